This design comes from an exercise in tuning for small area on the open sky130 flow, not from production work. Only simulation tests tie the RTL to the original design; equivalence was not proved. The runs stand in the order in which they began. Some may have run side by side, so a run need not build on the results above it, and the first need not be the original design. The series may have gaps, and a smaller design here may also do less where the tests do not look. Power figures rest on the tool's default switching activity, not on a simulated workload.

**flow/hann_window.mem**
```
0000
0014
0050
00b4
0140
01f3
02cd
03cd
04f3
063d
07ad
093f
0af3
0cc9
0ebf
10d4
1306
1555
17be
1a41
1cdb
1f8b
2250
2527
280e
2b05
2e09
3119
3431
3751
3a77
3da0
40ca
43f4
471b
4a3e
4d5b
506f
5379
5677
5966
5c46
5f14
61cf
6474
6703
6979
6bd5
6e15
7039
723f
7425
75ea
778e
790e
7a6c
7ba4
7cb7
7da4
7e6b
7f0a
7f82
7fd2
7ffa
7ffa
7fd2
7f82
7f0a
7e6b
7da4
7cb7
7ba4
7a6c
790e
778e
75ea
7425
723f
7039
6e15
6bd5
6979
6703
6474
61cf
5f14
5c46
5966
5677
5379
506f
4d5b
4a3e
471b
43f4
40ca
3da0
3a77
3751
3431
3119
2e09
2b05
280e
2527
2250
1f8b
1cdb
1a41
17be
1555
1306
10d4
0ebf
0cc9
0af3
093f
07ad
063d
04f3
03cd
02cd
01f3
0140
00b4
0050
0014
0000
```
**flow/run.sh**
```bash
#!/bin/bash
# synth_recipe.tcl (not shown) runs the flow's synth.tcl, then flattens the netlist and writes it again
# the make line also repeats each setting of config.mk as NAME=value (left out here)
make -C /OpenROAD-flow-scripts/flow DESIGN_CONFIG=/design/flow/config.mk WORK_HOME=/design/flow/orfs CLKGATE_MAP_FILE= SYNTH_SCRIPT=/design/flow/synth_recipe.tcl finish
```
**flow/config.mk**
```make
export PLATFORM = sky130hd
export DESIGN_NAME = hann_windowing_unit
export DESIGN_NICKNAME = hann_windowing_unit
export VERILOG_FILES = /design/flow/design.v
export SDC_FILE = /design/flow/constraint.sdc
export NUM_CORES = 4
export LEC_CHECK = 0
export CAP_MARGIN = 20
export CORE_MARGIN = 2
export CORE_UTILIZATION = 40
export SLEW_MARGIN = 20
```
**flow/constraint.sdc**
```tcl
create_clock -name core_clock -period 7.5 [get_ports {clk}]
set_input_delay 1.5000 -clock core_clock [delete_from_list [all_inputs] [get_ports {clk}]]
set_output_delay 1.5000 -clock core_clock [all_outputs]
set_load 0.01 [all_outputs]
```
**flow/design.v**
```verilog
`timescale 1ns / 1ps
module hann_window (
    input  wire        clk,
    input  wire        rst,
    input  wire        in_valid,          
    output reg  signed [15:0] hann_coeff,
    output reg         out_valid          
);
    reg [6:0] addr;
    reg signed [15:0] rom [0:127];        
    initial $readmemh("hann_window.mem", rom);
    always @(posedge clk) begin
        if (rst) begin
            addr <= 0;
            hann_coeff <= 0;
            out_valid <= 0;
        end else if (in_valid) begin
            hann_coeff <= rom[addr];
            out_valid <= 1;
            addr <= (addr == 127) ? 0 : addr + 1;
        end else begin
            out_valid <= 0;
        end
    end
endmodule
`timescale 1ns / 1ps
module hann_windowing_unit (
    input  wire        clk,
    input  wire        rst,
    input  wire        in_valid,
    input  wire [31:0] in_data,
    output reg         out_valid,
    output reg  [31:0] out_data
);
    wire signed [15:0] hann_coeff;
    wire               coeff_valid;
    hann_window u_hann (
        .clk       (clk),
        .rst       (rst),
        .in_valid  (in_valid),
        .hann_coeff(hann_coeff),
        .out_valid (coeff_valid)
    );
    reg [31:0] sample_d;
    always @(posedge clk) begin
        if (in_valid)
            sample_d <= in_data;
    end
    reg signed [31:0] prod_re;
    reg signed [31:0] prod_im;
    reg               prod_valid;
    always @(posedge clk) begin
        if (rst) begin
            prod_valid <= 1'b0;
        end else begin
            prod_valid <= coeff_valid;
            if (coeff_valid) begin
                prod_re <= $signed(sample_d[15:0])  * hann_coeff;
                prod_im <= $signed(sample_d[31:16]) * hann_coeff;
            end
        end
    end
    always @(posedge clk) begin
        if (rst) begin
            out_valid <= 1'b0;
        end else begin
            out_valid <= prod_valid;
            if (prod_valid)
                out_data <= {prod_im[30:15], prod_re[30:15]};
        end
    end
endmodule
```
==> run summary, run 1 <==
The synthesized area per cell is 9.36 um2. The via count of the first global-routing pass came out at 19000. Across all register-to-register paths, the minimum setup slack is 0.44 ns.

The minimum clock period came out at 7.06 ns. The total wirelength of the detailed-routed design is 61000 um. The number of failing setup endpoints in the final timing report came out at 0. By startpoint and endpoint, the worst setup path is classified as reg2reg.

The final HPWL from detailed placement is 48200 um. The post-cts repair resize count came out at 0. Measured against its own limit, the worst slew margin works out to 26.3%. Entering global routing, the biggest net connects 82 pins.

The kind of launch point of the worst setup path is a register. The worst setup path is captured at a register. The largest fanout of any net on the critical path is 24. The startpoint identified for the worst hold timing path is prod_re[19]$_DFFE_PP_. The post-route cell area is 26100 um2. The leakage power of the design came out at 12.4 nW. The proportion of synthesized flip-flops having asynchronous set or reset is 0%. The number of nets at the end of the flow is 3246. The aggregate global-route resource usage is 20.8%. The setup clock skew after layout is 0.0146 ns. The top-level I/O count came out at 68.

The clock transition time at the flip-flop clock pins of the worst setup and hold paths came out at 0.06 ns. After detailed routing, the number of remaining DRC violations is 0. The antenna diode count came out at 0.

The number of maximum-capacitance constraint violations is 0. The worst path uses 94.1% of the clock period. The H-tree generated during clock tree synthesis spans 4 levels.

The post-synthesis instance area came out at 24100 um2. The die footprint came out at 62200 um2. Dividing the detail-routed wire length by the instance count gives 18.2 um.

The maximum VDD drop is 0.182 mV. The number of buffers created by CTS came out at 17. In this run the critical register-to-register path is launched from u_hann.hann_coeff[1]$_SDFFE_PP0P_. Following the worst setup path forward leads to its endpoint at prod_re[29]$_DFFE_PP_. For the worst setup path, the data arrival time is 7.28 ns. The worst-case setup margin in the final layout came out at 0.445 ns. The synthesized netlist devotes 48.8% of its cell area to adder and majority cells.

The quantity of I/O buffers inserted on ports came out at 67. Before CTS, the worst setup slack after placement is 0.459 ns. After synthesis, the largest family of logic cells by area is adder cells. The core footprint came out at 59200 um2. Routability-driven placement finished with a final weighted congestion of 0.923. Setup repair after global routing left no endpoint under its margin. Summing the areas of all and, or, nand and nor instances in the mapped netlist gives 14.8% of the synthesized area.

The clock net sink count came out at 121. During synthesis, Yosys emitted a total of 2 warnings. The number of distinct library cells after synthesis came out at 70. The number of cells on the worst hold path came out at 0. The number of non-filler instances in the completed layout is 3346. The post-synthesis compound-gate area fraction is 8.43%.

The area added between synthesis and finish is 8.19%. The count of pins over their slew limit came out at 0. The number of antenna violations at the first check in global routing came out at 0. The effective utilization at floorplan came out at 40.7%. The wire length of the first global-routing pass is 102000 um. The chip height is 249 um.

CTS placed an instance of clkbuf_16 at the clock tree root. Among all flip-flop cells after synthesis, the most frequent one is edfxtp_1. The path class of the tightest hold or removal check is reg2reg. The count of TritonRoute iterations in the first routing pass came out at 7.

The net count after synthesis came out at 3260. STA puts the critical path data required time at 7.72 ns. TritonCTS built the clock tree. By count the netlist is led by inv_1 (553), fa_1 (480), nand2_1 (300). The number of hold-repair buffers added at the cts stage came out at 0.

In this run the worst setup path begins at u_hann.hann_coeff[1]$_SDFFE_PP0P_. The post-synthesis instance total came out at 2574. The power per unit of standard cell area is 134 nW/um2. Static timing analysis puts the maximum clock frequency at 142 MHz. The number of cell instances on the worst register-to-register path is 19. The synthesized design devotes to its leading area cell type 39.9% of total area. The sequential area share after synthesis came out at 14.0%. Setup total negative slack on the finished layout was measured at 0 ns. In this run the deepest clock path goes through 2 buffers. Of the post-synthesis cell area, the part taken by muxes is 1.09%.

The fraction of final layout cells with drive strength greater than 1 is 3.89%. The total overflow left after global routing is 0. The actual slew at the worst max-slew pin is 1.11 ns. The number of vias per cell after detailed routing came out at 5.15.

The remaining number of nets flagged by the antenna check after routing came out at 0. Once placement finished, the instance area stood at 25500 um2. The number of cells in the design after placement came out at 3313. Yosys mapped a number of flops with a built-in enable equal to 96. The minimum hold slack came out at 0.417 ns.

The synthesized design spends more area on one cell type than any other, namely fa_1. At the later pin of the worst-skew pair, clock insertion delay measures 0.49 ns. The flow ran to the end and the layout has no timing, DRC or antenna violations.

In this run the critical register-to-register path is captured at prod_re[29]$_DFFE_PP_. The via total after detailed routing came out at 17200. Among all cell types in the netlist, the one instantiated most often is inv_1.

The count of routing violations after the opening detailed-route iteration came out at 1143. After synthesis, the cell types taking the most area are fa_1 (40%), edfxtp_1 (12%), ha_1 (8.9%), inv_1 (8.6%), and2_1 (6.3%). Row generation in the floorplan step produced 89 rows.

The width of the die came out at 249 um. The number of storage elements in the synthesis netlist came out at 121. The post-CTS setup buffer count came out at 0. The area share of xor/xnor cells in the synthesized design came out at 1.89%. The final hold violation count came out at 0.
worst min-delay path by stage:
stage / endpoint / slack, ns
after CTS: out_data[15]$_DFFE_PP_ / 0.42
after global routing: out_data[4]$_DFFE_PP_ / 0.42
after detailed placement: out_data[12]$_DFFE_PP_ / 0.40
final: out_data[4]$_DFFE_PP_ / 0.42
after global placement: out_data[5]$_DFFE_PP_ / 0.40
after floorplan: out_data[0]$_DFFE_PP_ / 0.40
cells by family after synthesis:
kind of cell    after synthesis
compound gates              311
mux                          16
buf+inv                     693
simple gates                730
xor+xnor                     52
flops                       121
fa+ha+maj                   651
per-stage QoR:
step	utilization (%)	power [mW]
final	44.0	3.48
after global placement	43.0	2.62
after detailed placement	43.0	2.65
after global routing	44.0	3.83
after CTS	44.0	3.54
after floorplan	-	2.20
where the power goes:
part	switching (mW)	total [mW]	internal (mW)	leakage, nW
Sequential	0.0883	0.916	0.828	1.11
Combinational	0.990	1.72	0.732	11.0
Clock	0.376	0.843	0.467	0.280
cell usage in the layout (no fill, tap or decap), drive strengths merged, types with 13 or more instances in the layout:
cell,instances
inv,561
fa,480
nand2,300
and2,242
ha,171
edfxtp,96
nor2,91
o21ai,84
a21oi,71
clkdlybuf4s50,66
xnor2,39
buf,39
a211oi,31
dfxtp,25
nand3,19
nor3,19
o211ai,17
clkbuf,17
nand2b,15
a31oi,14
a21o,13
xor2,13
layout make-up:
| class | instances | area, um2 |
|---|---|---|
| Clock buffer | 17 | 425 |
| Clock inverter | 15 | 161 |
| Fill cell | 5705 | 33200 |
| Inverter | 555 | 2080 |
| Multi-Input combinational cell | 1760 | 18100 |
| Sequential cell | 121 | 3390 |
| Tap cell | 773 | 967 |
| Timing Repair Buffer | 105 | 963 |
layer usage:
metal	vias to the layer above	GRT usage [%]	share of wire, %
met4	0	7.28	2.4
met5	-	0	0
li1	7914	-	-
met3	103	3.69	5.6
met1	8711	28.0	45
met2	518	33.8	47
sequential cells by signal, summed over array words and instances, names as in the netlist:
register	count
out_data	32
sample_d	32
prod_im	16
prod_re	16
u_hann.hann_coeff	15
u_hann.addr	7
out_valid	1
prod_valid	1
u_hann.out_valid	1
critical path: stages (launching register included):
cell and delay, ns:
dfxtp_1 0.98, buf_4 0.32, nand2_1 0.09, fa_1 0.54
fa_1 0.53, fa_1 0.52, inv_1 0.06, fa_1 0.46
fa_1 0.51, inv_1 0.05, fa_1 0.47, inv_1 0.04
ha_1 0.28, a21o_1 0.16, a221oi_1 0.63, a211oi_1 0.16
or2_2 0.37, o21ai_1 0.32, o21bai_1 0.12, xor2_1 0.15
==> run 2, diff against run 1 <==
==> flow/design.v (replaced) <==
`timescale 1ns / 1ps
module hann_window(pos, digits);
  input [6:0] pos;
  wire [6:0] pos;
  output [15:0] digits;
  wire [15:0] digits;
  wire _000_;
  wire _001_;
  wire _002_;
  wire _003_;
  wire _004_;
  wire _005_;
  wire _006_;
  wire _007_;
  wire _008_;
  wire _009_;
  wire _010_;
  wire _011_;
  wire _012_;
  wire _013_;
  wire _014_;
  wire _015_;
  wire _016_;
  wire _017_;
  wire _018_;
  wire _019_;
  wire _020_;
  wire _021_;
  wire _022_;
  wire _023_;
  wire _024_;
  wire _025_;
  wire _026_;
  wire _027_;
  wire _028_;
  wire _029_;
  wire _030_;
  wire _031_;
  wire _032_;
  wire _033_;
  wire _034_;
  wire _035_;
  wire _036_;
  wire _037_;
  wire _038_;
  wire _039_;
  wire _040_;
  wire _041_;
  wire _042_;
  wire _043_;
  wire _044_;
  wire _045_;
  wire _046_;
  wire _047_;
  wire _048_;
  wire _049_;
  wire _050_;
  wire _051_;
  wire _052_;
  wire _053_;
  wire _054_;
  wire _055_;
  wire _056_;
  wire _057_;
  wire _058_;
  wire _059_;
  wire _060_;
  wire _061_;
  wire _062_;
  wire _063_;
  wire _064_;
  wire _065_;
  wire _066_;
  wire _067_;
  wire _068_;
  wire _069_;
  wire _070_;
  wire _071_;
  wire _072_;
  wire _073_;
  wire _074_;
  wire _075_;
  wire _076_;
  wire _077_;
  wire _078_;
  wire _079_;
  wire _080_;
  wire _081_;
  wire _082_;
  wire _083_;
  wire _084_;
  wire _085_;
  wire _086_;
  wire _087_;
  wire _088_;
  wire _089_;
  wire _090_;
  wire _091_;
  wire _092_;
  wire _093_;
  wire _094_;
  wire _095_;
  wire _096_;
  wire _097_;
  wire _098_;
  wire _099_;
  wire _100_;
  wire _101_;
  wire _102_;
  wire _103_;
  wire _104_;
  wire _105_;
  wire _106_;
  wire _107_;
  wire _108_;
  wire _109_;
  wire _110_;
  wire _111_;
  wire _112_;
  wire _113_;
  wire _114_;
  wire _115_;
  wire _116_;
  wire _117_;
  wire _118_;
  wire _119_;
  wire _120_;
  wire _121_;
  wire _122_;
  wire _123_;
  wire _124_;
  wire _125_;
  wire _126_;
  wire _127_;
  wire _128_;
  wire _129_;
  wire _130_;
  wire _131_;
  wire _132_;
  wire _133_;
  wire _134_;
  wire _135_;
  wire _136_;
  wire _137_;
  wire _138_;
  wire _139_;
  wire _140_;
  wire _141_;
  wire _142_;
  wire _143_;
  wire _144_;
  wire _145_;
  wire _146_;
  wire _147_;
  wire _148_;
  wire _149_;
  wire _150_;
  wire _151_;
  wire _152_;
  wire _153_;
  wire _154_;
  wire _155_;
  wire _156_;
  wire _157_;
  wire _158_;
  wire _159_;
  wire _160_;
  wire _161_;
  wire _162_;
  wire _163_;
  wire _164_;
  wire _165_;
  wire _166_;
  hw_nand2_1 _167_ (
    .A(pos[6]),
    .B(pos[5]),
    .Y(_096_)
  );
  hw_o21ai_0 _168_ (
    .A1(pos[6]),
    .A2(pos[5]),
    .B1(_096_),
    .Y(_097_)
  );
  hw_inv_1 _169_ (
    .A(_097_),
    .Y(_098_)
  );
  hw_nand2_1 _170_ (
    .A(pos[6]),
    .B(pos[4]),
    .Y(_099_)
  );
  hw_o21ai_0 _171_ (
    .A1(pos[6]),
    .A2(pos[4]),
    .B1(_099_),
    .Y(_100_)
  );
  hw_inv_1 _172_ (
    .A(_100_),
    .Y(_101_)
  );
  hw_nand2_1 _173_ (
    .A(pos[1]),
    .B(pos[6]),
    .Y(_102_)
  );
  hw_o21ai_0 _174_ (
    .A1(pos[1]),
    .A2(pos[6]),
    .B1(_102_),
    .Y(_103_)
  );
  hw_inv_1 _175_ (
    .A(_103_),
    .Y(_104_)
  );
  hw_nand2_1 _176_ (
    .A(pos[6]),
    .B(pos[0]),
    .Y(_105_)
  );
  hw_o21ai_0 _177_ (
    .A1(pos[6]),
    .A2(pos[0]),
    .B1(_105_),
    .Y(_106_)
  );
  hw_inv_1 _178_ (
    .A(_106_),
    .Y(_107_)
  );
  hw_nor2_1 _179_ (
    .A(_103_),
    .B(_106_),
    .Y(_108_)
  );
  hw_nand2_1 _180_ (
    .A(pos[6]),
    .B(pos[3]),
    .Y(_109_)
  );
  hw_o21ai_0 _181_ (
    .A1(pos[6]),
    .A2(pos[3]),
    .B1(_109_),
    .Y(_110_)
  );
  hw_inv_1 _182_ (
    .A(_110_),
    .Y(_111_)
  );
  hw_nand2_1 _183_ (
    .A(pos[6]),
    .B(pos[2]),
    .Y(_112_)
  );
  hw_o21ai_0 _184_ (
    .A1(pos[6]),
    .A2(pos[2]),
    .B1(_112_),
    .Y(_113_)
  );
  hw_inv_1 _185_ (
    .A(_113_),
    .Y(_114_)
  );
  hw_nor2_1 _186_ (
    .A(_110_),
    .B(_113_),
    .Y(_115_)
  );
  hw_nor2_1 _187_ (
    .A(_103_),
    .B(_113_),
    .Y(_116_)
  );
  hw_inv_1 _188_ (
    .A(_116_),
    .Y(_117_)
  );
  hw_nand2_1 _189_ (
    .A(_107_),
    .B(_111_),
    .Y(_118_)
  );
  hw_nor2_1 _190_ (
    .A(_117_),
    .B(_118_),
    .Y(_119_)
  );
  hw_nor2_1 _191_ (
    .A(_101_),
    .B(_119_),
    .Y(_120_)
  );
  hw_inv_1 _192_ (
    .A(_120_),
    .Y(_121_)
  );
  hw_nor2_1 _193_ (
    .A(_097_),
    .B(_120_),
    .Y(digits[15])
  );
  hw_nor2_1 _194_ (
    .A(_104_),
    .B(_107_),
    .Y(_122_)
  );
  hw_nand2_1 _195_ (
    .A(_111_),
    .B(_117_),
    .Y(_123_)
  );
  hw_nor2_1 _196_ (
    .A(_108_),
    .B(_123_),
    .Y(_124_)
  );
  hw_nor2_1 _197_ (
    .A(_103_),
    .B(_107_),
    .Y(_125_)
  );
  hw_nor2_1 _198_ (
    .A(_104_),
    .B(_106_),
    .Y(_126_)
  );
  hw_nor2_1 _199_ (
    .A(_125_),
    .B(_126_),
    .Y(_127_)
  );
  hw_inv_1 _200_ (
    .A(_127_),
    .Y(_128_)
  );
  hw_nor2_1 _201_ (
    .A(_107_),
    .B(_114_),
    .Y(_129_)
  );
  hw_nor2_1 _202_ (
    .A(_110_),
    .B(_129_),
    .Y(_130_)
  );
  hw_a31oi_1 _203_ (
    .A1(_111_),
    .A2(_117_),
    .A3(_128_),
    .B1(_130_),
    .Y(_131_)
  );
  hw_nand2_1 _204_ (
    .A(_097_),
    .B(_101_),
    .Y(_132_)
  );
  hw_o22ai_1 _205_ (
    .A1(_131_),
    .A2(_132_),
    .B1(_097_),
    .B2(_121_),
    .Y(digits[14])
  );
  hw_o22ai_1 _206_ (
    .A1(_100_),
    .A2(_111_),
    .B1(_101_),
    .B2(_131_),
    .Y(_133_)
  );
  hw_nor2_1 _207_ (
    .A(_111_),
    .B(_114_),
    .Y(_134_)
  );
  hw_inv_1 _208_ (
    .A(_134_),
    .Y(_135_)
  );
  hw_nor2_1 _209_ (
    .A(_119_),
    .B(_132_),
    .Y(_136_)
  );
  hw_a22o_1 _210_ (
    .A1(_098_),
    .A2(_133_),
    .B1(_135_),
    .B2(_136_),
    .X(digits[13])
  );
  hw_nor2_1 _211_ (
    .A(_104_),
    .B(_114_),
    .Y(_137_)
  );
  hw_nor2_1 _212_ (
    .A(_113_),
    .B(_122_),
    .Y(_138_)
  );
  hw_nor2_1 _213_ (
    .A(_137_),
    .B(_138_),
    .Y(_139_)
  );
  hw_nor2_1 _214_ (
    .A(_128_),
    .B(_139_),
    .Y(_140_)
  );
  hw_o21ai_0 _215_ (
    .A1(_110_),
    .A2(_140_),
    .B1(_135_),
    .Y(_141_)
  );
  hw_o22a_1 _216_ (
    .A1(_100_),
    .A2(_111_),
    .B1(_101_),
    .B2(_141_),
    .X(_142_)
  );
  hw_nor2_1 _217_ (
    .A(_100_),
    .B(_141_),
    .Y(_143_)
  );
  hw_o21ai_0 _218_ (
    .A1(_101_),
    .A2(_115_),
    .B1(_097_),
    .Y(_144_)
  );
  hw_o22ai_1 _219_ (
    .A1(_097_),
    .A2(_142_),
    .B1(_143_),
    .B2(_144_),
    .Y(digits[12])
  );
  hw_nor2_1 _220_ (
    .A(_111_),
    .B(_139_),
    .Y(_145_)
  );
  hw_a21o_1 _221_ (
    .A1(_111_),
    .A2(_139_),
    .B1(_145_),
    .X(_146_)
  );
  hw_nand2_1 _222_ (
    .A(_100_),
    .B(_146_),
    .Y(_147_)
  );
  hw_nor2_1 _223_ (
    .A(_111_),
    .B(_122_),
    .Y(_148_)
  );
  hw_o21ai_0 _224_ (
    .A1(_114_),
    .A2(_148_),
    .B1(_101_),
    .Y(_149_)
  );
  hw_a21o_1 _225_ (
    .A1(_110_),
    .A2(_138_),
    .B1(_149_),
    .X(_150_)
  );
  hw_nor2_1 _226_ (
    .A(_114_),
    .B(_128_),
    .Y(_151_)
  );
  hw_o21ai_0 _227_ (
    .A1(_104_),
    .A2(_113_),
    .B1(_111_),
    .Y(_152_)
  );
  hw_inv_1 _228_ (
    .A(_152_),
    .Y(_153_)
  );
  hw_nor2_1 _229_ (
    .A(_107_),
    .B(_117_),
    .Y(_154_)
  );
  hw_o21ai_0 _230_ (
    .A1(_107_),
    .A2(_117_),
    .B1(_153_),
    .Y(_155_)
  );
  hw_nor2_1 _231_ (
    .A(_151_),
    .B(_155_),
    .Y(_156_)
  );
  hw_o21ai_0 _232_ (
    .A1(_151_),
    .A2(_155_),
    .B1(_146_),
    .Y(_157_)
  );
  hw_o21ai_0 _233_ (
    .A1(_104_),
    .A2(_114_),
    .B1(_100_),
    .Y(_158_)
  );
  hw_nand2_1 _234_ (
    .A(_101_),
    .B(_157_),
    .Y(_159_)
  );
  hw_o21ai_0 _235_ (
    .A1(_123_),
    .A2(_158_),
    .B1(_159_),
    .Y(_160_)
  );
  hw_a32o_1 _236_ (
    .A1(_098_),
    .A2(_150_),
    .A3(_147_),
    .B1(_097_),
    .B2(_160_),
    .X(digits[11])
  );
  hw_nor2_1 _237_ (
    .A(_103_),
    .B(_114_),
    .Y(_161_)
  );
  hw_nor2_1 _238_ (
    .A(_113_),
    .B(_127_),
    .Y(_162_)
  );
  hw_nor2_1 _239_ (
    .A(_129_),
    .B(_162_),
    .Y(_163_)
  );
  hw_o21ai_0 _240_ (
    .A1(_103_),
    .A2(_114_),
    .B1(_163_),
    .Y(_164_)
  );
  hw_inv_1 _241_ (
    .A(_164_),
    .Y(_165_)
  );
  hw_a31oi_1 _242_ (
    .A1(_104_),
    .A2(_114_),
    .A3(_110_),
    .B1(_101_),
    .Y(_166_)
  );
  hw_nand2_1 _243_ (
    .A(_164_),
    .B(_166_),
    .Y(_000_)
  );
  hw_o21ai_0 _244_ (
    .A1(_113_),
    .A2(_122_),
    .B1(_110_),
    .Y(_001_)
  );
  hw_nor2_1 _245_ (
    .A(_128_),
    .B(_001_),
    .Y(_002_)
  );
  hw_nor2_1 _246_ (
    .A(_149_),
    .B(_002_),
    .Y(_003_)
  );
  hw_nor2_1 _247_ (
    .A(_111_),
    .B(_137_),
    .Y(_004_)
  );
  hw_nand2_1 _248_ (
    .A(_113_),
    .B(_128_),
    .Y(_005_)
  );
  hw_o31a_1 _249_ (
    .A1(_111_),
    .A2(_139_),
    .A3(_125_),
    .B1(_005_),
    .X(_006_)
  );
  hw_o21ai_0 _250_ (
    .A1(_004_),
    .A2(_006_),
    .B1(_164_),
    .Y(_007_)
  );
  hw_nor2_1 _251_ (
    .A(_100_),
    .B(_007_),
    .Y(_008_)
  );
  hw_o21ai_0 _252_ (
    .A1(_104_),
    .A2(_110_),
    .B1(_166_),
    .Y(_009_)
  );
  hw_nand2_1 _253_ (
    .A(_098_),
    .B(_000_),
    .Y(_010_)
  );
  hw_nand2_1 _254_ (
    .A(_097_),
    .B(_009_),
    .Y(_011_)
  );
  hw_o22ai_1 _255_ (
    .A1(_003_),
    .A2(_010_),
    .B1(_008_),
    .B2(_011_),
    .Y(digits[10])
  );
  hw_nor2_1 _256_ (
    .A(_151_),
    .B(_001_),
    .Y(_012_)
  );
  hw_nor2_1 _257_ (
    .A(_100_),
    .B(_012_),
    .Y(_013_)
  );
  hw_nor2_1 _258_ (
    .A(_125_),
    .B(_134_),
    .Y(_014_)
  );
  hw_o21ai_0 _259_ (
    .A1(_128_),
    .A2(_134_),
    .B1(_013_),
    .Y(_015_)
  );
  hw_nand2_1 _260_ (
    .A(_110_),
    .B(_162_),
    .Y(_016_)
  );
  hw_o21ai_0 _261_ (
    .A1(_106_),
    .A2(_137_),
    .B1(_130_),
    .Y(_017_)
  );
  hw_nand3_1 _262_ (
    .A(_097_),
    .B(_017_),
    .C(_016_),
    .Y(_018_)
  );
  hw_nand2_1 _263_ (
    .A(_132_),
    .B(_018_),
    .Y(_019_)
  );
  hw_o21ai_0 _264_ (
    .A1(_123_),
    .A2(_127_),
    .B1(_166_),
    .Y(_020_)
  );
  hw_nor2_1 _265_ (
    .A(_161_),
    .B(_020_),
    .Y(_021_)
  );
  hw_or3_1 _266_ (
    .A(_101_),
    .B(_137_),
    .C(_021_),
    .X(_022_)
  );
  hw_nor2_1 _267_ (
    .A(_100_),
    .B(_156_),
    .Y(_023_)
  );
  hw_nor2_1 _268_ (
    .A(_129_),
    .B(_014_),
    .Y(_024_)
  );
  hw_inv_1 _269_ (
    .A(_024_),
    .Y(_025_)
  );
  hw_nand2_1 _270_ (
    .A(_023_),
    .B(_025_),
    .Y(_026_)
  );
  hw_a32oi_1 _271_ (
    .A1(_098_),
    .A2(_026_),
    .A3(_022_),
    .B1(_015_),
    .B2(_019_),
    .Y(digits[9])
  );
  hw_or2_1 _272_ (
    .A(_101_),
    .B(_006_),
    .X(_027_)
  );
  hw_o21ai_0 _273_ (
    .A1(_106_),
    .A2(_137_),
    .B1(_110_),
    .Y(_028_)
  );
  hw_inv_1 _274_ (
    .A(_028_),
    .Y(_029_)
  );
  hw_nand3_1 _275_ (
    .A(_117_),
    .B(_028_),
    .C(_118_),
    .Y(_030_)
  );
  hw_nor2_1 _276_ (
    .A(_126_),
    .B(_030_),
    .Y(_031_)
  );
  hw_o21ai_0 _277_ (
    .A1(_125_),
    .A2(_031_),
    .B1(_101_),
    .Y(_032_)
  );
  hw_nand2_1 _278_ (
    .A(_101_),
    .B(_016_),
    .Y(_033_)
  );
  hw_nor2_1 _279_ (
    .A(_110_),
    .B(_163_),
    .Y(_034_)
  );
  hw_nor2_1 _280_ (
    .A(_107_),
    .B(_111_),
    .Y(_035_)
  );
  hw_o32a_1 _281_ (
    .A1(_101_),
    .A2(_035_),
    .A3(_034_),
    .B1(_124_),
    .B2(_033_),
    .X(_036_)
  );
  hw_a32o_1 _282_ (
    .A1(_097_),
    .A2(_032_),
    .A3(_027_),
    .B1(_098_),
    .B2(_036_),
    .X(digits[8])
  );
  hw_o22ai_1 _283_ (
    .A1(_151_),
    .A2(_001_),
    .B1(_104_),
    .B2(_115_),
    .Y(_037_)
  );
  hw_nor2_1 _284_ (
    .A(_101_),
    .B(_037_),
    .Y(_038_)
  );
  hw_o21ai_0 _285_ (
    .A1(_148_),
    .A2(_157_),
    .B1(_038_),
    .Y(_039_)
  );
  hw_a31oi_1 _286_ (
    .A1(_103_),
    .A2(_114_),
    .A3(_110_),
    .B1(_153_),
    .Y(_040_)
  );
  hw_inv_1 _287_ (
    .A(_040_),
    .Y(_041_)
  );
  hw_o21bai_1 _288_ (
    .A1(_129_),
    .A2(_041_),
    .B1_N(_149_),
    .Y(_042_)
  );
  hw_or2_1 _289_ (
    .A(_116_),
    .B(_146_),
    .X(_043_)
  );
  hw_nor2_1 _290_ (
    .A(_111_),
    .B(_014_),
    .Y(_044_)
  );
  hw_nor2_1 _291_ (
    .A(_100_),
    .B(_044_),
    .Y(_045_)
  );
  hw_nand2_1 _292_ (
    .A(_115_),
    .B(_127_),
    .Y(_046_)
  );
  hw_a32oi_1 _293_ (
    .A1(_100_),
    .A2(_005_),
    .A3(_043_),
    .B1(_045_),
    .B2(_046_),
    .Y(_047_)
  );
  hw_a32oi_1 _294_ (
    .A1(_097_),
    .A2(_042_),
    .A3(_039_),
    .B1(_098_),
    .B2(_047_),
    .Y(digits[7])
  );
  hw_nor2_1 _295_ (
    .A(_129_),
    .B(_152_),
    .Y(_048_)
  );
  hw_inv_1 _296_ (
    .A(_048_),
    .Y(_049_)
  );
  hw_o21ai_0 _297_ (
    .A1(_108_),
    .A2(_049_),
    .B1(_013_),
    .Y(_050_)
  );
  hw_nor2_1 _298_ (
    .A(_101_),
    .B(_002_),
    .Y(_051_)
  );
  hw_o21ai_0 _299_ (
    .A1(_125_),
    .A2(_152_),
    .B1(_051_),
    .Y(_052_)
  );
  hw_nor2_1 _300_ (
    .A(_158_),
    .B(_031_),
    .Y(_053_)
  );
  hw_inv_1 _301_ (
    .A(_053_),
    .Y(_054_)
  );
  hw_o21ai_0 _302_ (
    .A1(_126_),
    .A2(_054_),
    .B1(_021_),
    .Y(_055_)
  );
  hw_nor2_1 _303_ (
    .A(_111_),
    .B(_024_),
    .Y(_056_)
  );
  hw_o21ai_0 _304_ (
    .A1(_153_),
    .A2(_056_),
    .B1(_013_),
    .Y(_057_)
  );
  hw_and3_1 _305_ (
    .A(_098_),
    .B(_052_),
    .C(_050_),
    .X(_058_)
  );
  hw_a31o_1 _306_ (
    .A1(_097_),
    .A2(_057_),
    .A3(_055_),
    .B1(_058_),
    .X(digits[6])
  );
  hw_nand2_1 _307_ (
    .A(_097_),
    .B(_030_),
    .Y(_059_)
  );
  hw_nand2_1 _308_ (
    .A(_132_),
    .B(_059_),
    .Y(_060_)
  );
  hw_nand2_1 _309_ (
    .A(_114_),
    .B(_045_),
    .Y(_061_)
  );
  hw_o21ai_0 _310_ (
    .A1(_126_),
    .A2(_061_),
    .B1(_060_),
    .Y(_062_)
  );
  hw_nand2_1 _311_ (
    .A(_110_),
    .B(_163_),
    .Y(_063_)
  );
  hw_inv_1 _312_ (
    .A(_063_),
    .Y(_064_)
  );
  hw_nand2_1 _313_ (
    .A(_106_),
    .B(_111_),
    .Y(_065_)
  );
  hw_nor2_1 _314_ (
    .A(_139_),
    .B(_065_),
    .Y(_066_)
  );
  hw_a31oi_1 _315_ (
    .A1(_103_),
    .A2(_106_),
    .A3(_111_),
    .B1(_101_),
    .Y(_067_)
  );
  hw_o21ai_0 _316_ (
    .A1(_111_),
    .A2(_151_),
    .B1(_067_),
    .Y(_068_)
  );
  hw_nor2_1 _317_ (
    .A(_066_),
    .B(_068_),
    .Y(_069_)
  );
  hw_a31oi_1 _318_ (
    .A1(_101_),
    .A2(_155_),
    .A3(_063_),
    .B1(_069_),
    .Y(_070_)
  );
  hw_o21a_1 _319_ (
    .A1(_097_),
    .A2(_070_),
    .B1(_062_),
    .X(digits[5])
  );
  hw_nand2_1 _320_ (
    .A(_043_),
    .B(_051_),
    .Y(_071_)
  );
  hw_nor2_1 _321_ (
    .A(_145_),
    .B(_048_),
    .Y(_072_)
  );
  hw_o21ai_0 _322_ (
    .A1(_145_),
    .A2(_048_),
    .B1(_101_),
    .Y(_073_)
  );
  hw_nor2_1 _323_ (
    .A(_111_),
    .B(_126_),
    .Y(_074_)
  );
  hw_inv_1 _324_ (
    .A(_074_),
    .Y(_075_)
  );
  hw_o21ai_0 _325_ (
    .A1(_154_),
    .A2(_075_),
    .B1(_023_),
    .Y(_076_)
  );
  hw_o22ai_1 _326_ (
    .A1(_117_),
    .A2(_118_),
    .B1(_111_),
    .B2(_122_),
    .Y(_077_)
  );
  hw_o21ai_0 _327_ (
    .A1(_059_),
    .A2(_077_),
    .B1(_132_),
    .Y(_078_)
  );
  hw_a32oi_1 _328_ (
    .A1(_098_),
    .A2(_073_),
    .A3(_071_),
    .B1(_076_),
    .B2(_078_),
    .Y(digits[4])
  );
  hw_nor2_1 _329_ (
    .A(_154_),
    .B(_074_),
    .Y(_079_)
  );
  hw_nor2_1 _330_ (
    .A(_126_),
    .B(_135_),
    .Y(_080_)
  );
  hw_o32a_1 _331_ (
    .A1(_100_),
    .A2(_080_),
    .A3(_034_),
    .B1(_101_),
    .B2(_079_),
    .X(_081_)
  );
  hw_a221o_1 _332_ (
    .A1(_004_),
    .A2(_025_),
    .B1(_153_),
    .B2(_164_),
    .C1(_100_),
    .X(_082_)
  );
  hw_nand3_1 _333_ (
    .A(_097_),
    .B(_020_),
    .C(_082_),
    .Y(_083_)
  );
  hw_o21ai_0 _334_ (
    .A1(_097_),
    .A2(_081_),
    .B1(_083_),
    .Y(digits[3])
  );
  hw_a222oi_1 _335_ (
    .A1(_132_),
    .A2(_059_),
    .B1(_000_),
    .B2(_051_),
    .C1(_101_),
    .C2(_037_),
    .Y(_084_)
  );
  hw_or2_1 _336_ (
    .A(_115_),
    .B(_050_),
    .X(_085_)
  );
  hw_o21ai_0 _337_ (
    .A1(_165_),
    .A2(_072_),
    .B1(_166_),
    .Y(_086_)
  );
  hw_a31oi_1 _338_ (
    .A1(_098_),
    .A2(_086_),
    .A3(_085_),
    .B1(_084_),
    .Y(digits[2])
  );
  hw_o21ai_0 _339_ (
    .A1(_007_),
    .A2(_040_),
    .B1(_067_),
    .Y(_087_)
  );
  hw_o311a_1 _340_ (
    .A1(_056_),
    .A2(_066_),
    .A3(_100_),
    .B1(_097_),
    .C1(_087_),
    .X(_088_)
  );
  hw_or3_1 _341_ (
    .A(_056_),
    .B(_071_),
    .C(_151_),
    .X(_089_)
  );
  hw_nor2_1 _342_ (
    .A(_130_),
    .B(_033_),
    .Y(_090_)
  );
  hw_nand2_1 _343_ (
    .A(_042_),
    .B(_090_),
    .Y(_091_)
  );
  hw_a31o_1 _344_ (
    .A1(_098_),
    .A2(_091_),
    .A3(_089_),
    .B1(_088_),
    .X(digits[1])
  );
  hw_a31oi_1 _345_ (
    .A1(_101_),
    .A2(_113_),
    .A3(_065_),
    .B1(_053_),
    .Y(_092_)
  );
  hw_nor2_1 _346_ (
    .A(_140_),
    .B(_029_),
    .Y(_093_)
  );
  hw_o21ai_0 _347_ (
    .A1(_064_),
    .A2(_093_),
    .B1(_101_),
    .Y(_094_)
  );
  hw_nand2_1 _348_ (
    .A(_120_),
    .B(_001_),
    .Y(_095_)
  );
  hw_a32oi_1 _349_ (
    .A1(_097_),
    .A2(_095_),
    .A3(_094_),
    .B1(_098_),
    .B2(_092_),
    .Y(digits[0])
  );
endmodule
module hw_a21o_1 (input wire A1, input wire A2, input wire B1, output wire X);
    assign X = (A1&A2) | (B1);
endmodule
module hw_a221o_1 (input wire A1, input wire A2, input wire B1, input wire B2, input wire C1, output wire X);
    assign X = (B1&B2) | (A1&A2) | (C1);
endmodule
module hw_a222oi_1 (input wire A1, input wire A2, input wire B1, input wire B2, input wire C1, input wire C2, output wire Y);
    assign Y = (~A1&~B1&~C1) | (~A1&~B1&~C2) | (~A1&~B2&~C1) | (~A2&~B1&~C1) | (~A1&~B2&~C2) | (~A2&~B1&~C2) | (~A2&~B2&~C1) | (~A2&~B2&~C2);
endmodule
module hw_a22o_1 (input wire A1, input wire A2, input wire B1, input wire B2, output wire X);
    assign X = (B1&B2) | (A1&A2);
endmodule
module hw_a31o_1 (input wire A1, input wire A2, input wire A3, input wire B1, output wire X);
    assign X = (A1&A2&A3) | (B1);
endmodule
module hw_a31oi_1 (input wire A1, input wire A2, input wire A3, input wire B1, output wire Y);
    assign Y = (~A1&~B1) | (~A2&~B1) | (~A3&~B1);
endmodule
module hw_a32o_1 (input wire A1, input wire A2, input wire A3, input wire B1, input wire B2, output wire X);
    assign X = (A1&A2&A3) | (B1&B2);
endmodule
module hw_a32oi_1 (input wire A1, input wire A2, input wire A3, input wire B1, input wire B2, output wire Y);
    assign Y = (~A1&~B1) | (~A1&~B2) | (~A2&~B1) | (~A3&~B1) | (~A2&~B2) | (~A3&~B2);
endmodule
module hw_and2_1 (input wire A, input wire B, output wire X);
    assign X = (A&B);
endmodule
module hw_and3_1 (input wire A, input wire B, input wire C, output wire X);
    assign X = (A&B&C);
endmodule
module hw_inv_1 (input wire A, output wire Y);
    assign Y = (~A);
endmodule
module hw_nand2_1 (input wire A, input wire B, output wire Y);
    assign Y = (~A) | (~B);
endmodule
module hw_nand3_1 (input wire A, input wire B, input wire C, output wire Y);
    assign Y = (~A) | (~B) | (~C);
endmodule
module hw_nand3b_1 (input wire A_N, input wire B, input wire C, output wire Y);
    assign Y = (A_N) | (~B) | (~C);
endmodule
module hw_nand4_1 (input wire A, input wire B, input wire C, input wire D, output wire Y);
    assign Y = (~A) | (~B) | (~C) | (~D);
endmodule
module hw_nor2_1 (input wire A, input wire B, output wire Y);
    assign Y = (~A&~B);
endmodule
module hw_o21a_1 (input wire A1, input wire A2, input wire B1, output wire X);
    assign X = (A1&B1) | (A2&B1);
endmodule
module hw_o21ai_0 (input wire A1, input wire A2, input wire B1, output wire Y);
    assign Y = (~A1&~A2) | (~B1);
endmodule
module hw_o21bai_1 (input wire A1, input wire A2, input wire B1_N, output wire Y);
    assign Y = (~A1&~A2) | (B1_N);
endmodule
module hw_o22a_1 (input wire A1, input wire A2, input wire B1, input wire B2, output wire X);
    assign X = (A1&B1) | (A2&B1) | (A1&B2) | (A2&B2);
endmodule
module hw_o22ai_1 (input wire A1, input wire A2, input wire B1, input wire B2, output wire Y);
    assign Y = (~B1&~B2) | (~A1&~A2);
endmodule
module hw_o311a_1 (input wire A1, input wire A2, input wire A3, input wire B1, input wire C1, output wire X);
    assign X = (A1&B1&C1) | (A2&B1&C1) | (A3&B1&C1);
endmodule
module hw_o31a_1 (input wire A1, input wire A2, input wire A3, input wire B1, output wire X);
    assign X = (A1&B1) | (A2&B1) | (A3&B1);
endmodule
module hw_o32a_1 (input wire A1, input wire A2, input wire A3, input wire B1, input wire B2, output wire X);
    assign X = (A1&B1) | (A1&B2) | (A2&B1) | (A3&B1) | (A2&B2) | (A3&B2);
endmodule
module hw_or2_1 (input wire A, input wire B, output wire X);
    assign X = (A) | (B);
endmodule
module hw_or3_1 (input wire A, input wire B, input wire C, output wire X);
    assign X = (A) | (B) | (C);
endmodule
module hw_xnor2_1 (input wire A, input wire B, output wire Y);
    assign Y = (~A&~B) | (A&B);
endmodule
module hw_fa (input wire a, input wire b, input wire c, output wire s, output wire co);
    assign s  = a ^ b ^ c;
    assign co = (a & b) | (a & c) | (b & c);
endmodule
module hw_ha (input wire a, input wire b, output wire s, output wire co);
    assign s  = a ^ b;
    assign co = a & b;
endmodule
`timescale 1ns / 1ps
module hann_windowing_unit (
    input  wire        clk,
    input  wire        rst,
    input  wire        in_valid,
    input  wire [31:0] in_data,
    output reg         out_valid,
    output reg  [31:0] out_data
);
    reg  [6:0]  pos;
    wire [15:0] digits;
    hann_window u_hann (.pos(pos), .digits(digits));
    reg  [31:0] sample_d;
    reg  [15:0] digits_d;
    reg         valid_d;
    always @(posedge clk) begin
        if (rst) begin
            pos     <= 7'd0;
            valid_d <= 1'b0;
        end else begin
            valid_d <= in_valid;
            if (in_valid)
                pos <= pos + 7'd1;
        end
        sample_d <= in_data;
        digits_d <= digits;
    end
    wire [7:0] dpos, dposn, dtwo, dpt;
    wire [6:0] dneg, dnegn;
    wire       dtwon7;
    hann_dec u_dec (.digits(digits_d), .pos(dpos), .posn(dposn), .two(dtwo), .neg(dneg),
                    .negn(dnegn), .pt(dpt), .twon7(dtwon7));
    wire [15:0] prod_re_n, prod_im_n;
    hann_mul u_mul_re (.x(sample_d[15:0]), .pos(dpos), .posn(dposn), .two(dtwo), .neg(dneg),
                       .negn(dnegn), .pt(dpt), .twon7(dtwon7), .yn(prod_re_n));
    hann_mul u_mul_im (.x(sample_d[31:16]), .pos(dpos), .posn(dposn), .two(dtwo), .neg(dneg),
                       .negn(dnegn), .pt(dpt), .twon7(dtwon7), .yn(prod_im_n));
    reg [31:0] prod_n;
    reg        prod_valid;
    always @(posedge clk) begin
        if (rst)
            prod_valid <= 1'b0;
        else
            prod_valid <= valid_d;
        prod_n <= {prod_im_n, prod_re_n};
    end
    wire [31:0] prod;
    genvar gi;
    generate for (gi = 0; gi < 32; gi = gi + 1) begin : oinv
        hw_inv_1 u_inv (.A(prod_n[gi]), .Y(prod[gi]));
    end endgenerate
    always @(posedge clk) begin
        if (rst)
            out_valid <= 1'b0;
        else
            out_valid <= prod_valid;
        out_data <= prod;
    end
endmodule
module hann_dec(digits, pos, posn, two, neg, negn, pt, twon7);
  input [15:0] digits;
  wire [15:0] digits;
  output [7:0] pos;
  wire [7:0] pos;
  output [7:0] posn;
  wire [7:0] posn;
  output [7:0] two;
  wire [7:0] two;
  output [6:0] neg;
  wire [6:0] neg;
  output [6:0] negn;
  wire [6:0] negn;
  output [7:0] pt;
  wire [7:0] pt;
  output twon7;
  wire twon7;
  wire _00_;
  wire _01_;
  wire _02_;
  wire _03_;
  wire _04_;
  wire _05_;
  wire _06_;
  wire _07_;
  wire _08_;
  wire _09_;
  wire _10_;
  wire _11_;
  wire _12_;
  wire _13_;
  wire _14_;
  hw_inv_1 _15_ (
    .A(digits[6]),
    .Y(_00_)
  );
  hw_inv_1 _16_ (
    .A(digits[7]),
    .Y(_01_)
  );
  hw_inv_1 _17_ (
    .A(digits[3]),
    .Y(_02_)
  );
  hw_inv_1 _18_ (
    .A(digits[2]),
    .Y(_03_)
  );
  hw_inv_1 _19_ (
    .A(digits[14]),
    .Y(_04_)
  );
  hw_inv_1 _20_ (
    .A(digits[1]),
    .Y(_05_)
  );
  hw_inv_1 _21_ (
    .A(digits[0]),
    .Y(_06_)
  );
  hw_inv_1 _22_ (
    .A(digits[9]),
    .Y(_07_)
  );
  hw_inv_1 _23_ (
    .A(digits[8]),
    .Y(_08_)
  );
  hw_inv_1 _24_ (
    .A(digits[10]),
    .Y(_09_)
  );
  hw_inv_1 _25_ (
    .A(digits[11]),
    .Y(_10_)
  );
  hw_inv_1 _26_ (
    .A(digits[5]),
    .Y(_11_)
  );
  hw_inv_1 _27_ (
    .A(digits[4]),
    .Y(_12_)
  );
  hw_inv_1 _28_ (
    .A(digits[13]),
    .Y(_13_)
  );
  hw_inv_1 _29_ (
    .A(digits[12]),
    .Y(_14_)
  );
  hw_nor2_1 _30_ (
    .A(_00_),
    .B(_01_),
    .Y(neg[3])
  );
  hw_inv_1 _31_ (
    .A(neg[3]),
    .Y(negn[3])
  );
  hw_nor2_1 _32_ (
    .A(digits[3]),
    .B(_03_),
    .Y(pos[1])
  );
  hw_inv_1 _33_ (
    .A(pos[1]),
    .Y(posn[1])
  );
  hw_nand2_1 _34_ (
    .A(_04_),
    .B(digits[15]),
    .Y(twon7)
  );
  hw_inv_1 _35_ (
    .A(twon7),
    .Y(two[7])
  );
  hw_nor2_1 _36_ (
    .A(_05_),
    .B(_06_),
    .Y(neg[0])
  );
  hw_inv_1 _37_ (
    .A(neg[0]),
    .Y(negn[0])
  );
  hw_nor2_1 _38_ (
    .A(_07_),
    .B(_08_),
    .Y(neg[4])
  );
  hw_inv_1 _39_ (
    .A(neg[4]),
    .Y(negn[4])
  );
  hw_nor2_1 _40_ (
    .A(_00_),
    .B(digits[7]),
    .Y(pos[3])
  );
  hw_inv_1 _41_ (
    .A(pos[3]),
    .Y(posn[3])
  );
  hw_nor2_1 _42_ (
    .A(digits[1]),
    .B(_06_),
    .Y(pos[0])
  );
  hw_inv_1 _43_ (
    .A(pos[0]),
    .Y(posn[0])
  );
  hw_nor2_1 _44_ (
    .A(_04_),
    .B(digits[15]),
    .Y(pos[7])
  );
  hw_inv_1 _45_ (
    .A(pos[7]),
    .Y(posn[7])
  );
  hw_nor2_1 _46_ (
    .A(_09_),
    .B(_10_),
    .Y(neg[5])
  );
  hw_inv_1 _47_ (
    .A(neg[5]),
    .Y(negn[5])
  );
  hw_nor2_1 _48_ (
    .A(_09_),
    .B(digits[11]),
    .Y(pos[5])
  );
  hw_inv_1 _49_ (
    .A(pos[5]),
    .Y(posn[5])
  );
  hw_nor2_1 _50_ (
    .A(digits[10]),
    .B(_10_),
    .Y(two[5])
  );
  hw_o21ai_0 _51_ (
    .A1(digits[10]),
    .A2(_10_),
    .B1(posn[5]),
    .Y(pt[5])
  );
  hw_nor2_1 _52_ (
    .A(_11_),
    .B(_12_),
    .Y(neg[2])
  );
  hw_inv_1 _53_ (
    .A(neg[2]),
    .Y(negn[2])
  );
  hw_nor2_1 _54_ (
    .A(digits[9]),
    .B(_08_),
    .Y(pos[4])
  );
  hw_inv_1 _55_ (
    .A(pos[4]),
    .Y(posn[4])
  );
  hw_nor2_1 _56_ (
    .A(_07_),
    .B(digits[8]),
    .Y(two[4])
  );
  hw_o21ai_0 _57_ (
    .A1(_07_),
    .A2(digits[8]),
    .B1(posn[4]),
    .Y(pt[4])
  );
  hw_nor2_1 _58_ (
    .A(_13_),
    .B(_14_),
    .Y(neg[6])
  );
  hw_inv_1 _59_ (
    .A(neg[6]),
    .Y(negn[6])
  );
  hw_nor2_1 _60_ (
    .A(digits[6]),
    .B(_01_),
    .Y(two[3])
  );
  hw_o21ai_0 _61_ (
    .A1(digits[6]),
    .A2(_01_),
    .B1(posn[3]),
    .Y(pt[3])
  );
  hw_nor2_1 _62_ (
    .A(digits[13]),
    .B(_14_),
    .Y(pos[6])
  );
  hw_inv_1 _63_ (
    .A(pos[6]),
    .Y(posn[6])
  );
  hw_nor2_1 _64_ (
    .A(_13_),
    .B(digits[12]),
    .Y(two[6])
  );
  hw_o21ai_0 _65_ (
    .A1(_13_),
    .A2(digits[12]),
    .B1(posn[6]),
    .Y(pt[6])
  );
  hw_nor2_1 _66_ (
    .A(digits[5]),
    .B(_12_),
    .Y(pos[2])
  );
  hw_inv_1 _67_ (
    .A(pos[2]),
    .Y(posn[2])
  );
  hw_nor2_1 _68_ (
    .A(_11_),
    .B(digits[4]),
    .Y(two[2])
  );
  hw_o21ai_0 _69_ (
    .A1(_11_),
    .A2(digits[4]),
    .B1(posn[2]),
    .Y(pt[2])
  );
  hw_nor2_1 _70_ (
    .A(_02_),
    .B(_03_),
    .Y(neg[1])
  );
  hw_inv_1 _71_ (
    .A(neg[1]),
    .Y(negn[1])
  );
  hw_nor2_1 _72_ (
    .A(_02_),
    .B(digits[2]),
    .Y(two[1])
  );
  hw_o21ai_0 _73_ (
    .A1(_02_),
    .A2(digits[2]),
    .B1(posn[1]),
    .Y(pt[1])
  );
  hw_nand2_1 _74_ (
    .A(twon7),
    .B(posn[7]),
    .Y(pt[7])
  );
  hw_nor2_1 _75_ (
    .A(_05_),
    .B(digits[0]),
    .Y(two[0])
  );
  hw_o21ai_0 _76_ (
    .A1(_05_),
    .A2(digits[0]),
    .B1(posn[0]),
    .Y(pt[0])
  );
endmodule
module hann_cla(ra, rb, cn);
  input [26:0] ra;
  wire [26:0] ra;
  input [26:0] rb;
  wire [26:0] rb;
  output [3:0] cn;
  wire [3:0] cn;
  wire _000_;
  wire _001_;
  wire _002_;
  wire _003_;
  wire _004_;
  wire _005_;
  wire _006_;
  wire _007_;
  wire _008_;
  wire _009_;
  wire _010_;
  wire _011_;
  wire _012_;
  wire _013_;
  wire _014_;
  wire _015_;
  wire _016_;
  wire _017_;
  wire _018_;
  wire _019_;
  wire _020_;
  wire _021_;
  wire _022_;
  wire _023_;
  wire _024_;
  wire _025_;
  wire _026_;
  wire _027_;
  wire _028_;
  wire _029_;
  wire _030_;
  wire _031_;
  wire _032_;
  wire _033_;
  wire _034_;
  wire _035_;
  wire _036_;
  wire _037_;
  wire _038_;
  wire _039_;
  wire _040_;
  wire _041_;
  wire _042_;
  wire _043_;
  wire _044_;
  wire _045_;
  wire _046_;
  wire _047_;
  wire _048_;
  wire _049_;
  wire _050_;
  wire _051_;
  wire _052_;
  wire _053_;
  wire _054_;
  wire _055_;
  wire _056_;
  wire _057_;
  wire _058_;
  wire _059_;
  wire _060_;
  wire _061_;
  wire _062_;
  wire _063_;
  wire _064_;
  wire _065_;
  wire _066_;
  wire _067_;
  wire _068_;
  wire _069_;
  wire _070_;
  wire _071_;
  wire _072_;
  wire _073_;
  wire _074_;
  wire _075_;
  wire _076_;
  wire _077_;
  wire _078_;
  wire _079_;
  wire _080_;
  wire _081_;
  wire _082_;
  hw_inv_1 _083_ (
    .A(ra[1]),
    .Y(_041_)
  );
  hw_nor2_1 _084_ (
    .A(rb[0]),
    .B(ra[0]),
    .Y(_042_)
  );
  hw_nand2_1 _085_ (
    .A(rb[3]),
    .B(ra[3]),
    .Y(_043_)
  );
  hw_nand2_1 _086_ (
    .A(rb[2]),
    .B(ra[2]),
    .Y(_044_)
  );
  hw_nand4_1 _087_ (
    .A(_042_),
    .B(_041_),
    .C(_043_),
    .D(_044_),
    .Y(_045_)
  );
  hw_or2_1 _088_ (
    .A(rb[3]),
    .B(ra[3]),
    .X(_046_)
  );
  hw_nor2_1 _089_ (
    .A(rb[2]),
    .B(ra[2]),
    .Y(_047_)
  );
  hw_nand2_1 _090_ (
    .A(_047_),
    .B(_043_),
    .Y(_048_)
  );
  hw_nand2_1 _091_ (
    .A(rb[4]),
    .B(ra[4]),
    .Y(_049_)
  );
  hw_nand2_1 _092_ (
    .A(rb[7]),
    .B(ra[7]),
    .Y(_050_)
  );
  hw_nand2_1 _093_ (
    .A(rb[6]),
    .B(ra[6]),
    .Y(_051_)
  );
  hw_nand2_1 _094_ (
    .A(rb[5]),
    .B(ra[5]),
    .Y(_052_)
  );
  hw_nand4_1 _095_ (
    .A(_049_),
    .B(_050_),
    .C(_051_),
    .D(_052_),
    .Y(_053_)
  );
  hw_a31oi_1 _096_ (
    .A1(_045_),
    .A2(_046_),
    .A3(_048_),
    .B1(_053_),
    .Y(_054_)
  );
  hw_nand3_1 _097_ (
    .A(_050_),
    .B(_051_),
    .C(_052_),
    .Y(_055_)
  );
  hw_o22a_1 _098_ (
    .A1(rb[5]),
    .A2(ra[5]),
    .B1(rb[4]),
    .B2(ra[4]),
    .X(_056_)
  );
  hw_inv_1 _099_ (
    .A(rb[6]),
    .Y(_057_)
  );
  hw_inv_1 _100_ (
    .A(ra[6]),
    .Y(_058_)
  );
  hw_nor2_1 _101_ (
    .A(rb[7]),
    .B(ra[7]),
    .Y(_059_)
  );
  hw_a31oi_1 _102_ (
    .A1(_050_),
    .A2(_057_),
    .A3(_058_),
    .B1(_059_),
    .Y(_060_)
  );
  hw_o21ai_0 _103_ (
    .A1(_055_),
    .A2(_056_),
    .B1(_060_),
    .Y(_061_)
  );
  hw_nand2_1 _104_ (
    .A(rb[9]),
    .B(ra[9]),
    .Y(_062_)
  );
  hw_nand2_1 _105_ (
    .A(rb[8]),
    .B(ra[8]),
    .Y(_063_)
  );
  hw_nand2_1 _106_ (
    .A(_062_),
    .B(_063_),
    .Y(_064_)
  );
  hw_inv_1 _107_ (
    .A(_064_),
    .Y(_065_)
  );
  hw_nand2_1 _108_ (
    .A(rb[12]),
    .B(ra[12]),
    .Y(_066_)
  );
  hw_nand2_1 _109_ (
    .A(rb[14]),
    .B(ra[14]),
    .Y(_067_)
  );
  hw_nand2_1 _110_ (
    .A(rb[13]),
    .B(ra[13]),
    .Y(_068_)
  );
  hw_nand3_1 _111_ (
    .A(_066_),
    .B(_067_),
    .C(_068_),
    .Y(_069_)
  );
  hw_nand2_1 _112_ (
    .A(rb[11]),
    .B(ra[11]),
    .Y(_070_)
  );
  hw_nand2_1 _113_ (
    .A(rb[10]),
    .B(ra[10]),
    .Y(_071_)
  );
  hw_nand2_1 _114_ (
    .A(_070_),
    .B(_071_),
    .Y(_072_)
  );
  hw_inv_1 _115_ (
    .A(_072_),
    .Y(_073_)
  );
  hw_nand3b_1 _116_ (
    .A_N(_069_),
    .B(_065_),
    .C(_073_),
    .Y(_074_)
  );
  hw_o21bai_1 _117_ (
    .A1(_061_),
    .A2(_054_),
    .B1_N(_074_),
    .Y(_075_)
  );
  hw_nor2_1 _118_ (
    .A(rb[12]),
    .B(ra[12]),
    .Y(_076_)
  );
  hw_nor2_1 _119_ (
    .A(rb[13]),
    .B(ra[13]),
    .Y(_077_)
  );
  hw_nand2_1 _120_ (
    .A(_077_),
    .B(_067_),
    .Y(_078_)
  );
  hw_o21ai_0 _121_ (
    .A1(rb[14]),
    .A2(ra[14]),
    .B1(_078_),
    .Y(_079_)
  );
  hw_a31oi_1 _122_ (
    .A1(_067_),
    .A2(_068_),
    .A3(_076_),
    .B1(_079_),
    .Y(_080_)
  );
  hw_inv_1 _123_ (
    .A(rb[10]),
    .Y(_081_)
  );
  hw_inv_1 _124_ (
    .A(ra[10]),
    .Y(_082_)
  );
  hw_nor2_1 _125_ (
    .A(rb[11]),
    .B(ra[11]),
    .Y(_000_)
  );
  hw_a31oi_1 _126_ (
    .A1(_070_),
    .A2(_081_),
    .A3(_082_),
    .B1(_000_),
    .Y(_001_)
  );
  hw_o22ai_1 _127_ (
    .A1(rb[9]),
    .A2(ra[9]),
    .B1(rb[8]),
    .B2(ra[8]),
    .Y(_002_)
  );
  hw_nand4_1 _128_ (
    .A(_002_),
    .B(_062_),
    .C(_070_),
    .D(_071_),
    .Y(_003_)
  );
  hw_a21o_1 _129_ (
    .A1(_003_),
    .A2(_001_),
    .B1(_069_),
    .X(_004_)
  );
  hw_nand3_1 _130_ (
    .A(_075_),
    .B(_080_),
    .C(_004_),
    .Y(_005_)
  );
  hw_inv_1 _131_ (
    .A(_005_),
    .Y(cn[0])
  );
  hw_nand2_1 _132_ (
    .A(rb[15]),
    .B(ra[15]),
    .Y(_006_)
  );
  hw_nand2_1 _133_ (
    .A(rb[18]),
    .B(ra[18]),
    .Y(_007_)
  );
  hw_nand2_1 _134_ (
    .A(rb[17]),
    .B(ra[17]),
    .Y(_008_)
  );
  hw_nand2_1 _135_ (
    .A(rb[16]),
    .B(ra[16]),
    .Y(_009_)
  );
  hw_nand3_1 _136_ (
    .A(_007_),
    .B(_008_),
    .C(_009_),
    .Y(_010_)
  );
  hw_inv_1 _137_ (
    .A(_010_),
    .Y(_011_)
  );
  hw_nand2_1 _138_ (
    .A(_011_),
    .B(_006_),
    .Y(_012_)
  );
  hw_a31oi_1 _139_ (
    .A1(_075_),
    .A2(_080_),
    .A3(_004_),
    .B1(_012_),
    .Y(_013_)
  );
  hw_o22ai_1 _140_ (
    .A1(rb[16]),
    .A2(ra[16]),
    .B1(rb[15]),
    .B2(ra[15]),
    .Y(_014_)
  );
  hw_o22ai_1 _141_ (
    .A1(rb[18]),
    .A2(ra[18]),
    .B1(rb[17]),
    .B2(ra[17]),
    .Y(_015_)
  );
  hw_a22o_1 _142_ (
    .A1(_007_),
    .A2(_015_),
    .B1(_011_),
    .B2(_014_),
    .X(_016_)
  );
  hw_nor2_1 _143_ (
    .A(_016_),
    .B(_013_),
    .Y(cn[1])
  );
  hw_nand2_1 _144_ (
    .A(rb[19]),
    .B(ra[19]),
    .Y(_017_)
  );
  hw_inv_1 _145_ (
    .A(rb[21]),
    .Y(_018_)
  );
  hw_inv_1 _146_ (
    .A(ra[21]),
    .Y(_019_)
  );
  hw_nand2_1 _147_ (
    .A(rb[22]),
    .B(ra[22]),
    .Y(_020_)
  );
  hw_o21ai_0 _148_ (
    .A1(_018_),
    .A2(_019_),
    .B1(_020_),
    .Y(_021_)
  );
  hw_inv_1 _149_ (
    .A(_021_),
    .Y(_022_)
  );
  hw_nand2_1 _150_ (
    .A(rb[20]),
    .B(ra[20]),
    .Y(_023_)
  );
  hw_nand3_1 _151_ (
    .A(_022_),
    .B(_017_),
    .C(_023_),
    .Y(_024_)
  );
  hw_o21bai_1 _152_ (
    .A1(_016_),
    .A2(_013_),
    .B1_N(_024_),
    .Y(_025_)
  );
  hw_o22ai_1 _153_ (
    .A1(rb[20]),
    .A2(ra[20]),
    .B1(rb[19]),
    .B2(ra[19]),
    .Y(_026_)
  );
  hw_nor2_1 _154_ (
    .A(rb[22]),
    .B(ra[22]),
    .Y(_027_)
  );
  hw_a31o_1 _155_ (
    .A1(_020_),
    .A2(_018_),
    .A3(_019_),
    .B1(_027_),
    .X(_028_)
  );
  hw_a31oi_1 _156_ (
    .A1(_022_),
    .A2(_023_),
    .A3(_026_),
    .B1(_028_),
    .Y(_029_)
  );
  hw_nand2_1 _157_ (
    .A(_025_),
    .B(_029_),
    .Y(_030_)
  );
  hw_inv_1 _158_ (
    .A(_030_),
    .Y(cn[2])
  );
  hw_nand2_1 _159_ (
    .A(rb[23]),
    .B(ra[23]),
    .Y(_031_)
  );
  hw_nand2_1 _160_ (
    .A(rb[26]),
    .B(ra[26]),
    .Y(_032_)
  );
  hw_nand2_1 _161_ (
    .A(rb[25]),
    .B(ra[25]),
    .Y(_033_)
  );
  hw_nand2_1 _162_ (
    .A(rb[24]),
    .B(ra[24]),
    .Y(_034_)
  );
  hw_nand3_1 _163_ (
    .A(_032_),
    .B(_033_),
    .C(_034_),
    .Y(_035_)
  );
  hw_inv_1 _164_ (
    .A(_035_),
    .Y(_036_)
  );
  hw_o22ai_1 _165_ (
    .A1(rb[24]),
    .A2(ra[24]),
    .B1(rb[23]),
    .B2(ra[23]),
    .Y(_037_)
  );
  hw_nor2_1 _166_ (
    .A(rb[25]),
    .B(ra[25]),
    .Y(_038_)
  );
  hw_nor2_1 _167_ (
    .A(rb[26]),
    .B(ra[26]),
    .Y(_039_)
  );
  hw_a221o_1 _168_ (
    .A1(_032_),
    .A2(_038_),
    .B1(_036_),
    .B2(_037_),
    .C1(_039_),
    .X(_040_)
  );
  hw_a31oi_1 _169_ (
    .A1(_030_),
    .A2(_031_),
    .A3(_036_),
    .B1(_040_),
    .Y(cn[3])
  );
endmodule
module hann_mul (
    input  wire [15:0] x,
    input  wire [7:0]  pos, input wire [7:0] posn, input wire [7:0] two,
    input  wire [6:0]  neg, input wire [6:0] negn, input wire [7:0] pt,
    input  wire        twon7,
    output wire [15:0] yn
);
    wire [15:0] xn;
    hw_inv_1 u_xn0 (.A(x[0]), .Y(xn[0]));
    hw_inv_1 u_xn1 (.A(x[1]), .Y(xn[1]));
    hw_inv_1 u_xn2 (.A(x[2]), .Y(xn[2]));
    hw_inv_1 u_xn3 (.A(x[3]), .Y(xn[3]));
    hw_inv_1 u_xn4 (.A(x[4]), .Y(xn[4]));
    hw_inv_1 u_xn5 (.A(x[5]), .Y(xn[5]));
    hw_inv_1 u_xn6 (.A(x[6]), .Y(xn[6]));
    hw_inv_1 u_xn7 (.A(x[7]), .Y(xn[7]));
    hw_inv_1 u_xn8 (.A(x[8]), .Y(xn[8]));
    hw_inv_1 u_xn9 (.A(x[9]), .Y(xn[9]));
    hw_inv_1 u_xn10 (.A(x[10]), .Y(xn[10]));
    hw_inv_1 u_xn11 (.A(x[11]), .Y(xn[11]));
    hw_inv_1 u_xn12 (.A(x[12]), .Y(xn[12]));
    hw_inv_1 u_xn13 (.A(x[13]), .Y(xn[13]));
    hw_inv_1 u_xn14 (.A(x[14]), .Y(xn[14]));
    hw_inv_1 u_xn15 (.A(x[15]), .Y(xn[15]));
    wire pn0_0;
    wire pn0_1;
    wire pn0_2;
    wire pn0_3;
    wire pn0_4;
    wire pn0_5;
    wire pn0_6;
    wire pn0_7;
    wire pn0_8;
    wire pn0_9;
    wire pn0_10;
    wire pn0_11;
    wire pn0_12;
    wire pn0_13;
    wire pn0_14;
    wire pn0_15;
    wire pn0_16;
    wire pn1_0;
    wire pn1_1;
    wire pn1_2;
    wire pn1_3;
    wire pn1_4;
    wire pn1_5;
    wire pn1_6;
    wire pn1_7;
    wire pn1_8;
    wire pn1_9;
    wire pn1_10;
    wire pn1_11;
    wire pn1_12;
    wire pn1_13;
    wire pn1_14;
    wire pn1_15;
    wire pn1_16;
    wire pn2_0;
    wire pn2_1;
    wire pn2_2;
    wire pn2_3;
    wire pn2_4;
    wire pn2_5;
    wire pn2_6;
    wire pn2_7;
    wire pn2_8;
    wire pn2_9;
    wire pn2_10;
    wire pn2_11;
    wire pn2_12;
    wire pn2_13;
    wire pn2_14;
    wire pn2_15;
    wire pn2_16;
    wire pn3_0;
    wire pn3_1;
    wire pn3_2;
    wire pn3_3;
    wire pn3_4;
    wire pn3_5;
    wire pn3_6;
    wire pn3_7;
    wire pn3_8;
    wire pn3_9;
    wire pn3_10;
    wire pn3_11;
    wire pn3_12;
    wire pn3_13;
    wire pn3_14;
    wire pn3_15;
    wire pn3_16;
    wire pn4_0;
    wire pn4_1;
    wire pn4_2;
    wire pn4_3;
    wire pn4_4;
    wire pn4_5;
    wire pn4_6;
    wire pn4_7;
    wire pn4_8;
    wire pn4_9;
    wire pn4_10;
    wire pn4_11;
    wire pn4_12;
    wire pn4_13;
    wire pn4_14;
    wire pn4_15;
    wire pn4_16;
    wire pn5_0;
    wire pn5_1;
    wire pn5_2;
    wire pn5_3;
    wire pn5_4;
    wire pn5_5;
    wire pn5_6;
    wire pn5_7;
    wire pn5_8;
    wire pn5_9;
    wire pn5_10;
    wire pn5_11;
    wire pn5_12;
    wire pn5_13;
    wire pn5_14;
    wire pn5_15;
    wire pn5_16;
    wire pn6_0;
    wire pn6_1;
    wire pn6_2;
    wire pn6_3;
    wire pn6_4;
    wire pn6_5;
    wire pn6_6;
    wire pn6_7;
    wire pn6_8;
    wire pn6_9;
    wire pn6_10;
    wire pn6_11;
    wire pn6_12;
    wire pn6_13;
    wire pn6_14;
    wire pn6_15;
    wire pn6_16;
    wire pn7_0;
    wire pn7_1;
    wire pn7_2;
    wire pn7_3;
    wire pn7_4;
    wire pn7_5;
    wire pn7_6;
    wire pn7_7;
    wire pn7_8;
    wire pn7_9;
    wire pn7_10;
    wire pn7_11;
    wire pn7_12;
    wire pn7_13;
    wire pn7_14;
    wire pn7_15;
    wire pn7_16;
    wire t1;
    wire t2;
    wire t3;
    wire t4;
    wire t5;
    wire t6;
    wire t7;
    wire t8;
    wire t9;
    wire t10;
    wire t11;
    wire t12;
    wire t13;
    wire t14;
    wire t15;
    wire t16;
    wire t17;
    wire t18;
    wire t19;
    wire t20;
    wire t21;
    wire t22;
    wire t23;
    wire t24;
    wire t25;
    wire t26;
    wire t27;
    wire t28;
    wire t29;
    wire t30;
    wire t31;
    wire t32;
    wire t33;
    wire t34;
    wire t35;
    wire t36;
    wire t37;
    wire t38;
    wire t39;
    wire t40;
    wire t41;
    wire t42;
    wire t43;
    wire t44;
    wire t45;
    wire t46;
    wire t47;
    wire t48;
    wire t49;
    wire t50;
    wire t51;
    wire t52;
    wire t53;
    wire t54;
    wire t55;
    wire t56;
    wire t57;
    wire t58;
    wire t59;
    wire t60;
    wire t61;
    wire t62;
    wire t63;
    wire t64;
    wire t65;
    wire t66;
    wire t67;
    wire t68;
    wire t69;
    wire t70;
    wire t71;
    wire t72;
    wire t73;
    wire t74;
    wire t75;
    wire t76;
    wire t77;
    wire t78;
    wire t79;
    wire t80;
    wire t81;
    wire t82;
    wire t83;
    wire t84;
    wire t85;
    wire t86;
    wire t87;
    wire t88;
    wire t89;
    wire t90;
    wire t91;
    wire t92;
    wire t93;
    wire t94;
    wire t95;
    wire t96;
    wire t97;
    wire t98;
    wire t99;
    wire t100;
    wire t101;
    wire t102;
    wire t103;
    wire t104;
    wire t105;
    wire t106;
    wire t107;
    wire t108;
    wire t109;
    wire t110;
    wire t111;
    wire t112;
    wire t113;
    wire t114;
    wire t115;
    wire t116;
    wire t117;
    wire t118;
    wire t119;
    wire t120;
    wire t121;
    wire t122;
    wire t123;
    wire t124;
    wire t125;
    wire t126;
    wire t127;
    wire t128;
    wire t129;
    wire t130;
    wire t131;
    wire t132;
    wire t133;
    wire t134;
    wire t135;
    wire t136;
    wire t137;
    wire t138;
    wire t139;
    wire t140;
    wire t141;
    wire t142;
    wire t143;
    wire t144;
    wire t145;
    wire t146;
    wire t147;
    wire t148;
    wire t149;
    wire t150;
    wire t151;
    wire t152;
    wire t153;
    wire t154;
    wire t155;
    wire t156;
    wire t157;
    wire t158;
    wire t159;
    wire t160;
    wire t161;
    wire t162;
    wire t163;
    wire t164;
    wire t165;
    wire t166;
    wire t167;
    wire t168;
    wire t169;
    wire t170;
    wire t171;
    wire t172;
    wire t173;
    wire t174;
    wire t175;
    wire t176;
    wire t177;
    wire t178;
    wire t179;
    wire t180;
    wire t181;
    wire t182;
    wire t183;
    wire t184;
    wire t185;
    wire t186;
    wire t187;
    wire t188;
    wire t189;
    wire t190;
    wire t191;
    wire t192;
    wire t193;
    wire t194;
    wire t195;
    wire t196;
    wire t197;
    wire t198;
    wire t199;
    wire t200;
    wire t201;
    wire t202;
    wire t203;
    wire t204;
    wire t205;
    wire t206;
    wire t207;
    wire t208;
    wire t209;
    wire t210;
    wire t211;
    wire t212;
    wire t213;
    wire t214;
    wire t215;
    wire t216;
    wire t217;
    wire t218;
    wire t219;
    wire t220;
    wire t221;
    wire t222;
    wire t223;
    wire t224;
    wire t225;
    wire t226;
    wire t227;
    wire t228;
    wire t229;
    wire t230;
    wire t231;
    wire t232;
    wire t233;
    wire t234;
    wire t235;
    wire t236;
    wire t237;
    wire t238;
    wire t239;
    wire t240;
    wire t241;
    wire t242;
    wire t243;
    wire t244;
    wire t245;
    wire t246;
    wire t247;
    wire t248;
    wire t249;
    wire t250;
    wire t251;
    wire t252;
    hw_o22a_1 u_pn0_0 (.A1(posn[0]), .A2(xn[0]), .B1(negn[0]), .B2(x[0]), .X(pn0_0));
    hw_a222oi_1 u_pn0_1 (.A1(pos[0]), .A2(x[1]), .B1(neg[0]), .B2(xn[1]), .C1(two[0]), .C2(x[0]), .Y(pn0_1));
    hw_a222oi_1 u_pn0_2 (.A1(pos[0]), .A2(x[2]), .B1(neg[0]), .B2(xn[2]), .C1(two[0]), .C2(x[1]), .Y(pn0_2));
    hw_a222oi_1 u_pn0_3 (.A1(pos[0]), .A2(x[3]), .B1(neg[0]), .B2(xn[3]), .C1(two[0]), .C2(x[2]), .Y(pn0_3));
    hw_a222oi_1 u_pn0_4 (.A1(pos[0]), .A2(x[4]), .B1(neg[0]), .B2(xn[4]), .C1(two[0]), .C2(x[3]), .Y(pn0_4));
    hw_a222oi_1 u_pn0_5 (.A1(pos[0]), .A2(x[5]), .B1(neg[0]), .B2(xn[5]), .C1(two[0]), .C2(x[4]), .Y(pn0_5));
    hw_a222oi_1 u_pn0_6 (.A1(pos[0]), .A2(x[6]), .B1(neg[0]), .B2(xn[6]), .C1(two[0]), .C2(x[5]), .Y(pn0_6));
    hw_a222oi_1 u_pn0_7 (.A1(pos[0]), .A2(x[7]), .B1(neg[0]), .B2(xn[7]), .C1(two[0]), .C2(x[6]), .Y(pn0_7));
    hw_a222oi_1 u_pn0_8 (.A1(pos[0]), .A2(x[8]), .B1(neg[0]), .B2(xn[8]), .C1(two[0]), .C2(x[7]), .Y(pn0_8));
    hw_a222oi_1 u_pn0_9 (.A1(pos[0]), .A2(x[9]), .B1(neg[0]), .B2(xn[9]), .C1(two[0]), .C2(x[8]), .Y(pn0_9));
    hw_a222oi_1 u_pn0_10 (.A1(pos[0]), .A2(x[10]), .B1(neg[0]), .B2(xn[10]), .C1(two[0]), .C2(x[9]), .Y(pn0_10));
    hw_a222oi_1 u_pn0_11 (.A1(pos[0]), .A2(x[11]), .B1(neg[0]), .B2(xn[11]), .C1(two[0]), .C2(x[10]), .Y(pn0_11));
    hw_a222oi_1 u_pn0_12 (.A1(pos[0]), .A2(x[12]), .B1(neg[0]), .B2(xn[12]), .C1(two[0]), .C2(x[11]), .Y(pn0_12));
    hw_a222oi_1 u_pn0_13 (.A1(pos[0]), .A2(x[13]), .B1(neg[0]), .B2(xn[13]), .C1(two[0]), .C2(x[12]), .Y(pn0_13));
    hw_a222oi_1 u_pn0_14 (.A1(pos[0]), .A2(x[14]), .B1(neg[0]), .B2(xn[14]), .C1(two[0]), .C2(x[13]), .Y(pn0_14));
    hw_a222oi_1 u_pn0_15 (.A1(pos[0]), .A2(x[15]), .B1(neg[0]), .B2(xn[15]), .C1(two[0]), .C2(x[14]), .Y(pn0_15));
    hw_a22o_1 u_pn0_16 (.A1(pt[0]), .A2(x[15]), .B1(neg[0]), .B2(xn[15]), .X(pn0_16));
    hw_o22a_1 u_pn1_0 (.A1(posn[1]), .A2(xn[0]), .B1(negn[1]), .B2(x[0]), .X(pn1_0));
    hw_a222oi_1 u_pn1_1 (.A1(pos[1]), .A2(x[1]), .B1(neg[1]), .B2(xn[1]), .C1(two[1]), .C2(x[0]), .Y(pn1_1));
    hw_a222oi_1 u_pn1_2 (.A1(pos[1]), .A2(x[2]), .B1(neg[1]), .B2(xn[2]), .C1(two[1]), .C2(x[1]), .Y(pn1_2));
    hw_a222oi_1 u_pn1_3 (.A1(pos[1]), .A2(x[3]), .B1(neg[1]), .B2(xn[3]), .C1(two[1]), .C2(x[2]), .Y(pn1_3));
    hw_a222oi_1 u_pn1_4 (.A1(pos[1]), .A2(x[4]), .B1(neg[1]), .B2(xn[4]), .C1(two[1]), .C2(x[3]), .Y(pn1_4));
    hw_a222oi_1 u_pn1_5 (.A1(pos[1]), .A2(x[5]), .B1(neg[1]), .B2(xn[5]), .C1(two[1]), .C2(x[4]), .Y(pn1_5));
    hw_a222oi_1 u_pn1_6 (.A1(pos[1]), .A2(x[6]), .B1(neg[1]), .B2(xn[6]), .C1(two[1]), .C2(x[5]), .Y(pn1_6));
    hw_a222oi_1 u_pn1_7 (.A1(pos[1]), .A2(x[7]), .B1(neg[1]), .B2(xn[7]), .C1(two[1]), .C2(x[6]), .Y(pn1_7));
    hw_a222oi_1 u_pn1_8 (.A1(pos[1]), .A2(x[8]), .B1(neg[1]), .B2(xn[8]), .C1(two[1]), .C2(x[7]), .Y(pn1_8));
    hw_a222oi_1 u_pn1_9 (.A1(pos[1]), .A2(x[9]), .B1(neg[1]), .B2(xn[9]), .C1(two[1]), .C2(x[8]), .Y(pn1_9));
    hw_a222oi_1 u_pn1_10 (.A1(pos[1]), .A2(x[10]), .B1(neg[1]), .B2(xn[10]), .C1(two[1]), .C2(x[9]), .Y(pn1_10));
    hw_a222oi_1 u_pn1_11 (.A1(pos[1]), .A2(x[11]), .B1(neg[1]), .B2(xn[11]), .C1(two[1]), .C2(x[10]), .Y(pn1_11));
    hw_a222oi_1 u_pn1_12 (.A1(pos[1]), .A2(x[12]), .B1(neg[1]), .B2(xn[12]), .C1(two[1]), .C2(x[11]), .Y(pn1_12));
    hw_a222oi_1 u_pn1_13 (.A1(pos[1]), .A2(x[13]), .B1(neg[1]), .B2(xn[13]), .C1(two[1]), .C2(x[12]), .Y(pn1_13));
    hw_a222oi_1 u_pn1_14 (.A1(pos[1]), .A2(x[14]), .B1(neg[1]), .B2(xn[14]), .C1(two[1]), .C2(x[13]), .Y(pn1_14));
    hw_a222oi_1 u_pn1_15 (.A1(pos[1]), .A2(x[15]), .B1(neg[1]), .B2(xn[15]), .C1(two[1]), .C2(x[14]), .Y(pn1_15));
    hw_a22o_1 u_pn1_16 (.A1(pt[1]), .A2(x[15]), .B1(neg[1]), .B2(xn[15]), .X(pn1_16));
    hw_o22a_1 u_pn2_0 (.A1(posn[2]), .A2(xn[0]), .B1(negn[2]), .B2(x[0]), .X(pn2_0));
    hw_a222oi_1 u_pn2_1 (.A1(pos[2]), .A2(x[1]), .B1(neg[2]), .B2(xn[1]), .C1(two[2]), .C2(x[0]), .Y(pn2_1));
    hw_a222oi_1 u_pn2_2 (.A1(pos[2]), .A2(x[2]), .B1(neg[2]), .B2(xn[2]), .C1(two[2]), .C2(x[1]), .Y(pn2_2));
    hw_a222oi_1 u_pn2_3 (.A1(pos[2]), .A2(x[3]), .B1(neg[2]), .B2(xn[3]), .C1(two[2]), .C2(x[2]), .Y(pn2_3));
    hw_a222oi_1 u_pn2_4 (.A1(pos[2]), .A2(x[4]), .B1(neg[2]), .B2(xn[4]), .C1(two[2]), .C2(x[3]), .Y(pn2_4));
    hw_a222oi_1 u_pn2_5 (.A1(pos[2]), .A2(x[5]), .B1(neg[2]), .B2(xn[5]), .C1(two[2]), .C2(x[4]), .Y(pn2_5));
    hw_a222oi_1 u_pn2_6 (.A1(pos[2]), .A2(x[6]), .B1(neg[2]), .B2(xn[6]), .C1(two[2]), .C2(x[5]), .Y(pn2_6));
    hw_a222oi_1 u_pn2_7 (.A1(pos[2]), .A2(x[7]), .B1(neg[2]), .B2(xn[7]), .C1(two[2]), .C2(x[6]), .Y(pn2_7));
    hw_a222oi_1 u_pn2_8 (.A1(pos[2]), .A2(x[8]), .B1(neg[2]), .B2(xn[8]), .C1(two[2]), .C2(x[7]), .Y(pn2_8));
    hw_a222oi_1 u_pn2_9 (.A1(pos[2]), .A2(x[9]), .B1(neg[2]), .B2(xn[9]), .C1(two[2]), .C2(x[8]), .Y(pn2_9));
    hw_a222oi_1 u_pn2_10 (.A1(pos[2]), .A2(x[10]), .B1(neg[2]), .B2(xn[10]), .C1(two[2]), .C2(x[9]), .Y(pn2_10));
    hw_a222oi_1 u_pn2_11 (.A1(pos[2]), .A2(x[11]), .B1(neg[2]), .B2(xn[11]), .C1(two[2]), .C2(x[10]), .Y(pn2_11));
    hw_a222oi_1 u_pn2_12 (.A1(pos[2]), .A2(x[12]), .B1(neg[2]), .B2(xn[12]), .C1(two[2]), .C2(x[11]), .Y(pn2_12));
    hw_a222oi_1 u_pn2_13 (.A1(pos[2]), .A2(x[13]), .B1(neg[2]), .B2(xn[13]), .C1(two[2]), .C2(x[12]), .Y(pn2_13));
    hw_a222oi_1 u_pn2_14 (.A1(pos[2]), .A2(x[14]), .B1(neg[2]), .B2(xn[14]), .C1(two[2]), .C2(x[13]), .Y(pn2_14));
    hw_a222oi_1 u_pn2_15 (.A1(pos[2]), .A2(x[15]), .B1(neg[2]), .B2(xn[15]), .C1(two[2]), .C2(x[14]), .Y(pn2_15));
    hw_a22o_1 u_pn2_16 (.A1(pt[2]), .A2(x[15]), .B1(neg[2]), .B2(xn[15]), .X(pn2_16));
    hw_o22a_1 u_pn3_0 (.A1(posn[3]), .A2(xn[0]), .B1(negn[3]), .B2(x[0]), .X(pn3_0));
    hw_a222oi_1 u_pn3_1 (.A1(pos[3]), .A2(x[1]), .B1(neg[3]), .B2(xn[1]), .C1(two[3]), .C2(x[0]), .Y(pn3_1));
    hw_a222oi_1 u_pn3_2 (.A1(pos[3]), .A2(x[2]), .B1(neg[3]), .B2(xn[2]), .C1(two[3]), .C2(x[1]), .Y(pn3_2));
    hw_a222oi_1 u_pn3_3 (.A1(pos[3]), .A2(x[3]), .B1(neg[3]), .B2(xn[3]), .C1(two[3]), .C2(x[2]), .Y(pn3_3));
    hw_a222oi_1 u_pn3_4 (.A1(pos[3]), .A2(x[4]), .B1(neg[3]), .B2(xn[4]), .C1(two[3]), .C2(x[3]), .Y(pn3_4));
    hw_a222oi_1 u_pn3_5 (.A1(pos[3]), .A2(x[5]), .B1(neg[3]), .B2(xn[5]), .C1(two[3]), .C2(x[4]), .Y(pn3_5));
    hw_a222oi_1 u_pn3_6 (.A1(pos[3]), .A2(x[6]), .B1(neg[3]), .B2(xn[6]), .C1(two[3]), .C2(x[5]), .Y(pn3_6));
    hw_a222oi_1 u_pn3_7 (.A1(pos[3]), .A2(x[7]), .B1(neg[3]), .B2(xn[7]), .C1(two[3]), .C2(x[6]), .Y(pn3_7));
    hw_a222oi_1 u_pn3_8 (.A1(pos[3]), .A2(x[8]), .B1(neg[3]), .B2(xn[8]), .C1(two[3]), .C2(x[7]), .Y(pn3_8));
    hw_a222oi_1 u_pn3_9 (.A1(pos[3]), .A2(x[9]), .B1(neg[3]), .B2(xn[9]), .C1(two[3]), .C2(x[8]), .Y(pn3_9));
    hw_a222oi_1 u_pn3_10 (.A1(pos[3]), .A2(x[10]), .B1(neg[3]), .B2(xn[10]), .C1(two[3]), .C2(x[9]), .Y(pn3_10));
    hw_a222oi_1 u_pn3_11 (.A1(pos[3]), .A2(x[11]), .B1(neg[3]), .B2(xn[11]), .C1(two[3]), .C2(x[10]), .Y(pn3_11));
    hw_a222oi_1 u_pn3_12 (.A1(pos[3]), .A2(x[12]), .B1(neg[3]), .B2(xn[12]), .C1(two[3]), .C2(x[11]), .Y(pn3_12));
    hw_a222oi_1 u_pn3_13 (.A1(pos[3]), .A2(x[13]), .B1(neg[3]), .B2(xn[13]), .C1(two[3]), .C2(x[12]), .Y(pn3_13));
    hw_a222oi_1 u_pn3_14 (.A1(pos[3]), .A2(x[14]), .B1(neg[3]), .B2(xn[14]), .C1(two[3]), .C2(x[13]), .Y(pn3_14));
    hw_a222oi_1 u_pn3_15 (.A1(pos[3]), .A2(x[15]), .B1(neg[3]), .B2(xn[15]), .C1(two[3]), .C2(x[14]), .Y(pn3_15));
    hw_a22o_1 u_pn3_16 (.A1(pt[3]), .A2(x[15]), .B1(neg[3]), .B2(xn[15]), .X(pn3_16));
    hw_o22a_1 u_pn4_0 (.A1(posn[4]), .A2(xn[0]), .B1(negn[4]), .B2(x[0]), .X(pn4_0));
    hw_a222oi_1 u_pn4_1 (.A1(pos[4]), .A2(x[1]), .B1(neg[4]), .B2(xn[1]), .C1(two[4]), .C2(x[0]), .Y(pn4_1));
    hw_a222oi_1 u_pn4_2 (.A1(pos[4]), .A2(x[2]), .B1(neg[4]), .B2(xn[2]), .C1(two[4]), .C2(x[1]), .Y(pn4_2));
    hw_a222oi_1 u_pn4_3 (.A1(pos[4]), .A2(x[3]), .B1(neg[4]), .B2(xn[3]), .C1(two[4]), .C2(x[2]), .Y(pn4_3));
    hw_a222oi_1 u_pn4_4 (.A1(pos[4]), .A2(x[4]), .B1(neg[4]), .B2(xn[4]), .C1(two[4]), .C2(x[3]), .Y(pn4_4));
    hw_a222oi_1 u_pn4_5 (.A1(pos[4]), .A2(x[5]), .B1(neg[4]), .B2(xn[5]), .C1(two[4]), .C2(x[4]), .Y(pn4_5));
    hw_a222oi_1 u_pn4_6 (.A1(pos[4]), .A2(x[6]), .B1(neg[4]), .B2(xn[6]), .C1(two[4]), .C2(x[5]), .Y(pn4_6));
    hw_a222oi_1 u_pn4_7 (.A1(pos[4]), .A2(x[7]), .B1(neg[4]), .B2(xn[7]), .C1(two[4]), .C2(x[6]), .Y(pn4_7));
    hw_a222oi_1 u_pn4_8 (.A1(pos[4]), .A2(x[8]), .B1(neg[4]), .B2(xn[8]), .C1(two[4]), .C2(x[7]), .Y(pn4_8));
    hw_a222oi_1 u_pn4_9 (.A1(pos[4]), .A2(x[9]), .B1(neg[4]), .B2(xn[9]), .C1(two[4]), .C2(x[8]), .Y(pn4_9));
    hw_a222oi_1 u_pn4_10 (.A1(pos[4]), .A2(x[10]), .B1(neg[4]), .B2(xn[10]), .C1(two[4]), .C2(x[9]), .Y(pn4_10));
    hw_a222oi_1 u_pn4_11 (.A1(pos[4]), .A2(x[11]), .B1(neg[4]), .B2(xn[11]), .C1(two[4]), .C2(x[10]), .Y(pn4_11));
    hw_a222oi_1 u_pn4_12 (.A1(pos[4]), .A2(x[12]), .B1(neg[4]), .B2(xn[12]), .C1(two[4]), .C2(x[11]), .Y(pn4_12));
    hw_a222oi_1 u_pn4_13 (.A1(pos[4]), .A2(x[13]), .B1(neg[4]), .B2(xn[13]), .C1(two[4]), .C2(x[12]), .Y(pn4_13));
    hw_a222oi_1 u_pn4_14 (.A1(pos[4]), .A2(x[14]), .B1(neg[4]), .B2(xn[14]), .C1(two[4]), .C2(x[13]), .Y(pn4_14));
    hw_a222oi_1 u_pn4_15 (.A1(pos[4]), .A2(x[15]), .B1(neg[4]), .B2(xn[15]), .C1(two[4]), .C2(x[14]), .Y(pn4_15));
    hw_a22o_1 u_pn4_16 (.A1(pt[4]), .A2(x[15]), .B1(neg[4]), .B2(xn[15]), .X(pn4_16));
    hw_o22a_1 u_pn5_0 (.A1(posn[5]), .A2(xn[0]), .B1(negn[5]), .B2(x[0]), .X(pn5_0));
    hw_a222oi_1 u_pn5_1 (.A1(pos[5]), .A2(x[1]), .B1(neg[5]), .B2(xn[1]), .C1(two[5]), .C2(x[0]), .Y(pn5_1));
    hw_a222oi_1 u_pn5_2 (.A1(pos[5]), .A2(x[2]), .B1(neg[5]), .B2(xn[2]), .C1(two[5]), .C2(x[1]), .Y(pn5_2));
    hw_a222oi_1 u_pn5_3 (.A1(pos[5]), .A2(x[3]), .B1(neg[5]), .B2(xn[3]), .C1(two[5]), .C2(x[2]), .Y(pn5_3));
    hw_a222oi_1 u_pn5_4 (.A1(pos[5]), .A2(x[4]), .B1(neg[5]), .B2(xn[4]), .C1(two[5]), .C2(x[3]), .Y(pn5_4));
    hw_a222oi_1 u_pn5_5 (.A1(pos[5]), .A2(x[5]), .B1(neg[5]), .B2(xn[5]), .C1(two[5]), .C2(x[4]), .Y(pn5_5));
    hw_a222oi_1 u_pn5_6 (.A1(pos[5]), .A2(x[6]), .B1(neg[5]), .B2(xn[6]), .C1(two[5]), .C2(x[5]), .Y(pn5_6));
    hw_a222oi_1 u_pn5_7 (.A1(pos[5]), .A2(x[7]), .B1(neg[5]), .B2(xn[7]), .C1(two[5]), .C2(x[6]), .Y(pn5_7));
    hw_a222oi_1 u_pn5_8 (.A1(pos[5]), .A2(x[8]), .B1(neg[5]), .B2(xn[8]), .C1(two[5]), .C2(x[7]), .Y(pn5_8));
    hw_a222oi_1 u_pn5_9 (.A1(pos[5]), .A2(x[9]), .B1(neg[5]), .B2(xn[9]), .C1(two[5]), .C2(x[8]), .Y(pn5_9));
    hw_a222oi_1 u_pn5_10 (.A1(pos[5]), .A2(x[10]), .B1(neg[5]), .B2(xn[10]), .C1(two[5]), .C2(x[9]), .Y(pn5_10));
    hw_a222oi_1 u_pn5_11 (.A1(pos[5]), .A2(x[11]), .B1(neg[5]), .B2(xn[11]), .C1(two[5]), .C2(x[10]), .Y(pn5_11));
    hw_a222oi_1 u_pn5_12 (.A1(pos[5]), .A2(x[12]), .B1(neg[5]), .B2(xn[12]), .C1(two[5]), .C2(x[11]), .Y(pn5_12));
    hw_a222oi_1 u_pn5_13 (.A1(pos[5]), .A2(x[13]), .B1(neg[5]), .B2(xn[13]), .C1(two[5]), .C2(x[12]), .Y(pn5_13));
    hw_a222oi_1 u_pn5_14 (.A1(pos[5]), .A2(x[14]), .B1(neg[5]), .B2(xn[14]), .C1(two[5]), .C2(x[13]), .Y(pn5_14));
    hw_a222oi_1 u_pn5_15 (.A1(pos[5]), .A2(x[15]), .B1(neg[5]), .B2(xn[15]), .C1(two[5]), .C2(x[14]), .Y(pn5_15));
    hw_a22o_1 u_pn5_16 (.A1(pt[5]), .A2(x[15]), .B1(neg[5]), .B2(xn[15]), .X(pn5_16));
    hw_o22a_1 u_pn6_0 (.A1(posn[6]), .A2(xn[0]), .B1(negn[6]), .B2(x[0]), .X(pn6_0));
    hw_a222oi_1 u_pn6_1 (.A1(pos[6]), .A2(x[1]), .B1(neg[6]), .B2(xn[1]), .C1(two[6]), .C2(x[0]), .Y(pn6_1));
    hw_a222oi_1 u_pn6_2 (.A1(pos[6]), .A2(x[2]), .B1(neg[6]), .B2(xn[2]), .C1(two[6]), .C2(x[1]), .Y(pn6_2));
    hw_a222oi_1 u_pn6_3 (.A1(pos[6]), .A2(x[3]), .B1(neg[6]), .B2(xn[3]), .C1(two[6]), .C2(x[2]), .Y(pn6_3));
    hw_a222oi_1 u_pn6_4 (.A1(pos[6]), .A2(x[4]), .B1(neg[6]), .B2(xn[4]), .C1(two[6]), .C2(x[3]), .Y(pn6_4));
    hw_a222oi_1 u_pn6_5 (.A1(pos[6]), .A2(x[5]), .B1(neg[6]), .B2(xn[5]), .C1(two[6]), .C2(x[4]), .Y(pn6_5));
    hw_a222oi_1 u_pn6_6 (.A1(pos[6]), .A2(x[6]), .B1(neg[6]), .B2(xn[6]), .C1(two[6]), .C2(x[5]), .Y(pn6_6));
    hw_a222oi_1 u_pn6_7 (.A1(pos[6]), .A2(x[7]), .B1(neg[6]), .B2(xn[7]), .C1(two[6]), .C2(x[6]), .Y(pn6_7));
    hw_a222oi_1 u_pn6_8 (.A1(pos[6]), .A2(x[8]), .B1(neg[6]), .B2(xn[8]), .C1(two[6]), .C2(x[7]), .Y(pn6_8));
    hw_a222oi_1 u_pn6_9 (.A1(pos[6]), .A2(x[9]), .B1(neg[6]), .B2(xn[9]), .C1(two[6]), .C2(x[8]), .Y(pn6_9));
    hw_a222oi_1 u_pn6_10 (.A1(pos[6]), .A2(x[10]), .B1(neg[6]), .B2(xn[10]), .C1(two[6]), .C2(x[9]), .Y(pn6_10));
    hw_a222oi_1 u_pn6_11 (.A1(pos[6]), .A2(x[11]), .B1(neg[6]), .B2(xn[11]), .C1(two[6]), .C2(x[10]), .Y(pn6_11));
    hw_a222oi_1 u_pn6_12 (.A1(pos[6]), .A2(x[12]), .B1(neg[6]), .B2(xn[12]), .C1(two[6]), .C2(x[11]), .Y(pn6_12));
    hw_a222oi_1 u_pn6_13 (.A1(pos[6]), .A2(x[13]), .B1(neg[6]), .B2(xn[13]), .C1(two[6]), .C2(x[12]), .Y(pn6_13));
    hw_a222oi_1 u_pn6_14 (.A1(pos[6]), .A2(x[14]), .B1(neg[6]), .B2(xn[14]), .C1(two[6]), .C2(x[13]), .Y(pn6_14));
    hw_a222oi_1 u_pn6_15 (.A1(pos[6]), .A2(x[15]), .B1(neg[6]), .B2(xn[15]), .C1(two[6]), .C2(x[14]), .Y(pn6_15));
    hw_a22o_1 u_pn6_16 (.A1(pt[6]), .A2(x[15]), .B1(neg[6]), .B2(xn[15]), .X(pn6_16));
    hw_nand2_1 u_pn7_0 (.A(pos[7]), .B(x[0]), .Y(pn7_0));
    hw_o22a_1 u_pn7_1 (.A1(posn[7]), .A2(xn[1]), .B1(twon7), .B2(xn[0]), .X(pn7_1));
    hw_o22a_1 u_pn7_2 (.A1(posn[7]), .A2(xn[2]), .B1(twon7), .B2(xn[1]), .X(pn7_2));
    hw_o22a_1 u_pn7_3 (.A1(posn[7]), .A2(xn[3]), .B1(twon7), .B2(xn[2]), .X(pn7_3));
    hw_o22a_1 u_pn7_4 (.A1(posn[7]), .A2(xn[4]), .B1(twon7), .B2(xn[3]), .X(pn7_4));
    hw_o22a_1 u_pn7_5 (.A1(posn[7]), .A2(xn[5]), .B1(twon7), .B2(xn[4]), .X(pn7_5));
    hw_o22a_1 u_pn7_6 (.A1(posn[7]), .A2(xn[6]), .B1(twon7), .B2(xn[5]), .X(pn7_6));
    hw_o22a_1 u_pn7_7 (.A1(posn[7]), .A2(xn[7]), .B1(twon7), .B2(xn[6]), .X(pn7_7));
    hw_o22a_1 u_pn7_8 (.A1(posn[7]), .A2(xn[8]), .B1(twon7), .B2(xn[7]), .X(pn7_8));
    hw_o22a_1 u_pn7_9 (.A1(posn[7]), .A2(xn[9]), .B1(twon7), .B2(xn[8]), .X(pn7_9));
    hw_o22a_1 u_pn7_10 (.A1(posn[7]), .A2(xn[10]), .B1(twon7), .B2(xn[9]), .X(pn7_10));
    hw_o22a_1 u_pn7_11 (.A1(posn[7]), .A2(xn[11]), .B1(twon7), .B2(xn[10]), .X(pn7_11));
    hw_o22a_1 u_pn7_12 (.A1(posn[7]), .A2(xn[12]), .B1(twon7), .B2(xn[11]), .X(pn7_12));
    hw_o22a_1 u_pn7_13 (.A1(posn[7]), .A2(xn[13]), .B1(twon7), .B2(xn[12]), .X(pn7_13));
    hw_o22a_1 u_pn7_14 (.A1(posn[7]), .A2(xn[14]), .B1(twon7), .B2(xn[13]), .X(pn7_14));
    hw_o22a_1 u_pn7_15 (.A1(posn[7]), .A2(xn[15]), .B1(twon7), .B2(xn[14]), .X(pn7_15));
    hw_and2_1 u_pn7_16 (.A(pt[7]), .B(x[15]), .X(pn7_16));
    hw_xnor2_1 u_t1 (.A(pn0_10), .B(pn1_8), .Y(t1));
    hw_or2_1 u_t2 (.A(pn0_10), .B(pn1_8), .X(t2));
    hw_xnor2_1 u_t3 (.A(pn0_11), .B(pn1_9), .Y(t3));
    hw_or2_1 u_t4 (.A(pn0_11), .B(pn1_9), .X(t4));
    hw_fa u_t5 (.a(pn0_12), .b(pn1_10), .c(pn2_8), .s(t5), .co(t6));
    hw_xnor2_1 u_t7 (.A(pn3_6), .B(pn4_4), .Y(t7));
    hw_or2_1 u_t8 (.A(pn3_6), .B(pn4_4), .X(t8));
    hw_fa u_t9 (.a(pn0_13), .b(pn1_11), .c(pn2_9), .s(t9), .co(t10));
    hw_xnor2_1 u_t11 (.A(pn3_7), .B(pn4_5), .Y(t11));
    hw_or2_1 u_t12 (.A(pn3_7), .B(pn4_5), .X(t12));
    hw_fa u_t13 (.a(pn0_14), .b(pn1_12), .c(pn2_10), .s(t13), .co(t14));
    hw_fa u_t15 (.a(pn3_8), .b(pn4_6), .c(pn5_4), .s(t15), .co(t16));
    hw_fa u_t17 (.a(pn0_15), .b(pn1_13), .c(pn2_11), .s(t17), .co(t18));
    hw_fa u_t19 (.a(pn3_9), .b(pn4_7), .c(pn5_5), .s(t19), .co(t20));
    hw_ha u_t21 (.a(pn0_16), .b(pn1_14), .s(t21), .co(t22));
    hw_fa u_t23 (.a(pn2_12), .b(pn3_10), .c(pn4_8), .s(t23), .co(t24));
    hw_xnor2_1 u_t25 (.A(pn5_6), .B(pn6_4), .Y(t25));
    hw_or2_1 u_t26 (.A(pn5_6), .B(pn6_4), .X(t26));
    hw_ha u_t27 (.a(pn1_15), .b(pn2_13), .s(t27), .co(t28));
    hw_fa u_t29 (.a(pn3_11), .b(pn4_9), .c(pn5_7), .s(t29), .co(t30));
    hw_xnor2_1 u_t31 (.A(pn6_5), .B(pn7_3), .Y(t31));
    hw_or2_1 u_t32 (.A(pn6_5), .B(pn7_3), .X(t32));
    hw_fa u_t33 (.a(pn1_16), .b(pn2_14), .c(pn3_12), .s(t33), .co(t34));
    hw_fa u_t35 (.a(pn4_10), .b(pn5_8), .c(pn6_6), .s(t35), .co(t36));
    hw_ha u_t37 (.a(pn2_15), .b(pn3_13), .s(t37), .co(t38));
    hw_xnor2_1 u_t39 (.A(pn4_11), .B(pn5_9), .Y(t39));
    hw_or2_1 u_t40 (.A(pn4_11), .B(pn5_9), .X(t40));
    hw_fa u_t41 (.a(pn2_16), .b(pn3_14), .c(pn4_12), .s(t41), .co(t42));
    hw_inv_1 u_t43 (.A(pn3_15), .Y(t43));
    hw_xnor2_1 u_t45 (.A(pn0_6), .B(pn1_4), .Y(t45));
    hw_or2_1 u_t46 (.A(pn0_6), .B(pn1_4), .X(t46));
    hw_xnor2_1 u_t47 (.A(pn0_7), .B(pn1_5), .Y(t47));
    hw_or2_1 u_t48 (.A(pn0_7), .B(pn1_5), .X(t48));
    hw_fa u_t49 (.a(pn0_8), .b(pn1_6), .c(pn2_4), .s(t49), .co(t50));
    hw_xnor2_1 u_t51 (.A(pn3_2), .B(pn4_0), .Y(t51));
    hw_or2_1 u_t52 (.A(pn3_2), .B(pn4_0), .X(t52));
    hw_fa u_t53 (.a(pn0_9), .b(pn1_7), .c(pn2_5), .s(t53), .co(t54));
    hw_xnor2_1 u_t55 (.A(pn3_3), .B(pn4_1), .Y(t55));
    hw_or2_1 u_t56 (.A(pn3_3), .B(pn4_1), .X(t56));
    hw_fa u_t57 (.a(t1), .b(pn2_6), .c(pn3_4), .s(t57), .co(t58));
    hw_fa u_t59 (.a(pn4_2), .b(pn5_0), .c(negn[5]), .s(t59), .co(t60));
    hw_fa u_t61 (.a(t3), .b(pn2_7), .c(pn3_5), .s(t61), .co(t62));
    hw_fa u_t63 (.a(pn4_3), .b(pn5_1), .c(t2), .s(t63), .co(t64));
    hw_fa u_t65 (.a(t5), .b(t7), .c(pn5_2), .s(t65), .co(t66));
    hw_fa u_t67 (.a(pn6_0), .b(negn[6]), .c(t4), .s(t67), .co(t68));
    hw_fa u_t69 (.a(t9), .b(t11), .c(pn5_3), .s(t69), .co(t70));
    hw_fa u_t71 (.a(pn6_1), .b(t6), .c(t8), .s(t71), .co(t72));
    hw_fa u_t73 (.a(t13), .b(t15), .c(pn6_2), .s(t73), .co(t74));
    hw_fa u_t75 (.a(pn7_0), .b(t10), .c(t12), .s(t75), .co(t76));
    hw_fa u_t77 (.a(t17), .b(t19), .c(pn6_3), .s(t77), .co(t78));
    hw_fa u_t79 (.a(pn7_1), .b(t14), .c(t16), .s(t79), .co(t80));
    hw_fa u_t81 (.a(t21), .b(t23), .c(t25), .s(t81), .co(t82));
    hw_fa u_t83 (.a(pn7_2), .b(t18), .c(t20), .s(t83), .co(t84));
    hw_fa u_t85 (.a(t27), .b(t29), .c(t31), .s(t85), .co(t86));
    hw_fa u_t87 (.a(t22), .b(t24), .c(t26), .s(t87), .co(t88));
    hw_fa u_t89 (.a(t33), .b(t35), .c(pn7_4), .s(t89), .co(t90));
    hw_fa u_t91 (.a(t28), .b(t30), .c(t32), .s(t91), .co(t92));
    hw_fa u_t93 (.a(t37), .b(t39), .c(pn6_7), .s(t93), .co(t94));
    hw_fa u_t95 (.a(pn7_5), .b(t34), .c(t36), .s(t95), .co(t96));
    hw_fa u_t97 (.a(t41), .b(pn5_10), .c(pn6_8), .s(t97), .co(t98));
    hw_fa u_t99 (.a(pn7_6), .b(t38), .c(t40), .s(t99), .co(t100));
    hw_fa u_t101 (.a(t43), .b(pn4_13), .c(pn5_11), .s(t101), .co(t102));
    hw_fa u_t103 (.a(pn6_9), .b(pn7_7), .c(t42), .s(t103), .co(t104));
    hw_fa u_t105 (.a(pn3_16), .b(pn4_14), .c(pn5_12), .s(t105), .co(t106));
    hw_fa u_t107 (.a(pn6_10), .b(pn7_8), .c(pn3_15), .s(t107), .co(t108));
    hw_ha u_t109 (.a(pn4_15), .b(pn5_13), .s(t109), .co(t110));
    hw_xnor2_1 u_t111 (.A(pn6_11), .B(pn7_9), .Y(t111));
    hw_or2_1 u_t112 (.A(pn6_11), .B(pn7_9), .X(t112));
    hw_fa u_t113 (.a(pn4_16), .b(pn5_14), .c(pn6_12), .s(t113), .co(t114));
    hw_inv_1 u_t115 (.A(pn5_15), .Y(t115));
    hw_xnor2_1 u_t117 (.A(pn0_4), .B(pn1_2), .Y(t117));
    hw_or2_1 u_t118 (.A(pn0_4), .B(pn1_2), .X(t118));
    hw_xnor2_1 u_t119 (.A(pn0_5), .B(pn1_3), .Y(t119));
    hw_or2_1 u_t120 (.A(pn0_5), .B(pn1_3), .X(t120));
    hw_fa u_t121 (.a(t45), .b(pn2_2), .c(pn3_0), .s(t121), .co(t122));
    hw_fa u_t123 (.a(t47), .b(pn2_3), .c(pn3_1), .s(t123), .co(t124));
    hw_fa u_t125 (.a(t49), .b(t51), .c(negn[4]), .s(t125), .co(t126));
    hw_fa u_t127 (.a(t53), .b(t55), .c(t50), .s(t127), .co(t128));
    hw_fa u_t129 (.a(t57), .b(t59), .c(t54), .s(t129), .co(t130));
    hw_fa u_t131 (.a(t61), .b(t63), .c(t58), .s(t131), .co(t132));
    hw_fa u_t133 (.a(t65), .b(t67), .c(t62), .s(t133), .co(t134));
    hw_fa u_t135 (.a(t69), .b(t71), .c(t66), .s(t135), .co(t136));
    hw_fa u_t137 (.a(t73), .b(t75), .c(t70), .s(t137), .co(t138));
    hw_fa u_t139 (.a(t77), .b(t79), .c(t74), .s(t139), .co(t140));
    hw_fa u_t141 (.a(t81), .b(t83), .c(t78), .s(t141), .co(t142));
    hw_fa u_t143 (.a(t85), .b(t87), .c(t82), .s(t143), .co(t144));
    hw_fa u_t145 (.a(t89), .b(t91), .c(t86), .s(t145), .co(t146));
    hw_fa u_t147 (.a(t93), .b(t95), .c(t90), .s(t147), .co(t148));
    hw_fa u_t149 (.a(t97), .b(t99), .c(t94), .s(t149), .co(t150));
    hw_fa u_t151 (.a(t101), .b(t103), .c(t98), .s(t151), .co(t152));
    hw_fa u_t153 (.a(t105), .b(t107), .c(t102), .s(t153), .co(t154));
    hw_fa u_t155 (.a(t109), .b(t111), .c(t106), .s(t155), .co(t156));
    hw_fa u_t157 (.a(t113), .b(pn7_10), .c(t110), .s(t157), .co(t158));
    hw_fa u_t159 (.a(t115), .b(pn6_13), .c(pn7_11), .s(t159), .co(t160));
    hw_fa u_t161 (.a(pn5_16), .b(pn6_14), .c(pn7_12), .s(t161), .co(t162));
    hw_inv_1 u_t163 (.A(pn6_15), .Y(t163));
    hw_xnor2_1 u_t165 (.A(pn0_2), .B(pn1_0), .Y(t165));
    hw_or2_1 u_t166 (.A(pn0_2), .B(pn1_0), .X(t166));
    hw_xnor2_1 u_t167 (.A(pn0_3), .B(pn1_1), .Y(t167));
    hw_or2_1 u_t168 (.A(pn0_3), .B(pn1_1), .X(t168));
    hw_fa u_t169 (.a(t117), .b(pn2_0), .c(negn[2]), .s(t169), .co(t170));
    hw_fa u_t171 (.a(t119), .b(pn2_1), .c(t118), .s(t171), .co(t172));
    hw_fa u_t173 (.a(t121), .b(negn[3]), .c(t120), .s(t173), .co(t174));
    hw_fa u_t175 (.a(t123), .b(t46), .c(t122), .s(t175), .co(t176));
    hw_fa u_t177 (.a(t125), .b(t48), .c(t124), .s(t177), .co(t178));
    hw_fa u_t179 (.a(t127), .b(t52), .c(t126), .s(t179), .co(t180));
    hw_fa u_t181 (.a(t129), .b(t56), .c(t128), .s(t181), .co(t182));
    hw_fa u_t183 (.a(t131), .b(t60), .c(t130), .s(t183), .co(t184));
    hw_fa u_t185 (.a(t133), .b(t64), .c(t132), .s(t185), .co(t186));
    hw_fa u_t187 (.a(t135), .b(t68), .c(t134), .s(t187), .co(t188));
    hw_fa u_t189 (.a(t137), .b(t72), .c(t136), .s(t189), .co(t190));
    hw_fa u_t191 (.a(t139), .b(t76), .c(t138), .s(t191), .co(t192));
    hw_fa u_t193 (.a(t141), .b(t80), .c(t140), .s(t193), .co(t194));
    hw_fa u_t195 (.a(t143), .b(t84), .c(t142), .s(t195), .co(t196));
    hw_fa u_t197 (.a(t145), .b(t88), .c(t144), .s(t197), .co(t198));
    hw_fa u_t199 (.a(t147), .b(t92), .c(t146), .s(t199), .co(t200));
    hw_fa u_t201 (.a(t149), .b(t96), .c(t148), .s(t201), .co(t202));
    hw_fa u_t203 (.a(t151), .b(t100), .c(t150), .s(t203), .co(t204));
    hw_fa u_t205 (.a(t153), .b(t104), .c(t152), .s(t205), .co(t206));
    hw_fa u_t207 (.a(t155), .b(t108), .c(t154), .s(t207), .co(t208));
    hw_fa u_t209 (.a(t157), .b(t112), .c(t156), .s(t209), .co(t210));
    hw_fa u_t211 (.a(t159), .b(t114), .c(t158), .s(t211), .co(t212));
    hw_fa u_t213 (.a(t161), .b(pn5_15), .c(t160), .s(t213), .co(t214));
    hw_fa u_t215 (.a(t163), .b(pn7_13), .c(t162), .s(t215), .co(t216));
    hw_fa u_t217 (.a(pn6_16), .b(pn7_14), .c(pn6_15), .s(t217), .co(t218));
    hw_inv_1 u_t219 (.A(pn7_15), .Y(t219));
    hw_fa u_t221 (.a(t191), .b(t190), .c(cn[0]), .s(t221), .co(t222));
    hw_fa u_t223 (.a(t193), .b(t192), .c(t222), .s(t223), .co(t224));
    hw_fa u_t225 (.a(t195), .b(t194), .c(t224), .s(t225), .co(t226));
    hw_fa u_t227 (.a(t197), .b(t196), .c(t226), .s(t227), .co(t228));
    hw_fa u_t229 (.a(t199), .b(t198), .c(cn[1]), .s(t229), .co(t230));
    hw_fa u_t231 (.a(t201), .b(t200), .c(t230), .s(t231), .co(t232));
    hw_fa u_t233 (.a(t203), .b(t202), .c(t232), .s(t233), .co(t234));
    hw_fa u_t235 (.a(t205), .b(t204), .c(t234), .s(t235), .co(t236));
    hw_fa u_t237 (.a(t207), .b(t206), .c(cn[2]), .s(t237), .co(t238));
    hw_fa u_t239 (.a(t209), .b(t208), .c(t238), .s(t239), .co(t240));
    hw_fa u_t241 (.a(t211), .b(t210), .c(t240), .s(t241), .co(t242));
    hw_fa u_t243 (.a(t213), .b(t212), .c(t242), .s(t243), .co(t244));
    hw_fa u_t245 (.a(t215), .b(t214), .c(cn[3]), .s(t245), .co(t246));
    hw_fa u_t247 (.a(t217), .b(t216), .c(t246), .s(t247), .co(t248));
    hw_fa u_t249 (.a(t219), .b(t218), .c(t248), .s(t249), .co(t250));
    hw_fa u_t251 (.a(pn7_16), .b(pn7_15), .c(t250), .s(t251), .co(t252));
    wire [3:0] cn;
    hann_cla u_cla (.ra({t213, t211, t209, t207, t205, t203, t201, t199, t197, t195, t193, t191, t189, t187, t185, t183, t181, t179, t177, t175, t173, t171, t169, t167, t165, pn0_1, pn0_0}), .rb({t212, t210, t208, t206, t204, t202, t200, t198, t196, t194, t192, t190, t188, t186, t184, t182, t180, t178, t176, t174, t172, t170, t168, t166, negn[1], 1'b1, negn[0]}), .cn(cn));
    assign yn = {t251, t249, t247, t245, t243, t241, t239, t237, t235, t233, t231, t229, t227, t225, t223, t221};
endmodule
--- a/flow/config.mk
+++ b/flow/config.mk
@@ -11 +11,2 @@
 export SLEW_MARGIN = 20
+export SYNTH_HIERARCHICAL = 1
removed: flow/hann_window.mem
==> run 2 against run 1 <==
  * Still clean
  * Total power down 8.1%
  * Clock power down 3.6%
  * Register-to-register slack better by 0.26 ns
  * Global-route usage up 5.1 points
  * Critical endpoint is now prod_n[15]$_DFF_P_
  * Highest routed layer unchanged
==> run summary, run 2 <==
The effective utilization at floorplan is 40.6%. The number of filler cells placed in the layout came out at 2887. The worst setup path is captured at a register.

The count of routing violations after the opening detailed-route iteration came out at 3035. The master cell of the clock root buffer is clkbuf_16. The critical path data required time came out at 7.82 ns.

The count of warnings emitted by yosys is 7. TritonCTS built the clock tree. The kind of launch point of the worst setup path is a register. Traced cell by cell, the critical path runs through inv_1 > nor2_2 > buf_4 > a222oi_1 > fa_1 > fa_1 > fa_1 > fa_1 > nand2_1 > nand3_1 > nand3b_1 > o21bai_1 > a31oi_1 > o21bai_1 > nand2_1 > a31oi_1 > fa_1 > fa_1 > fa_1 > fa_1. Once the clock tree was built, the resizer swapped 0 gates to a different size.

The total negative setup slack is 0 ns. The worst hold path class is reg2reg. The total wirelength of the detailed-routed design came out at 42500 um. The total grt overflow is 0. The data arrival time of the worst path came out at 7.11 ns. The fraction of final layout cells with drive strength greater than 1 came out at 6.98%. Detailed placement finished with a half-perimeter wire length of 30100 um. The number of H-tree levels is 4.

The remaining number of nets flagged by the antenna check after routing came out at 0. The largest registers in the layout are out_data (32), prod_n (32), sample_d (32). The run finished with no timing, DRC or antenna violations.

The clock net sink count came out at 122. Across the VDD grid, the largest voltage drop is 0.220 mV. For this design the static power due to leakage is 4.86 nW. Dividing total power by cell area gives a power density of 224 nW/um2.

The normalized max-slew margin came out at 38.5%. The final hold violation count is 0. In this run the deepest clock path goes through 2 buffers.

The largest net degree at the start of global routing came out at 34. In the final layout, the multi-input gates occupy 9170 um2. The total DRC errors in the routed layout came out at 0. When the netlist entered floorplanning its net count stood at 1468. From synthesis to final layout, the design area changed by 15.2%. The latest clock arrival within the worst-skew pair came out at 0.44 ns. The tool flagged a number of max-cap violations equal to 0.

Counting both buffers and inverters, the worst setup path holds a total of 2. The post-route cell area came out at 14300 um2. In this run the worst path has a maximum fanout of 17. The synthesized area per cell is 10.1 um2.

The first global-routing pass estimated 65800 um of wire. In the final routed layout, each cell accounts on average for 24.6 um. The via count of the first global-routing pass is 11400. By startpoint and endpoint, the worst setup path is classified as reg2reg.

Summing all flip-flop and latch instances after layout gives 2440 um2. The share of the cycle needed by the critical path after routing is 90.5%. The number of hold-repair buffers added at the cts stage came out at 0. The number of antenna violations at the first check in global routing is 0. The cell that appears most often on the critical path is fa_1. The area after detailed placement is 13700 um2. The aggregate global-route resource usage is 25.9%. The via total after detailed routing is 11700. The library cell contributing the largest single delay on the critical path is nor2_2. The worst path needs 6.79 ns of the cycle, external delays included. For the pin with the worst max-slew slack, the measured transition is 0.922 ns. The maximum cell stage delay along the critical path came out at 0.71 ns. During placement, the flow inserted port buffers numbering 67. The number of setup buffers added after CTS is 0.

The top achievable clock speed is 147 MHz. The count of pins over their slew limit is 0. Leaving out fill and tap cells, the most frequent cells in the layout are a222oi_1 (211), fa_1 (204), inv_1 (149).

The largest delay contributor family on the critical path is adder cells. The chip height is 180 um. The post-synthesis instance area came out at 12400 um2. For this design the top-level I/O count stands at 68.

After clock tree synthesis, the clock-pin slew on the worst setup and hold paths is 0.06 ns. Setup repair after global routing left no endpoint under its margin. The post-synthesis instance total came out at 1220.

The number of failing setup endpoints in the final timing report came out at 0. The number of placement rows is 64. The number of buffers created by CTS is 17.

The antenna diode count is 0. The number of vias per cell after detailed routing came out at 6.78. The number of nets at the end of the flow is 1568.

The die footprint came out at 32400 um2. The setup clock skew after layout is 0.0107 ns. The final core utilization came out at 46.8%. The core footprint is 30500 um2. Routability-driven placement finished with a final weighted congestion of 0.953. The die is 180 um wide.

Leaving out fill and tap cells, the most frequent cell in the layout is a222oi_1. The count of TritonRoute iterations in the first routing pass is 19.
run 2: final cells by class:
type	instances	share of cell area, %
clock buffers	21	3.16
clock inverters	11	0.851
well taps	396	3.47
inverters	149	3.92
multi-input cells	915	64.3
flip-flops and latches	122	17.1
repair buffers	115	7.23
run 2: power breakdown:
part           internal [mW]  leakage (nW)  total, mW  switching, mW
sequential             0.848          1.02      0.924         0.0753
combinational          0.659          3.57       1.46          0.804
clock                  0.495         0.265      0.813          0.318
total                   2.00          4.86       3.20           1.20
run 2: stage by stage:
stage	cells	setup WS [ns]	hold slack, ns	total power [mW]
floorplan	1220	1.07	0.338	2.18
global placement	1697	1.03	0.338	2.38
detailed placement	1697	0.928	0.342	2.39
CTS	1729	0.911	0.347	3.24
global route	1729	0.615	0.367	3.47
finish	1729	0.709	0.345	3.20
run 2: worst register-to-register path, stage by stage (launching register included):
cell and delay (ns):
dfxtp_1 0.34, inv_1 0.07, nor2_2 0.71, buf_4 0.38
a222oi_1 0.14, fa_1 0.52, fa_1 0.52, fa_1 0.51
fa_1 0.50, nand2_1 0.13, nand3_1 0.10, nand3b_1 0.19
o21bai_1 0.27, a31oi_1 0.29, o21bai_1 0.11, nand2_1 0.12
a31oi_1 0.11, fa_1 0.41, fa_1 0.40, fa_1 0.39
fa_1 0.43
run 2: metal layers:
layer | part of all wire (%) | wire length [um] | vias to the layer above | GRT usage (%)
met2 | 44 | 18600 | 939 | 38.9
met3 | 12 | 4920 | 151 | 6.16
met5 | 0 | 0 | - | 0
met4 | 4.5 | 1900 | 0 | 11.5
li1 | - | - | 4919 | -
met1 | 40 | 17000 | 5709 | 35.4
run 2: path summary, 6_finish.rpt:
kind	cells past startpoint	start	slack, ns	endpoint
worst min-delay path	1	prod_n[19]$_DFF_P_	0.35	out_data[19]$_DFF_P_
worst max register to register	20	digits_d[4]$_DFF_P_	0.71	prod_n[15]$_DFF_P_
worst max-delay path	20	digits_d[4]$_DFF_P_	0.71	prod_n[15]$_DFF_P_
worst min register to register	1	prod_n[19]$_DFF_P_	0.35	out_data[19]$_DFF_P_
## Run 3: large edit since run 2, in outline
flow/design.v: 2915 -> 3094 lines; modules unchanged: 31
  hann_window: edited, 1189 -> 1179 lines
  hw_a211o_1: new, 3 lines
  hw_o21ai_1: new, 3 lines
  hw_o311ai_0: new, 3 lines
  hw_xor2_1: new, 3 lines
  hann_dec: edited, 319 -> 273 lines
  hann_mul: edited, 694 -> 917 lines, shown in part
==> module hann_window as of run 3 <==
module hann_window(pos, digits);
  input [6:0] pos;
  wire [6:0] pos;
  output [15:0] digits;
  wire [15:0] digits;
  wire _000_;
  wire _001_;
  wire _002_;
  wire _003_;
  wire _004_;
  wire _005_;
  wire _006_;
  wire _007_;
  wire _008_;
  wire _009_;
  wire _010_;
  wire _011_;
  wire _012_;
  wire _013_;
  wire _014_;
  wire _015_;
  wire _016_;
  wire _017_;
  wire _018_;
  wire _019_;
  wire _020_;
  wire _021_;
  wire _022_;
  wire _023_;
  wire _024_;
  wire _025_;
  wire _026_;
  wire _027_;
  wire _028_;
  wire _029_;
  wire _030_;
  wire _031_;
  wire _032_;
  wire _033_;
  wire _034_;
  wire _035_;
  wire _036_;
  wire _037_;
  wire _038_;
  wire _039_;
  wire _040_;
  wire _041_;
  wire _042_;
  wire _043_;
  wire _044_;
  wire _045_;
  wire _046_;
  wire _047_;
  wire _048_;
  wire _049_;
  wire _050_;
  wire _051_;
  wire _052_;
  wire _053_;
  wire _054_;
  wire _055_;
  wire _056_;
  wire _057_;
  wire _058_;
  wire _059_;
  wire _060_;
  wire _061_;
  wire _062_;
  wire _063_;
  wire _064_;
  wire _065_;
  wire _066_;
  wire _067_;
  wire _068_;
  wire _069_;
  wire _070_;
  wire _071_;
  wire _072_;
  wire _073_;
  wire _074_;
  wire _075_;
  wire _076_;
  wire _077_;
  wire _078_;
  wire _079_;
  wire _080_;
  wire _081_;
  wire _082_;
  wire _083_;
  wire _084_;
  wire _085_;
  wire _086_;
  wire _087_;
  wire _088_;
  wire _089_;
  wire _090_;
  wire _091_;
  wire _092_;
  wire _093_;
  wire _094_;
  wire _095_;
  wire _096_;
  wire _097_;
  wire _098_;
  wire _099_;
  wire _100_;
  wire _101_;
  wire _102_;
  wire _103_;
  wire _104_;
  wire _105_;
  wire _106_;
  wire _107_;
  wire _108_;
  wire _109_;
  wire _110_;
  wire _111_;
  wire _112_;
  wire _113_;
  wire _114_;
  wire _115_;
  wire _116_;
  wire _117_;
  wire _118_;
  wire _119_;
  wire _120_;
  wire _121_;
  wire _122_;
  wire _123_;
  wire _124_;
  wire _125_;
  wire _126_;
  wire _127_;
  wire _128_;
  wire _129_;
  wire _130_;
  wire _131_;
  wire _132_;
  wire _133_;
  wire _134_;
  wire _135_;
  wire _136_;
  wire _137_;
  wire _138_;
  wire _139_;
  wire _140_;
  wire _141_;
  wire _142_;
  wire _143_;
  wire _144_;
  wire _145_;
  wire _146_;
  wire _147_;
  wire _148_;
  wire _149_;
  wire _150_;
  wire _151_;
  wire _152_;
  wire _153_;
  wire _154_;
  wire _155_;
  wire _156_;
  wire _157_;
  wire _158_;
  wire _159_;
  wire _160_;
  wire _161_;
  wire _162_;
  wire _163_;
  wire _164_;
  wire _165_;
  hw_nand2_1 _166_ (
    .A(pos[5]),
    .B(pos[6]),
    .Y(_093_)
  );
  hw_o21ai_0 _167_ (
    .A1(pos[5]),
    .A2(pos[6]),
    .B1(_093_),
    .Y(_094_)
  );
  hw_inv_1 _168_ (
    .A(_094_),
    .Y(digits[14])
  );
  hw_nand2_1 _169_ (
    .A(pos[6]),
    .B(pos[4]),
    .Y(_095_)
  );
  hw_o21ai_0 _170_ (
    .A1(pos[6]),
    .A2(pos[4]),
    .B1(_095_),
    .Y(_096_)
  );
  hw_inv_1 _171_ (
    .A(_096_),
    .Y(_097_)
  );
  hw_nand2_1 _172_ (
    .A(pos[6]),
    .B(pos[3]),
    .Y(_098_)
  );
  hw_o21ai_0 _173_ (
    .A1(pos[6]),
    .A2(pos[3]),
    .B1(_098_),
    .Y(_099_)
  );
  hw_inv_1 _174_ (
    .A(_099_),
    .Y(_100_)
  );
  hw_nand2_1 _175_ (
    .A(pos[6]),
    .B(pos[2]),
    .Y(_101_)
  );
  hw_o21ai_0 _176_ (
    .A1(pos[6]),
    .A2(pos[2]),
    .B1(_101_),
    .Y(_102_)
  );
  hw_inv_1 _177_ (
    .A(_102_),
    .Y(_103_)
  );
  hw_nand2_1 _178_ (
    .A(pos[6]),
    .B(pos[1]),
    .Y(_104_)
  );
  hw_o21ai_0 _179_ (
    .A1(pos[6]),
    .A2(pos[1]),
    .B1(_104_),
    .Y(_105_)
  );
  hw_inv_1 _180_ (
    .A(_105_),
    .Y(_106_)
  );
  hw_nor2_1 _181_ (
    .A(_102_),
    .B(_105_),
    .Y(_107_)
  );
  hw_nor2_1 _182_ (
    .A(_100_),
    .B(_107_),
    .Y(_108_)
  );
  hw_inv_1 _183_ (
    .A(_108_),
    .Y(_109_)
  );
  hw_nand2_1 _184_ (
    .A(pos[6]),
    .B(pos[0]),
    .Y(_110_)
  );
  hw_o21ai_0 _185_ (
    .A1(pos[6]),
    .A2(pos[0]),
    .B1(_110_),
    .Y(_111_)
  );
  hw_inv_1 _186_ (
    .A(_111_),
    .Y(_112_)
  );
  hw_nor2_1 _187_ (
    .A(_105_),
    .B(_111_),
    .Y(_113_)
  );
  hw_nor2_1 _188_ (
    .A(_103_),
    .B(_113_),
    .Y(_114_)
  );
  hw_nor2_1 _189_ (
    .A(_099_),
    .B(_114_),
    .Y(_115_)
  );
  hw_inv_1 _190_ (
    .A(_115_),
    .Y(_116_)
  );
  hw_nor2_1 _191_ (
    .A(_094_),
    .B(_116_),
    .Y(_117_)
  );
  hw_o22a_1 _192_ (
    .A1(_097_),
    .A2(_117_),
    .B1(digits[14]),
    .B2(_109_),
    .X(digits[13])
  );
  hw_nand2_1 _193_ (
    .A(_109_),
    .B(_116_),
    .Y(_118_)
  );
  hw_nand2_1 _194_ (
    .A(_097_),
    .B(_118_),
    .Y(_119_)
  );
  hw_and3_1 _195_ (
    .A(_106_),
    .B(_112_),
    .C(_100_),
    .X(_120_)
  );
  hw_nand2_1 _196_ (
    .A(_103_),
    .B(_113_),
    .Y(_121_)
  );
  hw_nor2_1 _197_ (
    .A(_099_),
    .B(_121_),
    .Y(_122_)
  );
  hw_nor2_1 _198_ (
    .A(_102_),
    .B(_111_),
    .Y(_123_)
  );
  hw_nor2_1 _199_ (
    .A(_106_),
    .B(_112_),
    .Y(_124_)
  );
  hw_inv_1 _200_ (
    .A(_124_),
    .Y(_125_)
  );
  hw_nand3_1 _201_ (
    .A(_103_),
    .B(_125_),
    .C(_099_),
    .Y(_126_)
  );
  hw_nor2_1 _202_ (
    .A(_103_),
    .B(_112_),
    .Y(_127_)
  );
  hw_nor2_1 _203_ (
    .A(_103_),
    .B(_125_),
    .Y(_128_)
  );
  hw_nor2_1 _204_ (
    .A(_096_),
    .B(_128_),
    .Y(_129_)
  );
  hw_nor2_1 _205_ (
    .A(_094_),
    .B(_129_),
    .Y(_130_)
  );
  hw_nor2_1 _206_ (
    .A(digits[14]),
    .B(_122_),
    .Y(_131_)
  );
  hw_a32oi_1 _207_ (
    .A1(_126_),
    .A2(_130_),
    .A3(_118_),
    .B1(_119_),
    .B2(_131_),
    .Y(digits[12])
  );
  hw_nor2_1 _208_ (
    .A(_103_),
    .B(_105_),
    .Y(_132_)
  );
  hw_nor2_1 _209_ (
    .A(_102_),
    .B(_106_),
    .Y(_133_)
  );
  hw_inv_1 _210_ (
    .A(_133_),
    .Y(_134_)
  );
  hw_nor2_1 _211_ (
    .A(_132_),
    .B(_133_),
    .Y(_135_)
  );
  hw_nor2_1 _212_ (
    .A(_099_),
    .B(_127_),
    .Y(_136_)
  );
  hw_inv_1 _213_ (
    .A(_136_),
    .Y(_137_)
  );
  hw_o21ai_0 _214_ (
    .A1(_103_),
    .A2(_113_),
    .B1(_108_),
    .Y(_138_)
  );
  hw_nand2_1 _215_ (
    .A(_099_),
    .B(_138_),
    .Y(_139_)
  );
  hw_o21ai_0 _216_ (
    .A1(_135_),
    .A2(_137_),
    .B1(_139_),
    .Y(_140_)
  );
  hw_nand2_1 _217_ (
    .A(_097_),
    .B(_140_),
    .Y(_141_)
  );
  hw_nand2_1 _218_ (
    .A(_115_),
    .B(_121_),
    .Y(_142_)
  );
  hw_nand2_1 _219_ (
    .A(_096_),
    .B(_142_),
    .Y(_143_)
  );
  hw_a31oi_1 _220_ (
    .A1(_103_),
    .A2(_125_),
    .A3(_099_),
    .B1(_140_),
    .Y(_144_)
  );
  hw_o32a_1 _221_ (
    .A1(_096_),
    .A2(_128_),
    .A3(_109_),
    .B1(_097_),
    .B2(_144_),
    .X(_145_)
  );
  hw_a32o_1 _222_ (
    .A1(_094_),
    .A2(_143_),
    .A3(_141_),
    .B1(digits[14]),
    .B2(_145_),
    .X(digits[11])
  );
  hw_nor2_1 _223_ (
    .A(_123_),
    .B(_127_),
    .Y(_146_)
  );
  hw_nor2_1 _224_ (
    .A(_100_),
    .B(_146_),
    .Y(_147_)
  );
  hw_inv_1 _225_ (
    .A(_147_),
    .Y(_148_)
  );
  hw_nor2_1 _226_ (
    .A(_105_),
    .B(_148_),
    .Y(_149_)
  );
  hw_nor2_1 _227_ (
    .A(_100_),
    .B(_103_),
    .Y(_150_)
  );
  hw_inv_1 _228_ (
    .A(_150_),
    .Y(_151_)
  );
  hw_nor2_1 _229_ (
    .A(_113_),
    .B(_124_),
    .Y(_152_)
  );
  hw_nor2_1 _230_ (
    .A(_150_),
    .B(_152_),
    .Y(_153_)
  );
  hw_or3_1 _231_ (
    .A(_100_),
    .B(_149_),
    .C(_153_),
    .X(_154_)
  );
  hw_inv_1 _232_ (
    .A(_154_),
    .Y(_155_)
  );
  hw_nor2_1 _233_ (
    .A(_099_),
    .B(_112_),
    .Y(_156_)
  );
  hw_inv_1 _234_ (
    .A(_156_),
    .Y(_157_)
  );
  hw_and3_1 _235_ (
    .A(_100_),
    .B(_111_),
    .C(_135_),
    .X(_158_)
  );
  hw_or2_1 _236_ (
    .A(_097_),
    .B(_120_),
    .X(_159_)
  );
  hw_and3_1 _237_ (
    .A(_097_),
    .B(_102_),
    .C(_157_),
    .X(_160_)
  );
  hw_o22ai_1 _238_ (
    .A1(_128_),
    .A2(_139_),
    .B1(_129_),
    .B2(_160_),
    .Y(_161_)
  );
  hw_o311ai_0 _239_ (
    .A1(_158_),
    .A2(_159_),
    .A3(_155_),
    .B1(digits[14]),
    .C1(_161_),
    .Y(_162_)
  );
  hw_nor2_1 _240_ (
    .A(_105_),
    .B(_112_),
    .Y(_163_)
  );
  hw_nor2_1 _241_ (
    .A(_103_),
    .B(_163_),
    .Y(_164_)
  );
  hw_nor2_1 _242_ (
    .A(_106_),
    .B(_151_),
    .Y(_165_)
  );
  hw_and3_1 _243_ (
    .A(_105_),
    .B(_150_),
    .C(_112_),
    .X(_000_)
  );
  hw_nand2_1 _244_ (
    .A(_103_),
    .B(_163_),
    .Y(_001_)
  );
  hw_o311a_1 _245_ (
    .A1(_103_),
    .A2(_163_),
    .A3(_000_),
    .B1(_097_),
    .C1(_001_),
    .X(_002_)
  );
  hw_nor2_1 _246_ (
    .A(_099_),
    .B(_113_),
    .Y(_003_)
  );
  hw_o21ai_0 _247_ (
    .A1(_112_),
    .A2(_134_),
    .B1(_003_),
    .Y(_004_)
  );
  hw_inv_1 _248_ (
    .A(_004_),
    .Y(_005_)
  );
  hw_nor2_1 _249_ (
    .A(_097_),
    .B(_004_),
    .Y(_006_)
  );
  hw_o31a_1 _250_ (
    .A1(digits[14]),
    .A2(_006_),
    .A3(_002_),
    .B1(_162_),
    .X(digits[10])
  );
  hw_nand2_1 _251_ (
    .A(_138_),
    .B(_148_),
    .Y(_007_)
  );
  hw_o21ai_0 _252_ (
    .A1(_132_),
    .A2(_007_),
    .B1(_151_),
    .Y(_008_)
  );
  hw_nor2_1 _253_ (
    .A(_109_),
    .B(_124_),
    .Y(_009_)
  );
  hw_o31a_1 _254_ (
    .A1(_113_),
    .A2(_124_),
    .A3(_135_),
    .B1(_100_),
    .X(_010_)
  );
  hw_nor2_1 _255_ (
    .A(_009_),
    .B(_010_),
    .Y(_011_)
  );
  hw_nor2_1 _256_ (
    .A(_008_),
    .B(_011_),
    .Y(_012_)
  );
  hw_nor2_1 _257_ (
    .A(_100_),
    .B(_113_),
    .Y(_013_)
  );
  hw_o22ai_1 _258_ (
    .A1(_008_),
    .A2(_011_),
    .B1(_123_),
    .B2(_013_),
    .Y(_014_)
  );
  hw_nor2_1 _259_ (
    .A(_111_),
    .B(_014_),
    .Y(_015_)
  );
  hw_nor2_1 _260_ (
    .A(_105_),
    .B(_136_),
    .Y(_016_)
  );
  hw_nor2_1 _261_ (
    .A(_015_),
    .B(_016_),
    .Y(_017_)
  );
  hw_nand2_1 _262_ (
    .A(_096_),
    .B(_017_),
    .Y(_018_)
  );
  hw_or2_1 _263_ (
    .A(_147_),
    .B(_158_),
    .X(_019_)
  );
  hw_o311ai_0 _264_ (
    .A1(_096_),
    .A2(_115_),
    .A3(_019_),
    .B1(digits[14]),
    .C1(_018_),
    .Y(_020_)
  );
  hw_nor2_1 _265_ (
    .A(_096_),
    .B(_153_),
    .Y(_021_)
  );
  hw_nor2_1 _266_ (
    .A(_106_),
    .B(_146_),
    .Y(_022_)
  );
  hw_nor2_1 _267_ (
    .A(_159_),
    .B(_022_),
    .Y(_023_)
  );
  hw_inv_1 _268_ (
    .A(_023_),
    .Y(_024_)
  );
  hw_o32a_1 _269_ (
    .A1(_096_),
    .A2(_153_),
    .A3(_000_),
    .B1(_108_),
    .B2(_024_),
    .X(_025_)
  );
  hw_o21ai_0 _270_ (
    .A1(digits[14]),
    .A2(_025_),
    .B1(_020_),
    .Y(digits[9])
  );
  hw_nor2_1 _271_ (
    .A(_100_),
    .B(_111_),
    .Y(_026_)
  );
  hw_nor2_1 _272_ (
    .A(_096_),
    .B(_026_),
    .Y(_027_)
  );
  hw_o22ai_1 _273_ (
    .A1(_002_),
    .A2(_027_),
    .B1(_112_),
    .B2(_150_),
    .Y(_028_)
  );
  hw_o21a_1 _274_ (
    .A1(_097_),
    .A2(_008_),
    .B1(_028_),
    .X(_029_)
  );
  hw_or2_1 _275_ (
    .A(_094_),
    .B(_160_),
    .X(_030_)
  );
  hw_o21ai_0 _276_ (
    .A1(_106_),
    .A2(_146_),
    .B1(_013_),
    .Y(_031_)
  );
  hw_nor2_1 _277_ (
    .A(_097_),
    .B(_100_),
    .Y(_032_)
  );
  hw_o21a_1 _278_ (
    .A1(_023_),
    .A2(_032_),
    .B1(_031_),
    .X(_033_)
  );
  hw_nor2_1 _279_ (
    .A(_016_),
    .B(_033_),
    .Y(_034_)
  );
  hw_nor2_1 _280_ (
    .A(_163_),
    .B(_034_),
    .Y(_035_)
  );
  hw_o22ai_1 _281_ (
    .A1(digits[14]),
    .A2(_029_),
    .B1(_030_),
    .B2(_035_),
    .Y(digits[8])
  );
  hw_nor2_1 _282_ (
    .A(_109_),
    .B(_164_),
    .Y(_036_)
  );
  hw_o21ai_0 _283_ (
    .A1(_122_),
    .A2(_036_),
    .B1(_097_),
    .Y(_037_)
  );
  hw_o21ai_0 _284_ (
    .A1(_102_),
    .A2(_124_),
    .B1(_013_),
    .Y(_038_)
  );
  hw_nor2_1 _285_ (
    .A(_103_),
    .B(_111_),
    .Y(_039_)
  );
  hw_nor2_1 _286_ (
    .A(_097_),
    .B(_039_),
    .Y(_040_)
  );
  hw_o21ai_0 _287_ (
    .A1(_032_),
    .A2(_040_),
    .B1(_038_),
    .Y(_041_)
  );
  hw_o21a_1 _288_ (
    .A1(_096_),
    .A2(_103_),
    .B1(_141_),
    .X(_042_)
  );
  hw_o22a_1 _289_ (
    .A1(_005_),
    .A2(_042_),
    .B1(_159_),
    .B2(_165_),
    .X(_043_)
  );
  hw_nor2_1 _290_ (
    .A(_094_),
    .B(_043_),
    .Y(_044_)
  );
  hw_a31oi_1 _291_ (
    .A1(_094_),
    .A2(_041_),
    .A3(_037_),
    .B1(_044_),
    .Y(digits[7])
  );
  hw_or2_1 _292_ (
    .A(_135_),
    .B(_017_),
    .X(_045_)
  );
  hw_nand2_1 _293_ (
    .A(_138_),
    .B(_027_),
    .Y(_046_)
  );
  hw_inv_1 _294_ (
    .A(_046_),
    .Y(_047_)
  );
  hw_nor2_1 _295_ (
    .A(_021_),
    .B(_047_),
    .Y(_048_)
  );
  hw_o22ai_1 _296_ (
    .A1(_021_),
    .A2(_047_),
    .B1(_105_),
    .B2(_137_),
    .Y(_049_)
  );
  hw_nand3_1 _297_ (
    .A(digits[14]),
    .B(_049_),
    .C(_045_),
    .Y(_050_)
  );
  hw_o21ai_0 _298_ (
    .A1(_102_),
    .A2(_124_),
    .B1(_003_),
    .Y(_051_)
  );
  hw_inv_1 _299_ (
    .A(_051_),
    .Y(_052_)
  );
  hw_nor2_1 _300_ (
    .A(_120_),
    .B(_052_),
    .Y(_053_)
  );
  hw_inv_1 _301_ (
    .A(_053_),
    .Y(_054_)
  );
  hw_nand2_1 _302_ (
    .A(_099_),
    .B(_164_),
    .Y(_055_)
  );
  hw_o21ai_0 _303_ (
    .A1(_105_),
    .A2(_157_),
    .B1(_040_),
    .Y(_056_)
  );
  hw_inv_1 _304_ (
    .A(_056_),
    .Y(_057_)
  );
  hw_a32oi_1 _305_ (
    .A1(_097_),
    .A2(_148_),
    .A3(_053_),
    .B1(_055_),
    .B2(_057_),
    .Y(_058_)
  );
  hw_o21ai_0 _306_ (
    .A1(digits[14]),
    .A2(_058_),
    .B1(_050_),
    .Y(digits[6])
  );
  hw_nor2_1 _307_ (
    .A(_009_),
    .B(_054_),
    .Y(_059_)
  );
  hw_o22ai_1 _308_ (
    .A1(_021_),
    .A2(_047_),
    .B1(_133_),
    .B2(_059_),
    .Y(_060_)
  );
  hw_o21ai_0 _309_ (
    .A1(_132_),
    .A2(_157_),
    .B1(_096_),
    .Y(_061_)
  );
  hw_a211o_1 _310_ (
    .A1(_099_),
    .A2(_107_),
    .B1(_026_),
    .C1(_061_),
    .X(_062_)
  );
  hw_nor2_1 _311_ (
    .A(_120_),
    .B(_156_),
    .Y(_063_)
  );
  hw_nor2_1 _312_ (
    .A(_102_),
    .B(_063_),
    .Y(_064_)
  );
  hw_o32a_1 _313_ (
    .A1(_096_),
    .A2(_149_),
    .A3(_064_),
    .B1(_097_),
    .B2(_014_),
    .X(_065_)
  );
  hw_a32o_1 _314_ (
    .A1(digits[14]),
    .A2(_062_),
    .A3(_060_),
    .B1(_094_),
    .B2(_065_),
    .X(digits[5])
  );
  hw_a32o_1 _315_ (
    .A1(_097_),
    .A2(_142_),
    .A3(_031_),
    .B1(_096_),
    .B2(_011_),
    .X(_066_)
  );
  hw_nand2_1 _316_ (
    .A(_100_),
    .B(_107_),
    .Y(_067_)
  );
  hw_nand2_1 _317_ (
    .A(_114_),
    .B(_157_),
    .Y(_068_)
  );
  hw_nand2_1 _318_ (
    .A(_067_),
    .B(_068_),
    .Y(_069_)
  );
  hw_nand2_1 _319_ (
    .A(_097_),
    .B(_069_),
    .Y(_070_)
  );
  hw_o22ai_1 _320_ (
    .A1(_106_),
    .A2(_146_),
    .B1(_032_),
    .B2(_040_),
    .Y(_071_)
  );
  hw_a32oi_1 _321_ (
    .A1(digits[14]),
    .A2(_071_),
    .A3(_070_),
    .B1(_094_),
    .B2(_066_),
    .Y(digits[4])
  );
  hw_nor2_1 _322_ (
    .A(_096_),
    .B(_036_),
    .Y(_072_)
  );
  hw_o21ai_0 _323_ (
    .A1(_103_),
    .A2(_063_),
    .B1(_072_),
    .Y(_073_)
  );
  hw_nand3_1 _324_ (
    .A(_100_),
    .B(_121_),
    .C(_125_),
    .Y(_074_)
  );
  hw_o31a_1 _325_ (
    .A1(_102_),
    .A2(_105_),
    .A3(_100_),
    .B1(_074_),
    .X(_075_)
  );
  hw_nand2_1 _326_ (
    .A(_096_),
    .B(_075_),
    .Y(_076_)
  );
  hw_nand3_1 _327_ (
    .A(_094_),
    .B(_076_),
    .C(_073_),
    .Y(_077_)
  );
  hw_nor2_1 _328_ (
    .A(_096_),
    .B(_005_),
    .Y(_078_)
  );
  hw_o21ai_0 _329_ (
    .A1(_151_),
    .A2(_152_),
    .B1(_078_),
    .Y(_079_)
  );
  hw_o31a_1 _330_ (
    .A1(_097_),
    .A2(_052_),
    .A3(_015_),
    .B1(_079_),
    .X(_080_)
  );
  hw_o21ai_0 _331_ (
    .A1(_094_),
    .A2(_080_),
    .B1(_077_),
    .Y(digits[3])
  );
  hw_nor2_1 _332_ (
    .A(_026_),
    .B(_054_),
    .Y(_081_)
  );
  hw_nor2_1 _333_ (
    .A(_127_),
    .B(_038_),
    .Y(_082_)
  );
  hw_o32a_1 _334_ (
    .A1(_096_),
    .A2(_115_),
    .A3(_082_),
    .B1(_097_),
    .B2(_081_),
    .X(_083_)
  );
  hw_a222oi_1 _335_ (
    .A1(_114_),
    .A2(_157_),
    .B1(_135_),
    .B2(_003_),
    .C1(_119_),
    .C2(_046_),
    .Y(_084_)
  );
  hw_o21ai_0 _336_ (
    .A1(_107_),
    .A2(_056_),
    .B1(_094_),
    .Y(_085_)
  );
  hw_o22ai_1 _337_ (
    .A1(_094_),
    .A2(_083_),
    .B1(_084_),
    .B2(_085_),
    .Y(digits[2])
  );
  hw_nor2_1 _338_ (
    .A(_007_),
    .B(_071_),
    .Y(_086_)
  );
  hw_nand3_1 _339_ (
    .A(_137_),
    .B(_072_),
    .C(_001_),
    .Y(_087_)
  );
  hw_nor2_1 _340_ (
    .A(_012_),
    .B(_061_),
    .Y(_088_)
  );
  hw_nand2_1 _341_ (
    .A(digits[14]),
    .B(_087_),
    .Y(_089_)
  );
  hw_o21ai_0 _342_ (
    .A1(_019_),
    .A2(_048_),
    .B1(_094_),
    .Y(_090_)
  );
  hw_o22ai_1 _343_ (
    .A1(_086_),
    .A2(_089_),
    .B1(_088_),
    .B2(_090_),
    .Y(digits[1])
  );
  hw_a31o_1 _344_ (
    .A1(_096_),
    .A2(_055_),
    .A3(_051_),
    .B1(_030_),
    .X(_091_)
  );
  hw_a32oi_1 _345_ (
    .A1(_142_),
    .A2(_074_),
    .A3(_047_),
    .B1(_075_),
    .B2(_088_),
    .Y(_092_)
  );
  hw_o21a_1 _346_ (
    .A1(digits[14]),
    .A2(_092_),
    .B1(_091_),
    .X(digits[0])
  );
  assign digits[15] = 1'h0;
endmodule
==> module hw_a211o_1 as of run 3 <==
module hw_a211o_1 (input wire A1, input wire A2, input wire B1, input wire C1, output wire X);
    assign X = (A1&A2) | (B1) | (C1);
endmodule
==> module hw_o21ai_1 as of run 3 <==
module hw_o21ai_1 (input wire A1, input wire A2, input wire B1, output wire Y);
    assign Y = (~A1&~A2) | (~B1);
endmodule
==> module hw_o311ai_0 as of run 3 <==
module hw_o311ai_0 (input wire A1, input wire A2, input wire A3, input wire B1, input wire C1, output wire Y);
    assign Y = (~A1&~A2&~A3) | (~B1) | (~C1);
endmodule
==> module hw_xor2_1 as of run 3 <==
module hw_xor2_1 (input wire A, input wire B, output wire X);
    assign X = (A&~B) | (~A&B);
endmodule
==> module hann_dec as of run 3 <==
module hann_dec(digits, pos, posn, two, neg, negn, pt, twon7);
  input [15:0] digits;
  wire [15:0] digits;
  output [7:0] pos;
  wire [7:0] pos;
  output [7:0] posn;
  wire [7:0] posn;
  output [7:0] two;
  wire [7:0] two;
  output [6:0] neg;
  wire [6:0] neg;
  output [6:0] negn;
  wire [6:0] negn;
  output [7:0] pt;
  wire [7:0] pt;
  output twon7;
  wire twon7;
  wire _00_;
  wire _01_;
  wire _02_;
  wire _03_;
  wire _04_;
  wire _05_;
  wire _06_;
  wire _07_;
  wire _08_;
  wire _09_;
  wire _10_;
  wire _11_;
  hw_inv_1 _12_ (
    .A(digits[5]),
    .Y(negn[2])
  );
  hw_inv_1 _13_ (
    .A(digits[9]),
    .Y(negn[4])
  );
  hw_inv_1 _14_ (
    .A(digits[3]),
    .Y(negn[1])
  );
  hw_inv_1 _15_ (
    .A(digits[11]),
    .Y(negn[5])
  );
  hw_inv_1 _16_ (
    .A(digits[13]),
    .Y(negn[6])
  );
  hw_inv_1 _17_ (
    .A(digits[7]),
    .Y(negn[3])
  );
  hw_inv_1 _18_ (
    .A(digits[1]),
    .Y(negn[0])
  );
  hw_inv_1 _19_ (
    .A(digits[0]),
    .Y(posn[0])
  );
  hw_nor2_1 _20_ (
    .A(digits[5]),
    .B(digits[6]),
    .Y(_00_)
  );
  hw_and2_1 _21_ (
    .A(digits[5]),
    .B(digits[6]),
    .X(_01_)
  );
  hw_nor2_1 _22_ (
    .A(_00_),
    .B(_01_),
    .Y(pos[3])
  );
  hw_inv_1 _23_ (
    .A(pos[3]),
    .Y(posn[3])
  );
  hw_and2_1 _24_ (
    .A(digits[3]),
    .B(digits[4]),
    .X(_02_)
  );
  hw_nor2_1 _25_ (
    .A(digits[3]),
    .B(digits[4]),
    .Y(_03_)
  );
  hw_o22ai_1 _26_ (
    .A1(digits[5]),
    .A2(_02_),
    .B1(negn[2]),
    .B2(_03_),
    .Y(pt[2])
  );
  hw_inv_1 _27_ (
    .A(pt[2]),
    .Y(two[2])
  );
  hw_and2_1 _28_ (
    .A(digits[11]),
    .B(digits[12]),
    .X(_04_)
  );
  hw_nor2_1 _29_ (
    .A(digits[11]),
    .B(digits[12]),
    .Y(_05_)
  );
  hw_o22ai_1 _30_ (
    .A1(digits[13]),
    .A2(_04_),
    .B1(negn[6]),
    .B2(_05_),
    .Y(pt[6])
  );
  hw_inv_1 _31_ (
    .A(pt[6]),
    .Y(two[6])
  );
  hw_o22ai_1 _32_ (
    .A1(digits[7]),
    .A2(_01_),
    .B1(negn[3]),
    .B2(_00_),
    .Y(pt[3])
  );
  hw_inv_1 _33_ (
    .A(pt[3]),
    .Y(two[3])
  );
  hw_and2_1 _34_ (
    .A(digits[9]),
    .B(digits[10]),
    .X(_06_)
  );
  hw_nor2_1 _35_ (
    .A(digits[9]),
    .B(digits[10]),
    .Y(_07_)
  );
  hw_o22ai_1 _36_ (
    .A1(digits[11]),
    .A2(_06_),
    .B1(negn[5]),
    .B2(_07_),
    .Y(pt[5])
  );
  hw_inv_1 _37_ (
    .A(pt[5]),
    .Y(two[5])
  );
  hw_and2_1 _38_ (
    .A(digits[7]),
    .B(digits[8]),
    .X(_08_)
  );
  hw_nor2_1 _39_ (
    .A(digits[7]),
    .B(digits[8]),
    .Y(_09_)
  );
  hw_o22ai_1 _40_ (
    .A1(digits[9]),
    .A2(_08_),
    .B1(negn[4]),
    .B2(_09_),
    .Y(pt[4])
  );
  hw_inv_1 _41_ (
    .A(pt[4]),
    .Y(two[4])
  );
  hw_nor2_1 _42_ (
    .A(_02_),
    .B(_03_),
    .Y(pos[2])
  );
  hw_inv_1 _43_ (
    .A(pos[2]),
    .Y(posn[2])
  );
  hw_and2_1 _44_ (
    .A(digits[1]),
    .B(digits[2]),
    .X(_10_)
  );
  hw_nor2_1 _45_ (
    .A(digits[1]),
    .B(digits[2]),
    .Y(_11_)
  );
  hw_o22ai_1 _46_ (
    .A1(digits[3]),
    .A2(_10_),
    .B1(negn[1]),
    .B2(_11_),
    .Y(pt[1])
  );
  hw_inv_1 _47_ (
    .A(pt[1]),
    .Y(two[1])
  );
  hw_nor2_1 _48_ (
    .A(_04_),
    .B(_05_),
    .Y(pos[6])
  );
  hw_inv_1 _49_ (
    .A(pos[6]),
    .Y(posn[6])
  );
  hw_nor2_1 _50_ (
    .A(_10_),
    .B(_11_),
    .Y(pos[1])
  );
  hw_inv_1 _51_ (
    .A(pos[1]),
    .Y(posn[1])
  );
  hw_nor2_1 _52_ (
    .A(_06_),
    .B(_07_),
    .Y(pos[5])
  );
  hw_inv_1 _53_ (
    .A(pos[5]),
    .Y(posn[5])
  );
  hw_nor2_1 _54_ (
    .A(negn[0]),
    .B(digits[0]),
    .Y(two[0])
  );
  hw_inv_1 _55_ (
    .A(two[0]),
    .Y(pt[0])
  );
  hw_nand2_1 _56_ (
    .A(digits[13]),
    .B(digits[14]),
    .Y(pt[7])
  );
  hw_inv_1 _57_ (
    .A(pt[7]),
    .Y(two[7])
  );
  hw_o21ai_0 _58_ (
    .A1(digits[13]),
    .A2(digits[14]),
    .B1(pt[7]),
    .Y(posn[7])
  );
  hw_inv_1 _59_ (
    .A(posn[7]),
    .Y(pos[7])
  );
  hw_nor2_1 _60_ (
    .A(_08_),
    .B(_09_),
    .Y(pos[4])
  );
  hw_inv_1 _61_ (
    .A(pos[4]),
    .Y(posn[4])
  );
  assign twon7 = pt[7];
  assign neg = { digits[13], digits[11], digits[9], digits[7], digits[5], digits[3], digits[1] };
  assign pos[0] = digits[0];
endmodule
==> module hann_mul, changes in run 3, first 101 of 680 lines <==
@@ -24,120 +24,239 @@
     hw_inv_1 u_xn15 (.A(x[15]), .Y(xn[15]));
+    wire sl0_0;
     wire pn0_0;
+    wire sl0_1;
     wire pn0_1;
+    wire sl0_2;
     wire pn0_2;
+    wire sl0_3;
     wire pn0_3;
+    wire sl0_4;
     wire pn0_4;
+    wire sl0_5;
     wire pn0_5;
+    wire sl0_6;
     wire pn0_6;
+    wire sl0_7;
     wire pn0_7;
+    wire sl0_8;
     wire pn0_8;
+    wire sl0_9;
     wire pn0_9;
+    wire sl0_10;
     wire pn0_10;
+    wire sl0_11;
     wire pn0_11;
+    wire sl0_12;
     wire pn0_12;
+    wire sl0_13;
     wire pn0_13;
+    wire sl0_14;
     wire pn0_14;
+    wire sl0_15;
     wire pn0_15;
+    wire sl0_16;
     wire pn0_16;
+    wire sl1_0;
     wire pn1_0;
+    wire sl1_1;
     wire pn1_1;
+    wire sl1_2;
     wire pn1_2;
+    wire sl1_3;
     wire pn1_3;
+    wire sl1_4;
     wire pn1_4;
+    wire sl1_5;
     wire pn1_5;
+    wire sl1_6;
     wire pn1_6;
+    wire sl1_7;
     wire pn1_7;
+    wire sl1_8;
     wire pn1_8;
+    wire sl1_9;
     wire pn1_9;
+    wire sl1_10;
     wire pn1_10;
+    wire sl1_11;
     wire pn1_11;
+    wire sl1_12;
     wire pn1_12;
+    wire sl1_13;
     wire pn1_13;
+    wire sl1_14;
     wire pn1_14;
+    wire sl1_15;
     wire pn1_15;
+    wire sl1_16;
     wire pn1_16;
+    wire sl2_0;
     wire pn2_0;
+    wire sl2_1;
     wire pn2_1;
+    wire sl2_2;
     wire pn2_2;
+    wire sl2_3;
     wire pn2_3;
+    wire sl2_4;
     wire pn2_4;
+    wire sl2_5;
     wire pn2_5;
+    wire sl2_6;
     wire pn2_6;
+    wire sl2_7;
     wire pn2_7;
+    wire sl2_8;
     wire pn2_8;
+    wire sl2_9;
     wire pn2_9;
+    wire sl2_10;
     wire pn2_10;
+    wire sl2_11;
     wire pn2_11;
+    wire sl2_12;
     wire pn2_12;
+    wire sl2_13;
     wire pn2_13;
+    wire sl2_14;
     wire pn2_14;
+    wire sl2_15;
--- a/flow/config.mk
+++ b/flow/config.mk
@@ -10,2 +10,3 @@
 export CORE_UTILIZATION = 40
+export CTS_BUF_LIST = sky130_fd_sc_hd__clkbuf_8
 export SLEW_MARGIN = 20
==> run 3 against run 2 <==
  * Still clean on timing, DRC and antenna
  * Die area rose by 7.7%
  * Synthesized cell count increased by 17%
  * Worst hold slack improved by 0.0094 ns
  * Synthesized area is 7.9% higher
  * Sequential cell count shrank 1
  * Design area rose by 7.5%
==> run summary, run 3 <==
The top cell types in the final layout, fill and taps aside, are xnor2_1 (257), o22ai_1 (229), fa_1 (204). The largest fanout of any net on the critical path is 25. OpenSTA, run right after detailed placement, puts the worst setup slack at 0.556 ns. Each instance of the synthesized netlist takes up on average 9.39 um2.

The post-route cell area is 15300 um2. The critical path endpoint category is a register. The number of antenna diodes in the final layout is 0. The maximum VDD drop is 0.282 mV.

After legalization and detailed placement, the total HPWL measured 29000 um. The largest registers in the layout are out_data (32), prod_n (32), sample_d (32). Derived from the worst setup path, the maximum achievable clock frequency is 142 MHz. The total DRC errors in the routed layout is 0. Max-cap violations in this run came to 0. Setup repair after global routing left no endpoint under its margin. Compared with the post-synthesis result, the final layout area differs by 14.8%. STA classifies the critical path startpoint as a register. For this block, the via count after detailed routing is 11400. The total wirelength of the detailed-routed design is 39500 um.

The routability-driven placement congestion ratio is 0.946. The width of the die came out at 187 um. Power spread over the standard cell area amounts to 191 nW/um2. The number of antenna violations at the first check in global routing was 0. After detailed routing, the average wire length per cell comes to 19.8 um.

Routed signal wires occupy layers up through met4. The number of H-tree levels came out at 4. The largest net degree at the start of global routing came out at 32.

The effective utilization at floorplan came out at 40.8%. The total grt overflow is 0. Data on the critical path arrives at its endpoint at 7.38 ns. The number of nets handed over by synthesis was 1670.

The quantity of I/O buffers inserted on ports came out at 67. The remaining number of nets flagged by the antenna check after routing is 0. The post-cts repair resize count is 0. The core footprint is 32700 um2. The run finished with no timing, DRC or antenna violations.

After layout, the worst path uses 93.7% of the clock period. The master cell of the clock root buffer is clkbuf_8. The minimum clock period is 7.03 ns. The leakage power of the design came out at 5.02 nW.

On the final layout, the worst clock skew is 0.0171 ns. The chip height came out at 187 um. The latest clock arrival within the worst-skew pair came out at 0.48 ns. The total length of routed met3 wires is 3540 um. The count of TritonRoute iterations in the first routing pass is 7.

The final hold violation count came out at 0. The via count of the first global-routing pass came out at 11300. The clock transition time at the flip-flop clock pins of the worst setup and hold paths came out at 0.07 ns. The number of nets at the end of the flow came out at 1794. The top-level I/O count came out at 68. The critical path is of the reg2reg type. In the post-route analysis, the smallest setup slack over all paths is 0.475 ns. The most frequent standard cell in the layout excluding fill and tap cells is xnor2_1. The path class of the tightest hold or removal check is reg2reg. The number of failing setup endpoints in the final timing report came out at 0. The number of cell instances on the worst register-to-register path came out at 21.

The post-synthesis instance total came out at 1422. The routed length on met2 is 18000 um. Along the worst hold path, the cell count comes to 1.

The fraction of final layout cells with drive strength greater than 1 is 6.09%. The deepest clock path buffer count came out at 2. The number of vias per cell after detailed routing came out at 5.71. The aggregate global-route resource usage came out at 23.0%. The number of hold-repair buffers added at the cts stage is 0.

The critical path data required time came out at 7.85 ns. The first global-routing pass estimated 63100 um of wire. At the pin with the least slew margin, the transition time is 1.12 ns. The number of buffers created by CTS came out at 17. TritonCTS built the clock tree. For this block, wires on met1 add up to 17400 um. The count of warnings emitted by yosys came out at 7.

In the final timing run, aggregate negative setup slack is 0 ns. The die footprint is 34900 um2. The count of pins over their slew limit came to 0. The initialized floorplan defines 66 standard-cell rows.

Measured against its own limit, the worst slew margin works out to 25.2%. The placed instances occupy a cell area of 14900 um2. The clock net sink count came out at 121.

The post-CTS setup buffer count is 0. The post-synthesis instance area came out at 13400 um2. The first routing iteration left 1038 violations.
-- run 3: area by class of cell --
type	count	area (um2)
fill	3246	17400
multi-input combinational	1145	10400
sequential	121	2430
timing repair buffer	115	1030
tap	442	553
inverter	146	548
clock buffer	19	262
clock inverter	13	156
-- run 3: report_power, final --
part           internal [mW]  total (mW)  switching [mW]
logic                  0.654        1.43           0.776
clock network          0.322       0.617           0.295
registers              0.840       0.890          0.0499
total                   1.82        2.94            1.12
-- run 3: worst max-delay path, stage by stage, from the launching register on --
cell	delay, ns
dfxtp_2	0.34
buf_4	0.29
o22ai_2	0.54
buf_4	0.40
o22ai_1	0.13
xnor2_1	0.28
fa_1	0.48
fa_1	0.52
fa_1	0.52
fa_1	0.50
nand2_1	0.11
nand3_1	0.15
nand3b_1	0.18
o21bai_1	0.17
a31oi_1	0.29
o21bai_1	0.12
nand2_1	0.13
a31oi_1	0.13
fa_1	0.39
fa_1	0.38
fa_1	0.38
fa_1	0.43
-- run 3: final timing paths --
kind	start	endpoint	slack, ns
worst max register to register	digits_d[3]$_DFF_P_	prod_n[31]$_DFF_P_	0.47
worst min register to register	prod_n[4]$_DFF_P_	out_data[4]$_DFF_P_	0.35
worst min-delay path	prod_n[4]$_DFF_P_	out_data[4]$_DFF_P_	0.35
worst max-delay path	digits_d[3]$_DFF_P_	prod_n[31]$_DFF_P_	0.47
-- run 3: routing by layer --
metal	global-route usage, %	vias to the layer above
li1	-	5171
met3	5.40	61
met4	6.01	0
met1	32.7	5655
met2	35.1	547
met5	0	-
-- run 3: per-stage QoR --
step           power [mW]  util (%)  std cells  hold WS, ns
4_1_cts              2.99      46.9       2001        0.359
3_5_place_dp         2.35      45.6       1969        0.342
6_report             2.94      46.9       2001        0.355
2_1_floorplan        1.87         -       1422        0.338
5_1_grt              3.22      46.9       2001        0.364
3_3_place_gp         2.33      45.6       1969        0.342
==> run 4, diff against run 3 <==
==> flow/flow/run.sh (new file) <==
#!/bin/bash
# Standard layout, except that the port buffers inserted before global
# placement are the platform's smallest buffer (buf_1) instead of the one
# buffer_ports picks on its own. Everything else, synthesis included, is
# standard.sh unchanged.
set -e
echo 'export BUFFER_PORTS_ARGS = -buffer_cell sky130_fd_sc_hd__buf_1' >> config.mk
bash standard.sh > standard.log 2>&1
==> flow/standard.sh (new file) <==
#!/bin/bash
# synth_recipe.tcl (not shown) runs the flow's synth.tcl, then flattens the netlist and writes it again
# the make line also repeats each setting of config.mk as NAME=value (left out here)
make -C /OpenROAD-flow-scripts/flow DESIGN_CONFIG=/design/flow/config.mk WORK_HOME=/design/flow/orfs CLKGATE_MAP_FILE= SYNTH_SCRIPT=/design/flow/synth_recipe.tcl "${@:-finish}"
--- a/flow/config.mk
+++ b/flow/config.mk
@@ -11,3 +11,6 @@
 export CTS_BUF_LIST = sky130_fd_sc_hd__clkbuf_8
+export CTS_CLUSTER_DIAMETER = 100
+export CTS_CLUSTER_SIZE = 30
 export SLEW_MARGIN = 20
 export SYNTH_HIERARCHICAL = 1
+export BUFFER_PORTS_ARGS = -buffer_cell sky130_fd_sc_hd__buf_1
removed: flow/run.sh
==> run 4 against run 3 <==
  * Still clean
  * Synthesized cell count did not move
  * Sequential cell count did not move
  * Global-route usage barely moved
  * Sequential share of layout area rose by 0.45 points
  * Sequential power barely moved
  * Via count fell by 1.2%
  * Setup slack got worse by 0.081 ns
  * Maximum frequency fell by 1.1%
  * Register-to-register slack got worse by 0.08 ns
  * Critical path depth did not move
  * Critical endpoint unchanged
==> run summary, run 4 <==
The run finished with no timing, DRC or antenna violations. The number of buffers created by CTS is 17. The area added between synthesis and finish came out at 11.6%. The portion of total power attributed to the clock network came out at 21.7%.

The leakage power of the design is 4.83 nW. CTS placed an instance of clkbuf_8 at the clock tree root. The synthesized area per cell came out at 9.39 um2. The number of antenna violations at the first check in global routing came out at 0.

The post-synthesis instance area is 13400 um2. The net count after synthesis came out at 1670. The final core utilization came out at 45.6%. Net switching is 40.4% of the power. The data arrival time of the worst path is 7.47 ns. The worst setup path is of the reg2reg kind. In this run the worst setup path begins at digits_d[1]$_DFF_P_. In this run the most critical hold path is launched from prod_n[0]$_DFF_P_. 0 antenna diodes ended up in the layout. The width of the die came out at 187 um. The final HPWL from detailed placement came out at 28800 um. The via count of the first global-routing pass came to 11300.

The combinational cell fraction of total power came out at 46.8%. The number of nets at the end of the flow came out at 1794. The sequential cell area is 2430 um2. The worst-case setup margin in the final layout is 0.393 ns. The top-level I/O count came out at 68. The startpoint identified for the worst register-to-register timing path is digits_d[1]$_DFF_P_. The number of placement rows came out at 66. The count of pins over their slew limit is 0. Global routing used 23.0% of the available tracks across all layers. The total grt overflow is 0.

The via total after detailed routing is 11300. The number of gates resized after CTS was 0. The register share of total power came out at 31.5%. The number of vias per cell after detailed routing came out at 5.64. The total wirelength of the detailed-routed design came out at 39200 um. The post-placement worst setup slack came out at 0.612 ns. The maximum VDD drop is 0.148 mV. The number of hold-repair buffers added at the cts stage is 0. TritonCTS built the clock tree. The library cells used most frequently in the layout, excluding fill and tap cells, are xnor2_1 (257), o22ai_1 (229), fa_1 (204). The filler cells instantiated in the layout total 3278.

The wire length of the first global-routing pass came out at 63400 um. The largest registers in the layout are out_data (32), prod_n (32), sample_d (32). Setup repair after global routing left no endpoint under its margin.

The net switching power figure is 1.14 mW. The number of non-filler instances in the completed layout is 2001. The latest clock arrival within the worst-skew pair is 0.50 ns.

The effective utilization at floorplan is 40.8%. The post-synthesis instance total is 1422. In this run the power density over the cells is 189 nW/um2. Clock-pin slew was measured on the worst setup and hold paths at 0.10 ns.

Once the clock tree was built, the setup fixing pass inserted 0 buffers. The multi-input combinational cell area came out at 10400 um2. The number of maximum-capacitance constraint violations is 0. The die covers 34900 um2. The most frequent standard cell in the layout excluding fill and tap cells is xnor2_1. The core footprint is 32700 um2. The worst setup path is captured at a register. The internal portion of the total power is 1.68 mW. Summed over all failing endpoints, the final setup total negative slack is 0 ns.

The largest net degree at the start of global routing came out at 36. The setup clock skew after layout came out at 0.0244 ns. The count of routing violations after the opening detailed-route iteration came out at 1235. After layout, the worst path uses 94.8% of the clock period. After detailed routing, the number of remaining DRC violations is 0. Based on the critical path, the design can be clocked at up to 141 MHz.

The critical path data required time is 7.86 ns. The count of warnings emitted by yosys came out at 7. The first detailed-routing pass took 6 iterations. Setup violations remaining at the end of the flow were counted as 0. The average routed wire per standard cell is 19.6 um. The normalized max-slew margin came out at 45.4%. The final hold violation count came out at 0. The quantity of I/O buffers inserted on ports came out at 67.

At the pin with the least slew margin, the transition time is 0.819 ns. The clock net sink count came out at 121. The worst hold path class is reg2reg. The number of H-tree levels came out at 4.

The minimum clock period came out at 7.11 ns. The largest fanout of any net on the critical path is 14. The deepest clock path buffer count is 2. The number of cells in the design after placement came out at 1969.

The fraction of final layout cells with drive strength greater than 1 is 6.03%. The detail route stage leaves a number of antenna-violating nets equal to 0. The routability-driven placement congestion ratio is 0.951. The chip height came out at 187 um. The worst setup path is launched from a register.
## run 4: cell type report
type                            count  share of cell area [%]
Timing Repair Buffer              115                    4.19
Clock buffer                       17                    1.57
Inverter                          146                    3.68
Clock inverter                     15                    1.11
Multi-Input combinational cell   1145                    69.4
Tap cell                          442                    3.71
Sequential cell                   121                    16.3
## run 4: worst paths after layout
path                               to  slack (ns)  cells past startpoint
hold reg to reg   out_data[0]$_DFF_P_        0.34                      1
setup reg to reg   prod_n[31]$_DFF_P_        0.39                     21
setup / recovery   prod_n[31]$_DFF_P_        0.39                     21
hold / removal    out_data[0]$_DFF_P_        0.34                      1
## run 4: layer usage
| layer | vias to the layer above | wire length [um] | global-route usage [%] |
|---|---|---|---|
| met5 | - | 0 | 0 |
| met4 | 0 | 791 | 6.81 |
| met3 | 64 | 3330 | 5.04 |
| met2 | 515 | 18000 | 35.5 |
| met1 | 5547 | 17200 | 32.3 |
| li1 | 5166 | - | - |
## run 4: power groups by stage
| stage | clock (mW) | sequential (mW) | combinational [mW] |
|---|---|---|---|
| CTS | 0.643 | 0.890 | 1.34 |
| global placement | 0 | 0.903 | 1.30 |
| detailed placement | 0 | 0.904 | 1.32 |
| floorplan | 0 | 0.942 | 0.924 |
| global route | 0.668 | 0.907 | 1.52 |
| finish | 0.613 | 0.888 | 1.32 |
## run 4: through the flow
stage	area, um2	power (mW)	hold slack [ns]
after global placement	14500	2.21	0.339
after floorplan	13400	1.87	0.338
after detailed placement	14500	2.23	0.341
after CTS	14900	2.87	0.341
after global routing	14900	3.09	0.364
final	14900	2.82	0.335
## run 4: critical path, stage by stage, from the launching register on
cell	delay (ns)
dfxtp_2	0.35
and2_1	0.18
nor2_1	0.44
inv_1	0.44
o22ai_1	0.30
xnor2_1	0.22
fa_1	0.50
fa_1	0.52
fa_1	0.52
fa_1	0.51
nand2_1	0.10
nand3_1	0.15
nand3b_1	0.20
o21bai_1	0.19
a31oi_1	0.35
o21bai_1	0.13
nand2_1	0.13
a31oi_1	0.14
fa_1	0.40
fa_1	0.38
fa_1	0.39
fa_1	0.43
==> run 5, diff against run 4 <==
==> flow/flow/run.sh (replaced) <==
#!/bin/bash
# Standard layout, except that:
#  - the port buffers inserted before global placement are the platform's
#    smallest buffer (buf_1) instead of the one buffer_ports picks on its own;
#  - clock tree synthesis inserts no dummy loads.
# Everything else, synthesis included, is standard.sh unchanged.
set -e
echo 'export BUFFER_PORTS_ARGS = -buffer_cell sky130_fd_sc_hd__buf_1' >> config.mk
echo 'export CTS_ARGS = -sink_clustering_enable -repair_clock_nets -buf_list sky130_fd_sc_hd__clkbuf_8 -dont_use_dummy_load' >> config.mk
bash standard.sh > standard.log 2>&1
--- a/flow/config.mk
+++ b/flow/config.mk
@@ -11,4 +11,2 @@
 export CTS_BUF_LIST = sky130_fd_sc_hd__clkbuf_8
-export CTS_CLUSTER_DIAMETER = 100
-export CTS_CLUSTER_SIZE = 30
 export SLEW_MARGIN = 20
@@ -16 +14,2 @@
 export BUFFER_PORTS_ARGS = -buffer_cell sky130_fd_sc_hd__buf_1
+export CTS_ARGS = -sink_clustering_enable -repair_clock_nets -buf_list sky130_fd_sc_hd__clkbuf_8 -dont_use_dummy_load
==> run 5 against run 4 <==
  * Via count grew 0.11%
  * Critical path type unchanged
  * Maximum frequency about the same
  * Highest routed layer unchanged
  * Global-route usage is 0.088 points lower
  * Sequential power about the same
  * Clock power fell by about 30%
  * Synthesized cell count stayed put
  * Count of clock-buffer cells in the layout unchanged
  * Setup slack got worse by 0.0056 ns
==> run summary, run 5 <==
Max-cap violations in this run came to 0. The data arrival time of the worst path came out at 7.46 ns. The highest layer touched by signal routing is met4. The critical path starts at digits_d[1]$_DFF_P_.

The normalized max-slew margin is 45.2%. The number of buffers created by CTS is 17. The master cell of the clock root buffer is clkbuf_8. The number of H-tree levels came out at 4. The launch point of the worst reg-to-reg path is digits_d[1]$_DFF_P_. The number of placement rows is 66. The post-cts repair resize count came out at 0. STA classifies the critical path endpoint as a register.

The leakage power of the design is 4.75 nW. Data on the critical path is required at its endpoint by 7.85 ns. The quantity of I/O buffers inserted on ports came out at 67.

The worst hold path class is reg2reg. Of the cells placed in the final design, the portion with a size suffix greater than 1 is 5.18%. Global routing used 22.9% of the available tracks. After detailed routing, the met2 layer carries 18000 um of wire.

The total wirelength of the detailed-routed design came out at 39200 um. The clock transition time at the flip-flop clock pins of the worst setup and hold paths came out at 0.06 ns. The chip height came out at 187 um. The cell area that synthesis handed to floorplanning was 13400 um2. The final hold violation count came out at 0.

Along the worst path, the maximum fanout reaches 14. The count of pins over their slew limit came out at 0. The kind of launch point of the worst setup path is a register. The average routed wire per standard cell came out at 19.7 um. Counting I/O delays and the setup requirement, the final critical path takes 7.11 ns. The total negative setup slack came out at 0 ns. The post-placement worst setup slack came out at 0.612 ns. The longest clock path from root to sink contains 2 buffers. The synthesized area per cell is 9.39 um2.

The via count of the first global-routing pass came out at 11300. In the final design database the tool counted 1794 nets. In this run the most critical hold path is launched from prod_n[25]$_DFF_P_. The routed layout has 11300 vias. Dividing total power by cell area gives a power density of 179 nW/um2. The total grt overflow came out at 0. VDD sags by at most 0.141 mV.

The total DRC errors in the routed layout came out at 0. The number of nets handed over by synthesis was 1670. The largest net degree at the start of global routing came out at 36. The share of the cycle needed by the critical path after routing is 94.8%. Compared with the post-synthesis result, the final layout area differs by 10.4%. The post-CTS setup buffer count is 0. Setup violations remaining at the end of the flow were counted as 0.

The count of routing violations after the opening detailed-route iteration came out at 1201. For this configuration, the core starts out at a cell density of 40.8%. The core footprint came out at 32700 um2. The total length of routed met3 wires came out at 3260 um. The critical path is of the reg2reg type. In the layout the commonest cells are xnor2_1 (257), o22ai_1 (229), fa_1 (204).

Once detail routing completed, the nets flagged for antenna violations numbered 0. In the synthesized netlist, the number of instances is 1422. The die footprint is 34900 um2. The count of warnings emitted by yosys is 7.

The number of vias per cell after detailed routing came out at 5.69. The clock net sink count is 121. The congestion estimate from routability-driven global placement came to 0.951. The top achievable clock speed came out at 141 MHz. The latest clock arrival within the worst-skew pair is 0.49 ns.

The antenna diode count is 0. The pre-antenna-repair detailed-routing pass consisted of 6 iterations. The number of filler cells placed in the layout is 3281. The setup clock skew after layout is 0.0424 ns. Setup repair after global routing left no endpoint under its margin. After detailed routing, the wire length on met1 is 17200 um.

The width of the die is 187 um. The run finished with no timing, DRC or antenna violations. Detailed placement finished with a half-perimeter wire length of 28800 um. The worst-case setup margin in the final layout came out at 0.388 ns. The largest registers in the layout are out_data (32), prod_n (32), sample_d (32).

TritonCTS built the clock tree. Leaving out fill and tap cells, the most frequent cell in the layout is xnor2_1. The number of antenna violations at the first check in global routing is 0. 68 I/O pins were placed.

The wire length of the first global-routing pass came out at 63200 um. The actual slew at the worst max-slew pin came out at 0.822 ns. The number of hold-repair buffers added at the cts stage is 0.
run 5: cell type report:
class	count	area, um2	area share, %
clock buffer	17	234	1.59
tap	442	553	3.75
inverter	146	548	3.72
timing repair buffer	115	624	4.23
multi-input combinational	1145	10400	70.2
sequential	121	2430	16.5
run 5: final timing paths:
path                                to  slack, ns  cells after the start
setup / recovery    prod_n[31]$_DFF_P_       0.39                     21
hold / removal    out_data[25]$_DFF_P_       0.35                      1
setup reg to reg    prod_n[31]$_DFF_P_       0.39                     21
hold reg to reg   out_data[25]$_DFF_P_       0.35                      1
run 5: per-stage QoR:
| step | cell area, um2 | utilization, % | hold WS, ns | power (mW) | instances |
|---|---|---|---|---|---|
| floorplan | 13400 | - | 0.338 | 1.87 | 1422 |
| global placement | 14500 | 44.4 | 0.339 | 2.21 | 1969 |
| detailed placement | 14500 | 44.4 | 0.341 | 2.23 | 1969 |
| CTS | 14700 | 45.1 | 0.348 | 2.69 | 1986 |
| global route | 14700 | 45.1 | 0.359 | 2.90 | 1986 |
| finish | 14700 | 45.1 | 0.345 | 2.64 | 1986 |
run 5: where the power goes:
part	leakage (nW)	switching (mW)	internal (mW)
Sequential	1.02	0.0481	0.841
Combinational	3.62	0.778	0.540
Clock	0.122	0.234	0.198
run 5: critical path, stage by stage (launching register included):
cell and delay (ns):
dfxtp_2 0.34, and2_1 0.18, nor2_1 0.44, inv_1 0.44, o22ai_1 0.29, xnor2_1 0.22, fa_1 0.50, fa_1 0.52
fa_1 0.51, fa_1 0.50, nand2_1 0.11, nand3_1 0.15, nand3b_1 0.20, o21bai_1 0.19, a31oi_1 0.34, o21bai_1 0.13
nand2_1 0.14, a31oi_1 0.16, fa_1 0.41, fa_1 0.38, fa_1 0.39, fa_1 0.43
run 5: metal layers:
metal,vias up,track usage (%)
li1,5160,-
met1,5567,32.2
met2,523,35.4
met3,54,5.13
met4,0,6.62
met5,-,0
==> run 6: too many edits to list; what changed since run 5 <==
flow/design.v: 3094 -> 3078 lines; modules unchanged: 34
  hann_window: edited, 1179 -> 1262 lines
  hw_a311oi_1: new, 3 lines
  hann_dec: edited, 273 -> 312 lines
  hann_mul: edited, 917 -> 779 lines, shown in part
  removed: hw_o32a_1
==> module hann_window as of run 6 <==
module hann_window(pos, digits);
  input [6:0] pos;
  wire [6:0] pos;
  output [15:0] digits;
  wire [15:0] digits;
  wire _000_;
  wire _001_;
  wire _002_;
  wire _003_;
  wire _004_;
  wire _005_;
  wire _006_;
  wire _007_;
  wire _008_;
  wire _009_;
  wire _010_;
  wire _011_;
  wire _012_;
  wire _013_;
  wire _014_;
  wire _015_;
  wire _016_;
  wire _017_;
  wire _018_;
  wire _019_;
  wire _020_;
  wire _021_;
  wire _022_;
  wire _023_;
  wire _024_;
  wire _025_;
  wire _026_;
  wire _027_;
  wire _028_;
  wire _029_;
  wire _030_;
  wire _031_;
  wire _032_;
  wire _033_;
  wire _034_;
  wire _035_;
  wire _036_;
  wire _037_;
  wire _038_;
  wire _039_;
  wire _040_;
  wire _041_;
  wire _042_;
  wire _043_;
  wire _044_;
  wire _045_;
  wire _046_;
  wire _047_;
  wire _048_;
  wire _049_;
  wire _050_;
  wire _051_;
  wire _052_;
  wire _053_;
  wire _054_;
  wire _055_;
  wire _056_;
  wire _057_;
  wire _058_;
  wire _059_;
  wire _060_;
  wire _061_;
  wire _062_;
  wire _063_;
  wire _064_;
  wire _065_;
  wire _066_;
  wire _067_;
  wire _068_;
  wire _069_;
  wire _070_;
  wire _071_;
  wire _072_;
  wire _073_;
  wire _074_;
  wire _075_;
  wire _076_;
  wire _077_;
  wire _078_;
  wire _079_;
  wire _080_;
  wire _081_;
  wire _082_;
  wire _083_;
  wire _084_;
  wire _085_;
  wire _086_;
  wire _087_;
  wire _088_;
  wire _089_;
  wire _090_;
  wire _091_;
  wire _092_;
  wire _093_;
  wire _094_;
  wire _095_;
  wire _096_;
  wire _097_;
  wire _098_;
  wire _099_;
  wire _100_;
  wire _101_;
  wire _102_;
  wire _103_;
  wire _104_;
  wire _105_;
  wire _106_;
  wire _107_;
  wire _108_;
  wire _109_;
  wire _110_;
  wire _111_;
  wire _112_;
  wire _113_;
  wire _114_;
  wire _115_;
  wire _116_;
  wire _117_;
  wire _118_;
  wire _119_;
  wire _120_;
  wire _121_;
  wire _122_;
  wire _123_;
  wire _124_;
  wire _125_;
  wire _126_;
  wire _127_;
  wire _128_;
  wire _129_;
  wire _130_;
  wire _131_;
  wire _132_;
  wire _133_;
  wire _134_;
  wire _135_;
  wire _136_;
  wire _137_;
  wire _138_;
  wire _139_;
  wire _140_;
  wire _141_;
  wire _142_;
  wire _143_;
  wire _144_;
  wire _145_;
  wire _146_;
  wire _147_;
  wire _148_;
  wire _149_;
  wire _150_;
  wire _151_;
  wire _152_;
  wire _153_;
  wire _154_;
  wire _155_;
  wire _156_;
  wire _157_;
  wire _158_;
  wire _159_;
  wire _160_;
  wire _161_;
  wire _162_;
  wire _163_;
  wire _164_;
  wire _165_;
  wire _166_;
  wire _167_;
  wire _168_;
  wire _169_;
  wire _170_;
  wire _171_;
  wire _172_;
  wire _173_;
  wire _174_;
  wire _175_;
  wire _176_;
  wire _177_;
  hw_nand3_1 _178_ (
    .A(_107_),
    .B(_099_),
    .C(_098_),
    .Y(_101_)
  );
  hw_o21ai_0 _179_ (
    .A1(_097_),
    .A2(_100_),
    .B1(_101_),
    .Y(digits[1])
  );
  hw_o21ai_0 _180_ (
    .A1(_117_),
    .A2(_161_),
    .B1(_124_),
    .Y(_102_)
  );
  hw_nand3_1 _181_ (
    .A(_123_),
    .B(_145_),
    .C(_163_),
    .Y(_103_)
  );
  hw_or2_1 _182_ (
    .A(_043_),
    .B(_076_),
    .X(_104_)
  );
  hw_o311a_1 _183_ (
    .A1(_124_),
    .A2(_012_),
    .A3(_020_),
    .B1(_108_),
    .C1(_102_),
    .X(_105_)
  );
  hw_a31o_1 _184_ (
    .A1(_107_),
    .A2(_104_),
    .A3(_103_),
    .B1(_105_),
    .X(digits[0])
  );
  hw_nand2_1 _185_ (
    .A(pos[6]),
    .B(pos[5]),
    .Y(_106_)
  );
  hw_o21ai_0 _186_ (
    .A1(pos[6]),
    .A2(pos[5]),
    .B1(_106_),
    .Y(_107_)
  );
  hw_inv_1 _187_ (
    .A(_107_),
    .Y(_108_)
  );
  hw_nand2_1 _188_ (
    .A(pos[6]),
    .B(pos[1]),
    .Y(_109_)
  );
  hw_o21ai_0 _189_ (
    .A1(pos[6]),
    .A2(pos[1]),
    .B1(_109_),
    .Y(_110_)
  );
  hw_inv_1 _190_ (
    .A(_110_),
    .Y(_111_)
  );
  hw_nand2_1 _191_ (
    .A(pos[6]),
    .B(pos[3]),
    .Y(_112_)
  );
  hw_o21ai_0 _192_ (
    .A1(pos[6]),
    .A2(pos[3]),
    .B1(_112_),
    .Y(_113_)
  );
  hw_inv_1 _193_ (
    .A(_113_),
    .Y(_114_)
  );
  hw_nand2_1 _194_ (
    .A(pos[6]),
    .B(pos[2]),
    .Y(_115_)
  );
  hw_o21ai_0 _195_ (
    .A1(pos[6]),
    .A2(pos[2]),
    .B1(_115_),
    .Y(_116_)
  );
  hw_inv_1 _196_ (
    .A(_116_),
    .Y(_117_)
  );
  hw_nor2_1 _197_ (
    .A(_113_),
    .B(_116_),
    .Y(_118_)
  );
  hw_nor2_1 _198_ (
    .A(_110_),
    .B(_116_),
    .Y(_119_)
  );
  hw_inv_1 _199_ (
    .A(_119_),
    .Y(_120_)
  );
  hw_nor2_1 _200_ (
    .A(_113_),
    .B(_120_),
    .Y(_121_)
  );
  hw_nand2_1 _201_ (
    .A(pos[6]),
    .B(pos[4]),
    .Y(_122_)
  );
  hw_o21ai_0 _202_ (
    .A1(pos[6]),
    .A2(pos[4]),
    .B1(_122_),
    .Y(_123_)
  );
  hw_inv_1 _203_ (
    .A(_123_),
    .Y(_124_)
  );
  hw_and3_1 _204_ (
    .A(_121_),
    .B(_124_),
    .C(_108_),
    .X(digits[15])
  );
  hw_nor2_1 _205_ (
    .A(_107_),
    .B(digits[15]),
    .Y(digits[14])
  );
  hw_nor2_1 _206_ (
    .A(_114_),
    .B(_117_),
    .Y(_125_)
  );
  hw_nor2_1 _207_ (
    .A(_114_),
    .B(_119_),
    .Y(_126_)
  );
  hw_o21ai_0 _208_ (
    .A1(_111_),
    .A2(_114_),
    .B1(_124_),
    .Y(_127_)
  );
  hw_inv_1 _209_ (
    .A(_127_),
    .Y(_128_)
  );
  hw_nor2_1 _210_ (
    .A(_123_),
    .B(_126_),
    .Y(_129_)
  );
  hw_nor2_1 _211_ (
    .A(_111_),
    .B(_117_),
    .Y(_130_)
  );
  hw_inv_1 _212_ (
    .A(_130_),
    .Y(_131_)
  );
  hw_nand2_1 _213_ (
    .A(pos[6]),
    .B(pos[0]),
    .Y(_132_)
  );
  hw_o21ai_0 _214_ (
    .A1(pos[6]),
    .A2(pos[0]),
    .B1(_132_),
    .Y(_133_)
  );
  hw_inv_1 _215_ (
    .A(_133_),
    .Y(_134_)
  );
  hw_nor2_1 _216_ (
    .A(_111_),
    .B(_134_),
    .Y(_135_)
  );
  hw_nor2_1 _217_ (
    .A(_131_),
    .B(_134_),
    .Y(_136_)
  );
  hw_o21ai_0 _218_ (
    .A1(_131_),
    .A2(_134_),
    .B1(_120_),
    .Y(_137_)
  );
  hw_o21ai_0 _219_ (
    .A1(_117_),
    .A2(_134_),
    .B1(_114_),
    .Y(_138_)
  );
  hw_inv_1 _220_ (
    .A(_138_),
    .Y(_139_)
  );
  hw_nor2_1 _221_ (
    .A(_130_),
    .B(_138_),
    .Y(_140_)
  );
  hw_inv_1 _222_ (
    .A(_140_),
    .Y(_141_)
  );
  hw_nor2_1 _223_ (
    .A(_113_),
    .B(_140_),
    .Y(_142_)
  );
  hw_nand2_1 _224_ (
    .A(_113_),
    .B(_117_),
    .Y(_143_)
  );
  hw_nor2_1 _225_ (
    .A(_135_),
    .B(_143_),
    .Y(_144_)
  );
  hw_inv_1 _226_ (
    .A(_144_),
    .Y(_145_)
  );
  hw_o21ai_0 _227_ (
    .A1(_123_),
    .A2(_137_),
    .B1(_145_),
    .Y(_146_)
  );
  hw_or3_1 _228_ (
    .A(_107_),
    .B(_142_),
    .C(_146_),
    .X(_147_)
  );
  hw_a31oi_1 _229_ (
    .A1(_110_),
    .A2(_133_),
    .A3(_113_),
    .B1(_124_),
    .Y(_148_)
  );
  hw_nor2_1 _230_ (
    .A(_111_),
    .B(_116_),
    .Y(_149_)
  );
  hw_inv_1 _231_ (
    .A(_149_),
    .Y(_150_)
  );
  hw_nand2_1 _232_ (
    .A(_114_),
    .B(_150_),
    .Y(_151_)
  );
  hw_nor2_1 _233_ (
    .A(_110_),
    .B(_134_),
    .Y(_152_)
  );
  hw_o21ai_0 _234_ (
    .A1(_151_),
    .A2(_152_),
    .B1(_148_),
    .Y(_153_)
  );
  hw_nand2_1 _235_ (
    .A(_120_),
    .B(_123_),
    .Y(_154_)
  );
  hw_o311a_1 _236_ (
    .A1(_123_),
    .A2(_126_),
    .A3(_140_),
    .B1(_153_),
    .C1(_154_),
    .X(_155_)
  );
  hw_o21a_1 _237_ (
    .A1(_108_),
    .A2(_155_),
    .B1(_147_),
    .X(digits[12])
  );
  hw_o21ai_0 _238_ (
    .A1(_126_),
    .A2(digits[12]),
    .B1(_123_),
    .Y(_156_)
  );
  hw_nor2_1 _239_ (
    .A(_107_),
    .B(_129_),
    .Y(_157_)
  );
  hw_a22o_1 _240_ (
    .A1(_129_),
    .A2(_147_),
    .B1(_156_),
    .B2(_157_),
    .X(digits[13])
  );
  hw_nor2_1 _241_ (
    .A(_121_),
    .B(_142_),
    .Y(_158_)
  );
  hw_o21ai_0 _242_ (
    .A1(_129_),
    .A2(_130_),
    .B1(_158_),
    .Y(_159_)
  );
  hw_nor2_1 _243_ (
    .A(_113_),
    .B(_137_),
    .Y(_160_)
  );
  hw_nor2_1 _244_ (
    .A(_113_),
    .B(_134_),
    .Y(_161_)
  );
  hw_inv_1 _245_ (
    .A(_161_),
    .Y(_162_)
  );
  hw_nor2_1 _246_ (
    .A(_160_),
    .B(_161_),
    .Y(_163_)
  );
  hw_nor2_1 _247_ (
    .A(_130_),
    .B(_163_),
    .Y(_164_)
  );
  hw_o21a_1 _248_ (
    .A1(_124_),
    .A2(_164_),
    .B1(_159_),
    .X(_165_)
  );
  hw_nor2_1 _249_ (
    .A(_108_),
    .B(_165_),
    .Y(_166_)
  );
  hw_nor2_1 _250_ (
    .A(_111_),
    .B(_133_),
    .Y(_167_)
  );
  hw_nor2_1 _251_ (
    .A(_110_),
    .B(_133_),
    .Y(_168_)
  );
  hw_nor2_1 _252_ (
    .A(_135_),
    .B(_168_),
    .Y(_169_)
  );
  hw_inv_1 _253_ (
    .A(_169_),
    .Y(_170_)
  );
  hw_nor2_1 _254_ (
    .A(_117_),
    .B(_167_),
    .Y(_171_)
  );
  hw_nor2_1 _255_ (
    .A(_117_),
    .B(_169_),
    .Y(_172_)
  );
  hw_inv_1 _256_ (
    .A(_172_),
    .Y(_173_)
  );
  hw_nor2_1 _257_ (
    .A(_117_),
    .B(_170_),
    .Y(_174_)
  );
  hw_nor2_1 _258_ (
    .A(_119_),
    .B(_174_),
    .Y(_175_)
  );
  hw_inv_1 _259_ (
    .A(_175_),
    .Y(_176_)
  );
  hw_nor2_1 _260_ (
    .A(_114_),
    .B(_176_),
    .Y(_177_)
  );
  hw_o21ai_0 _261_ (
    .A1(_114_),
    .A2(_131_),
    .B1(_145_),
    .Y(_000_)
  );
  hw_inv_1 _262_ (
    .A(_000_),
    .Y(_001_)
  );
  hw_nand2_1 _263_ (
    .A(_177_),
    .B(_001_),
    .Y(_002_)
  );
  hw_nand2_1 _264_ (
    .A(_158_),
    .B(_002_),
    .Y(_003_)
  );
  hw_nand2_1 _265_ (
    .A(_123_),
    .B(_003_),
    .Y(_004_)
  );
  hw_nor2_1 _266_ (
    .A(_121_),
    .B(_123_),
    .Y(_005_)
  );
  hw_o21ai_0 _267_ (
    .A1(_114_),
    .A2(_137_),
    .B1(_005_),
    .Y(_006_)
  );
  hw_a31oi_1 _268_ (
    .A1(_108_),
    .A2(_006_),
    .A3(_004_),
    .B1(_166_),
    .Y(digits[11])
  );
  hw_nor2_1 _269_ (
    .A(_116_),
    .B(_152_),
    .Y(_007_)
  );
  hw_nor2_1 _270_ (
    .A(_171_),
    .B(_007_),
    .Y(_008_)
  );
  hw_nor2_1 _271_ (
    .A(_113_),
    .B(_008_),
    .Y(_009_)
  );
  hw_nand2_1 _272_ (
    .A(_114_),
    .B(_167_),
    .Y(_010_)
  );
  hw_nand2_1 _273_ (
    .A(_113_),
    .B(_131_),
    .Y(_011_)
  );
  hw_o21ai_0 _274_ (
    .A1(_168_),
    .A2(_011_),
    .B1(_143_),
    .Y(_012_)
  );
  hw_o21ai_0 _275_ (
    .A1(_171_),
    .A2(_007_),
    .B1(_012_),
    .Y(_013_)
  );
  hw_inv_1 _276_ (
    .A(_013_),
    .Y(_014_)
  );
  hw_nor2_1 _277_ (
    .A(_172_),
    .B(_014_),
    .Y(_015_)
  );
  hw_nor2_1 _278_ (
    .A(_125_),
    .B(_133_),
    .Y(_016_)
  );
  hw_nand2_1 _279_ (
    .A(_010_),
    .B(_015_),
    .Y(_017_)
  );
  hw_o21ai_0 _280_ (
    .A1(_015_),
    .A2(_016_),
    .B1(_010_),
    .Y(_018_)
  );
  hw_or3_1 _281_ (
    .A(_113_),
    .B(_008_),
    .C(_018_),
    .X(_019_)
  );
  hw_nor2_1 _282_ (
    .A(_135_),
    .B(_141_),
    .Y(_020_)
  );
  hw_nor2_1 _283_ (
    .A(_111_),
    .B(_020_),
    .Y(_021_)
  );
  hw_o21ai_0 _284_ (
    .A1(_111_),
    .A2(_020_),
    .B1(_123_),
    .Y(_022_)
  );
  hw_o21ai_0 _285_ (
    .A1(_124_),
    .A2(_144_),
    .B1(_022_),
    .Y(_023_)
  );
  hw_o21ai_0 _286_ (
    .A1(_125_),
    .A2(_133_),
    .B1(_113_),
    .Y(_024_)
  );
  hw_nor2_1 _287_ (
    .A(_120_),
    .B(_134_),
    .Y(_025_)
  );
  hw_a211o_1 _288_ (
    .A1(_116_),
    .A2(_017_),
    .B1(_123_),
    .C1(_025_),
    .X(_026_)
  );
  hw_nand2_1 _289_ (
    .A(_107_),
    .B(_026_),
    .Y(_027_)
  );
  hw_a31oi_1 _290_ (
    .A1(_023_),
    .A2(_024_),
    .A3(_019_),
    .B1(_027_),
    .Y(_028_)
  );
  hw_o21ai_0 _291_ (
    .A1(_160_),
    .A2(_177_),
    .B1(_124_),
    .Y(_029_)
  );
  hw_nor2_1 _292_ (
    .A(_124_),
    .B(_025_),
    .Y(_030_)
  );
  hw_nor2_1 _293_ (
    .A(_145_),
    .B(_168_),
    .Y(_031_)
  );
  hw_inv_1 _294_ (
    .A(_031_),
    .Y(_032_)
  );
  hw_nand3_1 _295_ (
    .A(_030_),
    .B(_032_),
    .C(_173_),
    .Y(_033_)
  );
  hw_a31oi_1 _296_ (
    .A1(_108_),
    .A2(_033_),
    .A3(_029_),
    .B1(_028_),
    .Y(digits[10])
  );
  hw_a31oi_1 _297_ (
    .A1(_110_),
    .A2(_133_),
    .A3(_113_),
    .B1(_014_),
    .Y(_034_)
  );
  hw_o21a_1 _298_ (
    .A1(_113_),
    .A2(_176_),
    .B1(_034_),
    .X(_035_)
  );
  hw_o22a_1 _299_ (
    .A1(_123_),
    .A2(_035_),
    .B1(_121_),
    .B2(_022_),
    .X(_036_)
  );
  hw_nor2_1 _300_ (
    .A(_130_),
    .B(_133_),
    .Y(_037_)
  );
  hw_nor2_1 _301_ (
    .A(_138_),
    .B(_037_),
    .Y(_038_)
  );
  hw_o21ai_0 _302_ (
    .A1(_125_),
    .A2(_170_),
    .B1(_124_),
    .Y(_039_)
  );
  hw_nor2_1 _303_ (
    .A(_114_),
    .B(_173_),
    .Y(_040_)
  );
  hw_or2_1 _304_ (
    .A(_039_),
    .B(_040_),
    .X(_041_)
  );
  hw_o311ai_0 _305_ (
    .A1(_124_),
    .A2(_031_),
    .A3(_038_),
    .B1(_107_),
    .C1(_041_),
    .Y(_042_)
  );
  hw_o21ai_0 _306_ (
    .A1(_107_),
    .A2(_036_),
    .B1(_042_),
    .Y(digits[9])
  );
  hw_nor2_1 _307_ (
    .A(_118_),
    .B(_133_),
    .Y(_043_)
  );
  hw_and3_1 _308_ (
    .A(_114_),
    .B(_117_),
    .C(_170_),
    .X(_044_)
  );
  hw_o21ai_0 _309_ (
    .A1(_043_),
    .A2(_044_),
    .B1(_123_),
    .Y(_045_)
  );
  hw_or2_1 _310_ (
    .A(_161_),
    .B(_039_),
    .X(_046_)
  );
  hw_o21ai_0 _311_ (
    .A1(_174_),
    .A2(_000_),
    .B1(_030_),
    .Y(_047_)
  );
  hw_nor2_1 _312_ (
    .A(_127_),
    .B(_016_),
    .Y(_048_)
  );
  hw_nor2_1 _313_ (
    .A(_108_),
    .B(_048_),
    .Y(_049_)
  );
  hw_a32o_1 _314_ (
    .A1(digits[14]),
    .A2(_046_),
    .A3(_045_),
    .B1(_047_),
    .B2(_049_),
    .X(digits[8])
  );
  hw_nor2_1 _315_ (
    .A(_114_),
    .B(_007_),
    .Y(_050_)
  );
  hw_nor2_1 _316_ (
    .A(_141_),
    .B(_007_),
    .Y(_051_)
  );
  hw_inv_1 _317_ (
    .A(_051_),
    .Y(_052_)
  );
  hw_nor2_1 _318_ (
    .A(_174_),
    .B(_001_),
    .Y(_053_)
  );
  hw_o21ai_0 _319_ (
    .A1(_051_),
    .A2(_053_),
    .B1(_123_),
    .Y(_054_)
  );
  hw_nand2_1 _320_ (
    .A(_123_),
    .B(_044_),
    .Y(_055_)
  );
  hw_o31a_1 _321_ (
    .A1(_123_),
    .A2(_044_),
    .A3(_050_),
    .B1(_055_),
    .X(_056_)
  );
  hw_o21ai_0 _322_ (
    .A1(_133_),
    .A2(_011_),
    .B1(_162_),
    .Y(_057_)
  );
  hw_nor2_1 _323_ (
    .A(_117_),
    .B(_057_),
    .Y(_058_)
  );
  hw_o21ai_0 _324_ (
    .A1(_021_),
    .A2(_058_),
    .B1(_123_),
    .Y(_059_)
  );
  hw_nor2_1 _325_ (
    .A(_123_),
    .B(_139_),
    .Y(_060_)
  );
  hw_o21ai_0 _326_ (
    .A1(_168_),
    .A2(_011_),
    .B1(_060_),
    .Y(_061_)
  );
  hw_a31oi_1 _327_ (
    .A1(_006_),
    .A2(_061_),
    .A3(_059_),
    .B1(_108_),
    .Y(_062_)
  );
  hw_a31oi_1 _328_ (
    .A1(_054_),
    .A2(_056_),
    .A3(_108_),
    .B1(_062_),
    .Y(digits[7])
  );
  hw_o21ai_0 _329_ (
    .A1(_134_),
    .A2(_174_),
    .B1(_114_),
    .Y(_063_)
  );
  hw_nand4_1 _330_ (
    .A(_123_),
    .B(_063_),
    .C(_002_),
    .D(_110_),
    .Y(_064_)
  );
  hw_nor2_1 _331_ (
    .A(_123_),
    .B(_149_),
    .Y(_065_)
  );
  hw_o21ai_0 _332_ (
    .A1(_126_),
    .A2(_150_),
    .B1(_124_),
    .Y(_066_)
  );
  hw_o21bai_1 _333_ (
    .A1(_136_),
    .A2(_024_),
    .B1_N(_066_),
    .Y(_067_)
  );
  hw_o31a_1 _334_ (
    .A1(_040_),
    .A2(_053_),
    .A3(_009_),
    .B1(_124_),
    .X(_068_)
  );
  hw_nand3_1 _335_ (
    .A(_107_),
    .B(_067_),
    .C(_064_),
    .Y(_069_)
  );
  hw_o21ai_0 _336_ (
    .A1(_153_),
    .A2(_172_),
    .B1(_108_),
    .Y(_070_)
  );
  hw_o21ai_0 _337_ (
    .A1(_068_),
    .A2(_070_),
    .B1(_069_),
    .Y(digits[6])
  );
  hw_o22ai_1 _338_ (
    .A1(_111_),
    .A2(_133_),
    .B1(_114_),
    .B2(_007_),
    .Y(_071_)
  );
  hw_o22ai_1 _339_ (
    .A1(_114_),
    .A2(_123_),
    .B1(_123_),
    .B2(_171_),
    .Y(_072_)
  );
  hw_inv_1 _340_ (
    .A(_072_),
    .Y(_073_)
  );
  hw_nor2_1 _341_ (
    .A(_071_),
    .B(_073_),
    .Y(_074_)
  );
  hw_nand3b_1 _342_ (
    .A_N(_040_),
    .B(_063_),
    .C(_123_),
    .Y(_075_)
  );
  hw_o21ai_0 _343_ (
    .A1(_110_),
    .A2(_162_),
    .B1(_065_),
    .Y(_076_)
  );
  hw_o21ai_0 _344_ (
    .A1(_123_),
    .A2(_139_),
    .B1(_076_),
    .Y(_077_)
  );
  hw_nand2_1 _345_ (
    .A(_125_),
    .B(_133_),
    .Y(_078_)
  );
  hw_nand3_1 _346_ (
    .A(_032_),
    .B(_077_),
    .C(_078_),
    .Y(_079_)
  );
  hw_a311oi_1 _347_ (
    .A1(_120_),
    .A2(_123_),
    .A3(_057_),
    .B1(_108_),
    .C1(_074_),
    .Y(_080_)
  );
  hw_a31oi_1 _348_ (
    .A1(_108_),
    .A2(_079_),
    .A3(_075_),
    .B1(_080_),
    .Y(digits[5])
  );
  hw_o21ai_0 _349_ (
    .A1(_111_),
    .A2(_133_),
    .B1(_113_),
    .Y(_081_)
  );
  hw_o22ai_1 _350_ (
    .A1(_175_),
    .A2(_063_),
    .B1(_025_),
    .B2(_081_),
    .Y(_082_)
  );
  hw_nor2_1 _351_ (
    .A(_123_),
    .B(_082_),
    .Y(_083_)
  );
  hw_a31oi_1 _352_ (
    .A1(_148_),
    .A2(_010_),
    .A3(_052_),
    .B1(_083_),
    .Y(_084_)
  );
  hw_or2_1 _353_ (
    .A(_124_),
    .B(_018_),
    .X(_085_)
  );
  hw_o21bai_1 _354_ (
    .A1(_139_),
    .A2(_000_),
    .B1_N(_066_),
    .Y(_086_)
  );
  hw_a32oi_1 _355_ (
    .A1(_108_),
    .A2(_086_),
    .A3(_085_),
    .B1(_107_),
    .B2(_084_),
    .Y(digits[4])
  );
  hw_o21ai_0 _356_ (
    .A1(_113_),
    .A2(_124_),
    .B1(_154_),
    .Y(_087_)
  );
  hw_o21ai_0 _357_ (
    .A1(_168_),
    .A2(_063_),
    .B1(_087_),
    .Y(_088_)
  );
  hw_nand3_1 _358_ (
    .A(_052_),
    .B(_072_),
    .C(_013_),
    .Y(_089_)
  );
  hw_o21ai_0 _359_ (
    .A1(_043_),
    .A2(_044_),
    .B1(_011_),
    .Y(_090_)
  );
  hw_a32oi_1 _360_ (
    .A1(_124_),
    .A2(_143_),
    .A3(_090_),
    .B1(_030_),
    .B2(_081_),
    .Y(_091_)
  );
  hw_a32o_1 _361_ (
    .A1(_107_),
    .A2(_089_),
    .A3(_088_),
    .B1(_108_),
    .B2(_091_),
    .X(digits[3])
  );
  hw_nor2_1 _362_ (
    .A(_035_),
    .B(_057_),
    .Y(_092_)
  );
  hw_nor2_1 _363_ (
    .A(_051_),
    .B(_092_),
    .Y(_093_)
  );
  hw_nor2_1 _364_ (
    .A(_124_),
    .B(_093_),
    .Y(_094_)
  );
  hw_a311oi_1 _365_ (
    .A1(_128_),
    .A2(_078_),
    .A3(_131_),
    .B1(_108_),
    .C1(_094_),
    .Y(_095_)
  );
  hw_or3_1 _366_ (
    .A(_040_),
    .B(_053_),
    .C(_073_),
    .X(_096_)
  );
  hw_a31o_1 _367_ (
    .A1(_108_),
    .A2(_054_),
    .A3(_096_),
    .B1(_095_),
    .X(digits[2])
  );
  hw_nor2_1 _368_ (
    .A(_124_),
    .B(_017_),
    .Y(_097_)
  );
  hw_o21ai_0 _369_ (
    .A1(_071_),
    .A2(_082_),
    .B1(_023_),
    .Y(_098_)
  );
  hw_o311ai_0 _370_ (
    .A1(_134_),
    .A2(_174_),
    .A3(_151_),
    .B1(_124_),
    .C1(_034_),
    .Y(_099_)
  );
  hw_nand2_1 _371_ (
    .A(_108_),
    .B(_061_),
    .Y(_100_)
  );
endmodule
==> module hw_a311oi_1 as of run 6 <==
module hw_a311oi_1 (input wire A1, input wire A2, input wire A3, input wire B1, input wire C1, output wire Y);
    assign Y = (~A1&~B1&~C1) | (~A2&~B1&~C1) | (~A3&~B1&~C1);
endmodule
==> module hann_dec as of run 6 <==
module hann_dec(digits, pos, posn, two, neg, negn, pt, twon7);
  input [15:0] digits;
  wire [15:0] digits;
  output [7:0] pos;
  wire [7:0] pos;
  output [7:0] posn;
  wire [7:0] posn;
  output [7:0] two;
  wire [7:0] two;
  output [6:0] neg;
  wire [6:0] neg;
  output [6:0] negn;
  wire [6:0] negn;
  output [7:0] pt;
  wire [7:0] pt;
  output twon7;
  wire twon7;
  wire _00_;
  wire _01_;
  wire _02_;
  wire _03_;
  wire _04_;
  wire _05_;
  wire _06_;
  wire _07_;
  wire _08_;
  wire _09_;
  wire _10_;
  wire _11_;
  wire _12_;
  wire _13_;
  wire _14_;
  wire _15_;
  hw_inv_1 _16_ (
    .A(digits[1]),
    .Y(_02_)
  );
  hw_inv_1 _17_ (
    .A(digits[0]),
    .Y(_03_)
  );
  hw_inv_1 _18_ (
    .A(digits[13]),
    .Y(negn[6])
  );
  hw_inv_1 _19_ (
    .A(digits[15]),
    .Y(_04_)
  );
  hw_inv_1 _20_ (
    .A(digits[6]),
    .Y(_05_)
  );
  hw_inv_1 _21_ (
    .A(digits[7]),
    .Y(_06_)
  );
  hw_inv_1 _22_ (
    .A(digits[4]),
    .Y(_07_)
  );
  hw_inv_1 _23_ (
    .A(digits[5]),
    .Y(_08_)
  );
  hw_inv_1 _24_ (
    .A(digits[11]),
    .Y(negn[5])
  );
  hw_inv_1 _25_ (
    .A(digits[9]),
    .Y(negn[4])
  );
  hw_inv_1 _26_ (
    .A(digits[8]),
    .Y(posn[4])
  );
  hw_inv_1 _27_ (
    .A(digits[3]),
    .Y(_09_)
  );
  hw_inv_1 _28_ (
    .A(digits[2]),
    .Y(_10_)
  );
  hw_nor2_1 _29_ (
    .A(_02_),
    .B(_03_),
    .Y(neg[0])
  );
  hw_inv_1 _30_ (
    .A(neg[0]),
    .Y(negn[0])
  );
  hw_nand2_1 _31_ (
    .A(digits[14]),
    .B(digits[13]),
    .Y(_11_)
  );
  hw_nand2_1 _32_ (
    .A(_04_),
    .B(_11_),
    .Y(_12_)
  );
  hw_nor2_1 _33_ (
    .A(digits[14]),
    .B(digits[13]),
    .Y(_13_)
  );
  hw_o21ai_0 _34_ (
    .A1(_04_),
    .A2(_13_),
    .B1(_12_),
    .Y(twon7)
  );
  hw_inv_1 _35_ (
    .A(twon7),
    .Y(two[7])
  );
  hw_nor2_1 _36_ (
    .A(_05_),
    .B(digits[7]),
    .Y(pos[3])
  );
  hw_inv_1 _37_ (
    .A(pos[3]),
    .Y(posn[3])
  );
  hw_nor2_1 _38_ (
    .A(_07_),
    .B(digits[5]),
    .Y(pos[2])
  );
  hw_inv_1 _39_ (
    .A(pos[2]),
    .Y(posn[2])
  );
  hw_nor2_1 _40_ (
    .A(digits[1]),
    .B(_03_),
    .Y(pos[0])
  );
  hw_inv_1 _41_ (
    .A(pos[0]),
    .Y(posn[0])
  );
  hw_nor2_1 _42_ (
    .A(_05_),
    .B(_06_),
    .Y(neg[3])
  );
  hw_inv_1 _43_ (
    .A(neg[3]),
    .Y(negn[3])
  );
  hw_nor2_1 _44_ (
    .A(_07_),
    .B(_08_),
    .Y(neg[2])
  );
  hw_inv_1 _45_ (
    .A(neg[2]),
    .Y(negn[2])
  );
  hw_and2_1 _46_ (
    .A(digits[9]),
    .B(digits[10]),
    .X(_14_)
  );
  hw_nor2_1 _47_ (
    .A(digits[9]),
    .B(digits[10]),
    .Y(_15_)
  );
  hw_nor2_1 _48_ (
    .A(_14_),
    .B(_15_),
    .Y(pos[5])
  );
  hw_inv_1 _49_ (
    .A(pos[5]),
    .Y(posn[5])
  );
  hw_nor2_1 _50_ (
    .A(negn[4]),
    .B(digits[8]),
    .Y(two[4])
  );
  hw_inv_1 _51_ (
    .A(two[4]),
    .Y(pt[4])
  );
  hw_nor2_1 _52_ (
    .A(_12_),
    .B(_13_),
    .Y(pos[7])
  );
  hw_inv_1 _53_ (
    .A(pos[7]),
    .Y(posn[7])
  );
  hw_nand2_1 _54_ (
    .A(twon7),
    .B(posn[7]),
    .Y(pt[7])
  );
  hw_nor2_1 _55_ (
    .A(digits[6]),
    .B(_06_),
    .Y(two[3])
  );
  hw_o21ai_0 _56_ (
    .A1(digits[6]),
    .A2(_06_),
    .B1(posn[3]),
    .Y(pt[3])
  );
  hw_nor2_1 _57_ (
    .A(_09_),
    .B(_10_),
    .Y(neg[1])
  );
  hw_inv_1 _58_ (
    .A(neg[1]),
    .Y(negn[1])
  );
  hw_and2_1 _59_ (
    .A(digits[11]),
    .B(digits[12]),
    .X(_00_)
  );
  hw_nor2_1 _60_ (
    .A(digits[11]),
    .B(digits[12]),
    .Y(_01_)
  );
  hw_nor2_1 _61_ (
    .A(_00_),
    .B(_01_),
    .Y(pos[6])
  );
  hw_inv_1 _62_ (
    .A(pos[6]),
    .Y(posn[6])
  );
  hw_nor2_1 _63_ (
    .A(digits[4]),
    .B(_08_),
    .Y(two[2])
  );
  hw_o21ai_0 _64_ (
    .A1(digits[4]),
    .A2(_08_),
    .B1(posn[2]),
    .Y(pt[2])
  );
  hw_o22ai_1 _65_ (
    .A1(digits[13]),
    .A2(_00_),
    .B1(negn[6]),
    .B2(_01_),
    .Y(pt[6])
  );
  hw_inv_1 _66_ (
    .A(pt[6]),
    .Y(two[6])
  );
  hw_nor2_1 _67_ (
    .A(digits[3]),
    .B(_10_),
    .Y(pos[1])
  );
  hw_inv_1 _68_ (
    .A(pos[1]),
    .Y(posn[1])
  );
  hw_nor2_1 _69_ (
    .A(_09_),
    .B(digits[2]),
    .Y(two[1])
  );
  hw_o21ai_0 _70_ (
    .A1(_09_),
    .A2(digits[2]),
    .B1(posn[1]),
    .Y(pt[1])
  );
  hw_o22ai_1 _71_ (
    .A1(digits[11]),
    .A2(_14_),
    .B1(negn[5]),
    .B2(_15_),
    .Y(pt[5])
  );
  hw_inv_1 _72_ (
    .A(pt[5]),
    .Y(two[5])
  );
  hw_nor2_1 _73_ (
    .A(_02_),
    .B(digits[0]),
    .Y(two[0])
  );
  hw_o21ai_0 _74_ (
    .A1(_02_),
    .A2(digits[0]),
    .B1(posn[0]),
    .Y(pt[0])
  );
  assign neg[6:4] = { digits[13], digits[11], digits[9] };
  assign pos[4] = digits[8];
endmodule
==> module hann_mul, changes in run 6, first 101 of 355 lines <==
@@ -24,137 +24,69 @@
     hw_inv_1 u_xn15 (.A(x[15]), .Y(xn[15]));
-    wire sl0_0;
     wire pn0_0;
-    wire sl0_1;
     wire pn0_1;
-    wire sl0_2;
     wire pn0_2;
-    wire sl0_3;
     wire pn0_3;
-    wire sl0_4;
     wire pn0_4;
-    wire sl0_5;
     wire pn0_5;
-    wire sl0_6;
     wire pn0_6;
-    wire sl0_7;
     wire pn0_7;
-    wire sl0_8;
     wire pn0_8;
-    wire sl0_9;
     wire pn0_9;
-    wire sl0_10;
     wire pn0_10;
-    wire sl0_11;
     wire pn0_11;
-    wire sl0_12;
     wire pn0_12;
-    wire sl0_13;
     wire pn0_13;
-    wire sl0_14;
     wire pn0_14;
-    wire sl0_15;
     wire pn0_15;
-    wire sl0_16;
     wire pn0_16;
-    wire sl1_0;
     wire pn1_0;
-    wire sl1_1;
     wire pn1_1;
-    wire sl1_2;
     wire pn1_2;
-    wire sl1_3;
     wire pn1_3;
-    wire sl1_4;
     wire pn1_4;
-    wire sl1_5;
     wire pn1_5;
-    wire sl1_6;
     wire pn1_6;
-    wire sl1_7;
     wire pn1_7;
-    wire sl1_8;
     wire pn1_8;
-    wire sl1_9;
     wire pn1_9;
-    wire sl1_10;
     wire pn1_10;
-    wire sl1_11;
     wire pn1_11;
-    wire sl1_12;
     wire pn1_12;
-    wire sl1_13;
     wire pn1_13;
-    wire sl1_14;
     wire pn1_14;
-    wire sl1_15;
     wire pn1_15;
-    wire sl1_16;
     wire pn1_16;
-    wire sl2_0;
     wire pn2_0;
-    wire sl2_1;
     wire pn2_1;
-    wire sl2_2;
     wire pn2_2;
-    wire sl2_3;
     wire pn2_3;
-    wire sl2_4;
     wire pn2_4;
-    wire sl2_5;
     wire pn2_5;
-    wire sl2_6;
     wire pn2_6;
-    wire sl2_7;
     wire pn2_7;
-    wire sl2_8;
     wire pn2_8;
-    wire sl2_9;
     wire pn2_9;
-    wire sl2_10;
     wire pn2_10;
-    wire sl2_11;
     wire pn2_11;
-    wire sl2_12;
     wire pn2_12;
-    wire sl2_13;
     wire pn2_13;
-    wire sl2_14;
     wire pn2_14;
-    wire sl2_15;
==> run 6 against run 5 <==
  * Still clean on timing, DRC and antenna
  * Setup slack better by 0.34 ns
  * Sequential share of layout area up 0.94 points
  * Combinational power about the same
  * Final cell count down 8.2%
  * Core utilization down 0.50 points
  * Critical endpoint is now prod_n[15]$_DFF_P_
==> run summary, run 6 <==
The flow ran to the end and the layout has no timing, DRC or antenna violations. The sum of routed wire segments on met1 came out at 16400 um. The number of filler cells placed in the layout came out at 3030. The largest fanout of any net on the critical path is 17. Setup repair after global routing left no endpoint under its margin.

Data on the critical path is required at its endpoint by 7.86 ns. The final hold violation count came out at 0. The clock transition time at the flip-flop clock pins of the worst setup and hold paths is 0.08 ns.

For this design the top-level I/O count stands at 68. Clock tree synthesis found a total of 122 sinks. The path with the worst hold slack has its endpoint at out_data[4]$_DFF_P_.

The count of routing violations after the opening detailed-route iteration came out at 1804. In this run the mean area of a mapped cell was 9.78 um2. The final HPWL from detailed placement is 29400 um. The startpoint identified for the worst register-to-register timing path is digits_d[9]$_DFF_P_.

The effective utilization at floorplan is 40.5%. The top achievable clock speed is 148 MHz. The maximum VDD drop is 0.167 mV. The number of placement rows is 65.

The number of vias per cell after detailed routing is 6.24. The core footprint is 31500 um2. The deepest clock path buffer count came out at 2.

The minimum clock period came out at 6.77 ns. The share of the cycle needed by the critical path after routing came out at 90.3%. The post-CTS setup buffer count came out at 0.

The total wirelength of the detailed-routed design came out at 39400 um. The latest clock arrival within the worst-skew pair is 0.49 ns. The data arrival time of the worst path came out at 7.14 ns.

The worst flop-to-flop path endpoint is prod_n[15]$_DFF_P_. Summed over all nets, the switching power comes to 1.10 mW. The number of cell instances on the worst register-to-register path came out at 22. TritonCTS built the clock tree.

In this run switching power makes up 40.9% of total power. The largest registers in the layout are out_data (32), prod_n (32), sample_d (32). The master cell of the clock root buffer is clkbuf_8. Headroom to the max-slew limit came out at 36.7%. The post-cts repair resize count is 0. The startpoint identified for the worst hold timing path is prod_n[4]$_DFF_P_.

The number of antenna violations at the first check in global routing is 0. The minimum hold slack came out at 0.344 ns. The actual slew at the worst max-slew pin is 0.946 ns. The number of cells on the worst hold path came out at 1.

Clock skew on the completed layout was measured at 0.0266 ns. Buffers placed on the I/O ports in this run total 67. The routed length on met2 came out at 17900 um. The die footprint is 33300 um2. The signal on the critical path passes through buf_4 > and2_1 > nor2_1 > inv_1 > o22ai_1 > xnor2_1 > fa_1 > fa_1 > fa_1 > fa_1 > nand2_1 > nand3_1 > nand3b_1 > o21bai_1 > a31oi_1 > o21bai_1 > nand2_1 > a31oi_1 > fa_1 > fa_1 > fa_1 > fa_1. The largest delay contributor family on the critical path is adder cells. The chip height is 182 um.

By startpoint and endpoint, the worst setup path is classified as reg2reg. The number of hold-repair buffers added at the cts stage is 0. The internal power came out at 1.58 mW. The wire length of the first global-routing pass is 63000 um. The total negative setup slack is 0 ns. The number of antenna diodes in the final layout is 0.

The tool flagged a number of max-cap violations equal to 0. The number of buffers and inverters on the critical path is 2. The number of nets in the synthesized netlist is 1550. The combinational cell fraction of total power came out at 49.5%. The leakage power of the design came out at 4.59 nW.

The worst setup path is captured at a register. In this run the cell area of the synthesized design comes to 12700 um2. Setup violations remaining at the end of the flow were counted as 0. The register share of total power came out at 34.3%. For this run, the slowest stage of the critical path takes 0.54 ns. The average routed wire per standard cell came out at 21.6 um. The remaining number of nets flagged by the antenna check after routing is 0. The clock network burns 16.1% of the power. The worst hold path class is reg2reg. The count of TritonRoute iterations in the first routing pass is 13. The kind of launch point of the worst setup path is a register. At the end of routability-driven placement, the weighted congestion stood at 0.940. The aggregate global-route resource usage came out at 24.4%. The library cell contributing the largest single delay on the critical path is fa_1. The most numerous cell on the critical path is fa_1. The area added between synthesis and finish is 10.2%. The width of the die is 182 um. The number of buffers created by CTS is 17. In the final layout, the share of cells above drive strength 1 is 5.28%. The total grt overflow is 0. The most frequent standard cell in the layout excluding fill and tap cells is fa_1. In this run the register-to-register setup slack is 0.73 ns.

The highest metal layer carrying signal wires in the routed design is met4. The via count of the first global-routing pass is 11300. The power per unit of standard cell area is 191 nW/um2. The total DRC errors in the routed layout came out at 0. The routed design uses 3720 um of met3 wire. The post-synthesis instance total came out at 1302. Across all layers, the routed design uses 11400 vias. The number of H-tree levels came out at 4. The count of pins over their slew limit is 0.

The count of warnings emitted by yosys is 7. The largest net degree at the start of global routing came out at 35. The number of nets at the end of the flow is 1671. The library cells used most frequently in the layout, excluding fill and tap cells, are fa_1 (204), inv_1 (149), xnor2_1 (129).
-- run 6: area by class of cell --
class	count	area (um2)	share of cell area (%)
clock buffers	17	234	1.67
inverters	149	559	3.99
multi-input cells	1025	9730	69.4
flip-flops and latches	122	2450	17.4
well taps	402	503	3.58
repair buffers	108	559	3.99
-- run 6: through the flow --
stage / total power, mW / std cells / utilization [%] / worst slack, ns / instance area, um2
after CTS: 2.72 / 1823 / 44.6 / 0.753 / 14000
after floorplan: 1.88 / 1302 / - / 0.907 / 12700
after global routing: 2.96 / 1823 / 44.6 / 0.346 / 14000
after global placement: 2.24 / 1806 / 43.8 / 0.881 / 13800
after detailed placement: 2.26 / 1806 / 43.8 / 0.754 / 13800
final: 2.68 / 1823 / 44.6 / 0.727 / 14000
-- run 6: power by group through the flow --
stage	logic [mW]	registers, mW	clock network (mW)
5_1_grt	1.54	0.938	0.486
3_5_place_dp	1.33	0.933	0
6_report	1.33	0.921	0.433
3_3_place_gp	1.31	0.932	0
2_1_floorplan	0.921	0.963	0
4_1_cts	1.34	0.921	0.460
-- run 6: worst max path at each step --
stage	from	to	slack (ns)	cells after the start
after detailed placement	digits_d[9]$_DFF_P_	prod_n[15]$_DFF_P_	0.75	22
after CTS	digits_d[9]$_DFF_P_	prod_n[15]$_DFF_P_	0.75	22
after global placement	digits_d[9]$_DFF_P_	prod_n[31]$_DFF_P_	0.88	23
after global routing	digits_d[9]$_DFF_P_	prod_n[31]$_DFF_P_	0.35	23
after floorplan	digits_d[9]$_DFF_P_	prod_n[15]$_DFF_P_	0.91	20
final	digits_d[9]$_DFF_P_	prod_n[15]$_DFF_P_	0.73	22
-- run 6: worst register-to-register path, delay by kind of cell (launching register included) --
kind / cells / cell delay [ns]
AOI/OAI and AO/OA: 5 / 0.97
DFF: 1 / 0.31
adders and majority gates: 8 / 3.63
buffers and inverters: 2 / 0.60
xor gates and xnor gates: 1 / 0.16
and+or+nand+nor: 6 / 1.00
-- run 6: layer usage --
layer / vias up / track usage [%]
li1: 5039 / -
met1: 5537 / 32.8
met2: 710 / 38.2
met3: 96 / 6.03
met4: 0 / 8.81
met5: - / 0
==> run 7, diff against run 6 <==
--- a/flow/design.v
+++ b/flow/design.v
@@ -173,80 +173,75 @@
   wire _166_;
-  wire _167_;
-  wire _168_;
-  wire _169_;
-  wire _170_;
-  wire _171_;
-  wire _172_;
-  wire _173_;
-  wire _174_;
-  wire _175_;
-  wire _176_;
-  wire _177_;
-  hw_nand3_1 _178_ (
-    .A(_107_),
-    .B(_099_),
-    .C(_098_),
-    .Y(_101_)
+  hw_nand2_1 _167_ (
+    .A(pos[6]),
+    .B(pos[5]),
+    .Y(_096_)
   );
-  hw_o21ai_0 _179_ (
-    .A1(_097_),
-    .A2(_100_),
-    .B1(_101_),
-    .Y(digits[1])
+  hw_o21ai_0 _168_ (
+    .A1(pos[6]),
+    .A2(pos[5]),
+    .B1(_096_),
+    .Y(_097_)
   );
-  hw_o21ai_0 _180_ (
-    .A1(_117_),
-    .A2(_161_),
-    .B1(_124_),
+  hw_inv_1 _169_ (
+    .A(_097_),
+    .Y(_098_)
+  );
+  hw_nand2_1 _170_ (
+    .A(pos[6]),
+    .B(pos[4]),
+    .Y(_099_)
+  );
+  hw_o21ai_0 _171_ (
+    .A1(pos[6]),
+    .A2(pos[4]),
+    .B1(_099_),
+    .Y(_100_)
+  );
+  hw_inv_1 _172_ (
+    .A(_100_),
+    .Y(_101_)
+  );
+  hw_nand2_1 _173_ (
+    .A(pos[1]),
+    .B(pos[6]),
     .Y(_102_)
   );
-  hw_nand3_1 _181_ (
-    .A(_123_),
-    .B(_145_),
-    .C(_163_),
+  hw_o21ai_0 _174_ (
+    .A1(pos[1]),
+    .A2(pos[6]),
+    .B1(_102_),
     .Y(_103_)
   );
-  hw_or2_1 _182_ (
-    .A(_043_),
-    .B(_076_),
-    .X(_104_)
+  hw_inv_1 _175_ (
+    .A(_103_),
+    .Y(_104_)
   );
-  hw_o311a_1 _183_ (
-    .A1(_124_),
-    .A2(_012_),
-    .A3(_020_),
-    .B1(_108_),
-    .C1(_102_),
-    .X(_105_)
+  hw_nand2_1 _176_ (
+    .A(pos[6]),
+    .B(pos[0]),
+    .Y(_105_)
   );
-  hw_a31o_1 _184_ (
-    .A1(_107_),
-    .A2(_104_),
-    .A3(_103_),
+  hw_o21ai_0 _177_ (
+    .A1(pos[6]),
+    .A2(pos[0]),
     .B1(_105_),
-    .X(digits[0])
-  );
-  hw_nand2_1 _185_ (
-    .A(pos[6]),
-    .B(pos[5]),
     .Y(_106_)
   );
-  hw_o21ai_0 _186_ (
-    .A1(pos[6]),
-    .A2(pos[5]),
-    .B1(_106_),
+  hw_inv_1 _178_ (
+    .A(_106_),
     .Y(_107_)
   );
-  hw_inv_1 _187_ (
-    .A(_107_),
+  hw_nor2_1 _179_ (
+    .A(_103_),
+    .B(_106_),
     .Y(_108_)
   );
-  hw_nand2_1 _188_ (
+  hw_nand2_1 _180_ (
     .A(pos[6]),
-    .B(pos[1]),
+    .B(pos[3]),
     .Y(_109_)
   );
-  hw_o21ai_0 _189_ (
+  hw_o21ai_0 _181_ (
     .A1(pos[6]),
-    .A2(pos[1]),
+    .A2(pos[3]),
     .B1(_109_),
@@ -254,3 +249,3 @@
   );
-  hw_inv_1 _190_ (
+  hw_inv_1 _182_ (
     .A(_110_),
@@ -258,10 +253,10 @@
   );
-  hw_nand2_1 _191_ (
+  hw_nand2_1 _183_ (
     .A(pos[6]),
-    .B(pos[3]),
+    .B(pos[2]),
     .Y(_112_)
   );
-  hw_o21ai_0 _192_ (
+  hw_o21ai_0 _184_ (
     .A1(pos[6]),
-    .A2(pos[3]),
+    .A2(pos[2]),
     .B1(_112_),
@@ -269,3 +264,3 @@
   );
-  hw_inv_1 _193_ (
+  hw_inv_1 _185_ (
     .A(_113_),
@@ -273,14 +268,13 @@
   );
-  hw_nand2_1 _194_ (
-    .A(pos[6]),
-    .B(pos[2]),
+  hw_nor2_1 _186_ (
+    .A(_110_),
+    .B(_113_),
     .Y(_115_)
   );
-  hw_o21ai_0 _195_ (
-    .A1(pos[6]),
-    .A2(pos[2]),
-    .B1(_115_),
+  hw_nor2_1 _187_ (
+    .A(_103_),
+    .B(_113_),
     .Y(_116_)
   );
-  hw_inv_1 _196_ (
+  hw_inv_1 _188_ (
     .A(_116_),
@@ -288,64 +282,57 @@
   );
-  hw_nor2_1 _197_ (
-    .A(_113_),
-    .B(_116_),
+  hw_nand2_1 _189_ (
+    .A(_107_),
+    .B(_111_),
     .Y(_118_)
   );
-  hw_nor2_1 _198_ (
-    .A(_110_),
-    .B(_116_),
+  hw_nor2_1 _190_ (
+    .A(_117_),
+    .B(_118_),
     .Y(_119_)
   );
-  hw_inv_1 _199_ (
-    .A(_119_),
+  hw_nor2_1 _191_ (
+    .A(_101_),
+    .B(_119_),
     .Y(_120_)
   );
-  hw_nor2_1 _200_ (
-    .A(_113_),
-    .B(_120_),
+  hw_inv_1 _192_ (
+    .A(_120_),
     .Y(_121_)
   );
-  hw_nand2_1 _201_ (
-    .A(pos[6]),
-    .B(pos[4]),
+  hw_nor2_1 _193_ (
+    .A(_097_),
+    .B(_120_),
+    .Y(digits[15])
+  );
+  hw_nor2_1 _194_ (
+    .A(_104_),
+    .B(_107_),
     .Y(_122_)
   );
-  hw_o21ai_0 _202_ (
-    .A1(pos[6]),
-    .A2(pos[4]),
-    .B1(_122_),
+  hw_nand2_1 _195_ (
+    .A(_111_),
+    .B(_117_),
     .Y(_123_)
   );
-  hw_inv_1 _203_ (
-    .A(_123_),
+  hw_nor2_1 _196_ (
+    .A(_108_),
+    .B(_123_),
     .Y(_124_)
   );
-  hw_and3_1 _204_ (
-    .A(_121_),
-    .B(_124_),
-    .C(_108_),
-    .X(digits[15])
-  );
-  hw_nor2_1 _205_ (
-    .A(_107_),
-    .B(digits[15]),
-    .Y(digits[14])
-  );
-  hw_nor2_1 _206_ (
-    .A(_114_),
-    .B(_117_),
+  hw_nor2_1 _197_ (
+    .A(_103_),
+    .B(_107_),
     .Y(_125_)
   );
-  hw_nor2_1 _207_ (
-    .A(_114_),
-    .B(_119_),
+  hw_nor2_1 _198_ (
+    .A(_104_),
+    .B(_106_),
     .Y(_126_)
   );
-  hw_o21ai_0 _208_ (
-    .A1(_111_),
-    .A2(_114_),
-    .B1(_124_),
+  hw_nor2_1 _199_ (
+    .A(_125_),
+    .B(_126_),
     .Y(_127_)
   );
-  hw_inv_1 _209_ (
+  hw_inv_1 _200_ (
     .A(_127_),
@@ -353,276 +340,250 @@
   );
-  hw_nor2_1 _210_ (
-    .A(_123_),
-    .B(_126_),
+  hw_nor2_1 _201_ (
+    .A(_107_),
+    .B(_114_),
     .Y(_129_)
   );
-  hw_nor2_1 _211_ (
-    .A(_111_),
-    .B(_117_),
+  hw_nor2_1 _202_ (
+    .A(_110_),
+    .B(_129_),
     .Y(_130_)
   );
-  hw_inv_1 _212_ (
-    .A(_130_),
+  hw_a31oi_1 _203_ (
+    .A1(_111_),
+    .A2(_117_),
+    .A3(_128_),
+    .B1(_130_),
     .Y(_131_)
   );
-  hw_nand2_1 _213_ (
-    .A(pos[6]),
-    .B(pos[0]),
+  hw_nand2_1 _204_ (
+    .A(_097_),
+    .B(_101_),
     .Y(_132_)
   );
-  hw_o21ai_0 _214_ (
-    .A1(pos[6]),
-    .A2(pos[0]),
-    .B1(_132_),
+  hw_o22ai_1 _205_ (
+    .A1(_131_),
+    .A2(_132_),
+    .B1(_097_),
+    .B2(_121_),
+    .Y(digits[14])
+  );
+  hw_o22ai_1 _206_ (
+    .A1(_100_),
+    .A2(_111_),
+    .B1(_101_),
+    .B2(_131_),
     .Y(_133_)
   );
-  hw_inv_1 _215_ (
-    .A(_133_),
+  hw_nor2_1 _207_ (
+    .A(_111_),
+    .B(_114_),
     .Y(_134_)
   );
-  hw_nor2_1 _216_ (
-    .A(_111_),
-    .B(_134_),
+  hw_inv_1 _208_ (
+    .A(_134_),
     .Y(_135_)
   );
-  hw_nor2_1 _217_ (
-    .A(_131_),
-    .B(_134_),
+  hw_nor2_1 _209_ (
+    .A(_119_),
+    .B(_132_),
     .Y(_136_)
   );
-  hw_o21ai_0 _218_ (
-    .A1(_131_),
-    .A2(_134_),
-    .B1(_120_),
+  hw_a22o_1 _210_ (
+    .A1(_098_),
+    .A2(_133_),
+    .B1(_135_),
+    .B2(_136_),
+    .X(digits[13])
+  );
+  hw_nor2_1 _211_ (
+    .A(_104_),
+    .B(_114_),
     .Y(_137_)
   );
-  hw_o21ai_0 _219_ (
-    .A1(_117_),
-    .A2(_134_),
-    .B1(_114_),
+  hw_nor2_1 _212_ (
+    .A(_113_),
+    .B(_122_),
     .Y(_138_)
   );
-  hw_inv_1 _220_ (
-    .A(_138_),
+  hw_nor2_1 _213_ (
+    .A(_137_),
+    .B(_138_),
     .Y(_139_)
   );
-  hw_nor2_1 _221_ (
-    .A(_130_),
-    .B(_138_),
+  hw_nor2_1 _214_ (
+    .A(_128_),
+    .B(_139_),
     .Y(_140_)
   );
-  hw_inv_1 _222_ (
-    .A(_140_),
+  hw_o21ai_0 _215_ (
+    .A1(_110_),
+    .A2(_140_),
+    .B1(_135_),
     .Y(_141_)
   );
-  hw_nor2_1 _223_ (
-    .A(_113_),
-    .B(_140_),
-    .Y(_142_)
+  hw_o22a_1 _216_ (
+    .A1(_100_),
+    .A2(_111_),
+    .B1(_101_),
+    .B2(_141_),
+    .X(_142_)
   );
-  hw_nand2_1 _224_ (
-    .A(_113_),
-    .B(_117_),
+  hw_nor2_1 _217_ (
+    .A(_100_),
+    .B(_141_),
     .Y(_143_)
   );
-  hw_nor2_1 _225_ (
-    .A(_135_),
-    .B(_143_),
+  hw_o21ai_0 _218_ (
+    .A1(_101_),
+    .A2(_115_),
+    .B1(_097_),
     .Y(_144_)
   );
-  hw_inv_1 _226_ (
-    .A(_144_),
+  hw_o22ai_1 _219_ (
+    .A1(_097_),
+    .A2(_142_),
+    .B1(_143_),
+    .B2(_144_),
+    .Y(digits[12])
+  );
+  hw_nor2_1 _220_ (
+    .A(_111_),
+    .B(_139_),
     .Y(_145_)
   );
-  hw_o21ai_0 _227_ (
-    .A1(_123_),
-    .A2(_137_),
+  hw_a21o_1 _221_ (
+    .A1(_111_),
+    .A2(_139_),
     .B1(_145_),
-    .Y(_146_)
+    .X(_146_)
   );
-  hw_or3_1 _228_ (
-    .A(_107_),
-    .B(_142_),
-    .C(_146_),
-    .X(_147_)
+  hw_nand2_1 _222_ (
+    .A(_100_),
+    .B(_146_),
+    .Y(_147_)
   );
-  hw_a31oi_1 _229_ (
-    .A1(_110_),
-    .A2(_133_),
-    .A3(_113_),
-    .B1(_124_),
+  hw_nor2_1 _223_ (
+    .A(_111_),
+    .B(_122_),
     .Y(_148_)
   );
-  hw_nor2_1 _230_ (
-    .A(_111_),
-    .B(_116_),
+  hw_o21ai_0 _224_ (
+    .A1(_114_),
+    .A2(_148_),
+    .B1(_101_),
     .Y(_149_)
   );
-  hw_inv_1 _231_ (
-    .A(_149_),
-    .Y(_150_)
+  hw_a21o_1 _225_ (
+    .A1(_110_),
+    .A2(_138_),
+    .B1(_149_),
+    .X(_150_)
   );
-  hw_nand2_1 _232_ (
+  hw_nor2_1 _226_ (
     .A(_114_),
-    .B(_150_),
+    .B(_128_),
     .Y(_151_)
   );
-  hw_nor2_1 _233_ (
-    .A(_110_),
-    .B(_134_),
+  hw_o21ai_0 _227_ (
+    .A1(_104_),
+    .A2(_113_),
+    .B1(_111_),
     .Y(_152_)
   );
-  hw_o21ai_0 _234_ (
-    .A1(_151_),
-    .A2(_152_),
-    .B1(_148_),
+  hw_inv_1 _228_ (
+    .A(_152_),
     .Y(_153_)
   );
-  hw_nand2_1 _235_ (
-    .A(_120_),
-    .B(_123_),
+  hw_nor2_1 _229_ (
+    .A(_107_),
+    .B(_117_),
     .Y(_154_)
   );
-  hw_o311a_1 _236_ (
-    .A1(_123_),
-    .A2(_126_),
-    .A3(_140_),
+  hw_o21ai_0 _230_ (
+    .A1(_107_),
+    .A2(_117_),
     .B1(_153_),
-    .C1(_154_),
-    .X(_155_)
-  );
-  hw_o21a_1 _237_ (
-    .A1(_108_),
-    .A2(_155_),
-    .B1(_147_),
-    .X(digits[12])
+    .Y(_155_)
   );
-  hw_o21ai_0 _238_ (
-    .A1(_126_),
-    .A2(digits[12]),
-    .B1(_123_),
+  hw_nor2_1 _231_ (
+    .A(_151_),
+    .B(_155_),
     .Y(_156_)
   );
-  hw_nor2_1 _239_ (
-    .A(_107_),
-    .B(_129_),
+  hw_o21ai_0 _232_ (
+    .A1(_151_),
+    .A2(_155_),
+    .B1(_146_),
     .Y(_157_)
   );
-  hw_a22o_1 _240_ (
-    .A1(_129_),
-    .A2(_147_),
-    .B1(_156_),
-    .B2(_157_),
-    .X(digits[13])
-  );
-  hw_nor2_1 _241_ (
-    .A(_121_),
-    .B(_142_),
+  hw_o21ai_0 _233_ (
+    .A1(_104_),
+    .A2(_114_),
+    .B1(_100_),
     .Y(_158_)
   );
-  hw_o21ai_0 _242_ (
-    .A1(_129_),
-    .A2(_130_),
-    .B1(_158_),
+  hw_nand2_1 _234_ (
+    .A(_101_),
+    .B(_157_),
     .Y(_159_)
   );
-  hw_nor2_1 _243_ (
-    .A(_113_),
-    .B(_137_),
+  hw_o21ai_0 _235_ (
+    .A1(_123_),
+    .A2(_158_),
+    .B1(_159_),
     .Y(_160_)
   );
-  hw_nor2_1 _244_ (
-    .A(_113_),
-    .B(_134_),
+  hw_a32o_1 _236_ (
+    .A1(_098_),
+    .A2(_150_),
+    .A3(_147_),
+    .B1(_097_),
+    .B2(_160_),
+    .X(digits[11])
+  );
+  hw_nor2_1 _237_ (
+    .A(_103_),
+    .B(_114_),
     .Y(_161_)
   );
-  hw_inv_1 _245_ (
-    .A(_161_),
+  hw_nor2_1 _238_ (
+    .A(_113_),
+    .B(_127_),
     .Y(_162_)
   );
-  hw_nor2_1 _246_ (
-    .A(_160_),
-    .B(_161_),
+  hw_nor2_1 _239_ (
+    .A(_129_),
+    .B(_162_),
     .Y(_163_)
   );
-  hw_nor2_1 _247_ (
-    .A(_130_),
-    .B(_163_),
+  hw_o21ai_0 _240_ (
+    .A1(_103_),
+    .A2(_114_),
+    .B1(_163_),
     .Y(_164_)
   );
-  hw_o21a_1 _248_ (
-    .A1(_124_),
-    .A2(_164_),
-    .B1(_159_),
-    .X(_165_)
+  hw_inv_1 _241_ (
+    .A(_164_),
+    .Y(_165_)
   );
-  hw_nor2_1 _249_ (
-    .A(_108_),
-    .B(_165_),
+  hw_a31oi_1 _242_ (
+    .A1(_104_),
+    .A2(_114_),
+    .A3(_110_),
+    .B1(_101_),
     .Y(_166_)
   );
-  hw_nor2_1 _250_ (
-    .A(_111_),
-    .B(_133_),
-    .Y(_167_)
-  );
-  hw_nor2_1 _251_ (
-    .A(_110_),
-    .B(_133_),
-    .Y(_168_)
-  );
-  hw_nor2_1 _252_ (
-    .A(_135_),
-    .B(_168_),
-    .Y(_169_)
-  );
-  hw_inv_1 _253_ (
-    .A(_169_),
-    .Y(_170_)
-  );
-  hw_nor2_1 _254_ (
-    .A(_117_),
-    .B(_167_),
-    .Y(_171_)
-  );
-  hw_nor2_1 _255_ (
-    .A(_117_),
-    .B(_169_),
-    .Y(_172_)
-  );
-  hw_inv_1 _256_ (
-    .A(_172_),
-    .Y(_173_)
-  );
-  hw_nor2_1 _257_ (
-    .A(_117_),
-    .B(_170_),
-    .Y(_174_)
-  );
-  hw_nor2_1 _258_ (
-    .A(_119_),
-    .B(_174_),
-    .Y(_175_)
-  );
-  hw_inv_1 _259_ (
-    .A(_175_),
-    .Y(_176_)
-  );
-  hw_nor2_1 _260_ (
-    .A(_114_),
-    .B(_176_),
-    .Y(_177_)
-  );
-  hw_o21ai_0 _261_ (
-    .A1(_114_),
-    .A2(_131_),
-    .B1(_145_),
+  hw_nand2_1 _243_ (
+    .A(_164_),
+    .B(_166_),
     .Y(_000_)
   );
-  hw_inv_1 _262_ (
-    .A(_000_),
+  hw_o21ai_0 _244_ (
+    .A1(_113_),
+    .A2(_122_),
+    .B1(_110_),
     .Y(_001_)
   );
-  hw_nand2_1 _263_ (
-    .A(_177_),
+  hw_nor2_1 _245_ (
+    .A(_128_),
     .B(_001_),
@@ -630,4 +591,4 @@
   );
-  hw_nand2_1 _264_ (
-    .A(_158_),
+  hw_nor2_1 _246_ (
+    .A(_149_),
     .B(_002_),
@@ -635,32 +596,27 @@
   );
-  hw_nand2_1 _265_ (
-    .A(_123_),
-    .B(_003_),
+  hw_nor2_1 _247_ (
+    .A(_111_),
+    .B(_137_),
     .Y(_004_)
   );
-  hw_nor2_1 _266_ (
-    .A(_121_),
-    .B(_123_),
+  hw_nand2_1 _248_ (
+    .A(_113_),
+    .B(_128_),
     .Y(_005_)
   );
-  hw_o21ai_0 _267_ (
-    .A1(_114_),
-    .A2(_137_),
+  hw_o31a_1 _249_ (
+    .A1(_111_),
+    .A2(_139_),
+    .A3(_125_),
     .B1(_005_),
-    .Y(_006_)
+    .X(_006_)
   );
-  hw_a31oi_1 _268_ (
-    .A1(_108_),
+  hw_o21ai_0 _250_ (
+    .A1(_004_),
     .A2(_006_),
-    .A3(_004_),
-    .B1(_166_),
-    .Y(digits[11])
-  );
-  hw_nor2_1 _269_ (
-    .A(_116_),
-    .B(_152_),
+    .B1(_164_),
     .Y(_007_)
   );
-  hw_nor2_1 _270_ (
-    .A(_171_),
+  hw_nor2_1 _251_ (
+    .A(_100_),
     .B(_007_),
@@ -668,67 +624,76 @@
   );
-  hw_nor2_1 _271_ (
-    .A(_113_),
-    .B(_008_),
+  hw_o21ai_0 _252_ (
+    .A1(_104_),
+    .A2(_110_),
+    .B1(_166_),
     .Y(_009_)
   );
-  hw_nand2_1 _272_ (
-    .A(_114_),
-    .B(_167_),
+  hw_nand2_1 _253_ (
+    .A(_098_),
+    .B(_000_),
     .Y(_010_)
   );
-  hw_nand2_1 _273_ (
-    .A(_113_),
-    .B(_131_),
+  hw_nand2_1 _254_ (
+    .A(_097_),
+    .B(_009_),
     .Y(_011_)
   );
-  hw_o21ai_0 _274_ (
-    .A1(_168_),
-    .A2(_011_),
-    .B1(_143_),
+  hw_o22ai_1 _255_ (
+    .A1(_003_),
+    .A2(_010_),
+    .B1(_008_),
+    .B2(_011_),
+    .Y(digits[10])
+  );
+  hw_nor2_1 _256_ (
+    .A(_151_),
+    .B(_001_),
     .Y(_012_)
   );
-  hw_o21ai_0 _275_ (
-    .A1(_171_),
-    .A2(_007_),
-    .B1(_012_),
+  hw_nor2_1 _257_ (
+    .A(_100_),
+    .B(_012_),
     .Y(_013_)
   );
-  hw_inv_1 _276_ (
-    .A(_013_),
+  hw_nor2_1 _258_ (
+    .A(_125_),
+    .B(_134_),
     .Y(_014_)
   );
-  hw_nor2_1 _277_ (
-    .A(_172_),
-    .B(_014_),
+  hw_o21ai_0 _259_ (
+    .A1(_128_),
+    .A2(_134_),
+    .B1(_013_),
     .Y(_015_)
   );
-  hw_nor2_1 _278_ (
-    .A(_125_),
-    .B(_133_),
+  hw_nand2_1 _260_ (
+    .A(_110_),
+    .B(_162_),
     .Y(_016_)
   );
-  hw_nand2_1 _279_ (
-    .A(_010_),
-    .B(_015_),
+  hw_o21ai_0 _261_ (
+    .A1(_106_),
+    .A2(_137_),
+    .B1(_130_),
     .Y(_017_)
   );
-  hw_o21ai_0 _280_ (
-    .A1(_015_),
-    .A2(_016_),
-    .B1(_010_),
+  hw_nand3_1 _262_ (
+    .A(_097_),
+    .B(_017_),
+    .C(_016_),
     .Y(_018_)
   );
-  hw_or3_1 _281_ (
-    .A(_113_),
-    .B(_008_),
-    .C(_018_),
-    .X(_019_)
+  hw_nand2_1 _263_ (
+    .A(_132_),
+    .B(_018_),
+    .Y(_019_)
   );
-  hw_nor2_1 _282_ (
-    .A(_135_),
-    .B(_141_),
+  hw_o21ai_0 _264_ (
+    .A1(_123_),
+    .A2(_127_),
+    .B1(_166_),
     .Y(_020_)
   );
-  hw_nor2_1 _283_ (
-    .A(_111_),
+  hw_nor2_1 _265_ (
+    .A(_161_),
     .B(_020_),
@@ -736,104 +701,107 @@
   );
-  hw_o21ai_0 _284_ (
-    .A1(_111_),
-    .A2(_020_),
-    .B1(_123_),
-    .Y(_022_)
+  hw_or3_1 _266_ (
+    .A(_101_),
+    .B(_137_),
+    .C(_021_),
+    .X(_022_)
   );
-  hw_o21ai_0 _285_ (
-    .A1(_124_),
-    .A2(_144_),
-    .B1(_022_),
+  hw_nor2_1 _267_ (
+    .A(_100_),
+    .B(_156_),
     .Y(_023_)
   );
-  hw_o21ai_0 _286_ (
-    .A1(_125_),
-    .A2(_133_),
-    .B1(_113_),
+  hw_nor2_1 _268_ (
+    .A(_129_),
+    .B(_014_),
     .Y(_024_)
   );
-  hw_nor2_1 _287_ (
-    .A(_120_),
-    .B(_134_),
+  hw_inv_1 _269_ (
+    .A(_024_),
     .Y(_025_)
   );
-  hw_a211o_1 _288_ (
-    .A1(_116_),
-    .A2(_017_),
-    .B1(_123_),
-    .C1(_025_),
-    .X(_026_)
+  hw_nand2_1 _270_ (
+    .A(_023_),
+    .B(_025_),
+    .Y(_026_)
   );
-  hw_nand2_1 _289_ (
-    .A(_107_),
-    .B(_026_),
-    .Y(_027_)
+  hw_a32oi_1 _271_ (
+    .A1(_098_),
+    .A2(_026_),
+    .A3(_022_),
+    .B1(_015_),
+    .B2(_019_),
+    .Y(digits[9])
   );
-  hw_a31oi_1 _290_ (
-    .A1(_023_),
-    .A2(_024_),
-    .A3(_019_),
-    .B1(_027_),
+  hw_or2_1 _272_ (
+    .A(_101_),
+    .B(_006_),
+    .X(_027_)
+  );
+  hw_o21ai_0 _273_ (
+    .A1(_106_),
+    .A2(_137_),
+    .B1(_110_),
     .Y(_028_)
   );
-  hw_o21ai_0 _291_ (
-    .A1(_160_),
-    .A2(_177_),
-    .B1(_124_),
+  hw_inv_1 _274_ (
+    .A(_028_),
     .Y(_029_)
   );
-  hw_nor2_1 _292_ (
-    .A(_124_),
-    .B(_025_),
+  hw_nand3_1 _275_ (
+    .A(_117_),
+    .B(_028_),
+    .C(_118_),
     .Y(_030_)
   );
-  hw_nor2_1 _293_ (
-    .A(_145_),
-    .B(_168_),
+  hw_nor2_1 _276_ (
+    .A(_126_),
+    .B(_030_),
     .Y(_031_)
   );
-  hw_inv_1 _294_ (
-    .A(_031_),
+  hw_o21ai_0 _277_ (
+    .A1(_125_),
+    .A2(_031_),
+    .B1(_101_),
     .Y(_032_)
   );
-  hw_nand3_1 _295_ (
-    .A(_030_),
-    .B(_032_),
-    .C(_173_),
+  hw_nand2_1 _278_ (
+    .A(_101_),
+    .B(_016_),
     .Y(_033_)
   );
-  hw_a31oi_1 _296_ (
-    .A1(_108_),
-    .A2(_033_),
-    .A3(_029_),
-    .B1(_028_),
-    .Y(digits[10])
-  );
-  hw_a31oi_1 _297_ (
-    .A1(_110_),
-    .A2(_133_),
-    .A3(_113_),
-    .B1(_014_),
+  hw_nor2_1 _279_ (
+    .A(_110_),
+    .B(_163_),
     .Y(_034_)
   );
-  hw_o21a_1 _298_ (
-    .A1(_113_),
-    .A2(_176_),
-    .B1(_034_),
-    .X(_035_)
+  hw_nor2_1 _280_ (
+    .A(_107_),
+    .B(_111_),
+    .Y(_035_)
   );
-  hw_o22a_1 _299_ (
-    .A1(_123_),
+  hw_o32a_1 _281_ (
+    .A1(_101_),
     .A2(_035_),
-    .B1(_121_),
-    .B2(_022_),
+    .A3(_034_),
+    .B1(_124_),
+    .B2(_033_),
     .X(_036_)
   );
-  hw_nor2_1 _300_ (
-    .A(_130_),
-    .B(_133_),
+  hw_a32o_1 _282_ (
+    .A1(_097_),
+    .A2(_032_),
+    .A3(_027_),
+    .B1(_098_),
+    .B2(_036_),
+    .X(digits[8])
+  );
+  hw_o22ai_1 _283_ (
+    .A1(_151_),
+    .A2(_001_),
+    .B1(_104_),
+    .B2(_115_),
     .Y(_037_)
   );
-  hw_nor2_1 _301_ (
-    .A(_138_),
+  hw_nor2_1 _284_ (
+    .A(_101_),
     .B(_037_),
@@ -841,427 +809,383 @@
   );
-  hw_o21ai_0 _302_ (
-    .A1(_125_),
-    .A2(_170_),
-    .B1(_124_),
+  hw_o21ai_0 _285_ (
+    .A1(_148_),
+    .A2(_157_),
+    .B1(_038_),
     .Y(_039_)
   );
-  hw_nor2_1 _303_ (
-    .A(_114_),
-    .B(_173_),
+  hw_a31oi_1 _286_ (
+    .A1(_103_),
+    .A2(_114_),
+    .A3(_110_),
+    .B1(_153_),
     .Y(_040_)
   );
-  hw_or2_1 _304_ (
-    .A(_039_),
-    .B(_040_),
-    .X(_041_)
+  hw_inv_1 _287_ (
+    .A(_040_),
+    .Y(_041_)
   );
-  hw_o311ai_0 _305_ (
-    .A1(_124_),
-    .A2(_031_),
-    .A3(_038_),
-    .B1(_107_),
-    .C1(_041_),
+  hw_o21bai_1 _288_ (
+    .A1(_129_),
+    .A2(_041_),
+    .B1_N(_149_),
     .Y(_042_)
   );
-  hw_o21ai_0 _306_ (
-    .A1(_107_),
-    .A2(_036_),
-    .B1(_042_),
-    .Y(digits[9])
-  );
-  hw_nor2_1 _307_ (
-    .A(_118_),
-    .B(_133_),
-    .Y(_043_)
+  hw_or2_1 _289_ (
+    .A(_116_),
+    .B(_146_),
+    .X(_043_)
   );
-  hw_and3_1 _308_ (
-    .A(_114_),
-    .B(_117_),
-    .C(_170_),
-    .X(_044_)
+  hw_nor2_1 _290_ (
+    .A(_111_),
+    .B(_014_),
+    .Y(_044_)
   );
-  hw_o21ai_0 _309_ (
-    .A1(_043_),
-    .A2(_044_),
-    .B1(_123_),
+  hw_nor2_1 _291_ (
+    .A(_100_),
+    .B(_044_),
     .Y(_045_)
   );
-  hw_or2_1 _310_ (
-    .A(_161_),
-    .B(_039_),
-    .X(_046_)
-  );
-  hw_o21ai_0 _311_ (
-    .A1(_174_),
-    .A2(_000_),
-    .B1(_030_),
+  hw_nand2_1 _292_ (
+    .A(_115_),
+    .B(_127_),
+    .Y(_046_)
+  );
+  hw_a32oi_1 _293_ (
+    .A1(_100_),
+    .A2(_005_),
+    .A3(_043_),
+    .B1(_045_),
+    .B2(_046_),
     .Y(_047_)
   );
-  hw_nor2_1 _312_ (
-    .A(_127_),
-    .B(_016_),
+  hw_a32oi_1 _294_ (
+    .A1(_097_),
+    .A2(_042_),
+    .A3(_039_),
+    .B1(_098_),
+    .B2(_047_),
+    .Y(digits[7])
+  );
+  hw_nor2_1 _295_ (
+    .A(_129_),
+    .B(_152_),
     .Y(_048_)
   );
-  hw_nor2_1 _313_ (
-    .A(_108_),
-    .B(_048_),
+  hw_inv_1 _296_ (
+    .A(_048_),
     .Y(_049_)
   );
-  hw_a32o_1 _314_ (
-    .A1(digits[14]),
-    .A2(_046_),
-    .A3(_045_),
-    .B1(_047_),
-    .B2(_049_),
-    .X(digits[8])
-  );
-  hw_nor2_1 _315_ (
-    .A(_114_),
-    .B(_007_),
+  hw_o21ai_0 _297_ (
+    .A1(_108_),
+    .A2(_049_),
+    .B1(_013_),
     .Y(_050_)
   );
-  hw_nor2_1 _316_ (
-    .A(_141_),
-    .B(_007_),
+  hw_nor2_1 _298_ (
+    .A(_101_),
+    .B(_002_),
     .Y(_051_)
   );
-  hw_inv_1 _317_ (
-    .A(_051_),
+  hw_o21ai_0 _299_ (
+    .A1(_125_),
+    .A2(_152_),
+    .B1(_051_),
     .Y(_052_)
   );
-  hw_nor2_1 _318_ (
-    .A(_174_),
-    .B(_001_),
+  hw_nor2_1 _300_ (
+    .A(_158_),
+    .B(_031_),
     .Y(_053_)
   );
-  hw_o21ai_0 _319_ (
-    .A1(_051_),
-    .A2(_053_),
-    .B1(_123_),
+  hw_inv_1 _301_ (
+    .A(_053_),
     .Y(_054_)
   );
-  hw_nand2_1 _320_ (
-    .A(_123_),
-    .B(_044_),
+  hw_o21ai_0 _302_ (
+    .A1(_126_),
+    .A2(_054_),
+    .B1(_021_),
     .Y(_055_)
   );
-  hw_o31a_1 _321_ (
-    .A1(_123_),
-    .A2(_044_),
-    .A3(_050_),
-    .B1(_055_),
-    .X(_056_)
+  hw_nor2_1 _303_ (
+    .A(_111_),
+    .B(_024_),
+    .Y(_056_)
   );
-  hw_o21ai_0 _322_ (
-    .A1(_133_),
-    .A2(_011_),
-    .B1(_162_),
+  hw_o21ai_0 _304_ (
+    .A1(_153_),
+    .A2(_056_),
+    .B1(_013_),
     .Y(_057_)
   );
-  hw_nor2_1 _323_ (
-    .A(_117_),
-    .B(_057_),
-    .Y(_058_)
+  hw_and3_1 _305_ (
+    .A(_098_),
+    .B(_052_),
+    .C(_050_),
+    .X(_058_)
   );
-  hw_o21ai_0 _324_ (
-    .A1(_021_),
-    .A2(_058_),
-    .B1(_123_),
+  hw_a31o_1 _306_ (
+    .A1(_097_),
+    .A2(_057_),
+    .A3(_055_),
+    .B1(_058_),
+    .X(digits[6])
+  );
+  hw_nand2_1 _307_ (
+    .A(_097_),
+    .B(_030_),
     .Y(_059_)
   );
-  hw_nor2_1 _325_ (
-    .A(_123_),
-    .B(_139_),
+  hw_nand2_1 _308_ (
+    .A(_132_),
+    .B(_059_),
     .Y(_060_)
   );
-  hw_o21ai_0 _326_ (
-    .A1(_168_),
-    .A2(_011_),
-    .B1(_060_),
+  hw_nand2_1 _309_ (
+    .A(_114_),
+    .B(_045_),
     .Y(_061_)
   );
-  hw_a31oi_1 _327_ (
-    .A1(_006_),
+  hw_o21ai_0 _310_ (
+    .A1(_126_),
     .A2(_061_),
-    .A3(_059_),
-    .B1(_108_),
+    .B1(_060_),
     .Y(_062_)
   );
-  hw_a31oi_1 _328_ (
-    .A1(_054_),
-    .A2(_056_),
-    .A3(_108_),
-    .B1(_062_),
-    .Y(digits[7])
-  );
-  hw_o21ai_0 _329_ (
-    .A1(_134_),
-    .A2(_174_),
-    .B1(_114_),
+  hw_nand2_1 _311_ (
+    .A(_110_),
+    .B(_163_),
     .Y(_063_)
   );
-  hw_nand4_1 _330_ (
-    .A(_123_),
-    .B(_063_),
-    .C(_002_),
-    .D(_110_),
+  hw_inv_1 _312_ (
+    .A(_063_),
     .Y(_064_)
   );
-  hw_nor2_1 _331_ (
-    .A(_123_),
-    .B(_149_),
+  hw_nand2_1 _313_ (
+    .A(_106_),
+    .B(_111_),
     .Y(_065_)
   );
-  hw_o21ai_0 _332_ (
-    .A1(_126_),
-    .A2(_150_),
-    .B1(_124_),
+  hw_nor2_1 _314_ (
+    .A(_139_),
+    .B(_065_),
     .Y(_066_)
   );
-  hw_o21bai_1 _333_ (
-    .A1(_136_),
-    .A2(_024_),
-    .B1_N(_066_),
+  hw_a31oi_1 _315_ (
+    .A1(_103_),
+    .A2(_106_),
+    .A3(_111_),
+    .B1(_101_),
     .Y(_067_)
   );
-  hw_o31a_1 _334_ (
-    .A1(_040_),
-    .A2(_053_),
-    .A3(_009_),
-    .B1(_124_),
-    .X(_068_)
+  hw_o21ai_0 _316_ (
+    .A1(_111_),
+    .A2(_151_),
+    .B1(_067_),
+    .Y(_068_)
   );
-  hw_nand3_1 _335_ (
-    .A(_107_),
-    .B(_067_),
-    .C(_064_),
+  hw_nor2_1 _317_ (
+    .A(_066_),
+    .B(_068_),
     .Y(_069_)
   );
-  hw_o21ai_0 _336_ (
-    .A1(_153_),
-    .A2(_172_),
-    .B1(_108_),
+  hw_a31oi_1 _318_ (
+    .A1(_101_),
+    .A2(_155_),
+    .A3(_063_),
+    .B1(_069_),
     .Y(_070_)
   );
-  hw_o21ai_0 _337_ (
-    .A1(_068_),
+  hw_o21a_1 _319_ (
+    .A1(_097_),
     .A2(_070_),
-    .B1(_069_),
-    .Y(digits[6])
+    .B1(_062_),
+    .X(digits[5])
   );
-  hw_o22ai_1 _338_ (
-    .A1(_111_),
-    .A2(_133_),
-    .B1(_114_),
-    .B2(_007_),
+  hw_nand2_1 _320_ (
+    .A(_043_),
+    .B(_051_),
     .Y(_071_)
   );
-  hw_o22ai_1 _339_ (
-    .A1(_114_),
-    .A2(_123_),
-    .B1(_123_),
-    .B2(_171_),
+  hw_nor2_1 _321_ (
+    .A(_145_),
+    .B(_048_),
     .Y(_072_)
   );
-  hw_inv_1 _340_ (
-    .A(_072_),
+  hw_o21ai_0 _322_ (
+    .A1(_145_),
+    .A2(_048_),
+    .B1(_101_),
     .Y(_073_)
   );
-  hw_nor2_1 _341_ (
-    .A(_071_),
-    .B(_073_),
+  hw_nor2_1 _323_ (
+    .A(_111_),
+    .B(_126_),
     .Y(_074_)
   );
-  hw_nand3b_1 _342_ (
-    .A_N(_040_),
-    .B(_063_),
-    .C(_123_),
+  hw_inv_1 _324_ (
+    .A(_074_),
     .Y(_075_)
   );
-  hw_o21ai_0 _343_ (
-    .A1(_110_),
-    .A2(_162_),
-    .B1(_065_),
+  hw_o21ai_0 _325_ (
+    .A1(_154_),
+    .A2(_075_),
+    .B1(_023_),
     .Y(_076_)
   );
-  hw_o21ai_0 _344_ (
-    .A1(_123_),
-    .A2(_139_),
-    .B1(_076_),
+  hw_o22ai_1 _326_ (
+    .A1(_117_),
+    .A2(_118_),
+    .B1(_111_),
+    .B2(_122_),
     .Y(_077_)
   );
-  hw_nand2_1 _345_ (
-    .A(_125_),
-    .B(_133_),
+  hw_o21ai_0 _327_ (
+    .A1(_059_),
+    .A2(_077_),
+    .B1(_132_),
     .Y(_078_)
   );
-  hw_nand3_1 _346_ (
-    .A(_032_),
-    .B(_077_),
-    .C(_078_),
+  hw_a32oi_1 _328_ (
+    .A1(_098_),
+    .A2(_073_),
+    .A3(_071_),
+    .B1(_076_),
+    .B2(_078_),
+    .Y(digits[4])
+  );
+  hw_nor2_1 _329_ (
+    .A(_154_),
+    .B(_074_),
     .Y(_079_)
   );
-  hw_a311oi_1 _347_ (
-    .A1(_120_),
-    .A2(_123_),
-    .A3(_057_),
-    .B1(_108_),
-    .C1(_074_),
+  hw_nor2_1 _330_ (
+    .A(_126_),
+    .B(_135_),
     .Y(_080_)
   );
-  hw_a31oi_1 _348_ (
-    .A1(_108_),
-    .A2(_079_),
-    .A3(_075_),
-    .B1(_080_),
-    .Y(digits[5])
-  );
-  hw_o21ai_0 _349_ (
-    .A1(_111_),
-    .A2(_133_),
-    .B1(_113_),
-    .Y(_081_)
+  hw_o32a_1 _331_ (
+    .A1(_100_),
+    .A2(_080_),
+    .A3(_034_),
+    .B1(_101_),
+    .B2(_079_),
+    .X(_081_)
   );
-  hw_o22ai_1 _350_ (
-    .A1(_175_),
-    .A2(_063_),
-    .B1(_025_),
-    .B2(_081_),
-    .Y(_082_)
+  hw_a221o_1 _332_ (
+    .A1(_004_),
+    .A2(_025_),
+    .B1(_153_),
+    .B2(_164_),
+    .C1(_100_),
+    .X(_082_)
   );
-  hw_nor2_1 _351_ (
-    .A(_123_),
-    .B(_082_),
+  hw_nand3_1 _333_ (
+    .A(_097_),
+    .B(_020_),
+    .C(_082_),
     .Y(_083_)
   );
-  hw_a31oi_1 _352_ (
-    .A1(_148_),
-    .A2(_010_),
-    .A3(_052_),
+  hw_o21ai_0 _334_ (
+    .A1(_097_),
+    .A2(_081_),
     .B1(_083_),
+    .Y(digits[3])
+  );
+  hw_a222oi_1 _335_ (
+    .A1(_132_),
+    .A2(_059_),
+    .B1(_000_),
+    .B2(_051_),
+    .C1(_101_),
+    .C2(_037_),
     .Y(_084_)
   );
-  hw_or2_1 _353_ (
-    .A(_124_),
-    .B(_018_),
+  hw_or2_1 _336_ (
+    .A(_115_),
+    .B(_050_),
     .X(_085_)
   );
-  hw_o21bai_1 _354_ (
-    .A1(_139_),
-    .A2(_000_),
-    .B1_N(_066_),
+  hw_o21ai_0 _337_ (
+    .A1(_165_),
+    .A2(_072_),
+    .B1(_166_),
     .Y(_086_)
   );
-  hw_a32oi_1 _355_ (
-    .A1(_108_),
+  hw_a31oi_1 _338_ (
+    .A1(_098_),
     .A2(_086_),
     .A3(_085_),
-    .B1(_107_),
-    .B2(_084_),
-    .Y(digits[4])
+    .B1(_084_),
+    .Y(digits[2])
   );
-  hw_o21ai_0 _356_ (
-    .A1(_113_),
-    .A2(_124_),
-    .B1(_154_),
+  hw_o21ai_0 _339_ (
+    .A1(_007_),
+    .A2(_040_),
+    .B1(_067_),
     .Y(_087_)
   );
-  hw_o21ai_0 _357_ (
-    .A1(_168_),
-    .A2(_063_),
-    .B1(_087_),
-    .Y(_088_)
-  );
-  hw_nand3_1 _358_ (
-    .A(_052_),
-    .B(_072_),
-    .C(_013_),
-    .Y(_089_)
-  );
-  hw_o21ai_0 _359_ (
-    .A1(_043_),
-    .A2(_044_),
-    .B1(_011_),
+  hw_o311a_1 _340_ (
+    .A1(_056_),
+    .A2(_066_),
+    .A3(_100_),
+    .B1(_097_),
+    .C1(_087_),
+    .X(_088_)
+  );
+  hw_or3_1 _341_ (
+    .A(_056_),
+    .B(_071_),
+    .C(_151_),
+    .X(_089_)
+  );
+  hw_nor2_1 _342_ (
+    .A(_130_),
+    .B(_033_),
     .Y(_090_)
   );
-  hw_a32oi_1 _360_ (
-    .A1(_124_),
-    .A2(_143_),
-    .A3(_090_),
-    .B1(_030_),
-    .B2(_081_),
+  hw_nand2_1 _343_ (
+    .A(_042_),
+    .B(_090_),
     .Y(_091_)
   );
-  hw_a32o_1 _361_ (
-    .A1(_107_),
-    .A2(_089_),
-    .A3(_088_),
-    .B1(_108_),
-    .B2(_091_),
-    .X(digits[3])
-  );
-  hw_nor2_1 _362_ (
-    .A(_035_),
-    .B(_057_),
+  hw_a31o_1 _344_ (
+    .A1(_098_),
+    .A2(_091_),
+    .A3(_089_),
+    .B1(_088_),
+    .X(digits[1])
+  );
+  hw_a31oi_1 _345_ (
+    .A1(_101_),
+    .A2(_113_),
+    .A3(_065_),
+    .B1(_053_),
     .Y(_092_)
   );
-  hw_nor2_1 _363_ (
-    .A(_051_),
-    .B(_092_),
+  hw_nor2_1 _346_ (
+    .A(_140_),
+    .B(_029_),
     .Y(_093_)
   );
-  hw_nor2_1 _364_ (
-    .A(_124_),
-    .B(_093_),
+  hw_o21ai_0 _347_ (
+    .A1(_064_),
+    .A2(_093_),
+    .B1(_101_),
     .Y(_094_)
   );
-  hw_a311oi_1 _365_ (
-    .A1(_128_),
-    .A2(_078_),
-    .A3(_131_),
-    .B1(_108_),
-    .C1(_094_),
+  hw_nand2_1 _348_ (
+    .A(_120_),
+    .B(_001_),
     .Y(_095_)
   );
-  hw_or3_1 _366_ (
-    .A(_040_),
-    .B(_053_),
-    .C(_073_),
-    .X(_096_)
-  );
-  hw_a31o_1 _367_ (
-    .A1(_108_),
-    .A2(_054_),
-    .A3(_096_),
-    .B1(_095_),
-    .X(digits[2])
-  );
-  hw_nor2_1 _368_ (
-    .A(_124_),
-    .B(_017_),
-    .Y(_097_)
-  );
-  hw_o21ai_0 _369_ (
-    .A1(_071_),
-    .A2(_082_),
-    .B1(_023_),
-    .Y(_098_)
-  );
-  hw_o311ai_0 _370_ (
-    .A1(_134_),
-    .A2(_174_),
-    .A3(_151_),
-    .B1(_124_),
-    .C1(_034_),
-    .Y(_099_)
-  );
-  hw_nand2_1 _371_ (
-    .A(_108_),
-    .B(_061_),
-    .Y(_100_)
+  hw_a32oi_1 _349_ (
+    .A1(_097_),
+    .A2(_095_),
+    .A3(_094_),
+    .B1(_098_),
+    .B2(_092_),
+    .Y(digits[0])
   );
 endmodule
-module hw_a211o_1 (input wire A1, input wire A2, input wire B1, input wire C1, output wire X);
-    assign X = (A1&A2) | (B1) | (C1);
-endmodule
 module hw_a21o_1 (input wire A1, input wire A2, input wire B1, output wire X);
@@ -1278,5 +1202,2 @@
 endmodule
-module hw_a311oi_1 (input wire A1, input wire A2, input wire A3, input wire B1, input wire C1, output wire Y);
-    assign Y = (~A1&~B1&~C1) | (~A2&~B1&~C1) | (~A3&~B1&~C1);
-endmodule
 module hw_a31o_1 (input wire A1, input wire A2, input wire A3, input wire B1, output wire X);
@@ -1323,5 +1244,2 @@
 endmodule
-module hw_o21ai_1 (input wire A1, input wire A2, input wire B1, output wire Y);
-    assign Y = (~A1&~A2) | (~B1);
-endmodule
 module hw_o21bai_1 (input wire A1, input wire A2, input wire B1_N, output wire Y);
@@ -1338,5 +1256,2 @@
 endmodule
-module hw_o311ai_0 (input wire A1, input wire A2, input wire A3, input wire B1, input wire C1, output wire Y);
-    assign Y = (~A1&~A2&~A3) | (~B1) | (~C1);
-endmodule
 module hw_o31a_1 (input wire A1, input wire A2, input wire A3, input wire B1, output wire X);
@@ -1344,2 +1259,5 @@
 endmodule
+module hw_o32a_1 (input wire A1, input wire A2, input wire A3, input wire B1, input wire B2, output wire X);
+    assign X = (A1&B1) | (A1&B2) | (A2&B1) | (A3&B1) | (A2&B2) | (A3&B2);
+endmodule
 module hw_or2_1 (input wire A, input wire B, output wire X);
@@ -1353,5 +1271,2 @@
 endmodule
-module hw_xor2_1 (input wire A, input wire B, output wire X);
-    assign X = (A&~B) | (~A&B);
-endmodule
 module hw_fa (input wire a, input wire b, input wire c, output wire s, output wire co);
@@ -1455,17 +1370,20 @@
   wire _14_;
-  wire _15_;
+  hw_inv_1 _15_ (
+    .A(digits[6]),
+    .Y(_00_)
+  );
   hw_inv_1 _16_ (
-    .A(digits[1]),
-    .Y(_02_)
+    .A(digits[7]),
+    .Y(_01_)
   );
   hw_inv_1 _17_ (
-    .A(digits[0]),
-    .Y(_03_)
+    .A(digits[3]),
+    .Y(_02_)
   );
   hw_inv_1 _18_ (
-    .A(digits[13]),
-    .Y(negn[6])
+    .A(digits[2]),
+    .Y(_03_)
   );
   hw_inv_1 _19_ (
-    .A(digits[15]),
+    .A(digits[14]),
     .Y(_04_)
@@ -1473,3 +1391,3 @@
   hw_inv_1 _20_ (
-    .A(digits[6]),
+    .A(digits[1]),
     .Y(_05_)
@@ -1477,3 +1395,3 @@
   hw_inv_1 _21_ (
-    .A(digits[7]),
+    .A(digits[0]),
     .Y(_06_)
@@ -1481,3 +1399,3 @@
   hw_inv_1 _22_ (
-    .A(digits[4]),
+    .A(digits[9]),
     .Y(_07_)
@@ -1485,3 +1403,3 @@
   hw_inv_1 _23_ (
-    .A(digits[5]),
+    .A(digits[8]),
     .Y(_08_)
@@ -1489,49 +1407,46 @@
   hw_inv_1 _24_ (
-    .A(digits[11]),
-    .Y(negn[5])
+    .A(digits[10]),
+    .Y(_09_)
   );
   hw_inv_1 _25_ (
-    .A(digits[9]),
-    .Y(negn[4])
+    .A(digits[11]),
+    .Y(_10_)
   );
   hw_inv_1 _26_ (
-    .A(digits[8]),
-    .Y(posn[4])
+    .A(digits[5]),
+    .Y(_11_)
   );
   hw_inv_1 _27_ (
-    .A(digits[3]),
-    .Y(_09_)
+    .A(digits[4]),
+    .Y(_12_)
   );
   hw_inv_1 _28_ (
-    .A(digits[2]),
-    .Y(_10_)
+    .A(digits[13]),
+    .Y(_13_)
   );
-  hw_nor2_1 _29_ (
-    .A(_02_),
-    .B(_03_),
-    .Y(neg[0])
+  hw_inv_1 _29_ (
+    .A(digits[12]),
+    .Y(_14_)
   );
-  hw_inv_1 _30_ (
-    .A(neg[0]),
-    .Y(negn[0])
+  hw_nor2_1 _30_ (
+    .A(_00_),
+    .B(_01_),
+    .Y(neg[3])
   );
-  hw_nand2_1 _31_ (
-    .A(digits[14]),
-    .B(digits[13]),
-    .Y(_11_)
+  hw_inv_1 _31_ (
+    .A(neg[3]),
+    .Y(negn[3])
   );
-  hw_nand2_1 _32_ (
-    .A(_04_),
-    .B(_11_),
-    .Y(_12_)
+  hw_nor2_1 _32_ (
+    .A(digits[3]),
+    .B(_03_),
+    .Y(pos[1])
   );
-  hw_nor2_1 _33_ (
-    .A(digits[14]),
-    .B(digits[13]),
-    .Y(_13_)
+  hw_inv_1 _33_ (
+    .A(pos[1]),
+    .Y(posn[1])
   );
-  hw_o21ai_0 _34_ (
-    .A1(_04_),
-    .A2(_13_),
-    .B1(_12_),
+  hw_nand2_1 _34_ (
+    .A(_04_),
+    .B(digits[15]),
     .Y(twon7)
@@ -1544,8 +1459,8 @@
     .A(_05_),
-    .B(digits[7]),
-    .Y(pos[3])
+    .B(_06_),
+    .Y(neg[0])
   );
   hw_inv_1 _37_ (
-    .A(pos[3]),
-    .Y(posn[3])
+    .A(neg[0]),
+    .Y(negn[0])
   );
@@ -1553,49 +1468,48 @@
     .A(_07_),
-    .B(digits[5]),
-    .Y(pos[2])
+    .B(_08_),
+    .Y(neg[4])
   );
   hw_inv_1 _39_ (
-    .A(pos[2]),
-    .Y(posn[2])
+    .A(neg[4]),
+    .Y(negn[4])
   );
   hw_nor2_1 _40_ (
-    .A(digits[1]),
-    .B(_03_),
-    .Y(pos[0])
+    .A(_00_),
+    .B(digits[7]),
+    .Y(pos[3])
   );
   hw_inv_1 _41_ (
-    .A(pos[0]),
-    .Y(posn[0])
+    .A(pos[3]),
+    .Y(posn[3])
   );
   hw_nor2_1 _42_ (
-    .A(_05_),
+    .A(digits[1]),
     .B(_06_),
-    .Y(neg[3])
+    .Y(pos[0])
   );
   hw_inv_1 _43_ (
-    .A(neg[3]),
-    .Y(negn[3])
+    .A(pos[0]),
+    .Y(posn[0])
   );
   hw_nor2_1 _44_ (
-    .A(_07_),
-    .B(_08_),
-    .Y(neg[2])
+    .A(_04_),
+    .B(digits[15]),
+    .Y(pos[7])
   );
   hw_inv_1 _45_ (
-    .A(neg[2]),
-    .Y(negn[2])
+    .A(pos[7]),
+    .Y(posn[7])
   );
-  hw_and2_1 _46_ (
-    .A(digits[9]),
-    .B(digits[10]),
-    .X(_14_)
+  hw_nor2_1 _46_ (
+    .A(_09_),
+    .B(_10_),
+    .Y(neg[5])
   );
-  hw_nor2_1 _47_ (
-    .A(digits[9]),
-    .B(digits[10]),
-    .Y(_15_)
+  hw_inv_1 _47_ (
+    .A(neg[5]),
+    .Y(negn[5])
   );
   hw_nor2_1 _48_ (
-    .A(_14_),
-    .B(_15_),
+    .A(_09_),
+    .B(digits[11]),
     .Y(pos[5])
@@ -1607,32 +1521,58 @@
   hw_nor2_1 _50_ (
-    .A(negn[4]),
-    .B(digits[8]),
-    .Y(two[4])
+    .A(digits[10]),
+    .B(_10_),
+    .Y(two[5])
   );
-  hw_inv_1 _51_ (
-    .A(two[4]),
-    .Y(pt[4])
+  hw_o21ai_0 _51_ (
+    .A1(digits[10]),
+    .A2(_10_),
+    .B1(posn[5]),
+    .Y(pt[5])
   );
   hw_nor2_1 _52_ (
-    .A(_12_),
-    .B(_13_),
-    .Y(pos[7])
+    .A(_11_),
+    .B(_12_),
+    .Y(neg[2])
   );
   hw_inv_1 _53_ (
-    .A(pos[7]),
-    .Y(posn[7])
+    .A(neg[2]),
+    .Y(negn[2])
   );
-  hw_nand2_1 _54_ (
-    .A(twon7),
-    .B(posn[7]),
-    .Y(pt[7])
+  hw_nor2_1 _54_ (
+    .A(digits[9]),
+    .B(_08_),
+    .Y(pos[4])
+  );
+  hw_inv_1 _55_ (
+    .A(pos[4]),
+    .Y(posn[4])
   );
-  hw_nor2_1 _55_ (
+  hw_nor2_1 _56_ (
+    .A(_07_),
+    .B(digits[8]),
+    .Y(two[4])
+  );
+  hw_o21ai_0 _57_ (
+    .A1(_07_),
+    .A2(digits[8]),
+    .B1(posn[4]),
+    .Y(pt[4])
+  );
+  hw_nor2_1 _58_ (
+    .A(_13_),
+    .B(_14_),
+    .Y(neg[6])
+  );
+  hw_inv_1 _59_ (
+    .A(neg[6]),
+    .Y(negn[6])
+  );
+  hw_nor2_1 _60_ (
     .A(digits[6]),
-    .B(_06_),
+    .B(_01_),
     .Y(two[3])
   );
-  hw_o21ai_0 _56_ (
+  hw_o21ai_0 _61_ (
     .A1(digits[6]),
-    .A2(_06_),
+    .A2(_01_),
     .B1(posn[3]),
@@ -1640,38 +1580,39 @@
   );
-  hw_nor2_1 _57_ (
-    .A(_09_),
-    .B(_10_),
-    .Y(neg[1])
+  hw_nor2_1 _62_ (
+    .A(digits[13]),
+    .B(_14_),
+    .Y(pos[6])
   );
-  hw_inv_1 _58_ (
-    .A(neg[1]),
-    .Y(negn[1])
+  hw_inv_1 _63_ (
+    .A(pos[6]),
+    .Y(posn[6])
   );
-  hw_and2_1 _59_ (
-    .A(digits[11]),
+  hw_nor2_1 _64_ (
+    .A(_13_),
     .B(digits[12]),
-    .X(_00_)
+    .Y(two[6])
   );
-  hw_nor2_1 _60_ (
-    .A(digits[11]),
-    .B(digits[12]),
-    .Y(_01_)
+  hw_o21ai_0 _65_ (
+    .A1(_13_),
+    .A2(digits[12]),
+    .B1(posn[6]),
+    .Y(pt[6])
   );
-  hw_nor2_1 _61_ (
-    .A(_00_),
-    .B(_01_),
-    .Y(pos[6])
+  hw_nor2_1 _66_ (
+    .A(digits[5]),
+    .B(_12_),
+    .Y(pos[2])
   );
-  hw_inv_1 _62_ (
-    .A(pos[6]),
-    .Y(posn[6])
+  hw_inv_1 _67_ (
+    .A(pos[2]),
+    .Y(posn[2])
   );
-  hw_nor2_1 _63_ (
-    .A(digits[4]),
-    .B(_08_),
+  hw_nor2_1 _68_ (
+    .A(_11_),
+    .B(digits[4]),
     .Y(two[2])
   );
-  hw_o21ai_0 _64_ (
-    .A1(digits[4]),
-    .A2(_08_),
+  hw_o21ai_0 _69_ (
+    .A1(_11_),
+    .A2(digits[4]),
     .B1(posn[2]),
@@ -1679,24 +1620,13 @@
   );
-  hw_o22ai_1 _65_ (
-    .A1(digits[13]),
-    .A2(_00_),
-    .B1(negn[6]),
-    .B2(_01_),
-    .Y(pt[6])
-  );
-  hw_inv_1 _66_ (
-    .A(pt[6]),
-    .Y(two[6])
-  );
-  hw_nor2_1 _67_ (
-    .A(digits[3]),
-    .B(_10_),
-    .Y(pos[1])
+  hw_nor2_1 _70_ (
+    .A(_02_),
+    .B(_03_),
+    .Y(neg[1])
   );
-  hw_inv_1 _68_ (
-    .A(pos[1]),
-    .Y(posn[1])
+  hw_inv_1 _71_ (
+    .A(neg[1]),
+    .Y(negn[1])
   );
-  hw_nor2_1 _69_ (
-    .A(_09_),
+  hw_nor2_1 _72_ (
+    .A(_02_),
     .B(digits[2]),
@@ -1704,4 +1634,4 @@
   );
-  hw_o21ai_0 _70_ (
-    .A1(_09_),
+  hw_o21ai_0 _73_ (
+    .A1(_02_),
     .A2(digits[2]),
@@ -1710,15 +1640,9 @@
   );
-  hw_o22ai_1 _71_ (
-    .A1(digits[11]),
-    .A2(_14_),
-    .B1(negn[5]),
-    .B2(_15_),
-    .Y(pt[5])
-  );
-  hw_inv_1 _72_ (
-    .A(pt[5]),
-    .Y(two[5])
+  hw_nand2_1 _74_ (
+    .A(twon7),
+    .B(posn[7]),
+    .Y(pt[7])
   );
-  hw_nor2_1 _73_ (
-    .A(_02_),
+  hw_nor2_1 _75_ (
+    .A(_05_),
     .B(digits[0]),
@@ -1726,4 +1650,4 @@
   );
-  hw_o21ai_0 _74_ (
-    .A1(_02_),
+  hw_o21ai_0 _76_ (
+    .A1(_05_),
     .A2(digits[0]),
@@ -1732,4 +1656,2 @@
   );
-  assign neg[6:4] = { digits[13], digits[11], digits[9] };
-  assign pos[4] = digits[8];
 endmodule
@@ -2391,103 +2313,52 @@
     wire pn3_16;
-    wire sl4_0;
     wire pn4_0;
-    wire sl4_1;
     wire pn4_1;
-    wire sl4_2;
     wire pn4_2;
-    wire sl4_3;
     wire pn4_3;
-    wire sl4_4;
     wire pn4_4;
-    wire sl4_5;
     wire pn4_5;
-    wire sl4_6;
     wire pn4_6;
-    wire sl4_7;
     wire pn4_7;
-    wire sl4_8;
     wire pn4_8;
-    wire sl4_9;
     wire pn4_9;
-    wire sl4_10;
     wire pn4_10;
-    wire sl4_11;
     wire pn4_11;
-    wire sl4_12;
     wire pn4_12;
-    wire sl4_13;
     wire pn4_13;
-    wire sl4_14;
     wire pn4_14;
-    wire sl4_15;
     wire pn4_15;
-    wire sl4_16;
     wire pn4_16;
-    wire sl5_0;
     wire pn5_0;
-    wire sl5_1;
     wire pn5_1;
-    wire sl5_2;
     wire pn5_2;
-    wire sl5_3;
     wire pn5_3;
-    wire sl5_4;
     wire pn5_4;
-    wire sl5_5;
     wire pn5_5;
-    wire sl5_6;
     wire pn5_6;
-    wire sl5_7;
     wire pn5_7;
-    wire sl5_8;
     wire pn5_8;
-    wire sl5_9;
     wire pn5_9;
-    wire sl5_10;
     wire pn5_10;
-    wire sl5_11;
     wire pn5_11;
-    wire sl5_12;
     wire pn5_12;
-    wire sl5_13;
     wire pn5_13;
-    wire sl5_14;
     wire pn5_14;
-    wire sl5_15;
     wire pn5_15;
-    wire sl5_16;
     wire pn5_16;
-    wire sl6_0;
     wire pn6_0;
-    wire sl6_1;
     wire pn6_1;
-    wire sl6_2;
     wire pn6_2;
-    wire sl6_3;
     wire pn6_3;
-    wire sl6_4;
     wire pn6_4;
-    wire sl6_5;
     wire pn6_5;
-    wire sl6_6;
     wire pn6_6;
-    wire sl6_7;
     wire pn6_7;
-    wire sl6_8;
     wire pn6_8;
-    wire sl6_9;
     wire pn6_9;
-    wire sl6_10;
     wire pn6_10;
-    wire sl6_11;
     wire pn6_11;
-    wire sl6_12;
     wire pn6_12;
-    wire sl6_13;
     wire pn6_13;
-    wire sl6_14;
     wire pn6_14;
-    wire sl6_15;
     wire pn6_15;
-    wire sl6_16;
     wire pn6_16;
@@ -2814,104 +2685,53 @@
     hw_a22o_1 u_pn3_16 (.A1(pt[3]), .A2(x[15]), .B1(neg[3]), .B2(xn[15]), .X(pn3_16));
-    hw_nand2_1 u_sl4_0 (.A(pos[4]), .B(x[0]), .Y(sl4_0));
-    hw_xor2_1 u_pn4_0 (.A(neg[4]), .B(sl4_0), .X(pn4_0));
-    hw_o22ai_1 u_sl4_1 (.A1(posn[4]), .A2(xn[1]), .B1(pt[4]), .B2(xn[0]), .Y(sl4_1));
-    hw_xnor2_1 u_pn4_1 (.A(neg[4]), .B(sl4_1), .Y(pn4_1));
-    hw_o22ai_1 u_sl4_2 (.A1(posn[4]), .A2(xn[2]), .B1(pt[4]), .B2(xn[1]), .Y(sl4_2));
-    hw_xnor2_1 u_pn4_2 (.A(neg[4]), .B(sl4_2), .Y(pn4_2));
-    hw_o22ai_1 u_sl4_3 (.A1(posn[4]), .A2(xn[3]), .B1(pt[4]), .B2(xn[2]), .Y(sl4_3));
-    hw_xnor2_1 u_pn4_3 (.A(neg[4]), .B(sl4_3), .Y(pn4_3));
-    hw_o22ai_1 u_sl4_4 (.A1(posn[4]), .A2(xn[4]), .B1(pt[4]), .B2(xn[3]), .Y(sl4_4));
-    hw_xnor2_1 u_pn4_4 (.A(neg[4]), .B(sl4_4), .Y(pn4_4));
-    hw_o22ai_1 u_sl4_5 (.A1(posn[4]), .A2(xn[5]), .B1(pt[4]), .B2(xn[4]), .Y(sl4_5));
-    hw_xnor2_1 u_pn4_5 (.A(neg[4]), .B(sl4_5), .Y(pn4_5));
-    hw_o22ai_1 u_sl4_6 (.A1(posn[4]), .A2(xn[6]), .B1(pt[4]), .B2(xn[5]), .Y(sl4_6));
-    hw_xnor2_1 u_pn4_6 (.A(neg[4]), .B(sl4_6), .Y(pn4_6));
-    hw_o22ai_1 u_sl4_7 (.A1(posn[4]), .A2(xn[7]), .B1(pt[4]), .B2(xn[6]), .Y(sl4_7));
-    hw_xnor2_1 u_pn4_7 (.A(neg[4]), .B(sl4_7), .Y(pn4_7));
-    hw_o22ai_1 u_sl4_8 (.A1(posn[4]), .A2(xn[8]), .B1(pt[4]), .B2(xn[7]), .Y(sl4_8));
-    hw_xnor2_1 u_pn4_8 (.A(neg[4]), .B(sl4_8), .Y(pn4_8));
-    hw_o22ai_1 u_sl4_9 (.A1(posn[4]), .A2(xn[9]), .B1(pt[4]), .B2(xn[8]), .Y(sl4_9));
-    hw_xnor2_1 u_pn4_9 (.A(neg[4]), .B(sl4_9), .Y(pn4_9));
-    hw_o22ai_1 u_sl4_10 (.A1(posn[4]), .A2(xn[10]), .B1(pt[4]), .B2(xn[9]), .Y(sl4_10));
-    hw_xnor2_1 u_pn4_10 (.A(neg[4]), .B(sl4_10), .Y(pn4_10));
-    hw_o22ai_1 u_sl4_11 (.A1(posn[4]), .A2(xn[11]), .B1(pt[4]), .B2(xn[10]), .Y(sl4_11));
-    hw_xnor2_1 u_pn4_11 (.A(neg[4]), .B(sl4_11), .Y(pn4_11));
-    hw_o22ai_1 u_sl4_12 (.A1(posn[4]), .A2(xn[12]), .B1(pt[4]), .B2(xn[11]), .Y(sl4_12));
-    hw_xnor2_1 u_pn4_12 (.A(neg[4]), .B(sl4_12), .Y(pn4_12));
-    hw_o22ai_1 u_sl4_13 (.A1(posn[4]), .A2(xn[13]), .B1(pt[4]), .B2(xn[12]), .Y(sl4_13));
-    hw_xnor2_1 u_pn4_13 (.A(neg[4]), .B(sl4_13), .Y(pn4_13));
-    hw_o22ai_1 u_sl4_14 (.A1(posn[4]), .A2(xn[14]), .B1(pt[4]), .B2(xn[13]), .Y(sl4_14));
-    hw_xnor2_1 u_pn4_14 (.A(neg[4]), .B(sl4_14), .Y(pn4_14));
-    hw_o22ai_1 u_sl4_15 (.A1(posn[4]), .A2(xn[15]), .B1(pt[4]), .B2(xn[14]), .Y(sl4_15));
-    hw_xnor2_1 u_pn4_15 (.A(neg[4]), .B(sl4_15), .Y(pn4_15));
-    hw_o21ai_1 u_sl4_16 (.A1(pos[4]), .A2(two[4]), .B1(x[15]), .Y(sl4_16));
-    hw_xnor2_1 u_pn4_16 (.A(neg[4]), .B(sl4_16), .Y(pn4_16));
-    hw_nand2_1 u_sl5_0 (.A(pos[5]), .B(x[0]), .Y(sl5_0));
-    hw_xor2_1 u_pn5_0 (.A(neg[5]), .B(sl5_0), .X(pn5_0));
-    hw_o22ai_1 u_sl5_1 (.A1(posn[5]), .A2(xn[1]), .B1(pt[5]), .B2(xn[0]), .Y(sl5_1));
-    hw_xnor2_1 u_pn5_1 (.A(neg[5]), .B(sl5_1), .Y(pn5_1));
-    hw_o22ai_1 u_sl5_2 (.A1(posn[5]), .A2(xn[2]), .B1(pt[5]), .B2(xn[1]), .Y(sl5_2));
-    hw_xnor2_1 u_pn5_2 (.A(neg[5]), .B(sl5_2), .Y(pn5_2));
-    hw_o22ai_1 u_sl5_3 (.A1(posn[5]), .A2(xn[3]), .B1(pt[5]), .B2(xn[2]), .Y(sl5_3));
-    hw_xnor2_1 u_pn5_3 (.A(neg[5]), .B(sl5_3), .Y(pn5_3));
-    hw_o22ai_1 u_sl5_4 (.A1(posn[5]), .A2(xn[4]), .B1(pt[5]), .B2(xn[3]), .Y(sl5_4));
-    hw_xnor2_1 u_pn5_4 (.A(neg[5]), .B(sl5_4), .Y(pn5_4));
-    hw_o22ai_1 u_sl5_5 (.A1(posn[5]), .A2(xn[5]), .B1(pt[5]), .B2(xn[4]), .Y(sl5_5));
-    hw_xnor2_1 u_pn5_5 (.A(neg[5]), .B(sl5_5), .Y(pn5_5));
-    hw_o22ai_1 u_sl5_6 (.A1(posn[5]), .A2(xn[6]), .B1(pt[5]), .B2(xn[5]), .Y(sl5_6));
-    hw_xnor2_1 u_pn5_6 (.A(neg[5]), .B(sl5_6), .Y(pn5_6));
-    hw_o22ai_1 u_sl5_7 (.A1(posn[5]), .A2(xn[7]), .B1(pt[5]), .B2(xn[6]), .Y(sl5_7));
-    hw_xnor2_1 u_pn5_7 (.A(neg[5]), .B(sl5_7), .Y(pn5_7));
-    hw_o22ai_1 u_sl5_8 (.A1(posn[5]), .A2(xn[8]), .B1(pt[5]), .B2(xn[7]), .Y(sl5_8));
-    hw_xnor2_1 u_pn5_8 (.A(neg[5]), .B(sl5_8), .Y(pn5_8));
-    hw_o22ai_1 u_sl5_9 (.A1(posn[5]), .A2(xn[9]), .B1(pt[5]), .B2(xn[8]), .Y(sl5_9));
-    hw_xnor2_1 u_pn5_9 (.A(neg[5]), .B(sl5_9), .Y(pn5_9));
-    hw_o22ai_1 u_sl5_10 (.A1(posn[5]), .A2(xn[10]), .B1(pt[5]), .B2(xn[9]), .Y(sl5_10));
-    hw_xnor2_1 u_pn5_10 (.A(neg[5]), .B(sl5_10), .Y(pn5_10));
-    hw_o22ai_1 u_sl5_11 (.A1(posn[5]), .A2(xn[11]), .B1(pt[5]), .B2(xn[10]), .Y(sl5_11));
-    hw_xnor2_1 u_pn5_11 (.A(neg[5]), .B(sl5_11), .Y(pn5_11));
-    hw_o22ai_1 u_sl5_12 (.A1(posn[5]), .A2(xn[12]), .B1(pt[5]), .B2(xn[11]), .Y(sl5_12));
-    hw_xnor2_1 u_pn5_12 (.A(neg[5]), .B(sl5_12), .Y(pn5_12));
-    hw_o22ai_1 u_sl5_13 (.A1(posn[5]), .A2(xn[13]), .B1(pt[5]), .B2(xn[12]), .Y(sl5_13));
-    hw_xnor2_1 u_pn5_13 (.A(neg[5]), .B(sl5_13), .Y(pn5_13));
-    hw_o22ai_1 u_sl5_14 (.A1(posn[5]), .A2(xn[14]), .B1(pt[5]), .B2(xn[13]), .Y(sl5_14));
-    hw_xnor2_1 u_pn5_14 (.A(neg[5]), .B(sl5_14), .Y(pn5_14));
-    hw_o22ai_1 u_sl5_15 (.A1(posn[5]), .A2(xn[15]), .B1(pt[5]), .B2(xn[14]), .Y(sl5_15));
-    hw_xnor2_1 u_pn5_15 (.A(neg[5]), .B(sl5_15), .Y(pn5_15));
-    hw_o21ai_1 u_sl5_16 (.A1(pos[5]), .A2(two[5]), .B1(x[15]), .Y(sl5_16));
-    hw_xnor2_1 u_pn5_16 (.A(neg[5]), .B(sl5_16), .Y(pn5_16));
-    hw_nand2_1 u_sl6_0 (.A(pos[6]), .B(x[0]), .Y(sl6_0));
-    hw_xor2_1 u_pn6_0 (.A(neg[6]), .B(sl6_0), .X(pn6_0));
-    hw_o22ai_1 u_sl6_1 (.A1(posn[6]), .A2(xn[1]), .B1(pt[6]), .B2(xn[0]), .Y(sl6_1));
-    hw_xnor2_1 u_pn6_1 (.A(neg[6]), .B(sl6_1), .Y(pn6_1));
-    hw_o22ai_1 u_sl6_2 (.A1(posn[6]), .A2(xn[2]), .B1(pt[6]), .B2(xn[1]), .Y(sl6_2));
-    hw_xnor2_1 u_pn6_2 (.A(neg[6]), .B(sl6_2), .Y(pn6_2));
-    hw_o22ai_1 u_sl6_3 (.A1(posn[6]), .A2(xn[3]), .B1(pt[6]), .B2(xn[2]), .Y(sl6_3));
-    hw_xnor2_1 u_pn6_3 (.A(neg[6]), .B(sl6_3), .Y(pn6_3));
-    hw_o22ai_1 u_sl6_4 (.A1(posn[6]), .A2(xn[4]), .B1(pt[6]), .B2(xn[3]), .Y(sl6_4));
-    hw_xnor2_1 u_pn6_4 (.A(neg[6]), .B(sl6_4), .Y(pn6_4));
-    hw_o22ai_1 u_sl6_5 (.A1(posn[6]), .A2(xn[5]), .B1(pt[6]), .B2(xn[4]), .Y(sl6_5));
-    hw_xnor2_1 u_pn6_5 (.A(neg[6]), .B(sl6_5), .Y(pn6_5));
-    hw_o22ai_1 u_sl6_6 (.A1(posn[6]), .A2(xn[6]), .B1(pt[6]), .B2(xn[5]), .Y(sl6_6));
-    hw_xnor2_1 u_pn6_6 (.A(neg[6]), .B(sl6_6), .Y(pn6_6));
-    hw_o22ai_1 u_sl6_7 (.A1(posn[6]), .A2(xn[7]), .B1(pt[6]), .B2(xn[6]), .Y(sl6_7));
-    hw_xnor2_1 u_pn6_7 (.A(neg[6]), .B(sl6_7), .Y(pn6_7));
-    hw_o22ai_1 u_sl6_8 (.A1(posn[6]), .A2(xn[8]), .B1(pt[6]), .B2(xn[7]), .Y(sl6_8));
-    hw_xnor2_1 u_pn6_8 (.A(neg[6]), .B(sl6_8), .Y(pn6_8));
-    hw_o22ai_1 u_sl6_9 (.A1(posn[6]), .A2(xn[9]), .B1(pt[6]), .B2(xn[8]), .Y(sl6_9));
-    hw_xnor2_1 u_pn6_9 (.A(neg[6]), .B(sl6_9), .Y(pn6_9));
-    hw_o22ai_1 u_sl6_10 (.A1(posn[6]), .A2(xn[10]), .B1(pt[6]), .B2(xn[9]), .Y(sl6_10));
-    hw_xnor2_1 u_pn6_10 (.A(neg[6]), .B(sl6_10), .Y(pn6_10));
-    hw_o22ai_1 u_sl6_11 (.A1(posn[6]), .A2(xn[11]), .B1(pt[6]), .B2(xn[10]), .Y(sl6_11));
-    hw_xnor2_1 u_pn6_11 (.A(neg[6]), .B(sl6_11), .Y(pn6_11));
-    hw_o22ai_1 u_sl6_12 (.A1(posn[6]), .A2(xn[12]), .B1(pt[6]), .B2(xn[11]), .Y(sl6_12));
-    hw_xnor2_1 u_pn6_12 (.A(neg[6]), .B(sl6_12), .Y(pn6_12));
-    hw_o22ai_1 u_sl6_13 (.A1(posn[6]), .A2(xn[13]), .B1(pt[6]), .B2(xn[12]), .Y(sl6_13));
-    hw_xnor2_1 u_pn6_13 (.A(neg[6]), .B(sl6_13), .Y(pn6_13));
-    hw_o22ai_1 u_sl6_14 (.A1(posn[6]), .A2(xn[14]), .B1(pt[6]), .B2(xn[13]), .Y(sl6_14));
-    hw_xnor2_1 u_pn6_14 (.A(neg[6]), .B(sl6_14), .Y(pn6_14));
-    hw_o22ai_1 u_sl6_15 (.A1(posn[6]), .A2(xn[15]), .B1(pt[6]), .B2(xn[14]), .Y(sl6_15));
-    hw_xnor2_1 u_pn6_15 (.A(neg[6]), .B(sl6_15), .Y(pn6_15));
-    hw_o21ai_1 u_sl6_16 (.A1(pos[6]), .A2(two[6]), .B1(x[15]), .Y(sl6_16));
-    hw_xnor2_1 u_pn6_16 (.A(neg[6]), .B(sl6_16), .Y(pn6_16));
+    hw_o22a_1 u_pn4_0 (.A1(posn[4]), .A2(xn[0]), .B1(negn[4]), .B2(x[0]), .X(pn4_0));
+    hw_a222oi_1 u_pn4_1 (.A1(pos[4]), .A2(x[1]), .B1(neg[4]), .B2(xn[1]), .C1(two[4]), .C2(x[0]), .Y(pn4_1));
+    hw_a222oi_1 u_pn4_2 (.A1(pos[4]), .A2(x[2]), .B1(neg[4]), .B2(xn[2]), .C1(two[4]), .C2(x[1]), .Y(pn4_2));
+    hw_a222oi_1 u_pn4_3 (.A1(pos[4]), .A2(x[3]), .B1(neg[4]), .B2(xn[3]), .C1(two[4]), .C2(x[2]), .Y(pn4_3));
+    hw_a222oi_1 u_pn4_4 (.A1(pos[4]), .A2(x[4]), .B1(neg[4]), .B2(xn[4]), .C1(two[4]), .C2(x[3]), .Y(pn4_4));
+    hw_a222oi_1 u_pn4_5 (.A1(pos[4]), .A2(x[5]), .B1(neg[4]), .B2(xn[5]), .C1(two[4]), .C2(x[4]), .Y(pn4_5));
+    hw_a222oi_1 u_pn4_6 (.A1(pos[4]), .A2(x[6]), .B1(neg[4]), .B2(xn[6]), .C1(two[4]), .C2(x[5]), .Y(pn4_6));
+    hw_a222oi_1 u_pn4_7 (.A1(pos[4]), .A2(x[7]), .B1(neg[4]), .B2(xn[7]), .C1(two[4]), .C2(x[6]), .Y(pn4_7));
+    hw_a222oi_1 u_pn4_8 (.A1(pos[4]), .A2(x[8]), .B1(neg[4]), .B2(xn[8]), .C1(two[4]), .C2(x[7]), .Y(pn4_8));
+    hw_a222oi_1 u_pn4_9 (.A1(pos[4]), .A2(x[9]), .B1(neg[4]), .B2(xn[9]), .C1(two[4]), .C2(x[8]), .Y(pn4_9));
+    hw_a222oi_1 u_pn4_10 (.A1(pos[4]), .A2(x[10]), .B1(neg[4]), .B2(xn[10]), .C1(two[4]), .C2(x[9]), .Y(pn4_10));
+    hw_a222oi_1 u_pn4_11 (.A1(pos[4]), .A2(x[11]), .B1(neg[4]), .B2(xn[11]), .C1(two[4]), .C2(x[10]), .Y(pn4_11));
+    hw_a222oi_1 u_pn4_12 (.A1(pos[4]), .A2(x[12]), .B1(neg[4]), .B2(xn[12]), .C1(two[4]), .C2(x[11]), .Y(pn4_12));
+    hw_a222oi_1 u_pn4_13 (.A1(pos[4]), .A2(x[13]), .B1(neg[4]), .B2(xn[13]), .C1(two[4]), .C2(x[12]), .Y(pn4_13));
+    hw_a222oi_1 u_pn4_14 (.A1(pos[4]), .A2(x[14]), .B1(neg[4]), .B2(xn[14]), .C1(two[4]), .C2(x[13]), .Y(pn4_14));
+    hw_a222oi_1 u_pn4_15 (.A1(pos[4]), .A2(x[15]), .B1(neg[4]), .B2(xn[15]), .C1(two[4]), .C2(x[14]), .Y(pn4_15));
+    hw_a22o_1 u_pn4_16 (.A1(pt[4]), .A2(x[15]), .B1(neg[4]), .B2(xn[15]), .X(pn4_16));
+    hw_o22a_1 u_pn5_0 (.A1(posn[5]), .A2(xn[0]), .B1(negn[5]), .B2(x[0]), .X(pn5_0));
+    hw_a222oi_1 u_pn5_1 (.A1(pos[5]), .A2(x[1]), .B1(neg[5]), .B2(xn[1]), .C1(two[5]), .C2(x[0]), .Y(pn5_1));
+    hw_a222oi_1 u_pn5_2 (.A1(pos[5]), .A2(x[2]), .B1(neg[5]), .B2(xn[2]), .C1(two[5]), .C2(x[1]), .Y(pn5_2));
+    hw_a222oi_1 u_pn5_3 (.A1(pos[5]), .A2(x[3]), .B1(neg[5]), .B2(xn[3]), .C1(two[5]), .C2(x[2]), .Y(pn5_3));
+    hw_a222oi_1 u_pn5_4 (.A1(pos[5]), .A2(x[4]), .B1(neg[5]), .B2(xn[4]), .C1(two[5]), .C2(x[3]), .Y(pn5_4));
+    hw_a222oi_1 u_pn5_5 (.A1(pos[5]), .A2(x[5]), .B1(neg[5]), .B2(xn[5]), .C1(two[5]), .C2(x[4]), .Y(pn5_5));
+    hw_a222oi_1 u_pn5_6 (.A1(pos[5]), .A2(x[6]), .B1(neg[5]), .B2(xn[6]), .C1(two[5]), .C2(x[5]), .Y(pn5_6));
+    hw_a222oi_1 u_pn5_7 (.A1(pos[5]), .A2(x[7]), .B1(neg[5]), .B2(xn[7]), .C1(two[5]), .C2(x[6]), .Y(pn5_7));
+    hw_a222oi_1 u_pn5_8 (.A1(pos[5]), .A2(x[8]), .B1(neg[5]), .B2(xn[8]), .C1(two[5]), .C2(x[7]), .Y(pn5_8));
+    hw_a222oi_1 u_pn5_9 (.A1(pos[5]), .A2(x[9]), .B1(neg[5]), .B2(xn[9]), .C1(two[5]), .C2(x[8]), .Y(pn5_9));
+    hw_a222oi_1 u_pn5_10 (.A1(pos[5]), .A2(x[10]), .B1(neg[5]), .B2(xn[10]), .C1(two[5]), .C2(x[9]), .Y(pn5_10));
+    hw_a222oi_1 u_pn5_11 (.A1(pos[5]), .A2(x[11]), .B1(neg[5]), .B2(xn[11]), .C1(two[5]), .C2(x[10]), .Y(pn5_11));
+    hw_a222oi_1 u_pn5_12 (.A1(pos[5]), .A2(x[12]), .B1(neg[5]), .B2(xn[12]), .C1(two[5]), .C2(x[11]), .Y(pn5_12));
+    hw_a222oi_1 u_pn5_13 (.A1(pos[5]), .A2(x[13]), .B1(neg[5]), .B2(xn[13]), .C1(two[5]), .C2(x[12]), .Y(pn5_13));
+    hw_a222oi_1 u_pn5_14 (.A1(pos[5]), .A2(x[14]), .B1(neg[5]), .B2(xn[14]), .C1(two[5]), .C2(x[13]), .Y(pn5_14));
+    hw_a222oi_1 u_pn5_15 (.A1(pos[5]), .A2(x[15]), .B1(neg[5]), .B2(xn[15]), .C1(two[5]), .C2(x[14]), .Y(pn5_15));
+    hw_a22o_1 u_pn5_16 (.A1(pt[5]), .A2(x[15]), .B1(neg[5]), .B2(xn[15]), .X(pn5_16));
+    hw_o22a_1 u_pn6_0 (.A1(posn[6]), .A2(xn[0]), .B1(negn[6]), .B2(x[0]), .X(pn6_0));
+    hw_a222oi_1 u_pn6_1 (.A1(pos[6]), .A2(x[1]), .B1(neg[6]), .B2(xn[1]), .C1(two[6]), .C2(x[0]), .Y(pn6_1));
+    hw_a222oi_1 u_pn6_2 (.A1(pos[6]), .A2(x[2]), .B1(neg[6]), .B2(xn[2]), .C1(two[6]), .C2(x[1]), .Y(pn6_2));
+    hw_a222oi_1 u_pn6_3 (.A1(pos[6]), .A2(x[3]), .B1(neg[6]), .B2(xn[3]), .C1(two[6]), .C2(x[2]), .Y(pn6_3));
+    hw_a222oi_1 u_pn6_4 (.A1(pos[6]), .A2(x[4]), .B1(neg[6]), .B2(xn[4]), .C1(two[6]), .C2(x[3]), .Y(pn6_4));
+    hw_a222oi_1 u_pn6_5 (.A1(pos[6]), .A2(x[5]), .B1(neg[6]), .B2(xn[5]), .C1(two[6]), .C2(x[4]), .Y(pn6_5));
+    hw_a222oi_1 u_pn6_6 (.A1(pos[6]), .A2(x[6]), .B1(neg[6]), .B2(xn[6]), .C1(two[6]), .C2(x[5]), .Y(pn6_6));
+    hw_a222oi_1 u_pn6_7 (.A1(pos[6]), .A2(x[7]), .B1(neg[6]), .B2(xn[7]), .C1(two[6]), .C2(x[6]), .Y(pn6_7));
+    hw_a222oi_1 u_pn6_8 (.A1(pos[6]), .A2(x[8]), .B1(neg[6]), .B2(xn[8]), .C1(two[6]), .C2(x[7]), .Y(pn6_8));
+    hw_a222oi_1 u_pn6_9 (.A1(pos[6]), .A2(x[9]), .B1(neg[6]), .B2(xn[9]), .C1(two[6]), .C2(x[8]), .Y(pn6_9));
+    hw_a222oi_1 u_pn6_10 (.A1(pos[6]), .A2(x[10]), .B1(neg[6]), .B2(xn[10]), .C1(two[6]), .C2(x[9]), .Y(pn6_10));
+    hw_a222oi_1 u_pn6_11 (.A1(pos[6]), .A2(x[11]), .B1(neg[6]), .B2(xn[11]), .C1(two[6]), .C2(x[10]), .Y(pn6_11));
+    hw_a222oi_1 u_pn6_12 (.A1(pos[6]), .A2(x[12]), .B1(neg[6]), .B2(xn[12]), .C1(two[6]), .C2(x[11]), .Y(pn6_12));
+    hw_a222oi_1 u_pn6_13 (.A1(pos[6]), .A2(x[13]), .B1(neg[6]), .B2(xn[13]), .C1(two[6]), .C2(x[12]), .Y(pn6_13));
+    hw_a222oi_1 u_pn6_14 (.A1(pos[6]), .A2(x[14]), .B1(neg[6]), .B2(xn[14]), .C1(two[6]), .C2(x[13]), .Y(pn6_14));
+    hw_a222oi_1 u_pn6_15 (.A1(pos[6]), .A2(x[15]), .B1(neg[6]), .B2(xn[15]), .C1(two[6]), .C2(x[14]), .Y(pn6_15));
+    hw_a22o_1 u_pn6_16 (.A1(pt[6]), .A2(x[15]), .B1(neg[6]), .B2(xn[15]), .X(pn6_16));
     hw_nand2_1 u_pn7_0 (.A(pos[7]), .B(x[0]), .Y(pn7_0));
==> run 7 against run 6 <==
  * Clock skew grew 0.0048 ns
  * Core utilization grew 0.79 points
  * Combinational power is essentially flat
  * Highest routed layer unchanged
==> run summary, run 7 <==
The post-route cell area is 13500 um2. The largest fanout of any net on the critical path came out at 16. The post-route total power came out at 2.71 mW. The number of cells in the design after placement came out at 1693. The count of warnings emitted by yosys is 7. The number of nets at the end of the flow is 1570. The fraction of final layout cells with drive strength greater than 1 came out at 6.44%. In this run the tool buffered the top-level ports with 67 buffer cells. The worst setup path is captured at a register. The share of the cycle needed by the critical path after routing is 86.7%. The number of antenna violations at the first check in global routing came out at 0. After floorplanning, the core was sized to cover 29800 um2. The remaining number of nets flagged by the antenna check after routing is 0.

The maximum VDD drop came out at 0.229 mV. The total DRC errors in the routed layout is 0. The total negative setup slack came out at 0 ns.

Prior to clock tree synthesis, the placed netlist has a worst setup slack of 1.02 ns. The leakage power of the design is 4.54 nW. The net count after synthesis is 1436.

The minimum hold slack came out at 0.346 ns. After clock tree synthesis, the clock-pin slew on the worst setup and hold paths is 0.08 ns. The first detailed-routing pass took 15 iterations.

In the layout the commonest cells are a222oi_1 (211), fa_1 (204), inv_1 (149). The post-CTS setup buffer count came out at 0. The area added between synthesis and finish came out at 11.4%. The most numerous cell on the critical path is fa_1. Traced cell by cell, the critical path runs through inv_1 > nor2_2 > a222oi_1 > fa_1 > fa_1 > fa_1 > fa_1 > nand2_1 > nand3_1 > nand3b_1 > o21bai_1 > a31oi_1 > o21bai_1 > nand2_1 > a31oi_1 > fa_1 > fa_1 > fa_1 > fa_1. The die covers 31800 um2. The worst path needs 6.51 ns of the cycle, external delays included. The tightest min-delay check is of the reg2reg type.

The final hold violation count came to 0. The largest registers in the layout are out_data (32), prod_n (32), sample_d (32). The worst-case setup margin in the final layout came out at 0.995 ns. The number of H-tree levels came out at 4. The classification of the worst setup path is reg2reg. In this run, CTS created clock tree buffers numbering 17. The routability-driven placement congestion ratio is 0.949. The total wirelength of the detailed-routed design came out at 40500 um.

Setup repair after global routing left no endpoint under its margin. The via count of the first global-routing pass came out at 11200. The number of hold-repair buffers added at the cts stage came out at 0. The top-level I/O count is 68. The post-cts repair resize count is 0. The effective utilization at floorplan came out at 40.7%. The maximum cell stage delay along the critical path came out at 0.73 ns. The post-synthesis instance total is 1188. After legalization and detailed placement, the total HPWL measured 29400 um. The library cell contributing the largest single delay on the critical path is nor2_2. The post-synthesis instance area is 12100 um2. The first global-routing pass estimated 64200 um of wire. The power per unit of standard cell area is 201 nW/um2. The routed layout has 11500 vias. For the pin with the worst max-slew slack, the measured transition is 0.936 ns. Headroom to the max-slew limit came out at 37.5%. The latest clock arrival within the worst-skew pair came out at 0.47 ns. 0 antenna diodes ended up in the layout. Timing would allow up to 154 MHz. TritonCTS built the clock tree. The number of non-filler instances in the completed layout came out at 1710. The number of filler cells placed in the layout came out at 2844. The area after detailed placement is 13300 um2. The width of the die came out at 178 um. At the end of the flow the core is filled with cells to 45.4%. Data on the critical path arrives at its endpoint at 6.83 ns. The aggregate global-route resource usage is 26.3%. The count of pins over their slew limit was 0. The critical path data required time came out at 7.82 ns.

Clock tree synthesis found a total of 122 sinks. The number of placement rows came out at 63. Across the routed clock network, the largest skew measured is 0.0314 ns. The number of vias per cell after detailed routing came out at 6.70. The first routing iteration left 2587 violations. The master cell of the clock root buffer is clkbuf_8. Across the run, the number of max-cap violations was 0.

The average routed wire per standard cell is 23.7 um. The die is 178 um tall. The flow ran to the end and the layout has no timing, DRC or antenna violations. The library cell used most frequently in the layout, excluding fill and tap cells, is a222oi_1. The clock passes through at most 2 buffers. STA classifies the critical path startpoint as a register.

Entering global routing, the biggest net connects 34 pins. The total grt overflow is 0. The synthesized area per cell is 10.2 um2. The number of failing setup endpoints in the final timing report came out at 0.
==> run 7: cell types whose count changed in the layout (fill, tap and decap cells not counted), sizes merged, moves of 3 or more <==
cell	change
nand3	-3
a22o	+6
a222oi	+91
o22a	+6
a32oi	+3
buf	+9
xnor2	-96
xor2	-6
o22ai	-89
o21ai	-10
==> run 7: final cells by class <==
type	count	area [um2]	area share, %
clock buffers	17	234	1.73
inverters	149	559	4.14
multi-input cells	915	9170	67.8
flip-flops and latches	122	2440	18.1
well taps	390	488	3.61
repair buffers	117	627	4.64
==> run 7: power breakdown <==
part           switching (mW)  internal, mW
Sequential             0.0771         0.848
Clock                   0.248         0.199
Combinational           0.793         0.547
Total                    1.12          1.59
==> run 7: routing by layer <==
| layer | vias up | global-route usage, % | part of all wire, % |
|---|---|---|---|
| li1 | 4904 | - | - |
| met1 | 5588 | 37.5 | 41 |
| met2 | 842 | 38.8 | 43 |
| met5 | - | 0 | 0 |
| met3 | 128 | 5.92 | 12 |
| met4 | 0 | 9.82 | 3.9 |
==> run 7: path summary, 6_finish.rpt <==
| check | start | slack (ns) | end | cells after the start |
|---|---|---|---|---|
| setup / recovery | digits_d[4]$_DFF_P_ | 0.99 | prod_n[15]$_DFF_P_ | 19 |
| setup reg to reg | digits_d[4]$_DFF_P_ | 0.99 | prod_n[15]$_DFF_P_ | 19 |
| hold / removal | prod_n[0]$_DFF_P_ | 0.35 | out_data[0]$_DFF_P_ | 1 |
| hold reg to reg | prod_n[0]$_DFF_P_ | 0.35 | out_data[0]$_DFF_P_ | 1 |
==> run 7: critical path, delay by kind of cell (launching register included) <==
| kind | cells | cell delay, ns |
|---|---|---|
| fa+ha+maj | 8 | 3.74 |
| simple gates | 5 | 1.23 |
| compound gates | 5 | 0.93 |
| flops | 1 | 0.36 |
| buf+inv | 1 | 0.08 |

-- separate check: timing with driven ports --
The results above use ideal ports. As a check the final layouts listed here were re-extracted and re-timed, cells and wires unchanged. Step 1 sets driving cells, clkbuf_16 on the clock port and buf_2 on the other inputs (assumed; they add their load-dependent delay and slew). Step 2 times the ports against the registers' clock, not the clock port: input delays grow and output delays shrink by t, the midpoint of the rising clock arrivals with the driver on. a / b / c = ideal / step 1 / step 2; a / b = the first two.
| run | shift t [ns] | slack for setup (ns) | worst hold slack (ns) | clock arrival spread, ns | worst data-port slew with drivers (ns) |
|---|---|---|---|---|---|
| run 1 | 0.538 | 0.445 / 0.445 / 0.445 | 0.417 / 0.417 / 0.417 | 0.018 / 0.018 | 0.04 |
| run 2 | 0.491 | 0.709 / 0.709 / 0.709 | 0.345 / 0.345 / 0.345 | 0.012 / 0.012 | 0.05 |
| run 3 | 0.524 | 0.475 / 0.475 / 0.475 | 0.355 / 0.355 / 0.355 | 0.018 / 0.018 | 0.04 |
| run 4 | 0.537 | 0.393 / 0.393 / 0.393 | 0.335 / 0.335 / 0.335 | 0.025 / 0.024 | 0.04 |
| run 5 | 0.520 | 0.388 / 0.388 / 0.388 | 0.345 / 0.345 / 0.345 | 0.042 / 0.043 | 0.04 |
| run 6 | 0.521 | 0.727 / 0.727 / 0.727 | 0.344 / 0.344 / 0.344 | 0.032 / 0.032 | 0.04 |
| run 7 | 0.504 | 0.995 / 0.995 / 0.995 | 0.346 / 0.346 / 0.346 | 0.031 / 0.032 | 0.04 |
After both steps every run listed still meets setup and hold.
